From an optimization exercise on the open Yosys and OpenROAD flow, aimed at small area, a short achievable clock period and few clock cycles per item; shortcuts taken in it are not production practice. At most, simulation tests tie the RTL to the original design; equivalence was not proved. The runs stand in the order in which they began. Some may have run side by side, so a run need not build on the results above it, and the first need not be the original design. Some runs may be left out. An edit can pass the tests and still lose a function that they never use. Function not checked in runs 5, 6, 11 to 14, 16 to 18 and 20: the RTL went through the layout flow alone. No activity file was given, so power comes from the tool's default toggle rates.

### design/flow/constraint.sdc
create_clock -name core_clock -period 8.5 [get_ports {ap_clk}]
set_input_delay 1.7000 -clock core_clock [delete_from_list [all_inputs] [get_ports {ap_clk}]]
set_output_delay 1.7000 -clock core_clock [all_outputs]
set_load 0.01 [all_outputs]
### design/flow/design.v
`timescale 1 ns / 1 ps
module fir_shift_reg_ram (addr0, ce0, d0, we0, q0,  clk, reset);
parameter DWIDTH = 32;
parameter AWIDTH = 4;
parameter MEM_SIZE = 11;
input[AWIDTH-1:0] addr0;
input ce0;
input[DWIDTH-1:0] d0;
input we0;
output reg[DWIDTH-1:0] q0;
input clk;
input reset;
(* ram_style = "distributed" *)reg [DWIDTH-1:0] ram[0:MEM_SIZE-1];
integer i;
always @(posedge clk)  
begin 
    if (reset) begin
        for (i = 0; i < MEM_SIZE; i = i + 1)
            ram[i] <= {DWIDTH{1'b0}};
    end else if (ce0) begin
        if (we0) 
            ram[addr0] <= d0; 
        q0 <= ram[addr0];
    end
end
endmodule
`timescale 1 ns / 1 ps
module fir_shift_reg(
    reset,
    clk,
    address0,
    ce0,
    we0,
    d0,
    q0);
parameter DataWidth = 32'd32;
parameter AddressRange = 32'd11;
parameter AddressWidth = 32'd4;
input reset;
input clk;
input[AddressWidth - 1:0] address0;
input ce0;
input we0;
input[DataWidth - 1:0] d0;
output[DataWidth - 1:0] q0;
fir_shift_reg_ram fir_shift_reg_ram_U(
    .clk( clk ),
    .reset( reset ),
    .addr0( address0 ),
    .ce0( ce0 ),
    .we0( we0 ),
    .d0( d0 ),
    .q0( q0 ));
endmodule
`timescale 1 ns / 1 ps
module fir_mul_32s_32s_3bkb_MulnS_0(clk, ce, a, b, p);
input clk;
input ce;
input[32 - 1 : 0] a; 
input[32 - 1 : 0] b; 
output[32 - 1 : 0] p;
reg signed [32 - 1 : 0] a_reg0;
reg signed [32 - 1 : 0] b_reg0;
wire signed [32 - 1 : 0] tmp_product;
reg signed [32 - 1 : 0] buff0;
reg signed [32 - 1 : 0] buff1;
reg signed [32 - 1 : 0] buff2;
reg signed [32 - 1 : 0] buff3;
reg signed [32 - 1 : 0] buff4;
assign p = buff4;
assign tmp_product = a_reg0 * b_reg0;
always @ (posedge clk) begin
    if (ce) begin
        a_reg0 <= a;
        b_reg0 <= b;
        buff0 <= tmp_product;
        buff1 <= buff0;
        buff2 <= buff1;
        buff3 <= buff2;
        buff4 <= buff3;
    end
end
endmodule
`timescale 1 ns / 1 ps
module fir_mul_32s_32s_3bkb(
    clk,
    reset,
    ce,
    din0,
    din1,
    dout);
parameter ID = 32'd1;
parameter NUM_STAGE = 32'd1;
parameter din0_WIDTH = 32'd1;
parameter din1_WIDTH = 32'd1;
parameter dout_WIDTH = 32'd1;
input clk;
input reset;
input ce;
input[din0_WIDTH - 1:0] din0;
input[din1_WIDTH - 1:0] din1;
output[dout_WIDTH - 1:0] dout;
fir_mul_32s_32s_3bkb_MulnS_0 fir_mul_32s_32s_3bkb_MulnS_0_U(
    .clk( clk ),
    .ce( ce ),
    .a( din0 ),
    .b( din1 ),
    .p( dout ));
endmodule
`timescale 1 ns / 1 ps 
(* CORE_GENERATION_INFO="fir,hls_ip_2019_2,{HLS_INPUT_TYPE=c,HLS_INPUT_FLOAT=0,HLS_INPUT_FIXED=0,HLS_INPUT_PART=xc7k160t-fbg484-1,HLS_INPUT_CLOCK=3.333000,HLS_INPUT_ARCH=others,HLS_SYN_CLOCK=2.850000,HLS_SYN_LAT=122,HLS_SYN_TPT=none,HLS_SYN_MEM=0,HLS_SYN_DSP=3,HLS_SYN_FF=494,HLS_SYN_LUT=224,HLS_VERSION=2019_2}" *)
module fir (
        ap_clk,
        ap_rst,
        ap_start,
        ap_done,
        ap_idle,
        ap_ready,
        y,
        y_ap_vld,
        c_address0,
        c_ce0,
        c_q0,
        x
);
parameter    ap_ST_fsm_state1 = 12'd1;
parameter    ap_ST_fsm_state2 = 12'd2;
parameter    ap_ST_fsm_state3 = 12'd4;
parameter    ap_ST_fsm_state4 = 12'd8;
parameter    ap_ST_fsm_state5 = 12'd16;
parameter    ap_ST_fsm_state6 = 12'd32;
parameter    ap_ST_fsm_state7 = 12'd64;
parameter    ap_ST_fsm_state8 = 12'd128;
parameter    ap_ST_fsm_state9 = 12'd256;
parameter    ap_ST_fsm_state10 = 12'd512;
parameter    ap_ST_fsm_state11 = 12'd1024;
parameter    ap_ST_fsm_state12 = 12'd2048;
input   ap_clk;
input   ap_rst;
input   ap_start;
output   ap_done;
output   ap_idle;
output   ap_ready;
output  [31:0] y;
output   y_ap_vld;
output  [3:0] c_address0;
output   c_ce0;
input  [31:0] c_q0;
input  [31:0] x;
reg ap_done;
reg ap_idle;
reg ap_ready;
reg y_ap_vld;
reg c_ce0;
(* fsm_encoding = "none" *) reg   [11:0] ap_CS_fsm;
wire    ap_CS_fsm_state1;
reg   [3:0] shift_reg_address0;
reg    shift_reg_ce0;
reg    shift_reg_we0;
reg   [31:0] shift_reg_d0;
wire   [31:0] shift_reg_q0;
wire  signed [31:0] sext_ln60_fu_133_p1;
reg  signed [31:0] sext_ln60_reg_180;
wire    ap_CS_fsm_state2;
wire   [0:0] icmp_ln61_fu_145_p2;
reg   [0:0] icmp_ln61_reg_189;
wire   [0:0] tmp_fu_137_p3;
wire    ap_CS_fsm_state3;
wire   [4:0] grp_fu_126_p2;
reg   [4:0] i_reg_208;
reg  signed [31:0] c_load_reg_213;
wire    ap_CS_fsm_state4;
wire   [31:0] grp_fu_164_p2;
reg   [31:0] mul_ln68_reg_218;
wire    ap_CS_fsm_state11;
wire   [31:0] acc_fu_169_p2;
wire    ap_CS_fsm_state12;
reg   [31:0] acc_0_reg_91;
wire  signed [4:0] ap_phi_mux_i_0_phi_fu_108_p4;
reg  signed [4:0] i_0_reg_104;
reg  signed [31:0] data_0_reg_116;
wire   [63:0] zext_ln65_fu_151_p1;
wire   [63:0] zext_ln65_1_fu_156_p1;
wire   [63:0] zext_ln68_fu_160_p1;
reg  signed [4:0] grp_fu_126_p0;
wire    ap_CS_fsm_state5;
reg   [11:0] ap_NS_fsm;
fir_shift_reg #(
    .DataWidth( 32 ),
    .AddressRange( 11 ),
    .AddressWidth( 4 ))
shift_reg_U(
    .clk(ap_clk),
    .reset(ap_rst),
    .address0(shift_reg_address0),
    .ce0(shift_reg_ce0),
    .we0(shift_reg_we0),
    .d0(shift_reg_d0),
    .q0(shift_reg_q0)
);
fir_mul_32s_32s_3bkb #(
    .ID( 1 ),
    .NUM_STAGE( 7 ),
    .din0_WIDTH( 32 ),
    .din1_WIDTH( 32 ),
    .dout_WIDTH( 32 ))
fir_mul_32s_32s_3bkb_U1(
    .clk(ap_clk),
    .reset(ap_rst),
    .din0(c_load_reg_213),
    .din1(data_0_reg_116),
    .ce(1'b1),
    .dout(grp_fu_164_p2)
);
always @ (posedge ap_clk) begin
    if (ap_rst == 1'b1) begin
        ap_CS_fsm <= ap_ST_fsm_state1;
    end else begin
        ap_CS_fsm <= ap_NS_fsm;
    end
end
always @ (posedge ap_clk) begin
    if ((1'b1 == ap_CS_fsm_state12)) begin
        acc_0_reg_91 <= acc_fu_169_p2;
    end else if (((1'b1 == ap_CS_fsm_state1) & (ap_start == 1'b1))) begin
        acc_0_reg_91 <= 32'd0;
    end
end
always @ (posedge ap_clk) begin
    if (((icmp_ln61_reg_189 == 1'd0) & (1'b1 == ap_CS_fsm_state3))) begin
        data_0_reg_116 <= shift_reg_q0;
    end else if (((tmp_fu_137_p3 == 1'd0) & (icmp_ln61_fu_145_p2 == 1'd1) & (1'b1 == ap_CS_fsm_state2))) begin
        data_0_reg_116 <= x;
    end
end
always @ (posedge ap_clk) begin
    if ((1'b1 == ap_CS_fsm_state12)) begin
        i_0_reg_104 <= i_reg_208;
    end else if (((1'b1 == ap_CS_fsm_state1) & (ap_start == 1'b1))) begin
        i_0_reg_104 <= 5'd10;
    end
end
always @ (posedge ap_clk) begin
    if ((1'b1 == ap_CS_fsm_state4)) begin
        c_load_reg_213 <= c_q0;
    end
end
always @ (posedge ap_clk) begin
    if ((1'b1 == ap_CS_fsm_state3)) begin
        i_reg_208 <= grp_fu_126_p2;
    end
end
always @ (posedge ap_clk) begin
    if (((tmp_fu_137_p3 == 1'd0) & (1'b1 == ap_CS_fsm_state2))) begin
        icmp_ln61_reg_189 <= icmp_ln61_fu_145_p2;
    end
end
always @ (posedge ap_clk) begin
    if ((1'b1 == ap_CS_fsm_state11)) begin
        mul_ln68_reg_218 <= grp_fu_164_p2;
    end
end
always @ (posedge ap_clk) begin
    if ((1'b1 == ap_CS_fsm_state2)) begin
        sext_ln60_reg_180 <= sext_ln60_fu_133_p1;
    end
end
always @ (*) begin
    if (((tmp_fu_137_p3 == 1'd1) & (1'b1 == ap_CS_fsm_state2))) begin
        ap_done = 1'b1;
    end else begin
        ap_done = 1'b0;
    end
end
always @ (*) begin
    if (((ap_start == 1'b0) & (1'b1 == ap_CS_fsm_state1))) begin
        ap_idle = 1'b1;
    end else begin
        ap_idle = 1'b0;
    end
end
always @ (*) begin
    if (((tmp_fu_137_p3 == 1'd1) & (1'b1 == ap_CS_fsm_state2))) begin
        ap_ready = 1'b1;
    end else begin
        ap_ready = 1'b0;
    end
end
always @ (*) begin
    if ((1'b1 == ap_CS_fsm_state3)) begin
        c_ce0 = 1'b1;
    end else begin
        c_ce0 = 1'b0;
    end
end
always @ (*) begin
    if ((1'b1 == ap_CS_fsm_state3)) begin
        grp_fu_126_p0 = i_0_reg_104;
    end else if ((1'b1 == ap_CS_fsm_state2)) begin
        grp_fu_126_p0 = ap_phi_mux_i_0_phi_fu_108_p4;
    end else begin
        grp_fu_126_p0 = 'bx;
    end
end
always @ (*) begin
    if ((1'b1 == ap_CS_fsm_state3)) begin
        shift_reg_address0 = zext_ln65_1_fu_156_p1;
    end else if (((tmp_fu_137_p3 == 1'd0) & (icmp_ln61_fu_145_p2 == 1'd1) & (1'b1 == ap_CS_fsm_state2))) begin
        shift_reg_address0 = 4'd0;
    end else if (((tmp_fu_137_p3 == 1'd0) & (icmp_ln61_fu_145_p2 == 1'd0) & (1'b1 == ap_CS_fsm_state2))) begin
        shift_reg_address0 = zext_ln65_fu_151_p1;
    end else begin
        shift_reg_address0 = 'bx;
    end
end
always @ (*) begin
    if (((1'b1 == ap_CS_fsm_state3) | ((tmp_fu_137_p3 == 1'd0) & (icmp_ln61_fu_145_p2 == 1'd0) & (1'b1 == ap_CS_fsm_state2)) | ((tmp_fu_137_p3 == 1'd0) & (icmp_ln61_fu_145_p2 == 1'd1) & (1'b1 == ap_CS_fsm_state2)))) begin
        shift_reg_ce0 = 1'b1;
    end else begin
        shift_reg_ce0 = 1'b0;
    end
end
always @ (*) begin
    if ((1'b1 == ap_CS_fsm_state3)) begin
        shift_reg_d0 = shift_reg_q0;
    end else if (((tmp_fu_137_p3 == 1'd0) & (icmp_ln61_fu_145_p2 == 1'd1) & (1'b1 == ap_CS_fsm_state2))) begin
        shift_reg_d0 = x;
    end else begin
        shift_reg_d0 = 'bx;
    end
end
always @ (*) begin
    if ((((icmp_ln61_reg_189 == 1'd0) & (1'b1 == ap_CS_fsm_state3)) | ((tmp_fu_137_p3 == 1'd0) & (icmp_ln61_fu_145_p2 == 1'd1) & (1'b1 == ap_CS_fsm_state2)))) begin
        shift_reg_we0 = 1'b1;
    end else begin
        shift_reg_we0 = 1'b0;
    end
end
always @ (*) begin
    if (((tmp_fu_137_p3 == 1'd1) & (1'b1 == ap_CS_fsm_state2))) begin
        y_ap_vld = 1'b1;
    end else begin
        y_ap_vld = 1'b0;
    end
end
always @ (*) begin
    case (ap_CS_fsm)
        ap_ST_fsm_state1 : begin
            if (((1'b1 == ap_CS_fsm_state1) & (ap_start == 1'b1))) begin
                ap_NS_fsm = ap_ST_fsm_state2;
            end else begin
                ap_NS_fsm = ap_ST_fsm_state1;
            end
        end
        ap_ST_fsm_state2 : begin
            if (((tmp_fu_137_p3 == 1'd1) & (1'b1 == ap_CS_fsm_state2))) begin
                ap_NS_fsm = ap_ST_fsm_state1;
            end else begin
                ap_NS_fsm = ap_ST_fsm_state3;
            end
        end
        ap_ST_fsm_state3 : begin
            ap_NS_fsm = ap_ST_fsm_state4;
        end
        ap_ST_fsm_state4 : begin
            ap_NS_fsm = ap_ST_fsm_state5;
        end
        ap_ST_fsm_state5 : begin
            ap_NS_fsm = ap_ST_fsm_state6;
        end
        ap_ST_fsm_state6 : begin
            ap_NS_fsm = ap_ST_fsm_state7;
        end
        ap_ST_fsm_state7 : begin
            ap_NS_fsm = ap_ST_fsm_state8;
        end
        ap_ST_fsm_state8 : begin
            ap_NS_fsm = ap_ST_fsm_state9;
        end
        ap_ST_fsm_state9 : begin
            ap_NS_fsm = ap_ST_fsm_state10;
        end
        ap_ST_fsm_state10 : begin
            ap_NS_fsm = ap_ST_fsm_state11;
        end
        ap_ST_fsm_state11 : begin
            ap_NS_fsm = ap_ST_fsm_state12;
        end
        ap_ST_fsm_state12 : begin
            ap_NS_fsm = ap_ST_fsm_state2;
        end
        default : begin
            ap_NS_fsm = 'bx;
        end
    endcase
end
assign acc_fu_169_p2 = (mul_ln68_reg_218 + acc_0_reg_91);
assign ap_CS_fsm_state1 = ap_CS_fsm[32'd0];
assign ap_CS_fsm_state11 = ap_CS_fsm[32'd10];
assign ap_CS_fsm_state12 = ap_CS_fsm[32'd11];
assign ap_CS_fsm_state2 = ap_CS_fsm[32'd1];
assign ap_CS_fsm_state3 = ap_CS_fsm[32'd2];
assign ap_CS_fsm_state4 = ap_CS_fsm[32'd3];
assign ap_CS_fsm_state5 = ap_CS_fsm[32'd4];
assign ap_phi_mux_i_0_phi_fu_108_p4 = i_0_reg_104;
assign c_address0 = zext_ln68_fu_160_p1;
assign grp_fu_126_p2 = ($signed(grp_fu_126_p0) + $signed(5'd31));
assign icmp_ln61_fu_145_p2 = ((i_0_reg_104 == 5'd0) ? 1'b1 : 1'b0);
assign sext_ln60_fu_133_p1 = i_0_reg_104;
assign tmp_fu_137_p3 = i_0_reg_104[32'd4];
assign y = acc_0_reg_91;
assign zext_ln65_1_fu_156_p1 = $unsigned(sext_ln60_reg_180);
assign zext_ln65_fu_151_p1 = grp_fu_126_p2;
assign zext_ln68_fu_160_p1 = $unsigned(sext_ln60_reg_180);
endmodule  
### design/flow/config.mk
export PLATFORM = sky130hd
export DESIGN_NAME = fir
export DESIGN_NICKNAME = fir
export VERILOG_FILES = /design/flow/design.v
export SDC_FILE = /design/flow/constraint.sdc
export NUM_CORES = 4
export LEC_CHECK = 0
export CAP_MARGIN = 20
export CORE_MARGIN = 2
export CORE_UTILIZATION = 40
export PLACE_DENSITY = 0.6
export SLEW_MARGIN = 20
### design/flow/run.sh
#!/bin/bash
# synth_recipe.tcl (not shown) runs the flow's synth.tcl, then flattens the netlist and writes it again
# the make line also repeats each setting of config.mk as NAME=value (left out here)
make -C /OpenROAD-flow-scripts/flow DESIGN_CONFIG=/design/flow/config.mk WORK_HOME=/design/flow/orfs CLKGATE_MAP_FILE= SYNTH_SCRIPT=/design/flow/synth_recipe.tcl finish
==> results of run 1 <==
==> cell usage after synthesis, drive strengths merged, types with 64 or more instances <==
master	n
a21oi	108
a311oi	96
and2	337
and3	77
buf	76
clkbuf	183
dfxtp	268
edfxtp	655
fa	409
ha	182
inv	490
mux2	64
nand2	827
nand3	176
nor2	323
xnor2	85
==> routing by layer <==
metal / routed length (µm) / up-vias
li1: - / 15200
met4: 4210 / 0
met3: 9420 / 254
met2: 65300 / 1109
met1: 55100 / 16900
met5: 0 / -
==> worst max-delay path by stage <==
stage	slack [ns]	from	to	depth (start not counted)
after floorplan	1.66	register	register	25
after global placement	0.94	register	register	19
after detailed placement	0.82	register	register	22
after CTS	0.83	register	register	22
after global routing	0.50	register	register	22
final	0.79	register	register	19
==> kinds of logic after synthesis <==
group,count (synthesis),share of synthesized area (%)
adders and majority gates,591,20.5
DFF,923,49.0
buffers and inverters,749,5.72
AOI/OAI and AO/OA,366,4.96
xor gates and xnor gates,113,1.94
muxes,69,1.51
and+or+nand+nor,1823,16.3
==> layout make-up <==
| type | count | share of cell area (%) |
|---|---|---|
| flip-flops and latches | 923 | 43.8 |
| multi-input cells | 2962 | 40.7 |
| clock buffers | 134 | 5.11 |
| well taps | 1662 | 3.64 |
| inverters | 490 | 3.22 |
| repair buffers | 177 | 2.85 |
| clock inverters | 48 | 0.735 |
==> stage by stage <==
step	utilization, %	cell area (µm²)	hold WS (ns)
after floorplan	-	51000	0.310
after global placement	42.4	53800	0.310
after detailed placement	42.4	53800	0.312
after CTS	45.0	57100	0.320
after global routing	45.0	57200	0.322
final	45.0	57200	0.320
==> power breakdown <==
| group | switching (mW) | leakage [nW] | internal (mW) | total (mW) |
|---|---|---|---|---|
| Clock | 1.84 | 1.65 | 2.51 | 4.35 |
| Sequential | 0.0766 | 9.01 | 5.12 | 5.20 |
| Combinational | 0.589 | 12.3 | 0.393 | 0.982 |
==> worst reg2reg max path, delay by kind of cell (launching register included) <==
family                   cells  cell delay [ns]
adder cells (fa/ha/maj)      9             4.36
AO/OA/AOI/OAI                3             1.10
flip-flops                   1             0.98
AND/OR/NAND/NOR              4             0.93
XOR/XNOR                     1             0.12
buffers and inverters        2             0.10
==> impl_metrics.env, run 1 <==
export IMPL_status="timing/DRC/antenna clean"
export IMPL_gp_congestion=0.831
export IMPL_finalCriticalPeriod_ns=7.71
export IMPL_use_met1_pct=26.7
export IMPL_min_path_cells=0
export IMPL_fmax_mhz=130
export IMPL_cpPeakStageDelay_ns=0.98
export IMPL_num_vias=33500
export IMPL_dr_pass1_iters=6
export IMPL_synth_edf_count=655
export IMPL_fin_crit_sh_pct=90.7
export IMPL_pre_cts_ws_ns=0.822
export IMPL_synth_warnings=3
export IMPL_fin_worst_skew_ns=0.0484
export IMPL_numPortBuffers=107
export IMPL_wl_per_cell_um=21.0
export IMPL_finalHoldViolations=0
export IMPL_die_x_um=361
export IMPL_avgSynthCellArea_um2=11.0
export IMPL_yosysTopAreaCellShare_pct=38.5
export IMPL_drv_slew=0
export IMPL_start_util_pct=40.2
export IMPL_final_common_cell="nand2_1"
export IMPL_seq_area_um2=25000
export IMPL_first_global_vias=34000
export IMPL_n_antenna_cell=0
export IMPL_cts_sinks=923
export IMPL_crit_fanout=29
export IMPL_synthTopCellsByArea="edfxtp_1, fa_1, dfxtp_1, nand2_1, ha_1"
export IMPL_crit_chain="and2_1 -> fa_1 -> fa_1 -> inv_1 -> fa_1 -> fa_1 -> inv_1 -> fa_1 -> fa_1 -> fa_1 -> fa_1 -> ha_1 -> and3_1 -> nand2_1 -> or3_1 -> o311ai_0 -> a31o_2 -> a21oi_1 -> xnor2_1"
export IMPL_antenna_left=0
export IMPL_layout_nets=5308
export IMPL_drt_initial_drc_count=2784
export IMPL_r2r_setup_slack_ns=0.79
export IMPL_setup_violations=0
export IMPL_core_um2=127000
export IMPL_final_cells=6396
export IMPL_io_pins=108
export IMPL_hpwl_um=85700
export IMPL_setup_slack_ns=0.792
export IMPL_maxCapViolCount=0
export IMPL_cts_root_buf="clkbuf_16"
export IMPL_largest_reg_flops=512
export IMPL_h_tree_depth=3
export IMPL_area_growth_pct=12.0
export IMPL_power_total_mw=10.5
export IMPL_min_path_type="register to register"
export IMPL_post_synth_top_area_cell="edfxtp_1"
export IMPL_grt_total_usage_pct=20.6
export IMPL_clk_pin_slew_worst_paths_ns=0.06
export IMPL_place_inst=6213
export IMPL_die_y_um=361
export IMPL_final_cell_mix="nand2_1, edfxtp_1, inv_1"
export IMPL_rr_worst_depth=19
export IMPL_leakage_nw=23.0
export IMPL_antenna_found_initial=5
export IMPL_hold_buffers=0
export IMPL_syn_nets=5292
export IMPL_crit_slowest_cell="dfxtp_1"
export IMPL_grt_first_pass_wirelength_um=204000
export IMPL_cp_arrival_ns=8.28
export IMPL_grtUsageMet3_pct=3.55
export IMPL_largest_register="shift_reg_U.fir_shift_reg_ram_U.ram"
export IMPL_clockBufferDepth=3
export IMPL_power_density_nw_per_um2=184
export IMPL_cp_end_kind="register"
export IMPL_worst_pin_slew_ns=1.07
export IMPL_clk_latency_ns=0.72
export IMPL_multi_input_comb_area_um2=23200
export IMPL_netlist_area_um2=51000
export IMPL_async_flop_share_pct=0
export IMPL_ys_seq_area_share_pct=49.0
export IMPL_dieArea_um2=130000
export IMPL_routed_wl_um=134000
export IMPL_post_cts_buffers=0
export IMPL_ys_ff_latch=923
export IMPL_worst_path_buf_inv=2
export IMPL_syn_inst=4634
export IMPL_cts_tree="done"
export IMPL_rsz0062_at_grt="false"
export IMPL_cp_top_family="adder cells"
export IMPL_slew_headroom_pct=28.7
export IMPL_crit_path_start_kind="register"
export IMPL_grt_max_degree=182
export IMPL_grt_busiest_layer="met2"
export IMPL_yosysUniqueCellTypes=68
export IMPL_ir_drop_mv=0.178
export IMPL_numCtsBuffers=96
export IMPL_crit_required_ns=9.07
export IMPL_grt_use_met2_pct=34.9
export IMPL_critical_path_class="register to register"
export IMPL_via_per_inst=5.23
export IMPL_rows=131
export IMPL_fillers=11700
export IMPL_timing_setup_tns_ns=0
export IMPL_synthFlopType="edfxtp_1"
export IMPL_drc=0
export IMPL_grt_overflow_total=0
export IMPL_final_layout_size_suffix_gt1_share_pct=7.20
export IMPL_crit_top_cell="fa_1"
export IMPL_cts_resized=0
Testbench counts, summed over its fixed seeds: cycles 196,800, items 1,600.
==> inputs of run 2 (changes only) <==
==> design/flow/design.v (replaced) <==
module fir (
    input  wire        ap_clk,
    input  wire        ap_rst,
    input  wire        ap_start,
    output wire        ap_done,
    output wire        ap_idle,
    output wire        ap_ready,
    output wire [31:0] y,
    output wire        y_ap_vld,
    output wire [3:0]  c_address0,
    output wire        c_ce0,
    input  wire [31:0] c_q0,
    input  wire [31:0] x
);
reg  [3:0]  cnt;       
reg  [3:0]  ph;        
reg  [3:0]  nvalid;    
reg         done_q;
reg         clr;       
reg  [31:0] ring [0:9];
reg  [31:0] c_reg;
reg  [15:0] bone, btwo, bneg;
reg  [31:0] acc_s, acc_c;
wire busy_rd = (cnt <= 4'd10);
wire ld_ring = (cnt >= 4'd1) && (cnt <= 4'd10);
assign ap_idle    = ~ap_start;
assign ap_done    = done_q;
assign ap_ready   = done_q;
assign y_ap_vld   = done_q;
assign c_ce0      = ap_start & busy_rd;
assign c_address0 = (cnt == 4'd10) ? 4'd0 : ((ph == 4'd9) ? 4'd1 : ph + 4'd2);
assign y          = acc_s + acc_c;
always @(posedge ap_clk) begin
    if (ap_rst) begin
        cnt    <= 4'd0;
        done_q <= 1'b0;
        clr    <= 1'b0;
        ph     <= 4'd0;
        nvalid <= 4'd0;
    end else begin
        if (cnt == 4'd0)
            cnt <= {3'd0, ap_start};
        else if (cnt == 4'd13)
            cnt <= 4'd0;
        else
            cnt <= cnt + 4'd1;
        done_q <= (cnt == 4'd12);
        clr    <= (cnt == 4'd1);
        if (done_q) begin
            ph <= (ph >= 4'd8) ? ph - 4'd8 : ph + 4'd2;
            if (nvalid != 4'd10)
                nvalid <= nvalid + 4'd1;
        end else begin
            ph <= (ph == 4'd9) ? 4'd0 : ph + 4'd1;
        end
    end
end
integer r;
always @(posedge ap_clk) begin
    for (r = 0; r < 9; r = r + 1)
        ring[r] <= ring[r + 1];
    ring[9] <= (ld_ring && ph == 4'd9) ? x : ring[0];
end
wire [31:0] dsel = (cnt == 4'd11) ? x : ((ph < nvalid) ? ring[0] : 32'd0);
wire [32:0] dx   = {dsel, 1'b0};
integer g;
always @(posedge ap_clk) begin
    c_reg <= c_q0;
    for (g = 0; g < 16; g = g + 1) begin
        bone[g] <= (dx[2*g+1] ^ dx[2*g]);
        btwo[g] <= ((dx[2*g+2] & ~dx[2*g+1] & ~dx[2*g]) | (~dx[2*g+2] & dx[2*g+1] & dx[2*g]));
        bneg[g] <= dx[2*g+2];
    end
end
wire [31:0] pp0 = ((c_reg[31:0] & {32{bone[0]}}) | ({c_reg[30:0], 1'b0} & {32{btwo[0]}})) ^ {32{bneg[0]}};
wire [29:0] pp1 = ((c_reg[29:0] & {30{bone[1]}}) | ({c_reg[28:0], 1'b0} & {30{btwo[1]}})) ^ {30{bneg[1]}};
wire [27:0] pp2 = ((c_reg[27:0] & {28{bone[2]}}) | ({c_reg[26:0], 1'b0} & {28{btwo[2]}})) ^ {28{bneg[2]}};
wire [25:0] pp3 = ((c_reg[25:0] & {26{bone[3]}}) | ({c_reg[24:0], 1'b0} & {26{btwo[3]}})) ^ {26{bneg[3]}};
wire [23:0] pp4 = ((c_reg[23:0] & {24{bone[4]}}) | ({c_reg[22:0], 1'b0} & {24{btwo[4]}})) ^ {24{bneg[4]}};
wire [21:0] pp5 = ((c_reg[21:0] & {22{bone[5]}}) | ({c_reg[20:0], 1'b0} & {22{btwo[5]}})) ^ {22{bneg[5]}};
wire [19:0] pp6 = ((c_reg[19:0] & {20{bone[6]}}) | ({c_reg[18:0], 1'b0} & {20{btwo[6]}})) ^ {20{bneg[6]}};
wire [17:0] pp7 = ((c_reg[17:0] & {18{bone[7]}}) | ({c_reg[16:0], 1'b0} & {18{btwo[7]}})) ^ {18{bneg[7]}};
wire [15:0] pp8 = ((c_reg[15:0] & {16{bone[8]}}) | ({c_reg[14:0], 1'b0} & {16{btwo[8]}})) ^ {16{bneg[8]}};
wire [13:0] pp9 = ((c_reg[13:0] & {14{bone[9]}}) | ({c_reg[12:0], 1'b0} & {14{btwo[9]}})) ^ {14{bneg[9]}};
wire [11:0] pp10 = ((c_reg[11:0] & {12{bone[10]}}) | ({c_reg[10:0], 1'b0} & {12{btwo[10]}})) ^ {12{bneg[10]}};
wire [9:0] pp11 = ((c_reg[9:0] & {10{bone[11]}}) | ({c_reg[8:0], 1'b0} & {10{btwo[11]}})) ^ {10{bneg[11]}};
wire [7:0] pp12 = ((c_reg[7:0] & {8{bone[12]}}) | ({c_reg[6:0], 1'b0} & {8{btwo[12]}})) ^ {8{bneg[12]}};
wire [5:0] pp13 = ((c_reg[5:0] & {6{bone[13]}}) | ({c_reg[4:0], 1'b0} & {6{btwo[13]}})) ^ {6{bneg[13]}};
wire [3:0] pp14 = ((c_reg[3:0] & {4{bone[14]}}) | ({c_reg[2:0], 1'b0} & {4{btwo[14]}})) ^ {4{bneg[14]}};
wire [1:0] pp15 = ((c_reg[1:0] & {2{bone[15]}}) | ({c_reg[0:0], 1'b0} & {2{btwo[15]}})) ^ {2{bneg[15]}};
wire [31:0] sm = acc_s & {32{~clr}};
wire [31:0] cm = acc_c & {32{~clr}};
wire s_1 = bneg[0] ^ sm[0] ^ cm[0];
wire c_2 = (bneg[0] & sm[0]) | (cm[0] & (bneg[0] ^ sm[0]));
wire s_3 = sm[1] ^ cm[1] ^ pp0[1];
wire c_4 = (sm[1] & cm[1]) | (pp0[1] & (sm[1] ^ cm[1]));
wire s_5 = bneg[1] ^ sm[2] ^ cm[2];
wire c_6 = (bneg[1] & sm[2]) | (cm[2] & (bneg[1] ^ sm[2]));
wire s_7 = pp0[2] ^ pp1[0] ^ s_5;
wire c_8 = (pp0[2] & pp1[0]) | (s_5 & (pp0[2] ^ pp1[0]));
wire s_9 = sm[3] ^ cm[3] ^ pp0[3];
wire c_10 = (sm[3] & cm[3]) | (pp0[3] & (sm[3] ^ cm[3]));
wire s_11 = pp1[1] ^ c_6 ^ s_9;
wire c_12 = (pp1[1] & c_6) | (s_9 & (pp1[1] ^ c_6));
wire s_13 = bneg[2] ^ sm[4] ^ cm[4];
wire c_14 = (bneg[2] & sm[4]) | (cm[4] & (bneg[2] ^ sm[4]));
wire s_15 = pp0[4] ^ pp1[2] ^ pp2[0];
wire c_16 = (pp0[4] & pp1[2]) | (pp2[0] & (pp0[4] ^ pp1[2]));
wire s_17 = s_13 ^ c_10 ^ s_15;
wire c_18 = (s_13 & c_10) | (s_15 & (s_13 ^ c_10));
wire s_19 = sm[5] ^ cm[5] ^ pp0[5];
wire c_20 = (sm[5] & cm[5]) | (pp0[5] & (sm[5] ^ cm[5]));
wire s_21 = pp1[3] ^ pp2[1] ^ c_14;
wire c_22 = (pp1[3] & pp2[1]) | (c_14 & (pp1[3] ^ pp2[1]));
wire s_23 = c_16 ^ s_19 ^ s_21;
wire c_24 = (c_16 & s_19) | (s_21 & (c_16 ^ s_19));
wire s_25 = bneg[3] ^ sm[6] ^ cm[6];
wire c_26 = (bneg[3] & sm[6]) | (cm[6] & (bneg[3] ^ sm[6]));
wire s_27 = pp0[6] ^ pp1[4] ^ pp2[2];
wire c_28 = (pp0[6] & pp1[4]) | (pp2[2] & (pp0[6] ^ pp1[4]));
wire s_29 = pp3[0] ^ s_25 ^ c_20;
wire c_30 = (pp3[0] & s_25) | (c_20 & (pp3[0] ^ s_25));
wire s_31 = s_27 ^ c_22 ^ s_29;
wire c_32 = (s_27 & c_22) | (s_29 & (s_27 ^ c_22));
wire s_33 = sm[7] ^ cm[7] ^ pp0[7];
wire c_34 = (sm[7] & cm[7]) | (pp0[7] & (sm[7] ^ cm[7]));
wire s_35 = pp1[5] ^ pp2[3] ^ pp3[1];
wire c_36 = (pp1[5] & pp2[3]) | (pp3[1] & (pp1[5] ^ pp2[3]));
wire s_37 = c_26 ^ c_28 ^ s_33;
wire c_38 = (c_26 & c_28) | (s_33 & (c_26 ^ c_28));
wire s_39 = s_35 ^ c_30 ^ s_37;
wire c_40 = (s_35 & c_30) | (s_37 & (s_35 ^ c_30));
wire s_41 = bneg[4] ^ sm[8] ^ cm[8];
wire c_42 = (bneg[4] & sm[8]) | (cm[8] & (bneg[4] ^ sm[8]));
wire s_43 = pp0[8] ^ pp1[6] ^ pp2[4];
wire c_44 = (pp0[8] & pp1[6]) | (pp2[4] & (pp0[8] ^ pp1[6]));
wire s_45 = pp3[2] ^ pp4[0] ^ s_41;
wire c_46 = (pp3[2] & pp4[0]) | (s_41 & (pp3[2] ^ pp4[0]));
wire s_47 = c_34 ^ c_36 ^ s_43;
wire c_48 = (c_34 & c_36) | (s_43 & (c_34 ^ c_36));
wire s_49 = s_45 ^ c_38 ^ s_47;
wire c_50 = (s_45 & c_38) | (s_47 & (s_45 ^ c_38));
wire s_51 = sm[9] ^ cm[9] ^ pp0[9];
wire c_52 = (sm[9] & cm[9]) | (pp0[9] & (sm[9] ^ cm[9]));
wire s_53 = pp1[7] ^ pp2[5] ^ pp3[3];
wire c_54 = (pp1[7] & pp2[5]) | (pp3[3] & (pp1[7] ^ pp2[5]));
wire s_55 = pp4[1] ^ c_42 ^ c_44;
wire c_56 = (pp4[1] & c_42) | (c_44 & (pp4[1] ^ c_42));
wire s_57 = s_51 ^ s_53 ^ c_46;
wire c_58 = (s_51 & s_53) | (c_46 & (s_51 ^ s_53));
wire s_59 = c_48 ^ s_55 ^ s_57;
wire c_60 = (c_48 & s_55) | (s_57 & (c_48 ^ s_55));
wire s_61 = bneg[5] ^ sm[10] ^ cm[10];
wire c_62 = (bneg[5] & sm[10]) | (cm[10] & (bneg[5] ^ sm[10]));
wire s_63 = pp0[10] ^ pp1[8] ^ pp2[6];
wire c_64 = (pp0[10] & pp1[8]) | (pp2[6] & (pp0[10] ^ pp1[8]));
wire s_65 = pp3[4] ^ pp4[2] ^ pp5[0];
wire c_66 = (pp3[4] & pp4[2]) | (pp5[0] & (pp3[4] ^ pp4[2]));
wire s_67 = s_61 ^ c_52 ^ c_54;
wire c_68 = (s_61 & c_52) | (c_54 & (s_61 ^ c_52));
wire s_69 = s_63 ^ s_65 ^ c_56;
wire c_70 = (s_63 & s_65) | (c_56 & (s_63 ^ s_65));
wire s_71 = s_67 ^ c_58 ^ s_69;
wire c_72 = (s_67 & c_58) | (s_69 & (s_67 ^ c_58));
wire s_73 = sm[11] ^ cm[11] ^ pp0[11];
wire c_74 = (sm[11] & cm[11]) | (pp0[11] & (sm[11] ^ cm[11]));
wire s_75 = pp1[9] ^ pp2[7] ^ pp3[5];
wire c_76 = (pp1[9] & pp2[7]) | (pp3[5] & (pp1[9] ^ pp2[7]));
wire s_77 = pp4[3] ^ pp5[1] ^ c_62;
wire c_78 = (pp4[3] & pp5[1]) | (c_62 & (pp4[3] ^ pp5[1]));
wire s_79 = c_64 ^ c_66 ^ s_73;
wire c_80 = (c_64 & c_66) | (s_73 & (c_64 ^ c_66));
wire s_81 = s_75 ^ s_77 ^ c_68;
wire c_82 = (s_75 & s_77) | (c_68 & (s_75 ^ s_77));
wire s_83 = s_79 ^ c_70 ^ s_81;
wire c_84 = (s_79 & c_70) | (s_81 & (s_79 ^ c_70));
wire s_85 = bneg[6] ^ sm[12] ^ cm[12];
wire c_86 = (bneg[6] & sm[12]) | (cm[12] & (bneg[6] ^ sm[12]));
wire s_87 = pp0[12] ^ pp1[10] ^ pp2[8];
wire c_88 = (pp0[12] & pp1[10]) | (pp2[8] & (pp0[12] ^ pp1[10]));
wire s_89 = pp3[6] ^ pp4[4] ^ pp5[2];
wire c_90 = (pp3[6] & pp4[4]) | (pp5[2] & (pp3[6] ^ pp4[4]));
wire s_91 = pp6[0] ^ s_85 ^ c_74;
wire c_92 = (pp6[0] & s_85) | (c_74 & (pp6[0] ^ s_85));
wire s_93 = c_76 ^ s_87 ^ s_89;
wire c_94 = (c_76 & s_87) | (s_89 & (c_76 ^ s_87));
wire s_95 = c_78 ^ c_80 ^ s_91;
wire c_96 = (c_78 & c_80) | (s_91 & (c_78 ^ c_80));
wire s_97 = s_93 ^ c_82 ^ s_95;
wire c_98 = (s_93 & c_82) | (s_95 & (s_93 ^ c_82));
wire s_99 = sm[13] ^ cm[13] ^ pp0[13];
wire c_100 = (sm[13] & cm[13]) | (pp0[13] & (sm[13] ^ cm[13]));
wire s_101 = pp1[11] ^ pp2[9] ^ pp3[7];
wire c_102 = (pp1[11] & pp2[9]) | (pp3[7] & (pp1[11] ^ pp2[9]));
wire s_103 = pp4[5] ^ pp5[3] ^ pp6[1];
wire c_104 = (pp4[5] & pp5[3]) | (pp6[1] & (pp4[5] ^ pp5[3]));
wire s_105 = c_86 ^ c_88 ^ c_90;
wire c_106 = (c_86 & c_88) | (c_90 & (c_86 ^ c_88));
wire s_107 = s_99 ^ s_101 ^ s_103;
wire c_108 = (s_99 & s_101) | (s_103 & (s_99 ^ s_101));
wire s_109 = c_92 ^ c_94 ^ s_105;
wire c_110 = (c_92 & c_94) | (s_105 & (c_92 ^ c_94));
wire s_111 = s_107 ^ c_96 ^ s_109;
wire c_112 = (s_107 & c_96) | (s_109 & (s_107 ^ c_96));
wire s_113 = bneg[7] ^ sm[14] ^ cm[14];
wire c_114 = (bneg[7] & sm[14]) | (cm[14] & (bneg[7] ^ sm[14]));
wire s_115 = pp0[14] ^ pp1[12] ^ pp2[10];
wire c_116 = (pp0[14] & pp1[12]) | (pp2[10] & (pp0[14] ^ pp1[12]));
wire s_117 = pp3[8] ^ pp4[6] ^ pp5[4];
wire c_118 = (pp3[8] & pp4[6]) | (pp5[4] & (pp3[8] ^ pp4[6]));
wire s_119 = pp6[2] ^ pp7[0] ^ s_113;
wire c_120 = (pp6[2] & pp7[0]) | (s_113 & (pp6[2] ^ pp7[0]));
wire s_121 = c_100 ^ c_102 ^ c_104;
wire c_122 = (c_100 & c_102) | (c_104 & (c_100 ^ c_102));
wire s_123 = s_115 ^ s_117 ^ s_119;
wire c_124 = (s_115 & s_117) | (s_119 & (s_115 ^ s_117));
wire s_125 = c_106 ^ c_108 ^ s_121;
wire c_126 = (c_106 & c_108) | (s_121 & (c_106 ^ c_108));
wire s_127 = s_123 ^ c_110 ^ s_125;
wire c_128 = (s_123 & c_110) | (s_125 & (s_123 ^ c_110));
wire s_129 = sm[15] ^ cm[15] ^ pp0[15];
wire c_130 = (sm[15] & cm[15]) | (pp0[15] & (sm[15] ^ cm[15]));
wire s_131 = pp1[13] ^ pp2[11] ^ pp3[9];
wire c_132 = (pp1[13] & pp2[11]) | (pp3[9] & (pp1[13] ^ pp2[11]));
wire s_133 = pp4[7] ^ pp5[5] ^ pp6[3];
wire c_134 = (pp4[7] & pp5[5]) | (pp6[3] & (pp4[7] ^ pp5[5]));
wire s_135 = pp7[1] ^ c_114 ^ c_116;
wire c_136 = (pp7[1] & c_114) | (c_116 & (pp7[1] ^ c_114));
wire s_137 = c_118 ^ s_129 ^ s_131;
wire c_138 = (c_118 & s_129) | (s_131 & (c_118 ^ s_129));
wire s_139 = s_133 ^ c_120 ^ c_122;
wire c_140 = (s_133 & c_120) | (c_122 & (s_133 ^ c_120));
wire s_141 = s_135 ^ s_137 ^ c_124;
wire c_142 = (s_135 & s_137) | (c_124 & (s_135 ^ s_137));
wire s_143 = c_126 ^ s_139 ^ s_141;
wire c_144 = (c_126 & s_139) | (s_141 & (c_126 ^ s_139));
wire s_145 = bneg[8] ^ sm[16] ^ cm[16];
wire c_146 = (bneg[8] & sm[16]) | (cm[16] & (bneg[8] ^ sm[16]));
wire s_147 = pp0[16] ^ pp1[14] ^ pp2[12];
wire c_148 = (pp0[16] & pp1[14]) | (pp2[12] & (pp0[16] ^ pp1[14]));
wire s_149 = pp3[10] ^ pp4[8] ^ pp5[6];
wire c_150 = (pp3[10] & pp4[8]) | (pp5[6] & (pp3[10] ^ pp4[8]));
wire s_151 = pp6[4] ^ pp7[2] ^ pp8[0];
wire c_152 = (pp6[4] & pp7[2]) | (pp8[0] & (pp6[4] ^ pp7[2]));
wire s_153 = s_145 ^ c_130 ^ c_132;
wire c_154 = (s_145 & c_130) | (c_132 & (s_145 ^ c_130));
wire s_155 = c_134 ^ s_147 ^ s_149;
wire c_156 = (c_134 & s_147) | (s_149 & (c_134 ^ s_147));
wire s_157 = s_151 ^ c_136 ^ c_138;
wire c_158 = (s_151 & c_136) | (c_138 & (s_151 ^ c_136));
wire s_159 = s_153 ^ s_155 ^ c_140;
wire c_160 = (s_153 & s_155) | (c_140 & (s_153 ^ s_155));
wire s_161 = s_157 ^ c_142 ^ s_159;
wire c_162 = (s_157 & c_142) | (s_159 & (s_157 ^ c_142));
wire s_163 = sm[17] ^ cm[17] ^ pp0[17];
wire c_164 = (sm[17] & cm[17]) | (pp0[17] & (sm[17] ^ cm[17]));
wire s_165 = pp1[15] ^ pp2[13] ^ pp3[11];
wire c_166 = (pp1[15] & pp2[13]) | (pp3[11] & (pp1[15] ^ pp2[13]));
wire s_167 = pp4[9] ^ pp5[7] ^ pp6[5];
wire c_168 = (pp4[9] & pp5[7]) | (pp6[5] & (pp4[9] ^ pp5[7]));
wire s_169 = pp7[3] ^ pp8[1] ^ c_146;
wire c_170 = (pp7[3] & pp8[1]) | (c_146 & (pp7[3] ^ pp8[1]));
wire s_171 = c_148 ^ c_150 ^ c_152;
wire c_172 = (c_148 & c_150) | (c_152 & (c_148 ^ c_150));
wire s_173 = s_163 ^ s_165 ^ s_167;
wire c_174 = (s_163 & s_165) | (s_167 & (s_163 ^ s_165));
wire s_175 = s_169 ^ c_154 ^ c_156;
wire c_176 = (s_169 & c_154) | (c_156 & (s_169 ^ c_154));
wire s_177 = s_171 ^ s_173 ^ c_158;
wire c_178 = (s_171 & s_173) | (c_158 & (s_171 ^ s_173));
wire s_179 = s_175 ^ c_160 ^ s_177;
wire c_180 = (s_175 & c_160) | (s_177 & (s_175 ^ c_160));
wire s_181 = bneg[9] ^ sm[18] ^ cm[18];
wire c_182 = (bneg[9] & sm[18]) | (cm[18] & (bneg[9] ^ sm[18]));
wire s_183 = pp0[18] ^ pp1[16] ^ pp2[14];
wire c_184 = (pp0[18] & pp1[16]) | (pp2[14] & (pp0[18] ^ pp1[16]));
wire s_185 = pp3[12] ^ pp4[10] ^ pp5[8];
wire c_186 = (pp3[12] & pp4[10]) | (pp5[8] & (pp3[12] ^ pp4[10]));
wire s_187 = pp6[6] ^ pp7[4] ^ pp8[2];
wire c_188 = (pp6[6] & pp7[4]) | (pp8[2] & (pp6[6] ^ pp7[4]));
wire s_189 = pp9[0] ^ s_181 ^ c_164;
wire c_190 = (pp9[0] & s_181) | (c_164 & (pp9[0] ^ s_181));
wire s_191 = c_166 ^ c_168 ^ s_183;
wire c_192 = (c_166 & c_168) | (s_183 & (c_166 ^ c_168));
wire s_193 = s_185 ^ s_187 ^ c_170;
wire c_194 = (s_185 & s_187) | (c_170 & (s_185 ^ s_187));
wire s_195 = c_172 ^ c_174 ^ s_189;
wire c_196 = (c_172 & c_174) | (s_189 & (c_172 ^ c_174));
wire s_197 = s_191 ^ s_193 ^ c_176;
wire c_198 = (s_191 & s_193) | (c_176 & (s_191 ^ s_193));
wire s_199 = s_195 ^ c_178 ^ s_197;
wire c_200 = (s_195 & c_178) | (s_197 & (s_195 ^ c_178));
wire s_201 = sm[19] ^ cm[19] ^ pp0[19];
wire c_202 = (sm[19] & cm[19]) | (pp0[19] & (sm[19] ^ cm[19]));
wire s_203 = pp1[17] ^ pp2[15] ^ pp3[13];
wire c_204 = (pp1[17] & pp2[15]) | (pp3[13] & (pp1[17] ^ pp2[15]));
wire s_205 = pp4[11] ^ pp5[9] ^ pp6[7];
wire c_206 = (pp4[11] & pp5[9]) | (pp6[7] & (pp4[11] ^ pp5[9]));
wire s_207 = pp7[5] ^ pp8[3] ^ pp9[1];
wire c_208 = (pp7[5] & pp8[3]) | (pp9[1] & (pp7[5] ^ pp8[3]));
wire s_209 = c_182 ^ c_184 ^ c_186;
wire c_210 = (c_182 & c_184) | (c_186 & (c_182 ^ c_184));
wire s_211 = c_188 ^ s_201 ^ s_203;
wire c_212 = (c_188 & s_201) | (s_203 & (c_188 ^ s_201));
wire s_213 = s_205 ^ s_207 ^ c_190;
wire c_214 = (s_205 & s_207) | (c_190 & (s_205 ^ s_207));
wire s_215 = c_192 ^ s_209 ^ s_211;
wire c_216 = (c_192 & s_209) | (s_211 & (c_192 ^ s_209));
wire s_217 = c_194 ^ c_196 ^ s_213;
wire c_218 = (c_194 & c_196) | (s_213 & (c_194 ^ c_196));
wire s_219 = s_215 ^ c_198 ^ s_217;
wire c_220 = (s_215 & c_198) | (s_217 & (s_215 ^ c_198));
wire s_221 = bneg[10] ^ sm[20] ^ cm[20];
wire c_222 = (bneg[10] & sm[20]) | (cm[20] & (bneg[10] ^ sm[20]));
wire s_223 = pp0[20] ^ pp1[18] ^ pp2[16];
wire c_224 = (pp0[20] & pp1[18]) | (pp2[16] & (pp0[20] ^ pp1[18]));
wire s_225 = pp3[14] ^ pp4[12] ^ pp5[10];
wire c_226 = (pp3[14] & pp4[12]) | (pp5[10] & (pp3[14] ^ pp4[12]));
wire s_227 = pp6[8] ^ pp7[6] ^ pp8[4];
wire c_228 = (pp6[8] & pp7[6]) | (pp8[4] & (pp6[8] ^ pp7[6]));
wire s_229 = pp9[2] ^ pp10[0] ^ s_221;
wire c_230 = (pp9[2] & pp10[0]) | (s_221 & (pp9[2] ^ pp10[0]));
wire s_231 = c_202 ^ c_204 ^ c_206;
wire c_232 = (c_202 & c_204) | (c_206 & (c_202 ^ c_204));
wire s_233 = c_208 ^ s_223 ^ s_225;
wire c_234 = (c_208 & s_223) | (s_225 & (c_208 ^ s_223));
wire s_235 = s_227 ^ s_229 ^ c_210;
wire c_236 = (s_227 & s_229) | (c_210 & (s_227 ^ s_229));
wire s_237 = c_212 ^ s_231 ^ s_233;
wire c_238 = (c_212 & s_231) | (s_233 & (c_212 ^ s_231));
wire s_239 = c_214 ^ s_235 ^ c_216;
wire c_240 = (c_214 & s_235) | (c_216 & (c_214 ^ s_235));
wire s_241 = s_237 ^ c_218 ^ s_239;
wire c_242 = (s_237 & c_218) | (s_239 & (s_237 ^ c_218));
wire s_243 = sm[21] ^ cm[21] ^ pp0[21];
wire c_244 = (sm[21] & cm[21]) | (pp0[21] & (sm[21] ^ cm[21]));
wire s_245 = pp1[19] ^ pp2[17] ^ pp3[15];
wire c_246 = (pp1[19] & pp2[17]) | (pp3[15] & (pp1[19] ^ pp2[17]));
wire s_247 = pp4[13] ^ pp5[11] ^ pp6[9];
wire c_248 = (pp4[13] & pp5[11]) | (pp6[9] & (pp4[13] ^ pp5[11]));
wire s_249 = pp7[7] ^ pp8[5] ^ pp9[3];
wire c_250 = (pp7[7] & pp8[5]) | (pp9[3] & (pp7[7] ^ pp8[5]));
wire s_251 = pp10[1] ^ c_222 ^ c_224;
wire c_252 = (pp10[1] & c_222) | (c_224 & (pp10[1] ^ c_222));
wire s_253 = c_226 ^ c_228 ^ s_243;
wire c_254 = (c_226 & c_228) | (s_243 & (c_226 ^ c_228));
wire s_255 = s_245 ^ s_247 ^ s_249;
wire c_256 = (s_245 & s_247) | (s_249 & (s_245 ^ s_247));
wire s_257 = c_230 ^ c_232 ^ c_234;
wire c_258 = (c_230 & c_232) | (c_234 & (c_230 ^ c_232));
wire s_259 = s_251 ^ s_253 ^ s_255;
wire c_260 = (s_251 & s_253) | (s_255 & (s_251 ^ s_253));
wire s_261 = c_236 ^ c_238 ^ s_257;
wire c_262 = (c_236 & c_238) | (s_257 & (c_236 ^ c_238));
wire s_263 = s_259 ^ c_240 ^ s_261;
wire c_264 = (s_259 & c_240) | (s_261 & (s_259 ^ c_240));
wire s_265 = bneg[11] ^ sm[22] ^ cm[22];
wire c_266 = (bneg[11] & sm[22]) | (cm[22] & (bneg[11] ^ sm[22]));
wire s_267 = pp0[22] ^ pp1[20] ^ pp2[18];
wire c_268 = (pp0[22] & pp1[20]) | (pp2[18] & (pp0[22] ^ pp1[20]));
wire s_269 = pp3[16] ^ pp4[14] ^ pp5[12];
wire c_270 = (pp3[16] & pp4[14]) | (pp5[12] & (pp3[16] ^ pp4[14]));
wire s_271 = pp6[10] ^ pp7[8] ^ pp8[6];
wire c_272 = (pp6[10] & pp7[8]) | (pp8[6] & (pp6[10] ^ pp7[8]));
wire s_273 = pp9[4] ^ pp10[2] ^ pp11[0];
wire c_274 = (pp9[4] & pp10[2]) | (pp11[0] & (pp9[4] ^ pp10[2]));
wire s_275 = s_265 ^ c_244 ^ c_246;
wire c_276 = (s_265 & c_244) | (c_246 & (s_265 ^ c_244));
wire s_277 = c_248 ^ c_250 ^ s_267;
wire c_278 = (c_248 & c_250) | (s_267 & (c_248 ^ c_250));
wire s_279 = s_269 ^ s_271 ^ s_273;
wire c_280 = (s_269 & s_271) | (s_273 & (s_269 ^ s_271));
wire s_281 = c_252 ^ c_254 ^ c_256;
wire c_282 = (c_252 & c_254) | (c_256 & (c_252 ^ c_254));
wire s_283 = s_275 ^ s_277 ^ s_279;
wire c_284 = (s_275 & s_277) | (s_279 & (s_275 ^ s_277));
wire s_285 = c_258 ^ c_260 ^ s_281;
wire c_286 = (c_258 & c_260) | (s_281 & (c_258 ^ c_260));
wire s_287 = s_283 ^ c_262 ^ s_285;
wire c_288 = (s_283 & c_262) | (s_285 & (s_283 ^ c_262));
wire s_289 = sm[23] ^ cm[23] ^ pp0[23];
wire c_290 = (sm[23] & cm[23]) | (pp0[23] & (sm[23] ^ cm[23]));
wire s_291 = pp1[21] ^ pp2[19] ^ pp3[17];
wire c_292 = (pp1[21] & pp2[19]) | (pp3[17] & (pp1[21] ^ pp2[19]));
wire s_293 = pp4[15] ^ pp5[13] ^ pp6[11];
wire c_294 = (pp4[15] & pp5[13]) | (pp6[11] & (pp4[15] ^ pp5[13]));
wire s_295 = pp7[9] ^ pp8[7] ^ pp9[5];
wire c_296 = (pp7[9] & pp8[7]) | (pp9[5] & (pp7[9] ^ pp8[7]));
wire s_297 = pp10[3] ^ pp11[1] ^ c_266;
wire c_298 = (pp10[3] & pp11[1]) | (c_266 & (pp10[3] ^ pp11[1]));
wire s_299 = c_268 ^ c_270 ^ c_272;
wire c_300 = (c_268 & c_270) | (c_272 & (c_268 ^ c_270));
wire s_301 = c_274 ^ s_289 ^ s_291;
wire c_302 = (c_274 & s_289) | (s_291 & (c_274 ^ s_289));
wire s_303 = s_293 ^ s_295 ^ s_297;
wire c_304 = (s_293 & s_295) | (s_297 & (s_293 ^ s_295));
wire s_305 = c_276 ^ c_278 ^ c_280;
wire c_306 = (c_276 & c_278) | (c_280 & (c_276 ^ c_278));
wire s_307 = s_299 ^ s_301 ^ s_303;
wire c_308 = (s_299 & s_301) | (s_303 & (s_299 ^ s_301));
wire s_309 = c_282 ^ c_284 ^ s_305;
wire c_310 = (c_282 & c_284) | (s_305 & (c_282 ^ c_284));
wire s_311 = s_307 ^ c_286 ^ s_309;
wire c_312 = (s_307 & c_286) | (s_309 & (s_307 ^ c_286));
wire s_313 = bneg[12] ^ sm[24] ^ cm[24];
wire c_314 = (bneg[12] & sm[24]) | (cm[24] & (bneg[12] ^ sm[24]));
wire s_315 = pp0[24] ^ pp1[22] ^ pp2[20];
wire c_316 = (pp0[24] & pp1[22]) | (pp2[20] & (pp0[24] ^ pp1[22]));
wire s_317 = pp3[18] ^ pp4[16] ^ pp5[14];
wire c_318 = (pp3[18] & pp4[16]) | (pp5[14] & (pp3[18] ^ pp4[16]));
wire s_319 = pp6[12] ^ pp7[10] ^ pp8[8];
wire c_320 = (pp6[12] & pp7[10]) | (pp8[8] & (pp6[12] ^ pp7[10]));
wire s_321 = pp9[6] ^ pp10[4] ^ pp11[2];
wire c_322 = (pp9[6] & pp10[4]) | (pp11[2] & (pp9[6] ^ pp10[4]));
wire s_323 = pp12[0] ^ s_313 ^ c_290;
wire c_324 = (pp12[0] & s_313) | (c_290 & (pp12[0] ^ s_313));
wire s_325 = c_292 ^ c_294 ^ c_296;
wire c_326 = (c_292 & c_294) | (c_296 & (c_292 ^ c_294));
wire s_327 = s_315 ^ s_317 ^ s_319;
wire c_328 = (s_315 & s_317) | (s_319 & (s_315 ^ s_317));
wire s_329 = s_321 ^ c_298 ^ c_300;
wire c_330 = (s_321 & c_298) | (c_300 & (s_321 ^ c_298));
wire s_331 = c_302 ^ s_323 ^ s_325;
wire c_332 = (c_302 & s_323) | (s_325 & (c_302 ^ s_323));
wire s_333 = s_327 ^ c_304 ^ c_306;
wire c_334 = (s_327 & c_304) | (c_306 & (s_327 ^ c_304));
wire s_335 = s_329 ^ s_331 ^ c_308;
wire c_336 = (s_329 & s_331) | (c_308 & (s_329 ^ s_331));
wire s_337 = c_310 ^ s_333 ^ s_335;
wire c_338 = (c_310 & s_333) | (s_335 & (c_310 ^ s_333));
wire s_339 = sm[25] ^ cm[25] ^ pp0[25];
wire c_340 = (sm[25] & cm[25]) | (pp0[25] & (sm[25] ^ cm[25]));
wire s_341 = pp1[23] ^ pp2[21] ^ pp3[19];
wire c_342 = (pp1[23] & pp2[21]) | (pp3[19] & (pp1[23] ^ pp2[21]));
wire s_343 = pp4[17] ^ pp5[15] ^ pp6[13];
wire c_344 = (pp4[17] & pp5[15]) | (pp6[13] & (pp4[17] ^ pp5[15]));
wire s_345 = pp7[11] ^ pp8[9] ^ pp9[7];
wire c_346 = (pp7[11] & pp8[9]) | (pp9[7] & (pp7[11] ^ pp8[9]));
wire s_347 = pp10[5] ^ pp11[3] ^ pp12[1];
wire c_348 = (pp10[5] & pp11[3]) | (pp12[1] & (pp10[5] ^ pp11[3]));
wire s_349 = c_314 ^ c_316 ^ c_318;
wire c_350 = (c_314 & c_316) | (c_318 & (c_314 ^ c_316));
wire s_351 = c_320 ^ c_322 ^ s_339;
wire c_352 = (c_320 & c_322) | (s_339 & (c_320 ^ c_322));
wire s_353 = s_341 ^ s_343 ^ s_345;
wire c_354 = (s_341 & s_343) | (s_345 & (s_341 ^ s_343));
wire s_355 = s_347 ^ c_324 ^ c_326;
wire c_356 = (s_347 & c_324) | (c_326 & (s_347 ^ c_324));
wire s_357 = c_328 ^ s_349 ^ s_351;
wire c_358 = (c_328 & s_349) | (s_351 & (c_328 ^ s_349));
wire s_359 = s_353 ^ c_330 ^ c_332;
wire c_360 = (s_353 & c_330) | (c_332 & (s_353 ^ c_330));
wire s_361 = s_355 ^ s_357 ^ c_334;
wire c_362 = (s_355 & s_357) | (c_334 & (s_355 ^ s_357));
wire s_363 = s_359 ^ c_336 ^ s_361;
wire c_364 = (s_359 & c_336) | (s_361 & (s_359 ^ c_336));
wire s_365 = bneg[13] ^ sm[26] ^ cm[26];
wire c_366 = (bneg[13] & sm[26]) | (cm[26] & (bneg[13] ^ sm[26]));
wire s_367 = pp0[26] ^ pp1[24] ^ pp2[22];
wire c_368 = (pp0[26] & pp1[24]) | (pp2[22] & (pp0[26] ^ pp1[24]));
wire s_369 = pp3[20] ^ pp4[18] ^ pp5[16];
wire c_370 = (pp3[20] & pp4[18]) | (pp5[16] & (pp3[20] ^ pp4[18]));
wire s_371 = pp6[14] ^ pp7[12] ^ pp8[10];
wire c_372 = (pp6[14] & pp7[12]) | (pp8[10] & (pp6[14] ^ pp7[12]));
wire s_373 = pp9[8] ^ pp10[6] ^ pp11[4];
wire c_374 = (pp9[8] & pp10[6]) | (pp11[4] & (pp9[8] ^ pp10[6]));
wire s_375 = pp12[2] ^ pp13[0] ^ s_365;
wire c_376 = (pp12[2] & pp13[0]) | (s_365 & (pp12[2] ^ pp13[0]));
wire s_377 = c_340 ^ c_342 ^ c_344;
wire c_378 = (c_340 & c_342) | (c_344 & (c_340 ^ c_342));
wire s_379 = c_346 ^ c_348 ^ s_367;
wire c_380 = (c_346 & c_348) | (s_367 & (c_346 ^ c_348));
wire s_381 = s_369 ^ s_371 ^ s_373;
wire c_382 = (s_369 & s_371) | (s_373 & (s_369 ^ s_371));
wire s_383 = s_375 ^ c_350 ^ c_352;
wire c_384 = (s_375 & c_350) | (c_352 & (s_375 ^ c_350));
wire s_385 = c_354 ^ s_377 ^ s_379;
wire c_386 = (c_354 & s_377) | (s_379 & (c_354 ^ s_377));
wire s_387 = s_381 ^ c_356 ^ c_358;
wire c_388 = (s_381 & c_356) | (c_358 & (s_381 ^ c_356));
wire s_389 = s_383 ^ s_385 ^ c_360;
wire c_390 = (s_383 & s_385) | (c_360 & (s_383 ^ s_385));
wire s_391 = s_387 ^ c_362 ^ s_389;
wire c_392 = (s_387 & c_362) | (s_389 & (s_387 ^ c_362));
wire s_393 = sm[27] ^ cm[27] ^ pp0[27];
wire c_394 = (sm[27] & cm[27]) | (pp0[27] & (sm[27] ^ cm[27]));
wire s_395 = pp1[25] ^ pp2[23] ^ pp3[21];
wire c_396 = (pp1[25] & pp2[23]) | (pp3[21] & (pp1[25] ^ pp2[23]));
wire s_397 = pp4[19] ^ pp5[17] ^ pp6[15];
wire c_398 = (pp4[19] & pp5[17]) | (pp6[15] & (pp4[19] ^ pp5[17]));
wire s_399 = pp7[13] ^ pp8[11] ^ pp9[9];
wire c_400 = (pp7[13] & pp8[11]) | (pp9[9] & (pp7[13] ^ pp8[11]));
wire s_401 = pp10[7] ^ pp11[5] ^ pp12[3];
wire c_402 = (pp10[7] & pp11[5]) | (pp12[3] & (pp10[7] ^ pp11[5]));
wire s_403 = pp13[1] ^ c_366 ^ c_368;
wire c_404 = (pp13[1] & c_366) | (c_368 & (pp13[1] ^ c_366));
wire s_405 = c_370 ^ c_372 ^ c_374;
wire c_406 = (c_370 & c_372) | (c_374 & (c_370 ^ c_372));
wire s_407 = s_393 ^ s_395 ^ s_397;
wire c_408 = (s_393 & s_395) | (s_397 & (s_393 ^ s_395));
wire s_409 = s_399 ^ s_401 ^ c_376;
wire c_410 = (s_399 & s_401) | (c_376 & (s_399 ^ s_401));
wire s_411 = c_378 ^ c_380 ^ c_382;
wire c_412 = (c_378 & c_380) | (c_382 & (c_378 ^ c_380));
wire s_413 = s_403 ^ s_405 ^ s_407;
wire c_414 = (s_403 & s_405) | (s_407 & (s_403 ^ s_405));
wire s_415 = s_409 ^ c_384 ^ c_386;
wire c_416 = (s_409 & c_384) | (c_386 & (s_409 ^ c_384));
wire s_417 = s_411 ^ s_413 ^ c_388;
wire c_418 = (s_411 & s_413) | (c_388 & (s_411 ^ s_413));
wire s_419 = s_415 ^ c_390 ^ s_417;
wire c_420 = (s_415 & c_390) | (s_417 & (s_415 ^ c_390));
wire s_421 = bneg[14] ^ sm[28] ^ cm[28];
wire c_422 = (bneg[14] & sm[28]) | (cm[28] & (bneg[14] ^ sm[28]));
wire s_423 = pp0[28] ^ pp1[26] ^ pp2[24];
wire c_424 = (pp0[28] & pp1[26]) | (pp2[24] & (pp0[28] ^ pp1[26]));
wire s_425 = pp3[22] ^ pp4[20] ^ pp5[18];
wire c_426 = (pp3[22] & pp4[20]) | (pp5[18] & (pp3[22] ^ pp4[20]));
wire s_427 = pp6[16] ^ pp7[14] ^ pp8[12];
wire c_428 = (pp6[16] & pp7[14]) | (pp8[12] & (pp6[16] ^ pp7[14]));
wire s_429 = pp9[10] ^ pp10[8] ^ pp11[6];
wire c_430 = (pp9[10] & pp10[8]) | (pp11[6] & (pp9[10] ^ pp10[8]));
wire s_431 = pp12[4] ^ pp13[2] ^ pp14[0];
wire c_432 = (pp12[4] & pp13[2]) | (pp14[0] & (pp12[4] ^ pp13[2]));
wire s_433 = s_421 ^ c_394 ^ c_396;
wire c_434 = (s_421 & c_394) | (c_396 & (s_421 ^ c_394));
wire s_435 = c_398 ^ c_400 ^ c_402;
wire c_436 = (c_398 & c_400) | (c_402 & (c_398 ^ c_400));
wire s_437 = s_423 ^ s_425 ^ s_427;
wire c_438 = (s_423 & s_425) | (s_427 & (s_423 ^ s_425));
wire s_439 = s_429 ^ s_431 ^ c_404;
wire c_440 = (s_429 & s_431) | (c_404 & (s_429 ^ s_431));
wire s_441 = c_406 ^ c_408 ^ s_433;
wire c_442 = (c_406 & c_408) | (s_433 & (c_406 ^ c_408));
wire s_443 = s_435 ^ s_437 ^ c_410;
wire c_444 = (s_435 & s_437) | (c_410 & (s_435 ^ s_437));
wire s_445 = c_412 ^ s_439 ^ c_414;
wire c_446 = (c_412 & s_439) | (c_414 & (c_412 ^ s_439));
wire s_447 = s_441 ^ s_443 ^ c_416;
wire c_448 = (s_441 & s_443) | (c_416 & (s_441 ^ s_443));
wire s_449 = s_445 ^ c_418 ^ s_447;
wire c_450 = (s_445 & c_418) | (s_447 & (s_445 ^ c_418));
wire s_451 = sm[29] ^ cm[29] ^ pp0[29];
wire c_452 = (sm[29] & cm[29]) | (pp0[29] & (sm[29] ^ cm[29]));
wire s_453 = pp1[27] ^ pp2[25] ^ pp3[23];
wire c_454 = (pp1[27] & pp2[25]) | (pp3[23] & (pp1[27] ^ pp2[25]));
wire s_455 = pp4[21] ^ pp5[19] ^ pp6[17];
wire c_456 = (pp4[21] & pp5[19]) | (pp6[17] & (pp4[21] ^ pp5[19]));
wire s_457 = pp7[15] ^ pp8[13] ^ pp9[11];
wire c_458 = (pp7[15] & pp8[13]) | (pp9[11] & (pp7[15] ^ pp8[13]));
wire s_459 = pp10[9] ^ pp11[7] ^ pp12[5];
wire c_460 = (pp10[9] & pp11[7]) | (pp12[5] & (pp10[9] ^ pp11[7]));
wire s_461 = pp13[3] ^ pp14[1] ^ c_422;
wire c_462 = (pp13[3] & pp14[1]) | (c_422 & (pp13[3] ^ pp14[1]));
wire s_463 = c_424 ^ c_426 ^ c_428;
wire c_464 = (c_424 & c_426) | (c_428 & (c_424 ^ c_426));
wire s_465 = c_430 ^ c_432 ^ s_451;
wire c_466 = (c_430 & c_432) | (s_451 & (c_430 ^ c_432));
wire s_467 = s_453 ^ s_455 ^ s_457;
wire c_468 = (s_453 & s_455) | (s_457 & (s_453 ^ s_455));
wire s_469 = s_459 ^ s_461 ^ c_434;
wire c_470 = (s_459 & s_461) | (c_434 & (s_459 ^ s_461));
wire s_471 = c_436 ^ c_438 ^ s_463;
wire c_472 = (c_436 & c_438) | (s_463 & (c_436 ^ c_438));
wire s_473 = s_465 ^ s_467 ^ c_440;
wire c_474 = (s_465 & s_467) | (c_440 & (s_465 ^ s_467));
wire s_475 = c_442 ^ s_469 ^ s_471;
wire c_476 = (c_442 & s_469) | (s_471 & (c_442 ^ s_469));
wire s_477 = c_444 ^ s_473 ^ c_446;
wire c_478 = (c_444 & s_473) | (c_446 & (c_444 ^ s_473));
wire s_479 = s_475 ^ c_448 ^ s_477;
wire c_480 = (s_475 & c_448) | (s_477 & (s_475 ^ c_448));
wire s_481 = bneg[15] ^ sm[30] ^ cm[30];
wire c_482 = (bneg[15] & sm[30]) | (cm[30] & (bneg[15] ^ sm[30]));
wire s_483 = pp0[30] ^ pp1[28] ^ pp2[26];
wire c_484 = (pp0[30] & pp1[28]) | (pp2[26] & (pp0[30] ^ pp1[28]));
wire s_485 = pp3[24] ^ pp4[22] ^ pp5[20];
wire c_486 = (pp3[24] & pp4[22]) | (pp5[20] & (pp3[24] ^ pp4[22]));
wire s_487 = pp6[18] ^ pp7[16] ^ pp8[14];
wire c_488 = (pp6[18] & pp7[16]) | (pp8[14] & (pp6[18] ^ pp7[16]));
wire s_489 = pp9[12] ^ pp10[10] ^ pp11[8];
wire c_490 = (pp9[12] & pp10[10]) | (pp11[8] & (pp9[12] ^ pp10[10]));
wire s_491 = pp12[6] ^ pp13[4] ^ pp14[2];
wire c_492 = (pp12[6] & pp13[4]) | (pp14[2] & (pp12[6] ^ pp13[4]));
wire s_493 = pp15[0] ^ s_481 ^ c_452;
wire c_494 = (pp15[0] & s_481) | (c_452 & (pp15[0] ^ s_481));
wire s_495 = c_454 ^ c_456 ^ c_458;
wire c_496 = (c_454 & c_456) | (c_458 & (c_454 ^ c_456));
wire s_497 = c_460 ^ s_483 ^ s_485;
wire c_498 = (c_460 & s_483) | (s_485 & (c_460 ^ s_483));
wire s_499 = s_487 ^ s_489 ^ s_491;
wire c_500 = (s_487 & s_489) | (s_491 & (s_487 ^ s_489));
wire s_501 = c_462 ^ c_464 ^ c_466;
wire c_502 = (c_462 & c_464) | (c_466 & (c_462 ^ c_464));
wire s_503 = c_468 ^ s_493 ^ s_495;
wire c_504 = (c_468 & s_493) | (s_495 & (c_468 ^ s_493));
wire s_505 = s_497 ^ s_499 ^ c_470;
wire c_506 = (s_497 & s_499) | (c_470 & (s_497 ^ s_499));
wire s_507 = c_472 ^ s_501 ^ s_503;
wire c_508 = (c_472 & s_501) | (s_503 & (c_472 ^ s_501));
wire s_509 = c_474 ^ s_505 ^ c_476;
wire c_510 = (c_474 & s_505) | (c_476 & (c_474 ^ s_505));
wire s_511 = s_507 ^ c_478 ^ s_509;
wire c_512 = (s_507 & c_478) | (s_509 & (s_507 ^ c_478));
wire s_513 = sm[31] ^ cm[31] ^ pp0[31];
wire s_514 = pp1[29] ^ pp2[27] ^ pp3[25];
wire s_515 = pp4[23] ^ pp5[21] ^ pp6[19];
wire s_516 = pp7[17] ^ pp8[15] ^ pp9[13];
wire s_517 = pp10[11] ^ pp11[9] ^ pp12[7];
wire s_518 = pp13[5] ^ pp14[3] ^ pp15[1];
wire s_519 = c_482 ^ c_484 ^ c_486;
wire s_520 = c_488 ^ c_490 ^ c_492;
wire s_521 = s_513 ^ s_514 ^ s_515;
wire s_522 = s_516 ^ s_517 ^ s_518;
wire s_523 = c_494 ^ c_496 ^ c_498;
wire s_524 = c_500 ^ s_519 ^ s_520;
wire s_525 = s_521 ^ s_522 ^ c_502;
wire s_526 = c_504 ^ s_523 ^ s_524;
wire s_527 = c_506 ^ c_508 ^ s_525;
wire s_528 = s_526 ^ c_510 ^ s_527;
wire [31:0] nxt_s = {c_512, c_480, c_450, c_420, c_392, c_364, c_338, c_312, c_288, c_264, c_242, c_220, c_200, c_180, c_162, c_144, c_128, c_112, c_98, c_84, c_72, c_60, c_50, c_40, c_32, c_24, c_18, c_12, c_8, c_4, c_2, pp0[0]};
wire [31:0] nxt_c = {s_528, s_511, s_479, s_449, s_419, s_391, s_363, s_337, s_311, s_287, s_263, s_241, s_219, s_199, s_179, s_161, s_143, s_127, s_111, s_97, s_83, s_71, s_59, s_49, s_39, s_31, s_23, s_17, s_11, s_7, s_3, s_1};
always @(posedge ap_clk) begin
    acc_s <= nxt_s;
    acc_c <= nxt_c;
end
endmodule
==> impl_metrics.env, run 2 <==
export IMPL_rsz0062_at_grt="false"
export IMPL_drv_slew=0
export IMPL_cp_top_family="compound AO/OA/AOI/OAI gates"
export IMPL_synthFlopType="dfxtp_1"
export IMPL_cp_arrival_ns=4.20
export IMPL_ys_ff_latch=478
export IMPL_cts_sinks=478
export IMPL_final_cell_mix="dfxtp_1, a22oi_1, fa_1"
export IMPL_die_x_um=250
export IMPL_start_util_pct=40.2
export IMPL_dr_pass1_iters=5
export IMPL_crit_required_ns=6.80
export IMPL_timing_setup_tns_ns=0
export IMPL_synthTopCellsByArea="dfxtp_1, fa_1, a22oi_1, xor2_1, xnor2_1"
export IMPL_setup_violations=0
export IMPL_routed_wl_um=59900
export IMPL_rows=90
export IMPL_ys_seq_area_share_pct=39.7
export IMPL_post_cts_buffers=0
export IMPL_grt_total_usage_pct=19.6
export IMPL_largest_reg_flops=320
export IMPL_io_pins=108
export IMPL_fin_worst_skew_ns=0.0193
export IMPL_wl_per_cell_um=19.9
export IMPL_dieArea_um2=62300
export IMPL_crit_start="acc_s[0]"
export IMPL_numPortBuffers=107
export IMPL_min_path_type="register to register"
export IMPL_via_per_inst=5.15
export IMPL_rr_worst_depth=13
export IMPL_crit_path_start_kind="register"
export IMPL_async_flop_share_pct=0
export IMPL_gp_congestion=0.900
export IMPL_yosys_top_cells_count="dfxtp_1, a22oi_1, fa_1"
export IMPL_leakage_nw=10.4
export IMPL_synth_warnings=2
export IMPL_finalHoldViolations=0
export IMPL_swShare_pct=26.6
export IMPL_crit_chain="ha_1 -> inv_1 -> fa_1 -> nor2b_4 -> o31a_4 -> o31ai_4 -> a211oi_2 -> a21oi_2 -> o31ai_1 -> a22o_1 -> a31oi_1 -> xnor2_1 -> clkdlybuf4s50_1"
export IMPL_p_seq_share_pct=44.5
export IMPL_h_tree_depth=2
export IMPL_cts_resized=0
export IMPL_dpl_instance_area_um2=25900
export IMPL_cp_end_kind="output pin"
export IMPL_hpwl_um=42900
export IMPL_numCtsBuffers=48
export IMPL_power_density_nw_per_um2=197
export IMPL_largest_register="ring"
export IMPL_clockPowerShare_pct=39.2
export IMPL_antenna_left=0
export IMPL_final_layout_size_suffix_gt1_share_pct=7.79
export IMPL_r2r_setup_slack_ns=3.84
export IMPL_cts_root_buf="clkbuf_16"
export IMPL_area_growth_pct=14.0
export IMPL_slew_headroom_pct=30.2
export IMPL_drt_initial_drc_count=1194
export IMPL_netlist_area_um2=24100
export IMPL_reg2reg_from="bneg[0]"
export IMPL_crit_slowest_cell="clkdlybuf4s50_1"
export IMPL_n_antenna_cell=0
export IMPL_synth_edf_count=0
export IMPL_path_depth=13
export IMPL_p_sw_mw=1.44
export IMPL_worst_path_buf_inv=2
export IMPL_antenna_found_initial=0
export IMPL_syn_inst=2142
export IMPL_layout_nets=2552
export IMPL_hold_buffers=0
export IMPL_worst_pin_slew_ns=1.05
export IMPL_cts_tree="done"
export IMPL_endpoint="y[30]"
export IMPL_critical_path_class="register to output pin"
export IMPL_internal_power_mw=3.98
export IMPL_p_comb_share_pct=16.4
export IMPL_synth_most_common_cell="dfxtp_1"
export IMPL_post_synth_top_area_cell="dfxtp_1"
export IMPL_crit_fanout=4
export IMPL_avgSynthCellArea_um2=11.3
export IMPL_yosysTopAreaCellShare_pct=39.7
export IMPL_clk_pin_slew_worst_paths_ns=0.06
export IMPL_clockBufferDepth=3
export IMPL_yosysUniqueCellTypes=52
export IMPL_fin_crit_sh_pct=69.5
export IMPL_grt_max_degree=64
export IMPL_drc=0
export IMPL_fmax_mhz=169
export IMPL_syn_nets=2508
export IMPL_r2r_end="acc_c[31]"
export IMPL_num_vias=15500
export IMPL_grt_overflow_total=0
export IMPL_maxCapViolCount=0
export IMPL_finalCriticalPeriod_ns=5.90
export IMPL_final_common_cell="dfxtp_1"
export IMPL_first_global_vias=16500
export IMPL_clk_latency_ns=0.58
export IMPL_status="timing/DRC/antenna clean"
export IMPL_design_area_um2=27500
export IMPL_cpPeakStageDelay_ns=0.57
export IMPL_core_um2=60000
export IMPL_ir_drop_mv=0.180
export IMPL_die_y_um=250
export IMPL_grt_first_pass_wirelength_um=95600
[run 2: stage by stage]
stage | power [mW] | util, % | instances | hold slack (ns) | setup WS (ns)
final | 5.42 | 45.8 | 3003 | 0.318 | 2.60
after global routing | 5.69 | 45.8 | 3003 | 0.326 | 2.39
after CTS | 5.50 | 45.8 | 3003 | 0.322 | 2.54
after detailed placement | 3.36 | 43.1 | 2918 | 0.312 | 3.19
after global placement | 3.34 | 43.1 | 2918 | 0.310 | 3.19
after floorplan | 2.99 | - | 2142 | 0.310 | 3.94
[run 2: cell type report]
type	instances	area, µm²
sequential	478	9570
inverter	214	803
timing repair buffer	147	1370
fill	5463	32500
clock buffer	63	1370
multi-input combinational	1297	13200
tap	782	978
clock inverter	22	245
[run 2: how the worst min path moves through the flow]
stage | cells after the start | end | slack (ns) | startpoint
finish | 0 | ring[3][8] | 0.32 | ring[4][8]
global route | 0 | ring[0][27] | 0.33 | ring[1][27]
CTS | 0 | ring[3][8] | 0.32 | ring[4][8]
detailed placement | 0 | ring[8][12] | 0.31 | ring[9][12]
global placement | 0 | ring[8][27] | 0.31 | ring[9][27]
floorplan | 0 | ring[0][0] | 0.31 | ring[1][0]
[run 2: power by group through the flow]
| stage | clock network (mW) | logic (mW) | registers, mW |
|---|---|---|---|
| floorplan | 0 | 0.563 | 2.42 |
| global placement | 0 | 0.882 | 2.45 |
| detailed placement | 0 | 0.898 | 2.46 |
| CTS | 2.18 | 0.906 | 2.41 |
| global route | 2.27 | 1.00 | 2.42 |
| finish | 2.12 | 0.888 | 2.41 |
[run 2: metal layers]
metal | wire [µm] | GRT usage (%)
met1 | 25700 | 25.9
met2 | 28300 | 31.7
met3 | 3460 | 3.29
met4 | 2430 | 8.55
met5 | 0 | 0
[run 2: logic make-up (layout without fill, tap and decap cells)]
group / Yosys count / count (layout) / synth area share [%]
adders and majority gates: 299 / 299 / 23.5
xor gates and xnor gates: 353 / 353 / 12.8
AOI/OAI and AO/OA: 398 / 398 / 12.2
and+or+nand+nor: 214 / 214 / 4.48
buffers and inverters: 367 / 446 / 5.77
muxes: 33 / 33 / 1.54
DFF: 478 / 478 / 39.7
[run 2: worst reg2reg max path, stage by stage, from the launching register on]
cell and delay (ns):
dfxtp_2 0.77, buf_4 0.45, xor2_1 0.14, fa_1 0.42, fa_1 0.49, fa_1 0.47, fa_1 0.46, fa_1 0.46
xnor2_1 0.19, xnor2_1 0.15, xnor2_1 0.15, xnor2_1 0.15, xnor2_1 0.15, xnor2_1 0.09
Testbench counts for the RTL of run 2, summed over its fixed seeds: cycles 22,400, items 1,600.
==> inputs of run 3 (changes only) <==
--- a/design/flow/config.mk
+++ b/design/flow/config.mk
@@ -5,8 +5,10 @@
 export SDC_FILE = /design/flow/constraint.sdc
 export NUM_CORES = 4
 export LEC_CHECK = 0
+export ABC_CLOCK_PERIOD_IN_PS = 3500
 export CAP_MARGIN = 20
 export CORE_MARGIN = 2
 export CORE_UTILIZATION = 40
 export PLACE_DENSITY = 0.6
+export SETUP_SLACK_MARGIN = 4.5
 export SLEW_MARGIN = 20
==> impl_metrics.env, run 3 <==
export IMPL_clockBufferDepth=3
export IMPL_first_global_vias=17300
export IMPL_power_density_nw_per_um2=186
export IMPL_drv_slew=0
export IMPL_antenna_found_initial=0
export IMPL_status="timing/DRC/antenna clean"
export IMPL_setup_violations=0
export IMPL_avgSynthCellArea_um2=11.3
export IMPL_pre_cts_ws_ns=3.16
export IMPL_clk_pin_slew_worst_paths_ns=0.06
export IMPL_dr_pass1_iters=6
export IMPL_worst_pin_slew_ns=0.631
export IMPL_die_x_um=250
export IMPL_fin_worst_skew_ns=0.0286
export IMPL_crit_top_cell="o31ai_4"
export IMPL_ys_seq_area_share_pct=39.7
export IMPL_synth_most_common_cell="dfxtp_1"
export IMPL_min_path_cells=0
export IMPL_cp_top_family="compound AO/OA/AOI/OAI gates"
export IMPL_finalHoldViolations=0
export IMPL_rr_worst_depth=15
export IMPL_finalCriticalPeriod_ns=4.96
export IMPL_post_synth_top_area_cell="dfxtp_1"
export IMPL_dpl_instance_area_um2=25900
export IMPL_maxCapViolCount=0
export IMPL_h_tree_depth=2
export IMPL_cts_root_buf="clkbuf_16"
export IMPL_min_path_type="register to register"
export IMPL_worst_path_buf_inv=2
export IMPL_cp_end_kind="output pin"
export IMPL_crit_chain="ha_4 -> inv_2 -> fa_2 -> nor2b_4 -> o31a_4 -> o31ai_4 -> a211oi_4 -> a21oi_4 -> o31ai_4 -> a22o_4 -> o41ai_4 -> xnor2_1 -> buf_2"
export IMPL_yosys_top_cells_count="dfxtp_1, a22oi_1, fa_1"
export IMPL_hold_buffers=0
export IMPL_fin_crit_sh_pct=58.3
export IMPL_synth_warnings=2
export IMPL_cts_tree="done"
export IMPL_area_growth_pct=23.0
export IMPL_layout_nets=2622
export IMPL_final_layout_size_suffix_gt1_share_pct=20.2
export IMPL_final_common_cell="dfxtp_1"
export IMPL_core_um2=60000
export IMPL_ys_ff_latch=478
export IMPL_drc=0
export IMPL_timing_setup_tns_ns=0
export IMPL_cp_arrival_ns=3.26
export IMPL_r2r_end="acc_c[31]"
export IMPL_ir_drop_mv=0.187
export IMPL_die_y_um=250
export IMPL_largest_register="ring"
export IMPL_synth_edf_count=0
export IMPL_cpPeakStageDelay_ns=0.33
export IMPL_hpwl_um=43200
export IMPL_numPortBuffers=107
export IMPL_synthTopCellsByArea="dfxtp_1, fa_1, a22oi_1, xor2_1, xnor2_1"
export IMPL_reg2reg_from="bneg[0]"
export IMPL_antenna_left=0
export IMPL_design_area_um2=29700
export IMPL_yosysTopAreaCellShare_pct=39.7
export IMPL_grt_overflow_total=0
export IMPL_slew_headroom_pct=57.9
export IMPL_r2r_setup_slack_ns=4.49
export IMPL_crit_fanout=3
export IMPL_min_delay_worst_endpoint="ring[7][9]"
export IMPL_clk_latency_ns=0.58
export IMPL_syn_nets=2508
export IMPL_final_util_pct=49.4
export IMPL_crit_required_ns=6.80
export IMPL_start_util_pct=40.2
export IMPL_grt_max_degree=51
export IMPL_crit_slowest_cell="dfxtp_2"
export IMPL_dieArea_um2=62300
export IMPL_grt_first_pass_wirelength_um=103000
export IMPL_async_flop_share_pct=0
export IMPL_cts_sinks=478
export IMPL_wl_per_cell_um=22.0
export IMPL_setup_slack_ns=3.54
export IMPL_leakage_nw=11.2
export IMPL_via_per_inst=5.31
export IMPL_netlist_area_um2=24100
export IMPL_n_antenna_cell=0
export IMPL_rsz0062_at_grt="true"
export IMPL_crit_path_start_kind="register"
export IMPL_yosysUniqueCellTypes=52
export IMPL_routed_wl_um=67500
export IMPL_fmax_mhz=202
export IMPL_syn_inst=2142
export IMPL_critical_path_class="register to output pin"
export IMPL_num_vias=16300
export IMPL_gp_congestion=0.881
export IMPL_rows=90
export IMPL_numCtsBuffers=47
export IMPL_hold_ws_ns=0.319
export IMPL_grt_total_usage_pct=21.5
export IMPL_io_pins=108
export IMPL_synthFlopType="dfxtp_1"
export IMPL_largest_reg_flops=320
export IMPL_final_cell_mix="dfxtp_1, a22oi_1, fa_1"
export IMPL_drt_initial_drc_count=1365
export IMPL_min_delay_start="ring[8][9]"
[run 3: timing repair]
item	in CTS	in global routing
buffers inserted	40	17
gates resized for setup	334	121
pin swaps	48	59
gates cloned	9	7
endpoints found under the setup margin	61	41
[run 3: logic make-up (layout without fill, tap and decap cells)]
group	Yosys count	in the layout	share of synthesized area, %
buf+inv	367	517	5.77
fa+ha+maj	299	299	23.5
mux	33	33	1.54
xor+xnor	353	353	12.8
compound gates	398	398	12.2
simple gates	214	214	4.48
flops	478	478	39.7
[run 3: worst reg2reg max path, stage by stage (launching register included)]
cell,delay [ns]
dfxtp_2,0.34
buf_12,0.27
xor2_1,0.23
fa_2,0.46
fa_1,0.52
fa_1,0.55
inv_1,0.06
fa_2,0.38
inv_2,0.07
fa_2,0.21
xnor2_2,0.12
xnor2_1,0.15
xnor2_1,0.15
xnor2_1,0.15
xnor2_1,0.15
xnor2_1,0.09
[run 3: power breakdown]
part           switching [mW]  internal [mW]
Clock                   0.874           1.32
Sequential             0.0887           2.34
Combinational           0.506          0.401
Total                    1.47           4.06
[run 3: worst max path at each step]
| stage | endpoint | start | slack (ns) | cells after the start |
|---|---|---|---|---|
| after floorplan | y[16] | acc_s[0] | 4.36 | 11 |
| after global placement | y[29] | acc_s[1] | 3.14 | 11 |
| after detailed placement | y[29] | acc_s[1] | 3.16 | 11 |
| after CTS | y[29] | acc_c[1] | 3.43 | 13 |
| after global routing | y[28] | acc_s[17] | 3.38 | 11 |
| final | y[28] | acc_s[0] | 3.54 | 13 |
[run 3: final cells by class]
cell class / count / area, µm²
multi-input cells: 1297 / 13900
flip-flops and latches: 478 / 9720
repair buffers: 218 / 2550
fillers: 5244 / 30400
clock inverters: 24 / 383
inverters: 214 / 810
clock buffers: 61 / 1290
well taps: 782 / 978
[run 3: per-layer routing]
metal,track usage [%],up-vias,part of all wire (%)
met1,28.1,8145,41
met3,4.52,189,7.9
met2,34.1,803,47
met4,10.1,0,4.6
met5,0,-,0
li1,-,7191,-
[run 3: per-stage QoR]
stage / total power, mW / cells
after floorplan: 2.99 / 2142
after global placement: 3.34 / 2916
after detailed placement: 3.36 / 2916
after CTS: 5.57 / 3050
after global routing: 5.81 / 3074
final: 5.53 / 3074
==> inputs of run 4 (changes only) <==
==> design/flow/config.mk (replaced) <==
export PLATFORM = sky130hd
export DESIGN_NAME = fir
export DESIGN_NICKNAME = fir
export VERILOG_FILES = /design/flow/design.v
export SDC_FILE = /design/flow/constraint.sdc
export NUM_CORES = 4
export LEC_CHECK = 0
export ABC_CLOCK_PERIOD_IN_PS = 4000
export CAP_MARGIN = 20
export CORE_MARGIN = 2
export CORE_UTILIZATION = 60
export PLACE_DENSITY = 0.7
export SETUP_SLACK_MARGIN = 4.0
export SLEW_MARGIN = 20
==> impl_metrics.env, run 4 <==
export IMPL_final_cell_mix="dfxtp_1, a22oi_1, fa_1"
export IMPL_crit_slowest_cell="dfxtp_4"
export IMPL_ys_seq_area_share_pct=39.7
export IMPL_r2r_setup_slack_ns=4.16
export IMPL_netlist_area_um2=24100
export IMPL_die_y_um=204
export IMPL_grt_first_pass_wirelength_um=94300
export IMPL_crit_fanout=3
export IMPL_power_density_nw_per_um2=192
export IMPL_antenna_found_initial=0
export IMPL_syn_inst=2142
export IMPL_crit_required_ns=6.80
export IMPL_timing_setup_tns_ns=0
export IMPL_grt_busiest_layer="met2"
export IMPL_syn_nets=2508
export IMPL_cp_end_kind="output pin"
export IMPL_cts_tree="done"
export IMPL_internal_power_mw=3.90
export IMPL_status="timing/DRC/antenna clean"
export IMPL_fillers=2888
export IMPL_antenna_left=0
export IMPL_avgSynthCellArea_um2=11.3
export IMPL_ir_drop_mv=0.230
export IMPL_synth_edf_count=0
export IMPL_synthFlopType="dfxtp_1"
export IMPL_p_sw_mw=1.45
export IMPL_rows=73
export IMPL_worst_path_buf_inv=4
export IMPL_swShare_pct=27.0
export IMPL_n_antenna_cell=0
export IMPL_yosys_top_cells_count="dfxtp_1, a22oi_1, fa_1"
export IMPL_numCtsBuffers=45
export IMPL_drt_initial_drc_count=1270
export IMPL_clockBufferDepth=3
export IMPL_setup_violations=0
export IMPL_finalHoldViolations=0
export IMPL_worst_pin_slew_ns=0.817
export IMPL_routed_wl_um=59800
export IMPL_slew_headroom_pct=44.1
export IMPL_min_path_type="register to register"
export IMPL_rr_worst_depth=14
export IMPL_crit_top_cell="o31ai_4"
export IMPL_clk_latency_ns=0.58
export IMPL_numPortBuffers=107
export IMPL_place_inst=2659
export IMPL_fin_crit_sh_pct=59.4
export IMPL_drv_slew=0
export IMPL_maxCapViolCount=0
export IMPL_core_um2=39700
export IMPL_grt_use_met2_pct=47.7
export IMPL_reg2reg_from="bone[1]"
export IMPL_synthTopCellsByArea="dfxtp_1, fa_1, a22oi_1, xor2_1, xnor2_1"
export IMPL_cts_root_buf="clkbuf_16"
export IMPL_min_delay_worst_endpoint="ring[4][6]"
export IMPL_cp_arrival_ns=3.35
export IMPL_final_cells=2773
export IMPL_grt_max_degree=64
export IMPL_cts_sinks=478
export IMPL_leakage_nw=10.6
export IMPL_io_pins=108
export IMPL_p_comb_share_pct=16.6
export IMPL_use_met1_pct=37.0
export IMPL_min_delay_start="ring[5][6]"
export IMPL_grt_total_usage_pct=29.4
export IMPL_area_growth_pct=15.3
export IMPL_crit_start="acc_c[1]"
export IMPL_p_seq_share_pct=45.4
export IMPL_drc=0
export IMPL_largest_reg_flops=320
export IMPL_final_util_pct=70.0
export IMPL_yosysUniqueCellTypes=52
export IMPL_grtUsageMet3_pct=6.36
export IMPL_critical_path_class="register to output pin"
export IMPL_via_per_inst=5.75
export IMPL_first_global_vias=17100
export IMPL_gp_congestion=0.914
export IMPL_start_util_pct=60.7
export IMPL_layout_nets=2581
export IMPL_clk_pin_slew_worst_paths_ns=0.07
export IMPL_clockPowerShare_pct=38.0
export IMPL_yosysTopAreaCellShare_pct=39.7
export IMPL_die_x_um=204
export IMPL_largest_register="ring"
export IMPL_synth_warnings=2
export IMPL_cpPeakStageDelay_ns=0.35
export IMPL_h_tree_depth=2
export IMPL_hpwl_um=40500
export IMPL_dieArea_um2=41800
export IMPL_fin_worst_skew_ns=0.0204
export IMPL_cp_top_family="compound AO/OA/AOI/OAI gates"
export IMPL_min_path_cells=0
export IMPL_final_common_cell="dfxtp_1"
export IMPL_fmax_mhz=198
export IMPL_wl_per_cell_um=21.6
export IMPL_ys_ff_latch=478
export IMPL_rsz0062_at_grt="true"
export IMPL_post_synth_top_area_cell="dfxtp_1"
export IMPL_r2r_end="acc_c[31]"
export IMPL_dr_pass1_iters=7
export IMPL_finalCriticalPeriod_ns=5.05
export IMPL_setup_slack_ns=3.45
export IMPL_crit_path_start_kind="register"
export IMPL_synth_most_common_cell="dfxtp_1"
export IMPL_grt_overflow_total=0
export IMPL_num_vias=15900
export IMPL_pre_cts_ws_ns=3.21
export IMPL_crit_chain="buf_4 -> inv_1 -> fa_2 -> nor2b_4 -> o31a_4 -> o31ai_4 -> a211oi_4 -> a21oi_4 -> buf_12 -> o31ai_4 -> a22o_4 -> o41ai_4 -> xnor2_1 -> buf_2"
export IMPL_async_flop_share_pct=0
export IMPL_final_layout_size_suffix_gt1_share_pct=13.2
==> run 4: power by group through the flow <==
stage,Combinational (mW),Clock (mW),Sequential (mW)
after detailed placement,0.877,0,2.46
after floorplan,0.563,0,2.42
after global routing,0.988,2.16,2.43
after global placement,0.855,0,2.46
after CTS,0.853,2.07,2.42
final,0.886,2.03,2.43
==> run 4: final cells by class <==
| class | count | area [µm²] | share of cell area [%] |
|---|---|---|---|
| repair buffers | 179 | 1630 | 5.85 |
| clock buffers | 60 | 1250 | 4.51 |
| well taps | 525 | 657 | 2.36 |
| multi-input cells | 1297 | 13600 | 48.9 |
| inverters | 214 | 803 | 2.89 |
| clock inverters | 20 | 253 | 0.909 |
| flip-flops and latches | 478 | 9620 | 34.6 |
==> run 4: stage by stage <==
| step | total power [mW] | area [µm²] | hold WS (ns) |
|---|---|---|---|
| 2_1_floorplan | 2.99 | 24100 | 0.310 |
| 3_3_place_gp | 3.31 | 25600 | 0.310 |
| 3_5_place_dp | 3.34 | 25600 | 0.312 |
| 4_1_cts | 5.34 | 27300 | 0.318 |
| 5_1_grt | 5.58 | 27800 | 0.327 |
| 6_report | 5.35 | 27800 | 0.317 |
==> run 4: kinds of logic after synthesis <==
family / after synthesis / synth area share, %
fa+ha+maj: 299 / 23.5
xor+xnor: 353 / 12.8
simple gates: 214 / 4.48
compound gates: 398 / 12.2
flops: 478 / 39.7
buf+inv: 367 / 5.77
mux: 33 / 1.54
==> run 4: worst max-delay path by stage <==
stage / end / slack [ns] / cells after the start
after floorplan: acc_c[25] / 4.10 / 11
after global placement: y[29] / 3.21 / 11
after detailed placement: y[29] / 3.21 / 11
after CTS: y[31] / 3.39 / 12
after global routing: y[16] / 3.36 / 13
final: y[28] / 3.45 / 14
==> run 4: routing by layer <==
layer  vias to the layer above  routed length, µm
met5                         -                  0
met3                       195               4390
li1                       7098                  -
met2                       707              28700
met4                         0               2940
met1                      7933              23800
==> run 4: what timing repair did <==
item                       in CTS  in global routing
resized for setup             152                 86
buffers inserted               16                 18
pin swaps                      36                 41
hold buffers                    0                  0
setup endpoints to repair      31                 27
==> run 4: worst register-to-register path: stages (launching register included) <==
cell and delay (ns):
dfxtp_1 0.32, buf_6 0.29, a22oi_1 0.15, xor2_1 0.18, fa_1 0.51, fa_1 0.48
fa_1 0.47, fa_1 0.46, fa_1 0.47, xnor2_1 0.19, xnor2_1 0.16, xnor2_1 0.16
xnor2_1 0.15, xnor2_1 0.15, xnor2_1 0.09
==> inputs of run 5 (changes only) <==
--- a/design/flow/design.v
+++ b/design/flow/design.v
@@ -29,7 +29,6 @@
 assign y_ap_vld   = done_q;
 assign c_ce0      = ap_start & busy_rd;
 assign c_address0 = (cnt == 4'd10) ? 4'd0 : ((ph == 4'd9) ? 4'd1 : ph + 4'd2);
-assign y          = acc_s + acc_c;
 always @(posedge ap_clk) begin
     if (ap_rst) begin
         cnt    <= 4'd0;
@@ -120,8 +119,8 @@
 wire c_28 = (pp0[6] & pp1[4]) | (pp2[2] & (pp0[6] ^ pp1[4]));
 wire s_29 = pp3[0] ^ s_25 ^ c_20;
 wire c_30 = (pp3[0] & s_25) | (c_20 & (pp3[0] ^ s_25));
-wire s_31 = s_27 ^ c_22 ^ s_29;
-wire c_32 = (s_27 & c_22) | (s_29 & (s_27 ^ c_22));
+wire s_31 = c_22 ^ s_27 ^ s_29;
+wire c_32 = (c_22 & s_27) | (s_29 & (c_22 ^ s_27));
 wire s_33 = sm[7] ^ cm[7] ^ pp0[7];
 wire c_34 = (sm[7] & cm[7]) | (pp0[7] & (sm[7] ^ cm[7]));
 wire s_35 = pp1[5] ^ pp2[3] ^ pp3[1];
@@ -182,10 +181,10 @@
 wire c_90 = (pp3[6] & pp4[4]) | (pp5[2] & (pp3[6] ^ pp4[4]));
 wire s_91 = pp6[0] ^ s_85 ^ c_74;
 wire c_92 = (pp6[0] & s_85) | (c_74 & (pp6[0] ^ s_85));
-wire s_93 = c_76 ^ s_87 ^ s_89;
-wire c_94 = (c_76 & s_87) | (s_89 & (c_76 ^ s_87));
-wire s_95 = c_78 ^ c_80 ^ s_91;
-wire c_96 = (c_78 & c_80) | (s_91 & (c_78 ^ c_80));
+wire s_93 = c_76 ^ c_78 ^ s_87;
+wire c_94 = (c_76 & c_78) | (s_87 & (c_76 ^ c_78));
+wire s_95 = s_89 ^ c_80 ^ s_91;
+wire c_96 = (s_89 & c_80) | (s_91 & (s_89 ^ c_80));
 wire s_97 = s_93 ^ c_82 ^ s_95;
 wire c_98 = (s_93 & c_82) | (s_95 & (s_93 ^ c_82));
 wire s_99 = sm[13] ^ cm[13] ^ pp0[13];
@@ -232,8 +231,8 @@
 wire c_140 = (s_133 & c_120) | (c_122 & (s_133 ^ c_120));
 wire s_141 = s_135 ^ s_137 ^ c_124;
 wire c_142 = (s_135 & s_137) | (c_124 & (s_135 ^ s_137));
-wire s_143 = c_126 ^ s_139 ^ s_141;
-wire c_144 = (c_126 & s_139) | (s_141 & (c_126 ^ s_139));
+wire s_143 = s_139 ^ c_126 ^ s_141;
+wire c_144 = (s_139 & c_126) | (s_141 & (s_139 ^ c_126));
 wire s_145 = bneg[8] ^ sm[16] ^ cm[16];
 wire c_146 = (bneg[8] & sm[16]) | (cm[16] & (bneg[8] ^ sm[16]));
 wire s_147 = pp0[16] ^ pp1[14] ^ pp2[12];
@@ -280,10 +279,10 @@
 wire c_188 = (pp6[6] & pp7[4]) | (pp8[2] & (pp6[6] ^ pp7[4]));
 wire s_189 = pp9[0] ^ s_181 ^ c_164;
 wire c_190 = (pp9[0] & s_181) | (c_164 & (pp9[0] ^ s_181));
-wire s_191 = c_166 ^ c_168 ^ s_183;
-wire c_192 = (c_166 & c_168) | (s_183 & (c_166 ^ c_168));
-wire s_193 = s_185 ^ s_187 ^ c_170;
-wire c_194 = (s_185 & s_187) | (c_170 & (s_185 ^ s_187));
+wire s_191 = c_166 ^ c_168 ^ c_170;
+wire c_192 = (c_166 & c_168) | (c_170 & (c_166 ^ c_168));
+wire s_193 = s_183 ^ s_185 ^ s_187;
+wire c_194 = (s_183 & s_185) | (s_187 & (s_183 ^ s_185));
 wire s_195 = c_172 ^ c_174 ^ s_189;
 wire c_196 = (c_172 & c_174) | (s_189 & (c_172 ^ c_174));
 wire s_197 = s_191 ^ s_193 ^ c_176;
@@ -304,10 +303,10 @@
 wire c_212 = (c_188 & s_201) | (s_203 & (c_188 ^ s_201));
 wire s_213 = s_205 ^ s_207 ^ c_190;
 wire c_214 = (s_205 & s_207) | (c_190 & (s_205 ^ s_207));
-wire s_215 = c_192 ^ s_209 ^ s_211;
-wire c_216 = (c_192 & s_209) | (s_211 & (c_192 ^ s_209));
-wire s_217 = c_194 ^ c_196 ^ s_213;
-wire c_218 = (c_194 & c_196) | (s_213 & (c_194 ^ c_196));
+wire s_215 = c_192 ^ c_194 ^ s_209;
+wire c_216 = (c_192 & c_194) | (s_209 & (c_192 ^ c_194));
+wire s_217 = s_211 ^ s_213 ^ c_196;
+wire c_218 = (s_211 & s_213) | (c_196 & (s_211 ^ s_213));
 wire s_219 = s_215 ^ c_198 ^ s_217;
 wire c_220 = (s_215 & c_198) | (s_217 & (s_215 ^ c_198));
 wire s_221 = bneg[10] ^ sm[20] ^ cm[20];
@@ -350,8 +349,8 @@
 wire c_258 = (c_230 & c_232) | (c_234 & (c_230 ^ c_232));
 wire s_259 = s_251 ^ s_253 ^ s_255;
 wire c_260 = (s_251 & s_253) | (s_255 & (s_251 ^ s_253));
-wire s_261 = c_236 ^ c_238 ^ s_257;
-wire c_262 = (c_236 & c_238) | (s_257 & (c_236 ^ c_238));
+wire s_261 = c_236 ^ s_257 ^ c_238;
+wire c_262 = (c_236 & s_257) | (c_238 & (c_236 ^ s_257));
 wire s_263 = s_259 ^ c_240 ^ s_261;
 wire c_264 = (s_259 & c_240) | (s_261 & (s_259 ^ c_240));
 wire s_265 = bneg[11] ^ sm[22] ^ cm[22];
@@ -374,8 +373,8 @@
 wire c_282 = (c_252 & c_254) | (c_256 & (c_252 ^ c_254));
 wire s_283 = s_275 ^ s_277 ^ s_279;
 wire c_284 = (s_275 & s_277) | (s_279 & (s_275 ^ s_277));
-wire s_285 = c_258 ^ c_260 ^ s_281;
-wire c_286 = (c_258 & c_260) | (s_281 & (c_258 ^ c_260));
+wire s_285 = c_258 ^ s_281 ^ c_260;
+wire c_286 = (c_258 & s_281) | (c_260 & (c_258 ^ s_281));
 wire s_287 = s_283 ^ c_262 ^ s_285;
 wire c_288 = (s_283 & c_262) | (s_285 & (s_283 ^ c_262));
 wire s_289 = sm[23] ^ cm[23] ^ pp0[23];
@@ -398,8 +397,8 @@
 wire c_306 = (c_276 & c_278) | (c_280 & (c_276 ^ c_278));
 wire s_307 = s_299 ^ s_301 ^ s_303;
 wire c_308 = (s_299 & s_301) | (s_303 & (s_299 ^ s_301));
-wire s_309 = c_282 ^ c_284 ^ s_305;
-wire c_310 = (c_282 & c_284) | (s_305 & (c_282 ^ c_284));
+wire s_309 = c_282 ^ s_305 ^ c_284;
+wire c_310 = (c_282 & s_305) | (c_284 & (c_282 ^ s_305));
 wire s_311 = s_307 ^ c_286 ^ s_309;
 wire c_312 = (s_307 & c_286) | (s_309 & (s_307 ^ c_286));
 wire s_313 = bneg[12] ^ sm[24] ^ cm[24];
@@ -416,18 +415,18 @@
 wire c_324 = (pp12[0] & s_313) | (c_290 & (pp12[0] ^ s_313));
 wire s_325 = c_292 ^ c_294 ^ c_296;
 wire c_326 = (c_292 & c_294) | (c_296 & (c_292 ^ c_294));
-wire s_327 = s_315 ^ s_317 ^ s_319;
-wire c_328 = (s_315 & s_317) | (s_319 & (s_315 ^ s_317));
-wire s_329 = s_321 ^ c_298 ^ c_300;
-wire c_330 = (s_321 & c_298) | (c_300 & (s_321 ^ c_298));
+wire s_327 = c_298 ^ s_315 ^ s_317;
+wire c_328 = (c_298 & s_315) | (s_317 & (c_298 ^ s_315));
+wire s_329 = s_319 ^ s_321 ^ c_300;
+wire c_330 = (s_319 & s_321) | (c_300 & (s_319 ^ s_321));
 wire s_331 = c_302 ^ s_323 ^ s_325;
 wire c_332 = (c_302 & s_323) | (s_325 & (c_302 ^ s_323));
-wire s_333 = s_327 ^ c_304 ^ c_306;
-wire c_334 = (s_327 & c_304) | (c_306 & (s_327 ^ c_304));
+wire s_333 = c_304 ^ s_327 ^ c_306;
+wire c_334 = (c_304 & s_327) | (c_306 & (c_304 ^ s_327));
 wire s_335 = s_329 ^ s_331 ^ c_308;
 wire c_336 = (s_329 & s_331) | (c_308 & (s_329 ^ s_331));
-wire s_337 = c_310 ^ s_333 ^ s_335;
-wire c_338 = (c_310 & s_333) | (s_335 & (c_310 ^ s_333));
+wire s_337 = s_333 ^ c_310 ^ s_335;
+wire c_338 = (s_333 & c_310) | (s_335 & (s_333 ^ c_310));
 wire s_339 = sm[25] ^ cm[25] ^ pp0[25];
 wire c_340 = (sm[25] & cm[25]) | (pp0[25] & (sm[25] ^ cm[25]));
 wire s_341 = pp1[23] ^ pp2[21] ^ pp3[19];
@@ -448,10 +447,10 @@
 wire c_356 = (s_347 & c_324) | (c_326 & (s_347 ^ c_324));
 wire s_357 = c_328 ^ s_349 ^ s_351;
 wire c_358 = (c_328 & s_349) | (s_351 & (c_328 ^ s_349));
-wire s_359 = s_353 ^ c_330 ^ c_332;
-wire c_360 = (s_353 & c_330) | (c_332 & (s_353 ^ c_330));
-wire s_361 = s_355 ^ s_357 ^ c_334;
-wire c_362 = (s_355 & s_357) | (c_334 & (s_355 ^ s_357));
+wire s_359 = s_353 ^ c_330 ^ s_355;
+wire c_360 = (s_353 & c_330) | (s_355 & (s_353 ^ c_330));
+wire s_361 = c_332 ^ s_357 ^ c_334;
+wire c_362 = (c_332 & s_357) | (c_334 & (c_332 ^ s_357));
 wire s_363 = s_359 ^ c_336 ^ s_361;
 wire c_364 = (s_359 & c_336) | (s_361 & (s_359 ^ c_336));
 wire s_365 = bneg[13] ^ sm[26] ^ cm[26];
@@ -476,10 +475,10 @@
 wire c_384 = (s_375 & c_350) | (c_352 & (s_375 ^ c_350));
 wire s_385 = c_354 ^ s_377 ^ s_379;
 wire c_386 = (c_354 & s_377) | (s_379 & (c_354 ^ s_377));
-wire s_387 = s_381 ^ c_356 ^ c_358;
-wire c_388 = (s_381 & c_356) | (c_358 & (s_381 ^ c_356));
-wire s_389 = s_383 ^ s_385 ^ c_360;
-wire c_390 = (s_383 & s_385) | (c_360 & (s_383 ^ s_385));
+wire s_387 = s_381 ^ c_356 ^ s_383;
+wire c_388 = (s_381 & c_356) | (s_383 & (s_381 ^ c_356));
+wire s_389 = c_358 ^ s_385 ^ c_360;
+wire c_390 = (c_358 & s_385) | (c_360 & (c_358 ^ s_385));
 wire s_391 = s_387 ^ c_362 ^ s_389;
 wire c_392 = (s_387 & c_362) | (s_389 & (s_387 ^ c_362));
 wire s_393 = sm[27] ^ cm[27] ^ pp0[27];
@@ -504,10 +503,10 @@
 wire c_412 = (c_378 & c_380) | (c_382 & (c_378 ^ c_380));
 wire s_413 = s_403 ^ s_405 ^ s_407;
 wire c_414 = (s_403 & s_405) | (s_407 & (s_403 ^ s_405));
-wire s_415 = s_409 ^ c_384 ^ c_386;
-wire c_416 = (s_409 & c_384) | (c_386 & (s_409 ^ c_384));
-wire s_417 = s_411 ^ s_413 ^ c_388;
-wire c_418 = (s_411 & s_413) | (c_388 & (s_411 ^ s_413));
+wire s_415 = s_409 ^ c_384 ^ s_411;
+wire c_416 = (s_409 & c_384) | (s_411 & (s_409 ^ c_384));
+wire s_417 = c_386 ^ s_413 ^ c_388;
+wire c_418 = (c_386 & s_413) | (c_388 & (c_386 ^ s_413));
 wire s_419 = s_415 ^ c_390 ^ s_417;
 wire c_420 = (s_415 & c_390) | (s_417 & (s_415 ^ c_390));
 wire s_421 = bneg[14] ^ sm[28] ^ cm[28];
@@ -532,8 +531,8 @@
 wire c_440 = (s_429 & s_431) | (c_404 & (s_429 ^ s_431));
 wire s_441 = c_406 ^ c_408 ^ s_433;
 wire c_442 = (c_406 & c_408) | (s_433 & (c_406 ^ c_408));
-wire s_443 = s_435 ^ s_437 ^ c_410;
-wire c_444 = (s_435 & s_437) | (c_410 & (s_435 ^ s_437));
+wire s_443 = s_435 ^ c_410 ^ s_437;
+wire c_444 = (s_435 & c_410) | (s_437 & (s_435 ^ c_410));
 wire s_445 = c_412 ^ s_439 ^ c_414;
 wire c_446 = (c_412 & s_439) | (c_414 & (c_412 ^ s_439));
 wire s_447 = s_441 ^ s_443 ^ c_416;
@@ -564,10 +563,10 @@
 wire c_472 = (c_436 & c_438) | (s_463 & (c_436 ^ c_438));
 wire s_473 = s_465 ^ s_467 ^ c_440;
 wire c_474 = (s_465 & s_467) | (c_440 & (s_465 ^ s_467));
-wire s_475 = c_442 ^ s_469 ^ s_471;
-wire c_476 = (c_442 & s_469) | (s_471 & (c_442 ^ s_469));
-wire s_477 = c_444 ^ s_473 ^ c_446;
-wire c_478 = (c_444 & s_473) | (c_446 & (c_444 ^ s_473));
+wire s_475 = s_469 ^ c_442 ^ c_444;
+wire c_476 = (s_469 & c_442) | (c_444 & (s_469 ^ c_442));
+wire s_477 = s_471 ^ s_473 ^ c_446;
+wire c_478 = (s_471 & s_473) | (c_446 & (s_471 ^ s_473));
 wire s_479 = s_475 ^ c_448 ^ s_477;
 wire c_480 = (s_475 & c_448) | (s_477 & (s_475 ^ c_448));
 wire s_481 = bneg[15] ^ sm[30] ^ cm[30];
@@ -586,12 +585,12 @@
 wire c_494 = (pp15[0] & s_481) | (c_452 & (pp15[0] ^ s_481));
 wire s_495 = c_454 ^ c_456 ^ c_458;
 wire c_496 = (c_454 & c_456) | (c_458 & (c_454 ^ c_456));
-wire s_497 = c_460 ^ s_483 ^ s_485;
-wire c_498 = (c_460 & s_483) | (s_485 & (c_460 ^ s_483));
-wire s_499 = s_487 ^ s_489 ^ s_491;
-wire c_500 = (s_487 & s_489) | (s_491 & (s_487 ^ s_489));
-wire s_501 = c_462 ^ c_464 ^ c_466;
-wire c_502 = (c_462 & c_464) | (c_466 & (c_462 ^ c_464));
+wire s_497 = c_460 ^ c_462 ^ s_483;
+wire c_498 = (c_460 & c_462) | (s_483 & (c_460 ^ c_462));
+wire s_499 = s_485 ^ s_487 ^ s_489;
+wire c_500 = (s_485 & s_487) | (s_489 & (s_485 ^ s_487));
+wire s_501 = s_491 ^ c_464 ^ c_466;
+wire c_502 = (s_491 & c_464) | (c_466 & (s_491 ^ c_464));
 wire s_503 = c_468 ^ s_493 ^ s_495;
 wire c_504 = (c_468 & s_493) | (s_495 & (c_468 ^ s_493));
 wire s_505 = s_497 ^ s_499 ^ c_470;
@@ -602,24 +601,53 @@
 wire c_510 = (c_474 & s_505) | (c_476 & (c_474 ^ s_505));
 wire s_511 = s_507 ^ c_478 ^ s_509;
 wire c_512 = (s_507 & c_478) | (s_509 & (s_507 ^ c_478));
-wire s_513 = sm[31] ^ cm[31] ^ pp0[31];
-wire s_514 = pp1[29] ^ pp2[27] ^ pp3[25];
-wire s_515 = pp4[23] ^ pp5[21] ^ pp6[19];
-wire s_516 = pp7[17] ^ pp8[15] ^ pp9[13];
-wire s_517 = pp10[11] ^ pp11[9] ^ pp12[7];
-wire s_518 = pp13[5] ^ pp14[3] ^ pp15[1];
-wire s_519 = c_482 ^ c_484 ^ c_486;
-wire s_520 = c_488 ^ c_490 ^ c_492;
-wire s_521 = s_513 ^ s_514 ^ s_515;
-wire s_522 = s_516 ^ s_517 ^ s_518;
-wire s_523 = c_494 ^ c_496 ^ c_498;
-wire s_524 = c_500 ^ s_519 ^ s_520;
-wire s_525 = s_521 ^ s_522 ^ c_502;
-wire s_526 = c_504 ^ s_523 ^ s_524;
-wire s_527 = c_506 ^ c_508 ^ s_525;
-wire s_528 = s_526 ^ c_510 ^ s_527;
-wire [31:0] nxt_s = {c_512, c_480, c_450, c_420, c_392, c_364, c_338, c_312, c_288, c_264, c_242, c_220, c_200, c_180, c_162, c_144, c_128, c_112, c_98, c_84, c_72, c_60, c_50, c_40, c_32, c_24, c_18, c_12, c_8, c_4, c_2, pp0[0]};
-wire [31:0] nxt_c = {s_528, s_511, s_479, s_449, s_419, s_391, s_363, s_337, s_311, s_287, s_263, s_241, s_219, s_199, s_179, s_161, s_143, s_127, s_111, s_97, s_83, s_71, s_59, s_49, s_39, s_31, s_23, s_17, s_11, s_7, s_3, s_1};
+wire s_513 = sm[31] ^ cm[31];
+wire s_514 = s_513 ^ pp0[31];
+wire s_515 = pp1[29] ^ pp2[27];
+wire s_516 = pp3[25] ^ pp4[23];
+wire s_517 = pp5[21] ^ pp6[19];
+wire s_518 = pp7[17] ^ pp8[15];
+wire s_519 = pp9[13] ^ pp10[11];
+wire s_520 = pp11[9] ^ pp12[7];
+wire s_521 = pp13[5] ^ pp14[3];
+wire s_522 = pp15[1] ^ c_482;
+wire s_523 = s_514 ^ s_515;
+wire s_524 = s_516 ^ s_517;
+wire s_525 = s_518 ^ s_519;
+wire s_526 = s_520 ^ s_521;
+wire s_527 = s_522 ^ s_523;
+wire s_528 = s_524 ^ s_525;
+wire s_529 = s_526 ^ c_484;
+wire s_530 = c_486 ^ c_488;
+wire s_531 = c_490 ^ c_492;
+wire s_532 = s_527 ^ s_528;
+wire s_533 = s_529 ^ s_530;
+wire s_534 = s_531 ^ s_532;
+wire s_535 = s_533 ^ c_494;
+wire s_536 = c_496 ^ c_498;
+wire s_537 = c_500 ^ s_534;
+wire s_538 = s_535 ^ s_536;
+wire s_539 = s_537 ^ s_538;
+wire s_540 = c_502 ^ c_504;
+wire s_541 = s_539 ^ s_540;
+wire s_542 = c_506 ^ s_541;
+wire s_543 = c_508 ^ s_542;
+wire s_544 = s_543 ^ c_510;
+wire [31:0] nxt_s = {s_544, c_480, c_450, c_420, c_392, c_364, c_338, c_312, c_288, c_264, c_242, c_220, c_200, c_180, c_162, c_144, c_128, c_112, c_98, c_84, c_72, c_60, c_50, c_40, c_32, c_24, c_18, c_12, c_8, c_4, c_2, pp0[0]};
+wire [31:0] nxt_c = {c_512, s_511, s_479, s_449, s_419, s_391, s_363, s_337, s_311, s_287, s_263, s_241, s_219, s_199, s_179, s_161, s_143, s_127, s_111, s_97, s_83, s_71, s_59, s_49, s_39, s_31, s_23, s_17, s_11, s_7, s_3, s_1};
+wire [31:0] kg0 = acc_s & acc_c;
+wire [31:0] kp0 = acc_s ^ acc_c;
+wire [31:0] kg1 = kg0 | (kp0 & {kg0[30:0], 1'b0});
+wire [31:0] kp1 = kp0 & {kp0[30:0], 1'b0};
+wire [31:0] kg2 = kg1 | (kp1 & {kg1[29:0], 2'b0});
+wire [31:0] kp2 = kp1 & {kp1[29:0], 2'b0};
+wire [31:0] kg3 = kg2 | (kp2 & {kg2[27:0], 4'b0});
+wire [31:0] kp3 = kp2 & {kp2[27:0], 4'b0};
+wire [31:0] kg4 = kg3 | (kp3 & {kg3[23:0], 8'b0});
+wire [31:0] kp4 = kp3 & {kp3[23:0], 8'b0};
+wire [31:0] kg5 = kg4 | (kp4 & {kg4[15:0], 16'b0});
+wire [31:0] kp5 = kp4 & {kp4[15:0], 16'b0};
+assign y = kp0 ^ {kg5[30:0], 1'b0};
 always @(posedge ap_clk) begin
     acc_s <= nxt_s;
     acc_c <= nxt_c;
==> design/flow/config.mk (replaced) <==
export PLATFORM = sky130hd
export DESIGN_NAME = fir
export DESIGN_NICKNAME = fir
export VERILOG_FILES = /design/flow/design.v
export SDC_FILE = /design/flow/constraint.sdc
export NUM_CORES = 4
export LEC_CHECK = 0
export ABC_CLOCK_PERIOD_IN_PS = 2500
export CAP_MARGIN = 20
export CORE_MARGIN = 2
export CORE_UTILIZATION = 55
export PLACE_DENSITY = 0.65
export SETUP_SLACK_MARGIN = 4.8
export SLEW_MARGIN = 20
==> impl_metrics.env, run 5 <==
export IMPL_status="timing/DRC/antenna clean"
export IMPL_die_x_um=214
export IMPL_power_total_mw=5.48
export IMPL_fin_worst_skew_ns=0.0263
export IMPL_hpwl_um=41300
export IMPL_syn_nets=2528
export IMPL_power_density_nw_per_um2=178
export IMPL_fin_crit_sh_pct=57.8
export IMPL_dieArea_um2=45700
export IMPL_yosysTopAreaCellShare_pct=39.5
export IMPL_min_delay_worst_endpoint="ring[2][4]"
export IMPL_final_cells=2949
export IMPL_place_inst=2738
export IMPL_largest_register="ring"
export IMPL_drv_slew=0
export IMPL_synthTopCellsByArea="dfxtp_1, fa_1, a22oi_1, xor2_1, xnor2_1"
export IMPL_critical_path_class="register to output pin"
export IMPL_area_growth_pct=27.1
export IMPL_start_util_pct=56.0
export IMPL_dpl_instance_area_um2=26000
export IMPL_clk_pin_slew_worst_paths_ns=0.06
export IMPL_layout_nets=2695
export IMPL_r2r_setup_slack_ns=4.49
export IMPL_fmax_mhz=204
export IMPL_antenna_found_initial=1
export IMPL_via_per_inst=5.67
export IMPL_num_vias=16700
export IMPL_post_synth_top_area_cell="dfxtp_1"
export IMPL_cts_tree="done"
export IMPL_setup_slack_ns=3.59
export IMPL_slew_headroom_pct=46.8
export IMPL_cp_arrival_ns=3.21
export IMPL_clockBufferDepth=3
export IMPL_cts_root_buf="clkbuf_16"
export IMPL_r2r_end="acc_c[26]"
export IMPL_numPortBuffers=107
export IMPL_reg2reg_from="btwo[0]"
export IMPL_ys_seq_area_share_pct=39.5
export IMPL_synth_most_common_cell="dfxtp_1"
export IMPL_grt_overflow_total=0
export IMPL_core_um2=43300
export IMPL_leakage_nw=11.7
export IMPL_grt_total_usage_pct=29.5
export IMPL_numCtsBuffers=46
export IMPL_worst_pin_slew_ns=0.798
export IMPL_synth_edf_count=0
export IMPL_rsz0062_at_grt="true"
export IMPL_h_tree_depth=2
export IMPL_netlist_area_um2=24200
export IMPL_design_area_um2=30800
export IMPL_cts_sinks=478
export IMPL_avgSynthCellArea_um2=11.2
export IMPL_final_cell_mix="dfxtp_1, a22oi_1, inv_1"
export IMPL_crit_path_start_kind="register"
export IMPL_grt_first_pass_wirelength_um=101000
export IMPL_drt_initial_drc_count=1534
export IMPL_min_path_cells=0
export IMPL_hold_ws_ns=0.311
export IMPL_finalCriticalPeriod_ns=4.91
export IMPL_ir_drop_mv=0.182
export IMPL_final_common_cell="dfxtp_1"
export IMPL_final_util_pct=71.1
export IMPL_synth_warnings=2
export IMPL_async_flop_share_pct=0
export IMPL_gp_congestion=0.881
export IMPL_clk_latency_ns=0.58
export IMPL_first_global_vias=17400
export IMPL_synthFlopType="dfxtp_1"
export IMPL_largest_reg_flops=320
export IMPL_yosys_top_cells_count="dfxtp_1, a22oi_1, fa_1"
export IMPL_finalHoldViolations=0
export IMPL_crit_required_ns=6.80
export IMPL_setup_violations=0
export IMPL_pre_cts_ws_ns=3.71
export IMPL_ys_ff_latch=478
export IMPL_wl_per_cell_um=22.4
export IMPL_die_y_um=214
export IMPL_routed_wl_um=66000
export IMPL_min_path_type="register to register"
export IMPL_antenna_left=0
export IMPL_final_layout_size_suffix_gt1_share_pct=30.3
export IMPL_dr_pass1_iters=9
export IMPL_rr_worst_depth=15
export IMPL_syn_inst=2162
export IMPL_timing_setup_tns_ns=0
export IMPL_drc=0
export IMPL_yosysUniqueCellTypes=61
export IMPL_rows=76
export IMPL_min_delay_start="ring[3][4]"
export IMPL_cp_end_kind="output pin"
export IMPL_maxCapViolCount=0
export IMPL_crit_fanout=5
export IMPL_grt_max_degree=34
export IMPL_io_pins=108
## run 5: cells by family after synthesis
group,Yosys count,share of synthesized area [%]
adder cells (fa/ha/maj),299,23.4
flip-flops,478,39.5
buffers and inverters,378,6.00
multiplexers,34,1.57
AO/OA/AOI/OAI,403,12.2
XOR/XNOR,350,12.7
AND/OR/NAND/NOR,220,4.70
## run 5: worst max-delay path by stage
stage,startpoint,to,slack [ns]
after floorplan,acc_s[0],y[18],4.61
after global placement,acc_s[1],y[31],3.71
after detailed placement,acc_s[15],y[28],3.71
after CTS,acc_s[0],y[18],3.57
after global routing,acc_c[9],y[18],3.52
final,acc_s[9],y[18],3.59
## run 5: timing repair
item / in CTS / in global routing
hold buffers: 0 / 0
pin swaps: 123 / 149
setup buffers: 72 / 36
endpoints found under the setup margin: 69 / 59
gates resized for setup: 500 / 165
gates cloned: 20 / 0
## run 5: area by class of cell
| cell class | count | area (µm²) |
|---|---|---|
| Antenna cell | 1 | 2.50 |
| Clock buffer | 59 | 1260 |
| Clock inverter | 23 | 211 |
| Fill cell | 2976 | 12500 |
| Inverter | 225 | 861 |
| Multi-Input combinational cell | 1306 | 14800 |
| Sequential cell | 478 | 9740 |
| Tap cell | 585 | 732 |
| Timing Repair Buffer | 272 | 3220 |
## run 5: per-layer routing
metal	global-route usage, %	routed length, µm	vias up	share of wire [%]
met5	0	0	-	0
met4	15.9	3630	0	5.5
met3	6.36	5430	246	8.2
met2	47.4	31100	781	47
met1	37.4	25800	8315	39
li1	-	-	7385	-
## run 5: report_power, final
part	internal, mW	total, mW	leakage [nW]	switching, mW
Combinational	0.507	1.06	7.03	0.557
Sequential	2.34	2.44	3.94	0.101
Clock	1.12	1.98	0.716	0.865
Total	3.96	5.48	11.7	1.52
## run 5: worst max-delay path: stages (launching register included)
cell	delay, ns
dfxtp_1	0.39
ha_4	0.25
a21oi_2	0.25
and3b_1	0.21
o21ai_1	0.06
o21bai_4	0.22
a21o_1	0.21
a21o_1	0.18
buf_4	0.14
a2111o_1	0.42
o311ai_2	0.11
buf_2	0.20
==> inputs of run 6 (changes only) <==
--- a/design/flow/config.mk
+++ b/design/flow/config.mk
@@ -5,7 +5,7 @@
 export SDC_FILE = /design/flow/constraint.sdc
 export NUM_CORES = 4
 export LEC_CHECK = 0
-export ABC_CLOCK_PERIOD_IN_PS = 2500
+export ABC_CLOCK_PERIOD_IN_PS = 3500
 export CAP_MARGIN = 20
 export CORE_MARGIN = 2
 export CORE_UTILIZATION = 55
==> impl_metrics.env, run 6 <==
export IMPL_status="timing/DRC/antenna clean"
export IMPL_setup_slack_ns=3.59
export IMPL_min_delay_start="ring[3][4]"
export IMPL_core_um2=43300
export IMPL_syn_inst=2162
export IMPL_die_x_um=214
export IMPL_r2r_end="acc_c[26]"
export IMPL_synth_compound_area_share_pct=12.2
export IMPL_die_y_um=214
export IMPL_hold_ws_ns=0.311
export IMPL_post_synth_top_area_cell="dfxtp_1"
export IMPL_setup_violations=0
export IMPL_yosys_top_cells_count="dfxtp_1, a22oi_1, fa_1"
export IMPL_hold_buffers=0
export IMPL_via_per_inst=5.67
export IMPL_yosysTopAreaCellShare_pct=39.5
export IMPL_synth_top_family_by_area="adder cells"
export IMPL_netlist_area_um2=24200
export IMPL_rr_worst_depth=15
export IMPL_area_growth_pct=27.1
export IMPL_synthFlopType="dfxtp_1"
export IMPL_dr_pass1_iters=9
export IMPL_fin_worst_skew_ns=0.0263
export IMPL_cts_sinks=478
export IMPL_seq_area_um2=9740
export IMPL_drc=0
export IMPL_clockBufferDepth=3
export IMPL_async_flop_share_pct=0
export IMPL_cp_arrival_ns=3.21
export IMPL_endpoint="y[18]"
export IMPL_largest_reg_flops=320
export IMPL_first_global_vias=17400
export IMPL_place_inst=2738
export IMPL_cp_end_kind="output pin"
export IMPL_crit_required_ns=6.80
export IMPL_fin_crit_sh_pct=57.8
export IMPL_fmax_mhz=204
export IMPL_gp_congestion=0.881
export IMPL_final_common_cell="dfxtp_1"
export IMPL_rsz0062_at_grt="true"
export IMPL_synth_mux_area_share_pct=1.57
export IMPL_critical_path_class="register to output pin"
export IMPL_cts_root_buf="clkbuf_16"
export IMPL_avgSynthCellArea_um2=11.2
export IMPL_layout_nets=2695
export IMPL_synth_edf_count=0
export IMPL_final_cells=2949
export IMPL_slew_headroom_pct=46.8
export IMPL_num_vias=16700
export IMPL_io_pins=108
export IMPL_synth_adder_area_share_pct=23.4
export IMPL_clk_pin_slew_worst_paths_ns=0.06
export IMPL_finalHoldViolations=0
export IMPL_antenna_left=0
export IMPL_drt_initial_drc_count=1534
export IMPL_numCtsBuffers=46
export IMPL_drv_slew=0
export IMPL_synth_simple_gate_area_share_pct=4.70
export IMPL_grt_total_usage_pct=29.5
export IMPL_cts_tree="done"
export IMPL_pre_cts_ws_ns=3.71
export IMPL_multi_input_comb_area_um2=14800
export IMPL_worst_pin_slew_ns=0.798
export IMPL_largest_register="ring"
export IMPL_ir_drop_mv=0.182
export IMPL_wl_per_cell_um=22.4
export IMPL_maxCapViolCount=0
export IMPL_numPortBuffers=107
export IMPL_hpwl_um=41300
export IMPL_syn_nets=2528
export IMPL_grt_overflow_total=0
export IMPL_crit_start="acc_s[9]"
export IMPL_start_util_pct=56.0
export IMPL_routed_wl_um=66000
export IMPL_dieArea_um2=45700
export IMPL_synth_most_common_cell="dfxtp_1"
export IMPL_final_layout_size_suffix_gt1_share_pct=30.3
export IMPL_antenna_found_initial=1
export IMPL_yosysUniqueCellTypes=61
export IMPL_final_cell_mix="dfxtp_1, a22oi_1, inv_1"
export IMPL_h_tree_depth=2
export IMPL_min_path_type="register to register"
export IMPL_finalCriticalPeriod_ns=4.91
export IMPL_final_util_pct=71.1
export IMPL_r2r_setup_slack_ns=4.49
export IMPL_synth_warnings=2
export IMPL_grt_max_degree=34
export IMPL_grt_first_pass_wirelength_um=101000
export IMPL_reg2reg_from="btwo[0]"
export IMPL_clk_latency_ns=0.58
export IMPL_ys_seq_area_share_pct=39.5
export IMPL_power_density_nw_per_um2=178
export IMPL_crit_path_start_kind="register"
export IMPL_synth_xor_area_share_pct=12.7
export IMPL_crit_fanout=5
export IMPL_timing_setup_tns_ns=0
export IMPL_fillers=2976
export IMPL_synthTopCellsByArea="dfxtp_1, fa_1, a22oi_1, xor2_1, xnor2_1"
export IMPL_ys_ff_latch=478
export IMPL_rows=76
export IMPL_leakage_nw=11.7
==> run 6: cell counts after synthesis <==
No cell type changed its count.
==> run 6: stage by stage <==
stage	power (mW)	area (µm²)
finish	5.48	30800
global route	5.73	30800
CTS	5.47	29900
detailed placement	3.41	26000
global placement	3.39	26000
floorplan	3.05	24900
==> run 6: worst max-delay path, stage by stage (launching register included) <==
cell and delay [ns]:
dfxtp_1 0.39, ha_4 0.25, a21oi_2 0.25, and3b_1 0.21
o21ai_1 0.06, o21bai_4 0.22, a21o_1 0.21, a21o_1 0.18
buf_4 0.14, a2111o_1 0.42, o311ai_2 0.11, buf_2 0.20
==> run 6: repair_timing <==
action | 4_1_cts | 5_1_grt
resized for setup | 500 | 165
endpoints found under the setup margin | 69 | 59
hold endpoints to repair | 0 | 0
setup buffers | 72 | 36
pin swaps | 123 | 149
gates cloned | 20 | 0
==> run 6: routing by layer <==
layer  GRT usage (%)  wire length [µm]
met5               0                 0
met4            15.9              3630
met3            6.36              5430
met2            47.4             31100
met1            37.4             25800
==> run 6: logic make-up (layout without fill, tap and decap cells) <==
family / Yosys count / after routing
simple gates: 220 / 220
mux: 34 / 34
flops: 478 / 478
xor+xnor: 350 / 350
fa+ha+maj: 299 / 299
buf+inv: 378 / 579
compound gates: 403 / 403
other cells: 0 / 1
==> run 6: power by group <==
group / total [mW] / internal (mW) / switching (mW)
Clock: 1.98 / 1.12 / 0.865
Sequential: 2.44 / 2.34 / 0.101
Combinational: 1.06 / 0.507 / 0.557
==> run 6: worst min-delay path by stage <==
stage,cells past startpoint,endpoint
after floorplan,0,ring[0][0]
after global placement,0,ring[1][2]
after detailed placement,0,ring[1][30]
after CTS,0,ring[0][22]
after global routing,0,ring[0][22]
final,0,ring[2][4]
==> run 6: area by class of cell <==
type | count | area share (%)
clock inverter | 23 | 0.687
sequential | 478 | 31.7
tap | 585 | 2.38
antenna | 1 | 0.00813
inverter | 225 | 2.80
clock buffer | 59 | 4.09
timing repair buffer | 272 | 10.4
multi-input combinational | 1306 | 47.9
==> inputs of run 7 (changes only) <==
--- a/design/flow/design.v
+++ b/design/flow/design.v
@@ -21,12 +21,14 @@
 reg  [31:0] c_reg;
 reg  [15:0] bone, btwo, bneg;
 reg  [31:0] acc_s, acc_c;
+reg  [31:0] y_q;
 wire busy_rd = (cnt <= 4'd10);
 wire ld_ring = (cnt >= 4'd1) && (cnt <= 4'd10);
 assign ap_idle    = ~ap_start;
 assign ap_done    = done_q;
 assign ap_ready   = done_q;
 assign y_ap_vld   = done_q;
+assign y          = y_q;
 assign c_ce0      = ap_start & busy_rd;
 assign c_address0 = (cnt == 4'd10) ? 4'd0 : ((ph == 4'd9) ? 4'd1 : ph + 4'd2);
 always @(posedge ap_clk) begin
@@ -39,11 +41,11 @@
     end else begin
         if (cnt == 4'd0)
             cnt <= {3'd0, ap_start};
-        else if (cnt == 4'd13)
+        else if (cnt == 4'd14)
             cnt <= 4'd0;
         else
             cnt <= cnt + 4'd1;
-        done_q <= (cnt == 4'd12);
+        done_q <= (cnt == 4'd13);
         clr    <= (cnt == 4'd1);
         if (done_q) begin
             ph <= (ph >= 4'd8) ? ph - 4'd8 : ph + 4'd2;
@@ -635,21 +637,9 @@
 wire s_544 = s_543 ^ c_510;
 wire [31:0] nxt_s = {s_544, c_480, c_450, c_420, c_392, c_364, c_338, c_312, c_288, c_264, c_242, c_220, c_200, c_180, c_162, c_144, c_128, c_112, c_98, c_84, c_72, c_60, c_50, c_40, c_32, c_24, c_18, c_12, c_8, c_4, c_2, pp0[0]};
 wire [31:0] nxt_c = {c_512, s_511, s_479, s_449, s_419, s_391, s_363, s_337, s_311, s_287, s_263, s_241, s_219, s_199, s_179, s_161, s_143, s_127, s_111, s_97, s_83, s_71, s_59, s_49, s_39, s_31, s_23, s_17, s_11, s_7, s_3, s_1};
-wire [31:0] kg0 = acc_s & acc_c;
-wire [31:0] kp0 = acc_s ^ acc_c;
-wire [31:0] kg1 = kg0 | (kp0 & {kg0[30:0], 1'b0});
-wire [31:0] kp1 = kp0 & {kp0[30:0], 1'b0};
-wire [31:0] kg2 = kg1 | (kp1 & {kg1[29:0], 2'b0});
-wire [31:0] kp2 = kp1 & {kp1[29:0], 2'b0};
-wire [31:0] kg3 = kg2 | (kp2 & {kg2[27:0], 4'b0});
-wire [31:0] kp3 = kp2 & {kp2[27:0], 4'b0};
-wire [31:0] kg4 = kg3 | (kp3 & {kg3[23:0], 8'b0});
-wire [31:0] kp4 = kp3 & {kp3[23:0], 8'b0};
-wire [31:0] kg5 = kg4 | (kp4 & {kg4[15:0], 16'b0});
-wire [31:0] kp5 = kp4 & {kp4[15:0], 16'b0};
-assign y = kp0 ^ {kg5[30:0], 1'b0};
 always @(posedge ap_clk) begin
     acc_s <= nxt_s;
     acc_c <= nxt_c;
+    y_q   <= acc_s + acc_c;
 end
 endmodule
==> design/flow/config.mk (replaced) <==
export PLATFORM = sky130hd
export DESIGN_NAME = fir
export DESIGN_NICKNAME = fir
export VERILOG_FILES = /design/flow/design.v
export SDC_FILE = /design/flow/constraint.sdc
export NUM_CORES = 4
export LEC_CHECK = 0
export CAP_MARGIN = 20
export CORE_MARGIN = 2
export CORE_UTILIZATION = 60
export PLACE_DENSITY = 0.7
export SETUP_SLACK_MARGIN = 4.3
export SLEW_MARGIN = 20
==> impl_metrics.env, run 7 <==
export IMPL_cts_tree="done"
export IMPL_clockPowerShare_pct=39.5
export IMPL_fin_worst_skew_ns=0.0201
export IMPL_io_pins=108
export IMPL_crit_slowest_cell="dfxtp_2"
export IMPL_area_growth_pct=14.4
export IMPL_die_x_um=208
export IMPL_dieArea_um2=43200
export IMPL_numCtsBuffers=49
export IMPL_largest_reg_flops=320
export IMPL_synthTopCellsByArea="dfxtp_1, fa_1, a22oi_1, xor2_1, xnor2_1"
export IMPL_start_util_pct=61.0
export IMPL_p_comb_share_pct=14.6
export IMPL_clk_pin_slew_worst_paths_ns=0.06
export IMPL_wl_per_cell_um=21.9
export IMPL_cts_sinks=510
export IMPL_netlist_area_um2=24900
export IMPL_final_cells=2808
export IMPL_status="timing/DRC/antenna clean"
export IMPL_clk_latency_ns=0.60
export IMPL_hpwl_um=43300
export IMPL_drv_slew=0
export IMPL_internal_power_mw=4.26
export IMPL_reg2reg_from="btwo[7]"
export IMPL_crit_path_start_kind="register"
export IMPL_dr_pass1_iters=7
export IMPL_synth_warnings=2
export IMPL_swShare_pct=25.8
export IMPL_timing_setup_tns_ns=0
export IMPL_numPortBuffers=107
export IMPL_gp_congestion=0.933
export IMPL_cp_top_family="adder cells"
export IMPL_slew_headroom_pct=56.8
export IMPL_min_delay_start="ring[7][24]"
export IMPL_num_vias=16100
export IMPL_min_delay_worst_endpoint="ring[6][24]"
export IMPL_grt_first_pass_wirelength_um=97400
export IMPL_p_sw_mw=1.48
export IMPL_antenna_left=0
export IMPL_r2r_setup_slack_ns=4.28
export IMPL_hold_buffers=0
export IMPL_synthFlopType="dfxtp_1"
export IMPL_h_tree_depth=2
export IMPL_r2r_end="acc_s[31]"
export IMPL_clockBufferDepth=3
export IMPL_ir_drop_mv=0.267
export IMPL_min_path_type="register to register"
export IMPL_antenna_found_initial=0
export IMPL_setup_violations=0
export IMPL_via_per_inst=5.73
export IMPL_yosysTopAreaCellShare_pct=40.9
export IMPL_fin_crit_sh_pct=49.7
export IMPL_synth_most_common_cell="dfxtp_1"
export IMPL_place_inst=2709
export IMPL_rsz0062_at_grt="true"
export IMPL_synth_edf_count=0
export IMPL_n_antenna_cell=0
export IMPL_power_density_nw_per_um2=201
export IMPL_drc=0
export IMPL_yosysUniqueCellTypes=61
export IMPL_yosys_top_cells_count="dfxtp_1, a22oi_1, fa_1"
export IMPL_largest_register="ring"
export IMPL_post_synth_top_area_cell="dfxtp_1"
export IMPL_first_global_vias=17100
export IMPL_final_common_cell="dfxtp_1"
export IMPL_worst_pin_slew_ns=0.642
export IMPL_final_cell_mix="dfxtp_1, a22oi_1, fa_1"
export IMPL_cpPeakStageDelay_ns=0.62
export IMPL_ys_ff_latch=510
export IMPL_fmax_mhz=237
export IMPL_grt_total_usage_pct=28.9
export IMPL_async_flop_share_pct=0
export IMPL_finalHoldViolations=0
export IMPL_core_um2=40900
export IMPL_finalCriticalPeriod_ns=4.22
export IMPL_crit_fanout=17
export IMPL_avgSynthCellArea_um2=11.4
export IMPL_routed_wl_um=61400
export IMPL_grt_max_degree=53
export IMPL_leakage_nw=10.9
export IMPL_layout_nets=2602
export IMPL_cp_end_kind="register"
export IMPL_crit_chain="a22oi_2 -> xor2_1 -> fa_1 -> fa_1 -> fa_1 -> inv_1 -> fa_1 -> inv_1 -> fa_1 -> xnor2_2 -> xnor2_2 -> xnor2_1 -> xnor2_1 -> xnor2_1 -> xnor2_1"
export IMPL_die_y_um=208
export IMPL_crit_top_cell="fa_1"
export IMPL_ys_seq_area_share_pct=40.9
export IMPL_crit_required_ns=9.01
export IMPL_syn_nets=2558
export IMPL_rows=74
export IMPL_min_path_cells=0
export IMPL_grt_overflow_total=0
export IMPL_maxCapViolCount=0
export IMPL_cp_arrival_ns=4.74
export IMPL_p_seq_share_pct=45.9
export IMPL_final_layout_size_suffix_gt1_share_pct=11.6
export IMPL_rr_worst_depth=15
export IMPL_critical_path_class="register to register"
export IMPL_cts_root_buf="clkbuf_16"
export IMPL_drt_initial_drc_count=1393
export IMPL_worst_path_buf_inv=2
export IMPL_syn_inst=2192
run 7: cell types whose count changed after synthesis, sizes merged, moves of 4 or more:
cell    delta
a21oi      +9
clkbuf     -7
buf        +6
inv        -4
nand2      +8
nor3       -5
dfxtp     +32
run 7: worst register-to-register path: cells and delay by family, from the launching register on:
family | cells | cell delay [ns]
buf+inv | 2 | 0.16
compound gates | 1 | 0.11
flops | 1 | 0.62
fa+ha+maj | 5 | 2.04
xor+xnor | 7 | 1.22
run 7: worst max-delay path by stage:
stage | start | endpoint | slack, ns | cells past startpoint
global route | btwo[7] | acc_s[31] | 4.21 | 15
finish | btwo[7] | acc_s[31] | 4.28 | 15
CTS | clr | acc_s[31] | 4.23 | 15
detailed placement | btwo[2] | acc_s[31] | 3.83 | 13
global placement | btwo[2] | acc_s[31] | 3.86 | 13
floorplan | bneg[9] | acc_c[28] | 4.33 | 12
run 7: timing repair:
action / in CTS / in global routing
resized for setup: 43 / 103
setup buffers: 2 / 5
pin swaps: 0 / 8
setup endpoints to repair: 16 / 16
gates cloned: 0 / 1
run 7: per-layer routing:
layer	global-route usage, %	up-vias	part of all wire (%)
met5	0	-	0
met2	47.4	723	48
met1	37.6	7933	40
met4	13.5	0	4.8
met3	4.94	188	7.2
li1	-	7249	-
run 7: logic make-up (layout without fill, tap and decap cells):
kind of cell,count (synthesis),after routing,share of synthesized area (%)
simple gates,214,214,4.34
buf+inv,375,459,5.80
fa+ha+maj,299,299,22.7
flops,510,510,40.9
compound gates,411,411,12.4
mux,33,33,1.48
xor+xnor,350,350,12.3
run 7: final cells by class:
class                      count  area [µm²]
fill                        2992       12400
multi-input combinational   1307       13400
timing repair buffer         145        1580
inverter                     223         851
tap                          532         666
sequential                   510       10300
clock buffer                  70        1420
clock inverter                21         297
run 7: per-stage QoR:
step | area (µm²) | util, % | total power [mW] | setup WS [ns] | hold slack, ns
2_1_floorplan | 25000 | - | 3.19 | 4.33 | 0.310
3_3_place_gp | 26300 | 64.3 | 3.49 | 3.86 | 0.310
3_5_place_dp | 26300 | 64.3 | 3.52 | 3.83 | 0.312
4_1_cts | 28100 | 68.7 | 5.79 | 4.23 | 0.323
5_1_grt | 28500 | 69.7 | 5.98 | 4.21 | 0.327
6_report | 28500 | 69.7 | 5.74 | 4.28 | 0.324
run 7: power by group through the flow:
| stage | sequential, mW | combinational, mW | clock [mW] |
|---|---|---|---|
| final | 2.64 | 0.838 | 2.27 |
| after global routing | 2.65 | 0.932 | 2.40 |
| after CTS | 2.64 | 0.837 | 2.31 |
| after detailed placement | 2.69 | 0.829 | 0 |
| after global placement | 2.69 | 0.806 | 0 |
| after floorplan | 2.69 | 0.498 | 0 |
Testbench counts for the RTL of run 7, summed over its fixed seeds: cycles 24,000, items 1,600.
==> inputs of run 8 (changes only) <==
--- a/design/flow/config.mk
+++ b/design/flow/config.mk
@@ -9,5 +9,5 @@
 export CORE_MARGIN = 2
 export CORE_UTILIZATION = 60
 export PLACE_DENSITY = 0.7
-export SETUP_SLACK_MARGIN = 4.3
+export SETUP_SLACK_MARGIN = 4.7
 export SLEW_MARGIN = 20
==> impl_metrics.env, run 8 <==
export IMPL_antenna_left=0
export IMPL_grt_total_usage_pct=29.8
export IMPL_p_sw_mw=1.53
export IMPL_grt_max_degree=42
export IMPL_min_path_type="register to register"
export IMPL_ys_ff_latch=510
export IMPL_worst_pin_slew_ns=0.639
export IMPL_clockPowerShare_pct=39.6
export IMPL_dieArea_um2=43200
export IMPL_async_flop_share_pct=0
export IMPL_netlist_area_um2=24900
export IMPL_fmax_mhz=256
export IMPL_hold_buffers=0
export IMPL_synth_warnings=2
export IMPL_yosys_top_cells_count="dfxtp_1, a22oi_1, fa_1"
export IMPL_synthTopCellsByArea="dfxtp_1, fa_1, a22oi_1, xor2_1, xnor2_1"
export IMPL_crit_required_ns=8.98
export IMPL_setup_violations=0
export IMPL_crit_fanout=6
export IMPL_grt_first_pass_wirelength_um=99800
export IMPL_ys_seq_area_share_pct=40.9
export IMPL_p_seq_share_pct=45.1
export IMPL_min_path_cells=0
export IMPL_largest_reg_flops=320
export IMPL_dr_pass1_iters=6
export IMPL_rsz0062_at_grt="true"
export IMPL_post_synth_top_area_cell="dfxtp_1"
export IMPL_synth_edf_count=0
export IMPL_gp_congestion=0.882
export IMPL_routed_wl_um=65400
export IMPL_status="timing/DRC/antenna clean"
export IMPL_cts_tree="done"
export IMPL_core_um2=40900
export IMPL_numCtsBuffers=48
export IMPL_syn_nets=2558
export IMPL_layout_nets=2636
export IMPL_maxCapViolCount=0
export IMPL_power_total_mw=5.84
export IMPL_cts_sinks=510
export IMPL_fin_crit_sh_pct=46.0
export IMPL_synth_most_common_cell="dfxtp_1"
export IMPL_drv_slew=0
export IMPL_syn_inst=2192
export IMPL_grt_overflow_total=0
export IMPL_critical_path_class="register to register"
export IMPL_rows=74
export IMPL_numPortBuffers=107
export IMPL_area_growth_pct=20.2
export IMPL_finalHoldViolations=0
export IMPL_clk_pin_slew_worst_paths_ns=0.07
export IMPL_h_tree_depth=2
export IMPL_synthFlopType="dfxtp_1"
export IMPL_cp_end_kind="register"
export IMPL_ir_drop_mv=0.213
export IMPL_avgSynthCellArea_um2=11.4
export IMPL_start_util_pct=61.0
export IMPL_swShare_pct=26.2
export IMPL_final_common_cell="dfxtp_1"
export IMPL_clk_latency_ns=0.61
export IMPL_fin_worst_skew_ns=0.0528
export IMPL_die_y_um=208
export IMPL_io_pins=108
export IMPL_p_comb_share_pct=15.3
export IMPL_leakage_nw=11.4
export IMPL_cts_root_buf="clkbuf_16"
export IMPL_power_density_nw_per_um2=195
export IMPL_yosysUniqueCellTypes=61
export IMPL_clockBufferDepth=3
export IMPL_cp_arrival_ns=4.40
export IMPL_timing_setup_tns_ns=0
export IMPL_rr_worst_depth=14
export IMPL_wl_per_cell_um=23.0
export IMPL_first_global_vias=17700
export IMPL_drc=0
export IMPL_internal_power_mw=4.31
export IMPL_via_per_inst=5.82
export IMPL_final_layout_size_suffix_gt1_share_pct=19.7
export IMPL_die_x_um=208
export IMPL_num_vias=16600
export IMPL_antenna_found_initial=3
export IMPL_hpwl_um=41900
export IMPL_crit_path_start_kind="register"
export IMPL_drt_initial_drc_count=1650
export IMPL_finalCriticalPeriod_ns=3.91
export IMPL_largest_register="ring"
export IMPL_slew_headroom_pct=57.4
export IMPL_final_cell_mix="dfxtp_1, a22oi_1, fa_1"
export IMPL_fillers=2787
export IMPL_yosysTopAreaCellShare_pct=40.9
-- run 8: cell counts after synthesis --
No cell type changed its count.
-- run 8: worst max-delay path: stages (launching register included) --
cell       delay [ns]
dfxtp_4          0.37
bufbuf_16        0.28
a22oi_2          0.20
xor2_2           0.11
fa_2             0.45
fa_2             0.40
fa_2             0.34
fa_2             0.35
fa_2             0.41
xnor2_2          0.14
xnor2_1          0.18
xnor2_1          0.16
xnor2_1          0.15
xnor2_1          0.16
xnor2_1          0.09
-- run 8: per-stage QoR --
| stage | util, % | std cells | setup slack [ns] | hold slack, ns | area (µm²) |
|---|---|---|---|---|---|
| 4_1_cts | 71.9 | 2833 | 4.58 | 0.313 | 29400 |
| 5_1_grt | 73.2 | 2843 | 4.49 | 0.326 | 30000 |
| 2_1_floorplan | - | 2192 | 4.69 | 0.310 | 25300 |
| 3_3_place_gp | 64.6 | 2715 | 3.90 | 0.310 | 26500 |
| 3_5_place_dp | 64.6 | 2715 | 3.91 | 0.312 | 26500 |
| 6_report | 73.2 | 2846 | 4.59 | 0.315 | 30000 |
-- run 8: area by class of cell --
class | count | area [µm²] | share of cell area, %
Timing Repair Buffer | 180 | 2450 | 8.16
Multi-Input combinational cell | 1307 | 13900 | 46.3
Antenna cell | 4 | 10.0 | 0.0334
Clock buffer | 59 | 1320 | 4.41
Sequential cell | 510 | 10400 | 34.6
Clock inverter | 31 | 424 | 1.42
Tap cell | 532 | 666 | 2.22
Inverter | 223 | 851 | 2.84
-- run 8: per-layer routing --
metal	vias up	global-route usage [%]	routed length [µm]
met5	-	0	0
met4	0	15.6	4040
met3	233	5.90	5190
met2	819	48.3	30700
met1	8188	38.1	25500
li1	7327	-	-
-- run 8: power groups by stage --
stage	registers, mW	clock network (mW)	logic (mW)
finish	2.64	2.31	0.893
global placement	2.68	0	0.807
global route	2.65	2.44	0.983
detailed placement	2.69	0	0.835
floorplan	2.69	0	0.504
CTS	2.64	2.34	0.873
-- run 8: final timing paths --
check	from	to	slack, ns
worst min register to register	ring[1][3]	ring[0][3]	0.32
worst min-delay path	ring[1][3]	ring[0][3]	0.32
worst max register to register	btwo[0]	acc_s[31]	4.59
worst max-delay path	btwo[0]	acc_s[31]	4.59
-- run 8: logic make-up after synthesis --
| logic type | share of synthesized area, % |
|---|---|
| XOR/XNOR | 12.3 |
| AO/OA/AOI/OAI | 12.4 |
| buffers and inverters | 5.80 |
| multiplexers | 1.48 |
| flip-flops | 40.9 |
| adder cells (fa/ha/maj) | 22.7 |
| AND/OR/NAND/NOR | 4.34 |
-- run 8: what timing repair did --
item / in CTS / in global routing
setup buffers: 14 / 3
cloned: 14 / 6
pin swaps: 66 / 69
endpoints found under the hold margin: 0 / 0
resized for setup: 224 / 101
setup endpoints to repair: 38 / 29
==> inputs of run 9 (changes only) <==
--- a/design/flow/config.mk
+++ b/design/flow/config.mk
@@ -8,6 +8,9 @@
 export CAP_MARGIN = 20
 export CORE_MARGIN = 2
 export CORE_UTILIZATION = 60
+export CTS_BUF_LIST = sky130_fd_sc_hd__clkbuf_16
+export CTS_CLUSTER_DIAMETER = 80
+export CTS_CLUSTER_SIZE = 24
 export PLACE_DENSITY = 0.7
 export SETUP_SLACK_MARGIN = 4.7
 export SLEW_MARGIN = 20
==> impl_metrics.env, run 9 <==
export IMPL_numCtsBuffers=28
export IMPL_post_synth_top_area_cell="dfxtp_1"
export IMPL_grt_overflow_total=0
export IMPL_synth_most_common_cell="dfxtp_1"
export IMPL_synth_warnings=2
export IMPL_setup_slack_ns=4.57
export IMPL_fmax_mhz=255
export IMPL_avgSynthCellArea_um2=11.4
export IMPL_cts_tree="done"
export IMPL_final_common_cell="dfxtp_1"
export IMPL_final_util_pct=70.7
export IMPL_wl_per_cell_um=22.6
export IMPL_crit_fanout=19
export IMPL_hold_buffers=0
export IMPL_grt_total_usage_pct=28.9
export IMPL_design_area_um2=29000
export IMPL_gp_congestion=0.882
export IMPL_async_flop_share_pct=0
export IMPL_p_comb_share_pct=17.8
export IMPL_finalCriticalPeriod_ns=3.93
export IMPL_via_per_inst=5.80
export IMPL_h_tree_depth=1
export IMPL_hpwl_um=41900
export IMPL_min_path_type="register to register"
export IMPL_timing_setup_tns_ns=0
export IMPL_maxCapViolCount=0
export IMPL_power_density_nw_per_um2=171
export IMPL_clk_latency_ns=0.63
export IMPL_start_util_pct=61.0
export IMPL_cp_arrival_ns=4.47
export IMPL_fillers=2925
export IMPL_fin_crit_sh_pct=46.2
export IMPL_netlist_area_um2=24900
export IMPL_cts_root_buf="clkbuf_16"
export IMPL_worst_pin_slew_ns=0.632
export IMPL_slew_headroom_pct=57.9
export IMPL_first_global_vias=17100
export IMPL_ys_seq_area_share_pct=40.9
export IMPL_min_path_cells=0
export IMPL_dieArea_um2=43200
export IMPL_die_y_um=208
export IMPL_status="timing/DRC/antenna clean"
export IMPL_clockPowerShare_pct=28.9
export IMPL_ys_ff_latch=510
export IMPL_rr_worst_depth=16
export IMPL_drt_initial_drc_count=1283
export IMPL_grt_first_pass_wirelength_um=97700
export IMPL_largest_register="ring"
export IMPL_pre_cts_ws_ns=3.91
export IMPL_ir_drop_mv=0.217
export IMPL_layout_nets=2615
export IMPL_drc=0
export IMPL_yosysTopAreaCellShare_pct=40.9
export IMPL_power_total_mw=4.94
export IMPL_swShare_pct=27.5
export IMPL_clockBufferDepth=3
export IMPL_leakage_nw=10.9
export IMPL_dpl_instance_area_um2=26500
export IMPL_crit_path_start_kind="register"
export IMPL_synthFlopType="dfxtp_1"
export IMPL_num_vias=16200
export IMPL_area_growth_pct=16.1
export IMPL_cts_sinks=510
export IMPL_cp_end_kind="register"
export IMPL_fin_worst_skew_ns=0.0283
export IMPL_drv_slew=0
export IMPL_yosysUniqueCellTypes=61
export IMPL_antenna_found_initial=2
export IMPL_syn_nets=2558
export IMPL_final_cell_mix="dfxtp_1, a22oi_1, fa_1"
export IMPL_synthTopCellsByArea="dfxtp_1, fa_1, a22oi_1, xor2_1, xnor2_1"
export IMPL_finalHoldViolations=0
export IMPL_clk_pin_slew_worst_paths_ns=0.10
export IMPL_final_layout_size_suffix_gt1_share_pct=16.9
export IMPL_internal_power_mw=3.58
export IMPL_rsz0062_at_grt="true"
export IMPL_yosys_top_cells_count="dfxtp_1, a22oi_1, fa_1"
export IMPL_core_um2=40900
export IMPL_dr_pass1_iters=6
export IMPL_synth_edf_count=0
export IMPL_largest_reg_flops=320
export IMPL_p_sw_mw=1.36
export IMPL_die_x_um=208
export IMPL_crit_required_ns=9.04
export IMPL_numPortBuffers=107
export IMPL_io_pins=108
export IMPL_rows=74
export IMPL_p_seq_share_pct=53.2
export IMPL_routed_wl_um=63000
export IMPL_syn_inst=2192
export IMPL_antenna_left=0
export IMPL_grt_max_degree=42
export IMPL_setup_violations=0
export IMPL_critical_path_class="register to register"
==> run 9: power groups by stage <==
stage	combinational, mW	clock [mW]	sequential [mW]
2_1_floorplan	0.504	0	2.69
3_3_place_gp	0.807	0	2.68
3_5_place_dp	0.835	0	2.69
4_1_cts	0.868	1.46	2.63
5_1_grt	0.974	1.55	2.65
6_report	0.882	1.43	2.63
==> run 9: layer usage <==
metal | vias up | GRT usage [%] | wire length (µm)
li1 | 7246 | - | -
met4 | 0 | 12.7 | 3520
met2 | 724 | 47.6 | 29400
met1 | 8036 | 37.7 | 25400
met5 | - | 0 | 0
met3 | 196 | 5.25 | 4670
==> run 9: through the flow <==
stage          hold slack [ns]  std cells
2_1_floorplan            0.310       2192
3_3_place_gp             0.310       2715
3_5_place_dp             0.312       2715
4_1_cts                  0.318       2777
5_1_grt                  0.331       2790
6_report                 0.308       2792
==> run 9: worst max-delay path, cell delays in order, from the launching register on <==
cell	delay, ns
dfxtp_1	0.34
buf_12	0.16
a22oi_2	0.17
xor2_1	0.25
fa_1	0.49
fa_1	0.52
fa_2	0.36
inv_2	0.06
fa_1	0.16
inv_1	0.05
fa_2	0.34
xnor2_2	0.15
xnor2_1	0.18
xnor2_1	0.16
xnor2_1	0.15
xnor2_1	0.16
xnor2_1	0.14
==> run 9: cell families (layout without fill, tap and decap cells) <==
group | after synthesis | in the layout | share of synthesized area, %
DFF | 510 | 510 | 40.9
AOI/OAI and AO/OA | 411 | 411 | 12.4
buffers and inverters | 375 | 440 | 5.80
xor gates and xnor gates | 350 | 350 | 12.3
adders and majority gates | 299 | 299 | 22.7
and+or+nand+nor | 214 | 214 | 4.34
muxes | 33 | 33 | 1.48
other | 0 | 3 | 0
==> run 9: final cells by class <==
type	count	area, µm²	share of cell area, %
clock buffer	28	701	2.42
sequential	510	10400	35.8
inverter	223	851	2.94
tap	532	666	2.30
antenna	3	7.51	0.0259
multi-input combinational	1307	13800	47.7
timing repair buffer	179	2400	8.29
clock inverter	10	143	0.493
==> run 9: final timing paths <==
| check | startpoint | to | slack (ns) |
|---|---|---|---|
| max | c_reg[13] | acc_s[31] | 4.57 |
| min | ring[2][7] | ring[1][7] | 0.31 |
| max reg2reg | c_reg[13] | acc_s[31] | 4.57 |
| min reg2reg | ring[2][7] | ring[1][7] | 0.31 |
==> run 9: repair_timing <==
item / in CTS / in global routing
gates cloned: 12 / 6
resized for setup: 204 / 104
setup endpoints to repair: 35 / 30
buffers inserted: 12 / 6
pin swaps: 71 / 57
==> inputs of run 10 (changes only) <==
--- a/design/flow/config.mk
+++ b/design/flow/config.mk
@@ -8,9 +8,9 @@
 export CAP_MARGIN = 20
 export CORE_MARGIN = 2
 export CORE_UTILIZATION = 60
-export CTS_BUF_LIST = sky130_fd_sc_hd__clkbuf_16
-export CTS_CLUSTER_DIAMETER = 80
-export CTS_CLUSTER_SIZE = 24
+export CTS_BUF_LIST = sky130_fd_sc_hd__clkbuf_8
+export CTS_CLUSTER_DIAMETER = 60
+export CTS_CLUSTER_SIZE = 16
 export PLACE_DENSITY = 0.7
 export SETUP_SLACK_MARGIN = 4.7
 export SLEW_MARGIN = 20
==> impl_metrics.env, run 10 <==
export IMPL_fin_worst_skew_ns=0.0509
export IMPL_antenna_left=0
export IMPL_cpPeakStageDelay_ns=0.51
export IMPL_fin_crit_sh_pct=45.7
export IMPL_cts_sinks=510
export IMPL_final_layout_size_suffix_gt1_share_pct=17.5
export IMPL_cp_end_kind="register"
export IMPL_area_growth_pct=15.8
export IMPL_timing_setup_tns_ns=0
export IMPL_hold_buffers=0
export IMPL_grt_max_degree=42
export IMPL_critical_path_class="register to register"
export IMPL_final_cell_mix="dfxtp_1, a22oi_1, fa_1"
export IMPL_die_y_um=208
export IMPL_drc=0
export IMPL_grt_total_usage_pct=29.2
export IMPL_layout_nets=2634
export IMPL_syn_nets=2558
export IMPL_async_flop_share_pct=0
export IMPL_min_path_type="register to register"
export IMPL_antenna_found_initial=4
export IMPL_h_tree_depth=2
export IMPL_r2r_setup_slack_ns=4.61
export IMPL_drv_slew=0
export IMPL_synth_most_common_cell="dfxtp_1"
export IMPL_crit_slowest_cell="fa_1"
export IMPL_crit_top_cell="xnor2_1"
export IMPL_crit_chain="buf_12 -> a22oi_1 -> xnor2_1 -> fa_1 -> fa_2 -> fa_2 -> inv_2 -> fa_1 -> inv_2 -> fa_2 -> xnor2_2 -> xnor2_1 -> xnor2_1 -> xnor2_1 -> xnor2_1 -> xnor2_1"
export IMPL_cp_top_family="adder cells"
export IMPL_cts_root_buf="clkbuf_8"
export IMPL_clk_latency_ns=0.66
export IMPL_p_comb_share_pct=18.1
export IMPL_setup_violations=0
export IMPL_cp_arrival_ns=4.44
export IMPL_p_sw_mw=1.37
export IMPL_worst_pin_slew_ns=0.614
export IMPL_synthTopCellsByArea="dfxtp_1, fa_1, a22oi_1, xor2_1, xnor2_1"
export IMPL_numCtsBuffers=44
export IMPL_crit_required_ns=9.06
export IMPL_rows=74
export IMPL_netlist_area_um2=24900
export IMPL_clk_pin_slew_worst_paths_ns=0.09
export IMPL_numPortBuffers=107
export IMPL_yosys_top_cells_count="dfxtp_1, a22oi_1, fa_1"
export IMPL_largest_reg_flops=320
export IMPL_clockPowerShare_pct=28.0
export IMPL_yosysTopAreaCellShare_pct=40.9
export IMPL_hpwl_um=41900
export IMPL_drt_initial_drc_count=1488
export IMPL_routed_wl_um=63200
export IMPL_via_per_inst=5.82
export IMPL_slew_headroom_pct=59.0
export IMPL_num_vias=16400
export IMPL_ys_ff_latch=510
export IMPL_setup_slack_ns=4.61
export IMPL_crit_fanout=14
export IMPL_synthFlopType="dfxtp_1"
export IMPL_yosysUniqueCellTypes=61
export IMPL_gp_congestion=0.882
export IMPL_ys_seq_area_share_pct=40.9
export IMPL_post_synth_top_area_cell="dfxtp_1"
export IMPL_synth_warnings=2
export IMPL_final_common_cell="dfxtp_1"
export IMPL_fillers=2942
export IMPL_wl_per_cell_um=22.4
export IMPL_grt_overflow_total=0
export IMPL_pre_cts_ws_ns=3.91
export IMPL_io_pins=108
export IMPL_power_density_nw_per_um2=169
export IMPL_cts_tree="done"
export IMPL_synth_edf_count=0
export IMPL_finalCriticalPeriod_ns=3.89
export IMPL_ir_drop_mv=0.210
export IMPL_clockBufferDepth=3
export IMPL_fmax_mhz=257
export IMPL_worst_path_buf_inv=3
export IMPL_largest_register="ring"
export IMPL_dr_pass1_iters=8
export IMPL_core_um2=40900
export IMPL_start_util_pct=61.0
export IMPL_leakage_nw=10.9
export IMPL_die_x_um=208
export IMPL_first_global_vias=17300
export IMPL_swShare_pct=28.0
export IMPL_crit_path_start_kind="register"
export IMPL_final_util_pct=70.6
export IMPL_avgSynthCellArea_um2=11.4
export IMPL_status="timing/DRC/antenna clean"
export IMPL_finalHoldViolations=0
export IMPL_syn_inst=2192
export IMPL_maxCapViolCount=0
export IMPL_rsz0062_at_grt="true"
export IMPL_internal_power_mw=3.51
export IMPL_p_seq_share_pct=54.0
export IMPL_dieArea_um2=43200
export IMPL_grt_first_pass_wirelength_um=98100
-- run 10: cell families (layout without fill, tap and decap cells) --
group | count (synthesis) | count (layout) | synth area share (%)
AOI/OAI and AO/OA | 411 | 411 | 12.4
xor gates and xnor gates | 350 | 350 | 12.3
adders and majority gates | 299 | 299 | 22.7
buffers and inverters | 375 | 466 | 5.80
DFF | 510 | 510 | 40.9
muxes | 33 | 33 | 1.48
other | 0 | 3 | 0
and+or+nand+nor | 214 | 214 | 4.34
-- run 10: per-stage QoR --
step / area [µm²] / std cells / power, mW / hold slack (ns)
5_1_grt: 28900 / 2816 / 5.11 / 0.321
3_3_place_gp: 26500 / 2715 / 3.49 / 0.310
4_1_cts: 28400 / 2802 / 4.90 / 0.315
3_5_place_dp: 26500 / 2715 / 3.52 / 0.312
6_report: 28900 / 2818 / 4.88 / 0.303
2_1_floorplan: 25300 / 2192 / 3.19 / 0.310
-- run 10: path summary, 6_finish.rpt --
check,depth (start not counted),end,from
worst min register to register,0,ring[6][14],ring[7][14]
worst max-delay path,16,acc_s[31],c_reg[5]
worst min-delay path,0,ring[6][14],ring[7][14]
worst max register to register,16,acc_s[31],c_reg[5]
-- run 10: power groups by stage --
stage	clock network [mW]	registers (mW)	logic, mW
floorplan	0	2.69	0.504
global placement	0	2.68	0.807
detailed placement	0	2.69	0.835
CTS	1.40	2.63	0.870
global route	1.49	2.65	0.975
finish	1.36	2.63	0.882
-- run 10: routing by layer --
layer	GRT usage, %	vias to the layer above	wire length, µm
met2	46.6	768	29500
li1	-	7283	-
met4	15.4	0	3430
met1	37.8	8157	25400
met5	0	-	0
met3	6.05	203	4900
-- run 10: layout make-up --
type	count	area (µm²)	area share [%]
clock buffer	46	633	2.19
antenna	3	7.51	0.0260
sequential	510	10400	35.9
inverter	223	853	2.95
timing repair buffer	182	2400	8.32
tap	532	666	2.30
multi-input combinational	1307	13800	47.7
clock inverter	15	169	0.585
-- run 10: worst register-to-register path, delay by kind of cell (launching register included) --
family,cells,cell delay [ns]
adders and majority gates,5,1.80
xor gates and xnor gates,7,1.08
DFF,1,0.38
AOI/OAI and AO/OA,1,0.27
buffers and inverters,3,0.26
-- run 10: what timing repair did --
item                                    4_1_cts  5_1_grt
buffers inserted                             15        7
gates cloned                                 11        6
gates resized for setup                     214       85
pin swaps                                    46       46
endpoints found under the hold margin         0        0
endpoints found under the setup margin       34       26
==> inputs of run 11 (changes only) <==
--- a/design/flow/design.v
+++ b/design/flow/design.v
@@ -21,14 +21,13 @@
 reg  [31:0] c_reg;
 reg  [15:0] bone, btwo, bneg;
 reg  [31:0] acc_s, acc_c;
-reg  [31:0] y_q;
 wire busy_rd = (cnt <= 4'd10);
 wire ld_ring = (cnt >= 4'd1) && (cnt <= 4'd10);
 assign ap_idle    = ~ap_start;
 assign ap_done    = done_q;
 assign ap_ready   = done_q;
 assign y_ap_vld   = done_q;
-assign y          = y_q;
+assign y          = c_reg;
 assign c_ce0      = ap_start & busy_rd;
 assign c_address0 = (cnt == 4'd10) ? 4'd0 : ((ph == 4'd9) ? 4'd1 : ph + 4'd2);
 always @(posedge ap_clk) begin
@@ -66,7 +65,7 @@
 wire [32:0] dx   = {dsel, 1'b0};
 integer g;
 always @(posedge ap_clk) begin
-    c_reg <= c_q0;
+    c_reg <= (cnt == 4'd13) ? acc_s + acc_c : c_q0;    
     for (g = 0; g < 16; g = g + 1) begin
         bone[g] <= (dx[2*g+1] ^ dx[2*g]);
         btwo[g] <= ((dx[2*g+2] & ~dx[2*g+1] & ~dx[2*g]) | (~dx[2*g+2] & dx[2*g+1] & dx[2*g]));
@@ -640,6 +639,5 @@
 always @(posedge ap_clk) begin
     acc_s <= nxt_s;
     acc_c <= nxt_c;
-    y_q   <= acc_s + acc_c;
 end
 endmodule
==> design/flow/flow/run.sh (new file) <==
#!/bin/bash
# Standard ORFS layout, with two changes:
#  1. after the standard synthesis, flow/polarity.py re-chooses the polarity of the full adders
#     and XOR gates to drop inverters (same function, same registers);
#  2. ports are buffered with buf_2 instead of the flow's default buffer.
set -euo pipefail
W=$(pwd)
R=$W/orfs/results/$FLOW_PLATFORM/fir/base
bash standard.sh "$R/1_2_yosys.v" > synth.log 2>&1
cp "$R/1_2_yosys.v" "$W/1_2_yosys_standard.v"
python3 flow/polarity.py "$W/1_2_yosys_standard.v" "$R/1_2_yosys.v" > polarity.log 2>&1
export BUFFER_PORTS_ARGS="-buffer_cell sky130_fd_sc_hd__buf_2"
bash standard.sh > layout.log 2>&1
==> design/flow/flow/polarity.py (new file) <==
#!/usr/bin/env python3
"""Re-choose the polarity of full adders and XOR gates in a mapped sky130 netlist so that
fewer inverters are needed.  A full adder is self-dual (inverting all three inputs inverts
both outputs) and an XOR/XNOR gate absorbs an inversion on any pin by swapping xor2<->xnor2,
so inverters next to them can often be removed.  The function of the netlist is unchanged.

usage: polarity.py IN.v OUT.v
"""
import re, sys, collections

src = open(sys.argv[1]).read()

# --- parse the single flat module ------------------------------------------------------
inst_re = re.compile(r'^\s*(sky130_fd_sc_hd__\w+)\s+(\S+)\s*\((.*?)\);\s*$', re.S | re.M)
pin_re = re.compile(r'\.(\w+)\(\s*([^()]*?)\s*\)')
OUTS = {'X', 'Y', 'Q', 'Q_N', 'SUM', 'COUT', 'HI', 'LO'}

insts = []
for m in inst_re.finditer(src):
    typ, name, body = m.group(1), m.group(2), m.group(3)
    pins = [(p, n) for p, n in pin_re.findall(body)]
    insts.append({'type': typ, 'name': name, 'pins': pins, 'span': m.span()})

def base(t):
    return re.sub(r'^sky130_fd_sc_hd__', '', t)

def kind(t):
    b = base(t)
    if re.match(r'(clk)?inv_\d+$', b): return 'inv'
    if re.match(r'fa_\d+$', b): return 'fa'
    if re.match(r'xor2_\d+$', b): return 'xor'
    if re.match(r'xnor2_\d+$', b): return 'xnor'
    return 'other'

driver = {}
loads = collections.defaultdict(list)   # net -> [(inst idx, pin)]
for i, c in enumerate(insts):
    c['kind'] = kind(c['type'])
    for p, n in c['pins']:
        if p in OUTS:
            driver[n] = (i, p)
        else:
            loads[n].append((i, p))

port_nets = set()
for m in re.finditer(r'^\s*(input|output|inout)\s+(\[[^\]]*\]\s*)?([^;]+);', src, re.M):
    for n in m.group(3).split(','):
        port_nets.add(n.strip())
def is_port(n):
    b = re.sub(r'\[\d+\]$', '', n.strip())
    return n in port_nets or b in port_nets

# --- logical signals: collapse inverters that touch an FA or XOR ---------------------------
# an inverter is collapsible when its input net is not a port and its output net is not a port
# and the output feeds only cells (no port)
def flexible(i):
    return insts[i]['kind'] in ('fa', 'xor', 'xnor')

coll = set()
for i, c in enumerate(insts):
    if c['kind'] != 'inv':
        continue
    a = dict(c['pins'])['A']; y = dict(c['pins'])['Y']
    if is_port(a) or is_port(y) or a not in driver:
        continue
    d = driver[a][0]
    touches = flexible(d) or any(flexible(j) for j, _ in loads[y])
    if touches and all(insts[j]['kind'] != 'inv' for j, _ in loads[y]):
        coll.add(i)

# root(net) -> (root net, parity)
inv_of = {}
for i in coll:
    pd = dict(insts[i]['pins']); inv_of[pd['Y']] = pd['A']
def root(n):
    par = 0
    while n in inv_of:
        n = inv_of[n]; par ^= 1
    return n, par

# signal = root net; consumers: (inst, pin, extra parity)
sig_cons = collections.defaultdict(list)
for i, c in enumerate(insts):
    if i in coll:
        continue
    for p, n in c['pins']:
        if p in OUTS:
            continue
        r, par = root(n)
        sig_cons[r].append((i, p, par))

# variables: FA flip f[i]; XOR output flip q[i]
var = {i: 0 for i, c in enumerate(insts) if c['kind'] in ('fa', 'xor', 'xnor') and i not in coll}

def drv_pol(sig):
    if sig in driver:
        i, p = driver[sig]
        if i in var:
            return var[i]
    return 0

def req(i, par):
    """polarity (relative to the signal) that consumer i needs on a pin fed with parity par"""
    k = insts[i]['kind']
    if k == 'fa':
        return var[i] ^ par
    if k in ('xor', 'xnor'):
        return None            # takes either
    return par

def sig_cost(sig):
    d = drv_pol(sig)
    need_other = False
    for i, p, par in sig_cons.get(sig, []):
        r = req(i, par)
        if r is not None and r != d:
            need_other = True
    # a port driven with the wrong polarity also needs an inverter
    return 1 if need_other else 0

# signals touched by each variable
touch = collections.defaultdict(set)
for i in var:
    for p, n in insts[i]['pins']:
        if p in OUTS:
            touch[i].add(n)
        elif insts[i]['kind'] == 'fa':
            touch[i].add(root(n)[0])
fixed_out = set()
for n in driver:
    if is_port(n):
        fixed_out.add(n)

def can_flip(i):
    for p, n in insts[i]['pins']:
        if p in OUTS and (is_port(n) or n in fixed_out):
            return False
    return True

before = sum(sig_cost(s) for s in set(sig_cons) | set(driver))
improved = True
rounds = 0
while improved and rounds < 50:
    improved = False; rounds += 1
    for i in var:
        if not can_flip(i):
            continue
        sigs = touch[i]
        c0 = sum(sig_cost(s) for s in sigs)
        var[i] ^= 1
        c1 = sum(sig_cost(s) for s in sigs)
        if c1 < c0:
            improved = True
        else:
            var[i] ^= 1
after = sum(sig_cost(s) for s in set(sig_cons) | set(driver))

# --- rewrite ------------------------------------------------------------------------------
# physical net of signal s with polarity d = drv_pol(s) is the root net itself (driver output).
# the opposite polarity is a new inverter output net.
inv_net = {}
new_cells = []
cnt = [0]
def other(sig):
    if sig not in inv_net:
        cnt[0] += 1
        nn = f'_pol{cnt[0]}_'
        inv_net[sig] = nn
        sp = ' ' if sig.startswith(chr(92)) else ''
        new_cells.append(f'  sky130_fd_sc_hd__inv_1 _polinv{cnt[0]}_ (\n    .A({sig}{sp}),\n    .Y({nn})\n  );\n')
    return inv_net[sig]

new_type = {}
new_pins = {}
for i, c in enumerate(insts):
    if i in coll:
        continue
    k = c['kind']
    pins = []
    parity = 0
    for p, n in c['pins']:
        if p in OUTS:
            pins.append((p, n)); continue
        sig, par = root(n)
        d = drv_pol(sig)
        r = req(i, par)
        if r is None:          # XOR consumer: take the driver's polarity
            r = d
            parity ^= d ^ par  # received value = wanted ^ (d ^ par)
        pins.append((p, sig if r == d else other(sig)))
    new_pins[i] = pins
    if k in ('xor', 'xnor'):
        inv = parity ^ var[i] ^ (1 if k == 'xnor' else 0)
        t = c['type']
        size = re.search(r'_(\d+)$', t).group(1)
        new_type[i] = f'sky130_fd_sc_hd__{"xnor2" if inv else "xor2"}_{size}'
        outp = 'Y' if inv else 'X'     # xnor2 drives Y, xor2 drives X
        new_pins[i] = [((outp if p in OUTS else p), n) for p, n in new_pins[i]]

# nets that lost their driver (collapsed inverter outputs) are simply left unused
out = []
last = 0
for i, c in enumerate(insts):
    s, e = c['span']
    out.append(src[last:s])
    last = e
    if i in coll:
        continue
    t = new_type.get(i, c['type'])
    body = ',\n'.join(f'    .{p}({n}{" " if n.startswith(chr(92)) else ""})' for p, n in new_pins[i])
    out.append(f'  {t} {c["name"]} (\n{body}\n  );')
tail = src[last:]
em = tail.rfind('endmodule')
out.append(tail[:em])
# declare new nets
decl = ''.join(f'  wire {inv_net[s]};\n' for s in inv_net)
out.append(decl + ''.join(new_cells) + tail[em:])
txt = ''.join(out)
open(sys.argv[2], 'w').write(txt)
ninv_before = sum(1 for c in insts if c['kind'] == 'inv')
sys.stderr.write(f'polarity: {len(coll)} inverters collapsed, {len(new_cells)} added '
                 f'(cost {before} -> {after}), {ninv_before} inverters before\n')
==> design/flow/standard.sh (new file) <==
#!/bin/bash
# synth_recipe.tcl (not shown) runs the flow's synth.tcl, then flattens the netlist and writes it again
# the make line also repeats each setting of config.mk as NAME=value (left out here)
make -C /OpenROAD-flow-scripts/flow DESIGN_CONFIG=/design/flow/config.mk WORK_HOME=/design/flow/orfs CLKGATE_MAP_FILE= SYNTH_SCRIPT=/design/flow/synth_recipe.tcl "${@:-finish}"
removed: design/flow/run.sh
==> impl_metrics.env, run 11 <==
export IMPL_status="timing/DRC/antenna clean"
export IMPL_numCtsBuffers=41
export IMPL_n_antenna_cell=0
export IMPL_leakage_nw=9.51
export IMPL_ir_drop_mv=0.196
export IMPL_h_tree_depth=2
export IMPL_timing_setup_tns_ns=0
export IMPL_hpwl_um=43500
export IMPL_drv_slew=0
export IMPL_syn_nets=2482
export IMPL_crit_required_ns=9.02
export IMPL_fin_worst_skew_ns=0.0449
export IMPL_syn_inst=2116
export IMPL_finalCriticalPeriod_ns=4.10
export IMPL_core_um2=39700
export IMPL_grt_overflow_total=0
export IMPL_antenna_found_initial=4
export IMPL_final_cell_mix="dfxtp_1, a22oi_1, xor2_1"
export IMPL_crit_fanout=12
export IMPL_die_y_um=204
export IMPL_min_delay_start="ring[4][30]"
export IMPL_clockBufferDepth=3
export IMPL_netlist_area_um2=24100
export IMPL_first_global_vias=17000
export IMPL_reg2reg_from="c_reg[12]"
export IMPL_worst_pin_slew_ns=0.944
export IMPL_avgSynthCellArea_um2=11.4
export IMPL_crit_start="c_reg[12]"
export IMPL_finalHoldViolations=0
export IMPL_largest_register="ring"
export IMPL_routed_wl_um=65900
export IMPL_clk_pin_slew_worst_paths_ns=0.11
export IMPL_endpoint="acc_s[31]"
export IMPL_maxCapViolCount=0
export IMPL_power_total_mw=4.50
export IMPL_cts_tree="done"
export IMPL_fin_crit_sh_pct=48.2
export IMPL_num_vias=16400
export IMPL_critical_path_class="register to register"
export IMPL_die_x_um=204
export IMPL_dieArea_um2=41800
export IMPL_gp_congestion=0.893
export IMPL_layout_nets=2556
export IMPL_final_cells=2731
export IMPL_cp_end_kind="register"
export IMPL_wl_per_cell_um=24.1
export IMPL_slew_headroom_pct=37.1
export IMPL_clk_latency_ns=0.64
export IMPL_io_pins=108
export IMPL_start_util_pct=60.7
export IMPL_cp_arrival_ns=4.62
export IMPL_grt_total_usage_pct=32.1
export IMPL_synth_warnings=2
export IMPL_crit_path_start_kind="register"
export IMPL_final_layout_size_suffix_gt1_share_pct=22.1
export IMPL_grt_max_degree=49
export IMPL_rsz0062_at_grt="true"
export IMPL_numPortBuffers=107
export IMPL_drc=0
export IMPL_final_common_cell="dfxtp_1"
export IMPL_r2r_setup_slack_ns=4.40
export IMPL_cts_sinks=478
export IMPL_r2r_end="acc_s[31]"
export IMPL_place_inst=2619
export IMPL_dr_pass1_iters=6
export IMPL_drt_initial_drc_count=1634
export IMPL_fillers=2925
export IMPL_cts_root_buf="clkbuf_8"
export IMPL_min_path_type="register to register"
export IMPL_rows=73
export IMPL_rr_worst_depth=13
export IMPL_fmax_mhz=244
export IMPL_grt_first_pass_wirelength_um=100000
export IMPL_power_density_nw_per_um2=164
export IMPL_setup_violations=0
export IMPL_via_per_inst=5.99
export IMPL_largest_reg_flops=320
export IMPL_area_growth_pct=13.4
export IMPL_antenna_left=0
[run 11: layer usage]
metal	routed length, µm	track usage [%]	vias to the layer above
met1	26200	42.7	8090
met2	30300	50.7	815
met4	3430	14.8	10
met3	5850	6.46	227
met5	48	0	-
li1	-	-	7212
[run 11: area by class of cell]
class / count / area [µm²] / area share, %
clock buffer: 44 / 606 / 2.21
tap: 525 / 657 / 2.40
multi-input combinational: 1367 / 14000 / 51.3
timing repair buffer: 190 / 1720 / 6.29
sequential: 478 / 9740 / 35.6
clock inverter: 15 / 169 / 0.617
inverter: 112 / 428 / 1.56
[run 11: worst min-delay path by stage]
stage | endpoint | slack (ns) | cells after the start
after floorplan | ring[0][0] | 0.31 | 0
after global placement | ring[3][22] | 0.31 | 0
after detailed placement | ring[0][23] | 0.31 | 0
after CTS | ring[3][30] | 0.30 | 0
after global routing | ring[3][30] | 0.32 | 0
final | ring[3][30] | 0.31 | 0
[run 11: critical path: stages (launching register included)]
cell     delay, ns
dfxtp_4       0.51
a22oi_2       0.14
xor2_2        0.19
fa_1          0.55
fa_1          0.48
fa_2          0.37
fa_2          0.35
fa_2          0.36
xor2_2        0.15
xnor2_1       0.18
xnor2_1       0.17
xnor2_1       0.17
xnor2_1       0.17
xnor2_1       0.16
[run 11: power by group]
part	leakage [nW]	total (mW)	internal, mW	switching (mW)
registers	3.93	2.42	2.33	0.0936
logic	5.20	0.771	0.329	0.442
clock network	0.387	1.30	0.529	0.774
total	9.51	4.50	3.19	1.31
[run 11: per-stage QoR]
stage | hold WS, ns | setup WS, ns | area [µm²] | utilization, %
after global placement | 0.310 | 4.10 | 25100 | 63.2
after floorplan | 0.310 | 4.65 | 24700 | -
final | 0.309 | 4.40 | 27400 | 68.9
after global routing | 0.321 | 4.27 | 27400 | 68.9
after detailed placement | 0.312 | 4.01 | 25100 | 63.2
after CTS | 0.300 | 4.45 | 26900 | 67.6
[run 11: timing repair]
action                     4_1_cts  5_1_grt
cloned                           8        3
pin swaps                       42       67
hold endpoints to repair         0        0
setup endpoints to repair       32       20
setup buffers                   29       13
hold buffers                     0        0
gates resized for setup        163       77
==> inputs of run 12 (changes only) <==
==> design/flow/design.v (replaced) <==
module fir (
    input  wire        ap_clk,
    input  wire        ap_rst,
    input  wire        ap_start,
    output wire        ap_done,
    output wire        ap_idle,
    output wire        ap_ready,
    output wire [31:0] y,
    output wire        y_ap_vld,
    output wire [3:0]  c_address0,
    output wire        c_ce0,
    input  wire [31:0] c_q0,
    input  wire [31:0] x
);
reg  [3:0]  cnt;       
reg  [3:0]  ph;        
reg  [3:0]  nvalid;    
reg         done_q;
reg         clr;       
reg  [31:0] ring [0:9];
reg  [31:0] c_reg;
reg  [15:0] dp1, dp2, dmn;    
reg  [31:0] accn_s, accn_c;   
wire busy_rd = (cnt <= 4'd10);
wire ld_ring = (cnt >= 4'd1) && (cnt <= 4'd10);
assign ap_idle    = ~ap_start;
assign ap_done    = done_q;
assign ap_ready   = done_q;
assign y_ap_vld   = done_q;
assign y          = c_reg;
assign c_ce0      = ap_start & busy_rd;
assign c_address0 = (cnt == 4'd10) ? 4'd0 : ((ph == 4'd9) ? 4'd1 : ph + 4'd2);
always @(posedge ap_clk) begin
    if (ap_rst) begin
        cnt    <= 4'd0;
        done_q <= 1'b0;
        clr    <= 1'b0;
        ph     <= 4'd0;
        nvalid <= 4'd0;
    end else begin
        if (cnt == 4'd0)
            cnt <= {3'd0, ap_start};
        else if (cnt == 4'd14)
            cnt <= 4'd0;
        else
            cnt <= cnt + 4'd1;
        done_q <= (cnt == 4'd13);
        clr    <= (cnt == 4'd1);
        if (done_q) begin
            ph <= (ph >= 4'd8) ? ph - 4'd8 : ph + 4'd2;
            if (nvalid != 4'd10)
                nvalid <= nvalid + 4'd1;
        end else begin
            ph <= (ph == 4'd9) ? 4'd0 : ph + 4'd1;
        end
    end
end
integer r;
always @(posedge ap_clk) begin
    for (r = 0; r < 9; r = r + 1)
        ring[r] <= ring[r + 1];
    ring[9] <= (ld_ring && ph == 4'd9) ? x : ring[0];
end
wire [31:0] dsel = (cnt == 4'd11) ? x : ((ph < nvalid) ? ring[0] : 32'd0);
wire [16:0] k;
assign k[0] = 1'b0;
genvar gi;
generate for (gi = 0; gi < 16; gi = gi + 1) begin : rec
    assign k[gi + 1] = dsel[2*gi+1] & (dsel[2*gi] | k[gi]);
end endgenerate
integer g;
always @(posedge ap_clk) begin
    c_reg <= (cnt == 4'd13) ? ~(accn_s + accn_c + 32'd1) : c_q0;    
    for (g = 0; g < 16; g = g + 1) begin
        dp1[g] <= ~dsel[2*g+1] & (dsel[2*g] ^ k[g]);
        dp2[g] <= dsel[2*g+1] ? ~(dsel[2*g] | k[g]) : (dsel[2*g] & k[g]);
        dmn[g] <= ~(dsel[2*g+1] & (dsel[2*g] ^ k[g]));
    end
end
wire [31:0] ppn0 = ~((c_reg[31:0] & {32{dp1[0]}}) | ({c_reg[30:0], 1'b0} & {32{dp2[0]}}) | (~c_reg[31:0] & {32{~dmn[0]}}));
wire [29:0] ppn1 = ~((c_reg[29:0] & {30{dp1[1]}}) | ({c_reg[28:0], 1'b0} & {30{dp2[1]}}) | (~c_reg[29:0] & {30{~dmn[1]}}));
wire [27:0] ppn2 = ~((c_reg[27:0] & {28{dp1[2]}}) | ({c_reg[26:0], 1'b0} & {28{dp2[2]}}) | (~c_reg[27:0] & {28{~dmn[2]}}));
wire [25:0] ppn3 = ~((c_reg[25:0] & {26{dp1[3]}}) | ({c_reg[24:0], 1'b0} & {26{dp2[3]}}) | (~c_reg[25:0] & {26{~dmn[3]}}));
wire [23:0] ppn4 = ~((c_reg[23:0] & {24{dp1[4]}}) | ({c_reg[22:0], 1'b0} & {24{dp2[4]}}) | (~c_reg[23:0] & {24{~dmn[4]}}));
wire [21:0] ppn5 = ~((c_reg[21:0] & {22{dp1[5]}}) | ({c_reg[20:0], 1'b0} & {22{dp2[5]}}) | (~c_reg[21:0] & {22{~dmn[5]}}));
wire [19:0] ppn6 = ~((c_reg[19:0] & {20{dp1[6]}}) | ({c_reg[18:0], 1'b0} & {20{dp2[6]}}) | (~c_reg[19:0] & {20{~dmn[6]}}));
wire [17:0] ppn7 = ~((c_reg[17:0] & {18{dp1[7]}}) | ({c_reg[16:0], 1'b0} & {18{dp2[7]}}) | (~c_reg[17:0] & {18{~dmn[7]}}));
wire [15:0] ppn8 = ~((c_reg[15:0] & {16{dp1[8]}}) | ({c_reg[14:0], 1'b0} & {16{dp2[8]}}) | (~c_reg[15:0] & {16{~dmn[8]}}));
wire [13:0] ppn9 = ~((c_reg[13:0] & {14{dp1[9]}}) | ({c_reg[12:0], 1'b0} & {14{dp2[9]}}) | (~c_reg[13:0] & {14{~dmn[9]}}));
wire [11:0] ppn10 = ~((c_reg[11:0] & {12{dp1[10]}}) | ({c_reg[10:0], 1'b0} & {12{dp2[10]}}) | (~c_reg[11:0] & {12{~dmn[10]}}));
wire [9:0] ppn11 = ~((c_reg[9:0] & {10{dp1[11]}}) | ({c_reg[8:0], 1'b0} & {10{dp2[11]}}) | (~c_reg[9:0] & {10{~dmn[11]}}));
wire [7:0] ppn12 = ~((c_reg[7:0] & {8{dp1[12]}}) | ({c_reg[6:0], 1'b0} & {8{dp2[12]}}) | (~c_reg[7:0] & {8{~dmn[12]}}));
wire [5:0] ppn13 = ~((c_reg[5:0] & {6{dp1[13]}}) | ({c_reg[4:0], 1'b0} & {6{dp2[13]}}) | (~c_reg[5:0] & {6{~dmn[13]}}));
wire [3:0] ppn14 = ~((c_reg[3:0] & {4{dp1[14]}}) | ({c_reg[2:0], 1'b0} & {4{dp2[14]}}) | (~c_reg[3:0] & {4{~dmn[14]}}));
wire [1:0] ppn15 = ~((c_reg[1:0] & {2{dp1[15]}}) | ({c_reg[0:0], 1'b0} & {2{dp2[15]}}) | (~c_reg[1:0] & {2{~dmn[15]}}));
wire [31:0] sn = accn_s | {32{clr}};
wire [31:0] cn = accn_c | {32{clr}};
wire s_1 = dmn[0] ^ sn[0] ^ cn[0];
wire c_2 = (dmn[0] & sn[0]) | (cn[0] & (dmn[0] ^ sn[0]));
wire s_3 = sn[1] ^ cn[1] ^ ppn0[1];
wire c_4 = (sn[1] & cn[1]) | (ppn0[1] & (sn[1] ^ cn[1]));
wire s_5 = dmn[1] ^ sn[2] ^ cn[2];
wire c_6 = (dmn[1] & sn[2]) | (cn[2] & (dmn[1] ^ sn[2]));
wire s_7 = ppn0[2] ^ ppn1[0] ^ s_5;
wire c_8 = (ppn0[2] & ppn1[0]) | (s_5 & (ppn0[2] ^ ppn1[0]));
wire s_9 = sn[3] ^ cn[3] ^ ppn0[3];
wire c_10 = (sn[3] & cn[3]) | (ppn0[3] & (sn[3] ^ cn[3]));
wire s_11 = ppn1[1] ^ c_6 ^ s_9;
wire c_12 = (ppn1[1] & c_6) | (s_9 & (ppn1[1] ^ c_6));
wire s_13 = dmn[2] ^ sn[4] ^ cn[4];
wire c_14 = (dmn[2] & sn[4]) | (cn[4] & (dmn[2] ^ sn[4]));
wire s_15 = ppn0[4] ^ ppn1[2] ^ ppn2[0];
wire c_16 = (ppn0[4] & ppn1[2]) | (ppn2[0] & (ppn0[4] ^ ppn1[2]));
wire s_17 = s_13 ^ c_10 ^ s_15;
wire c_18 = (s_13 & c_10) | (s_15 & (s_13 ^ c_10));
wire s_19 = sn[5] ^ cn[5] ^ ppn0[5];
wire c_20 = (sn[5] & cn[5]) | (ppn0[5] & (sn[5] ^ cn[5]));
wire s_21 = ppn1[3] ^ ppn2[1] ^ c_14;
wire c_22 = (ppn1[3] & ppn2[1]) | (c_14 & (ppn1[3] ^ ppn2[1]));
wire s_23 = c_16 ^ s_19 ^ s_21;
wire c_24 = (c_16 & s_19) | (s_21 & (c_16 ^ s_19));
wire s_25 = dmn[3] ^ sn[6] ^ cn[6];
wire c_26 = (dmn[3] & sn[6]) | (cn[6] & (dmn[3] ^ sn[6]));
wire s_27 = ppn0[6] ^ ppn1[4] ^ ppn2[2];
wire c_28 = (ppn0[6] & ppn1[4]) | (ppn2[2] & (ppn0[6] ^ ppn1[4]));
wire s_29 = ppn3[0] ^ s_25 ^ c_20;
wire c_30 = (ppn3[0] & s_25) | (c_20 & (ppn3[0] ^ s_25));
wire s_31 = s_27 ^ c_22 ^ s_29;
wire c_32 = (s_27 & c_22) | (s_29 & (s_27 ^ c_22));
wire s_33 = sn[7] ^ cn[7] ^ ppn0[7];
wire c_34 = (sn[7] & cn[7]) | (ppn0[7] & (sn[7] ^ cn[7]));
wire s_35 = ppn1[5] ^ ppn2[3] ^ ppn3[1];
wire c_36 = (ppn1[5] & ppn2[3]) | (ppn3[1] & (ppn1[5] ^ ppn2[3]));
wire s_37 = c_26 ^ c_28 ^ s_33;
wire c_38 = (c_26 & c_28) | (s_33 & (c_26 ^ c_28));
wire s_39 = s_35 ^ c_30 ^ s_37;
wire c_40 = (s_35 & c_30) | (s_37 & (s_35 ^ c_30));
wire s_41 = dmn[4] ^ sn[8] ^ cn[8];
wire c_42 = (dmn[4] & sn[8]) | (cn[8] & (dmn[4] ^ sn[8]));
wire s_43 = ppn0[8] ^ ppn1[6] ^ ppn2[4];
wire c_44 = (ppn0[8] & ppn1[6]) | (ppn2[4] & (ppn0[8] ^ ppn1[6]));
wire s_45 = ppn3[2] ^ ppn4[0] ^ s_41;
wire c_46 = (ppn3[2] & ppn4[0]) | (s_41 & (ppn3[2] ^ ppn4[0]));
wire s_47 = c_34 ^ c_36 ^ s_43;
wire c_48 = (c_34 & c_36) | (s_43 & (c_34 ^ c_36));
wire s_49 = s_45 ^ c_38 ^ s_47;
wire c_50 = (s_45 & c_38) | (s_47 & (s_45 ^ c_38));
wire s_51 = sn[9] ^ cn[9] ^ ppn0[9];
wire c_52 = (sn[9] & cn[9]) | (ppn0[9] & (sn[9] ^ cn[9]));
wire s_53 = ppn1[7] ^ ppn2[5] ^ ppn3[3];
wire c_54 = (ppn1[7] & ppn2[5]) | (ppn3[3] & (ppn1[7] ^ ppn2[5]));
wire s_55 = ppn4[1] ^ c_42 ^ c_44;
wire c_56 = (ppn4[1] & c_42) | (c_44 & (ppn4[1] ^ c_42));
wire s_57 = s_51 ^ s_53 ^ c_46;
wire c_58 = (s_51 & s_53) | (c_46 & (s_51 ^ s_53));
wire s_59 = c_48 ^ s_55 ^ s_57;
wire c_60 = (c_48 & s_55) | (s_57 & (c_48 ^ s_55));
wire s_61 = dmn[5] ^ sn[10] ^ cn[10];
wire c_62 = (dmn[5] & sn[10]) | (cn[10] & (dmn[5] ^ sn[10]));
wire s_63 = ppn0[10] ^ ppn1[8] ^ ppn2[6];
wire c_64 = (ppn0[10] & ppn1[8]) | (ppn2[6] & (ppn0[10] ^ ppn1[8]));
wire s_65 = ppn3[4] ^ ppn4[2] ^ ppn5[0];
wire c_66 = (ppn3[4] & ppn4[2]) | (ppn5[0] & (ppn3[4] ^ ppn4[2]));
wire s_67 = s_61 ^ c_52 ^ c_54;
wire c_68 = (s_61 & c_52) | (c_54 & (s_61 ^ c_52));
wire s_69 = s_63 ^ s_65 ^ c_56;
wire c_70 = (s_63 & s_65) | (c_56 & (s_63 ^ s_65));
wire s_71 = s_67 ^ c_58 ^ s_69;
wire c_72 = (s_67 & c_58) | (s_69 & (s_67 ^ c_58));
wire s_73 = sn[11] ^ cn[11] ^ ppn0[11];
wire c_74 = (sn[11] & cn[11]) | (ppn0[11] & (sn[11] ^ cn[11]));
wire s_75 = ppn1[9] ^ ppn2[7] ^ ppn3[5];
wire c_76 = (ppn1[9] & ppn2[7]) | (ppn3[5] & (ppn1[9] ^ ppn2[7]));
wire s_77 = ppn4[3] ^ ppn5[1] ^ c_62;
wire c_78 = (ppn4[3] & ppn5[1]) | (c_62 & (ppn4[3] ^ ppn5[1]));
wire s_79 = c_64 ^ c_66 ^ s_73;
wire c_80 = (c_64 & c_66) | (s_73 & (c_64 ^ c_66));
wire s_81 = s_75 ^ s_77 ^ c_68;
wire c_82 = (s_75 & s_77) | (c_68 & (s_75 ^ s_77));
wire s_83 = s_79 ^ c_70 ^ s_81;
wire c_84 = (s_79 & c_70) | (s_81 & (s_79 ^ c_70));
wire s_85 = dmn[6] ^ sn[12] ^ cn[12];
wire c_86 = (dmn[6] & sn[12]) | (cn[12] & (dmn[6] ^ sn[12]));
wire s_87 = ppn0[12] ^ ppn1[10] ^ ppn2[8];
wire c_88 = (ppn0[12] & ppn1[10]) | (ppn2[8] & (ppn0[12] ^ ppn1[10]));
wire s_89 = ppn3[6] ^ ppn4[4] ^ ppn5[2];
wire c_90 = (ppn3[6] & ppn4[4]) | (ppn5[2] & (ppn3[6] ^ ppn4[4]));
wire s_91 = ppn6[0] ^ s_85 ^ c_74;
wire c_92 = (ppn6[0] & s_85) | (c_74 & (ppn6[0] ^ s_85));
wire s_93 = c_76 ^ s_87 ^ s_89;
wire c_94 = (c_76 & s_87) | (s_89 & (c_76 ^ s_87));
wire s_95 = c_78 ^ c_80 ^ s_91;
wire c_96 = (c_78 & c_80) | (s_91 & (c_78 ^ c_80));
wire s_97 = s_93 ^ c_82 ^ s_95;
wire c_98 = (s_93 & c_82) | (s_95 & (s_93 ^ c_82));
wire s_99 = sn[13] ^ cn[13] ^ ppn0[13];
wire c_100 = (sn[13] & cn[13]) | (ppn0[13] & (sn[13] ^ cn[13]));
wire s_101 = ppn1[11] ^ ppn2[9] ^ ppn3[7];
wire c_102 = (ppn1[11] & ppn2[9]) | (ppn3[7] & (ppn1[11] ^ ppn2[9]));
wire s_103 = ppn4[5] ^ ppn5[3] ^ ppn6[1];
wire c_104 = (ppn4[5] & ppn5[3]) | (ppn6[1] & (ppn4[5] ^ ppn5[3]));
wire s_105 = c_86 ^ c_88 ^ c_90;
wire c_106 = (c_86 & c_88) | (c_90 & (c_86 ^ c_88));
wire s_107 = s_99 ^ s_101 ^ s_103;
wire c_108 = (s_99 & s_101) | (s_103 & (s_99 ^ s_101));
wire s_109 = c_92 ^ c_94 ^ s_105;
wire c_110 = (c_92 & c_94) | (s_105 & (c_92 ^ c_94));
wire s_111 = s_107 ^ c_96 ^ s_109;
wire c_112 = (s_107 & c_96) | (s_109 & (s_107 ^ c_96));
wire s_113 = dmn[7] ^ sn[14] ^ cn[14];
wire c_114 = (dmn[7] & sn[14]) | (cn[14] & (dmn[7] ^ sn[14]));
wire s_115 = ppn0[14] ^ ppn1[12] ^ ppn2[10];
wire c_116 = (ppn0[14] & ppn1[12]) | (ppn2[10] & (ppn0[14] ^ ppn1[12]));
wire s_117 = ppn3[8] ^ ppn4[6] ^ ppn5[4];
wire c_118 = (ppn3[8] & ppn4[6]) | (ppn5[4] & (ppn3[8] ^ ppn4[6]));
wire s_119 = ppn6[2] ^ ppn7[0] ^ s_113;
wire c_120 = (ppn6[2] & ppn7[0]) | (s_113 & (ppn6[2] ^ ppn7[0]));
wire s_121 = c_100 ^ c_102 ^ c_104;
wire c_122 = (c_100 & c_102) | (c_104 & (c_100 ^ c_102));
wire s_123 = s_115 ^ s_117 ^ s_119;
wire c_124 = (s_115 & s_117) | (s_119 & (s_115 ^ s_117));
wire s_125 = c_106 ^ c_108 ^ s_121;
wire c_126 = (c_106 & c_108) | (s_121 & (c_106 ^ c_108));
wire s_127 = s_123 ^ c_110 ^ s_125;
wire c_128 = (s_123 & c_110) | (s_125 & (s_123 ^ c_110));
wire s_129 = sn[15] ^ cn[15] ^ ppn0[15];
wire c_130 = (sn[15] & cn[15]) | (ppn0[15] & (sn[15] ^ cn[15]));
wire s_131 = ppn1[13] ^ ppn2[11] ^ ppn3[9];
wire c_132 = (ppn1[13] & ppn2[11]) | (ppn3[9] & (ppn1[13] ^ ppn2[11]));
wire s_133 = ppn4[7] ^ ppn5[5] ^ ppn6[3];
wire c_134 = (ppn4[7] & ppn5[5]) | (ppn6[3] & (ppn4[7] ^ ppn5[5]));
wire s_135 = ppn7[1] ^ c_114 ^ c_116;
wire c_136 = (ppn7[1] & c_114) | (c_116 & (ppn7[1] ^ c_114));
wire s_137 = c_118 ^ s_129 ^ s_131;
wire c_138 = (c_118 & s_129) | (s_131 & (c_118 ^ s_129));
wire s_139 = s_133 ^ c_120 ^ c_122;
wire c_140 = (s_133 & c_120) | (c_122 & (s_133 ^ c_120));
wire s_141 = s_135 ^ s_137 ^ c_124;
wire c_142 = (s_135 & s_137) | (c_124 & (s_135 ^ s_137));
wire s_143 = c_126 ^ s_139 ^ s_141;
wire c_144 = (c_126 & s_139) | (s_141 & (c_126 ^ s_139));
wire s_145 = dmn[8] ^ sn[16] ^ cn[16];
wire c_146 = (dmn[8] & sn[16]) | (cn[16] & (dmn[8] ^ sn[16]));
wire s_147 = ppn0[16] ^ ppn1[14] ^ ppn2[12];
wire c_148 = (ppn0[16] & ppn1[14]) | (ppn2[12] & (ppn0[16] ^ ppn1[14]));
wire s_149 = ppn3[10] ^ ppn4[8] ^ ppn5[6];
wire c_150 = (ppn3[10] & ppn4[8]) | (ppn5[6] & (ppn3[10] ^ ppn4[8]));
wire s_151 = ppn6[4] ^ ppn7[2] ^ ppn8[0];
wire c_152 = (ppn6[4] & ppn7[2]) | (ppn8[0] & (ppn6[4] ^ ppn7[2]));
wire s_153 = s_145 ^ c_130 ^ c_132;
wire c_154 = (s_145 & c_130) | (c_132 & (s_145 ^ c_130));
wire s_155 = c_134 ^ s_147 ^ s_149;
wire c_156 = (c_134 & s_147) | (s_149 & (c_134 ^ s_147));
wire s_157 = s_151 ^ c_136 ^ c_138;
wire c_158 = (s_151 & c_136) | (c_138 & (s_151 ^ c_136));
wire s_159 = s_153 ^ s_155 ^ c_140;
wire c_160 = (s_153 & s_155) | (c_140 & (s_153 ^ s_155));
wire s_161 = s_157 ^ c_142 ^ s_159;
wire c_162 = (s_157 & c_142) | (s_159 & (s_157 ^ c_142));
wire s_163 = sn[17] ^ cn[17] ^ ppn0[17];
wire c_164 = (sn[17] & cn[17]) | (ppn0[17] & (sn[17] ^ cn[17]));
wire s_165 = ppn1[15] ^ ppn2[13] ^ ppn3[11];
wire c_166 = (ppn1[15] & ppn2[13]) | (ppn3[11] & (ppn1[15] ^ ppn2[13]));
wire s_167 = ppn4[9] ^ ppn5[7] ^ ppn6[5];
wire c_168 = (ppn4[9] & ppn5[7]) | (ppn6[5] & (ppn4[9] ^ ppn5[7]));
wire s_169 = ppn7[3] ^ ppn8[1] ^ c_146;
wire c_170 = (ppn7[3] & ppn8[1]) | (c_146 & (ppn7[3] ^ ppn8[1]));
wire s_171 = c_148 ^ c_150 ^ c_152;
wire c_172 = (c_148 & c_150) | (c_152 & (c_148 ^ c_150));
wire s_173 = s_163 ^ s_165 ^ s_167;
wire c_174 = (s_163 & s_165) | (s_167 & (s_163 ^ s_165));
wire s_175 = s_169 ^ c_154 ^ c_156;
wire c_176 = (s_169 & c_154) | (c_156 & (s_169 ^ c_154));
wire s_177 = s_171 ^ s_173 ^ c_158;
wire c_178 = (s_171 & s_173) | (c_158 & (s_171 ^ s_173));
wire s_179 = s_175 ^ c_160 ^ s_177;
wire c_180 = (s_175 & c_160) | (s_177 & (s_175 ^ c_160));
wire s_181 = dmn[9] ^ sn[18] ^ cn[18];
wire c_182 = (dmn[9] & sn[18]) | (cn[18] & (dmn[9] ^ sn[18]));
wire s_183 = ppn0[18] ^ ppn1[16] ^ ppn2[14];
wire c_184 = (ppn0[18] & ppn1[16]) | (ppn2[14] & (ppn0[18] ^ ppn1[16]));
wire s_185 = ppn3[12] ^ ppn4[10] ^ ppn5[8];
wire c_186 = (ppn3[12] & ppn4[10]) | (ppn5[8] & (ppn3[12] ^ ppn4[10]));
wire s_187 = ppn6[6] ^ ppn7[4] ^ ppn8[2];
wire c_188 = (ppn6[6] & ppn7[4]) | (ppn8[2] & (ppn6[6] ^ ppn7[4]));
wire s_189 = ppn9[0] ^ s_181 ^ c_164;
wire c_190 = (ppn9[0] & s_181) | (c_164 & (ppn9[0] ^ s_181));
wire s_191 = c_166 ^ c_168 ^ s_183;
wire c_192 = (c_166 & c_168) | (s_183 & (c_166 ^ c_168));
wire s_193 = s_185 ^ s_187 ^ c_170;
wire c_194 = (s_185 & s_187) | (c_170 & (s_185 ^ s_187));
wire s_195 = c_172 ^ c_174 ^ s_189;
wire c_196 = (c_172 & c_174) | (s_189 & (c_172 ^ c_174));
wire s_197 = s_191 ^ s_193 ^ c_176;
wire c_198 = (s_191 & s_193) | (c_176 & (s_191 ^ s_193));
wire s_199 = s_195 ^ c_178 ^ s_197;
wire c_200 = (s_195 & c_178) | (s_197 & (s_195 ^ c_178));
wire s_201 = sn[19] ^ cn[19] ^ ppn0[19];
wire c_202 = (sn[19] & cn[19]) | (ppn0[19] & (sn[19] ^ cn[19]));
wire s_203 = ppn1[17] ^ ppn2[15] ^ ppn3[13];
wire c_204 = (ppn1[17] & ppn2[15]) | (ppn3[13] & (ppn1[17] ^ ppn2[15]));
wire s_205 = ppn4[11] ^ ppn5[9] ^ ppn6[7];
wire c_206 = (ppn4[11] & ppn5[9]) | (ppn6[7] & (ppn4[11] ^ ppn5[9]));
wire s_207 = ppn7[5] ^ ppn8[3] ^ ppn9[1];
wire c_208 = (ppn7[5] & ppn8[3]) | (ppn9[1] & (ppn7[5] ^ ppn8[3]));
wire s_209 = c_182 ^ c_184 ^ c_186;
wire c_210 = (c_182 & c_184) | (c_186 & (c_182 ^ c_184));
wire s_211 = c_188 ^ s_201 ^ s_203;
wire c_212 = (c_188 & s_201) | (s_203 & (c_188 ^ s_201));
wire s_213 = s_205 ^ s_207 ^ c_190;
wire c_214 = (s_205 & s_207) | (c_190 & (s_205 ^ s_207));
wire s_215 = c_192 ^ s_209 ^ s_211;
wire c_216 = (c_192 & s_209) | (s_211 & (c_192 ^ s_209));
wire s_217 = c_194 ^ c_196 ^ s_213;
wire c_218 = (c_194 & c_196) | (s_213 & (c_194 ^ c_196));
wire s_219 = s_215 ^ c_198 ^ s_217;
wire c_220 = (s_215 & c_198) | (s_217 & (s_215 ^ c_198));
wire s_221 = dmn[10] ^ sn[20] ^ cn[20];
wire c_222 = (dmn[10] & sn[20]) | (cn[20] & (dmn[10] ^ sn[20]));
wire s_223 = ppn0[20] ^ ppn1[18] ^ ppn2[16];
wire c_224 = (ppn0[20] & ppn1[18]) | (ppn2[16] & (ppn0[20] ^ ppn1[18]));
wire s_225 = ppn3[14] ^ ppn4[12] ^ ppn5[10];
wire c_226 = (ppn3[14] & ppn4[12]) | (ppn5[10] & (ppn3[14] ^ ppn4[12]));
wire s_227 = ppn6[8] ^ ppn7[6] ^ ppn8[4];
wire c_228 = (ppn6[8] & ppn7[6]) | (ppn8[4] & (ppn6[8] ^ ppn7[6]));
wire s_229 = ppn9[2] ^ ppn10[0] ^ s_221;
wire c_230 = (ppn9[2] & ppn10[0]) | (s_221 & (ppn9[2] ^ ppn10[0]));
wire s_231 = c_202 ^ c_204 ^ c_206;
wire c_232 = (c_202 & c_204) | (c_206 & (c_202 ^ c_204));
wire s_233 = c_208 ^ s_223 ^ s_225;
wire c_234 = (c_208 & s_223) | (s_225 & (c_208 ^ s_223));
wire s_235 = s_227 ^ s_229 ^ c_210;
wire c_236 = (s_227 & s_229) | (c_210 & (s_227 ^ s_229));
wire s_237 = c_212 ^ s_231 ^ s_233;
wire c_238 = (c_212 & s_231) | (s_233 & (c_212 ^ s_231));
wire s_239 = c_214 ^ s_235 ^ c_216;
wire c_240 = (c_214 & s_235) | (c_216 & (c_214 ^ s_235));
wire s_241 = s_237 ^ c_218 ^ s_239;
wire c_242 = (s_237 & c_218) | (s_239 & (s_237 ^ c_218));
wire s_243 = sn[21] ^ cn[21] ^ ppn0[21];
wire c_244 = (sn[21] & cn[21]) | (ppn0[21] & (sn[21] ^ cn[21]));
wire s_245 = ppn1[19] ^ ppn2[17] ^ ppn3[15];
wire c_246 = (ppn1[19] & ppn2[17]) | (ppn3[15] & (ppn1[19] ^ ppn2[17]));
wire s_247 = ppn4[13] ^ ppn5[11] ^ ppn6[9];
wire c_248 = (ppn4[13] & ppn5[11]) | (ppn6[9] & (ppn4[13] ^ ppn5[11]));
wire s_249 = ppn7[7] ^ ppn8[5] ^ ppn9[3];
wire c_250 = (ppn7[7] & ppn8[5]) | (ppn9[3] & (ppn7[7] ^ ppn8[5]));
wire s_251 = ppn10[1] ^ c_222 ^ c_224;
wire c_252 = (ppn10[1] & c_222) | (c_224 & (ppn10[1] ^ c_222));
wire s_253 = c_226 ^ c_228 ^ s_243;
wire c_254 = (c_226 & c_228) | (s_243 & (c_226 ^ c_228));
wire s_255 = s_245 ^ s_247 ^ s_249;
wire c_256 = (s_245 & s_247) | (s_249 & (s_245 ^ s_247));
wire s_257 = c_230 ^ c_232 ^ c_234;
wire c_258 = (c_230 & c_232) | (c_234 & (c_230 ^ c_232));
wire s_259 = s_251 ^ s_253 ^ s_255;
wire c_260 = (s_251 & s_253) | (s_255 & (s_251 ^ s_253));
wire s_261 = c_236 ^ c_238 ^ s_257;
wire c_262 = (c_236 & c_238) | (s_257 & (c_236 ^ c_238));
wire s_263 = s_259 ^ c_240 ^ s_261;
wire c_264 = (s_259 & c_240) | (s_261 & (s_259 ^ c_240));
wire s_265 = dmn[11] ^ sn[22] ^ cn[22];
wire c_266 = (dmn[11] & sn[22]) | (cn[22] & (dmn[11] ^ sn[22]));
wire s_267 = ppn0[22] ^ ppn1[20] ^ ppn2[18];
wire c_268 = (ppn0[22] & ppn1[20]) | (ppn2[18] & (ppn0[22] ^ ppn1[20]));
wire s_269 = ppn3[16] ^ ppn4[14] ^ ppn5[12];
wire c_270 = (ppn3[16] & ppn4[14]) | (ppn5[12] & (ppn3[16] ^ ppn4[14]));
wire s_271 = ppn6[10] ^ ppn7[8] ^ ppn8[6];
wire c_272 = (ppn6[10] & ppn7[8]) | (ppn8[6] & (ppn6[10] ^ ppn7[8]));
wire s_273 = ppn9[4] ^ ppn10[2] ^ ppn11[0];
wire c_274 = (ppn9[4] & ppn10[2]) | (ppn11[0] & (ppn9[4] ^ ppn10[2]));
wire s_275 = s_265 ^ c_244 ^ c_246;
wire c_276 = (s_265 & c_244) | (c_246 & (s_265 ^ c_244));
wire s_277 = c_248 ^ c_250 ^ s_267;
wire c_278 = (c_248 & c_250) | (s_267 & (c_248 ^ c_250));
wire s_279 = s_269 ^ s_271 ^ s_273;
wire c_280 = (s_269 & s_271) | (s_273 & (s_269 ^ s_271));
wire s_281 = c_252 ^ c_254 ^ c_256;
wire c_282 = (c_252 & c_254) | (c_256 & (c_252 ^ c_254));
wire s_283 = s_275 ^ s_277 ^ s_279;
wire c_284 = (s_275 & s_277) | (s_279 & (s_275 ^ s_277));
wire s_285 = c_258 ^ c_260 ^ s_281;
wire c_286 = (c_258 & c_260) | (s_281 & (c_258 ^ c_260));
wire s_287 = s_283 ^ c_262 ^ s_285;
wire c_288 = (s_283 & c_262) | (s_285 & (s_283 ^ c_262));
wire s_289 = sn[23] ^ cn[23] ^ ppn0[23];
wire c_290 = (sn[23] & cn[23]) | (ppn0[23] & (sn[23] ^ cn[23]));
wire s_291 = ppn1[21] ^ ppn2[19] ^ ppn3[17];
wire c_292 = (ppn1[21] & ppn2[19]) | (ppn3[17] & (ppn1[21] ^ ppn2[19]));
wire s_293 = ppn4[15] ^ ppn5[13] ^ ppn6[11];
wire c_294 = (ppn4[15] & ppn5[13]) | (ppn6[11] & (ppn4[15] ^ ppn5[13]));
wire s_295 = ppn7[9] ^ ppn8[7] ^ ppn9[5];
wire c_296 = (ppn7[9] & ppn8[7]) | (ppn9[5] & (ppn7[9] ^ ppn8[7]));
wire s_297 = ppn10[3] ^ ppn11[1] ^ c_266;
wire c_298 = (ppn10[3] & ppn11[1]) | (c_266 & (ppn10[3] ^ ppn11[1]));
wire s_299 = c_268 ^ c_270 ^ c_272;
wire c_300 = (c_268 & c_270) | (c_272 & (c_268 ^ c_270));
wire s_301 = c_274 ^ s_289 ^ s_291;
wire c_302 = (c_274 & s_289) | (s_291 & (c_274 ^ s_289));
wire s_303 = s_293 ^ s_295 ^ s_297;
wire c_304 = (s_293 & s_295) | (s_297 & (s_293 ^ s_295));
wire s_305 = c_276 ^ c_278 ^ c_280;
wire c_306 = (c_276 & c_278) | (c_280 & (c_276 ^ c_278));
wire s_307 = s_299 ^ s_301 ^ s_303;
wire c_308 = (s_299 & s_301) | (s_303 & (s_299 ^ s_301));
wire s_309 = c_282 ^ c_284 ^ s_305;
wire c_310 = (c_282 & c_284) | (s_305 & (c_282 ^ c_284));
wire s_311 = s_307 ^ c_286 ^ s_309;
wire c_312 = (s_307 & c_286) | (s_309 & (s_307 ^ c_286));
wire s_313 = dmn[12] ^ sn[24] ^ cn[24];
wire c_314 = (dmn[12] & sn[24]) | (cn[24] & (dmn[12] ^ sn[24]));
wire s_315 = ppn0[24] ^ ppn1[22] ^ ppn2[20];
wire c_316 = (ppn0[24] & ppn1[22]) | (ppn2[20] & (ppn0[24] ^ ppn1[22]));
wire s_317 = ppn3[18] ^ ppn4[16] ^ ppn5[14];
wire c_318 = (ppn3[18] & ppn4[16]) | (ppn5[14] & (ppn3[18] ^ ppn4[16]));
wire s_319 = ppn6[12] ^ ppn7[10] ^ ppn8[8];
wire c_320 = (ppn6[12] & ppn7[10]) | (ppn8[8] & (ppn6[12] ^ ppn7[10]));
wire s_321 = ppn9[6] ^ ppn10[4] ^ ppn11[2];
wire c_322 = (ppn9[6] & ppn10[4]) | (ppn11[2] & (ppn9[6] ^ ppn10[4]));
wire s_323 = ppn12[0] ^ s_313 ^ c_290;
wire c_324 = (ppn12[0] & s_313) | (c_290 & (ppn12[0] ^ s_313));
wire s_325 = c_292 ^ c_294 ^ c_296;
wire c_326 = (c_292 & c_294) | (c_296 & (c_292 ^ c_294));
wire s_327 = s_315 ^ s_317 ^ s_319;
wire c_328 = (s_315 & s_317) | (s_319 & (s_315 ^ s_317));
wire s_329 = s_321 ^ c_298 ^ c_300;
wire c_330 = (s_321 & c_298) | (c_300 & (s_321 ^ c_298));
wire s_331 = c_302 ^ s_323 ^ s_325;
wire c_332 = (c_302 & s_323) | (s_325 & (c_302 ^ s_323));
wire s_333 = s_327 ^ c_304 ^ c_306;
wire c_334 = (s_327 & c_304) | (c_306 & (s_327 ^ c_304));
wire s_335 = s_329 ^ s_331 ^ c_308;
wire c_336 = (s_329 & s_331) | (c_308 & (s_329 ^ s_331));
wire s_337 = s_333 ^ c_310 ^ s_335;
wire c_338 = (s_333 & c_310) | (s_335 & (s_333 ^ c_310));
wire s_339 = sn[25] ^ cn[25] ^ ppn0[25];
wire c_340 = (sn[25] & cn[25]) | (ppn0[25] & (sn[25] ^ cn[25]));
wire s_341 = ppn1[23] ^ ppn2[21] ^ ppn3[19];
wire c_342 = (ppn1[23] & ppn2[21]) | (ppn3[19] & (ppn1[23] ^ ppn2[21]));
wire s_343 = ppn4[17] ^ ppn5[15] ^ ppn6[13];
wire c_344 = (ppn4[17] & ppn5[15]) | (ppn6[13] & (ppn4[17] ^ ppn5[15]));
wire s_345 = ppn7[11] ^ ppn8[9] ^ ppn9[7];
wire c_346 = (ppn7[11] & ppn8[9]) | (ppn9[7] & (ppn7[11] ^ ppn8[9]));
wire s_347 = ppn10[5] ^ ppn11[3] ^ ppn12[1];
wire c_348 = (ppn10[5] & ppn11[3]) | (ppn12[1] & (ppn10[5] ^ ppn11[3]));
wire s_349 = c_314 ^ c_316 ^ c_318;
wire c_350 = (c_314 & c_316) | (c_318 & (c_314 ^ c_316));
wire s_351 = c_320 ^ c_322 ^ s_339;
wire c_352 = (c_320 & c_322) | (s_339 & (c_320 ^ c_322));
wire s_353 = s_341 ^ s_343 ^ s_345;
wire c_354 = (s_341 & s_343) | (s_345 & (s_341 ^ s_343));
wire s_355 = s_347 ^ c_324 ^ c_326;
wire c_356 = (s_347 & c_324) | (c_326 & (s_347 ^ c_324));
wire s_357 = c_328 ^ s_349 ^ s_351;
wire c_358 = (c_328 & s_349) | (s_351 & (c_328 ^ s_349));
wire s_359 = s_353 ^ c_330 ^ c_332;
wire c_360 = (s_353 & c_330) | (c_332 & (s_353 ^ c_330));
wire s_361 = s_355 ^ s_357 ^ c_334;
wire c_362 = (s_355 & s_357) | (c_334 & (s_355 ^ s_357));
wire s_363 = s_359 ^ c_336 ^ s_361;
wire c_364 = (s_359 & c_336) | (s_361 & (s_359 ^ c_336));
wire s_365 = dmn[13] ^ sn[26] ^ cn[26];
wire c_366 = (dmn[13] & sn[26]) | (cn[26] & (dmn[13] ^ sn[26]));
wire s_367 = ppn0[26] ^ ppn1[24] ^ ppn2[22];
wire c_368 = (ppn0[26] & ppn1[24]) | (ppn2[22] & (ppn0[26] ^ ppn1[24]));
wire s_369 = ppn3[20] ^ ppn4[18] ^ ppn5[16];
wire c_370 = (ppn3[20] & ppn4[18]) | (ppn5[16] & (ppn3[20] ^ ppn4[18]));
wire s_371 = ppn6[14] ^ ppn7[12] ^ ppn8[10];
wire c_372 = (ppn6[14] & ppn7[12]) | (ppn8[10] & (ppn6[14] ^ ppn7[12]));
wire s_373 = ppn9[8] ^ ppn10[6] ^ ppn11[4];
wire c_374 = (ppn9[8] & ppn10[6]) | (ppn11[4] & (ppn9[8] ^ ppn10[6]));
wire s_375 = ppn12[2] ^ ppn13[0] ^ s_365;
wire c_376 = (ppn12[2] & ppn13[0]) | (s_365 & (ppn12[2] ^ ppn13[0]));
wire s_377 = c_340 ^ c_342 ^ c_344;
wire c_378 = (c_340 & c_342) | (c_344 & (c_340 ^ c_342));
wire s_379 = c_346 ^ c_348 ^ s_367;
wire c_380 = (c_346 & c_348) | (s_367 & (c_346 ^ c_348));
wire s_381 = s_369 ^ s_371 ^ s_373;
wire c_382 = (s_369 & s_371) | (s_373 & (s_369 ^ s_371));
wire s_383 = s_375 ^ c_350 ^ c_352;
wire c_384 = (s_375 & c_350) | (c_352 & (s_375 ^ c_350));
wire s_385 = c_354 ^ s_377 ^ s_379;
wire c_386 = (c_354 & s_377) | (s_379 & (c_354 ^ s_377));
wire s_387 = s_381 ^ c_356 ^ c_358;
wire c_388 = (s_381 & c_356) | (c_358 & (s_381 ^ c_356));
wire s_389 = s_383 ^ s_385 ^ c_360;
wire c_390 = (s_383 & s_385) | (c_360 & (s_383 ^ s_385));
wire s_391 = s_387 ^ c_362 ^ s_389;
wire c_392 = (s_387 & c_362) | (s_389 & (s_387 ^ c_362));
wire s_393 = sn[27] ^ cn[27] ^ ppn0[27];
wire c_394 = (sn[27] & cn[27]) | (ppn0[27] & (sn[27] ^ cn[27]));
wire s_395 = ppn1[25] ^ ppn2[23] ^ ppn3[21];
wire c_396 = (ppn1[25] & ppn2[23]) | (ppn3[21] & (ppn1[25] ^ ppn2[23]));
wire s_397 = ppn4[19] ^ ppn5[17] ^ ppn6[15];
wire c_398 = (ppn4[19] & ppn5[17]) | (ppn6[15] & (ppn4[19] ^ ppn5[17]));
wire s_399 = ppn7[13] ^ ppn8[11] ^ ppn9[9];
wire c_400 = (ppn7[13] & ppn8[11]) | (ppn9[9] & (ppn7[13] ^ ppn8[11]));
wire s_401 = ppn10[7] ^ ppn11[5] ^ ppn12[3];
wire c_402 = (ppn10[7] & ppn11[5]) | (ppn12[3] & (ppn10[7] ^ ppn11[5]));
wire s_403 = ppn13[1] ^ c_366 ^ c_368;
wire c_404 = (ppn13[1] & c_366) | (c_368 & (ppn13[1] ^ c_366));
wire s_405 = c_370 ^ c_372 ^ c_374;
wire c_406 = (c_370 & c_372) | (c_374 & (c_370 ^ c_372));
wire s_407 = s_393 ^ s_395 ^ s_397;
wire c_408 = (s_393 & s_395) | (s_397 & (s_393 ^ s_395));
wire s_409 = s_399 ^ s_401 ^ c_376;
wire c_410 = (s_399 & s_401) | (c_376 & (s_399 ^ s_401));
wire s_411 = c_378 ^ c_380 ^ c_382;
wire c_412 = (c_378 & c_380) | (c_382 & (c_378 ^ c_380));
wire s_413 = s_403 ^ s_405 ^ s_407;
wire c_414 = (s_403 & s_405) | (s_407 & (s_403 ^ s_405));
wire s_415 = s_409 ^ c_384 ^ c_386;
wire c_416 = (s_409 & c_384) | (c_386 & (s_409 ^ c_384));
wire s_417 = s_411 ^ s_413 ^ c_388;
wire c_418 = (s_411 & s_413) | (c_388 & (s_411 ^ s_413));
wire s_419 = s_415 ^ c_390 ^ s_417;
wire c_420 = (s_415 & c_390) | (s_417 & (s_415 ^ c_390));
wire s_421 = dmn[14] ^ sn[28] ^ cn[28];
wire c_422 = (dmn[14] & sn[28]) | (cn[28] & (dmn[14] ^ sn[28]));
wire s_423 = ppn0[28] ^ ppn1[26] ^ ppn2[24];
wire c_424 = (ppn0[28] & ppn1[26]) | (ppn2[24] & (ppn0[28] ^ ppn1[26]));
wire s_425 = ppn3[22] ^ ppn4[20] ^ ppn5[18];
wire c_426 = (ppn3[22] & ppn4[20]) | (ppn5[18] & (ppn3[22] ^ ppn4[20]));
wire s_427 = ppn6[16] ^ ppn7[14] ^ ppn8[12];
wire c_428 = (ppn6[16] & ppn7[14]) | (ppn8[12] & (ppn6[16] ^ ppn7[14]));
wire s_429 = ppn9[10] ^ ppn10[8] ^ ppn11[6];
wire c_430 = (ppn9[10] & ppn10[8]) | (ppn11[6] & (ppn9[10] ^ ppn10[8]));
wire s_431 = ppn12[4] ^ ppn13[2] ^ ppn14[0];
wire c_432 = (ppn12[4] & ppn13[2]) | (ppn14[0] & (ppn12[4] ^ ppn13[2]));
wire s_433 = s_421 ^ c_394 ^ c_396;
wire c_434 = (s_421 & c_394) | (c_396 & (s_421 ^ c_394));
wire s_435 = c_398 ^ c_400 ^ c_402;
wire c_436 = (c_398 & c_400) | (c_402 & (c_398 ^ c_400));
wire s_437 = s_423 ^ s_425 ^ s_427;
wire c_438 = (s_423 & s_425) | (s_427 & (s_423 ^ s_425));
wire s_439 = s_429 ^ s_431 ^ c_404;
wire c_440 = (s_429 & s_431) | (c_404 & (s_429 ^ s_431));
wire s_441 = c_406 ^ c_408 ^ s_433;
wire c_442 = (c_406 & c_408) | (s_433 & (c_406 ^ c_408));
wire s_443 = s_435 ^ s_437 ^ c_410;
wire c_444 = (s_435 & s_437) | (c_410 & (s_435 ^ s_437));
wire s_445 = c_412 ^ s_439 ^ c_414;
wire c_446 = (c_412 & s_439) | (c_414 & (c_412 ^ s_439));
wire s_447 = s_441 ^ s_443 ^ c_416;
wire c_448 = (s_441 & s_443) | (c_416 & (s_441 ^ s_443));
wire s_449 = s_445 ^ c_418 ^ s_447;
wire c_450 = (s_445 & c_418) | (s_447 & (s_445 ^ c_418));
wire s_451 = sn[29] ^ cn[29] ^ ppn0[29];
wire c_452 = (sn[29] & cn[29]) | (ppn0[29] & (sn[29] ^ cn[29]));
wire s_453 = ppn1[27] ^ ppn2[25] ^ ppn3[23];
wire c_454 = (ppn1[27] & ppn2[25]) | (ppn3[23] & (ppn1[27] ^ ppn2[25]));
wire s_455 = ppn4[21] ^ ppn5[19] ^ ppn6[17];
wire c_456 = (ppn4[21] & ppn5[19]) | (ppn6[17] & (ppn4[21] ^ ppn5[19]));
wire s_457 = ppn7[15] ^ ppn8[13] ^ ppn9[11];
wire c_458 = (ppn7[15] & ppn8[13]) | (ppn9[11] & (ppn7[15] ^ ppn8[13]));
wire s_459 = ppn10[9] ^ ppn11[7] ^ ppn12[5];
wire c_460 = (ppn10[9] & ppn11[7]) | (ppn12[5] & (ppn10[9] ^ ppn11[7]));
wire s_461 = ppn13[3] ^ ppn14[1] ^ c_422;
wire c_462 = (ppn13[3] & ppn14[1]) | (c_422 & (ppn13[3] ^ ppn14[1]));
wire s_463 = c_424 ^ c_426 ^ c_428;
wire c_464 = (c_424 & c_426) | (c_428 & (c_424 ^ c_426));
wire s_465 = c_430 ^ c_432 ^ s_451;
wire c_466 = (c_430 & c_432) | (s_451 & (c_430 ^ c_432));
wire s_467 = s_453 ^ s_455 ^ s_457;
wire c_468 = (s_453 & s_455) | (s_457 & (s_453 ^ s_455));
wire s_469 = s_459 ^ s_461 ^ c_434;
wire c_470 = (s_459 & s_461) | (c_434 & (s_459 ^ s_461));
wire s_471 = c_436 ^ c_438 ^ s_463;
wire c_472 = (c_436 & c_438) | (s_463 & (c_436 ^ c_438));
wire s_473 = s_465 ^ s_467 ^ c_440;
wire c_474 = (s_465 & s_467) | (c_440 & (s_465 ^ s_467));
wire s_475 = c_442 ^ s_469 ^ s_471;
wire c_476 = (c_442 & s_469) | (s_471 & (c_442 ^ s_469));
wire s_477 = c_444 ^ s_473 ^ c_446;
wire c_478 = (c_444 & s_473) | (c_446 & (c_444 ^ s_473));
wire s_479 = s_475 ^ c_448 ^ s_477;
wire c_480 = (s_475 & c_448) | (s_477 & (s_475 ^ c_448));
wire s_481 = dmn[15] ^ sn[30] ^ cn[30];
wire c_482 = (dmn[15] & sn[30]) | (cn[30] & (dmn[15] ^ sn[30]));
wire s_483 = ppn0[30] ^ ppn1[28] ^ ppn2[26];
wire c_484 = (ppn0[30] & ppn1[28]) | (ppn2[26] & (ppn0[30] ^ ppn1[28]));
wire s_485 = ppn3[24] ^ ppn4[22] ^ ppn5[20];
wire c_486 = (ppn3[24] & ppn4[22]) | (ppn5[20] & (ppn3[24] ^ ppn4[22]));
wire s_487 = ppn6[18] ^ ppn7[16] ^ ppn8[14];
wire c_488 = (ppn6[18] & ppn7[16]) | (ppn8[14] & (ppn6[18] ^ ppn7[16]));
wire s_489 = ppn9[12] ^ ppn10[10] ^ ppn11[8];
wire c_490 = (ppn9[12] & ppn10[10]) | (ppn11[8] & (ppn9[12] ^ ppn10[10]));
wire s_491 = ppn12[6] ^ ppn13[4] ^ ppn14[2];
wire c_492 = (ppn12[6] & ppn13[4]) | (ppn14[2] & (ppn12[6] ^ ppn13[4]));
wire s_493 = ppn15[0] ^ s_481 ^ c_452;
wire c_494 = (ppn15[0] & s_481) | (c_452 & (ppn15[0] ^ s_481));
wire s_495 = c_454 ^ c_456 ^ c_458;
wire c_496 = (c_454 & c_456) | (c_458 & (c_454 ^ c_456));
wire s_497 = c_460 ^ s_483 ^ s_485;
wire c_498 = (c_460 & s_483) | (s_485 & (c_460 ^ s_483));
wire s_499 = s_487 ^ s_489 ^ s_491;
wire c_500 = (s_487 & s_489) | (s_491 & (s_487 ^ s_489));
wire s_501 = c_462 ^ c_464 ^ c_466;
wire c_502 = (c_462 & c_464) | (c_466 & (c_462 ^ c_464));
wire s_503 = c_468 ^ s_493 ^ s_495;
wire c_504 = (c_468 & s_493) | (s_495 & (c_468 ^ s_493));
wire s_505 = s_497 ^ s_499 ^ c_470;
wire c_506 = (s_497 & s_499) | (c_470 & (s_497 ^ s_499));
wire s_507 = c_472 ^ s_501 ^ s_503;
wire c_508 = (c_472 & s_501) | (s_503 & (c_472 ^ s_501));
wire s_509 = c_474 ^ s_505 ^ c_476;
wire c_510 = (c_474 & s_505) | (c_476 & (c_474 ^ s_505));
wire s_511 = s_507 ^ c_478 ^ s_509;
wire c_512 = (s_507 & c_478) | (s_509 & (s_507 ^ c_478));
wire s_513 = ~(sn[31] ^ cn[31]);
wire s_514 = ~(s_513 ^ ppn0[31]);
wire s_515 = ~(ppn1[29] ^ ppn2[27]);
wire s_516 = ~(ppn3[25] ^ ppn4[23]);
wire s_517 = ~(ppn5[21] ^ ppn6[19]);
wire s_518 = ~(ppn7[17] ^ ppn8[15]);
wire s_519 = ~(ppn9[13] ^ ppn10[11]);
wire s_520 = ~(ppn11[9] ^ ppn12[7]);
wire s_521 = ~(ppn13[5] ^ ppn14[3]);
wire s_522 = ~(ppn15[1] ^ c_482);
wire s_523 = ~(s_514 ^ s_515);
wire s_524 = ~(s_516 ^ s_517);
wire s_525 = ~(s_518 ^ s_519);
wire s_526 = ~(s_520 ^ s_521);
wire s_527 = ~(s_522 ^ s_523);
wire s_528 = ~(s_524 ^ s_525);
wire s_529 = ~(s_526 ^ c_484);
wire s_530 = ~(c_486 ^ c_488);
wire s_531 = ~(c_490 ^ c_492);
wire s_532 = ~(s_527 ^ s_528);
wire s_533 = ~(s_529 ^ s_530);
wire s_534 = ~(s_531 ^ s_532);
wire s_535 = ~(s_533 ^ c_494);
wire s_536 = ~(c_496 ^ c_498);
wire s_537 = ~(c_500 ^ s_534);
wire s_538 = ~(s_535 ^ s_536);
wire s_539 = ~(s_537 ^ s_538);
wire s_540 = ~(c_502 ^ c_504);
wire s_541 = ~(s_539 ^ s_540);
wire s_542 = ~(c_506 ^ s_541);
wire s_543 = ~(c_508 ^ s_542);
wire s_544 = ~(s_543 ^ c_510);
wire [31:0] nxt_sn = {s_544, c_480, c_450, c_420, c_392, c_364, c_338, c_312, c_288, c_264, c_242, c_220, c_200, c_180, c_162, c_144, c_128, c_112, c_98, c_84, c_72, c_60, c_50, c_40, c_32, c_24, c_18, c_12, c_8, c_4, c_2, ppn0[0]};
wire [31:0] nxt_cn = {c_512, s_511, s_479, s_449, s_419, s_391, s_363, s_337, s_311, s_287, s_263, s_241, s_219, s_199, s_179, s_161, s_143, s_127, s_111, s_97, s_83, s_71, s_59, s_49, s_39, s_31, s_23, s_17, s_11, s_7, s_3, s_1};
always @(posedge ap_clk) begin
    accn_s <= nxt_sn;
    accn_c <= nxt_cn;
end
endmodule
==> impl_metrics.env, run 12 <==
export IMPL_grt_max_degree=57
export IMPL_final_cells=2875
export IMPL_clk_pin_slew_worst_paths_ns=0.10
export IMPL_rsz0062_at_grt="true"
export IMPL_leakage_nw=10.2
export IMPL_fillers=2854
export IMPL_start_util_pct=60.6
export IMPL_antenna_found_initial=1
export IMPL_gp_congestion=0.900
export IMPL_cts_sinks=478
export IMPL_antenna_left=0
export IMPL_power_density_nw_per_um2=172
export IMPL_crit_required_ns=9.03
export IMPL_numPortBuffers=107
export IMPL_clk_latency_ns=0.65
export IMPL_area_growth_pct=17.1
export IMPL_syn_inst=2240
export IMPL_die_x_um=204
export IMPL_cts_tree="done"
export IMPL_final_common_cell="dfxtp_1"
export IMPL_finalHoldViolations=0
export IMPL_synth_warnings=2
export IMPL_drc=0
export IMPL_io_pins=108
export IMPL_hpwl_um=42100
export IMPL_maxCapViolCount=0
export IMPL_fmax_mhz=150
export IMPL_crit_path_start_kind="register"
export IMPL_dr_pass1_iters=10
export IMPL_routed_wl_um=71300
export IMPL_setup_violations=0
export IMPL_largest_register="ring"
export IMPL_crit_fanout=7
export IMPL_numCtsBuffers=42
export IMPL_first_global_vias=18200
export IMPL_cp_end_kind="register"
export IMPL_largest_reg_flops=320
export IMPL_place_inst=2712
export IMPL_grt_total_usage_pct=32.7
export IMPL_layout_nets=2730
export IMPL_drv_slew=0
export IMPL_clockBufferDepth=3
export IMPL_cp_arrival_ns=7.18
export IMPL_cp_top_family="adder cells"
export IMPL_slew_headroom_pct=34.4
export IMPL_avgSynthCellArea_um2=10.7
export IMPL_grt_overflow_total=0
export IMPL_worst_pin_slew_ns=0.981
export IMPL_worst_path_buf_inv=1
export IMPL_syn_nets=2636
export IMPL_timing_setup_tns_ns=0
export IMPL_ir_drop_mv=0.189
export IMPL_rows=73
export IMPL_final_cell_mix="dfxtp_1, nor2_1, fa_1"
export IMPL_grt_first_pass_wirelength_um=103000
export IMPL_core_um2=39600
export IMPL_via_per_inst=6.36
export IMPL_cpPeakStageDelay_ns=0.39
export IMPL_h_tree_depth=2
export IMPL_fin_crit_sh_pct=78.3
export IMPL_drt_initial_drc_count=2513
export IMPL_pre_cts_ws_ns=1.41
export IMPL_dieArea_um2=41700
export IMPL_die_y_um=204
export IMPL_crit_top_cell="ha_4"
export IMPL_crit_slowest_cell="dfxtp_4"
export IMPL_status="timing/DRC/antenna clean"
export IMPL_final_layout_size_suffix_gt1_share_pct=26.4
export IMPL_netlist_area_um2=24000
export IMPL_finalCriticalPeriod_ns=6.65
export IMPL_min_path_type="register to register"
export IMPL_cts_root_buf="clkbuf_8"
export IMPL_setup_slack_ns=1.85
export IMPL_critical_path_class="register to register"
export IMPL_num_vias=18300
export IMPL_fin_worst_skew_ns=0.0409
export IMPL_wl_per_cell_um=24.8
run 12: path summary, 6_finish.rpt:
check,startpoint,end,slack (ns),cells past startpoint
max,ph[1],dp2[15],1.85,39
min,ring[7][25],ring[6][25],0.31,0
max reg2reg,ph[1],dp2[15],1.85,39
min reg2reg,ring[7][25],ring[6][25],0.31,0
run 12: layout make-up:
type	instances	area (µm²)	share of cell area, %
multi-input combinational	1437	14100	49.9
sequential	478	9730	34.6
timing repair buffer	247	2450	8.72
tap	525	657	2.33
clock buffer	42	578	2.05
inverter	128	488	1.73
clock inverter	16	173	0.614
antenna	2	5.00	0.0178
run 12: power by group:
part | internal (mW) | switching [mW]
clock network | 0.509 | 0.775
logic | 0.490 | 0.656
registers | 2.33 | 0.0843
run 12: timing repair:
| action | 4_1_cts | 5_1_grt |
|---|---|---|
| setup endpoints to repair | 63 | 57 |
| pin swaps | 34 | 43 |
| gates cloned | 9 | 10 |
| hold buffers | 0 | 0 |
| setup buffers | 22 | 62 |
| gates resized for setup | 138 | 130 |
run 12: layer usage:
metal / track usage, % / vias to the layer above / wire, µm
met5: 0 / - / 11
met4: 13.5 / 2 / 4330
met3: 9.02 / 351 / 9170
met2: 50.8 / 1270 / 30500
met1: 43.3 / 8803 / 27200
li1: - / 7872 / -
run 12: stage by stage:
stage	total power [mW]	instance area, µm²	hold WS (ns)	utilization (%)
2_1_floorplan	3.24	25000	0.310	-
3_3_place_gp	3.47	25300	0.310	63.7
3_5_place_dp	3.50	25300	0.312	63.7
4_1_cts	4.81	26900	0.320	67.9
5_1_grt	5.08	28100	0.329	71.0
6_report	4.84	28100	0.314	71.0
==> inputs of run 13 (changes only) <==
==> design/flow/design.v (replaced) <==
module fir (
    input  wire        ap_clk,
    input  wire        ap_rst,
    input  wire        ap_start,
    output wire        ap_done,
    output wire        ap_idle,
    output wire        ap_ready,
    output wire [31:0] y,
    output wire        y_ap_vld,
    output wire [3:0]  c_address0,
    output wire        c_ce0,
    input  wire [31:0] c_q0,
    input  wire [31:0] x
);
reg  [3:0]  cnt;       
reg  [3:0]  ph;        
reg  [3:0]  nvalid;    
reg         done_q;
reg         clr;       
reg  [31:0] ring [0:9];
reg  [31:0] c_reg;
reg  [15:0] bone, btwo, bneg;
reg  [31:0] acc_s, acc_c;
reg  [1:0]  acc_t;      
wire busy_rd = (cnt <= 4'd10);
wire ld_ring = (cnt >= 4'd1) && (cnt <= 4'd10);
assign ap_idle    = ~ap_start;
assign ap_done    = done_q;
assign ap_ready   = done_q;
assign y_ap_vld   = done_q;
assign y          = c_reg;
assign c_ce0      = ap_start & busy_rd;
assign c_address0 = (cnt == 4'd10) ? 4'd0 : ((ph == 4'd9) ? 4'd1 : ph + 4'd2);
always @(posedge ap_clk) begin
    if (ap_rst) begin
        cnt    <= 4'd0;
        done_q <= 1'b0;
        clr    <= 1'b0;
        ph     <= 4'd0;
        nvalid <= 4'd0;
    end else begin
        if (cnt == 4'd0)
            cnt <= {3'd0, ap_start};
        else if (cnt == 4'd14)
            cnt <= 4'd0;
        else
            cnt <= cnt + 4'd1;
        done_q <= (cnt == 4'd13);
        clr    <= (cnt == 4'd1);
        if (done_q) begin
            ph <= (ph >= 4'd8) ? ph - 4'd8 : ph + 4'd2;
            if (nvalid != 4'd10)
                nvalid <= nvalid + 4'd1;
        end else begin
            ph <= (ph == 4'd9) ? 4'd0 : ph + 4'd1;
        end
    end
end
integer r;
always @(posedge ap_clk) begin
    for (r = 0; r < 9; r = r + 1)
        ring[r] <= ring[r + 1];
    ring[9] <= (ld_ring && ph == 4'd9) ? x : ring[0];
end
wire [31:0] dsel = (cnt == 4'd11) ? x : ((ph < nvalid) ? ring[0] : 32'd0);
wire [32:0] dx   = {dsel, 1'b0};
integer g;
always @(posedge ap_clk) begin
    c_reg <= (cnt == 4'd13) ? (acc_s + acc_c) ^ {^acc_t, 31'd0} : c_q0;    
    for (g = 0; g < 16; g = g + 1) begin
        bone[g] <= (dx[2*g+1] ^ dx[2*g]);
        btwo[g] <= ((dx[2*g+2] & ~dx[2*g+1] & ~dx[2*g]) | (~dx[2*g+2] & dx[2*g+1] & dx[2*g]));
        bneg[g] <= dx[2*g+2];
    end
end
wire [31:0] pp0 = ((c_reg[31:0] & {32{bone[0]}}) | ({c_reg[30:0], 1'b0} & {32{btwo[0]}})) ^ {32{bneg[0]}};
wire [29:0] pp1 = ((c_reg[29:0] & {30{bone[1]}}) | ({c_reg[28:0], 1'b0} & {30{btwo[1]}})) ^ {30{bneg[1]}};
wire [27:0] pp2 = ((c_reg[27:0] & {28{bone[2]}}) | ({c_reg[26:0], 1'b0} & {28{btwo[2]}})) ^ {28{bneg[2]}};
wire [25:0] pp3 = ((c_reg[25:0] & {26{bone[3]}}) | ({c_reg[24:0], 1'b0} & {26{btwo[3]}})) ^ {26{bneg[3]}};
wire [23:0] pp4 = ((c_reg[23:0] & {24{bone[4]}}) | ({c_reg[22:0], 1'b0} & {24{btwo[4]}})) ^ {24{bneg[4]}};
wire [21:0] pp5 = ((c_reg[21:0] & {22{bone[5]}}) | ({c_reg[20:0], 1'b0} & {22{btwo[5]}})) ^ {22{bneg[5]}};
wire [19:0] pp6 = ((c_reg[19:0] & {20{bone[6]}}) | ({c_reg[18:0], 1'b0} & {20{btwo[6]}})) ^ {20{bneg[6]}};
wire [17:0] pp7 = ((c_reg[17:0] & {18{bone[7]}}) | ({c_reg[16:0], 1'b0} & {18{btwo[7]}})) ^ {18{bneg[7]}};
wire [15:0] pp8 = ((c_reg[15:0] & {16{bone[8]}}) | ({c_reg[14:0], 1'b0} & {16{btwo[8]}})) ^ {16{bneg[8]}};
wire [13:0] pp9 = ((c_reg[13:0] & {14{bone[9]}}) | ({c_reg[12:0], 1'b0} & {14{btwo[9]}})) ^ {14{bneg[9]}};
wire [11:0] pp10 = ((c_reg[11:0] & {12{bone[10]}}) | ({c_reg[10:0], 1'b0} & {12{btwo[10]}})) ^ {12{bneg[10]}};
wire [9:0] pp11 = ((c_reg[9:0] & {10{bone[11]}}) | ({c_reg[8:0], 1'b0} & {10{btwo[11]}})) ^ {10{bneg[11]}};
wire [7:0] pp12 = ((c_reg[7:0] & {8{bone[12]}}) | ({c_reg[6:0], 1'b0} & {8{btwo[12]}})) ^ {8{bneg[12]}};
wire [5:0] pp13 = ((c_reg[5:0] & {6{bone[13]}}) | ({c_reg[4:0], 1'b0} & {6{btwo[13]}})) ^ {6{bneg[13]}};
wire [3:0] pp14 = ((c_reg[3:0] & {4{bone[14]}}) | ({c_reg[2:0], 1'b0} & {4{btwo[14]}})) ^ {4{bneg[14]}};
wire [1:0] pp15 = ((c_reg[1:0] & {2{bone[15]}}) | ({c_reg[0:0], 1'b0} & {2{btwo[15]}})) ^ {2{bneg[15]}};
wire [31:0] sm = acc_s & {32{~clr}};
wire [31:0] cm = acc_c & {32{~clr}};
wire [1:0]  tm = acc_t & {2{~clr}};
wire s_1 = bneg[0] ^ sm[0] ^ cm[0];
wire c_2 = (bneg[0] & sm[0]) | (cm[0] & (bneg[0] ^ sm[0]));
wire s_3 = sm[1] ^ cm[1] ^ c_2;
wire c_4 = (sm[1] & cm[1]) | (c_2 & (sm[1] ^ cm[1]));
wire s_5 = bneg[1] ^ sm[2] ^ cm[2];
wire c_6 = (bneg[1] & sm[2]) | (cm[2] & (bneg[1] ^ sm[2]));
wire s_7 = pp0[2] ^ pp1[0] ^ s_5;
wire c_8 = (pp0[2] & pp1[0]) | (s_5 & (pp0[2] ^ pp1[0]));
wire s_9 = sm[3] ^ cm[3] ^ c_6;
wire c_10 = (sm[3] & cm[3]) | (c_6 & (sm[3] ^ cm[3]));
wire s_11 = pp0[3] ^ pp1[1] ^ c_8;
wire c_12 = (pp0[3] & pp1[1]) | (c_8 & (pp0[3] ^ pp1[1]));
wire s_13 = bneg[2] ^ sm[4] ^ cm[4];
wire c_14 = (bneg[2] & sm[4]) | (cm[4] & (bneg[2] ^ sm[4]));
wire s_15 = pp0[4] ^ pp1[2] ^ pp2[0];
wire c_16 = (pp0[4] & pp1[2]) | (pp2[0] & (pp0[4] ^ pp1[2]));
wire s_17 = s_13 ^ c_10 ^ s_15;
wire c_18 = (s_13 & c_10) | (s_15 & (s_13 ^ c_10));
wire s_19 = sm[5] ^ cm[5] ^ c_14;
wire c_20 = (sm[5] & cm[5]) | (c_14 & (sm[5] ^ cm[5]));
wire s_21 = pp0[5] ^ pp1[3] ^ pp2[1];
wire c_22 = (pp0[5] & pp1[3]) | (pp2[1] & (pp0[5] ^ pp1[3]));
wire s_23 = c_16 ^ s_19 ^ s_21;
wire c_24 = (c_16 & s_19) | (s_21 & (c_16 ^ s_19));
wire s_25 = bneg[3] ^ sm[6] ^ cm[6];
wire c_26 = (bneg[3] & sm[6]) | (cm[6] & (bneg[3] ^ sm[6]));
wire s_27 = pp0[6] ^ pp1[4] ^ pp2[2];
wire c_28 = (pp0[6] & pp1[4]) | (pp2[2] & (pp0[6] ^ pp1[4]));
wire s_29 = pp3[0] ^ s_25 ^ c_20;
wire c_30 = (pp3[0] & s_25) | (c_20 & (pp3[0] ^ s_25));
wire s_31 = c_22 ^ s_27 ^ s_29;
wire c_32 = (c_22 & s_27) | (s_29 & (c_22 ^ s_27));
wire s_33 = sm[7] ^ cm[7] ^ c_26;
wire c_34 = (sm[7] & cm[7]) | (c_26 & (sm[7] ^ cm[7]));
wire s_35 = pp0[7] ^ pp1[5] ^ pp2[3];
wire c_36 = (pp0[7] & pp1[5]) | (pp2[3] & (pp0[7] ^ pp1[5]));
wire s_37 = pp3[1] ^ c_28 ^ s_33;
wire c_38 = (pp3[1] & c_28) | (s_33 & (pp3[1] ^ c_28));
wire s_39 = s_35 ^ c_30 ^ s_37;
wire c_40 = (s_35 & c_30) | (s_37 & (s_35 ^ c_30));
wire s_41 = bneg[4] ^ sm[8] ^ cm[8];
wire c_42 = (bneg[4] & sm[8]) | (cm[8] & (bneg[4] ^ sm[8]));
wire s_43 = pp0[8] ^ pp1[6] ^ pp2[4];
wire c_44 = (pp0[8] & pp1[6]) | (pp2[4] & (pp0[8] ^ pp1[6]));
wire s_45 = pp3[2] ^ pp4[0] ^ s_41;
wire c_46 = (pp3[2] & pp4[0]) | (s_41 & (pp3[2] ^ pp4[0]));
wire s_47 = c_34 ^ c_36 ^ s_43;
wire c_48 = (c_34 & c_36) | (s_43 & (c_34 ^ c_36));
wire s_49 = s_45 ^ c_38 ^ s_47;
wire c_50 = (s_45 & c_38) | (s_47 & (s_45 ^ c_38));
wire s_51 = sm[9] ^ cm[9] ^ c_42;
wire c_52 = (sm[9] & cm[9]) | (c_42 & (sm[9] ^ cm[9]));
wire s_53 = pp0[9] ^ pp1[7] ^ pp2[5];
wire c_54 = (pp0[9] & pp1[7]) | (pp2[5] & (pp0[9] ^ pp1[7]));
wire s_55 = pp3[3] ^ pp4[1] ^ c_44;
wire c_56 = (pp3[3] & pp4[1]) | (c_44 & (pp3[3] ^ pp4[1]));
wire s_57 = c_46 ^ s_51 ^ s_53;
wire c_58 = (c_46 & s_51) | (s_53 & (c_46 ^ s_51));
wire s_59 = c_48 ^ s_55 ^ s_57;
wire c_60 = (c_48 & s_55) | (s_57 & (c_48 ^ s_55));
wire s_61 = bneg[5] ^ sm[10] ^ cm[10];
wire c_62 = (bneg[5] & sm[10]) | (cm[10] & (bneg[5] ^ sm[10]));
wire s_63 = pp0[10] ^ pp1[8] ^ pp2[6];
wire c_64 = (pp0[10] & pp1[8]) | (pp2[6] & (pp0[10] ^ pp1[8]));
wire s_65 = pp3[4] ^ pp4[2] ^ pp5[0];
wire c_66 = (pp3[4] & pp4[2]) | (pp5[0] & (pp3[4] ^ pp4[2]));
wire s_67 = s_61 ^ c_52 ^ c_54;
wire c_68 = (s_61 & c_52) | (c_54 & (s_61 ^ c_52));
wire s_69 = s_63 ^ s_65 ^ c_56;
wire c_70 = (s_63 & s_65) | (c_56 & (s_63 ^ s_65));
wire s_71 = c_58 ^ s_67 ^ s_69;
wire c_72 = (c_58 & s_67) | (s_69 & (c_58 ^ s_67));
wire s_73 = sm[11] ^ cm[11] ^ c_62;
wire c_74 = (sm[11] & cm[11]) | (c_62 & (sm[11] ^ cm[11]));
wire s_75 = pp0[11] ^ pp1[9] ^ pp2[7];
wire c_76 = (pp0[11] & pp1[9]) | (pp2[7] & (pp0[11] ^ pp1[9]));
wire s_77 = pp3[5] ^ pp4[3] ^ pp5[1];
wire c_78 = (pp3[5] & pp4[3]) | (pp5[1] & (pp3[5] ^ pp4[3]));
wire s_79 = c_64 ^ c_66 ^ s_73;
wire c_80 = (c_64 & c_66) | (s_73 & (c_64 ^ c_66));
wire s_81 = s_75 ^ s_77 ^ c_68;
wire c_82 = (s_75 & s_77) | (c_68 & (s_75 ^ s_77));
wire s_83 = s_79 ^ c_70 ^ s_81;
wire c_84 = (s_79 & c_70) | (s_81 & (s_79 ^ c_70));
wire s_85 = bneg[6] ^ sm[12] ^ cm[12];
wire c_86 = (bneg[6] & sm[12]) | (cm[12] & (bneg[6] ^ sm[12]));
wire s_87 = pp0[12] ^ pp1[10] ^ pp2[8];
wire c_88 = (pp0[12] & pp1[10]) | (pp2[8] & (pp0[12] ^ pp1[10]));
wire s_89 = pp3[6] ^ pp4[4] ^ pp5[2];
wire c_90 = (pp3[6] & pp4[4]) | (pp5[2] & (pp3[6] ^ pp4[4]));
wire s_91 = pp6[0] ^ s_85 ^ c_74;
wire c_92 = (pp6[0] & s_85) | (c_74 & (pp6[0] ^ s_85));
wire s_93 = c_76 ^ c_78 ^ s_87;
wire c_94 = (c_76 & c_78) | (s_87 & (c_76 ^ c_78));
wire s_95 = s_89 ^ c_80 ^ s_91;
wire c_96 = (s_89 & c_80) | (s_91 & (s_89 ^ c_80));
wire s_97 = s_93 ^ c_82 ^ s_95;
wire c_98 = (s_93 & c_82) | (s_95 & (s_93 ^ c_82));
wire s_99 = sm[13] ^ cm[13] ^ c_86;
wire c_100 = (sm[13] & cm[13]) | (c_86 & (sm[13] ^ cm[13]));
wire s_101 = pp0[13] ^ pp1[11] ^ pp2[9];
wire c_102 = (pp0[13] & pp1[11]) | (pp2[9] & (pp0[13] ^ pp1[11]));
wire s_103 = pp3[7] ^ pp4[5] ^ pp5[3];
wire c_104 = (pp3[7] & pp4[5]) | (pp5[3] & (pp3[7] ^ pp4[5]));
wire s_105 = pp6[1] ^ c_88 ^ c_90;
wire c_106 = (pp6[1] & c_88) | (c_90 & (pp6[1] ^ c_88));
wire s_107 = s_99 ^ s_101 ^ s_103;
wire c_108 = (s_99 & s_101) | (s_103 & (s_99 ^ s_101));
wire s_109 = c_92 ^ c_94 ^ s_105;
wire c_110 = (c_92 & c_94) | (s_105 & (c_92 ^ c_94));
wire s_111 = s_107 ^ c_96 ^ s_109;
wire c_112 = (s_107 & c_96) | (s_109 & (s_107 ^ c_96));
wire s_113 = bneg[7] ^ sm[14] ^ cm[14];
wire c_114 = (bneg[7] & sm[14]) | (cm[14] & (bneg[7] ^ sm[14]));
wire s_115 = pp0[14] ^ pp1[12] ^ pp2[10];
wire c_116 = (pp0[14] & pp1[12]) | (pp2[10] & (pp0[14] ^ pp1[12]));
wire s_117 = pp3[8] ^ pp4[6] ^ pp5[4];
wire c_118 = (pp3[8] & pp4[6]) | (pp5[4] & (pp3[8] ^ pp4[6]));
wire s_119 = pp6[2] ^ pp7[0] ^ s_113;
wire c_120 = (pp6[2] & pp7[0]) | (s_113 & (pp6[2] ^ pp7[0]));
wire s_121 = c_100 ^ c_102 ^ c_104;
wire c_122 = (c_100 & c_102) | (c_104 & (c_100 ^ c_102));
wire s_123 = s_115 ^ s_117 ^ s_119;
wire c_124 = (s_115 & s_117) | (s_119 & (s_115 ^ s_117));
wire s_125 = c_106 ^ c_108 ^ s_121;
wire c_126 = (c_106 & c_108) | (s_121 & (c_106 ^ c_108));
wire s_127 = s_123 ^ c_110 ^ s_125;
wire c_128 = (s_123 & c_110) | (s_125 & (s_123 ^ c_110));
wire s_129 = sm[15] ^ cm[15] ^ c_114;
wire c_130 = (sm[15] & cm[15]) | (c_114 & (sm[15] ^ cm[15]));
wire s_131 = pp0[15] ^ pp1[13] ^ pp2[11];
wire c_132 = (pp0[15] & pp1[13]) | (pp2[11] & (pp0[15] ^ pp1[13]));
wire s_133 = pp3[9] ^ pp4[7] ^ pp5[5];
wire c_134 = (pp3[9] & pp4[7]) | (pp5[5] & (pp3[9] ^ pp4[7]));
wire s_135 = pp6[3] ^ pp7[1] ^ c_116;
wire c_136 = (pp6[3] & pp7[1]) | (c_116 & (pp6[3] ^ pp7[1]));
wire s_137 = c_118 ^ c_120 ^ s_129;
wire c_138 = (c_118 & c_120) | (s_129 & (c_118 ^ c_120));
wire s_139 = s_131 ^ s_133 ^ c_122;
wire c_140 = (s_131 & s_133) | (c_122 & (s_131 ^ s_133));
wire s_141 = s_135 ^ c_124 ^ s_137;
wire c_142 = (s_135 & c_124) | (s_137 & (s_135 ^ c_124));
wire s_143 = c_126 ^ s_139 ^ s_141;
wire c_144 = (c_126 & s_139) | (s_141 & (c_126 ^ s_139));
wire s_145 = bneg[8] ^ sm[16] ^ cm[16];
wire c_146 = (bneg[8] & sm[16]) | (cm[16] & (bneg[8] ^ sm[16]));
wire s_147 = pp0[16] ^ pp1[14] ^ pp2[12];
wire c_148 = (pp0[16] & pp1[14]) | (pp2[12] & (pp0[16] ^ pp1[14]));
wire s_149 = pp3[10] ^ pp4[8] ^ pp5[6];
wire c_150 = (pp3[10] & pp4[8]) | (pp5[6] & (pp3[10] ^ pp4[8]));
wire s_151 = pp6[4] ^ pp7[2] ^ pp8[0];
wire c_152 = (pp6[4] & pp7[2]) | (pp8[0] & (pp6[4] ^ pp7[2]));
wire s_153 = s_145 ^ c_130 ^ c_132;
wire c_154 = (s_145 & c_130) | (c_132 & (s_145 ^ c_130));
wire s_155 = c_134 ^ s_147 ^ s_149;
wire c_156 = (c_134 & s_147) | (s_149 & (c_134 ^ s_147));
wire s_157 = s_151 ^ c_136 ^ c_138;
wire c_158 = (s_151 & c_136) | (c_138 & (s_151 ^ c_136));
wire s_159 = s_153 ^ s_155 ^ c_140;
wire c_160 = (s_153 & s_155) | (c_140 & (s_153 ^ s_155));
wire s_161 = c_142 ^ s_157 ^ s_159;
wire c_162 = (c_142 & s_157) | (s_159 & (c_142 ^ s_157));
wire s_163 = sm[17] ^ cm[17] ^ c_146;
wire c_164 = (sm[17] & cm[17]) | (c_146 & (sm[17] ^ cm[17]));
wire s_165 = pp0[17] ^ pp1[15] ^ pp2[13];
wire c_166 = (pp0[17] & pp1[15]) | (pp2[13] & (pp0[17] ^ pp1[15]));
wire s_167 = pp3[11] ^ pp4[9] ^ pp5[7];
wire c_168 = (pp3[11] & pp4[9]) | (pp5[7] & (pp3[11] ^ pp4[9]));
wire s_169 = pp6[5] ^ pp7[3] ^ pp8[1];
wire c_170 = (pp6[5] & pp7[3]) | (pp8[1] & (pp6[5] ^ pp7[3]));
wire s_171 = c_148 ^ c_150 ^ c_152;
wire c_172 = (c_148 & c_150) | (c_152 & (c_148 ^ c_150));
wire s_173 = s_163 ^ s_165 ^ s_167;
wire c_174 = (s_163 & s_165) | (s_167 & (s_163 ^ s_165));
wire s_175 = s_169 ^ c_154 ^ c_156;
wire c_176 = (s_169 & c_154) | (c_156 & (s_169 ^ c_154));
wire s_177 = s_171 ^ s_173 ^ c_158;
wire c_178 = (s_171 & s_173) | (c_158 & (s_171 ^ s_173));
wire s_179 = s_175 ^ c_160 ^ s_177;
wire c_180 = (s_175 & c_160) | (s_177 & (s_175 ^ c_160));
wire s_181 = bneg[9] ^ sm[18] ^ cm[18];
wire c_182 = (bneg[9] & sm[18]) | (cm[18] & (bneg[9] ^ sm[18]));
wire s_183 = pp0[18] ^ pp1[16] ^ pp2[14];
wire c_184 = (pp0[18] & pp1[16]) | (pp2[14] & (pp0[18] ^ pp1[16]));
wire s_185 = pp3[12] ^ pp4[10] ^ pp5[8];
wire c_186 = (pp3[12] & pp4[10]) | (pp5[8] & (pp3[12] ^ pp4[10]));
wire s_187 = pp6[6] ^ pp7[4] ^ pp8[2];
wire c_188 = (pp6[6] & pp7[4]) | (pp8[2] & (pp6[6] ^ pp7[4]));
wire s_189 = pp9[0] ^ s_181 ^ c_164;
wire c_190 = (pp9[0] & s_181) | (c_164 & (pp9[0] ^ s_181));
wire s_191 = c_166 ^ c_168 ^ c_170;
wire c_192 = (c_166 & c_168) | (c_170 & (c_166 ^ c_168));
wire s_193 = s_183 ^ s_185 ^ s_187;
wire c_194 = (s_183 & s_185) | (s_187 & (s_183 ^ s_185));
wire s_195 = c_172 ^ s_189 ^ c_174;
wire c_196 = (c_172 & s_189) | (c_174 & (c_172 ^ s_189));
wire s_197 = s_191 ^ s_193 ^ c_176;
wire c_198 = (s_191 & s_193) | (c_176 & (s_191 ^ s_193));
wire s_199 = s_195 ^ c_178 ^ s_197;
wire c_200 = (s_195 & c_178) | (s_197 & (s_195 ^ c_178));
wire s_201 = sm[19] ^ cm[19] ^ c_182;
wire c_202 = (sm[19] & cm[19]) | (c_182 & (sm[19] ^ cm[19]));
wire s_203 = pp0[19] ^ pp1[17] ^ pp2[15];
wire c_204 = (pp0[19] & pp1[17]) | (pp2[15] & (pp0[19] ^ pp1[17]));
wire s_205 = pp3[13] ^ pp4[11] ^ pp5[9];
wire c_206 = (pp3[13] & pp4[11]) | (pp5[9] & (pp3[13] ^ pp4[11]));
wire s_207 = pp6[7] ^ pp7[5] ^ pp8[3];
wire c_208 = (pp6[7] & pp7[5]) | (pp8[3] & (pp6[7] ^ pp7[5]));
wire s_209 = pp9[1] ^ c_184 ^ c_186;
wire c_210 = (pp9[1] & c_184) | (c_186 & (pp9[1] ^ c_184));
wire s_211 = c_188 ^ s_201 ^ s_203;
wire c_212 = (c_188 & s_201) | (s_203 & (c_188 ^ s_201));
wire s_213 = s_205 ^ s_207 ^ c_190;
wire c_214 = (s_205 & s_207) | (c_190 & (s_205 ^ s_207));
wire s_215 = c_192 ^ c_194 ^ s_209;
wire c_216 = (c_192 & c_194) | (s_209 & (c_192 ^ c_194));
wire s_217 = s_211 ^ s_213 ^ c_196;
wire c_218 = (s_211 & s_213) | (c_196 & (s_211 ^ s_213));
wire s_219 = s_215 ^ c_198 ^ s_217;
wire c_220 = (s_215 & c_198) | (s_217 & (s_215 ^ c_198));
wire s_221 = bneg[10] ^ sm[20] ^ cm[20];
wire c_222 = (bneg[10] & sm[20]) | (cm[20] & (bneg[10] ^ sm[20]));
wire s_223 = pp0[20] ^ pp1[18] ^ pp2[16];
wire c_224 = (pp0[20] & pp1[18]) | (pp2[16] & (pp0[20] ^ pp1[18]));
wire s_225 = pp3[14] ^ pp4[12] ^ pp5[10];
wire c_226 = (pp3[14] & pp4[12]) | (pp5[10] & (pp3[14] ^ pp4[12]));
wire s_227 = pp6[8] ^ pp7[6] ^ pp8[4];
wire c_228 = (pp6[8] & pp7[6]) | (pp8[4] & (pp6[8] ^ pp7[6]));
wire s_229 = pp9[2] ^ pp10[0] ^ s_221;
wire c_230 = (pp9[2] & pp10[0]) | (s_221 & (pp9[2] ^ pp10[0]));
wire s_231 = c_202 ^ c_204 ^ c_206;
wire c_232 = (c_202 & c_204) | (c_206 & (c_202 ^ c_204));
wire s_233 = c_208 ^ s_223 ^ s_225;
wire c_234 = (c_208 & s_223) | (s_225 & (c_208 ^ s_223));
wire s_235 = s_227 ^ s_229 ^ c_210;
wire c_236 = (s_227 & s_229) | (c_210 & (s_227 ^ s_229));
wire s_237 = c_212 ^ s_231 ^ c_214;
wire c_238 = (c_212 & s_231) | (c_214 & (c_212 ^ s_231));
wire s_239 = s_233 ^ c_216 ^ s_235;
wire c_240 = (s_233 & c_216) | (s_235 & (s_233 ^ c_216));
wire s_241 = s_237 ^ c_218 ^ s_239;
wire c_242 = (s_237 & c_218) | (s_239 & (s_237 ^ c_218));
wire s_243 = sm[21] ^ cm[21] ^ c_222;
wire c_244 = (sm[21] & cm[21]) | (c_222 & (sm[21] ^ cm[21]));
wire s_245 = pp0[21] ^ pp1[19] ^ pp2[17];
wire c_246 = (pp0[21] & pp1[19]) | (pp2[17] & (pp0[21] ^ pp1[19]));
wire s_247 = pp3[15] ^ pp4[13] ^ pp5[11];
wire c_248 = (pp3[15] & pp4[13]) | (pp5[11] & (pp3[15] ^ pp4[13]));
wire s_249 = pp6[9] ^ pp7[7] ^ pp8[5];
wire c_250 = (pp6[9] & pp7[7]) | (pp8[5] & (pp6[9] ^ pp7[7]));
wire s_251 = pp9[3] ^ pp10[1] ^ c_224;
wire c_252 = (pp9[3] & pp10[1]) | (c_224 & (pp9[3] ^ pp10[1]));
wire s_253 = c_226 ^ c_228 ^ c_230;
wire c_254 = (c_226 & c_228) | (c_230 & (c_226 ^ c_228));
wire s_255 = s_243 ^ s_245 ^ s_247;
wire c_256 = (s_243 & s_245) | (s_247 & (s_243 ^ s_245));
wire s_257 = s_249 ^ c_232 ^ c_234;
wire c_258 = (s_249 & c_232) | (c_234 & (s_249 ^ c_232));
wire s_259 = s_251 ^ s_253 ^ s_255;
wire c_260 = (s_251 & s_253) | (s_255 & (s_251 ^ s_253));
wire s_261 = c_236 ^ c_238 ^ s_257;
wire c_262 = (c_236 & c_238) | (s_257 & (c_236 ^ c_238));
wire s_263 = s_259 ^ c_240 ^ s_261;
wire c_264 = (s_259 & c_240) | (s_261 & (s_259 ^ c_240));
wire s_265 = bneg[11] ^ sm[22] ^ cm[22];
wire c_266 = (bneg[11] & sm[22]) | (cm[22] & (bneg[11] ^ sm[22]));
wire s_267 = pp0[22] ^ pp1[20] ^ pp2[18];
wire c_268 = (pp0[22] & pp1[20]) | (pp2[18] & (pp0[22] ^ pp1[20]));
wire s_269 = pp3[16] ^ pp4[14] ^ pp5[12];
wire c_270 = (pp3[16] & pp4[14]) | (pp5[12] & (pp3[16] ^ pp4[14]));
wire s_271 = pp6[10] ^ pp7[8] ^ pp8[6];
wire c_272 = (pp6[10] & pp7[8]) | (pp8[6] & (pp6[10] ^ pp7[8]));
wire s_273 = pp9[4] ^ pp10[2] ^ pp11[0];
wire c_274 = (pp9[4] & pp10[2]) | (pp11[0] & (pp9[4] ^ pp10[2]));
wire s_275 = s_265 ^ c_244 ^ c_246;
wire c_276 = (s_265 & c_244) | (c_246 & (s_265 ^ c_244));
wire s_277 = c_248 ^ c_250 ^ s_267;
wire c_278 = (c_248 & c_250) | (s_267 & (c_248 ^ c_250));
wire s_279 = s_269 ^ s_271 ^ s_273;
wire c_280 = (s_269 & s_271) | (s_273 & (s_269 ^ s_271));
wire s_281 = c_252 ^ c_254 ^ c_256;
wire c_282 = (c_252 & c_254) | (c_256 & (c_252 ^ c_254));
wire s_283 = s_275 ^ s_277 ^ s_279;
wire c_284 = (s_275 & s_277) | (s_279 & (s_275 ^ s_277));
wire s_285 = c_258 ^ c_260 ^ s_281;
wire c_286 = (c_258 & c_260) | (s_281 & (c_258 ^ c_260));
wire s_287 = s_283 ^ c_262 ^ s_285;
wire c_288 = (s_283 & c_262) | (s_285 & (s_283 ^ c_262));
wire s_289 = sm[23] ^ cm[23] ^ c_266;
wire c_290 = (sm[23] & cm[23]) | (c_266 & (sm[23] ^ cm[23]));
wire s_291 = pp0[23] ^ pp1[21] ^ pp2[19];
wire c_292 = (pp0[23] & pp1[21]) | (pp2[19] & (pp0[23] ^ pp1[21]));
wire s_293 = pp3[17] ^ pp4[15] ^ pp5[13];
wire c_294 = (pp3[17] & pp4[15]) | (pp5[13] & (pp3[17] ^ pp4[15]));
wire s_295 = pp6[11] ^ pp7[9] ^ pp8[7];
wire c_296 = (pp6[11] & pp7[9]) | (pp8[7] & (pp6[11] ^ pp7[9]));
wire s_297 = pp9[5] ^ pp10[3] ^ pp11[1];
wire c_298 = (pp9[5] & pp10[3]) | (pp11[1] & (pp9[5] ^ pp10[3]));
wire s_299 = c_268 ^ c_270 ^ c_272;
wire c_300 = (c_268 & c_270) | (c_272 & (c_268 ^ c_270));
wire s_301 = c_274 ^ s_289 ^ s_291;
wire c_302 = (c_274 & s_289) | (s_291 & (c_274 ^ s_289));
wire s_303 = s_293 ^ s_295 ^ s_297;
wire c_304 = (s_293 & s_295) | (s_297 & (s_293 ^ s_295));
wire s_305 = c_276 ^ c_278 ^ c_280;
wire c_306 = (c_276 & c_278) | (c_280 & (c_276 ^ c_278));
wire s_307 = s_299 ^ s_301 ^ s_303;
wire c_308 = (s_299 & s_301) | (s_303 & (s_299 ^ s_301));
wire s_309 = c_282 ^ c_284 ^ s_305;
wire c_310 = (c_282 & c_284) | (s_305 & (c_282 ^ c_284));
wire s_311 = s_307 ^ c_286 ^ s_309;
wire c_312 = (s_307 & c_286) | (s_309 & (s_307 ^ c_286));
wire s_313 = bneg[12] ^ sm[24] ^ cm[24];
wire c_314 = (bneg[12] & sm[24]) | (cm[24] & (bneg[12] ^ sm[24]));
wire s_315 = pp0[24] ^ pp1[22] ^ pp2[20];
wire c_316 = (pp0[24] & pp1[22]) | (pp2[20] & (pp0[24] ^ pp1[22]));
wire s_317 = pp3[18] ^ pp4[16] ^ pp5[14];
wire c_318 = (pp3[18] & pp4[16]) | (pp5[14] & (pp3[18] ^ pp4[16]));
wire s_319 = pp6[12] ^ pp7[10] ^ pp8[8];
wire c_320 = (pp6[12] & pp7[10]) | (pp8[8] & (pp6[12] ^ pp7[10]));
wire s_321 = pp9[6] ^ pp10[4] ^ pp11[2];
wire c_322 = (pp9[6] & pp10[4]) | (pp11[2] & (pp9[6] ^ pp10[4]));
wire s_323 = pp12[0] ^ s_313 ^ c_290;
wire c_324 = (pp12[0] & s_313) | (c_290 & (pp12[0] ^ s_313));
wire s_325 = c_292 ^ c_294 ^ c_296;
wire c_326 = (c_292 & c_294) | (c_296 & (c_292 ^ c_294));
wire s_327 = c_298 ^ s_315 ^ s_317;
wire c_328 = (c_298 & s_315) | (s_317 & (c_298 ^ s_315));
wire s_329 = s_319 ^ s_321 ^ c_300;
wire c_330 = (s_319 & s_321) | (c_300 & (s_319 ^ s_321));
wire s_331 = s_323 ^ c_302 ^ c_304;
wire c_332 = (s_323 & c_302) | (c_304 & (s_323 ^ c_302));
wire s_333 = s_325 ^ s_327 ^ c_306;
wire c_334 = (s_325 & s_327) | (c_306 & (s_325 ^ s_327));
wire s_335 = s_329 ^ c_308 ^ s_331;
wire c_336 = (s_329 & c_308) | (s_331 & (s_329 ^ c_308));
wire s_337 = c_310 ^ s_333 ^ s_335;
wire c_338 = (c_310 & s_333) | (s_335 & (c_310 ^ s_333));
wire s_339 = sm[25] ^ cm[25] ^ c_314;
wire c_340 = (sm[25] & cm[25]) | (c_314 & (sm[25] ^ cm[25]));
wire s_341 = pp0[25] ^ pp1[23] ^ pp2[21];
wire c_342 = (pp0[25] & pp1[23]) | (pp2[21] & (pp0[25] ^ pp1[23]));
wire s_343 = pp3[19] ^ pp4[17] ^ pp5[15];
wire c_344 = (pp3[19] & pp4[17]) | (pp5[15] & (pp3[19] ^ pp4[17]));
wire s_345 = pp6[13] ^ pp7[11] ^ pp8[9];
wire c_346 = (pp6[13] & pp7[11]) | (pp8[9] & (pp6[13] ^ pp7[11]));
wire s_347 = pp9[7] ^ pp10[5] ^ pp11[3];
wire c_348 = (pp9[7] & pp10[5]) | (pp11[3] & (pp9[7] ^ pp10[5]));
wire s_349 = pp12[1] ^ c_316 ^ c_318;
wire c_350 = (pp12[1] & c_316) | (c_318 & (pp12[1] ^ c_316));
wire s_351 = c_320 ^ c_322 ^ s_339;
wire c_352 = (c_320 & c_322) | (s_339 & (c_320 ^ c_322));
wire s_353 = s_341 ^ s_343 ^ s_345;
wire c_354 = (s_341 & s_343) | (s_345 & (s_341 ^ s_343));
wire s_355 = s_347 ^ c_324 ^ c_326;
wire c_356 = (s_347 & c_324) | (c_326 & (s_347 ^ c_324));
wire s_357 = c_328 ^ s_349 ^ s_351;
wire c_358 = (c_328 & s_349) | (s_351 & (c_328 ^ s_349));
wire s_359 = s_353 ^ c_330 ^ c_332;
wire c_360 = (s_353 & c_330) | (c_332 & (s_353 ^ c_330));
wire s_361 = s_355 ^ s_357 ^ c_334;
wire c_362 = (s_355 & s_357) | (c_334 & (s_355 ^ s_357));
wire s_363 = c_336 ^ s_359 ^ s_361;
wire c_364 = (c_336 & s_359) | (s_361 & (c_336 ^ s_359));
wire s_365 = bneg[13] ^ sm[26] ^ cm[26];
wire c_366 = (bneg[13] & sm[26]) | (cm[26] & (bneg[13] ^ sm[26]));
wire s_367 = pp0[26] ^ pp1[24] ^ pp2[22];
wire c_368 = (pp0[26] & pp1[24]) | (pp2[22] & (pp0[26] ^ pp1[24]));
wire s_369 = pp3[20] ^ pp4[18] ^ pp5[16];
wire c_370 = (pp3[20] & pp4[18]) | (pp5[16] & (pp3[20] ^ pp4[18]));
wire s_371 = pp6[14] ^ pp7[12] ^ pp8[10];
wire c_372 = (pp6[14] & pp7[12]) | (pp8[10] & (pp6[14] ^ pp7[12]));
wire s_373 = pp9[8] ^ pp10[6] ^ pp11[4];
wire c_374 = (pp9[8] & pp10[6]) | (pp11[4] & (pp9[8] ^ pp10[6]));
wire s_375 = pp12[2] ^ pp13[0] ^ s_365;
wire c_376 = (pp12[2] & pp13[0]) | (s_365 & (pp12[2] ^ pp13[0]));
wire s_377 = c_340 ^ c_342 ^ c_344;
wire c_378 = (c_340 & c_342) | (c_344 & (c_340 ^ c_342));
wire s_379 = c_346 ^ c_348 ^ s_367;
wire c_380 = (c_346 & c_348) | (s_367 & (c_346 ^ c_348));
wire s_381 = s_369 ^ s_371 ^ s_373;
wire c_382 = (s_369 & s_371) | (s_373 & (s_369 ^ s_371));
wire s_383 = s_375 ^ c_350 ^ c_352;
wire c_384 = (s_375 & c_350) | (c_352 & (s_375 ^ c_350));
wire s_385 = c_354 ^ s_377 ^ s_379;
wire c_386 = (c_354 & s_377) | (s_379 & (c_354 ^ s_377));
wire s_387 = s_381 ^ c_356 ^ c_358;
wire c_388 = (s_381 & c_356) | (c_358 & (s_381 ^ c_356));
wire s_389 = s_383 ^ s_385 ^ c_360;
wire c_390 = (s_383 & s_385) | (c_360 & (s_383 ^ s_385));
wire s_391 = s_387 ^ c_362 ^ s_389;
wire c_392 = (s_387 & c_362) | (s_389 & (s_387 ^ c_362));
wire s_393 = sm[27] ^ cm[27] ^ c_366;
wire c_394 = (sm[27] & cm[27]) | (c_366 & (sm[27] ^ cm[27]));
wire s_395 = pp0[27] ^ pp1[25] ^ pp2[23];
wire c_396 = (pp0[27] & pp1[25]) | (pp2[23] & (pp0[27] ^ pp1[25]));
wire s_397 = pp3[21] ^ pp4[19] ^ pp5[17];
wire c_398 = (pp3[21] & pp4[19]) | (pp5[17] & (pp3[21] ^ pp4[19]));
wire s_399 = pp6[15] ^ pp7[13] ^ pp8[11];
wire c_400 = (pp6[15] & pp7[13]) | (pp8[11] & (pp6[15] ^ pp7[13]));
wire s_401 = pp9[9] ^ pp10[7] ^ pp11[5];
wire c_402 = (pp9[9] & pp10[7]) | (pp11[5] & (pp9[9] ^ pp10[7]));
wire s_403 = pp12[3] ^ pp13[1] ^ c_368;
wire c_404 = (pp12[3] & pp13[1]) | (c_368 & (pp12[3] ^ pp13[1]));
wire s_405 = c_370 ^ c_372 ^ c_374;
wire c_406 = (c_370 & c_372) | (c_374 & (c_370 ^ c_372));
wire s_407 = c_376 ^ s_393 ^ s_395;
wire c_408 = (c_376 & s_393) | (s_395 & (c_376 ^ s_393));
wire s_409 = s_397 ^ s_399 ^ s_401;
wire c_410 = (s_397 & s_399) | (s_401 & (s_397 ^ s_399));
wire s_411 = c_378 ^ c_380 ^ c_382;
wire c_412 = (c_378 & c_380) | (c_382 & (c_378 ^ c_380));
wire s_413 = s_403 ^ s_405 ^ s_407;
wire c_414 = (s_403 & s_405) | (s_407 & (s_403 ^ s_405));
wire s_415 = s_409 ^ c_384 ^ c_386;
wire c_416 = (s_409 & c_384) | (c_386 & (s_409 ^ c_384));
wire s_417 = s_411 ^ s_413 ^ c_388;
wire c_418 = (s_411 & s_413) | (c_388 & (s_411 ^ s_413));
wire s_419 = s_415 ^ c_390 ^ s_417;
wire c_420 = (s_415 & c_390) | (s_417 & (s_415 ^ c_390));
wire s_421 = bneg[14] ^ sm[28] ^ cm[28];
wire c_422 = (bneg[14] & sm[28]) | (cm[28] & (bneg[14] ^ sm[28]));
wire s_423 = pp0[28] ^ pp1[26] ^ pp2[24];
wire c_424 = (pp0[28] & pp1[26]) | (pp2[24] & (pp0[28] ^ pp1[26]));
wire s_425 = pp3[22] ^ pp4[20] ^ pp5[18];
wire c_426 = (pp3[22] & pp4[20]) | (pp5[18] & (pp3[22] ^ pp4[20]));
wire s_427 = pp6[16] ^ pp7[14] ^ pp8[12];
wire c_428 = (pp6[16] & pp7[14]) | (pp8[12] & (pp6[16] ^ pp7[14]));
wire s_429 = pp9[10] ^ pp10[8] ^ pp11[6];
wire c_430 = (pp9[10] & pp10[8]) | (pp11[6] & (pp9[10] ^ pp10[8]));
wire s_431 = pp12[4] ^ pp13[2] ^ pp14[0];
wire c_432 = (pp12[4] & pp13[2]) | (pp14[0] & (pp12[4] ^ pp13[2]));
wire s_433 = s_421 ^ c_394 ^ c_396;
wire c_434 = (s_421 & c_394) | (c_396 & (s_421 ^ c_394));
wire s_435 = c_398 ^ c_400 ^ c_402;
wire c_436 = (c_398 & c_400) | (c_402 & (c_398 ^ c_400));
wire s_437 = s_423 ^ s_425 ^ s_427;
wire c_438 = (s_423 & s_425) | (s_427 & (s_423 ^ s_425));
wire s_439 = s_429 ^ s_431 ^ c_404;
wire c_440 = (s_429 & s_431) | (c_404 & (s_429 ^ s_431));
wire s_441 = c_406 ^ c_408 ^ c_410;
wire c_442 = (c_406 & c_408) | (c_410 & (c_406 ^ c_408));
wire s_443 = s_433 ^ s_435 ^ s_437;
wire c_444 = (s_433 & s_435) | (s_437 & (s_433 ^ s_435));
wire s_445 = c_412 ^ s_439 ^ c_414;
wire c_446 = (c_412 & s_439) | (c_414 & (c_412 ^ s_439));
wire s_447 = s_441 ^ s_443 ^ c_416;
wire c_448 = (s_441 & s_443) | (c_416 & (s_441 ^ s_443));
wire s_449 = s_445 ^ c_418 ^ s_447;
wire c_450 = (s_445 & c_418) | (s_447 & (s_445 ^ c_418));
wire s_451 = sm[29] ^ cm[29] ^ c_422;
wire c_452 = (sm[29] & cm[29]) | (c_422 & (sm[29] ^ cm[29]));
wire s_453 = pp0[29] ^ pp1[27] ^ pp2[25];
wire c_454 = (pp0[29] & pp1[27]) | (pp2[25] & (pp0[29] ^ pp1[27]));
wire s_455 = pp3[23] ^ pp4[21] ^ pp5[19];
wire c_456 = (pp3[23] & pp4[21]) | (pp5[19] & (pp3[23] ^ pp4[21]));
wire s_457 = pp6[17] ^ pp7[15] ^ pp8[13];
wire c_458 = (pp6[17] & pp7[15]) | (pp8[13] & (pp6[17] ^ pp7[15]));
wire s_459 = pp9[11] ^ pp10[9] ^ pp11[7];
wire c_460 = (pp9[11] & pp10[9]) | (pp11[7] & (pp9[11] ^ pp10[9]));
wire s_461 = pp12[5] ^ pp13[3] ^ pp14[1];
wire c_462 = (pp12[5] & pp13[3]) | (pp14[1] & (pp12[5] ^ pp13[3]));
wire s_463 = c_424 ^ c_426 ^ c_428;
wire c_464 = (c_424 & c_426) | (c_428 & (c_424 ^ c_426));
wire s_465 = c_430 ^ c_432 ^ s_451;
wire c_466 = (c_430 & c_432) | (s_451 & (c_430 ^ c_432));
wire s_467 = s_453 ^ s_455 ^ s_457;
wire c_468 = (s_453 & s_455) | (s_457 & (s_453 ^ s_455));
wire s_469 = s_459 ^ s_461 ^ c_434;
wire c_470 = (s_459 & s_461) | (c_434 & (s_459 ^ s_461));
wire s_471 = c_436 ^ c_438 ^ s_463;
wire c_472 = (c_436 & c_438) | (s_463 & (c_436 ^ c_438));
wire s_473 = s_465 ^ s_467 ^ c_440;
wire c_474 = (s_465 & s_467) | (c_440 & (s_465 ^ s_467));
wire s_475 = c_442 ^ s_469 ^ c_444;
wire c_476 = (c_442 & s_469) | (c_444 & (c_442 ^ s_469));
wire s_477 = s_471 ^ s_473 ^ c_446;
wire c_478 = (s_471 & s_473) | (c_446 & (s_471 ^ s_473));
wire s_479 = s_475 ^ c_448 ^ s_477;
wire c_480 = (s_475 & c_448) | (s_477 & (s_475 ^ c_448));
wire s_481 = bneg[15] ^ sm[30] ^ cm[30];
wire c_482 = (bneg[15] & sm[30]) | (cm[30] & (bneg[15] ^ sm[30]));
wire s_483 = pp0[30] ^ pp1[28] ^ pp2[26];
wire c_484 = (pp0[30] & pp1[28]) | (pp2[26] & (pp0[30] ^ pp1[28]));
wire s_485 = pp3[24] ^ pp4[22] ^ pp5[20];
wire c_486 = (pp3[24] & pp4[22]) | (pp5[20] & (pp3[24] ^ pp4[22]));
wire s_487 = pp6[18] ^ pp7[16] ^ pp8[14];
wire c_488 = (pp6[18] & pp7[16]) | (pp8[14] & (pp6[18] ^ pp7[16]));
wire s_489 = pp9[12] ^ pp10[10] ^ pp11[8];
wire c_490 = (pp9[12] & pp10[10]) | (pp11[8] & (pp9[12] ^ pp10[10]));
wire s_491 = pp12[6] ^ pp13[4] ^ pp14[2];
wire c_492 = (pp12[6] & pp13[4]) | (pp14[2] & (pp12[6] ^ pp13[4]));
wire s_493 = pp15[0] ^ s_481 ^ c_452;
wire c_494 = (pp15[0] & s_481) | (c_452 & (pp15[0] ^ s_481));
wire s_495 = c_454 ^ c_456 ^ c_458;
wire c_496 = (c_454 & c_456) | (c_458 & (c_454 ^ c_456));
wire s_497 = c_460 ^ c_462 ^ s_483;
wire c_498 = (c_460 & c_462) | (s_483 & (c_460 ^ c_462));
wire s_499 = s_485 ^ s_487 ^ s_489;
wire c_500 = (s_485 & s_487) | (s_489 & (s_485 ^ s_487));
wire s_501 = s_491 ^ c_464 ^ c_466;
wire c_502 = (s_491 & c_464) | (c_466 & (s_491 ^ c_464));
wire s_503 = s_493 ^ c_468 ^ s_495;
wire c_504 = (s_493 & c_468) | (s_495 & (s_493 ^ c_468));
wire s_505 = s_497 ^ s_499 ^ c_470;
wire c_506 = (s_497 & s_499) | (c_470 & (s_497 ^ s_499));
wire s_507 = c_472 ^ s_501 ^ s_503;
wire c_508 = (c_472 & s_501) | (s_503 & (c_472 ^ s_501));
wire s_509 = c_474 ^ s_505 ^ c_476;
wire c_510 = (c_474 & s_505) | (c_476 & (c_474 ^ s_505));
wire s_511 = s_507 ^ c_478 ^ s_509;
wire c_512 = (s_507 & c_478) | (s_509 & (s_507 ^ c_478));
wire s_513 = sm[31] ^ cm[31];
wire s_514 = tm[0] ^ tm[1];
wire s_515 = s_513 ^ s_514;
wire s_516 = s_515 ^ c_482;
wire s_517 = pp0[31] ^ pp1[29];
wire s_518 = pp2[27] ^ pp3[25];
wire s_519 = pp4[23] ^ pp5[21];
wire s_520 = pp6[19] ^ pp7[17];
wire s_521 = pp8[15] ^ pp9[13];
wire s_522 = pp10[11] ^ pp11[9];
wire s_523 = pp12[7] ^ pp13[5];
wire s_524 = pp14[3] ^ pp15[1];
wire s_525 = s_516 ^ s_517;
wire s_526 = s_518 ^ s_519;
wire s_527 = s_520 ^ s_521;
wire s_528 = s_522 ^ s_523;
wire s_529 = s_524 ^ s_525;
wire s_530 = s_526 ^ s_527;
wire s_531 = s_528 ^ c_484;
wire s_532 = c_486 ^ c_488;
wire s_533 = c_490 ^ c_492;
wire s_534 = s_529 ^ s_530;
wire s_535 = s_531 ^ s_532;
wire s_536 = s_533 ^ c_494;
wire s_537 = s_534 ^ s_535;
wire s_538 = c_496 ^ s_536;
wire s_539 = s_537 ^ c_498;
wire s_540 = c_500 ^ s_538;
wire s_541 = s_539 ^ s_540;
wire s_542 = c_502 ^ c_504;
wire s_543 = s_541 ^ s_542;
wire s_544 = c_506 ^ s_543;
wire [31:0] nxt_s = {s_544, c_480, c_450, c_420, c_392, c_364, c_338, c_312, c_288, c_264, c_242, c_220, c_200, c_180, c_162, c_144, c_128, c_112, c_98, c_84, c_72, c_60, c_50, c_40, c_32, c_24, c_18, c_12, s_9, c_4, pp0[1], pp0[0]};
wire [31:0] nxt_c = {c_508, s_511, s_479, s_449, s_419, s_391, s_363, s_337, s_311, s_287, s_263, s_241, s_219, s_199, s_179, s_161, s_143, s_127, s_111, s_97, s_83, s_71, s_59, s_49, s_39, s_31, s_23, s_17, s_11, s_7, s_3, s_1};
wire [1:0]  nxt_t = {c_512, c_510};
always @(posedge ap_clk) begin
    acc_s <= nxt_s;
    acc_c <= nxt_c;
    acc_t <= nxt_t;
end
endmodule
==> impl_metrics.env, run 13 <==
export IMPL_crit_top_cell="fa_1"
export IMPL_synth_warnings=2
export IMPL_crit_chain="a22oi_2 -> xor2_2 -> fa_1 -> fa_2 -> fa_2 -> fa_1 -> fa_1 -> fa_1 -> inv_1"
export IMPL_via_per_inst=5.99
export IMPL_cts_root_buf="clkbuf_8"
export IMPL_start_util_pct=60.6
export IMPL_cp_top_family="adder cells"
export IMPL_use_met1_pct=41.0
export IMPL_power_density_nw_per_um2=166
export IMPL_fillers=2982
export IMPL_critical_path_class="register to register"
export IMPL_antenna_left=0
export IMPL_cp_end_kind="register"
export IMPL_min_delay_start="ring[6][31]"
export IMPL_routed_wl_um=66300
export IMPL_grt_busiest_layer="met2"
export IMPL_dieArea_um2=41600
export IMPL_syn_nets=2469
export IMPL_grt_overflow_total=0
export IMPL_antenna_found_initial=0
export IMPL_avgSynthCellArea_um2=11.4
export IMPL_design_area_um2=27200
export IMPL_final_layout_size_suffix_gt1_share_pct=20.9
export IMPL_wl_per_cell_um=24.4
export IMPL_drv_slew=0
export IMPL_power_total_mw=4.50
export IMPL_first_global_vias=16800
export IMPL_crit_slowest_cell="dfxtp_2"
export IMPL_cts_sinks=480
export IMPL_crit_required_ns=9.04
export IMPL_hold_buffers=0
export IMPL_rsz0062_at_grt="true"
export IMPL_min_path_type="register to register"
export IMPL_r2r_setup_slack_ns=4.52
export IMPL_gp_congestion=0.955
export IMPL_grt_max_degree=62
export IMPL_cpPeakStageDelay_ns=0.58
export IMPL_crit_fanout=8
export IMPL_area_growth_pct=13.1
export IMPL_finalHoldViolations=0
export IMPL_clk_pin_slew_worst_paths_ns=0.10
export IMPL_rows=73
export IMPL_drt_initial_drc_count=1837
export IMPL_io_pins=108
export IMPL_die_y_um=204
export IMPL_leakage_nw=9.57
export IMPL_numPortBuffers=107
export IMPL_r2r_end="acc_c[29]"
export IMPL_clk_latency_ns=0.64
export IMPL_worst_pin_slew_ns=0.650
export IMPL_min_path_cells=0
export IMPL_h_tree_depth=2
export IMPL_rr_worst_depth=9
export IMPL_grt_use_met2_pct=50.3
export IMPL_timing_setup_tns_ns=0
export IMPL_ir_drop_mv=0.198
export IMPL_setup_violations=0
export IMPL_grtUsageMet3_pct=6.09
export IMPL_core_um2=39600
export IMPL_largest_register="ring"
export IMPL_grt_total_usage_pct=31.6
export IMPL_clockBufferDepth=3
export IMPL_final_cell_mix="dfxtp_1, a22oi_1, fa_1"
export IMPL_dpl_instance_area_um2=25000
export IMPL_fin_crit_sh_pct=46.8
export IMPL_min_delay_worst_endpoint="ring[5][31]"
export IMPL_status="timing/DRC/antenna clean"
export IMPL_finalCriticalPeriod_ns=3.98
export IMPL_crit_path_start_kind="register"
export IMPL_final_common_cell="dfxtp_1"
export IMPL_netlist_area_um2=24000
export IMPL_syn_inst=2103
export IMPL_numCtsBuffers=42
export IMPL_largest_reg_flops=320
export IMPL_num_vias=16300
export IMPL_fmax_mhz=252
export IMPL_worst_path_buf_inv=1
export IMPL_slew_headroom_pct=56.7
export IMPL_hpwl_um=43000
export IMPL_dr_pass1_iters=7
export IMPL_drc=0
export IMPL_cp_arrival_ns=4.52
export IMPL_cts_tree="done"
export IMPL_die_x_um=204
export IMPL_maxCapViolCount=0
export IMPL_layout_nets=2548
export IMPL_fin_worst_skew_ns=0.0287
export IMPL_reg2reg_from="c_reg[25]"
export IMPL_grt_first_pass_wirelength_um=98300
run 13: layout make-up:
| type | instances | area [µm²] | area share (%) |
|---|---|---|---|
| Antenna cell | 1 | 2.50 | 0.00921 |
| Clock buffer | 46 | 633 | 2.33 |
| Clock inverter | 12 | 133 | 0.488 |
| Inverter | 111 | 435 | 1.60 |
| Multi-Input combinational cell | 1358 | 13800 | 50.9 |
| Sequential cell | 480 | 9770 | 36.0 |
| Tap cell | 525 | 657 | 2.42 |
| Timing Repair Buffer | 189 | 1690 | 6.22 |
run 13: repair_timing:
item | 4_1_cts | 5_1_grt
cloned | 4 | 7
gates resized for setup | 100 | 107
buffers inserted | 28 | 14
pin swaps | 7 | 44
endpoints found under the setup margin | 34 | 24
run 13: layer usage:
layer  wire, µm  vias up
met5          0        -
met4       4030        0
met3       6460      240
met2      30600      906
met1      25200     8014
li1           -     7134
run 13: worst max-delay path by stage:
stage / from / to / slack, ns / cells past startpoint
2_1_floorplan: c_reg[4] / acc_c[25] / 4.66 / 11
3_3_place_gp: btwo[2] / acc_c[29] / 4.06 / 9
3_5_place_dp: btwo[2] / acc_c[29] / 3.98 / 9
4_1_cts: bone[7] / acc_c[25] / 4.54 / 9
5_1_grt: clr / acc_c[29] / 4.50 / 10
6_report: c_reg[25] / acc_c[29] / 4.52 / 9
run 13: report_power, final:
| group | total [mW] | internal (mW) | leakage [nW] | switching (mW) |
|---|---|---|---|---|
| Combinational | 0.783 | 0.344 | 5.23 | 0.439 |
| Clock | 1.28 | 0.517 | 0.392 | 0.768 |
| Sequential | 2.43 | 2.34 | 3.95 | 0.0938 |
run 13: stage by stage:
| step | setup slack (ns) | util, % | hold slack, ns | instances |
|---|---|---|---|---|
| floorplan | 4.66 | - | 0.310 | 2103 |
| global placement | 4.06 | 63.0 | 0.310 | 2610 |
| detailed placement | 3.98 | 63.0 | 0.312 | 2610 |
| CTS | 4.54 | 66.7 | 0.317 | 2700 |
| global route | 4.50 | 68.5 | 0.321 | 2721 |
| finish | 4.52 | 68.5 | 0.307 | 2722 |
==> inputs of run 14 (changes only) <==
--- a/design/flow/config.mk
+++ b/design/flow/config.mk
@@ -7,10 +7,10 @@
 export LEC_CHECK = 0
 export CAP_MARGIN = 20
 export CORE_MARGIN = 2
-export CORE_UTILIZATION = 60
+export CORE_UTILIZATION = 70
 export CTS_BUF_LIST = sky130_fd_sc_hd__clkbuf_8
 export CTS_CLUSTER_DIAMETER = 60
 export CTS_CLUSTER_SIZE = 16
-export PLACE_DENSITY = 0.7
+export PLACE_DENSITY = 0.78
 export SETUP_SLACK_MARGIN = 4.7
 export SLEW_MARGIN = 20
==> impl_metrics.env, run 14 <==
export IMPL_status="timing/DRC/antenna clean"
export IMPL_cp_arrival_ns=4.44
export IMPL_slew_headroom_pct=51.9
export IMPL_maxCapViolCount=0
export IMPL_min_delay_worst_endpoint="ring[6][17]"
export IMPL_timing_setup_tns_ns=0
export IMPL_largest_register="ring"
export IMPL_drt_initial_drc_count=1820
export IMPL_r2r_setup_slack_ns=4.60
export IMPL_numCtsBuffers=39
export IMPL_r2r_end="acc_c[29]"
export IMPL_finalCriticalPeriod_ns=3.90
export IMPL_crit_fanout=8
export IMPL_fmax_mhz=256
export IMPL_start_util_pct=71.4
export IMPL_cts_sinks=480
export IMPL_first_global_vias=17300
export IMPL_largest_reg_flops=320
export IMPL_design_area_um2=27100
export IMPL_grt_busiest_layer="met2"
export IMPL_numPortBuffers=107
export IMPL_min_delay_start="ring[7][17]"
export IMPL_power_density_nw_per_um2=165
export IMPL_rsz0062_at_grt="true"
export IMPL_hold_ws_ns=0.279
export IMPL_fin_worst_skew_ns=0.0680
export IMPL_drv_slew=0
export IMPL_dr_pass1_iters=11
export IMPL_grt_overflow_total=0
export IMPL_fin_crit_sh_pct=45.9
export IMPL_num_vias=16700
export IMPL_grt_max_degree=62
export IMPL_worst_pin_slew_ns=0.711
export IMPL_core_um2=33600
export IMPL_grtUsageMet3_pct=8.45
export IMPL_crit_path_start_kind="register"
export IMPL_final_cell_mix="dfxtp_1, a22oi_1, fa_1"
export IMPL_io_pins=108
export IMPL_gp_congestion=0.991
export IMPL_grt_first_pass_wirelength_um=99700
export IMPL_min_path_type="register to register"
export IMPL_syn_inst=2103
export IMPL_final_layout_size_suffix_gt1_share_pct=21.6
export IMPL_hpwl_um=42300
export IMPL_cp_end_kind="register"
export IMPL_antenna_left=0
export IMPL_dieArea_um2=35800
export IMPL_area_growth_pct=13.0
export IMPL_cts_tree="done"
export IMPL_ir_drop_mv=0.272
export IMPL_netlist_area_um2=24000
export IMPL_min_path_cells=0
export IMPL_h_tree_depth=2
export IMPL_n_antenna_cell=0
export IMPL_final_common_cell="dfxtp_1"
export IMPL_synth_warnings=2
export IMPL_finalHoldViolations=0
export IMPL_die_y_um=189
export IMPL_wl_per_cell_um=25.5
export IMPL_clk_latency_ns=0.63
export IMPL_cts_root_buf="clkbuf_8"
export IMPL_drc=0
export IMPL_dpl_instance_area_um2=24900
export IMPL_routed_wl_um=67400
export IMPL_reg2reg_from="clr"
export IMPL_clk_pin_slew_worst_paths_ns=0.10
export IMPL_use_met1_pct=47.0
export IMPL_via_per_inst=6.29
export IMPL_setup_violations=0
export IMPL_rows=67
export IMPL_syn_nets=2469
export IMPL_crit_required_ns=9.04
export IMPL_leakage_nw=9.62
export IMPL_grt_use_met2_pct=58.7
export IMPL_rr_worst_depth=10
export IMPL_die_x_um=189
export IMPL_antenna_found_initial=3
export IMPL_clockBufferDepth=3
export IMPL_power_total_mw=4.47
export IMPL_layout_nets=2554
export IMPL_grt_total_usage_pct=36.8
export IMPL_critical_path_class="register to register"
export IMPL_avgSynthCellArea_um2=11.4
## run 14: repair_timing
action	in CTS	in global routing
hold buffers	0	0
setup buffers	32	13
setup endpoints to repair	32	28
gates resized for setup	145	83
cloned	6	8
pin swaps	37	62
## run 14: final cells by class
class                      count  area, µm²
clock buffer                  42        578
clock inverter                12        120
fill                        1953       6480
inverter                     111        435
multi-input combinational   1358      13900
sequential                   480       9780
tap                          448        561
timing repair buffer         198       1800
## run 14: layer usage
metal | wire length, µm | share of wire, %
met5 | 13 | 0.019
met4 | 4930 | 7.3
met3 | 7130 | 11
met2 | 30500 | 45
met1 | 24800 | 37
## run 14: how the worst max path moves through the flow
stage | start | to | slack (ns) | depth (start not counted)
global placement | bneg[0] | acc_c[28] | 4.15 | 10
CTS | clr | acc_c[29] | 4.54 | 10
global route | btwo[1] | acc_c[28] | 4.50 | 10
detailed placement | bneg[0] | acc_c[25] | 4.14 | 10
finish | clr | acc_c[29] | 4.60 | 10
floorplan | c_reg[4] | acc_c[25] | 4.66 | 11
## run 14: stage by stage
| step | utilization [%] | setup slack (ns) | std cells |
|---|---|---|---|
| 5_1_grt | 80.7 | 4.50 | 2649 |
| 3_3_place_gp | 74.1 | 4.15 | 2536 |
| 3_5_place_dp | 74.1 | 4.14 | 2536 |
| 4_1_cts | 78.9 | 4.54 | 2628 |
| 2_1_floorplan | - | 4.66 | 2103 |
| 6_report | 80.7 | 4.60 | 2649 |
## run 14: critical path: stages (launching register included)
cell	delay, ns
dfxtp_4	0.41
buf_12	0.16
nand2b_4	0.15
fa_2	0.35
fa_2	0.55
fa_2	0.45
fa_2	0.35
fa_2	0.35
fa_2	0.46
fa_2	0.53
inv_1	0.04
## run 14: power by group
group / internal [mW] / switching (mW)
clock network: 0.497 / 0.743
registers: 2.34 / 0.0985
logic: 0.346 / 0.448
total: 3.18 / 1.29
--- run 15: outline of the changes from run 14 ---
design/flow/design.v: 647 -> 688 lines; modules unchanged: 0
  fir: edited, 647 -> 688 lines, shown in part
==> module fir, changes in run 15, first 54 of 946 lines <==
@@ -19,9 +19,9 @@
 reg         clr;       
 reg  [31:0] ring [0:9];
 reg  [31:0] c_reg;
-reg  [15:0] bone, btwo, bneg;
-reg  [31:0] acc_s, acc_c;
-reg  [1:0]  acc_t;      
+reg  [15:0] dp1, dp2, dmn;    
+reg  [31:0] accn_s, accn_c;   
+reg  [1:0]  accn_t;           
 wire busy_rd = (cnt <= 4'd10);
 wire ld_ring = (cnt >= 4'd1) && (cnt <= 4'd10);
 assign ap_idle    = ~ap_start;
@@ -63,155 +63,196 @@
     ring[9] <= (ld_ring && ph == 4'd9) ? x : ring[0];
 end
 wire [31:0] dsel = (cnt == 4'd11) ? x : ((ph < nvalid) ? ring[0] : 32'd0);
-wire [32:0] dx   = {dsel, 1'b0};
+wire [15:0] kg0, kp0;
+assign kg0[0] = dsel[1] & dsel[0];
+assign kg0[1] = dsel[3] & dsel[2];
+assign kg0[2] = dsel[5] & dsel[4];
+assign kg0[3] = dsel[7] & dsel[6];
+assign kg0[4] = dsel[9] & dsel[8];
+assign kg0[5] = dsel[11] & dsel[10];
+assign kg0[6] = dsel[13] & dsel[12];
+assign kg0[7] = dsel[15] & dsel[14];
+assign kg0[8] = dsel[17] & dsel[16];
+assign kg0[9] = dsel[19] & dsel[18];
+assign kg0[10] = dsel[21] & dsel[20];
+assign kg0[11] = dsel[23] & dsel[22];
+assign kg0[12] = dsel[25] & dsel[24];
+assign kg0[13] = dsel[27] & dsel[26];
+assign kg0[14] = dsel[29] & dsel[28];
+assign kg0[15] = dsel[31] & dsel[30];
+assign kp0[0] = dsel[1];
+assign kp0[1] = dsel[3];
+assign kp0[2] = dsel[5];
+assign kp0[3] = dsel[7];
+assign kp0[4] = dsel[9];
+assign kp0[5] = dsel[11];
+assign kp0[6] = dsel[13];
+assign kp0[7] = dsel[15];
+assign kp0[8] = dsel[17];
+assign kp0[9] = dsel[19];
+assign kp0[10] = dsel[21];
+assign kp0[11] = dsel[23];
+assign kp0[12] = dsel[25];
+assign kp0[13] = dsel[27];
+assign kp0[14] = dsel[29];
+assign kp0[15] = dsel[31];
+wire [15:0] kg1 = kg0 | (kp0 & {kg0[14:0], 1'b0});
+wire [15:0] kp1 = kp0 & {kp0[14:0], 1'b0};
+wire [15:0] kg2 = kg1 | (kp1 & {kg1[13:0], 2'b0});
--- a/design/flow/config.mk
+++ b/design/flow/config.mk
@@ -7,10 +7,10 @@
 export LEC_CHECK = 0
 export CAP_MARGIN = 20
 export CORE_MARGIN = 2
-export CORE_UTILIZATION = 70
+export CORE_UTILIZATION = 60
 export CTS_BUF_LIST = sky130_fd_sc_hd__clkbuf_8
 export CTS_CLUSTER_DIAMETER = 60
 export CTS_CLUSTER_SIZE = 16
-export PLACE_DENSITY = 0.78
+export PLACE_DENSITY = 0.7
 export SETUP_SLACK_MARGIN = 4.7
 export SLEW_MARGIN = 20
==> impl_metrics.env, run 15 <==
export IMPL_h_tree_depth=2
export IMPL_crit_top_cell="fa_1"
export IMPL_cts_root_buf="clkbuf_8"
export IMPL_slew_headroom_pct=29.0
export IMPL_first_global_vias=18100
export IMPL_hpwl_um=44000
export IMPL_netlist_area_um2=24400
export IMPL_area_growth_pct=13.1
export IMPL_numCtsBuffers=42
export IMPL_p_seq_share_pct=50.0
export IMPL_core_um2=39900
export IMPL_grt_max_degree=47
export IMPL_largest_reg_flops=320
export IMPL_ir_drop_mv=0.242
export IMPL_dieArea_um2=42200
export IMPL_grt_first_pass_wirelength_um=107000
export IMPL_setup_violations=0
export IMPL_fillers=2973
export IMPL_antenna_left=0
export IMPL_final_common_cell="dfxtp_1"
export IMPL_crit_chain="buf_6 -> a221o_1 -> fa_1 -> inv_1 -> fa_1 -> inv_1 -> fa_2 -> fa_2 -> inv_2 -> fa_1 -> fa_1"
export IMPL_drt_initial_drc_count=2485
export IMPL_clk_pin_slew_worst_paths_ns=0.10
export IMPL_min_delay_worst_endpoint="ring[4][31]"
export IMPL_crit_path_start_kind="register"
export IMPL_drv_slew=0
export IMPL_rows=73
export IMPL_worst_pin_slew_ns=1.06
export IMPL_crit_slowest_cell="fa_1"
export IMPL_dpl_instance_area_um2=25100
export IMPL_min_delay_start="ring[5][31]"
export IMPL_setup_slack_ns=4.66
export IMPL_min_path_cells=0
export IMPL_syn_inst=2281
export IMPL_largest_register="ring"
export IMPL_antenna_found_initial=6
export IMPL_crit_start="c_reg[18]"
export IMPL_drc=0
export IMPL_synth_warnings=2
export IMPL_finalHoldViolations=0
export IMPL_start_util_pct=61.0
export IMPL_numPortBuffers=107
export IMPL_min_path_type="register to register"
export IMPL_place_inst=2748
export IMPL_finalCriticalPeriod_ns=3.84
export IMPL_status="timing/DRC/antenna clean"
export IMPL_critical_path_class="register to register"
export IMPL_crit_fanout=12
export IMPL_final_layout_size_suffix_gt1_share_pct=21.5
export IMPL_cpPeakStageDelay_ns=0.52
export IMPL_avgSynthCellArea_um2=10.7
export IMPL_rsz0062_at_grt="true"
export IMPL_dr_pass1_iters=6
export IMPL_wl_per_cell_um=24.8
export IMPL_r2r_setup_slack_ns=4.66
export IMPL_power_density_nw_per_um2=175
export IMPL_cp_arrival_ns=4.37
export IMPL_cts_sinks=480
export IMPL_die_x_um=206
export IMPL_die_y_um=206
export IMPL_routed_wl_um=71500
export IMPL_maxCapViolCount=0
export IMPL_fin_worst_skew_ns=0.0483
export IMPL_grt_overflow_total=0
export IMPL_final_cells=2882
export IMPL_io_pins=108
export IMPL_seq_area_um2=9780
export IMPL_grt_total_usage_pct=34.1
export IMPL_fmax_mhz=261
export IMPL_gp_congestion=0.914
export IMPL_p_sw_mw=1.51
export IMPL_hold_ws_ns=0.309
export IMPL_final_cell_mix="dfxtp_1, nor2_1, fa_1"
export IMPL_crit_required_ns=9.03
export IMPL_hold_buffers=0
export IMPL_cp_end_kind="register"
export IMPL_worst_path_buf_inv=4
export IMPL_clk_latency_ns=0.67
export IMPL_p_comb_share_pct=22.9
export IMPL_internal_power_mw=3.31
export IMPL_layout_nets=2734
export IMPL_clockPowerShare_pct=27.1
export IMPL_pre_cts_ws_ns=4.21
export IMPL_cp_top_family="adder cells"
export IMPL_clockBufferDepth=3
export IMPL_multi_input_comb_area_um2=13600
export IMPL_syn_nets=2677
export IMPL_num_vias=18200
export IMPL_leakage_nw=11.3
export IMPL_fin_crit_sh_pct=45.1
export IMPL_design_area_um2=27600
export IMPL_via_per_inst=6.31
export IMPL_rr_worst_depth=11
export IMPL_swShare_pct=31.4
export IMPL_cts_tree="done"
export IMPL_timing_setup_tns_ns=0
export IMPL_reg2reg_from="c_reg[18]"
export IMPL_r2r_end="accn_c[29]"
run 15: how the worst max path moves through the flow:
| stage | endpoint | slack, ns | cells after the start |
|---|---|---|---|
| 2_1_floorplan | accn_c[29] | 4.68 | 13 |
| 3_3_place_gp | accn_c[27] | 4.21 | 8 |
| 3_5_place_dp | accn_c[29] | 4.21 | 11 |
| 4_1_cts | accn_c[29] | 4.63 | 11 |
| 5_1_grt | accn_c[29] | 4.57 | 12 |
| 6_report | accn_c[29] | 4.66 | 11 |
run 15: power groups by stage:
stage | Clock [mW] | Sequential [mW] | Combinational [mW]
finish | 1.31 | 2.41 | 1.11
global route | 1.42 | 2.42 | 1.22
CTS | 1.34 | 2.41 | 1.07
detailed placement | 0 | 2.48 | 0.972
global placement | 0 | 2.48 | 0.951
floorplan | 0 | 2.43 | 0.761
run 15: area by class of cell:
cell class	count	area share, %
multi-input cells	1439	49.3
flip-flops and latches	480	35.5
repair buffers	205	7.69
well taps	525	2.38
inverters	170	2.32
clock buffers	44	2.20
clock inverters	16	0.604
diodes	3	0.0272
run 15: per-stage QoR:
step,power (mW),util [%]
after CTS,4.82,68.3
after floorplan,3.19,-
final,4.82,69.0
after detailed placement,3.45,62.9
after global placement,3.43,62.9
after global routing,5.06,69.0
run 15: repair_timing:
action,4_1_cts,5_1_grt
setup endpoints to repair,31,27
buffers inserted,41,13
gates resized for setup,159,42
pin swaps,34,57
cloned,15,2
run 15: worst reg2reg max path: stages (launching register included):
cell and delay [ns]:
dfxtp_4 0.42, buf_6 0.19, a221o_1 0.34, fa_1 0.49, inv_1 0.05, fa_1 0.52, inv_1 0.05, fa_2 0.36
fa_2 0.34, inv_2 0.06, fa_1 0.43, fa_1 0.44
run 15: per-layer routing:
layer  global-route usage [%]  vias to the layer above  wire, µm
li1                         -                     7868         -
met1                     43.4                     8797     26600
met2                     52.3                     1165     31600
met3                     10.2                      352      8460
met4                     18.3                        6      4780
met5                        0                        -        82
Testbench counts for the RTL of run 15, summed over its fixed seeds: cycles 24,000, items 1,600.
==> inputs of run 16 (changes only) <==
==> design/flow/design.v: back to that of run 13 <==
--- a/design/flow/config.mk
+++ b/design/flow/config.mk
@@ -7,10 +7,11 @@
 export LEC_CHECK = 0
 export CAP_MARGIN = 20
 export CORE_MARGIN = 2
-export CORE_UTILIZATION = 60
+export CORE_UTILIZATION = 70
 export CTS_BUF_LIST = sky130_fd_sc_hd__clkbuf_8
 export CTS_CLUSTER_DIAMETER = 60
 export CTS_CLUSTER_SIZE = 16
-export PLACE_DENSITY = 0.7
-export SETUP_SLACK_MARGIN = 4.7
+export GPL_TIMING_DRIVEN = 1
+export PLACE_DENSITY = 0.78
+export SETUP_SLACK_MARGIN = 4.8
 export SLEW_MARGIN = 20
==> impl_metrics.env, run 16 <==
export IMPL_final_layout_size_suffix_gt1_share_pct=22.6
export IMPL_r2r_setup_slack_ns=4.63
export IMPL_clk_latency_ns=0.68
export IMPL_grt_overflow_total=0
export IMPL_cts_tree="done"
export IMPL_critical_path_class="register to register"
export IMPL_drv_slew=0
export IMPL_crit_top_cell="fa_2"
export IMPL_setup_violations=0
export IMPL_syn_inst=2103
export IMPL_rr_worst_depth=10
export IMPL_largest_reg_flops=320
export IMPL_syn_nets=2469
export IMPL_finalHoldViolations=0
export IMPL_io_pins=108
export IMPL_leakage_nw=9.78
export IMPL_fin_worst_skew_ns=0.0704
export IMPL_first_global_vias=17800
export IMPL_antenna_left=0
export IMPL_dieArea_um2=35800
export IMPL_hold_buffers=0
export IMPL_power_total_mw=4.53
export IMPL_clk_pin_slew_worst_paths_ns=0.09
export IMPL_crit_required_ns=9.12
export IMPL_area_growth_pct=14.3
export IMPL_cpPeakStageDelay_ns=0.54
export IMPL_worst_path_buf_inv=2
export IMPL_maxCapViolCount=0
export IMPL_routed_wl_um=68600
export IMPL_slew_headroom_pct=55.1
export IMPL_dr_pass1_iters=7
export IMPL_worst_pin_slew_ns=0.673
export IMPL_drc=0
export IMPL_ir_drop_mv=0.250
export IMPL_largest_register="ring"
export IMPL_avgSynthCellArea_um2=11.4
export IMPL_cp_top_family="adder cells"
export IMPL_cts_sinks=480
export IMPL_numCtsBuffers=41
export IMPL_cp_end_kind="register"
export IMPL_antenna_found_initial=3
export IMPL_min_delay_start="ring[1][25]"
export IMPL_rows=67
export IMPL_grt_first_pass_wirelength_um=104000
export IMPL_crit_chain="buf_6 -> nand2b_4 -> fa_2 -> fa_2 -> fa_2 -> fa_2 -> fa_2 -> fa_2 -> fa_1 -> inv_1"
export IMPL_reg2reg_from="clr"
export IMPL_final_util_pct=81.6
export IMPL_gp_congestion=0.955
export IMPL_hpwl_um=42600
export IMPL_rsz0062_at_grt="true"
export IMPL_core_um2=33600
export IMPL_synth_warnings=2
export IMPL_fmax_mhz=258
export IMPL_start_util_pct=71.4
export IMPL_grt_max_degree=49
export IMPL_num_vias=17100
export IMPL_h_tree_depth=2
export IMPL_fin_crit_sh_pct=45.5
export IMPL_crit_fanout=8
export IMPL_crit_slowest_cell="fa_2"
export IMPL_layout_nets=2567
export IMPL_status="timing/DRC/antenna clean"
export IMPL_power_density_nw_per_um2=165
export IMPL_final_common_cell="dfxtp_1"
export IMPL_drt_initial_drc_count=2253
export IMPL_path_depth=10
export IMPL_timing_setup_tns_ns=0
export IMPL_numPortBuffers=107
export IMPL_fillers=1941
export IMPL_place_inst=2535
export IMPL_cp_arrival_ns=4.49
export IMPL_min_path_type="register to register"
export IMPL_crit_path_start_kind="register"
export IMPL_seq_area_um2=9780
export IMPL_die_y_um=189
export IMPL_grt_total_usage_pct=38.9
export IMPL_finalCriticalPeriod_ns=3.87
export IMPL_wl_per_cell_um=25.8
export IMPL_via_per_inst=6.43
export IMPL_die_x_um=189
export IMPL_final_cell_mix="dfxtp_1, a22oi_1, xor2_1"
export IMPL_clockBufferDepth=3
export IMPL_final_cells=2662
export IMPL_min_delay_worst_endpoint="ring[0][25]"
export IMPL_cts_root_buf="clkbuf_8"
export IMPL_r2r_end="acc_c[29]"
export IMPL_min_path_cells=0
export IMPL_netlist_area_um2=24000
export IMPL_multi_input_comb_area_um2=13900
run 16: area by class of cell:
cell class / instances / share of cell area (%)
clock inverters: 13 / 0.543
clock buffers: 42 / 2.11
well taps: 448 / 2.04
flip-flops and latches: 480 / 35.6
repair buffers: 209 / 7.44
inverters: 111 / 1.59
multi-input cells: 1358 / 50.6
diodes: 1 / 0.00912
run 16: routing by layer:
metal  up-vias  track usage [%]  routed length [µm]
li1       7193                -                   -
met1      8353             48.5               24700
met2      1166             59.8               30600
met3       397             11.1                7780
met4         2             24.7                5550
met5         -                0                  13
run 16: repair_timing:
action | in CTS | in global routing
endpoints found under the setup margin | 40 | 34
setup buffers | 50 | 7
resized for setup | 173 | 61
pin swaps | 44 | 38
endpoints found under the hold margin | 0 | 0
gates cloned | 12 | 2
run 16: worst max-delay path by stage:
stage	end	from
global placement	acc_c[17]	clr
global route	acc_c[29]	clr
detailed placement	acc_c[17]	clr
floorplan	acc_c[27]	clr
finish	acc_c[29]	clr
CTS	acc_c[21]	clr
run 16: worst reg2reg max path, cell delays in order (launching register included):
cell      delay (ns)
dfxtp_4         0.43
buf_6           0.16
nand2b_4        0.14
fa_2            0.36
fa_2            0.54
fa_2            0.46
fa_2            0.36
fa_2            0.35
fa_2            0.53
fa_1            0.41
inv_1           0.07
run 16: metrics by stage:
stage	hold WS [ns]	worst slack, ns	instance area (µm²)
final	0.268	4.63	27400
after global routing	0.297	4.59	27400
after CTS	0.291	4.65	27100
after detailed placement	0.312	4.04	25000
after global placement	0.310	4.07	25000
after floorplan	0.310	4.71	24500
run 16: power by group:
group,switching [mW],total (mW),internal (mW)
logic,0.456,0.808,0.352
clock network,0.770,1.27,0.504
registers,0.104,2.44,2.34
total,1.33,4.53,3.20
==> inputs of run 17 (changes only) <==
==> design/flow/config.mk (replaced) <==
export PLATFORM = sky130hd
export DESIGN_NAME = fir
export DESIGN_NICKNAME = fir
export VERILOG_FILES = /design/flow/design.v
export SDC_FILE = /design/flow/constraint.sdc
export NUM_CORES = 4
export LEC_CHECK = 0
export CAP_MARGIN = 5
export CORE_MARGIN = 2
export CORE_UTILIZATION = 70
export CTS_BUF_LIST = sky130_fd_sc_hd__clkbuf_8
export CTS_CLUSTER_DIAMETER = 60
export CTS_CLUSTER_SIZE = 16
export PLACE_DENSITY = 0.78
export SETUP_SLACK_MARGIN = 4.7
export SLEW_MARGIN = 5
export TNS_END_PERCENT = 30
==> impl_metrics.env, run 17 <==
export IMPL_antenna_left=0
export IMPL_fmax_mhz=257
export IMPL_first_global_vias=17300
export IMPL_clockBufferDepth=3
export IMPL_finalCriticalPeriod_ns=3.89
export IMPL_setup_violations=0
export IMPL_cp_end_kind="register"
export IMPL_timing_setup_tns_ns=0
export IMPL_routed_wl_um=67000
export IMPL_cts_tree="done"
export IMPL_grt_total_usage_pct=36.7
export IMPL_netlist_area_um2=24000
export IMPL_ir_drop_mv=0.270
export IMPL_numCtsBuffers=39
export IMPL_drc=0
export IMPL_core_um2=33600
export IMPL_cts_sinks=480
export IMPL_crit_start="c_reg[21]"
export IMPL_h_tree_depth=2
export IMPL_syn_nets=2469
export IMPL_via_per_inst=6.26
export IMPL_rsz0062_at_grt="true"
export IMPL_internal_power_mw=3.18
export IMPL_clk_pin_slew_worst_paths_ns=0.10
export IMPL_area_growth_pct=12.6
export IMPL_rr_worst_depth=9
export IMPL_r2r_setup_slack_ns=4.61
export IMPL_worst_pin_slew_ns=0.815
export IMPL_cp_arrival_ns=4.43
export IMPL_numPortBuffers=107
export IMPL_hpwl_um=42300
export IMPL_final_util_pct=80.4
export IMPL_clockPowerShare_pct=27.8
export IMPL_die_x_um=189
export IMPL_dieArea_um2=35800
export IMPL_min_path_type="register to register"
export IMPL_rows=67
export IMPL_final_common_cell="dfxtp_1"
export IMPL_status="timing/DRC/antenna clean"
export IMPL_final_cells=2644
export IMPL_fillers=1979
export IMPL_start_util_pct=71.4
export IMPL_avgSynthCellArea_um2=11.4
export IMPL_io_pins=108
export IMPL_swShare_pct=28.8
export IMPL_r2r_end="acc_c[28]"
export IMPL_maxCapViolCount=0
export IMPL_place_inst=2536
export IMPL_crit_required_ns=9.04
export IMPL_final_layout_size_suffix_gt1_share_pct=20.8
export IMPL_crit_fanout=12
export IMPL_dpl_instance_area_um2=24900
export IMPL_p_comb_share_pct=17.6
export IMPL_synth_warnings=2
export IMPL_setup_slack_ns=4.61
export IMPL_finalHoldViolations=0
export IMPL_antenna_found_initial=3
export IMPL_largest_reg_flops=320
export IMPL_critical_path_class="register to register"
export IMPL_die_y_um=189
export IMPL_final_cell_mix="dfxtp_1, a22oi_1, fa_1"
export IMPL_pre_cts_ws_ns=4.14
export IMPL_gp_congestion=0.991
export IMPL_fin_worst_skew_ns=0.0691
export IMPL_clk_latency_ns=0.64
export IMPL_slew_headroom_pct=44.8
export IMPL_design_area_um2=27000
export IMPL_fin_crit_sh_pct=45.7
export IMPL_endpoint="acc_c[28]"
export IMPL_syn_inst=2103
export IMPL_grt_first_pass_wirelength_um=99400
export IMPL_grt_max_degree=62
export IMPL_grt_overflow_total=0
export IMPL_hold_ws_ns=0.274
export IMPL_power_total_mw=4.46
export IMPL_p_sw_mw=1.28
export IMPL_wl_per_cell_um=25.4
export IMPL_crit_path_start_kind="register"
export IMPL_dr_pass1_iters=10
export IMPL_cts_root_buf="clkbuf_8"
export IMPL_num_vias=16600
export IMPL_reg2reg_from="c_reg[21]"
export IMPL_layout_nets=2548
export IMPL_leakage_nw=9.57
export IMPL_power_density_nw_per_um2=165
export IMPL_drt_initial_drc_count=1764
export IMPL_largest_register="ring"
export IMPL_drv_slew=0
export IMPL_p_seq_share_pct=54.6
==> run 17: power groups by stage <==
stage          logic [mW]  clock network, mW  registers, mW
2_1_floorplan       0.540                  0           2.45
3_3_place_gp        0.685                  0           2.48
3_5_place_dp        0.707                  0           2.48
4_1_cts             0.751               1.25           2.43
5_1_grt             0.869               1.33           2.44
6_report            0.784               1.24           2.44
==> run 17: layout make-up <==
class                      count  area (µm²)  area share, %
tap                          448         561           2.07
multi-input combinational   1358       13800           51.1
clock inverter                12         120          0.444
clock buffer                  42         578           2.14
sequential                   480        9780           36.2
timing repair buffer         192        1750           6.49
antenna                        1        2.50        0.00926
inverter                     111         435           1.61
==> run 17: worst min-delay path by stage <==
| stage | start | endpoint | slack (ns) | cells past startpoint |
|---|---|---|---|---|
| final | ring[7][17] | ring[6][17] | 0.27 | 0 |
| after global placement | ring[4][16] | ring[3][16] | 0.31 | 0 |
| after floorplan | ring[1][0] | ring[0][0] | 0.31 | 0 |
| after CTS | ring[4][28] | ring[3][28] | 0.29 | 0 |
| after detailed placement | ring[5][3] | ring[4][3] | 0.31 | 0 |
| after global routing | ring[4][28] | ring[3][28] | 0.29 | 0 |
==> run 17: routing by layer <==
metal,wire length [µm],vias up,GRT usage [%]
met4,5160,2,20.3
met2,30200,1056,58.3
met3,7080,342,8.99
li1,-,7138,-
met5,13,-,0
met1,24500,8026,46.5
==> run 17: critical path, stage by stage, from the launching register on <==
cell,delay [ns]
dfxtp_2,0.58
a22oi_2,0.17
xor2_2,0.26
fa_2,0.51
fa_1,0.51
fa_2,0.39
fa_2,0.37
fa_1,0.48
fa_1,0.49
inv_1,0.04
==> run 17: what timing repair did <==
item | 4_1_cts | 5_1_grt
hold buffers | 0 | 0
buffers inserted | 27 | 12
cloned | 6 | 8
resized for setup | 135 | 76
setup endpoints to repair | 32 | 31
pin swaps | 34 | 39
==> inputs of run 18 (changes only) <==
==> design/flow/config.mk (replaced) <==
export PLATFORM = sky130hd
export DESIGN_NAME = fir
export DESIGN_NICKNAME = fir
export VERILOG_FILES = /design/flow/design.v
export SDC_FILE = /design/flow/constraint.sdc
export NUM_CORES = 4
export LEC_CHECK = 0
export CAP_MARGIN = 0
export CORE_MARGIN = 2
export CORE_UTILIZATION = 72
export CTS_BUF_LIST = sky130_fd_sc_hd__clkbuf_8
export CTS_CLUSTER_DIAMETER = 60
export CTS_CLUSTER_SIZE = 16
export PLACE_DENSITY = 0.8
export SETUP_SLACK_MARGIN = 4.7
export SLEW_MARGIN = 0
export TNS_END_PERCENT = 10
==> impl_metrics.env, run 18 <==
export IMPL_r2r_end="acc_c[29]"
export IMPL_drv_slew=0
export IMPL_die_y_um=187
export IMPL_routed_wl_um=69500
export IMPL_grt_overflow_total=0
export IMPL_crit_required_ns=9.07
export IMPL_rr_worst_depth=10
export IMPL_finalHoldViolations=0
export IMPL_final_cell_mix="dfxtp_1, a22oi_1, fa_1"
export IMPL_grt_first_pass_wirelength_um=101000
export IMPL_hold_buffers=0
export IMPL_multi_input_comb_area_um2=13800
export IMPL_drt_initial_drc_count=2321
export IMPL_finalCriticalPeriod_ns=3.99
export IMPL_via_per_inst=6.46
export IMPL_cts_tree="done"
export IMPL_leakage_nw=9.62
export IMPL_cp_top_family="adder cells"
export IMPL_layout_nets=2558
export IMPL_largest_register="ring"
export IMPL_wl_per_cell_um=26.3
export IMPL_rsz0062_at_grt="true"
export IMPL_drc=0
export IMPL_reg2reg_from="bone[2]"
export IMPL_numPortBuffers=107
export IMPL_clk_latency_ns=0.62
export IMPL_antenna_found_initial=0
export IMPL_fin_crit_sh_pct=47.0
export IMPL_power_density_nw_per_um2=166
export IMPL_core_um2=32700
export IMPL_cts_sinks=480
export IMPL_die_x_um=187
export IMPL_seq_area_um2=9790
export IMPL_final_cells=2647
export IMPL_min_path_cells=0
export IMPL_crit_path_start_kind="register"
export IMPL_avgSynthCellArea_um2=11.4
export IMPL_cpPeakStageDelay_ns=0.55
export IMPL_num_vias=17100
export IMPL_clockBufferDepth=3
export IMPL_status="timing/DRC/antenna clean"
export IMPL_final_common_cell="dfxtp_1"
export IMPL_hpwl_um=43000
export IMPL_start_util_pct=73.4
export IMPL_crit_chain="buf_12 -> a22oi_1 -> xor2_1 -> fa_2 -> fa_2 -> fa_2 -> fa_2 -> fa_2 -> fa_1 -> inv_1"
export IMPL_largest_reg_flops=320
export IMPL_synth_warnings=2
export IMPL_setup_violations=0
export IMPL_io_pins=108
export IMPL_h_tree_depth=2
export IMPL_place_inst=2533
export IMPL_final_layout_size_suffix_gt1_share_pct=20.8
export IMPL_gp_congestion=0.999
export IMPL_antenna_left=0
export IMPL_cts_root_buf="clkbuf_8"
export IMPL_numCtsBuffers=40
export IMPL_grt_max_degree=62
export IMPL_cp_end_kind="register"
export IMPL_clk_pin_slew_worst_paths_ns=0.10
export IMPL_critical_path_class="register to register"
export IMPL_maxCapViolCount=0
export IMPL_grt_total_usage_pct=38.1
export IMPL_rows=66
export IMPL_crit_top_cell="fa_2"
export IMPL_crit_slowest_cell="fa_2"
export IMPL_dieArea_um2=34800
export IMPL_min_delay_worst_endpoint="ring[3][21]"
export IMPL_crit_fanout=14
export IMPL_netlist_area_um2=24000
export IMPL_fillers=1796
export IMPL_first_global_vias=17700
export IMPL_worst_path_buf_inv=2
export IMPL_timing_setup_tns_ns=0
export IMPL_syn_nets=2469
export IMPL_fin_worst_skew_ns=0.0168
export IMPL_worst_pin_slew_ns=0.821
export IMPL_min_path_type="register to register"
export IMPL_syn_inst=2103
export IMPL_cp_arrival_ns=4.57
export IMPL_dr_pass1_iters=10
export IMPL_min_delay_start="ring[4][21]"
export IMPL_r2r_setup_slack_ns=4.51
export IMPL_ir_drop_mv=0.224
export IMPL_hold_ws_ns=0.325
export IMPL_slew_headroom_pct=45.3
export IMPL_area_growth_pct=13.3
export IMPL_fmax_mhz=251
run 18: cell type report:
cell class,count,share of cell area (%)
well taps,442,2.03
multi-input cells,1358,50.7
repair buffers,201,6.95
inverters,111,1.61
clock buffers,40,2.02
clock inverters,14,0.658
diodes,1,0.00920
flip-flops and latches,480,36.0
run 18: timing repair:
| item | 4_1_cts | 5_1_grt |
|---|---|---|
| endpoints found under the setup margin | 34 | 28 |
| gates cloned | 4 | 9 |
| buffers inserted | 28 | 18 |
| resized for setup | 159 | 83 |
| pin swaps | 24 | 69 |
run 18: report_power, final:
part / switching, mW / total (mW) / internal, mW
logic: 0.464 / 0.806 / 0.342
registers: 0.0918 / 2.43 / 2.34
clock network: 0.757 / 1.27 / 0.517
run 18: per-stage QoR:
stage | utilization (%) | power (mW) | instance area (µm²) | worst slack (ns)
2_1_floorplan | - | 2.98 | 24400 | 4.64
3_3_place_gp | 76.1 | 3.16 | 24900 | 3.87
3_5_place_dp | 76.1 | 3.19 | 24900 | 3.77
4_1_cts | 81.1 | 4.46 | 26500 | 4.56
5_1_grt | 83.2 | 4.70 | 27200 | 4.53
6_report | 83.2 | 4.51 | 27200 | 4.51
run 18: worst register-to-register path, cell delays in order, from the launching register on:
cell	delay, ns
dfxtp_2	0.38
buf_12	0.17
a22oi_1	0.26
xor2_1	0.35
fa_2	0.55
fa_2	0.50
fa_2	0.36
fa_2	0.35
fa_2	0.55
fa_1	0.42
inv_1	0.06
run 18: worst max-delay path by stage:
stage	cells after the start	from	end	slack, ns
after floorplan	10	c_reg[9]	acc_c[28]	4.64
after global placement	10	bneg[0]	acc_c[25]	3.87
after detailed placement	10	bneg[0]	acc_c[25]	3.77
after CTS	10	clr	acc_c[29]	4.56
after global routing	10	bone[2]	acc_c[29]	4.53
final	10	bone[2]	acc_c[29]	4.51
run 18: metal layers:
layer	GRT usage, %	vias up	wire length, µm
met1	47.4	8198	24200
met4	23.8	0	5780
met5	0.412	-	0
met2	59.2	1302	30800
met3	10.7	440	8750
li1	-	7160	-
==> inputs of run 19 (changes only) <==
==> design/flow/design.v (replaced) <==
module fir (
    input  wire        ap_clk,
    input  wire        ap_rst,
    input  wire        ap_start,
    output wire        ap_done,
    output wire        ap_idle,
    output wire        ap_ready,
    output wire [31:0] y,
    output wire        y_ap_vld,
    output wire [3:0]  c_address0,
    output wire        c_ce0,
    input  wire [31:0] c_q0,
    input  wire [31:0] x
);
reg  [3:0]  cnt;       
reg  [3:0]  ph;        
reg  [3:0]  nvalid;    
reg         done_q;
reg         clr;       
reg  [31:0] ring [0:9];
reg  [31:0] c_reg;
reg  [15:0] bone, btwo, bneg;
reg  [31:0] acc_s, acc_c;
reg  [1:0]  acc_t;      
reg  [31:0] acc_e;      
wire busy_rd = (cnt <= 4'd10);
wire ld_ring = (cnt >= 4'd1) && (cnt <= 4'd10);
assign ap_idle    = ~ap_start;
assign ap_done    = done_q;
assign ap_ready   = done_q;
assign y_ap_vld   = done_q;
assign y          = c_reg;
assign c_ce0      = ap_start & busy_rd;
assign c_address0 = (cnt == 4'd10) ? 4'd0 : ((ph == 4'd9) ? 4'd1 : ph + 4'd2);
always @(posedge ap_clk) begin
    if (ap_rst) begin
        cnt    <= 4'd0;
        done_q <= 1'b0;
        clr    <= 1'b0;
        ph     <= 4'd0;
        nvalid <= 4'd0;
    end else begin
        if (cnt == 4'd0)
            cnt <= {3'd0, ap_start};
        else if (cnt == 4'd14)
            cnt <= 4'd0;
        else
            cnt <= cnt + 4'd1;
        done_q <= (cnt == 4'd13);
        clr    <= (cnt == 4'd1);
        if (done_q) begin
            ph <= (ph >= 4'd8) ? ph - 4'd8 : ph + 4'd2;
            if (nvalid != 4'd10)
                nvalid <= nvalid + 4'd1;
        end else begin
            ph <= (ph == 4'd9) ? 4'd0 : ph + 4'd1;
        end
    end
end
integer r;
always @(posedge ap_clk) begin
    for (r = 0; r < 9; r = r + 1)
        ring[r] <= ring[r + 1];
    ring[9] <= (ld_ring && ph == 4'd9) ? x : ring[0];
end
wire [31:0] dsel = (cnt == 4'd11) ? x : ((ph < nvalid) ? ring[0] : 32'd0);
wire [32:0] dx   = {dsel, 1'b0};
integer g;
always @(posedge ap_clk) begin
    c_reg <= (cnt == 4'd13) ? (acc_s + acc_c + acc_e) ^ {^acc_t, 31'd0} : c_q0;    
    for (g = 0; g < 16; g = g + 1) begin
        bone[g] <= (dx[2*g+1] ^ dx[2*g]);
        btwo[g] <= ((dx[2*g+2] & ~dx[2*g+1] & ~dx[2*g]) | (~dx[2*g+2] & dx[2*g+1] & dx[2*g]));
        bneg[g] <= dx[2*g+2];
    end
end
wire [31:0] pp0 = ((c_reg[31:0] & {32{bone[0]}}) | ({c_reg[30:0], 1'b0} & {32{btwo[0]}})) ^ {32{bneg[0]}};
wire [29:0] pp1 = ((c_reg[29:0] & {30{bone[1]}}) | ({c_reg[28:0], 1'b0} & {30{btwo[1]}})) ^ {30{bneg[1]}};
wire [27:0] pp2 = ((c_reg[27:0] & {28{bone[2]}}) | ({c_reg[26:0], 1'b0} & {28{btwo[2]}})) ^ {28{bneg[2]}};
wire [25:0] pp3 = ((c_reg[25:0] & {26{bone[3]}}) | ({c_reg[24:0], 1'b0} & {26{btwo[3]}})) ^ {26{bneg[3]}};
wire [23:0] pp4 = ((c_reg[23:0] & {24{bone[4]}}) | ({c_reg[22:0], 1'b0} & {24{btwo[4]}})) ^ {24{bneg[4]}};
wire [21:0] pp5 = ((c_reg[21:0] & {22{bone[5]}}) | ({c_reg[20:0], 1'b0} & {22{btwo[5]}})) ^ {22{bneg[5]}};
wire [19:0] pp6 = ((c_reg[19:0] & {20{bone[6]}}) | ({c_reg[18:0], 1'b0} & {20{btwo[6]}})) ^ {20{bneg[6]}};
wire [17:0] pp7 = ((c_reg[17:0] & {18{bone[7]}}) | ({c_reg[16:0], 1'b0} & {18{btwo[7]}})) ^ {18{bneg[7]}};
wire [15:0] pp8 = ((c_reg[15:0] & {16{bone[8]}}) | ({c_reg[14:0], 1'b0} & {16{btwo[8]}})) ^ {16{bneg[8]}};
wire [13:0] pp9 = ((c_reg[13:0] & {14{bone[9]}}) | ({c_reg[12:0], 1'b0} & {14{btwo[9]}})) ^ {14{bneg[9]}};
wire [11:0] pp10 = ((c_reg[11:0] & {12{bone[10]}}) | ({c_reg[10:0], 1'b0} & {12{btwo[10]}})) ^ {12{bneg[10]}};
wire [9:0] pp11 = ((c_reg[9:0] & {10{bone[11]}}) | ({c_reg[8:0], 1'b0} & {10{btwo[11]}})) ^ {10{bneg[11]}};
wire [7:0] pp12 = ((c_reg[7:0] & {8{bone[12]}}) | ({c_reg[6:0], 1'b0} & {8{btwo[12]}})) ^ {8{bneg[12]}};
wire [5:0] pp13 = ((c_reg[5:0] & {6{bone[13]}}) | ({c_reg[4:0], 1'b0} & {6{btwo[13]}})) ^ {6{bneg[13]}};
wire [3:0] pp14 = ((c_reg[3:0] & {4{bone[14]}}) | ({c_reg[2:0], 1'b0} & {4{btwo[14]}})) ^ {4{bneg[14]}};
wire [1:0] pp15 = ((c_reg[1:0] & {2{bone[15]}}) | ({c_reg[0:0], 1'b0} & {2{btwo[15]}})) ^ {2{bneg[15]}};
wire [31:0] sm = acc_s & {32{~clr}};
wire [31:0] cm = acc_c & {32{~clr}};
wire [1:0]  tm = acc_t & {2{~clr}};
wire [31:0] em = acc_e & {32{~clr}};
wire s_1 = bneg[0] ^ sm[0] ^ cm[0];
wire c_2 = (bneg[0] & sm[0]) | (cm[0] & (bneg[0] ^ sm[0]));
wire s_3 = sm[1] ^ cm[1] ^ c_2;
wire c_4 = (sm[1] & cm[1]) | (c_2 & (sm[1] ^ cm[1]));
wire s_5 = bneg[1] ^ sm[2] ^ cm[2];
wire c_6 = (bneg[1] & sm[2]) | (cm[2] & (bneg[1] ^ sm[2]));
wire s_7 = pp0[2] ^ pp1[0] ^ s_5;
wire c_8 = (pp0[2] & pp1[0]) | (s_5 & (pp0[2] ^ pp1[0]));
wire s_9 = sm[3] ^ cm[3] ^ c_6;
wire c_10 = (sm[3] & cm[3]) | (c_6 & (sm[3] ^ cm[3]));
wire s_11 = pp0[3] ^ pp1[1] ^ c_8;
wire c_12 = (pp0[3] & pp1[1]) | (c_8 & (pp0[3] ^ pp1[1]));
wire s_13 = bneg[2] ^ sm[4] ^ cm[4];
wire c_14 = (bneg[2] & sm[4]) | (cm[4] & (bneg[2] ^ sm[4]));
wire s_15 = pp0[4] ^ pp1[2] ^ pp2[0];
wire c_16 = (pp0[4] & pp1[2]) | (pp2[0] & (pp0[4] ^ pp1[2]));
wire s_17 = s_13 ^ c_10 ^ s_15;
wire c_18 = (s_13 & c_10) | (s_15 & (s_13 ^ c_10));
wire s_19 = sm[5] ^ cm[5] ^ c_14;
wire c_20 = (sm[5] & cm[5]) | (c_14 & (sm[5] ^ cm[5]));
wire s_21 = pp0[5] ^ pp1[3] ^ pp2[1];
wire c_22 = (pp0[5] & pp1[3]) | (pp2[1] & (pp0[5] ^ pp1[3]));
wire s_23 = c_16 ^ s_19 ^ s_21;
wire c_24 = (c_16 & s_19) | (s_21 & (c_16 ^ s_19));
wire s_25 = bneg[3] ^ sm[6] ^ cm[6];
wire c_26 = (bneg[3] & sm[6]) | (cm[6] & (bneg[3] ^ sm[6]));
wire s_27 = pp0[6] ^ pp1[4] ^ pp2[2];
wire c_28 = (pp0[6] & pp1[4]) | (pp2[2] & (pp0[6] ^ pp1[4]));
wire s_29 = pp3[0] ^ s_25 ^ c_20;
wire c_30 = (pp3[0] & s_25) | (c_20 & (pp3[0] ^ s_25));
wire s_31 = c_22 ^ s_27 ^ s_29;
wire c_32 = (c_22 & s_27) | (s_29 & (c_22 ^ s_27));
wire s_33 = sm[7] ^ cm[7] ^ c_26;
wire c_34 = (sm[7] & cm[7]) | (c_26 & (sm[7] ^ cm[7]));
wire s_35 = pp0[7] ^ pp1[5] ^ pp2[3];
wire c_36 = (pp0[7] & pp1[5]) | (pp2[3] & (pp0[7] ^ pp1[5]));
wire s_37 = pp3[1] ^ c_28 ^ s_33;
wire c_38 = (pp3[1] & c_28) | (s_33 & (pp3[1] ^ c_28));
wire s_39 = s_35 ^ c_30 ^ s_37;
wire c_40 = (s_35 & c_30) | (s_37 & (s_35 ^ c_30));
wire s_41 = bneg[4] ^ sm[8] ^ cm[8];
wire c_42 = (bneg[4] & sm[8]) | (cm[8] & (bneg[4] ^ sm[8]));
wire s_43 = pp0[8] ^ pp1[6] ^ pp2[4];
wire c_44 = (pp0[8] & pp1[6]) | (pp2[4] & (pp0[8] ^ pp1[6]));
wire s_45 = pp3[2] ^ pp4[0] ^ s_41;
wire c_46 = (pp3[2] & pp4[0]) | (s_41 & (pp3[2] ^ pp4[0]));
wire s_47 = c_34 ^ c_36 ^ s_43;
wire c_48 = (c_34 & c_36) | (s_43 & (c_34 ^ c_36));
wire s_49 = s_45 ^ c_38 ^ s_47;
wire c_50 = (s_45 & c_38) | (s_47 & (s_45 ^ c_38));
wire s_51 = sm[9] ^ cm[9] ^ c_42;
wire c_52 = (sm[9] & cm[9]) | (c_42 & (sm[9] ^ cm[9]));
wire s_53 = pp0[9] ^ pp1[7] ^ pp2[5];
wire c_54 = (pp0[9] & pp1[7]) | (pp2[5] & (pp0[9] ^ pp1[7]));
wire s_55 = pp3[3] ^ pp4[1] ^ c_44;
wire c_56 = (pp3[3] & pp4[1]) | (c_44 & (pp3[3] ^ pp4[1]));
wire s_57 = c_46 ^ s_51 ^ s_53;
wire c_58 = (c_46 & s_51) | (s_53 & (c_46 ^ s_51));
wire s_59 = c_48 ^ s_55 ^ s_57;
wire c_60 = (c_48 & s_55) | (s_57 & (c_48 ^ s_55));
wire s_61 = bneg[5] ^ sm[10] ^ cm[10];
wire c_62 = (bneg[5] & sm[10]) | (cm[10] & (bneg[5] ^ sm[10]));
wire s_63 = pp0[10] ^ pp1[8] ^ pp2[6];
wire c_64 = (pp0[10] & pp1[8]) | (pp2[6] & (pp0[10] ^ pp1[8]));
wire s_65 = pp3[4] ^ pp4[2] ^ pp5[0];
wire c_66 = (pp3[4] & pp4[2]) | (pp5[0] & (pp3[4] ^ pp4[2]));
wire s_67 = s_61 ^ c_52 ^ c_54;
wire c_68 = (s_61 & c_52) | (c_54 & (s_61 ^ c_52));
wire s_69 = s_63 ^ s_65 ^ c_56;
wire c_70 = (s_63 & s_65) | (c_56 & (s_63 ^ s_65));
wire s_71 = c_58 ^ s_67 ^ s_69;
wire c_72 = (c_58 & s_67) | (s_69 & (c_58 ^ s_67));
wire s_73 = sm[11] ^ cm[11] ^ c_62;
wire c_74 = (sm[11] & cm[11]) | (c_62 & (sm[11] ^ cm[11]));
wire s_75 = pp0[11] ^ pp1[9] ^ pp2[7];
wire c_76 = (pp0[11] & pp1[9]) | (pp2[7] & (pp0[11] ^ pp1[9]));
wire s_77 = pp3[5] ^ pp4[3] ^ pp5[1];
wire c_78 = (pp3[5] & pp4[3]) | (pp5[1] & (pp3[5] ^ pp4[3]));
wire s_79 = c_64 ^ c_66 ^ s_73;
wire c_80 = (c_64 & c_66) | (s_73 & (c_64 ^ c_66));
wire s_81 = s_75 ^ s_77 ^ c_68;
wire c_82 = (s_75 & s_77) | (c_68 & (s_75 ^ s_77));
wire s_83 = s_79 ^ c_70 ^ s_81;
wire c_84 = (s_79 & c_70) | (s_81 & (s_79 ^ c_70));
wire s_85 = bneg[6] ^ sm[12] ^ cm[12];
wire c_86 = (bneg[6] & sm[12]) | (cm[12] & (bneg[6] ^ sm[12]));
wire s_87 = pp0[12] ^ pp1[10] ^ pp2[8];
wire c_88 = (pp0[12] & pp1[10]) | (pp2[8] & (pp0[12] ^ pp1[10]));
wire s_89 = pp3[6] ^ pp4[4] ^ pp5[2];
wire c_90 = (pp3[6] & pp4[4]) | (pp5[2] & (pp3[6] ^ pp4[4]));
wire s_91 = pp6[0] ^ s_85 ^ c_74;
wire c_92 = (pp6[0] & s_85) | (c_74 & (pp6[0] ^ s_85));
wire s_93 = c_76 ^ c_78 ^ s_87;
wire c_94 = (c_76 & c_78) | (s_87 & (c_76 ^ c_78));
wire s_95 = s_89 ^ c_80 ^ s_91;
wire c_96 = (s_89 & c_80) | (s_91 & (s_89 ^ c_80));
wire s_97 = s_93 ^ c_82 ^ s_95;
wire c_98 = (s_93 & c_82) | (s_95 & (s_93 ^ c_82));
wire s_99 = sm[13] ^ cm[13] ^ c_86;
wire c_100 = (sm[13] & cm[13]) | (c_86 & (sm[13] ^ cm[13]));
wire s_101 = pp0[13] ^ pp1[11] ^ pp2[9];
wire c_102 = (pp0[13] & pp1[11]) | (pp2[9] & (pp0[13] ^ pp1[11]));
wire s_103 = pp3[7] ^ pp4[5] ^ pp5[3];
wire c_104 = (pp3[7] & pp4[5]) | (pp5[3] & (pp3[7] ^ pp4[5]));
wire s_105 = pp6[1] ^ c_88 ^ c_90;
wire c_106 = (pp6[1] & c_88) | (c_90 & (pp6[1] ^ c_88));
wire s_107 = s_99 ^ s_101 ^ s_103;
wire c_108 = (s_99 & s_101) | (s_103 & (s_99 ^ s_101));
wire s_109 = c_92 ^ c_94 ^ s_105;
wire c_110 = (c_92 & c_94) | (s_105 & (c_92 ^ c_94));
wire s_111 = s_107 ^ c_96 ^ s_109;
wire c_112 = (s_107 & c_96) | (s_109 & (s_107 ^ c_96));
wire s_113 = bneg[7] ^ sm[14] ^ cm[14];
wire c_114 = (bneg[7] & sm[14]) | (cm[14] & (bneg[7] ^ sm[14]));
wire s_115 = pp0[14] ^ pp1[12] ^ pp2[10];
wire c_116 = (pp0[14] & pp1[12]) | (pp2[10] & (pp0[14] ^ pp1[12]));
wire s_117 = pp3[8] ^ pp4[6] ^ pp5[4];
wire c_118 = (pp3[8] & pp4[6]) | (pp5[4] & (pp3[8] ^ pp4[6]));
wire s_119 = pp6[2] ^ pp7[0] ^ s_113;
wire c_120 = (pp6[2] & pp7[0]) | (s_113 & (pp6[2] ^ pp7[0]));
wire s_121 = c_100 ^ c_102 ^ c_104;
wire c_122 = (c_100 & c_102) | (c_104 & (c_100 ^ c_102));
wire s_123 = s_115 ^ s_117 ^ s_119;
wire c_124 = (s_115 & s_117) | (s_119 & (s_115 ^ s_117));
wire s_125 = c_106 ^ c_108 ^ s_121;
wire c_126 = (c_106 & c_108) | (s_121 & (c_106 ^ c_108));
wire s_127 = s_123 ^ c_110 ^ s_125;
wire c_128 = (s_123 & c_110) | (s_125 & (s_123 ^ c_110));
wire s_129 = sm[15] ^ cm[15] ^ c_114;
wire c_130 = (sm[15] & cm[15]) | (c_114 & (sm[15] ^ cm[15]));
wire s_131 = pp0[15] ^ pp1[13] ^ pp2[11];
wire c_132 = (pp0[15] & pp1[13]) | (pp2[11] & (pp0[15] ^ pp1[13]));
wire s_133 = pp3[9] ^ pp4[7] ^ pp5[5];
wire c_134 = (pp3[9] & pp4[7]) | (pp5[5] & (pp3[9] ^ pp4[7]));
wire s_135 = pp6[3] ^ pp7[1] ^ c_116;
wire c_136 = (pp6[3] & pp7[1]) | (c_116 & (pp6[3] ^ pp7[1]));
wire s_137 = c_118 ^ c_120 ^ s_129;
wire c_138 = (c_118 & c_120) | (s_129 & (c_118 ^ c_120));
wire s_139 = s_131 ^ s_133 ^ c_122;
wire c_140 = (s_131 & s_133) | (c_122 & (s_131 ^ s_133));
wire s_141 = s_135 ^ c_124 ^ s_137;
wire c_142 = (s_135 & c_124) | (s_137 & (s_135 ^ c_124));
wire s_143 = c_126 ^ s_139 ^ s_141;
wire c_144 = (c_126 & s_139) | (s_141 & (c_126 ^ s_139));
wire s_145 = bneg[8] ^ sm[16] ^ cm[16];
wire c_146 = (bneg[8] & sm[16]) | (cm[16] & (bneg[8] ^ sm[16]));
wire s_147 = pp0[16] ^ pp1[14] ^ pp2[12];
wire c_148 = (pp0[16] & pp1[14]) | (pp2[12] & (pp0[16] ^ pp1[14]));
wire s_149 = pp3[10] ^ pp4[8] ^ pp5[6];
wire c_150 = (pp3[10] & pp4[8]) | (pp5[6] & (pp3[10] ^ pp4[8]));
wire s_151 = pp6[4] ^ pp7[2] ^ pp8[0];
wire c_152 = (pp6[4] & pp7[2]) | (pp8[0] & (pp6[4] ^ pp7[2]));
wire s_153 = s_145 ^ c_130 ^ c_132;
wire c_154 = (s_145 & c_130) | (c_132 & (s_145 ^ c_130));
wire s_155 = c_134 ^ s_147 ^ s_149;
wire c_156 = (c_134 & s_147) | (s_149 & (c_134 ^ s_147));
wire s_157 = s_151 ^ c_136 ^ c_138;
wire c_158 = (s_151 & c_136) | (c_138 & (s_151 ^ c_136));
wire s_159 = s_153 ^ s_155 ^ c_140;
wire c_160 = (s_153 & s_155) | (c_140 & (s_153 ^ s_155));
wire s_161 = c_142 ^ s_157 ^ s_159;
wire c_162 = (c_142 & s_157) | (s_159 & (c_142 ^ s_157));
wire s_163 = sm[17] ^ cm[17] ^ c_146;
wire c_164 = (sm[17] & cm[17]) | (c_146 & (sm[17] ^ cm[17]));
wire s_165 = pp0[17] ^ pp1[15] ^ pp2[13];
wire c_166 = (pp0[17] & pp1[15]) | (pp2[13] & (pp0[17] ^ pp1[15]));
wire s_167 = pp3[11] ^ pp4[9] ^ pp5[7];
wire c_168 = (pp3[11] & pp4[9]) | (pp5[7] & (pp3[11] ^ pp4[9]));
wire s_169 = pp6[5] ^ pp7[3] ^ pp8[1];
wire c_170 = (pp6[5] & pp7[3]) | (pp8[1] & (pp6[5] ^ pp7[3]));
wire s_171 = c_148 ^ c_150 ^ c_152;
wire c_172 = (c_148 & c_150) | (c_152 & (c_148 ^ c_150));
wire s_173 = s_163 ^ s_165 ^ s_167;
wire c_174 = (s_163 & s_165) | (s_167 & (s_163 ^ s_165));
wire s_175 = s_169 ^ c_154 ^ c_156;
wire c_176 = (s_169 & c_154) | (c_156 & (s_169 ^ c_154));
wire s_177 = s_171 ^ s_173 ^ c_158;
wire c_178 = (s_171 & s_173) | (c_158 & (s_171 ^ s_173));
wire s_179 = s_175 ^ c_160 ^ s_177;
wire c_180 = (s_175 & c_160) | (s_177 & (s_175 ^ c_160));
wire s_181 = bneg[9] ^ sm[18] ^ cm[18];
wire c_182 = (bneg[9] & sm[18]) | (cm[18] & (bneg[9] ^ sm[18]));
wire s_183 = pp0[18] ^ pp1[16] ^ pp2[14];
wire c_184 = (pp0[18] & pp1[16]) | (pp2[14] & (pp0[18] ^ pp1[16]));
wire s_185 = pp3[12] ^ pp4[10] ^ pp5[8];
wire c_186 = (pp3[12] & pp4[10]) | (pp5[8] & (pp3[12] ^ pp4[10]));
wire s_187 = pp6[6] ^ pp7[4] ^ pp8[2];
wire c_188 = (pp6[6] & pp7[4]) | (pp8[2] & (pp6[6] ^ pp7[4]));
wire s_189 = pp9[0] ^ s_181 ^ c_164;
wire c_190 = (pp9[0] & s_181) | (c_164 & (pp9[0] ^ s_181));
wire s_191 = c_166 ^ c_168 ^ c_170;
wire c_192 = (c_166 & c_168) | (c_170 & (c_166 ^ c_168));
wire s_193 = s_183 ^ s_185 ^ s_187;
wire c_194 = (s_183 & s_185) | (s_187 & (s_183 ^ s_185));
wire s_195 = c_172 ^ s_189 ^ c_174;
wire c_196 = (c_172 & s_189) | (c_174 & (c_172 ^ s_189));
wire s_197 = s_191 ^ s_193 ^ c_176;
wire c_198 = (s_191 & s_193) | (c_176 & (s_191 ^ s_193));
wire s_199 = s_195 ^ c_178 ^ s_197;
wire c_200 = (s_195 & c_178) | (s_197 & (s_195 ^ c_178));
wire s_201 = sm[19] ^ cm[19] ^ c_182;
wire c_202 = (sm[19] & cm[19]) | (c_182 & (sm[19] ^ cm[19]));
wire s_203 = pp0[19] ^ pp1[17] ^ pp2[15];
wire c_204 = (pp0[19] & pp1[17]) | (pp2[15] & (pp0[19] ^ pp1[17]));
wire s_205 = pp3[13] ^ pp4[11] ^ pp5[9];
wire c_206 = (pp3[13] & pp4[11]) | (pp5[9] & (pp3[13] ^ pp4[11]));
wire s_207 = pp6[7] ^ pp7[5] ^ pp8[3];
wire c_208 = (pp6[7] & pp7[5]) | (pp8[3] & (pp6[7] ^ pp7[5]));
wire s_209 = pp9[1] ^ c_184 ^ c_186;
wire c_210 = (pp9[1] & c_184) | (c_186 & (pp9[1] ^ c_184));
wire s_211 = c_188 ^ s_201 ^ s_203;
wire c_212 = (c_188 & s_201) | (s_203 & (c_188 ^ s_201));
wire s_213 = s_205 ^ s_207 ^ c_190;
wire c_214 = (s_205 & s_207) | (c_190 & (s_205 ^ s_207));
wire s_215 = c_192 ^ c_194 ^ s_209;
wire c_216 = (c_192 & c_194) | (s_209 & (c_192 ^ c_194));
wire s_217 = s_211 ^ s_213 ^ c_196;
wire c_218 = (s_211 & s_213) | (c_196 & (s_211 ^ s_213));
wire s_219 = s_215 ^ c_198 ^ s_217;
wire c_220 = (s_215 & c_198) | (s_217 & (s_215 ^ c_198));
wire s_221 = bneg[10] ^ sm[20] ^ cm[20];
wire c_222 = (bneg[10] & sm[20]) | (cm[20] & (bneg[10] ^ sm[20]));
wire s_223 = em[20] ^ pp0[20] ^ pp1[18];
wire c_224 = (em[20] & pp0[20]) | (pp1[18] & (em[20] ^ pp0[20]));
wire s_225 = pp2[16] ^ pp3[14] ^ pp4[12];
wire c_226 = (pp2[16] & pp3[14]) | (pp4[12] & (pp2[16] ^ pp3[14]));
wire s_227 = pp5[10] ^ pp6[8] ^ pp7[6];
wire c_228 = (pp5[10] & pp6[8]) | (pp7[6] & (pp5[10] ^ pp6[8]));
wire s_229 = pp8[4] ^ pp9[2] ^ pp10[0];
wire c_230 = (pp8[4] & pp9[2]) | (pp10[0] & (pp8[4] ^ pp9[2]));
wire s_231 = s_221 ^ c_202 ^ c_204;
wire c_232 = (s_221 & c_202) | (c_204 & (s_221 ^ c_202));
wire s_233 = c_206 ^ c_208 ^ s_223;
wire c_234 = (c_206 & c_208) | (s_223 & (c_206 ^ c_208));
wire s_235 = s_225 ^ s_227 ^ s_229;
wire c_236 = (s_225 & s_227) | (s_229 & (s_225 ^ s_227));
wire s_237 = c_210 ^ c_212 ^ s_231;
wire c_238 = (c_210 & c_212) | (s_231 & (c_210 ^ c_212));
wire s_239 = c_214 ^ s_233 ^ s_235;
wire c_240 = (c_214 & s_233) | (s_235 & (c_214 ^ s_233));
wire s_241 = c_216 ^ s_237 ^ s_239;
wire c_242 = (c_216 & s_237) | (s_239 & (c_216 ^ s_237));
wire s_243 = sm[21] ^ cm[21] ^ em[21];
wire c_244 = (sm[21] & cm[21]) | (em[21] & (sm[21] ^ cm[21]));
wire s_245 = c_222 ^ pp0[21] ^ pp1[19];
wire c_246 = (c_222 & pp0[21]) | (pp1[19] & (c_222 ^ pp0[21]));
wire s_247 = pp2[17] ^ pp3[15] ^ pp4[13];
wire c_248 = (pp2[17] & pp3[15]) | (pp4[13] & (pp2[17] ^ pp3[15]));
wire s_249 = pp5[11] ^ pp6[9] ^ pp7[7];
wire c_250 = (pp5[11] & pp6[9]) | (pp7[7] & (pp5[11] ^ pp6[9]));
wire s_251 = pp8[5] ^ pp9[3] ^ pp10[1];
wire c_252 = (pp8[5] & pp9[3]) | (pp10[1] & (pp8[5] ^ pp9[3]));
wire s_253 = s_243 ^ c_224 ^ c_226;
wire c_254 = (s_243 & c_224) | (c_226 & (s_243 ^ c_224));
wire s_255 = c_228 ^ c_230 ^ s_245;
wire c_256 = (c_228 & c_230) | (s_245 & (c_228 ^ c_230));
wire s_257 = s_247 ^ s_249 ^ s_251;
wire c_258 = (s_247 & s_249) | (s_251 & (s_247 ^ s_249));
wire s_259 = c_232 ^ c_234 ^ c_236;
wire c_260 = (c_232 & c_234) | (c_236 & (c_232 ^ c_234));
wire s_261 = s_253 ^ s_255 ^ s_257;
wire c_262 = (s_253 & s_255) | (s_257 & (s_253 ^ s_255));
wire s_263 = c_238 ^ c_240 ^ s_259;
wire c_264 = (c_238 & c_240) | (s_259 & (c_238 ^ c_240));
wire s_265 = bneg[11] ^ sm[22] ^ cm[22];
wire c_266 = (bneg[11] & sm[22]) | (cm[22] & (bneg[11] ^ sm[22]));
wire s_267 = em[22] ^ c_244 ^ pp0[22];
wire c_268 = (em[22] & c_244) | (pp0[22] & (em[22] ^ c_244));
wire s_269 = pp1[20] ^ pp2[18] ^ pp3[16];
wire c_270 = (pp1[20] & pp2[18]) | (pp3[16] & (pp1[20] ^ pp2[18]));
wire s_271 = pp4[14] ^ pp5[12] ^ pp6[10];
wire c_272 = (pp4[14] & pp5[12]) | (pp6[10] & (pp4[14] ^ pp5[12]));
wire s_273 = pp7[8] ^ pp8[6] ^ pp9[4];
wire c_274 = (pp7[8] & pp8[6]) | (pp9[4] & (pp7[8] ^ pp8[6]));
wire s_275 = pp10[2] ^ pp11[0] ^ s_265;
wire c_276 = (pp10[2] & pp11[0]) | (s_265 & (pp10[2] ^ pp11[0]));
wire s_277 = c_246 ^ c_248 ^ c_250;
wire c_278 = (c_246 & c_248) | (c_250 & (c_246 ^ c_248));
wire s_279 = c_252 ^ s_267 ^ s_269;
wire c_280 = (c_252 & s_267) | (s_269 & (c_252 ^ s_267));
wire s_281 = s_271 ^ s_273 ^ s_275;
wire c_282 = (s_271 & s_273) | (s_275 & (s_271 ^ s_273));
wire s_283 = c_254 ^ c_256 ^ c_258;
wire c_284 = (c_254 & c_256) | (c_258 & (c_254 ^ c_256));
wire s_285 = s_277 ^ s_279 ^ s_281;
wire c_286 = (s_277 & s_279) | (s_281 & (s_277 ^ s_279));
wire s_287 = c_260 ^ c_262 ^ s_283;
wire c_288 = (c_260 & c_262) | (s_283 & (c_260 ^ c_262));
wire s_289 = sm[23] ^ cm[23] ^ em[23];
wire c_290 = (sm[23] & cm[23]) | (em[23] & (sm[23] ^ cm[23]));
wire s_291 = c_266 ^ pp0[23] ^ pp1[21];
wire c_292 = (c_266 & pp0[23]) | (pp1[21] & (c_266 ^ pp0[23]));
wire s_293 = pp2[19] ^ pp3[17] ^ pp4[15];
wire c_294 = (pp2[19] & pp3[17]) | (pp4[15] & (pp2[19] ^ pp3[17]));
wire s_295 = pp5[13] ^ pp6[11] ^ pp7[9];
wire c_296 = (pp5[13] & pp6[11]) | (pp7[9] & (pp5[13] ^ pp6[11]));
wire s_297 = pp8[7] ^ pp9[5] ^ pp10[3];
wire c_298 = (pp8[7] & pp9[5]) | (pp10[3] & (pp8[7] ^ pp9[5]));
wire s_299 = pp11[1] ^ s_289 ^ c_268;
wire c_300 = (pp11[1] & s_289) | (c_268 & (pp11[1] ^ s_289));
wire s_301 = c_270 ^ c_272 ^ c_274;
wire c_302 = (c_270 & c_272) | (c_274 & (c_270 ^ c_272));
wire s_303 = c_276 ^ s_291 ^ s_293;
wire c_304 = (c_276 & s_291) | (s_293 & (c_276 ^ s_291));
wire s_305 = s_295 ^ s_297 ^ c_278;
wire c_306 = (s_295 & s_297) | (c_278 & (s_295 ^ s_297));
wire s_307 = c_280 ^ s_299 ^ s_301;
wire c_308 = (c_280 & s_299) | (s_301 & (c_280 ^ s_299));
wire s_309 = c_282 ^ s_303 ^ c_284;
wire c_310 = (c_282 & s_303) | (c_284 & (c_282 ^ s_303));
wire s_311 = s_305 ^ s_307 ^ c_286;
wire c_312 = (s_305 & s_307) | (c_286 & (s_305 ^ s_307));
wire s_313 = bneg[12] ^ sm[24] ^ cm[24];
wire c_314 = (bneg[12] & sm[24]) | (cm[24] & (bneg[12] ^ sm[24]));
wire s_315 = em[24] ^ c_290 ^ pp0[24];
wire c_316 = (em[24] & c_290) | (pp0[24] & (em[24] ^ c_290));
wire s_317 = pp1[22] ^ pp2[20] ^ pp3[18];
wire c_318 = (pp1[22] & pp2[20]) | (pp3[18] & (pp1[22] ^ pp2[20]));
wire s_319 = pp4[16] ^ pp5[14] ^ pp6[12];
wire c_320 = (pp4[16] & pp5[14]) | (pp6[12] & (pp4[16] ^ pp5[14]));
wire s_321 = pp7[10] ^ pp8[8] ^ pp9[6];
wire c_322 = (pp7[10] & pp8[8]) | (pp9[6] & (pp7[10] ^ pp8[8]));
wire s_323 = pp10[4] ^ pp11[2] ^ pp12[0];
wire c_324 = (pp10[4] & pp11[2]) | (pp12[0] & (pp10[4] ^ pp11[2]));
wire s_325 = s_313 ^ c_292 ^ c_294;
wire c_326 = (s_313 & c_292) | (c_294 & (s_313 ^ c_292));
wire s_327 = c_296 ^ c_298 ^ s_315;
wire c_328 = (c_296 & c_298) | (s_315 & (c_296 ^ c_298));
wire s_329 = s_317 ^ s_319 ^ s_321;
wire c_330 = (s_317 & s_319) | (s_321 & (s_317 ^ s_319));
wire s_331 = s_323 ^ c_300 ^ c_302;
wire c_332 = (s_323 & c_300) | (c_302 & (s_323 ^ c_300));
wire s_333 = c_304 ^ s_325 ^ s_327;
wire c_334 = (c_304 & s_325) | (s_327 & (c_304 ^ s_325));
wire s_335 = s_329 ^ c_306 ^ c_308;
wire c_336 = (s_329 & c_306) | (c_308 & (s_329 ^ c_306));
wire s_337 = s_331 ^ s_333 ^ c_310;
wire c_338 = (s_331 & s_333) | (c_310 & (s_331 ^ s_333));
wire s_339 = sm[25] ^ cm[25] ^ em[25];
wire c_340 = (sm[25] & cm[25]) | (em[25] & (sm[25] ^ cm[25]));
wire s_341 = c_314 ^ pp0[25] ^ pp1[23];
wire c_342 = (c_314 & pp0[25]) | (pp1[23] & (c_314 ^ pp0[25]));
wire s_343 = pp2[21] ^ pp3[19] ^ pp4[17];
wire c_344 = (pp2[21] & pp3[19]) | (pp4[17] & (pp2[21] ^ pp3[19]));
wire s_345 = pp5[15] ^ pp6[13] ^ pp7[11];
wire c_346 = (pp5[15] & pp6[13]) | (pp7[11] & (pp5[15] ^ pp6[13]));
wire s_347 = pp8[9] ^ pp9[7] ^ pp10[5];
wire c_348 = (pp8[9] & pp9[7]) | (pp10[5] & (pp8[9] ^ pp9[7]));
wire s_349 = pp11[3] ^ pp12[1] ^ s_339;
wire c_350 = (pp11[3] & pp12[1]) | (s_339 & (pp11[3] ^ pp12[1]));
wire s_351 = c_316 ^ c_318 ^ c_320;
wire c_352 = (c_316 & c_318) | (c_320 & (c_316 ^ c_318));
wire s_353 = c_322 ^ c_324 ^ s_341;
wire c_354 = (c_322 & c_324) | (s_341 & (c_322 ^ c_324));
wire s_355 = s_343 ^ s_345 ^ s_347;
wire c_356 = (s_343 & s_345) | (s_347 & (s_343 ^ s_345));
wire s_357 = s_349 ^ c_326 ^ c_328;
wire c_358 = (s_349 & c_326) | (c_328 & (s_349 ^ c_326));
wire s_359 = c_330 ^ s_351 ^ s_353;
wire c_360 = (c_330 & s_351) | (s_353 & (c_330 ^ s_351));
wire s_361 = s_355 ^ c_332 ^ c_334;
wire c_362 = (s_355 & c_332) | (c_334 & (s_355 ^ c_332));
wire s_363 = s_357 ^ s_359 ^ c_336;
wire c_364 = (s_357 & s_359) | (c_336 & (s_357 ^ s_359));
wire s_365 = bneg[13] ^ sm[26] ^ cm[26];
wire c_366 = (bneg[13] & sm[26]) | (cm[26] & (bneg[13] ^ sm[26]));
wire s_367 = em[26] ^ c_340 ^ pp0[26];
wire c_368 = (em[26] & c_340) | (pp0[26] & (em[26] ^ c_340));
wire s_369 = pp1[24] ^ pp2[22] ^ pp3[20];
wire c_370 = (pp1[24] & pp2[22]) | (pp3[20] & (pp1[24] ^ pp2[22]));
wire s_371 = pp4[18] ^ pp5[16] ^ pp6[14];
wire c_372 = (pp4[18] & pp5[16]) | (pp6[14] & (pp4[18] ^ pp5[16]));
wire s_373 = pp7[12] ^ pp8[10] ^ pp9[8];
wire c_374 = (pp7[12] & pp8[10]) | (pp9[8] & (pp7[12] ^ pp8[10]));
wire s_375 = pp10[6] ^ pp11[4] ^ pp12[2];
wire c_376 = (pp10[6] & pp11[4]) | (pp12[2] & (pp10[6] ^ pp11[4]));
wire s_377 = pp13[0] ^ s_365 ^ c_342;
wire c_378 = (pp13[0] & s_365) | (c_342 & (pp13[0] ^ s_365));
wire s_379 = c_344 ^ c_346 ^ c_348;
wire c_380 = (c_344 & c_346) | (c_348 & (c_344 ^ c_346));
wire s_381 = c_350 ^ s_367 ^ s_369;
wire c_382 = (c_350 & s_367) | (s_369 & (c_350 ^ s_367));
wire s_383 = s_371 ^ s_373 ^ s_375;
wire c_384 = (s_371 & s_373) | (s_375 & (s_371 ^ s_373));
wire s_385 = c_352 ^ c_354 ^ c_356;
wire c_386 = (c_352 & c_354) | (c_356 & (c_352 ^ c_354));
wire s_387 = s_377 ^ s_379 ^ s_381;
wire c_388 = (s_377 & s_379) | (s_381 & (s_377 ^ s_379));
wire s_389 = s_383 ^ c_358 ^ c_360;
wire c_390 = (s_383 & c_358) | (c_360 & (s_383 ^ c_358));
wire s_391 = s_385 ^ s_387 ^ c_362;
wire c_392 = (s_385 & s_387) | (c_362 & (s_385 ^ s_387));
wire s_393 = sm[27] ^ cm[27] ^ em[27];
wire c_394 = (sm[27] & cm[27]) | (em[27] & (sm[27] ^ cm[27]));
wire s_395 = c_366 ^ pp0[27] ^ pp1[25];
wire c_396 = (c_366 & pp0[27]) | (pp1[25] & (c_366 ^ pp0[27]));
wire s_397 = pp2[23] ^ pp3[21] ^ pp4[19];
wire c_398 = (pp2[23] & pp3[21]) | (pp4[19] & (pp2[23] ^ pp3[21]));
wire s_399 = pp5[17] ^ pp6[15] ^ pp7[13];
wire c_400 = (pp5[17] & pp6[15]) | (pp7[13] & (pp5[17] ^ pp6[15]));
wire s_401 = pp8[11] ^ pp9[9] ^ pp10[7];
wire c_402 = (pp8[11] & pp9[9]) | (pp10[7] & (pp8[11] ^ pp9[9]));
wire s_403 = pp11[5] ^ pp12[3] ^ pp13[1];
wire c_404 = (pp11[5] & pp12[3]) | (pp13[1] & (pp11[5] ^ pp12[3]));
wire s_405 = s_393 ^ c_368 ^ c_370;
wire c_406 = (s_393 & c_368) | (c_370 & (s_393 ^ c_368));
wire s_407 = c_372 ^ c_374 ^ c_376;
wire c_408 = (c_372 & c_374) | (c_376 & (c_372 ^ c_374));
wire s_409 = s_395 ^ s_397 ^ s_399;
wire c_410 = (s_395 & s_397) | (s_399 & (s_395 ^ s_397));
wire s_411 = s_401 ^ s_403 ^ c_378;
wire c_412 = (s_401 & s_403) | (c_378 & (s_401 ^ s_403));
wire s_413 = c_380 ^ c_382 ^ c_384;
wire c_414 = (c_380 & c_382) | (c_384 & (c_380 ^ c_382));
wire s_415 = s_405 ^ s_407 ^ s_409;
wire c_416 = (s_405 & s_407) | (s_409 & (s_405 ^ s_407));
wire s_417 = c_386 ^ s_411 ^ c_388;
wire c_418 = (c_386 & s_411) | (c_388 & (c_386 ^ s_411));
wire s_419 = s_413 ^ s_415 ^ c_390;
wire c_420 = (s_413 & s_415) | (c_390 & (s_413 ^ s_415));
wire s_421 = bneg[14] ^ sm[28] ^ cm[28];
wire c_422 = (bneg[14] & sm[28]) | (cm[28] & (bneg[14] ^ sm[28]));
wire s_423 = em[28] ^ c_394 ^ pp0[28];
wire c_424 = (em[28] & c_394) | (pp0[28] & (em[28] ^ c_394));
wire s_425 = pp1[26] ^ pp2[24] ^ pp3[22];
wire c_426 = (pp1[26] & pp2[24]) | (pp3[22] & (pp1[26] ^ pp2[24]));
wire s_427 = pp4[20] ^ pp5[18] ^ pp6[16];
wire c_428 = (pp4[20] & pp5[18]) | (pp6[16] & (pp4[20] ^ pp5[18]));
wire s_429 = pp7[14] ^ pp8[12] ^ pp9[10];
wire c_430 = (pp7[14] & pp8[12]) | (pp9[10] & (pp7[14] ^ pp8[12]));
wire s_431 = pp10[8] ^ pp11[6] ^ pp12[4];
wire c_432 = (pp10[8] & pp11[6]) | (pp12[4] & (pp10[8] ^ pp11[6]));
wire s_433 = pp13[2] ^ pp14[0] ^ s_421;
wire c_434 = (pp13[2] & pp14[0]) | (s_421 & (pp13[2] ^ pp14[0]));
wire s_435 = c_396 ^ c_398 ^ c_400;
wire c_436 = (c_396 & c_398) | (c_400 & (c_396 ^ c_398));
wire s_437 = c_402 ^ c_404 ^ s_423;
wire c_438 = (c_402 & c_404) | (s_423 & (c_402 ^ c_404));
wire s_439 = s_425 ^ s_427 ^ s_429;
wire c_440 = (s_425 & s_427) | (s_429 & (s_425 ^ s_427));
wire s_441 = s_431 ^ s_433 ^ c_406;
wire c_442 = (s_431 & s_433) | (c_406 & (s_431 ^ s_433));
wire s_443 = c_408 ^ c_410 ^ s_435;
wire c_444 = (c_408 & c_410) | (s_435 & (c_408 ^ c_410));
wire s_445 = s_437 ^ s_439 ^ c_412;
wire c_446 = (s_437 & s_439) | (c_412 & (s_437 ^ s_439));
wire s_447 = c_414 ^ s_441 ^ c_416;
wire c_448 = (c_414 & s_441) | (c_416 & (c_414 ^ s_441));
wire s_449 = s_443 ^ s_445 ^ c_418;
wire c_450 = (s_443 & s_445) | (c_418 & (s_443 ^ s_445));
wire s_451 = sm[29] ^ cm[29] ^ em[29];
wire c_452 = (sm[29] & cm[29]) | (em[29] & (sm[29] ^ cm[29]));
wire s_453 = c_422 ^ pp0[29] ^ pp1[27];
wire c_454 = (c_422 & pp0[29]) | (pp1[27] & (c_422 ^ pp0[29]));
wire s_455 = pp2[25] ^ pp3[23] ^ pp4[21];
wire c_456 = (pp2[25] & pp3[23]) | (pp4[21] & (pp2[25] ^ pp3[23]));
wire s_457 = pp5[19] ^ pp6[17] ^ pp7[15];
wire c_458 = (pp5[19] & pp6[17]) | (pp7[15] & (pp5[19] ^ pp6[17]));
wire s_459 = pp8[13] ^ pp9[11] ^ pp10[9];
wire c_460 = (pp8[13] & pp9[11]) | (pp10[9] & (pp8[13] ^ pp9[11]));
wire s_461 = pp11[7] ^ pp12[5] ^ pp13[3];
wire c_462 = (pp11[7] & pp12[5]) | (pp13[3] & (pp11[7] ^ pp12[5]));
wire s_463 = pp14[1] ^ s_451 ^ c_424;
wire c_464 = (pp14[1] & s_451) | (c_424 & (pp14[1] ^ s_451));
wire s_465 = c_426 ^ c_428 ^ c_430;
wire c_466 = (c_426 & c_428) | (c_430 & (c_426 ^ c_428));
wire s_467 = c_432 ^ c_434 ^ s_453;
wire c_468 = (c_432 & c_434) | (s_453 & (c_432 ^ c_434));
wire s_469 = s_455 ^ s_457 ^ s_459;
wire c_470 = (s_455 & s_457) | (s_459 & (s_455 ^ s_457));
wire s_471 = s_461 ^ c_436 ^ c_438;
wire c_472 = (s_461 & c_436) | (c_438 & (s_461 ^ c_436));
wire s_473 = c_440 ^ s_463 ^ s_465;
wire c_474 = (c_440 & s_463) | (s_465 & (c_440 ^ s_463));
wire s_475 = s_467 ^ s_469 ^ c_442;
wire c_476 = (s_467 & s_469) | (c_442 & (s_467 ^ s_469));
wire s_477 = c_444 ^ s_471 ^ s_473;
wire c_478 = (c_444 & s_471) | (s_473 & (c_444 ^ s_471));
wire s_479 = c_446 ^ s_475 ^ c_448;
wire c_480 = (c_446 & s_475) | (c_448 & (c_446 ^ s_475));
wire s_481 = bneg[15] ^ sm[30] ^ cm[30];
wire c_482 = (bneg[15] & sm[30]) | (cm[30] & (bneg[15] ^ sm[30]));
wire s_483 = em[30] ^ c_452 ^ pp0[30];
wire c_484 = (em[30] & c_452) | (pp0[30] & (em[30] ^ c_452));
wire s_485 = pp1[28] ^ pp2[26] ^ pp3[24];
wire c_486 = (pp1[28] & pp2[26]) | (pp3[24] & (pp1[28] ^ pp2[26]));
wire s_487 = pp4[22] ^ pp5[20] ^ pp6[18];
wire c_488 = (pp4[22] & pp5[20]) | (pp6[18] & (pp4[22] ^ pp5[20]));
wire s_489 = pp7[16] ^ pp8[14] ^ pp9[12];
wire c_490 = (pp7[16] & pp8[14]) | (pp9[12] & (pp7[16] ^ pp8[14]));
wire s_491 = pp10[10] ^ pp11[8] ^ pp12[6];
wire c_492 = (pp10[10] & pp11[8]) | (pp12[6] & (pp10[10] ^ pp11[8]));
wire s_493 = pp13[4] ^ pp14[2] ^ pp15[0];
wire c_494 = (pp13[4] & pp14[2]) | (pp15[0] & (pp13[4] ^ pp14[2]));
wire s_495 = s_481 ^ c_454 ^ c_456;
wire c_496 = (s_481 & c_454) | (c_456 & (s_481 ^ c_454));
wire s_497 = c_458 ^ c_460 ^ c_462;
wire c_498 = (c_458 & c_460) | (c_462 & (c_458 ^ c_460));
wire s_499 = s_483 ^ s_485 ^ s_487;
wire c_500 = (s_483 & s_485) | (s_487 & (s_483 ^ s_485));
wire s_501 = s_489 ^ s_491 ^ s_493;
wire c_502 = (s_489 & s_491) | (s_493 & (s_489 ^ s_491));
wire s_503 = c_464 ^ c_466 ^ c_468;
wire c_504 = (c_464 & c_466) | (c_468 & (c_464 ^ c_466));
wire s_505 = c_470 ^ s_495 ^ s_497;
wire c_506 = (c_470 & s_495) | (s_497 & (c_470 ^ s_495));
wire s_507 = s_499 ^ s_501 ^ c_472;
wire c_508 = (s_499 & s_501) | (c_472 & (s_499 ^ s_501));
wire s_509 = c_474 ^ s_503 ^ s_505;
wire c_510 = (c_474 & s_503) | (s_505 & (c_474 ^ s_503));
wire s_511 = c_476 ^ c_478 ^ s_507;
wire c_512 = (c_476 & c_478) | (s_507 & (c_476 ^ c_478));
wire s_513 = sm[31] ^ cm[31];
wire s_514 = tm[0] ^ tm[1];
wire s_515 = s_513 ^ s_514;
wire s_516 = s_515 ^ c_482;
wire s_517 = pp0[31] ^ pp1[29];
wire s_518 = pp2[27] ^ pp3[25];
wire s_519 = pp4[23] ^ pp5[21];
wire s_520 = pp6[19] ^ pp7[17];
wire s_521 = pp8[15] ^ pp9[13];
wire s_522 = pp10[11] ^ pp11[9];
wire s_523 = pp12[7] ^ pp13[5];
wire s_524 = pp14[3] ^ pp15[1];
wire s_525 = s_516 ^ s_517;
wire s_526 = s_518 ^ s_519;
wire s_527 = s_520 ^ s_521;
wire s_528 = s_522 ^ s_523;
wire s_529 = s_524 ^ s_525;
wire s_530 = s_526 ^ s_527;
wire s_531 = s_528 ^ c_484;
wire s_532 = c_486 ^ c_488;
wire s_533 = c_490 ^ c_492;
wire s_534 = c_494 ^ s_529;
wire s_535 = s_530 ^ s_531;
wire s_536 = s_532 ^ s_533;
wire s_537 = s_534 ^ s_535;
wire s_538 = s_536 ^ c_496;
wire s_539 = c_498 ^ s_537;
wire s_540 = c_500 ^ c_502;
wire s_541 = s_538 ^ s_539;
wire s_542 = s_540 ^ s_541;
wire s_543 = c_504 ^ c_506;
wire s_544 = s_542 ^ s_543;
wire [31:0] nxt_s = {s_544, s_509, s_477, s_447, s_417, s_389, s_361, s_335, c_288, s_285, s_261, c_218, c_200, c_180, c_162, c_144, c_128, c_112, c_98, c_84, c_72, c_60, c_50, c_40, c_32, c_24, c_18, c_12, s_9, c_4, pp0[1], pp0[0]};
wire [31:0] nxt_c = {c_508, c_480, c_450, c_420, c_392, c_364, c_338, c_312, s_309, c_264, c_242, s_241, s_219, s_199, s_179, s_161, s_143, s_127, s_111, s_97, s_83, s_71, s_59, s_49, s_39, s_31, s_23, s_17, s_11, s_7, s_3, s_1};
wire [1:0]  nxt_t = {c_512, c_510};
wire [31:0] nxt_e = {1'b0, s_511, s_479, s_449, s_419, s_391, s_363, s_337, s_311, s_287, s_263, c_220, 1'b0, 1'b0, 1'b0, 1'b0, 1'b0, 1'b0, 1'b0, 1'b0, 1'b0, 1'b0, 1'b0, 1'b0, 1'b0, 1'b0, 1'b0, 1'b0, 1'b0, 1'b0, 1'b0, 1'b0};
always @(posedge ap_clk) begin
    acc_s <= nxt_s;
    acc_c <= nxt_c;
    acc_t <= nxt_t;
    acc_e <= nxt_e;
end
endmodule
==> design/flow/config.mk (replaced) <==
export PLATFORM = sky130hd
export DESIGN_NAME = fir
export DESIGN_NICKNAME = fir
export VERILOG_FILES = /design/flow/design.v
export SDC_FILE = /design/flow/constraint.sdc
export NUM_CORES = 4
export LEC_CHECK = 0
export CAP_MARGIN = 5
export CORE_MARGIN = 2
export CORE_UTILIZATION = 70
export CTS_BUF_LIST = sky130_fd_sc_hd__clkbuf_8
export CTS_CLUSTER_DIAMETER = 60
export CTS_CLUSTER_SIZE = 16
export PLACE_DENSITY = 0.78
export SETUP_SLACK_MARGIN = 4.7
export SLEW_MARGIN = 5
export TNS_END_PERCENT = 30
==> impl_metrics.env, run 19 <==
export IMPL_status="timing/DRC/antenna clean"
export IMPL_rsz0062_at_grt="true"
export IMPL_min_path_type="register to register"
export IMPL_largest_reg_flops=320
export IMPL_hpwl_um=44000
export IMPL_netlist_area_um2=25100
export IMPL_core_um2=35500
export IMPL_first_global_vias=17800
export IMPL_die_y_um=193
export IMPL_cpPeakStageDelay_ns=0.13
export IMPL_start_util_pct=70.8
export IMPL_gp_congestion=0.971
export IMPL_path_depth=3
export IMPL_synth_warnings=2
export IMPL_hold_ws_ns=0.278
export IMPL_drt_initial_drc_count=1785
export IMPL_leakage_nw=10.3
export IMPL_cts_sinks=491
export IMPL_wl_per_cell_um=23.5
export IMPL_worst_path_buf_inv=2
export IMPL_largest_register="ring"
export IMPL_grt_max_degree=45
export IMPL_setup_violations=0
export IMPL_cp_end_kind="output pin"
export IMPL_numCtsBuffers=41
export IMPL_crit_slowest_cell="buf_2"
export IMPL_routed_wl_um=64200
export IMPL_grt_overflow_total=0
export IMPL_maxCapViolCount=0
export IMPL_antenna_found_initial=2
export IMPL_min_delay_worst_endpoint="ring[2][21]"
export IMPL_dr_pass1_iters=7
export IMPL_dieArea_um2=37400
export IMPL_finalCriticalPeriod_ns=3.77
export IMPL_critical_path_class="primary input to output pin"
export IMPL_final_layout_size_suffix_gt1_share_pct=13.6
export IMPL_drc=0
export IMPL_worst_pin_slew_ns=0.747
export IMPL_ir_drop_mv=0.190
export IMPL_timing_setup_tns_ns=0
export IMPL_final_cell_mix="dfxtp_1, a22oi_1, fa_1"
export IMPL_crit_required_ns=6.80
export IMPL_finalHoldViolations=0
export IMPL_grt_busiest_layer="met2"
export IMPL_use_met1_pct=45.3
export IMPL_min_path_cells=0
export IMPL_die_x_um=193
export IMPL_syn_nets=2616
export IMPL_grtUsageMet3_pct=7.51
export IMPL_drv_slew=0
export IMPL_avgSynthCellArea_um2=11.3
export IMPL_clockBufferDepth=3
export IMPL_fmax_mhz=266
export IMPL_grt_total_usage_pct=34.6
export IMPL_reg2reg_from="c_reg[22]"
export IMPL_grt_first_pass_wirelength_um=100000
export IMPL_r2r_setup_slack_ns=4.75
export IMPL_final_util_pct=76.0
export IMPL_numPortBuffers=107
export IMPL_cp_top_family="buffers and inverters"
export IMPL_cp_arrival_ns=2.07
export IMPL_slew_headroom_pct=50.1
export IMPL_io_pins=108
export IMPL_layout_nets=2652
export IMPL_antenna_left=0
export IMPL_grt_use_met2_pct=54.5
export IMPL_power_density_nw_per_um2=172
export IMPL_crit_chain="buf_2 -> and2_1 -> buf_2"
export IMPL_crit_fanout=3
export IMPL_rr_worst_depth=8
export IMPL_crit_path_start_kind="primary input"
export IMPL_h_tree_depth=2
export IMPL_min_delay_start="ring[3][21]"
export IMPL_cts_root_buf="clkbuf_8"
export IMPL_fin_worst_skew_ns=0.0650
export IMPL_via_per_inst=6.27
export IMPL_area_growth_pct=7.48
export IMPL_final_common_cell="dfxtp_1"
export IMPL_fin_crit_sh_pct=44.3
export IMPL_num_vias=17100
export IMPL_clk_pin_slew_worst_paths_ns=0.09
export IMPL_crit_top_cell="buf_2"
export IMPL_rows=69
export IMPL_cts_tree="done"
export IMPL_r2r_end="acc_e[27]"
export IMPL_hold_buffers=0
export IMPL_clk_latency_ns=0.66
export IMPL_syn_inst=2220
[run 19: worst max-delay path by stage]
stage,startpoint,end,slack (ns)
after global routing,c_reg[6],acc_c[19],4.63
after global placement,bneg[6],acc_c[16],4.28
final,ap_start,c_ce0,4.73
after CTS,c_reg[0],acc_e[24],4.68
after detailed placement,bneg[6],acc_c[16],4.17
after floorplan,c_reg[7],acc_c[19],4.72
[run 19: metal layers]
| metal | vias to the layer above | share of wire [%] |
|---|---|---|
| met5 | - | 0.017 |
| met4 | 2 | 5.5 |
| met3 | 281 | 10 |
| met2 | 1081 | 46 |
| met1 | 8338 | 38 |
| li1 | 7431 | - |
[run 19: layout make-up]
cell class	instances	area, µm²
antenna	1	2.50
clock buffer	44	606
clock inverter	14	148
fill	2428	8500
inverter	153	593
multi-input combinational	1413	14100
sequential	491	9880
tap	461	577
timing repair buffer	156	1040
[run 19: power breakdown]
group / total [mW] / leakage [nW] / internal [mW] / switching [mW]
logic: 0.834 / 5.90 / 0.345 / 0.488
registers: 2.50 / 4.02 / 2.41 / 0.0977
clock network: 1.30 / 0.396 / 0.525 / 0.774
[run 19: per-stage QoR]
stage / area (µm²) / cells / setup WS [ns] / power [mW]
global route: 27000 / 2732 / 4.63 / 4.86
detailed placement: 25900 / 2659 / 4.17 / 3.36
CTS: 26800 / 2723 / 4.68 / 4.66
floorplan: 25100 / 2220 / 4.72 / 3.11
global placement: 25900 / 2659 / 4.28 / 3.33
finish: 27000 / 2733 / 4.73 / 4.64
[run 19: what timing repair did]
item                       in CTS  in global routing
pin swaps                       2                  7
setup buffers                   5                  9
resized for setup              43                 42
hold endpoints to repair        0                  0
setup endpoints to repair      32                 18
cloned                          1                  0
Testbench counts for the RTL of run 19, summed over its fixed seeds: cycles 24,000, items 1,600.
==> inputs of run 20 (changes only) <==
--- a/design/flow/design.v
+++ b/design/flow/design.v
@@ -16,6 +16,7 @@
 reg  [3:0]  ph;        
 reg  [3:0]  nvalid;    
 reg         done_q;
+reg         rd_q;      
 reg         clr;       
 reg  [31:0] ring [0:9];
 reg  [31:0] c_reg;
@@ -23,19 +24,19 @@
 reg  [31:0] acc_s, acc_c;
 reg  [1:0]  acc_t;      
 reg  [31:0] acc_e;      
-wire busy_rd = (cnt <= 4'd10);
 wire ld_ring = (cnt >= 4'd1) && (cnt <= 4'd10);
 assign ap_idle    = ~ap_start;
 assign ap_done    = done_q;
 assign ap_ready   = done_q;
 assign y_ap_vld   = done_q;
 assign y          = c_reg;
-assign c_ce0      = ap_start & busy_rd;
+assign c_ce0      = ap_start & rd_q;
 assign c_address0 = (cnt == 4'd10) ? 4'd0 : ((ph == 4'd9) ? 4'd1 : ph + 4'd2);
 always @(posedge ap_clk) begin
     if (ap_rst) begin
         cnt    <= 4'd0;
         done_q <= 1'b0;
+        rd_q   <= 1'b1;
         clr    <= 1'b0;
         ph     <= 4'd0;
         nvalid <= 4'd0;
@@ -47,6 +48,7 @@
         else
             cnt <= cnt + 4'd1;
         done_q <= (cnt == 4'd13);
+        rd_q   <= (cnt <= 4'd9) || (cnt == 4'd14);    
         clr    <= (cnt == 4'd1);
         if (done_q) begin
             ph <= (ph >= 4'd8) ? ph - 4'd8 : ph + 4'd2;
@@ -240,102 +242,102 @@
 wire c_144 = (c_126 & s_139) | (s_141 & (c_126 ^ s_139));
 wire s_145 = bneg[8] ^ sm[16] ^ cm[16];
 wire c_146 = (bneg[8] & sm[16]) | (cm[16] & (bneg[8] ^ sm[16]));
-wire s_147 = pp0[16] ^ pp1[14] ^ pp2[12];
-wire c_148 = (pp0[16] & pp1[14]) | (pp2[12] & (pp0[16] ^ pp1[14]));
-wire s_149 = pp3[10] ^ pp4[8] ^ pp5[6];
-wire c_150 = (pp3[10] & pp4[8]) | (pp5[6] & (pp3[10] ^ pp4[8]));
-wire s_151 = pp6[4] ^ pp7[2] ^ pp8[0];
-wire c_152 = (pp6[4] & pp7[2]) | (pp8[0] & (pp6[4] ^ pp7[2]));
-wire s_153 = s_145 ^ c_130 ^ c_132;
-wire c_154 = (s_145 & c_130) | (c_132 & (s_145 ^ c_130));
-wire s_155 = c_134 ^ s_147 ^ s_149;
-wire c_156 = (c_134 & s_147) | (s_149 & (c_134 ^ s_147));
-wire s_157 = s_151 ^ c_136 ^ c_138;
-wire c_158 = (s_151 & c_136) | (c_138 & (s_151 ^ c_136));
-wire s_159 = s_153 ^ s_155 ^ c_140;
-wire c_160 = (s_153 & s_155) | (c_140 & (s_153 ^ s_155));
-wire s_161 = c_142 ^ s_157 ^ s_159;
-wire c_162 = (c_142 & s_157) | (s_159 & (c_142 ^ s_157));
-wire s_163 = sm[17] ^ cm[17] ^ c_146;
-wire c_164 = (sm[17] & cm[17]) | (c_146 & (sm[17] ^ cm[17]));
-wire s_165 = pp0[17] ^ pp1[15] ^ pp2[13];
-wire c_166 = (pp0[17] & pp1[15]) | (pp2[13] & (pp0[17] ^ pp1[15]));
-wire s_167 = pp3[11] ^ pp4[9] ^ pp5[7];
-wire c_168 = (pp3[11] & pp4[9]) | (pp5[7] & (pp3[11] ^ pp4[9]));
-wire s_169 = pp6[5] ^ pp7[3] ^ pp8[1];
-wire c_170 = (pp6[5] & pp7[3]) | (pp8[1] & (pp6[5] ^ pp7[3]));
-wire s_171 = c_148 ^ c_150 ^ c_152;
-wire c_172 = (c_148 & c_150) | (c_152 & (c_148 ^ c_150));
-wire s_173 = s_163 ^ s_165 ^ s_167;
-wire c_174 = (s_163 & s_165) | (s_167 & (s_163 ^ s_165));
-wire s_175 = s_169 ^ c_154 ^ c_156;
-wire c_176 = (s_169 & c_154) | (c_156 & (s_169 ^ c_154));
-wire s_177 = s_171 ^ s_173 ^ c_158;
-wire c_178 = (s_171 & s_173) | (c_158 & (s_171 ^ s_173));
-wire s_179 = s_175 ^ c_160 ^ s_177;
-wire c_180 = (s_175 & c_160) | (s_177 & (s_175 ^ c_160));
+wire s_147 = em[16] ^ pp0[16] ^ pp1[14];
+wire c_148 = (em[16] & pp0[16]) | (pp1[14] & (em[16] ^ pp0[16]));
+wire s_149 = pp2[12] ^ pp3[10] ^ pp4[8];
+wire c_150 = (pp2[12] & pp3[10]) | (pp4[8] & (pp2[12] ^ pp3[10]));
+wire s_151 = pp5[6] ^ pp6[4] ^ pp7[2];
+wire c_152 = (pp5[6] & pp6[4]) | (pp7[2] & (pp5[6] ^ pp6[4]));
+wire s_153 = pp8[0] ^ s_145 ^ c_130;
+wire c_154 = (pp8[0] & s_145) | (c_130 & (pp8[0] ^ s_145));
+wire s_155 = c_132 ^ c_134 ^ s_147;
+wire c_156 = (c_132 & c_134) | (s_147 & (c_132 ^ c_134));
+wire s_157 = s_149 ^ s_151 ^ c_136;
+wire c_158 = (s_149 & s_151) | (c_136 & (s_149 ^ s_151));
+wire s_159 = c_138 ^ s_153 ^ s_155;
+wire c_160 = (c_138 & s_153) | (s_155 & (c_138 ^ s_153));
+wire s_161 = c_140 ^ s_157 ^ c_142;
+wire c_162 = (c_140 & s_157) | (c_142 & (c_140 ^ s_157));
+wire s_163 = sm[17] ^ cm[17] ^ em[17];
+wire c_164 = (sm[17] & cm[17]) | (em[17] & (sm[17] ^ cm[17]));
+wire s_165 = c_146 ^ pp0[17] ^ pp1[15];
+wire c_166 = (c_146 & pp0[17]) | (pp1[15] & (c_146 ^ pp0[17]));
+wire s_167 = pp2[13] ^ pp3[11] ^ pp4[9];
+wire c_168 = (pp2[13] & pp3[11]) | (pp4[9] & (pp2[13] ^ pp3[11]));
+wire s_169 = pp5[7] ^ pp6[5] ^ pp7[3];
+wire c_170 = (pp5[7] & pp6[5]) | (pp7[3] & (pp5[7] ^ pp6[5]));
+wire s_171 = pp8[1] ^ s_163 ^ c_148;
+wire c_172 = (pp8[1] & s_163) | (c_148 & (pp8[1] ^ s_163));
+wire s_173 = c_150 ^ c_152 ^ s_165;
+wire c_174 = (c_150 & c_152) | (s_165 & (c_150 ^ c_152));
+wire s_175 = s_167 ^ s_169 ^ c_154;
+wire c_176 = (s_167 & s_169) | (c_154 & (s_167 ^ s_169));
+wire s_177 = c_156 ^ s_171 ^ s_173;
+wire c_178 = (c_156 & s_171) | (s_173 & (c_156 ^ s_171));
+wire s_179 = c_158 ^ s_175 ^ c_160;
+wire c_180 = (c_158 & s_175) | (c_160 & (c_158 ^ s_175));
 wire s_181 = bneg[9] ^ sm[18] ^ cm[18];
 wire c_182 = (bneg[9] & sm[18]) | (cm[18] & (bneg[9] ^ sm[18]));
-wire s_183 = pp0[18] ^ pp1[16] ^ pp2[14];
-wire c_184 = (pp0[18] & pp1[16]) | (pp2[14] & (pp0[18] ^ pp1[16]));
-wire s_185 = pp3[12] ^ pp4[10] ^ pp5[8];
-wire c_186 = (pp3[12] & pp4[10]) | (pp5[8] & (pp3[12] ^ pp4[10]));
-wire s_187 = pp6[6] ^ pp7[4] ^ pp8[2];
-wire c_188 = (pp6[6] & pp7[4]) | (pp8[2] & (pp6[6] ^ pp7[4]));
-wire s_189 = pp9[0] ^ s_181 ^ c_164;
-wire c_190 = (pp9[0] & s_181) | (c_164 & (pp9[0] ^ s_181));
-wire s_191 = c_166 ^ c_168 ^ c_170;
-wire c_192 = (c_166 & c_168) | (c_170 & (c_166 ^ c_168));
-wire s_193 = s_183 ^ s_185 ^ s_187;
-wire c_194 = (s_183 & s_185) | (s_187 & (s_183 ^ s_185));
-wire s_195 = c_172 ^ s_189 ^ c_174;
-wire c_196 = (c_172 & s_189) | (c_174 & (c_172 ^ s_189));
-wire s_197 = s_191 ^ s_193 ^ c_176;
-wire c_198 = (s_191 & s_193) | (c_176 & (s_191 ^ s_193));
-wire s_199 = s_195 ^ c_178 ^ s_197;
-wire c_200 = (s_195 & c_178) | (s_197 & (s_195 ^ c_178));
-wire s_201 = sm[19] ^ cm[19] ^ c_182;
-wire c_202 = (sm[19] & cm[19]) | (c_182 & (sm[19] ^ cm[19]));
-wire s_203 = pp0[19] ^ pp1[17] ^ pp2[15];
-wire c_204 = (pp0[19] & pp1[17]) | (pp2[15] & (pp0[19] ^ pp1[17]));
-wire s_205 = pp3[13] ^ pp4[11] ^ pp5[9];
-wire c_206 = (pp3[13] & pp4[11]) | (pp5[9] & (pp3[13] ^ pp4[11]));
-wire s_207 = pp6[7] ^ pp7[5] ^ pp8[3];
-wire c_208 = (pp6[7] & pp7[5]) | (pp8[3] & (pp6[7] ^ pp7[5]));
-wire s_209 = pp9[1] ^ c_184 ^ c_186;
-wire c_210 = (pp9[1] & c_184) | (c_186 & (pp9[1] ^ c_184));
-wire s_211 = c_188 ^ s_201 ^ s_203;
-wire c_212 = (c_188 & s_201) | (s_203 & (c_188 ^ s_201));
-wire s_213 = s_205 ^ s_207 ^ c_190;
-wire c_214 = (s_205 & s_207) | (c_190 & (s_205 ^ s_207));
-wire s_215 = c_192 ^ c_194 ^ s_209;
-wire c_216 = (c_192 & c_194) | (s_209 & (c_192 ^ c_194));
-wire s_217 = s_211 ^ s_213 ^ c_196;
-wire c_218 = (s_211 & s_213) | (c_196 & (s_211 ^ s_213));
-wire s_219 = s_215 ^ c_198 ^ s_217;
-wire c_220 = (s_215 & c_198) | (s_217 & (s_215 ^ c_198));
+wire s_183 = em[18] ^ c_164 ^ pp0[18];
+wire c_184 = (em[18] & c_164) | (pp0[18] & (em[18] ^ c_164));
+wire s_185 = pp1[16] ^ pp2[14] ^ pp3[12];
+wire c_186 = (pp1[16] & pp2[14]) | (pp3[12] & (pp1[16] ^ pp2[14]));
+wire s_187 = pp4[10] ^ pp5[8] ^ pp6[6];
+wire c_188 = (pp4[10] & pp5[8]) | (pp6[6] & (pp4[10] ^ pp5[8]));
+wire s_189 = pp7[4] ^ pp8[2] ^ pp9[0];
+wire c_190 = (pp7[4] & pp8[2]) | (pp9[0] & (pp7[4] ^ pp8[2]));
+wire s_191 = s_181 ^ c_166 ^ c_168;
+wire c_192 = (s_181 & c_166) | (c_168 & (s_181 ^ c_166));
+wire s_193 = c_170 ^ s_183 ^ s_185;
+wire c_194 = (c_170 & s_183) | (s_185 & (c_170 ^ s_183));
+wire s_195 = s_187 ^ s_189 ^ c_172;
+wire c_196 = (s_187 & s_189) | (c_172 & (s_187 ^ s_189));
+wire s_197 = c_174 ^ s_191 ^ c_176;
+wire c_198 = (c_174 & s_191) | (c_176 & (c_174 ^ s_191));
+wire s_199 = s_193 ^ s_195 ^ c_178;
+wire c_200 = (s_193 & s_195) | (c_178 & (s_193 ^ s_195));
+wire s_201 = sm[19] ^ cm[19] ^ em[19];
+wire c_202 = (sm[19] & cm[19]) | (em[19] & (sm[19] ^ cm[19]));
+wire s_203 = c_182 ^ pp0[19] ^ pp1[17];
+wire c_204 = (c_182 & pp0[19]) | (pp1[17] & (c_182 ^ pp0[19]));
+wire s_205 = pp2[15] ^ pp3[13] ^ pp4[11];
+wire c_206 = (pp2[15] & pp3[13]) | (pp4[11] & (pp2[15] ^ pp3[13]));
+wire s_207 = pp5[9] ^ pp6[7] ^ pp7[5];
+wire c_208 = (pp5[9] & pp6[7]) | (pp7[5] & (pp5[9] ^ pp6[7]));
+wire s_209 = pp8[3] ^ pp9[1] ^ s_201;
+wire c_210 = (pp8[3] & pp9[1]) | (s_201 & (pp8[3] ^ pp9[1]));
+wire s_211 = c_184 ^ c_186 ^ c_188;
+wire c_212 = (c_184 & c_186) | (c_188 & (c_184 ^ c_186));
+wire s_213 = c_190 ^ s_203 ^ s_205;
+wire c_214 = (c_190 & s_203) | (s_205 & (c_190 ^ s_203));
+wire s_215 = s_207 ^ s_209 ^ c_192;
+wire c_216 = (s_207 & s_209) | (c_192 & (s_207 ^ s_209));
+wire s_217 = c_194 ^ s_211 ^ s_213;
+wire c_218 = (c_194 & s_211) | (s_213 & (c_194 ^ s_211));
+wire s_219 = c_196 ^ s_215 ^ c_198;
+wire c_220 = (c_196 & s_215) | (c_198 & (c_196 ^ s_215));
 wire s_221 = bneg[10] ^ sm[20] ^ cm[20];
 wire c_222 = (bneg[10] & sm[20]) | (cm[20] & (bneg[10] ^ sm[20]));
-wire s_223 = em[20] ^ pp0[20] ^ pp1[18];
-wire c_224 = (em[20] & pp0[20]) | (pp1[18] & (em[20] ^ pp0[20]));
-wire s_225 = pp2[16] ^ pp3[14] ^ pp4[12];
-wire c_226 = (pp2[16] & pp3[14]) | (pp4[12] & (pp2[16] ^ pp3[14]));
-wire s_227 = pp5[10] ^ pp6[8] ^ pp7[6];
-wire c_228 = (pp5[10] & pp6[8]) | (pp7[6] & (pp5[10] ^ pp6[8]));
-wire s_229 = pp8[4] ^ pp9[2] ^ pp10[0];
-wire c_230 = (pp8[4] & pp9[2]) | (pp10[0] & (pp8[4] ^ pp9[2]));
-wire s_231 = s_221 ^ c_202 ^ c_204;
-wire c_232 = (s_221 & c_202) | (c_204 & (s_221 ^ c_202));
-wire s_233 = c_206 ^ c_208 ^ s_223;
-wire c_234 = (c_206 & c_208) | (s_223 & (c_206 ^ c_208));
-wire s_235 = s_225 ^ s_227 ^ s_229;
-wire c_236 = (s_225 & s_227) | (s_229 & (s_225 ^ s_227));
-wire s_237 = c_210 ^ c_212 ^ s_231;
-wire c_238 = (c_210 & c_212) | (s_231 & (c_210 ^ c_212));
-wire s_239 = c_214 ^ s_233 ^ s_235;
-wire c_240 = (c_214 & s_233) | (s_235 & (c_214 ^ s_233));
-wire s_241 = c_216 ^ s_237 ^ s_239;
-wire c_242 = (c_216 & s_237) | (s_239 & (c_216 ^ s_237));
+wire s_223 = em[20] ^ c_202 ^ pp0[20];
+wire c_224 = (em[20] & c_202) | (pp0[20] & (em[20] ^ c_202));
+wire s_225 = pp1[18] ^ pp2[16] ^ pp3[14];
+wire c_226 = (pp1[18] & pp2[16]) | (pp3[14] & (pp1[18] ^ pp2[16]));
+wire s_227 = pp4[12] ^ pp5[10] ^ pp6[8];
+wire c_228 = (pp4[12] & pp5[10]) | (pp6[8] & (pp4[12] ^ pp5[10]));
+wire s_229 = pp7[6] ^ pp8[4] ^ pp9[2];
+wire c_230 = (pp7[6] & pp8[4]) | (pp9[2] & (pp7[6] ^ pp8[4]));
+wire s_231 = pp10[0] ^ s_221 ^ c_204;
+wire c_232 = (pp10[0] & s_221) | (c_204 & (pp10[0] ^ s_221));
+wire s_233 = c_206 ^ c_208 ^ c_210;
+wire c_234 = (c_206 & c_208) | (c_210 & (c_206 ^ c_208));
+wire s_235 = s_223 ^ s_225 ^ s_227;
+wire c_236 = (s_223 & s_225) | (s_227 & (s_223 ^ s_225));
+wire s_237 = s_229 ^ c_212 ^ c_214;
+wire c_238 = (s_229 & c_212) | (c_214 & (s_229 ^ c_212));
+wire s_239 = s_231 ^ s_233 ^ s_235;
+wire c_240 = (s_231 & s_233) | (s_235 & (s_231 ^ s_233));
+wire s_241 = c_216 ^ c_218 ^ s_237;
+wire c_242 = (c_216 & c_218) | (s_237 & (c_216 ^ c_218));
 wire s_243 = sm[21] ^ cm[21] ^ em[21];
 wire c_244 = (sm[21] & cm[21]) | (em[21] & (sm[21] ^ cm[21]));
 wire s_245 = c_222 ^ pp0[21] ^ pp1[19];
@@ -638,10 +640,10 @@
 wire s_542 = s_540 ^ s_541;
 wire s_543 = c_504 ^ c_506;
 wire s_544 = s_542 ^ s_543;
-wire [31:0] nxt_s = {s_544, s_509, s_477, s_447, s_417, s_389, s_361, s_335, c_288, s_285, s_261, c_218, c_200, c_180, c_162, c_144, c_128, c_112, c_98, c_84, c_72, c_60, c_50, c_40, c_32, c_24, c_18, c_12, s_9, c_4, pp0[1], pp0[0]};
-wire [31:0] nxt_c = {c_508, c_480, c_450, c_420, c_392, c_364, c_338, c_312, s_309, c_264, c_242, s_241, s_219, s_199, s_179, s_161, s_143, s_127, s_111, s_97, s_83, s_71, s_59, s_49, s_39, s_31, s_23, s_17, s_11, s_7, s_3, s_1};
+wire [31:0] nxt_s = {s_544, s_509, s_477, s_447, s_417, s_389, s_361, s_335, c_288, s_285, s_261, s_239, s_217, s_197, s_177, s_159, c_128, c_112, c_98, c_84, c_72, c_60, c_50, c_40, c_32, c_24, c_18, c_12, s_9, c_4, pp0[1], pp0[0]};
+wire [31:0] nxt_c = {c_508, c_480, c_450, c_420, c_392, c_364, c_338, c_312, s_309, c_264, c_242, c_220, c_200, c_180, c_162, c_144, s_143, s_127, s_111, s_97, s_83, s_71, s_59, s_49, s_39, s_31, s_23, s_17, s_11, s_7, s_3, s_1};
 wire [1:0]  nxt_t = {c_512, c_510};
-wire [31:0] nxt_e = {1'b0, s_511, s_479, s_449, s_419, s_391, s_363, s_337, s_311, s_287, s_263, c_220, 1'b0, 1'b0, 1'b0, 1'b0, 1'b0, 1'b0, 1'b0, 1'b0, 1'b0, 1'b0, 1'b0, 1'b0, 1'b0, 1'b0, 1'b0, 1'b0, 1'b0, 1'b0, 1'b0, 1'b0};
+wire [31:0] nxt_e = {1'b0, s_511, s_479, s_449, s_419, s_391, s_363, s_337, s_311, s_287, s_263, s_241, s_219, s_199, s_179, s_161, 1'b0, 1'b0, 1'b0, 1'b0, 1'b0, 1'b0, 1'b0, 1'b0, 1'b0, 1'b0, 1'b0, 1'b0, 1'b0, 1'b0, 1'b0, 1'b0};
 always @(posedge ap_clk) begin
     acc_s <= nxt_s;
     acc_c <= nxt_c;
--- a/design/flow/config.mk
+++ b/design/flow/config.mk
@@ -12,6 +12,6 @@
 export CTS_CLUSTER_DIAMETER = 60
 export CTS_CLUSTER_SIZE = 16
 export PLACE_DENSITY = 0.78
-export SETUP_SLACK_MARGIN = 4.7
+export SETUP_SLACK_MARGIN = 4.8
 export SLEW_MARGIN = 5
 export TNS_END_PERCENT = 30
==> impl_metrics.env, run 20 <==
export IMPL_status="timing/DRC/antenna clean"
export IMPL_min_path_type="register to register"
export IMPL_critical_path_class="primary input to output pin"
export IMPL_power_density_nw_per_um2=175
export IMPL_clk_latency_ns=0.65
export IMPL_io_pins=108
export IMPL_fmax_mhz=263
export IMPL_design_area_um2=27100
export IMPL_crit_chain="buf_4 -> and2_1 -> buf_2"
export IMPL_grt_first_pass_wirelength_um=102000
export IMPL_drt_initial_drc_count=1783
export IMPL_crit_slowest_cell="and2_1"
export IMPL_crit_required_ns=6.80
export IMPL_syn_nets=2623
export IMPL_timing_setup_tns_ns=0
export IMPL_clockPowerShare_pct=28.3
export IMPL_cts_sinks=496
export IMPL_die_y_um=194
export IMPL_routed_wl_um=65200
export IMPL_internal_power_mw=3.33
export IMPL_layout_nets=2666
export IMPL_setup_violations=0
export IMPL_via_per_inst=6.27
export IMPL_die_x_um=194
export IMPL_hpwl_um=44100
export IMPL_dieArea_um2=37600
export IMPL_p_seq_share_pct=53.2
export IMPL_first_global_vias=18400
export IMPL_dr_pass1_iters=6
export IMPL_antenna_found_initial=2
export IMPL_gp_congestion=0.925
export IMPL_largest_reg_flops=320
export IMPL_cpPeakStageDelay_ns=0.14
export IMPL_h_tree_depth=2
export IMPL_cts_root_buf="clkbuf_8"
export IMPL_grt_max_degree=42
export IMPL_num_vias=17200
export IMPL_dpl_instance_area_um2=26000
export IMPL_numPortBuffers=107
export IMPL_fin_crit_sh_pct=44.7
export IMPL_reg2reg_from="c_reg[9]"
export IMPL_avgSynthCellArea_um2=11.3
export IMPL_crit_fanout=3
export IMPL_grt_total_usage_pct=35.1
export IMPL_crit_path_start_kind="primary input"
export IMPL_cp_end_kind="output pin"
export IMPL_start_util_pct=70.9
export IMPL_wl_per_cell_um=23.7
export IMPL_clk_pin_slew_worst_paths_ns=0.09
export IMPL_ir_drop_mv=0.220
export IMPL_netlist_area_um2=25200
export IMPL_finalCriticalPeriod_ns=3.80
export IMPL_clockBufferDepth=3
export IMPL_rows=69
export IMPL_final_common_cell="dfxtp_1"
export IMPL_synth_warnings=2
export IMPL_area_growth_pct=7.62
export IMPL_syn_inst=2227
export IMPL_finalHoldViolations=0
export IMPL_core_um2=35600
export IMPL_final_cell_mix="dfxtp_1, a22oi_1, fa_1"
export IMPL_drv_slew=0
export IMPL_worst_pin_slew_ns=0.823
export IMPL_cp_arrival_ns=2.10
export IMPL_p_comb_share_pct=18.5
export IMPL_largest_register="ring"
export IMPL_antenna_left=0
export IMPL_rsz0062_at_grt="true"
export IMPL_slew_headroom_pct=45.1
export IMPL_swShare_pct=30.0
export IMPL_fin_worst_skew_ns=0.0380
export IMPL_final_layout_size_suffix_gt1_share_pct=14.2
export IMPL_leakage_nw=10.4
export IMPL_numCtsBuffers=44
export IMPL_cts_tree="done"
export IMPL_p_sw_mw=1.43
export IMPL_maxCapViolCount=0
export IMPL_min_delay_start="ring[1][19]"
export IMPL_grt_overflow_total=0
export IMPL_drc=0
export IMPL_crit_start="ap_start"
run 20: final cells by class:
cell class	count	area, µm²
Multi-Input combinational cell	1413	14200
Sequential cell	496	9980
Fill cell	2371	8420
Timing Repair Buffer	157	1010
Clock buffer	45	619
Inverter	158	604
Tap cell	461	577
Clock inverter	17	184
Antenna cell	1	2.50
run 20: stage by stage:
step	instances	power (mW)	util [%]	setup WS, ns	hold WS (ns)
after global routing	2747	4.97	76.3	4.69	0.328
after CTS	2741	4.77	75.8	4.69	0.329
after global placement	2673	3.39	73.2	4.29	0.310
after detailed placement	2673	3.42	73.2	4.20	0.312
final	2748	4.75	76.3	4.70	0.321
after floorplan	2227	3.15	-	4.69	0.310
run 20: worst paths after layout:
path | slack, ns | endpoint | cells past startpoint
worst max-delay path | 4.70 | c_ce0 | 3
worst min-delay path | 0.32 | ring[0][19] | 0
worst max register to register | 4.81 | acc_e[30] | 9
worst min register to register | 0.32 | ring[0][19] | 0
run 20: metal layers:
metal / vias up / track usage (%) / part of all wire (%)
met1: 8406 / 44.9 / 37
met4: 2 / 18.5 / 5.3
met2: 1088 / 55.9 / 46
met3: 300 / 8.24 / 11
met5: - / 0 / 0.020
li1: 7433 / - / -
run 20: worst max-delay path: cells and delay by family:
| kind | cells | cell delay [ns] |
|---|---|---|
| buf+inv | 2 | 0.26 |
| simple gates | 1 | 0.14 |
run 20: power groups by stage:
stage	Clock, mW	Combinational, mW	Sequential (mW)
floorplan	0	0.612	2.54
detailed placement	0	0.847	2.58
global placement	0	0.817	2.57
finish	1.35	0.879	2.53
CTS	1.38	0.865	2.52
global route	1.46	0.975	2.54
run 20: repair_timing:
item / in CTS / in global routing
pin swaps: 2 / 8
setup buffers: 5 / 6
endpoints found under the setup margin: 50 / 26
hold buffers: 0 / 0
cloned: 1 / 0
resized for setup: 31 / 44
==> inputs of run 21 (changes only) <==
--- a/design/flow/design.v
+++ b/design/flow/design.v
@@ -16,7 +16,6 @@
 reg  [3:0]  ph;        
 reg  [3:0]  nvalid;    
 reg         done_q;
-reg         rd_q;      
 reg         clr;       
 reg  [31:0] ring [0:9];
 reg  [31:0] c_reg;
@@ -30,13 +29,12 @@
 assign ap_ready   = done_q;
 assign y_ap_vld   = done_q;
 assign y          = c_reg;
-assign c_ce0      = ap_start & rd_q;
+assign c_ce0      = ap_start;
 assign c_address0 = (cnt == 4'd10) ? 4'd0 : ((ph == 4'd9) ? 4'd1 : ph + 4'd2);
 always @(posedge ap_clk) begin
     if (ap_rst) begin
         cnt    <= 4'd0;
         done_q <= 1'b0;
-        rd_q   <= 1'b1;
         clr    <= 1'b0;
         ph     <= 4'd0;
         nvalid <= 4'd0;
@@ -48,7 +46,6 @@
         else
             cnt <= cnt + 4'd1;
         done_q <= (cnt == 4'd13);
-        rd_q   <= (cnt <= 4'd9) || (cnt == 4'd14);    
         clr    <= (cnt == 4'd1);
         if (done_q) begin
             ph <= (ph >= 4'd8) ? ph - 4'd8 : ph + 4'd2;
--- a/design/flow/config.mk
+++ b/design/flow/config.mk
@@ -12,6 +12,6 @@
 export CTS_CLUSTER_DIAMETER = 60
 export CTS_CLUSTER_SIZE = 16
 export PLACE_DENSITY = 0.78
-export SETUP_SLACK_MARGIN = 4.8
+export SETUP_SLACK_MARGIN = 4.87
 export SLEW_MARGIN = 5
 export TNS_END_PERCENT = 30
==> impl_metrics.env, run 21 <==
export IMPL_wl_met1_um=24200
export IMPL_slew_headroom_pct=49.1
export IMPL_highest_layer="met5"
export IMPL_area_growth_pct=8.32
export IMPL_rsz0062_at_grt="true"
export IMPL_via_per_inst=6.10
export IMPL_clk_latency_ns=0.65
export IMPL_clockBufferDepth=3
export IMPL_finalCriticalPeriod_ns=3.72
export IMPL_final_cell_mix="dfxtp_1, a22oi_1, fa_1"
export IMPL_setup_slack_ns=4.78
export IMPL_hold_ws_ns=0.293
export IMPL_crit_top_cell="fa_1"
export IMPL_wl_per_cell_um=22.5
export IMPL_cp_arrival_ns=4.27
export IMPL_gp_congestion=0.892
export IMPL_num_vias=16600
export IMPL_crit_slowest_cell="fa_1"
export IMPL_setup_violations=0
export IMPL_avgSynthCellArea_um2=11.4
export IMPL_rows=69
export IMPL_worst_pin_slew_ns=0.764
export IMPL_layout_nets=2639
export IMPL_grt_total_usage_pct=33.8
export IMPL_ir_drop_mv=0.263
export IMPL_fillers=2344
export IMPL_crit_chain="buf_4 -> a22oi_1 -> xnor2_1 -> fa_1 -> fa_1 -> fa_2 -> fa_1 -> fa_1 -> inv_1"
export IMPL_io_pins=108
export IMPL_dr_pass1_iters=9
export IMPL_drv_slew=0
export IMPL_netlist_area_um2=25000
export IMPL_seq_area_um2=9970
export IMPL_timing_setup_tns_ns=0
export IMPL_hold_buffers=0
export IMPL_status="timing/DRC/antenna clean"
export IMPL_routed_wl_um=61300
export IMPL_antenna_found_initial=3
export IMPL_power_density_nw_per_um2=170
export IMPL_pre_cts_ws_ns=4.37
export IMPL_final_cells=2721
export IMPL_grt_overflow_total=0
export IMPL_maxCapViolCount=0
export IMPL_crit_required_ns=9.05
export IMPL_largest_reg_flops=320
export IMPL_numCtsBuffers=40
export IMPL_min_path_type="register to register"
export IMPL_fin_crit_sh_pct=43.8
export IMPL_synth_warnings=2
export IMPL_core_um2=35400
export IMPL_numPortBuffers=107
export IMPL_cp_end_kind="register"
export IMPL_syn_nets=2585
export IMPL_final_layout_size_suffix_gt1_share_pct=15.2
export IMPL_leakage_nw=10.3
export IMPL_hpwl_um=43000
export IMPL_clk_pin_slew_worst_paths_ns=0.10
export IMPL_critical_path_class="register to register"
export IMPL_largest_register="ring"
export IMPL_cts_root_buf="clkbuf_8"
export IMPL_cts_sinks=495
export IMPL_antenna_left=0
export IMPL_dieArea_um2=37200
export IMPL_crit_fanout=25
export IMPL_die_x_um=193
export IMPL_cts_tree="done"
export IMPL_fmax_mhz=269
export IMPL_crit_path_start_kind="register"
export IMPL_finalHoldViolations=0
export IMPL_start_util_pct=70.6
export IMPL_drc=0
export IMPL_final_common_cell="dfxtp_1"
export IMPL_place_inst=2634
export IMPL_multi_input_comb_area_um2=14100
export IMPL_die_y_um=193
export IMPL_fin_worst_skew_ns=0.0535
export IMPL_h_tree_depth=2
export IMPL_grt_first_pass_wirelength_um=94900
export IMPL_first_global_vias=17300
export IMPL_dr_wl_met3_um=5020
export IMPL_syn_inst=2189
export IMPL_drt_initial_drc_count=1618
export IMPL_cpPeakStageDelay_ns=0.54
export IMPL_grt_max_degree=62
export IMPL_wl_met2_um=28600
## run 21: cell type report
type | count | area share, %
Tap cell | 461 | 2.13
Antenna cell | 2 | 0.0185
Clock inverter | 16 | 0.481
Timing Repair Buffer | 167 | 4.23
Timing Repair inverter | 2 | 0.0554
Multi-Input combinational cell | 1380 | 51.9
Sequential cell | 495 | 36.8
Clock buffer | 41 | 2.08
Inverter | 157 | 2.23
## run 21: path summary, 6_finish.rpt
| path | depth (start not counted) | slack [ns] | from | to |
|---|---|---|---|---|
| min | 0 | 0.29 | ring[8][1] | ring[7][1] |
| max reg2reg | 9 | 4.78 | c_reg[7] | acc_e[24] |
| min reg2reg | 0 | 0.29 | ring[8][1] | ring[7][1] |
| max | 9 | 4.78 | c_reg[7] | acc_e[24] |
## run 21: worst max-delay path: cells and delay by family, from the launching register on
kind,cells,cell delay [ns]
flops,1,0.33
compound gates,1,0.20
fa+ha+maj,5,2.36
buf+inv,2,0.39
xor+xnor,1,0.33
## run 21: metal layers
layer / track usage (%) / vias to the layer above
met2: 53.8 / 871
met3: 7.04 / 243
met5: 0 / -
met4: 17.7 / 6
li1: - / 7305
met1: 44.0 / 8163
## run 21: timing repair
action                                  in CTS  in global routing
endpoints found under the setup margin      40                 35
pin swaps                                    2                 14
setup buffers                               13                  9
cloned                                       3                  3
resized for setup                           65                 38
## run 21: per-stage QoR
stage	area (µm²)	utilization [%]	total power, mW
after CTS	26800	75.7	4.61
after floorplan	25100	-	3.13
after global routing	27100	76.5	4.83
after detailed placement	25800	72.9	3.37
after global placement	25800	72.9	3.34
final	27100	76.5	4.60
## run 21: power by group
part           internal (mW)  leakage, nW  switching [mW]
Sequential              2.43         4.05          0.0942
Combinational          0.366         5.92           0.487
Clock                  0.463        0.357           0.765
Total                   3.26         10.3            1.35
Testbench counts for the RTL of run 21, summed over its fixed seeds: cycles 24,000, items 1,600.
==> inputs of run 22 (changes only) <==
--- a/design/flow/config.mk
+++ b/design/flow/config.mk
@@ -12,6 +12,6 @@
 export CTS_CLUSTER_DIAMETER = 60
 export CTS_CLUSTER_SIZE = 16
 export PLACE_DENSITY = 0.78
-export SETUP_SLACK_MARGIN = 4.87
+export SETUP_SLACK_MARGIN = 4.8
 export SLEW_MARGIN = 5
 export TNS_END_PERCENT = 30
==> impl_metrics.env, run 22 <==
export IMPL_status="timing/DRC/antenna clean"
export IMPL_grt_first_pass_wirelength_um=93600
export IMPL_crit_slowest_cell="fa_1"
export IMPL_maxCapViolCount=0
export IMPL_grt_max_degree=62
export IMPL_routed_wl_um=59300
export IMPL_cts_sinks=495
export IMPL_dpl_instance_area_um2=25700
export IMPL_gp_congestion=0.908
export IMPL_numCtsBuffers=40
export IMPL_largest_register="ring"
export IMPL_grt_overflow_total=0
export IMPL_antenna_found_initial=1
export IMPL_power_density_nw_per_um2=172
export IMPL_io_pins=108
export IMPL_grt_total_usage_pct=33.0
export IMPL_antenna_left=0
export IMPL_cp_end_kind="register"
export IMPL_start_util_pct=70.6
export IMPL_largest_reg_flops=320
export IMPL_die_x_um=193
export IMPL_clk_pin_slew_worst_paths_ns=0.10
export IMPL_synth_warnings=2
export IMPL_place_inst=2628
export IMPL_leakage_nw=10.2
export IMPL_h_tree_depth=2
export IMPL_crit_fanout=39
export IMPL_fmax_mhz=272
export IMPL_syn_nets=2585
export IMPL_finalCriticalPeriod_ns=3.68
export IMPL_cp_arrival_ns=4.20
export IMPL_netlist_area_um2=25000
export IMPL_num_vias=16200
export IMPL_setup_violations=0
export IMPL_fin_crit_sh_pct=43.3
export IMPL_slew_headroom_pct=55.3
export IMPL_area_growth_pct=7.29
export IMPL_crit_top_cell="fa_1"
export IMPL_finalHoldViolations=0
export IMPL_rsz0062_at_grt="true"
export IMPL_cts_tree="done"
export IMPL_critical_path_class="register to register"
export IMPL_timing_setup_tns_ns=0
export IMPL_drt_initial_drc_count=1653
export IMPL_via_per_inst=6.03
export IMPL_core_um2=35400
export IMPL_dieArea_um2=37200
export IMPL_die_y_um=193
export IMPL_final_util_pct=75.8
export IMPL_fin_worst_skew_ns=0.0309
export IMPL_rows=69
export IMPL_fillers=2426
export IMPL_clk_latency_ns=0.63
export IMPL_syn_inst=2189
export IMPL_ir_drop_mv=0.221
export IMPL_layout_nets=2616
export IMPL_cpPeakStageDelay_ns=0.52
export IMPL_avgSynthCellArea_um2=11.4
export IMPL_cts_root_buf="clkbuf_8"
export IMPL_crit_path_start_kind="register"
export IMPL_wl_per_cell_um=22.0
export IMPL_dr_pass1_iters=6
export IMPL_min_path_type="register to register"
export IMPL_drc=0
export IMPL_numPortBuffers=107
export IMPL_design_area_um2=26800
export IMPL_first_global_vias=17100
export IMPL_final_layout_size_suffix_gt1_share_pct=13.9
export IMPL_power_total_mw=4.62
export IMPL_worst_pin_slew_ns=0.670
export IMPL_crit_chain="buf_12 -> nand2b_1 -> fa_2 -> fa_1 -> inv_1 -> fa_1 -> fa_2 -> fa_1 -> fa_1"
export IMPL_crit_required_ns=9.02
export IMPL_final_cells=2692
export IMPL_final_common_cell="dfxtp_1"
export IMPL_hpwl_um=41900
export IMPL_drv_slew=0
export IMPL_final_cell_mix="dfxtp_1, a22oi_1, fa_1"
export IMPL_clockBufferDepth=3
run 22: path summary, 6_finish.rpt:
kind,start,to,slack (ns),cells past startpoint
max,clr,acc_e[27],4.82,9
min,ring[7][0],ring[6][0],0.31,0
max reg2reg,clr,acc_e[27],4.82,9
min reg2reg,ring[7][0],ring[6][0],0.31,0
run 22: through the flow:
step	hold slack [ns]	setup WS, ns
floorplan	0.310	4.69
global placement	0.310	4.32
detailed placement	0.312	4.30
CTS	0.312	4.75
global route	0.326	4.67
finish	0.312	4.82
run 22: cell type report:
| cell class | instances | area, µm² | share of cell area (%) |
|---|---|---|---|
| Timing Repair Buffer | 144 | 905 | 3.37 |
| Antenna cell | 1 | 2.50 | 0.00933 |
| Sequential cell | 495 | 9990 | 37.2 |
| Timing Repair inverter | 2 | 15.0 | 0.0560 |
| Clock inverter | 11 | 154 | 0.574 |
| Tap cell | 461 | 577 | 2.15 |
| Clock buffer | 41 | 564 | 2.10 |
| Multi-Input combinational cell | 1380 | 14000 | 52.2 |
| Inverter | 157 | 604 | 2.25 |
run 22: power by group:
part | switching (mW) | total (mW) | internal, mW
sequential | 0.0921 | 2.52 | 2.43
clock | 0.753 | 1.27 | 0.520
combinational | 0.477 | 0.830 | 0.354
run 22: timing repair:
item                       in CTS  in global routing
hold buffers                    0                  0
gates cloned                    3                  0
pin swaps                       3                 12
setup buffers                   8                  0
setup endpoints to repair      48                 34
hold endpoints to repair        0                  0
resized for setup              65                 30
run 22: per-layer routing:
layer	GRT usage, %	share of wire [%]	vias up	routed length (µm)
li1	-	-	7261	-
met1	43.6	41	7992	24100
met2	53.9	47	772	28000
met3	5.25	7.2	207	4300
met4	15.9	4.8	0	2870
met5	0	0	-	0
run 22: worst max-delay path: cells and delay by family (launching register included):
family	cells	cell delay (ns)
fa+ha+maj	6	2.74
flops	1	0.38
buf+inv	2	0.22
simple gates	1	0.19
==> inputs of run 23 (changes only) <==
--- a/design/flow/config.mk
+++ b/design/flow/config.mk
@@ -9,8 +9,8 @@
 export CORE_MARGIN = 2
 export CORE_UTILIZATION = 70
 export CTS_BUF_LIST = sky130_fd_sc_hd__clkbuf_8
-export CTS_CLUSTER_DIAMETER = 60
-export CTS_CLUSTER_SIZE = 16
+export CTS_CLUSTER_DIAMETER = 70
+export CTS_CLUSTER_SIZE = 22
 export PLACE_DENSITY = 0.78
 export SETUP_SLACK_MARGIN = 4.8
 export SLEW_MARGIN = 5
==> impl_metrics.env, run 23 <==
export IMPL_crit_required_ns=6.80
export IMPL_status="timing/DRC/antenna clean"
export IMPL_clk_latency_ns=0.61
export IMPL_path_depth=3
export IMPL_rsz0062_at_grt="true"
export IMPL_syn_nets=2585
export IMPL_fmax_mhz=273
export IMPL_fin_worst_skew_ns=0.0451
export IMPL_hold_buffers=0
export IMPL_crit_fanout=3
export IMPL_via_per_inst=6.02
export IMPL_worst_path_buf_inv=3
export IMPL_cts_tree="done"
export IMPL_p_seq_share_pct=55.2
export IMPL_place_inst=2628
export IMPL_setup_violations=0
export IMPL_min_path_cells=0
export IMPL_grt_total_usage_pct=33.0
export IMPL_ir_drop_mv=0.259
export IMPL_cp_arrival_ns=1.96
export IMPL_p_comb_share_pct=18.1
export IMPL_crit_chain="buf_2 -> inv_1 -> buf_2"
export IMPL_slew_headroom_pct=56.0
export IMPL_syn_inst=2189
export IMPL_start_util_pct=70.6
export IMPL_final_layout_size_suffix_gt1_share_pct=13.9
export IMPL_worst_pin_slew_ns=0.660
export IMPL_p_sw_mw=1.33
export IMPL_clockBufferDepth=3
export IMPL_internal_power_mw=3.23
export IMPL_rows=69
export IMPL_gp_congestion=0.908
export IMPL_synth_warnings=2
export IMPL_cp_end_kind="output pin"
export IMPL_final_cells=2691
export IMPL_finalHoldViolations=0
export IMPL_grt_max_degree=62
export IMPL_crit_top_cell="buf_2"
export IMPL_clk_pin_slew_worst_paths_ns=0.12
export IMPL_drc=0
export IMPL_cp_top_family="buffers and inverters"
export IMPL_die_x_um=193
export IMPL_largest_register="ring"
export IMPL_avgSynthCellArea_um2=11.4
export IMPL_power_density_nw_per_um2=170
export IMPL_numPortBuffers=107
export IMPL_grt_overflow_total=0
export IMPL_maxCapViolCount=0
export IMPL_fillers=2416
export IMPL_num_vias=16200
export IMPL_grt_first_pass_wirelength_um=93700
export IMPL_drt_initial_drc_count=1472
export IMPL_dr_pass1_iters=9
export IMPL_cts_root_buf="clkbuf_8"
export IMPL_final_common_cell="dfxtp_1"
export IMPL_cpPeakStageDelay_ns=0.11
export IMPL_h_tree_depth=2
export IMPL_wl_per_cell_um=22.0
export IMPL_swShare_pct=29.3
export IMPL_core_um2=35400
export IMPL_first_global_vias=17100
export IMPL_dieArea_um2=37200
export IMPL_largest_reg_flops=320
export IMPL_layout_nets=2612
export IMPL_timing_setup_tns_ns=0
export IMPL_crit_path_start_kind="primary input"
export IMPL_rr_worst_depth=9
export IMPL_routed_wl_um=59200
export IMPL_clockPowerShare_pct=26.7
export IMPL_die_y_um=193
export IMPL_drv_slew=0
export IMPL_hpwl_um=41900
export IMPL_cts_sinks=495
export IMPL_antenna_left=0
export IMPL_numCtsBuffers=34
export IMPL_leakage_nw=10.2
export IMPL_crit_slowest_cell="buf_2"
export IMPL_final_cell_mix="dfxtp_1, a22oi_1, fa_1"
export IMPL_netlist_area_um2=25000
export IMPL_critical_path_class="primary input to output pin"
export IMPL_min_path_type="register to register"
export IMPL_finalCriticalPeriod_ns=3.66
export IMPL_antenna_found_initial=1
export IMPL_area_growth_pct=7.15
export IMPL_fin_crit_sh_pct=43.1
export IMPL_io_pins=108
==> run 23: final cells by class <==
class / count / area [µm²] / share of cell area, %
timing repair buffer: 146 / 918 / 3.43
antenna: 1 / 2.50 / 0.00934
clock buffer: 35 / 482 / 1.80
sequential: 495 / 9990 / 37.3
tap: 461 / 577 / 2.15
inverter: 157 / 604 / 2.26
multi-input combinational: 1380 / 14000 / 52.3
timing repair inverter: 2 / 15.0 / 0.0561
clock inverter: 14 / 178 / 0.663
==> run 23: repair_timing <==
| action | CTS | global route |
|---|---|---|
| hold endpoints to repair | 0 | 0 |
| pin swaps | 3 | 9 |
| endpoints found under the setup margin | 49 | 26 |
| gates cloned | 3 | 0 |
| resized for setup | 62 | 34 |
| buffers inserted | 9 | 1 |
==> run 23: stage by stage <==
step	total power [mW]	hold WS, ns	setup WS (ns)	instance area, µm²	utilization, %
2_1_floorplan	3.13	0.310	4.69	25000	-
3_3_place_gp	3.34	0.310	4.32	25700	72.7
3_5_place_dp	3.37	0.312	4.30	25700	72.7
4_1_cts	4.58	0.327	4.76	26700	75.3
5_1_grt	4.79	0.327	4.67	26800	75.7
6_report	4.56	0.309	4.84	26800	75.7
==> run 23: worst paths after layout <==
path / start / endpoint / slack, ns
worst max-delay path: ap_start / ap_idle / 4.84
worst min register to register: ring[1][10] / ring[0][10] / 0.31
worst min-delay path: ring[1][10] / ring[0][10] / 0.31
worst max register to register: clr / acc_e[27] / 4.84
==> run 23: power by group through the flow <==
stage | registers (mW) | clock network [mW] | logic [mW]
2_1_floorplan | 2.54 | 0 | 0.591
3_3_place_gp | 2.56 | 0 | 0.777
3_5_place_dp | 2.57 | 0 | 0.801
4_1_cts | 2.52 | 1.24 | 0.823
5_1_grt | 2.53 | 1.32 | 0.936
6_report | 2.52 | 1.22 | 0.827
==> run 23: per-layer routing <==
metal  share of wire [%]  global-route usage [%]
met5                   0                       0
met4                 5.4                    16.3
met3                 7.2                    5.41
met2                  47                    53.2
met1                  41                    43.9

-- afterwards: timing with drivers on the ports --
The results above use ideal ports. As a check the final layouts listed here were re-extracted and re-timed, cells and wires unchanged. Step 1: set_driving_cell puts a clkbuf_16 on ap_clk and a buf_2 on each other input, an assumption about the parent block. Step 2 moves the port delays by t, midway between the first and last clock arrival at a register: inputs arrive t later, outputs are due t later. That takes back most of the time a late clock gives input paths. Three values: no drivers, after step 1, after step 2; two values: the first two.
run	shift t [ns]	slack for setup (ns)	worst setup path after step 2
run 1	0.764	0.792 / 0.792 / 0.792	register to register
run 2	0.633	2.597 / 2.536 / 3.169	register to output
run 3	0.625	3.543 / 3.485 / 4.110	register to output
run 4	0.629	3.454 / 3.397 / 4.026	register to output
run 5	0.620	3.586 / 3.530 / 4.150	register to output
run 6	0.620	3.586 / 3.530 / 4.150	register to output
run 7	0.644	4.278 / 4.278 / 4.278	register to register
run 8	0.637	4.587 / 4.587 / 4.587	register to register
run 9	0.667	4.573 / 4.573 / 4.573	register to register
run 10	0.693	4.613 / 4.613 / 4.613	register to register
run 11	0.669	4.404 / 4.404 / 4.404	register to register
run 12	0.688	1.845 / 1.845 / 1.403	input to register
run 13	0.683	4.525 / 4.525 / 4.525	register to register
run 14	0.652	4.598 / 4.598 / 4.598	register to register
run 15	0.699	4.662 / 4.662 / 4.566	input to register
run 16	0.694	4.631 / 4.631 / 4.631	register to register
run 17	0.652	4.614 / 4.614 / 4.614	register to register
run 18	0.665	4.509 / 4.509 / 4.509	register to register
run 19	0.682	4.734 / 4.715 / 4.715	input to output
run 20	0.679	4.704 / 4.677 / 4.677	input to output
run 21	0.674	4.781 / 4.781 / 4.781	register to register
run 22	0.662	4.819 / 4.817 / 4.817	input to output
run 23	0.639	4.837 / 4.818 / 4.818	input to output
After both steps every run listed still meets setup and hold. For run 12, which loses most, drivers alone change the setup slack by 0.000 ns; drivers and shift together by -0.442 ns.
